Source: an optimization exercise on an open RTL-to-GDS flow (aim: small area, a short achievable clock period and few clock cycles). Production flows keep margins and buffers that such runs may drop. RTL that was checked went through simulation tests only; none was proved equivalent to the original. Order is by start time. A run may have started before the one above it ended, and the first run may already hold edits. Not every run is shown, and edits may drop behaviour that the tests do not exercise. No functional check of the RTL was part of runs 2 to 6, 8 to 10, 14, 15, 18, 21, 24 and 30.

<file path="run.sh">
#!/bin/bash
# synth_recipe.tcl (not shown) runs the flow's synth.tcl, then flattens the netlist and writes it again
# the make line also repeats each setting of config.mk as NAME=value (left out here)
make -C /OpenROAD-flow-scripts/flow DESIGN_CONFIG=/design/flow/config.mk WORK_HOME=/design/flow/orfs CLKGATE_MAP_FILE= SYNTH_SCRIPT=/design/flow/synth_recipe.tcl finish
</file>
<file path="constraint.sdc">
create_clock -name core_clock -period 20.0 [get_ports {clk}]
set_input_delay 4.0000 -clock core_clock [delete_from_list [all_inputs] [get_ports {clk}]]
set_output_delay 4.0000 -clock core_clock [all_outputs]
set_load 0.01 [all_outputs]
</file>
<file path="design.v">
module DW_div_pipe #(
    parameter a_width     = 31,
    parameter b_width     = 31,
    parameter tc_mode     = 1,
    parameter rem_mode    = 0,
    parameter num_stages  = 10,
    parameter stall_mode  = 1,
    parameter rst_mode    = 1,
    parameter op_iso_mode = 0
) (
    input                      clk,
    input                      rst_n,
    input                      en,
    input      [a_width-1:0]   a,
    input      [b_width-1:0]   b,
    output     [a_width-1:0]   quotient,
    output     [b_width-1:0]   remainder,
    output                     divide_by_0
);
localparam NS = num_stages - 1;           
localparam W  = a_width;
wire          a_neg = (tc_mode != 0) & a[a_width-1];
wire          b_neg = (tc_mode != 0) & b[b_width-1];
wire [W-1:0]       a_mag = a_neg ? (~a + 1'b1) : a;
wire [b_width-1:0] b_mag = b_neg ? (~b + 1'b1) : b;
reg [b_width:0]   r_q [0:NS-1];
reg [W-1:0]       d_q [0:NS-1];
reg [b_width-1:0] m_q [0:NS-1];
reg               n_q [0:NS-1];
genvar k;
generate
    for (k = 0; k < NS; k = k + 1) begin : g_stage
        localparam integer LO = (k * W) / NS;
        localparam integer HI = ((k + 1) * W) / NS;
        wire [b_width:0]   r_in = (k == 0) ? {(b_width+1){1'b0}} : r_q[(k == 0) ? 0 : k-1];
        wire [W-1:0]       d_in = (k == 0) ? a_mag : d_q[(k == 0) ? 0 : k-1];
        wire [b_width-1:0] m_in = (k == 0) ? b_mag : m_q[(k == 0) ? 0 : k-1];
        wire               n_in = (k == 0) ? (a_neg ^ b_neg) : n_q[(k == 0) ? 0 : k-1];
        reg  [b_width:0]   r_c;
        reg  [W-1:0]       d_c;
        integer j;
        always @(*) begin
            r_c = r_in;
            d_c = d_in;
            for (j = LO; j < HI; j = j + 1) begin
                r_c = {r_c[b_width-1:0], d_c[W-1]};
                d_c = {d_c[W-2:0], 1'b0};
                if (r_c >= {1'b0, m_in}) begin
                    r_c = r_c - {1'b0, m_in};
                    d_c[0] = 1'b1;
                end
            end
        end
        always @(posedge clk or negedge rst_n) begin
            if (!rst_n) begin
                r_q[k] <= 0;
                d_q[k] <= 0;
                m_q[k] <= 0;
                n_q[k] <= 1'b0;
            end else if (en) begin
                r_q[k] <= r_c;
                d_q[k] <= d_c;
                m_q[k] <= m_in;
                n_q[k] <= n_in;
            end
        end
    end
endgenerate
assign quotient    = n_q[NS-1] ? (~d_q[NS-1] + 1'b1) : d_q[NS-1];
assign remainder   = {b_width{1'b0}};
assign divide_by_0 = 1'b0;
endmodule
module TRIANGLE(
    clk,
    rst_n,
    in_valid,
    in_length,
    out_cos,
    out_valid,
    out_tri
);
input wire clk, rst_n, in_valid;
input wire [7:0] in_length;
output reg out_valid;
output reg [15:0] out_cos;
output reg [1:0] out_tri;
reg 	      [7:0]length[0:2];
reg		      [3:0]cnt_in;
reg			  [4:0]current_state,next_state;	
parameter IDLE = 4'b0000;
parameter COMPUTE  = 4'b0001;
parameter COMPUTE2 = 4'b0010;
parameter COMPUTE3 = 4'b0011;
parameter COMPUTE4 = 4'b0100;
parameter inst_a_width = 31;
parameter inst_b_width = 31;
parameter inst_tc_mode = 1;
parameter inst_rem_mode = 0;
parameter inst_num_stages = 10;
parameter inst_stall_mode = 1;
parameter inst_rst_mode = 1;
parameter inst_op_iso_mode = 0;
integer i;
reg			  [4:0]active ;
wire  signed  [30:0]UP[0:2];
wire          [30:0]DOWN[0:2];
reg   signed  [30:0]a[0:2];
reg		      [30:0]b[0:2];
wire  signed  [30:0]ans[0:2];
wire	[30:0]ans1[0:2];
reg     [30:0]divide[0:2] ;
wire	c[0:2];
wire    en;
reg		[7:0]cnt_2, cnt_3;
wire	[2:0]sign[0:2];
reg 	[1:0]otri;
reg     [3:0]cnt_out,cnt_out2;
assign UP[0] =   length[1]*length[1] + length[2]*length[2] - length[0]*length[0];
assign UP[1] =   length[0]*length[0] + length[2]*length[2] - length[1]*length[1];
assign UP[2] =   length[0]*length[0] + length[1]*length[1] - length[2]*length[2]; 
assign DOWN[0] = 2*length[1]*length[2];
assign DOWN[1] = 2*length[0]*length[2];
assign DOWN[2] = 2*length[0]*length[1];
DW_div_pipe #(inst_a_width , inst_b_width, inst_tc_mode , inst_rem_mode , inst_num_stages , inst_stall_mode , inst_rst_mode , inst_op_iso_mode )
	D1(.clk(clk), .rst_n(rst_n), .en(1'b1), .a(a[0]), .b(b[0]), .quotient(ans[0]), .remainder(ans1[0]), .divide_by_0(c[0]));
DW_div_pipe #(inst_a_width , inst_b_width, inst_tc_mode , inst_rem_mode , inst_num_stages , inst_stall_mode , inst_rst_mode , inst_op_iso_mode )
	D2(.clk(clk), .rst_n(rst_n), .en(1'b1), .a(a[1]), .b(b[1]), .quotient(ans[1]), .remainder(ans1[1]), .divide_by_0(c[1]));
DW_div_pipe #(inst_a_width , inst_b_width, inst_tc_mode , inst_rem_mode , inst_num_stages , inst_stall_mode , inst_rst_mode , inst_op_iso_mode )
	D3(.clk(clk), .rst_n(rst_n), .en(1'b1), .a(a[2]), .b(b[2]), .quotient(ans[2]), .remainder(ans1[2]), .divide_by_0(c[2]));
assign sign[0] = (UP[0] < 0 ) ? 3'b100 : 3'b000;
assign sign[1] = (UP[1] < 0 ) ? 3'b100 : 3'b000;
assign sign[2] = (UP[2] < 0 ) ? 3'b100 : 3'b000;
always@(*)begin
	if(UP[0]==0 || UP[1]==0 || UP[2]==0)	otri = 2'b11 ;
	else if(sign[0] == 3'b100 || sign[1] == 3'b100 || sign[2] == 3'b100) otri = 2'b01 ;
	else otri = 2'b00 ;
end
always@(*)begin
	case(current_state)
	IDLE : begin
		a[0] = 0;
		a[1] = 0;
		a[2] = 0;
	end	
	COMPUTE : begin
		a[0] = UP[0] << 13;
		a[1] = UP[1] << 13;
		a[2] = UP[2] << 13;
	end
	default : begin
		a[0] = 0;
		a[1] = 0;
		a[2] = 0;
	end
	endcase
end 
always@(*)begin
	case(current_state)
	IDLE : begin
		b[0] = 2;
		b[1] = 2;
		b[2] = 2;
	end
	COMPUTE : begin
		b[0] = DOWN[0];
		b[1] = DOWN[1];
		b[2] = DOWN[2];
	end
	COMPUTE2: begin
		b[0] = 2;
		b[1] = 2;
		b[2] = 2;
	end
	default : begin
		b[0] = 2;
		b[1] = 2;
		b[2] = 2;
	end
	endcase
end
always@(posedge clk or negedge rst_n) begin
	if(!rst_n)begin
	   	divide[0] <= 0; 
		divide[1] <= 0;
		divide[2] <= 0;
	end
	else begin
	case(current_state)
	IDLE : begin
	   	divide[0] <= 0; 
		divide[1] <= 0;
		divide[2] <= 0;
	end
	COMPUTE2 : begin
		if(cnt_2 == 2 )begin
			divide[0] <= ans[0]; 
			divide[1] <= ans[1];
			divide[2] <= ans[2];
		end
	end
	default:; 
	endcase
	end
end
always@(posedge clk or negedge rst_n) begin
	if(!rst_n)   active <= 0;
	else begin
	case(current_state)
	IDLE : active <=0 ;
	COMPUTE : active <= active + 1;
	default:; 
	endcase
	end
end
always@(posedge clk or negedge rst_n) begin
	if(!rst_n)   cnt_2 <= 0;
	else begin
	case(current_state)
	IDLE : 	   cnt_2 <=0 ;
	COMPUTE2 : cnt_2 <= cnt_2 + 1;
	default:; 
	endcase
	end
end
always@(posedge clk or negedge rst_n) begin
	if(!rst_n)   cnt_3 <= 0;
	else begin
	case(current_state)
	IDLE : 	   cnt_3 <=0 ;
	COMPUTE3 : cnt_3 <= cnt_3 + 1;
	default:; 
	endcase
	end
end
always@(posedge clk or negedge rst_n)begin
	if(!rst_n)begin
		length[0] <= 0;
		length[1] <= 0;
		length[2] <= 0;
	end
	else begin
	if(in_valid ) length[cnt_in] <= in_length;
	else begin
		length[0] <= length[0];
		length[1] <= length[1];
		length[2] <= length[2];
	end
	end
end
always@(posedge clk or negedge rst_n)begin
	if(!rst_n)begin
		cnt_in <= 0;
	end
	else begin
	if(in_valid) cnt_in <= cnt_in + 1;
	else         cnt_in <= 0 ;	
	end
end
always@(posedge clk or negedge rst_n)begin
	if(!rst_n)  current_state <= IDLE;
	else 	    current_state <= next_state;
end	
always@(*)begin
	case(current_state)
	IDLE : begin
		if(cnt_in == 3 )	next_state = COMPUTE;
		else                next_state = IDLE;
	end
	COMPUTE : begin
		if(active == 9 ) next_state = COMPUTE2 ;
		else			 next_state = COMPUTE ; 
	end
	COMPUTE2 : begin
		if(cnt_2 == 3) next_state = COMPUTE3 ;
		else 			next_state = COMPUTE2 ;
	end
	COMPUTE3 : begin
		if(cnt_out2 == 2 )next_state = IDLE;
		else 	next_state = COMPUTE3 ;
	end
	default : next_state = current_state;
	endcase
end
always@(posedge clk or negedge rst_n) begin
	if(!rst_n)   cnt_out <= 0;
	else begin
	case(current_state)
	IDLE : cnt_out <=0 ;
	COMPUTE3 : cnt_out <= cnt_out + 1;
	default:; 
	endcase
	end
end
always@(posedge clk or negedge rst_n) begin
	if(!rst_n)   cnt_out2 <= 0;
	else begin
	case(current_state)
	IDLE : cnt_out2 <=0 ;
	COMPUTE3 : cnt_out2 <= cnt_out ;
	default:; 
	endcase
	end
end
always@(posedge clk or negedge rst_n)begin
	if(!rst_n)begin
		out_valid <= 0;
	end	
	else begin
		case(current_state)
		IDLE : out_valid <= 0;
		COMPUTE3 : begin
			if(cnt_out < 3 ) out_valid <= 1;
			else 			 out_valid <= 0;
		end
		default :out_valid <= 0;
		endcase
	end
end
always@(posedge clk or negedge rst_n)begin
	if(!rst_n)begin
		out_cos   <= 0;
	end	
	else begin
		case(current_state)
		IDLE : out_cos <= 0;
		COMPUTE3 : begin
			if( cnt_out2 < 2) out_cos <= divide[cnt_out];
			else out_cos <= 0;
		end
		default : out_cos <= 0;
		endcase
	end
end
always@(posedge clk or negedge rst_n)begin
	if(!rst_n)begin
		out_tri   <= 0;
	end	
	else begin
		case(current_state)
		IDLE : out_tri <= 0;
		COMPUTE3 : begin
			if(cnt_out == 0) out_tri <= otri;
			else			 out_tri <= 0;
		end
		default : out_tri <= 0;
		endcase
	end
end
endmodule
</file>
<file path="config.mk">
export PLATFORM = sky130hd
export DESIGN_NAME = TRIANGLE
export DESIGN_NICKNAME = TRIANGLE
export VERILOG_FILES = /design/flow/design.v
export SDC_FILE = /design/flow/constraint.sdc
export NUM_CORES = 4
export LEC_CHECK = 0
export CAP_MARGIN = 20
export CORE_MARGIN = 2
export CORE_UTILIZATION = 40
export PLACE_DENSITY = 0.6
export SLEW_MARGIN = 20
</file>
==> results by group, run 1 <==
Synthesis
  – Flops & latches, synth: 1514
  – Count leader, synth: nand2_1
  – Post-synthesis adder-cell area fraction: 16.1%
  – Synth Area in Compound Gates: 21.9%
  – Number of synthesized flops with an enable pin: 0
  – Post-Syn Instances: 21.0k
  – Synth area leader: dfrtp_1
  – Fraction of registers with async set/reset: 100%
  – Post-synth top area share: 22.8%
  – Avg Inst Size Synth: 7.90 um2
  – Synth Flop Type: dfrtp_1
  – Post-Synth Simple-Gate Area: around 22%
  – XOR/XNOR share of the synthesized area: 9.83%
  – Sequential-to-total area share from yosys stat: 22.8%
  – Most frequent cells after synthesis: 2000 x nand2_1, 1887 x nor2_1, 1694 x ha_1
  – Multiplexer share of the synthesized area: 2.14%
  – Syn. warnings: 14
  – Top cells by area, synth: dfrtp_1 23%, ha_1 13%, xnor2_1 6.6%
  – Main combinational cell family by area after synthesis: simple AND/OR/NAND/NOR gates
  – Mapped cell area: 166000 um2
  – Yosys cell types: ~100

STA
  – Worst hold slack: 0.293 ns
  – TNS Setup: 0 ns
  – Final Hold Vio Count: 0
  – RSZ-0062 raised after global routing: no
  – Post-layout min period: between 15 and 20 ns
  – Worst-Margin Slew: 1.21 ns
  – Final setup viols: 0
  – Slew margin rel.: a little under a fifth
  – Max Clock Skew: 0.0830 ns
  – Achievable Freq: 0.0650 GHz
  – Final worst-path cycle share: 77.0%
  – Fin. max-slew vios: 0

Critical path
  – Slowest cell delay on critical path: 0.56 ns
  – Crit path top cell by count: o21ai_0
  – Crit path capture type: flop
  – Crit Path Max Fanout: 35
  – Worst r2r path cells: 58
  – WS Path Type: reg -> reg
  – Reg-to-Reg Start: D3.m_q[1][2]
  – FF-to-FF setup slack: 4.61 ns
  – Critical Path AT: 16.14 ns
  – Critical path's slowest cell: a211oi_1
  – Crit path from: D3.m_q[1][2]
  – Critical Path RT: 20.75 ns
  – CP startpoint kind: flop
  – CP bufs+invs: 5
  – Critical path's top delay family: compound AO/OA/AOI/OAI gates
  – Reg-to-Reg End: D3.r_q[2][29]

Finish
  – Fillers: 41.7k
  – Area grow syn2layout: 7.61%
  – NumNets Final: 22.9k
  – Layout cells sized above 1: 4.84%
  – Fin util: 43.3%
  – Final Non-Filler Cells: 26.5k

Hold path
  – Hold path start: D1.d_q[2][24]
  – Hold path cells: 0
  – Worst hold endpoint: D1.d_q[3][27]
  – Worst hold path class: reg -> reg

Flow run
  – Maxcap violations: 0

Die
  – Io pins: 30
  – Die Wd: 649 um
  – Core Area: 413000 um2
  – Die ar.: roughly 420000 um2
  – Rows: approximately 240
  – Initial Util: between 40% and 50%
  – Die Span Y: ~650 um

GRT
  – Largest net degree at the start of global routing: 159
  – GRT overflow: 0
  – Number of antenna violations at the first check in global routing: 14
  – Gr usage total: 20.7%
  – First-pass GRT wire length: 735000 um
  – Vias in the first global route: approximately 140k

Route
  – Vias: approximately 150k
  – Avg WL per Cell: 17.1 um
  – ANT nets after route: 0
  – Initial DRC count: 10.3k
  – Vias/cell: approximately 5.6
  – DR pass1 iterations: 6
  – Drc violations: 0
  – Final wirelength: 452000 um

Clock tree
  – Worst-path clk slew: about 0.060 ns
  – Htree depth: 4
  – Clock Tree Buf Depth: 4
  – Skew-Pair Late Insertion Delay: 0.91 ns
  – CTS tree: done
  – CTS Hold Buffers Added: 0
  – Num CTS Buffers: between 150 and 200
  – CTS sink count: 1514
  – Post-CTS sizing: 0
  – Root cell of the clock tree: clkbuf_16
  – Setup Fix Bufs, Post-CTS: 0

Placed design
  – GP Congestion: 0.921
  – Post-DP HPWL: 369000 um
  – Placed insts: 26.2k
  – I/O Buffers: 29

Status
  – Status: complete, no violations
==> worst max-delay path by stage <==
stage                          endpoint  slack (ns)  depth (start not counted)
final                     D3.r_q[2][29]        4.61                         58
after global routing      D3.r_q[2][29]        2.76                         58
after CTS                 D3.r_q[2][29]        4.66                         58
after detailed placement  D3.r_q[2][29]        4.71                         58
after global placement    D2.r_q[2][22]        4.82                         58
after floorplan           D2.r_q[2][16]        6.64                         68
==> logic make-up (layout without fill, tap and decap cells) <==
logic type	Yosys count	in the layout
flops	1514	1514
simple gates	7512	7512
mux	325	325
compound gates	5705	5705
other cells	2	17
fa+ha+maj	1975	1975
buf+inv	2151	2111
xor+xnor	1863	1863
==> cell usage in the layout (no fill, tap or decap), types with 553 or more instances in the layout <==
cell,count
nor3_1,553
ha_1,1693
xor2_1,604
dfrtp_1,1513
a21oi_1,1576
o21ai_0,1360
inv_1,1585
a21o_1,558
nor2_1,1884
nand2_1,1999
xnor2_1,1258
==> metal layers <==
layer | part of all wire [%] | wire length [um] | vias to the layer above | track usage [%]
met5 | 0 | 0 | - | 0
met4 | 2.8 | 12600 | 0 | 5.44
met3 | 3.7 | 16600 | 602 | 1.70
met2 | 46 | 207000 | 2904 | 34.7
met1 | 48 | 216000 | 69600 | 28.5
li1 | - | - | 74900 | -
==> sequential cells by signal (all words and copies together) (netlist names), 84 cells and up <==
signal / flops
D1.d_q: 84
D2.d_q: 85
D2.m_q: 128
D3.m_q: 128
D2.r_q: 245
D1.m_q: 128
D1.r_q: 245
D3.r_q: 245
==> final cells by class <==
class                           instances  area [um2]  share of cell area, %
Clock inverter                         91        1190                  0.667
Antenna cell                            9        22.5                 0.0126
Inverter                             1599        6000                   3.36
Clock buffer                          236        4990                   2.79
Sequential cell                      1514       37900                   21.2
Tap cell                             5474        6850                   3.83
Timing Repair Buffer                  185        1540                  0.860
Multi-Input combinational cell      17400      120000                   67.3
==> stage by stage <==
stage          setup WS [ns]  area [um2]
2_1_floorplan           6.64      166000
3_3_place_gp            4.82      173000
3_5_place_dp            4.71      173000
4_1_cts                 4.66      179000
5_1_grt                 2.76      179000
6_report                4.61      179000
Testbench counts, summed over its fixed seeds: cycles 23,992.
Power of run 1 is left out: the tool's default activity adds up to more than one toggle a clock period on the data nets, which glitch-free logic cannot reach.
==> run 2: changes to the inputs <==
==> design.v (replaced) <==
module DW_div_pipe_unused;
endmodule
module TRIANGLE(
    input  wire        clk,
    input  wire        rst_n,
    input  wire        in_valid,
    input  wire [7:0]  in_length,
    output reg  [15:0] out_cos,
    output reg         out_valid,
    output reg  [1:0]  out_tri
);
localparam K  = 2;                        
localparam NC = (13 + K - 1) / K;         
localparam S  = NC * K;                   
localparam E  = S - 13;                   
localparam RW = 17 + E;                   
localparam [4:0] ST_CMP = 5'd3;
localparam [4:0] ST_DV0 = 5'd4;
localparam [4:0] ST_O0  = ST_DV0 + NC;
localparam [4:0] ST_O1  = ST_O0 + 5'd1;
localparam [4:0] ST_O2  = ST_O0 + 5'd2;
reg [4:0] st;
reg [7:0] la, lb, lc;                     
always @(posedge clk or negedge rst_n) begin
    if (!rst_n) st <= 5'd0;
    else if (st == 5'd0) st <= in_valid ? 5'd1 : 5'd0;
    else if (st == ST_O2) st <= 5'd0;
    else st <= st + 5'd1;
end
always @(posedge clk) begin
    if (in_valid) begin
        la <= in_length;
        lb <= la;
        lc <= lb;
    end
end
wire [15:0] s0 = lc * lc;
wire [15:0] s1 = lb * lb;
wire [15:0] s2 = la * la;
wire [15:0] p0 = lb * la;
wire [15:0] p1 = lc * la;
wire [15:0] p2 = lc * lb;
wire signed [17:0] up0 = $signed({2'b0, s1}) + $signed({2'b0, s2}) - $signed({2'b0, s0});
wire signed [17:0] up1 = $signed({2'b0, s0}) + $signed({2'b0, s2}) - $signed({2'b0, s1});
wire signed [17:0] up2 = $signed({2'b0, s0}) + $signed({2'b0, s1}) - $signed({2'b0, s2});
wire [16:0] a0 = up0[17] ? -up0[16:0] : up0[16:0];
wire [16:0] a1 = up1[17] ? -up1[16:0] : up1[16:0];
wire [16:0] a2 = up2[17] ? -up2[16:0] : up2[16:0];
wire [1:0] tri_c = (up0 == 0 || up1 == 0 || up2 == 0) ? 2'd3 :
                   (up0[17] | up1[17] | up2[17]) ? 2'd1 : 2'd0;
reg [RW-1:0] r0, r1, r2;
reg [15:0]   pp0, pp1, pp2;
reg [S-1:0]  q0, q1, q2;
reg          n0, n1, n2;
function [RW+S-1:0] dstep;    
    input [RW-1:0] r;
    input [S-1:0]  q;
    input [15:0]   p;
    reg [RW:0]   t;
    reg [RW:0]   d;
    reg [RW-1:0] rr;
    reg [S-1:0]  qq;
    integer j;
    begin
        rr = r; qq = q;
        d = {p, 1'b0} << E;
        for (j = 0; j < K; j = j + 1) begin
            t = {rr, 1'b0} - d;
            if (!t[RW]) begin rr = t[RW-1:0]; qq = {qq[S-2:0], 1'b1}; end
            else        begin rr = {rr[RW-2:0], 1'b0}; qq = {qq[S-2:0], 1'b0}; end
        end
        dstep = {rr, qq};
    end
endfunction
wire [RW+S-1:0] x0 = dstep(r0, q0, pp0);
wire [RW+S-1:0] x1 = dstep(r1, q1, pp1);
wire [RW+S-1:0] x2 = dstep(r2, q2, pp2);
always @(posedge clk) begin
    if (st == ST_CMP) begin
        r0 <= a0; r1 <= a1; r2 <= a2;
        pp0 <= p0; pp1 <= p1; pp2 <= p2;
        n0 <= up0[17]; n1 <= up1[17]; n2 <= up2[17];
        out_tri <= tri_c;
    end else if (st >= ST_DV0 && st < ST_O0) begin
        {r0, q0} <= x0;
        {r1, q1} <= x1;
        {r2, q2} <= x2;
    end
end
reg [12:0] qs;
reg        ns;
always @(*) begin
    case (st)
        ST_O1:   begin qs = q1[12:0]; ns = n1; end
        ST_O2:   begin qs = q2[12:0]; ns = n2; end
        default: begin qs = q0[12:0]; ns = n0; end
    endcase
end
wire [15:0] qx = {3'b0, qs};
always @(posedge clk) begin
    out_cos <= ns ? -qx : qx;
end
always @(posedge clk or negedge rst_n) begin
    if (!rst_n) out_valid <= 1'b0;
    else out_valid <= (st >= ST_O0 && st <= ST_O2);
end
endmodule
==> run 2 against run 1 <==
Net effect:
- still clean on timing, DRC and antenna
- non-clock buffer count fell by 124
- global-route usage fell by 0.68 points
- die area fell by 83%
- critical path type unchanged
- highest routed layer unchanged
==> results by group, run 2 <==
Status
  – Status: complete, no violations

Flow run
  – Maxcap violations: 0 (unchanged)

GRT
  – GRT overflow: 0 (unchanged)
  – Largest net degree at the start of global routing: 66 (-58%)
  – Gr usage total: 20.0% (-0.68 points)
  – Number of antenna violations at the first check in global routing: 1 (-13)
  – Vias in the first global route: 20.6k (-85%)
  – First-pass GRT wire length: 111000 um (-85%)

Finish
  – Commonest non-fill, non-tap cells in the layout: 432 x inv_1, 352 x ha_1, 256 x nand2_1
  – Commonest non-fill, non-tap cell in the layout: inv_1
  – Max reg flops: 18
  – Fillers: 6571 (-84%)
  – NumNets Final: 3616 (-84%)
  – Final Non-Filler Cells: 3906 (-85%)
  – Area grow syn2layout: 7.10%
  – Diode count: 0 (-9)
  – Layout cells sized above 1: 4.68% (-0.16 points)
  – Largest regs: r2 (18), r0 (17), r1 (17)
  – Largest Register: r2

Clock tree
  – Post-CTS sizing: 0 (unchanged)
  – Htree depth: 4 (unchanged)
  – CTS sink count: 190 (-87%)
  – Skew-Pair Late Insertion Delay: 0.51 ns (-0.40 ns)
  – Setup Fix Bufs, Post-CTS: 0 (unchanged)
  – Clock Tree Buf Depth: 2 (-2)
  – Root cell of the clock tree: clkbuf_16
  – Num CTS Buffers: 17 (-91%)
  – CTS Hold Buffers Added: 0 (unchanged)
  – CTS tree: done
  – Worst-path clk slew: 0.10 ns (+0.04 ns)

Route
  – ANT nets after route: 0 (unchanged)
  – Vias: 20.8k (-86%)
  – Routed wl met2: 30700 um (-85%)
  – Initial DRC count: 1425 (-86%)
  – Drc violations: 0 (unchanged)
  – Routed met1 length: 32700 um (-85%)
  – Routed wl met3: 3520 um (-79%)
  – DR pass1 iterations: 5 (-1)
  – Avg WL per Cell: 17.5 um (+2.4%)
  – DR top layer: met4
  – Final wirelength: 68200 um (-85%)
  – Vias/cell: 5.32 (-4.8%)

STA
  – Slew margin rel.: 34.1% (+16 points)
  – Final worst-path cycle share: 42.9% (-34 points)
  – Worst-Margin Slew: 0.988 ns (-0.222 ns)
  – Final Hold Vio Count: 0 (unchanged)
  – Post-layout min period: 8.59 ns (-6.81 ns)
  – Max Clock Skew: 0.0224 ns (-0.0606 ns)
  – TNS Setup: 0 ns (unchanged)
  – Final setup viols: 0 (unchanged)
  – Fin. max-slew vios: 0 (unchanged)
  – Fin worst setup slack: 11.41 ns (+6.81 ns)
  – Achievable Freq: 0.116 GHz (+79%)
  – Worst hold slack: 0.450 ns (+0.157 ns)
  – RSZ-0062 raised after global routing: no

Synthesis
  – Fraction of registers with async set/reset: 3.16% (-97 points)
  – Most frequent cells after synthesis: 433 x inv_1, 352 x ha_1, 257 x nand2_1
  – Synth area leader: edfxtp_1
  – Mapped cell area: 27300 um2 (-84%)
  – Sequential-to-total area share from yosys stat: 20.1% (-2.7 points)
  – Post-synth top area share: 18.1% (-4.6 points)
  – Flops & latches, synth: 190 (-87%)
  – Avg Inst Size Synth: 9.02 um2 (+14%)
  – Post-Syn Instances: 3026 (-86%)
  – Synth Flop Type: edfxtp_1
  – Syn. warnings: 1 (-13)
  – Count leader, synth: inv_1
  – Top cells by area, synth: edfxtp_1 18%, fa_1 17%, ha_1 16%
  – Number of synthesized flops with an enable pin: 165 (+165)
  – Yosys cell types: 89 (-14%)

Die
  – Initial Util: 40.5% (+0.31 points)
  – Rows: 95 (-60%)
  – Die Span Y: 265 um (-59%)
  – Die Wd: 265 um (-59%)
  – Die ar.: 70400 um2 (-83%)
  – Io pins: 30 (unchanged)
  – Core Area: 67400 um2 (-84%)

Critical path
  – Slowest cell delay on critical path: 0.92 ns (+0.36 ns)
  – WS Path Type: reg -> reg
  – CP bufs+invs: 6 (+1)
  – Crit Path Max Fanout: 18 (-49%)
  – Crit path capture type: flop
  – Critical path's top delay family: adder cells
  – Critical Path RT: 20.25 ns (-0.50 ns)
  – CP startpoint kind: flop
  – Crit path top cell by count: inv_1
  – Critical Path AT: 8.84 ns (-7.30 ns)
  – Critical path's slowest cell: edfxtp_1

Hold path
  – Worst hold path class: reg -> reg

Placed design
  – Placed insts: 3874 (-85%)
  – I/O Buffers: 29 (unchanged)
  – Post-DP HPWL: 53700 um (-85%)
  – GP Congestion: 0.909 (-1.3%)
  – Pre-CTS WS: 11.49 ns (+6.78 ns)
run 2: kinds of logic after synthesis:
group / share of synthesized area, %
xor+xnor: 7.57
mux: 2.34
buf+inv: 7.36
simple gates: 15.8
fa+ha+maj: 33.2
compound gates: 13.6
flops: 20.1
run 2: worst reg2reg max path: cells and delay by family, from the launching register on:
kind	cells	cell delay, ns
fa+ha+maj	7	2.96
simple gates	6	1.53
xor+xnor	1	0.17
flops	1	0.92
buf+inv	6	1.23
compound gates	8	1.54
run 2: through the flow:
step                      instance area [um2]  utilization (%)
after floorplan                         27300                -
after global placement                  28600             42.4
after detailed placement                28600             42.4
after CTS                               29200             43.4
after global routing                    29200             43.4
final                                   29200             43.4
run 2: final timing paths:
| check | start | to | slack, ns | cells past startpoint |
|---|---|---|---|---|
| max | lb[2] | out_tri[0] | 11.41 | 28 |
| max reg2reg | lb[2] | out_tri[0] | 11.41 | 28 |
| min in group asynchronous | rst_n | st[3] | 3.73 | 1 |
| min reg2reg | q0[7] | q0[9] | 0.45 | 0 |
| min | q0[7] | q0[9] | 0.45 | 0 |
| max in group asynchronous | rst_n | st[1] | 16.05 | 1 |
run 2: routing by layer:
metal / track usage [%] / vias to the layer above
met2: 32.1 / 439
met5: 0 / -
li1: - / 10200
met1: 28.1 / 10100
met4: 4.79 / 0
met3: 3.32 / 64
run 2: cell type report:
type	count	area, um2	share of cell area [%]
Multi-Input combinational cell	2309	19800	67.8
Sequential cell	190	5490	18.8
Inverter	441	1660	5.66
Tap cell	873	1090	3.74
Timing Repair Buffer	61	526	1.80
Clock buffer	17	425	1.45
Clock inverter	15	226	0.774
Power of run 2 is left out for the same reason.
==> run 3: changes to the inputs <==
==> design.v (replaced) <==
module DW_div_pipe #(
    parameter a_width     = 31,
    parameter b_width     = 31,
    parameter tc_mode     = 1,
    parameter rem_mode    = 0,
    parameter num_stages  = 10,
    parameter stall_mode  = 1,
    parameter rst_mode    = 1,
    parameter op_iso_mode = 0
) (
    input                      clk,
    input                      rst_n,
    input                      en,
    input      [a_width-1:0]   a,
    input      [b_width-1:0]   b,
    output     [a_width-1:0]   quotient,
    output     [b_width-1:0]   remainder,
    output                     divide_by_0
);
localparam NS = num_stages - 1;           
localparam W  = a_width;
wire          a_neg = (tc_mode != 0) & a[a_width-1];
wire          b_neg = (tc_mode != 0) & b[b_width-1];
wire [W-1:0]       a_mag = a_neg ? (~a + 1'b1) : a;
wire [b_width-1:0] b_mag = b_neg ? (~b + 1'b1) : b;
reg [b_width:0]   r_q [0:NS-1];
reg [W-1:0]       d_q [0:NS-1];
reg [b_width-1:0] m_q [0:NS-1];
reg               n_q [0:NS-1];
genvar k;
generate
    for (k = 0; k < NS; k = k + 1) begin : g_stage
        localparam integer LO = (k * W) / NS;
        localparam integer HI = ((k + 1) * W) / NS;
        wire [b_width:0]   r_in = (k == 0) ? {(b_width+1){1'b0}} : r_q[(k == 0) ? 0 : k-1];
        wire [W-1:0]       d_in = (k == 0) ? a_mag : d_q[(k == 0) ? 0 : k-1];
        wire [b_width-1:0] m_in = (k == 0) ? b_mag : m_q[(k == 0) ? 0 : k-1];
        wire               n_in = (k == 0) ? (a_neg ^ b_neg) : n_q[(k == 0) ? 0 : k-1];
        reg  [b_width:0]   r_c;
        reg  [W-1:0]       d_c;
        integer j;
        always @(*) begin
            r_c = r_in;
            d_c = d_in;
            for (j = LO; j < HI; j = j + 1) begin
                r_c = {r_c[b_width-1:0], d_c[W-1]};
                d_c = {d_c[W-2:0], 1'b0};
                if (r_c >= {1'b0, m_in}) begin
                    r_c = r_c - {1'b0, m_in};
                    d_c[0] = 1'b1;
                end
            end
        end
        always @(posedge clk or negedge rst_n) begin
            if (!rst_n) begin
                r_q[k] <= 0;
                d_q[k] <= 0;
                m_q[k] <= 0;
                n_q[k] <= 1'b0;
            end else if (en) begin
                r_q[k] <= r_c;
                d_q[k] <= d_c;
                m_q[k] <= m_in;
                n_q[k] <= n_in;
            end
        end
    end
endgenerate
assign quotient    = n_q[NS-1] ? (~d_q[NS-1] + 1'b1) : d_q[NS-1];
assign remainder   = {b_width{1'b0}};
assign divide_by_0 = 1'b0;
endmodule
module TRIANGLE(
    input  wire        clk,
    input  wire        rst_n,
    input  wire        in_valid,
    input  wire [7:0]  in_length,
    output reg  [15:0] out_cos,
    output reg         out_valid,
    output reg  [1:0]  out_tri
);
localparam K  = 2;                        
localparam NC = (13 + K - 1) / K;         
localparam QW = 12 + 2 * K;               
localparam [4:0] ST_CMP = 5'd3;
localparam [4:0] ST_DV0 = 5'd4;
localparam [4:0] ST_L   = ST_DV0 + NC - 1;    
localparam [4:0] ST_O0  = ST_L + 5'd1;
localparam [4:0] ST_O1  = ST_L + 5'd2;
reg [4:0] st;
always @(posedge clk or negedge rst_n) begin
    if (!rst_n) st <= 5'd0;
    else if (st == 5'd0) st <= in_valid ? 5'd1 : 5'd0;
    else if (st == ST_O1) st <= 5'd0;
    else st <= st + 5'd1;
end
reg [7:0] la, lb, lc;
always @(posedge clk) begin
    if (in_valid) begin
        la <= in_length;
        lb <= la;
        lc <= lb;
    end
end
wire [15:0] sq  = la * la;
wire [15:0] mab = la * lb;
wire [15:0] mac = la * lc;
reg signed [17:0] r0, r1, r2;
reg [15:0]        p0, p1, p2;
reg [QW-1:0]      q0, q1, q2;
reg               n0, n1, n2;
wire signed [17:0] sqs = $signed({2'b0, sq});
wire               first = (st == 5'd1);
wire signed [17:0] ac0 = first ? -sqs : r0 + sqs;
wire signed [17:0] ac1 = first ?  sqs : (st == 5'd2) ? r1 - sqs : r1 + sqs;
wire signed [17:0] ac2 = first ?  sqs : (st == 5'd2) ? r2 + sqs : r2 - sqs;
function [18+QW-1:0] dstep;    
    input [17:0]   r;
    input [QW-1:0] q;
    input [15:0]   p;
    input          n;
    reg signed [18:0] t, r2x, d;
    reg [17:0]   rr;
    reg [QW-1:0] qq;
    reg          b;
    integer j;
    begin
        rr = r; qq = q;
        d = n ? $signed({2'b0, p, 1'b0}) : -$signed({2'b0, p, 1'b0});
        for (j = 0; j < K; j = j + 1) begin
            r2x = {rr, 1'b0};
            t = r2x + d;
            b = n ? (t[18] | (t == 19'sd0)) : ~t[18];
            rr = b ? t[17:0] : r2x[17:0];
            qq = {qq[QW-2:0], b};
        end
        dstep = {rr, qq};
    end
endfunction
wire [18+QW-1:0] x0 = dstep(r0, q0, p0, n0);
wire [18+QW-1:0] x1 = dstep(r1, q1, p1, n1);
wire [18+QW-1:0] x2 = dstep(r2, q2, p2, n2);
always @(posedge clk) begin
    if (st >= 5'd1 && st <= ST_CMP) begin
        r0 <= ac0; r1 <= ac1; r2 <= ac2;
    end else begin
        {r0, q0} <= x0;
        {r1, q1} <= x1;
        {r2, q2} <= x2;
    end
    if (st == 5'd2) p2 <= mab;
    if (st == ST_CMP) begin
        p0 <= mab; p1 <= mac;
        n0 <= ac0[17]; n1 <= ac1[17]; n2 <= ac2[17];
    end
    if (st == ST_DV0)
        out_tri <= (r0 == 18'sd0 || r1 == 18'sd0 || r2 == 18'sd0) ? 2'd3 :
                   (n0 | n1 | n2) ? 2'd1 : 2'd0;
end
wire [11:0] qh0 = q0[11:0];
wire        b0  = x0[K-1];        
wire [12:0] q1f = q1[11+K-:13];
wire [12:0] q2f = q2[QW-1-:13];
wire        lst = (st == ST_L);
wire        o0  = (st == ST_O0);
wire [12:0] qsel = o0 ? q1f : q2f;
wire        nsel = o0 ? n1 : n2;
wire [15:0] negx = -{3'b0, lst ? {1'b0, qh0} : qsel};
wire [15:0] c0 = n0 ? (b0 ? {3'b111, ~qh0, 1'b1} : {negx[14:0], 1'b0})
                    : {3'b000, qh0, b0};
always @(posedge clk) begin
    out_cos <= lst ? c0 : (nsel ? negx : {3'b000, qsel});
end
always @(posedge clk or negedge rst_n) begin
    if (!rst_n) out_valid <= 1'b0;
    else out_valid <= (st == ST_L) | (st == ST_O0) | (st == ST_O1);
end
endmodule
--- a/config.mk
+++ b/config.mk
@@ -7,2 +7,3 @@
 export LEC_CHECK = 0
+export ABC_CLOCK_PERIOD_IN_PS = 4000
 export CAP_MARGIN = 20
==> run 3 against run 2 <==
Net effect:
- maximum frequency is 17% lower
- global-route usage rose by 1.1 points
- final area decreased by 15%
- synthesized cell count is 11% lower
- synthesized area is 15% lower
- clock-buffer cell count did not move
- cell count down 11%
- clock skew fell by 0.0022 ns
- critical endpoint is now r0[17]
- highest routed layer unchanged
==> results by group, run 3 <==
Clock tree
  – Htree depth: 4 (unchanged)
  – CTS Hold Buffers Added: 0 (unchanged)
  – CTS sink count: 195 (+2.6%)
  – Setup Fix Bufs, Post-CTS: 0 (unchanged)
  – Clock Tree Buf Depth: 2 (unchanged)
  – Post-CTS sizing: 0 (unchanged)
  – Root cell of the clock tree: clkbuf_16
  – Num CTS Buffers: 17 (unchanged)
  – CTS tree: done
  – Worst-path clk slew: 0.08 ns (-0.02 ns)
  – Skew-Pair Late Insertion Delay: 0.48 ns (-0.03 ns)

Placed design
  – Post-DP HPWL: 50600 um (-5.8%)
  – I/O Buffers: 29 (unchanged)
  – Pre-CTS WS: 9.97 ns (-1.52 ns)
  – GP Congestion: 0.945 (+4.0%)

Hold path
  – Worst hold path class: reg -> reg
  – Hold path start: q2[2]
  – Hold path cells: 0 (unchanged)
  – Worst hold endpoint: q2[4]

GRT
  – Number of antenna violations at the first check in global routing: 1 (unchanged)
  – Vias in the first global route: 18.9k (-7.8%)
  – Largest net degree at the start of global routing: 58 (-12%)
  – First-pass GRT wire length: 101000 um (-9.1%)
  – Gr usage total: 21.1% (+1.1 points)
  – GRT overflow: 0 (unchanged)

STA
  – Final worst-path cycle share: 51.4% (+8.5 points)
  – Final setup viols: 0 (unchanged)
  – Worst-Margin Slew: 1.05 ns (+0.0592 ns)
  – Slew margin rel.: 28.2% (-5.9 points)
  – TNS Setup: 0 ns (unchanged)
  – Worst hold slack: 0.430 ns (-0.0199 ns)
  – Post-layout min period: 10.29 ns (+1.70 ns)
  – RSZ-0062 raised after global routing: no
  – Fin. max-slew vios: 0 (unchanged)
  – Fin worst setup slack: 9.71 ns (-1.70 ns)
  – Final Hold Vio Count: 0 (unchanged)
  – Max Clock Skew: 0.0202 ns (-0.00217 ns)
  – Achievable Freq: 0.0972 GHz (-17%)

Critical path
  – Critical Path AT: 10.65 ns (+1.81 ns)
  – Critical path's slowest cell: o211ai_2
  – Slowest cell delay on critical path: 0.75 ns (-0.17 ns)
  – Reg-to-Reg End: r0[17]
  – CP startpoint kind: flop
  – Critical Path RT: 20.36 ns (+0.11 ns)
  – Crit path from: n0
  – Worst r2r path cells: 29 (+3.6%)
  – Crit path capture type: flop
  – Reg-to-Reg Start: n0
  – FF-to-FF setup slack: 9.71 ns (-1.70 ns)
  – WS Path Type: reg -> reg
  – Crit path top cell by count: a21oi_1
  – Crit Path Max Fanout: 42 (+24)

Synthesis
  – Post-synth top area share: 15.5% (-2.7 points)
  – Synth Area in Compound Gates: 18.8% (+5.2 points)
  – Multiplexer share of the synthesized area: 3.78% (+1.4 points)
  – Avg Inst Size Synth: 8.55 um2 (-5.2%)
  – Syn. warnings: 1 (unchanged)
  – Synth area leader: edfxtp_1
  – Yosys cell types: 88 (-1.1%)
  – Most frequent cells after synthesis: 259 x ha_1, 243 x inv_1, 217 x nand2_1
  – Sequential-to-total area share from yosys stat: 22.2% (+2.1 points)
  – Count leader, synth: ha_1
  – Post-synthesis adder-cell area fraction: 23.1% (-10 points)
  – Fraction of registers with async set/reset: 3.08% (-0.081 points)
  – Top cells by area, synth: edfxtp_1 15%, ha_1 14%, fa_1 9.1%
  – Main combinational cell family by area after synthesis: adder cells
  – Number of synthesized flops with an enable pin: 119 (-28%)
  – Post-Synth Simple-Gate Area: 18.2% (+2.3 points)
  – XOR/XNOR share of the synthesized area: 8.47% (+0.90 points)
  – Mapped cell area: 23100 um2 (-15%)
  – Synth Flop Type: edfxtp_1
  – Post-Syn Instances: 2703 (-11%)
  – Flops & latches, synth: 195 (+2.6%)

Route
  – DR pass1 iterations: 6 (+1)
  – Initial DRC count: 1251 (-12%)
  – Avg WL per Cell: 18.2 um (+4.0%)
  – Vias/cell: 5.63 (+5.9%)
  – Drc violations: 0 (unchanged)
  – ANT nets after route: 0 (unchanged)
  – Vias: 19.5k (-6.2%)
  – Final wirelength: 62900 um (-7.9%)

Die
  – Rows: 88 (-7.4%)
  – Die Wd: 244 um (-7.9%)
  – Io pins: 30 (unchanged)
  – Core Area: 57400 um2 (-15%)
  – Die Span Y: 244 um (-7.9%)
  – Initial Util: 40.3% (-0.21 points)
  – Die ar.: 59700 um2 (-15%)

Finish
  – Fin util: 43.1% (-0.25 points)
  – Layout cells sized above 1: 4.75% (+0.066 points)
  – Largest regs: r0 (18), r1 (18), r2 (18)
  – Diode count: 0 (unchanged)
  – Commonest non-fill, non-tap cells in the layout: 259 x ha_1, 242 x inv_1, 217 x nand2_1
  – Area grow syn2layout: 7.05% (about the same)
  – Commonest non-fill, non-tap cell in the layout: ha_1
  – NumNets Final: 3058 (-15%)

Status
  – Status: complete, no violations

Flow run
  – Maxcap violations: 0 (unchanged)
run 3: worst max-delay path by stage:
stage,endpoint,slack (ns),depth (start not counted)
3_5_place_dp,r0[17],9.97,29
2_1_floorplan,r2[11],11.65,34
3_3_place_gp,r0[17],10.16,31
4_1_cts,r0[17],9.88,29
6_report,r0[17],9.71,29
5_1_grt,r0[17],9.09,29
run 3: stage by stage:
stage	cells	cell area [um2]
2_1_floorplan	2703	23100
3_3_place_gp	3429	24200
3_5_place_dp	3429	24200
4_1_cts	3461	24700
5_1_grt	3461	24700
6_report	3461	24700
run 3: kinds of logic after synthesis:
| logic type | Yosys count |
|---|---|
| xor gates and xnor gates | 222 |
| and+or+nand+nor | 849 |
| adders and majority gates | 364 |
| DFF | 195 |
| AOI/OAI and AO/OA | 658 |
| muxes | 82 |
| buffers and inverters | 333 |
run 3: worst max-delay path, delay by kind of cell, from the launching register on:
kind            cells  cell delay [ns]
buf+inv             4             1.28
mux                 3             0.98
xor+xnor            2             0.40
compound gates     11             3.84
flops               1             0.32
fa+ha+maj           2             0.84
simple gates        7             2.47
run 3: layer usage:
layer | vias to the layer above | share of wire, % | track usage (%)
li1 | 9593 | - | -
met1 | 9423 | 47 | 28.4
met2 | 392 | 47 | 35.4
met3 | 90 | 3.4 | 2.30
met4 | 0 | 2.7 | 6.33
met5 | - | 0 | 0
run 3: layout make-up:
| cell class | count | area [um2] |
|---|---|---|
| flip-flops and latches | 195 | 5120 |
| inverters | 246 | 927 |
| multi-input cells | 2175 | 16700 |
| clock inverters | 15 | 149 |
| repair buffers | 48 | 433 |
| fillers | 5657 | 32600 |
| clock buffers | 17 | 425 |
| well taps | 765 | 957 |
Power of run 3 is left out for the same reason.
==> run 4: changes to the inputs <==
--- a/config.mk
+++ b/config.mk
@@ -7,3 +7,2 @@
 export LEC_CHECK = 0
-export ABC_CLOCK_PERIOD_IN_PS = 4000
 export CAP_MARGIN = 20
==> run 4 against run 3 <==
Net effect:
- still clean
- critical path depth unchanged
- synthesized area unchanged
- hold slack is the same
- wire length unchanged
- sequential share of layout area unchanged
- die area unchanged
- worst setup slack unchanged
- maximum frequency is the same
- global-route usage unchanged
- clock skew stayed put
- synthesized cell count did not move
- critical endpoint unchanged
- largest cell class unchanged
==> results by group, run 4 <==
Status
  – Status: complete, no violations

Hold path
  – Hold path start: q2[2]
  – Worst hold path class: reg -> reg

GRT
  – Largest net degree at the start of global routing: 58 (unchanged)
  – First-pass GRT wire length: 101000 um (unchanged)
  – Number of antenna violations at the first check in global routing: 1 (unchanged)
  – Gr usage total: 21.1% (unchanged)
  – Vias in the first global route: 18.9k (unchanged)
  – GRT overflow: 0 (unchanged)

Synthesis
  – Top cells by area, synth: edfxtp_1 15%, ha_1 14%, fa_1 9.1%
  – Post-synth top area share: 15.5% (unchanged)
  – Count leader, synth: ha_1
  – Yosys cell types: 88 (unchanged)
  – Post-Syn Instances: 2703 (unchanged)
  – Syn. warnings: 1 (unchanged)
  – Sequential-to-total area share from yosys stat: 22.2% (unchanged)
  – Flops & latches, synth: 195 (unchanged)
  – Mapped cell area: 23100 um2 (unchanged)
  – Number of synthesized flops with an enable pin: 119 (unchanged)
  – Most frequent cells after synthesis: 259 x ha_1, 243 x inv_1, 217 x nand2_1
  – Synth Flop Type: edfxtp_1
  – Synth area leader: edfxtp_1
  – Avg Inst Size Synth: 8.55 um2 (unchanged)
  – Fraction of registers with async set/reset: 3.08% (unchanged)

Critical path
  – Crit path from: n0
  – CP startpoint kind: flop
  – Crit Path Max Fanout: 42 (unchanged)
  – Crit path top cell by count: a21oi_1
  – Critical Path RT: 20.36 ns (about the same)
  – Slowest cell delay on critical path: 0.75 ns (about the same)
  – Critical path's slowest cell: o211ai_2
  – Reg-to-Reg Start: n0
  – WS Path Type: reg -> reg
  – FF-to-FF setup slack: 9.71 ns (about the same)
  – Crit path capture type: flop
  – Critical Path AT: 10.65 ns (about the same)

Clock tree
  – CTS sink count: 195 (unchanged)
  – Setup Fix Bufs, Post-CTS: 0 (unchanged)
  – Htree depth: 4 (unchanged)
  – Num CTS Buffers: 17 (unchanged)
  – Skew-Pair Late Insertion Delay: 0.48 ns (about the same)
  – Post-CTS sizing: 0 (unchanged)
  – Clock Tree Buf Depth: 2 (unchanged)
  – Worst-path clk slew: 0.08 ns (about the same)
  – CTS Hold Buffers Added: 0 (unchanged)
  – CTS tree: done
  – Root cell of the clock tree: clkbuf_16

Die
  – Io pins: 30 (unchanged)
  – Initial Util: 40.3% (unchanged)
  – Die Wd: 244 um (unchanged)
  – Die Span Y: 244 um (unchanged)
  – Core Area: 57400 um2 (unchanged)
  – Rows: 88 (unchanged)
  – Die ar.: 59700 um2 (unchanged)

STA
  – Post-layout min period: 10.29 ns (unchanged)
  – Achievable Freq: 0.0972 GHz (unchanged)
  – Final Hold Vio Count: 0 (unchanged)
  – Max Clock Skew: 0.0202 ns (unchanged)
  – Final setup viols: 0 (unchanged)
  – Fin. max-slew vios: 0 (unchanged)
  – RSZ-0062 raised after global routing: no
  – Slew margin rel.: 28.2% (unchanged)
  – Worst hold slack: 0.430 ns (unchanged)
  – Worst-Margin Slew: 1.05 ns (unchanged)
  – TNS Setup: 0 ns (unchanged)
  – Final worst-path cycle share: 51.4% (unchanged)

Finish
  – Largest regs: r0 (18), r1 (18), r2 (18)
  – Final Non-Filler Cells: 3461 (unchanged)
  – Cell area after layout: 24700 um2 (unchanged)
  – Commonest non-fill, non-tap cell in the layout: ha_1
  – Area grow syn2layout: 7.05% (unchanged)
  – Diode count: 0 (unchanged)
  – Commonest non-fill, non-tap cells in the layout: 259 x ha_1, 242 x inv_1, 217 x nand2_1
  – NumNets Final: 3058 (unchanged)
  – Layout cells sized above 1: 4.75% (unchanged)

Route
  – Drc violations: 0 (unchanged)
  – ANT nets after route: 0 (unchanged)
  – Final wirelength: 62900 um (unchanged)
  – Initial DRC count: 1251 (unchanged)
  – Vias: 19.5k (unchanged)
  – DR pass1 iterations: 6 (unchanged)
  – Avg WL per Cell: 18.2 um (unchanged)
  – Vias/cell: 5.63 (unchanged)

Flow run
  – Maxcap violations: 0 (unchanged)

Placed design
  – Placed insts: 3429 (unchanged)
  – Post-DP HPWL: 50600 um (unchanged)
  – I/O Buffers: 29 (unchanged)
  – Post-DP Area: 24200 um2 (unchanged)
  – GP Congestion: 0.945 (unchanged)
run 4: cell counts in the layout (fill, tap and decap cells not counted):
No cell type changed its count.
run 4: layout make-up:
class / count / area, um2
multi-input cells: 2175 / 16700
fillers: 5657 / 32600
flip-flops and latches: 195 / 5120
clock buffers: 17 / 425
inverters: 246 / 927
well taps: 765 / 957
repair buffers: 48 / 433
clock inverters: 15 / 149
run 4: path summary, 6_finish.rpt:
check                          to  cells after the start
setup / recovery           r0[17]                     29
hold / removal              q2[4]                      0
setup reg to reg           r0[17]                     29
hold reg to reg             q2[4]                      0
max in group asynchronous   st[3]                      1
min in group asynchronous   st[4]                      1
run 4: through the flow:
stage / utilization (%) / setup slack (ns)
floorplan: - / 11.65
global placement: 42.1 / 10.16
detailed placement: 42.1 / 9.97
CTS: 43.1 / 9.88
global route: 43.1 / 9.09
finish: 43.1 / 9.71
run 4: cells by family after synthesis:
family,after synthesis,synth area share [%]
flops,195,22.2
mux,82,3.78
buf+inv,333,5.50
simple gates,849,18.2
xor+xnor,222,8.47
fa+ha+maj,364,23.1
compound gates,658,18.8
run 4: critical path, delay by kind of cell (launching register included):
kind,cells,cell delay [ns]
buffers and inverters,4,1.28
AOI/OAI and AO/OA,11,3.84
muxes,3,0.98
and+or+nand+nor,7,2.47
xor gates and xnor gates,2,0.40
DFF,1,0.32
adders and majority gates,2,0.84
run 4: routing by layer:
metal | GRT usage, % | wire length [um] | vias to the layer above
met1 | 28.4 | 29600 | 9423
li1 | - | - | 9593
met5 | 0 | 0 | -
met3 | 2.30 | 2160 | 90
met2 | 35.4 | 29400 | 392
met4 | 6.33 | 1720 | 0
Power of run 4 is left out for the same reason.
==> run 5: changes to the inputs <==
--- a/design.v
+++ b/design.v
@@ -81,10 +81,9 @@
 );
-localparam K  = 2;                        
-localparam NC = (13 + K - 1) / K;         
-localparam QW = 12 + 2 * K;               
-localparam [4:0] ST_CMP = 5'd3;
-localparam [4:0] ST_DV0 = 5'd4;
-localparam [4:0] ST_L   = ST_DV0 + NC - 1;    
-localparam [4:0] ST_O0  = ST_L + 5'd1;
-localparam [4:0] ST_O1  = ST_L + 5'd2;
+localparam [4:0] ST_A1 = 5'd2;     
+localparam [4:0] ST_A2 = 5'd3;     
+localparam [4:0] ST_A3 = 5'd4;     
+localparam [4:0] ST_D0 = 5'd5;     
+localparam [4:0] ST_L  = 5'd17;    
+localparam [4:0] ST_O0 = 5'd18;
+localparam [4:0] ST_O1 = 5'd19;
 reg [4:0] st;
@@ -98,60 +97,67 @@
 always @(posedge clk) begin
-    if (in_valid) begin
-        la <= in_length;
-        lb <= la;
-        lc <= lb;
-    end
+    la <= in_length;
+    lb <= la;
+    lc <= lb;
 end
-wire [15:0] sq  = la * la;
-wire [15:0] mab = la * lb;
-wire [15:0] mac = la * lc;
-reg signed [17:0] r0, r1, r2;
-reg [15:0]        p0, p1, p2;
-reg [QW-1:0]      q0, q1, q2;
-reg               n0, n1, n2;
-wire signed [17:0] sqs = $signed({2'b0, sq});
-wire               first = (st == 5'd1);
-wire signed [17:0] ac0 = first ? -sqs : r0 + sqs;
-wire signed [17:0] ac1 = first ?  sqs : (st == 5'd2) ? r1 - sqs : r1 + sqs;
-wire signed [17:0] ac2 = first ?  sqs : (st == 5'd2) ? r2 + sqs : r2 - sqs;
-function [18+QW-1:0] dstep;    
-    input [17:0]   r;
-    input [QW-1:0] q;
-    input [15:0]   p;
-    input          n;
-    reg signed [18:0] t, r2x, d;
-    reg [17:0]   rr;
-    reg [QW-1:0] qq;
-    reg          b;
-    integer j;
+reg f_a1, f_a2, f_a3, f_acc;
+always @(posedge clk) begin
+    f_a1  <= (st == ST_A1 - 5'd1);
+    f_a2  <= (st == ST_A2 - 5'd1);
+    f_a3  <= (st == ST_A3 - 5'd1);
+    f_acc <= (st >= ST_A1 - 5'd1) && (st <= ST_A3 - 5'd1);
+end
+reg [15:0] s;
+always @(posedge clk) s <= la * la;
+wire [7:0]  mx = f_a3 ? lb : la;
+wire [7:0]  my = f_a1 ? lb : lc;
+wire [15:0] m  = mx * my;
+reg [15:0] p0, p1, p2;
+always @(posedge clk) begin
+    if (f_a1) p2 <= m;
+    if (f_a2) p1 <= m;
+    if (f_a3) p0 <= m;
+end
+wire acc  = f_acc;
+wire init = f_a1;
+function [17+1+1:0] lane;    
+    input [17:0] r;
+    input [15:0] p;
+    input        n;
+    input        sub;
+    input        acc;
+    input        init;
+    reg [18:0] a, bx, c, t;
+    reg        ci, z, b;
     begin
-        rr = r; qq = q;
-        d = n ? $signed({2'b0, p, 1'b0}) : -$signed({2'b0, p, 1'b0});
-        for (j = 0; j < K; j = j + 1) begin
-            r2x = {rr, 1'b0};
-            t = r2x + d;
-            b = n ? (t[18] | (t == 19'sd0)) : ~t[18];
-            rr = b ? t[17:0] : r2x[17:0];
-            qq = {qq[QW-2:0], b};
+        if (acc) begin
+            a  = init ? 19'd0 : {r[17], r};
+            bx = sub ? ~{3'b000, s} : {3'b000, s};
+            ci = sub;
+        end else begin
+            a  = {r, 1'b0};
+            bx = n ? {2'b00, p, 1'b0} : ~{2'b00, p, 1'b0};
+            ci = ~n;
         end
-        dstep = {rr, qq};
+        t = a + bx + {18'd0, ci};
+        c = {a[17:0] | bx[17:0], ci};
+        z = &(~(a ^ bx ^ c));
+        b = n ? (t[18] | z) : ~t[18];
+        lane = {(acc | b) ? t[17:0] : a[17:0], b, t[18]};
     end
 endfunction
-wire [18+QW-1:0] x0 = dstep(r0, q0, p0, n0);
-wire [18+QW-1:0] x1 = dstep(r1, q1, p1, n1);
-wire [18+QW-1:0] x2 = dstep(r2, q2, p2, n2);
+reg signed [17:0] r0, r1, r2;
+reg [12:0]        q0, q1, q2;
+reg               n0, n1, n2;
+wire [19:0] x0 = lane(r0, p0, n0, f_a1, acc, init);
+wire [19:0] x1 = lane(r1, p1, n1, f_a2, acc, init);
+wire [19:0] x2 = lane(r2, p2, n2, f_a3, acc, init);
 always @(posedge clk) begin
-    if (st >= 5'd1 && st <= ST_CMP) begin
-        r0 <= ac0; r1 <= ac1; r2 <= ac2;
-    end else begin
-        {r0, q0} <= x0;
-        {r1, q1} <= x1;
-        {r2, q2} <= x2;
+    r0 <= x0[19:2]; r1 <= x1[19:2]; r2 <= x2[19:2];
+    q0 <= {q0[11:0], x0[1]};
+    q1 <= {q1[11:0], x1[1]};
+    q2 <= {q2[11:0], x2[1]};
+    if (f_a3) begin
+        n0 <= x0[0]; n1 <= x1[0]; n2 <= x2[0];
     end
-    if (st == 5'd2) p2 <= mab;
-    if (st == ST_CMP) begin
-        p0 <= mab; p1 <= mac;
-        n0 <= ac0[17]; n1 <= ac1[17]; n2 <= ac2[17];
-    end
-    if (st == ST_DV0)
+    if (st == ST_D0)
         out_tri <= (r0 == 18'sd0 || r1 == 18'sd0 || r2 == 18'sd0) ? 2'd3 :
@@ -159,9 +165,9 @@
 end
+reg q2x;
+always @(posedge clk) q2x <= q2[12];
 wire [11:0] qh0 = q0[11:0];
-wire        b0  = x0[K-1];        
-wire [12:0] q1f = q1[11+K-:13];
-wire [12:0] q2f = q2[QW-1-:13];
+wire        b0  = x0[1];
 wire        lst = (st == ST_L);
 wire        o0  = (st == ST_O0);
-wire [12:0] qsel = o0 ? q1f : q2f;
+wire [12:0] qsel = o0 ? q1 : {q2x, q2[12:1]};
 wire        nsel = o0 ? n1 : n2;
@@ -175,3 +181,3 @@
     if (!rst_n) out_valid <= 1'b0;
-    else out_valid <= (st == ST_L) | (st == ST_O0) | (st == ST_O1);
+    else out_valid <= lst | o0 | (st == ST_O1);
 end
==> run 5 against run 4 <==
Net effect:
- critical path type unchanged
- sequential cell count rose by 15
- final area down 26%
- hold slack got worse by 0.098 ns
- synthesized cell count shrank 32%
- highest routed layer unchanged
- via count shrank 37%
- sequential share of layout area grew 5.2 points
- still clean on timing, DRC and antenna
- first-iteration DRC count fell by 44%
- die area decreased by 27%
==> results by group, run 5 <==
Clock tree
  – Skew-Pair Late Insertion Delay: 0.57 ns (+0.09 ns)
  – Setup Fix Bufs, Post-CTS: 0 (unchanged)
  – Worst-path clk slew: 0.06 ns (-0.02 ns)
  – CTS Hold Buffers Added: 0 (unchanged)
  – Htree depth: 1 (-3)
  – Root cell of the clock tree: clkbuf_16
  – Clock Tree Buf Depth: 3 (+1)
  – Num CTS Buffers: 26 (+9)
  – Post-CTS sizing: 0 (unchanged)
  – CTS sink count: 210 (+7.7%)
  – CTS tree: done

Synthesis
  – Syn. warnings: 1 (unchanged)
  – Synth Flop Type: dfxtp_1
  – Yosys cell types: 83 (-5.7%)
  – Number of synthesized flops with an enable pin: 53 (-55%)
  – Most frequent cells after synthesis: 230 x inv_1, 176 x ha_1, 168 x xnor2_1
  – Synth area leader: dfxtp_1
  – Post-Syn Instances: 1848 (-32%)
  – Mapped cell area: 16800 um2 (-27%)
  – Top cells by area, synth: dfxtp_1 18%, ha_1 13%, edfxtp_1 9.5%
  – Sequential-to-total area share from yosys stat: 28.4% (+6.2 points)
  – Flops & latches, synth: 210 (+7.7%)
  – Post-synth top area share: 18.0% (+2.6 points)
  – Avg Inst Size Synth: 9.07 um2 (+6.1%)
  – Count leader, synth: inv_1
  – Fraction of registers with async set/reset: 2.86% (-0.22 points)

Route
  – Initial DRC count: 697 (-44%)
  – ANT nets after route: 0 (unchanged)
  – Avg WL per Cell: 16.0 um (-12%)
  – Drc violations: 0 (unchanged)
  – Vias/cell: 5.14 (-8.8%)
  – DR pass1 iterations: 5 (-1)
  – Final wirelength: 38300 um (-39%)
  – Vias: 12.3k (-37%)

Die
  – Die Span Y: 209 um (-15%)
  – Die ar.: 43600 um2 (-27%)
  – Rows: 75 (-15%)
  – Io pins: 30 (unchanged)
  – Die Wd: 209 um (-15%)
  – Initial Util: 40.2% (-0.057 points)
  – Core Area: 41700 um2 (-27%)

Finish
  – Commonest non-fill, non-tap cells in the layout: 229 x inv_1, 176 x ha_1, 168 x xnor2_1
  – NumNets Final: 2094 (-32%)
  – Diode count: 0 (unchanged)
  – Area grow syn2layout: 9.66%
  – Commonest non-fill, non-tap cell in the layout: inv_1
  – Largest regs: r0 (18), r1 (18), r2 (18)
  – Layout cells sized above 1: 5.59% (+0.84 points)

STA
  – Worst-Margin Slew: 0.981 ns (-0.0661 ns)
  – Achievable Freq: 0.164 GHz (+69%)
  – TNS Setup: 0 ns (unchanged)
  – RSZ-0062 raised after global routing: no
  – Final worst-path cycle share: 30.5% (-21 points)
  – Max Clock Skew: 0.0400 ns (+0.0198 ns)
  – Final Hold Vio Count: 0 (unchanged)
  – Post-layout min period: 6.10 ns (-4.18 ns)
  – Final setup viols: 0 (unchanged)
  – Slew margin rel.: 34.6% (+6.4 points)
  – Fin. max-slew vios: 0 (unchanged)

Critical path
  – CP cell instances: buf_4, mux2i_1, or2_2, fa_1, fa_1, inv_1, fa_1, inv_1, fa_1, inv_1, ha_1, a21boi_0, o21ai_0, a21boi_0, o21ai_0, a21boi_0, o21ai_0, nor2b_1, xnor2_1
  – Critical Path RT: 20.34 ns (-0.02 ns)
  – Slowest cell delay on critical path: 0.68 ns (-0.07 ns)
  – Crit Path Max Fanout: 31 (-26%)
  – CP bufs+invs: 4 (unchanged)
  – Crit path capture type: flop
  – CP startpoint kind: flop
  – Critical path's slowest cell: mux2i_1
  – Crit path top cell by count: fa_1
  – Critical Path AT: 6.44 ns (-4.21 ns)
  – WS Path Type: reg -> reg
  – FF-to-FF setup slack: 13.90 ns (+4.18 ns)
  – Critical path's top delay family: adder cells

GRT
  – Vias in the first global route: 12.3k (-35%)
  – GRT overflow: 0 (unchanged)
  – Largest net degree at the start of global routing: 105 (+81%)
  – Number of antenna violations at the first check in global routing: 1 (unchanged)
  – Gr usage total: 17.9% (-3.2 points)
  – First-pass GRT wire length: 64100 um (-36%)

Status
  – Status: complete, no violations

Hold path
  – Worst hold path class: reg -> reg

Placed design
  – GP Congestion: 0.846 (-11%)
  – Post-DP HPWL: 29100 um (-43%)
  – I/O Buffers: 29 (unchanged)

Flow run
  – Maxcap violations: 0 (unchanged)
run 5: cell types whose count changed after synthesis, sizes merged, moves of 41 or more:
| cell | change |
|---|---|
| nor2 | -85 |
| a21oi | -90 |
| a22oi | +41 |
| nand2 | -102 |
| ha | -83 |
| and2 | -79 |
| edfxtp | -66 |
| xnor2 | +56 |
| o21ai | -76 |
| xor2 | -43 |
| dfxtp | +81 |
run 5: stage by stage:
step	hold slack (ns)	setup slack, ns	util [%]	area [um2]	instances
2_1_floorplan	0.310	14.00	-	16800	1848
3_3_place_gp	0.315	14.07	42.0	17500	2351
3_5_place_dp	0.317	13.93	42.0	17500	2351
4_1_cts	0.333	13.92	44.1	18400	2399
5_1_grt	0.342	13.31	44.1	18400	2399
6_report	0.332	13.90	44.1	18400	2399
run 5: worst paths after layout:
kind / start / to / depth (start not counted)
worst min-delay path: q2[0] / q2[1] / 0
max in group asynchronous: rst_n / st[1] / 1
worst max register to register: f_a3 / p2[13] / 19
worst min register to register: q2[0] / q2[1] / 0
min in group asynchronous: rst_n / st[4] / 1
worst max-delay path: f_a3 / p2[13] / 19
run 5: cell type report:
class / count / area (um2)
fill: 4121 / 23300
multi-input combinational: 1329 / 10800
sequential: 210 / 4770
inverter: 231 / 867
clock buffer: 29 / 703
tap: 539 / 674
timing repair buffer: 42 / 388
clock inverter: 19 / 175
run 5: logic make-up after synthesis:
logic type      count (synthesis)  synth area share (%)
buf+inv                       309                  7.25
simple gates                  430                  12.6
xor+xnor                      234                  12.2
compound gates                361                  14.8
mux                            61                  3.67
flops                         210                  28.4
fa+ha+maj                     243                  21.1
run 5: metal layers:
layer,global-route usage (%),wire length (um),vias up
met5,0,0,-
met2,30.4,18000,207
li1,-,-,6183
met1,24.3,18100,5892
met4,4.31,791,0
met3,1.97,1340,39
run 5: worst register-to-register path, cell delays in order (launching register included):
cell and delay, ns:
dfxtp_2 0.53, buf_4 0.51, mux2i_1 0.70, or2_2 0.24
fa_1 0.44, fa_1 0.56, inv_1 0.05, fa_1 0.47
inv_1 0.05, fa_1 0.47, inv_1 0.04, ha_1 0.30
a21boi_0 0.27, o21ai_0 0.14, a21boi_0 0.25, o21ai_0 0.14
a21boi_0 0.24, o21ai_0 0.13, nor2b_1 0.15, xnor2_1 0.24
Power of run 5 is left out for the same reason.
==> run 6: changes to the inputs <==
--- a/design.v
+++ b/design.v
@@ -95,8 +95,2 @@
 end
-reg [7:0] la, lb, lc;
-always @(posedge clk) begin
-    la <= in_length;
-    lb <= la;
-    lc <= lb;
-end
 reg f_a1, f_a2, f_a3, f_acc;
@@ -108,7 +102,11 @@
 end
+reg [7:0] la, lb, lc;
+always @(posedge clk) begin
+    la <= f_a2 ? la : in_length;
+    lb <= f_a2 ? lc : la;
+    lc <= lb;
+end
 reg [15:0] s;
 always @(posedge clk) s <= la * la;
-wire [7:0]  mx = f_a3 ? lb : la;
-wire [7:0]  my = f_a1 ? lb : lc;
-wire [15:0] m  = mx * my;
+wire [15:0] m = la * lb;
 reg [15:0] p0, p1, p2;
@@ -116,4 +114,4 @@
     if (f_a1) p2 <= m;
-    if (f_a2) p1 <= m;
-    if (f_a3) p0 <= m;
+    if (f_a2) p0 <= m;
+    if (f_a3) p1 <= m;
 end
--- a/config.mk
+++ b/config.mk
@@ -7,2 +7,3 @@
 export LEC_CHECK = 0
+export ABC_AREA = 1
 export CAP_MARGIN = 20
==> run 6 against run 5 <==
Net effect:
- critical path depth down 18
- clock skew fell by 0.022 ns
- synthesized cell count is 29% higher
- largest cell class unchanged
- final area rose by 5.8%
- hold slack worse by 0.0075 ns
- die area increased by 7.4%
- maximum frequency is 13% higher
- utilization shrank 0.22 points
==> results by group, run 6 <==
Status
  – Status: complete, no violations

Synthesis
  – Top cells by area, synth: dfxtp_1 16%, ha_1 12%, nand2_1 11%
  – Count leader, synth: nand2_1
  – Number of synthesized flops with an enable pin: 61 (+15%)
  – Most frequent cells after synthesis: 537 x nand2_1, 438 x inv_1, 176 x ha_1
  – Fraction of registers with async set/reset: 2.84% (-0.014 points)
  – Syn. warnings: 1 (unchanged)
  – Mapped cell area: 18000 um2 (+7.5%)
  – Synth area leader: dfxtp_1
  – Flops & latches, synth: 211 (+0.48%)
  – Post-Syn Instances: 2381 (+29%)
  – Avg Inst Size Synth: 7.57 um2 (-17%)
  – Yosys cell types: 50 (-40%)
  – Synth Flop Type: dfxtp_1
  – Post-synth top area share: 16.0% (-2.0 points)
  – Sequential-to-total area share from yosys stat: 27.0% (-1.4 points)

GRT
  – Vias in the first global route: 14.3k (+16%)
  – Number of antenna violations at the first check in global routing: 0 (-1)
  – Gr usage total: 18.7% (+0.85 points)
  – Largest net degree at the start of global routing: 78 (-26%)
  – First-pass GRT wire length: 71800 um (+12%)
  – GRT overflow: 0 (unchanged)

STA
  – Achievable Freq: 0.185 GHz (+13%)
  – Final setup viols: 0 (unchanged)
  – Final worst-path cycle share: 27.0% (-3.5 points)
  – RSZ-0062 raised after global routing: no
  – Max Clock Skew: 0.0180 ns (-0.0220 ns)
  – Worst-Margin Slew: 1.14 ns (+0.158 ns)
  – Slew margin rel.: 23.5% (-11 points)
  – TNS Setup: 0 ns (unchanged)
  – Fin worst setup slack: 14.59 ns (+0.699 ns)
  – Worst hold slack: 0.324 ns (-0.00753 ns)
  – Fin. max-slew vios: 0 (unchanged)
  – Final Hold Vio Count: 0 (unchanged)
  – Post-layout min period: 5.41 ns (-0.699 ns)

Placed design
  – Post-DP HPWL: 32500 um (+12%)
  – I/O Buffers: 29 (unchanged)
  – Pre-CTS WS: 15.16 ns (+1.23 ns)
  – GP Congestion: 0.870 (+2.8%)
  – Post-DP Area: 18600 um2 (+6.2%)

Flow run
  – Maxcap violations: 0 (unchanged)

Clock tree
  – Worst-path clk slew: 0.06 ns (about the same)
  – Num CTS Buffers: 27 (+3.8%)
  – Setup Fix Bufs, Post-CTS: 0 (unchanged)
  – CTS tree: done
  – CTS sink count: 211 (+0.48%)
  – Root cell of the clock tree: clkbuf_16
  – Post-CTS sizing: 0 (unchanged)
  – Skew-Pair Late Insertion Delay: 0.56 ns (about the same)
  – Htree depth: 1 (unchanged)
  – Clock Tree Buf Depth: 3 (unchanged)
  – CTS Hold Buffers Added: 0 (unchanged)

Route
  – Drc violations: 0 (unchanged)
  – Final wirelength: 43100 um (+13%)
  – Vias/cell: 4.92 (-4.2%)
  – DR pass1 iterations: 5 (unchanged)
  – Avg WL per Cell: 14.6 um (-8.4%)
  – Initial DRC count: 889 (+28%)
  – ANT nets after route: 0 (unchanged)
  – Vias: 14.5k (+18%)

Hold path
  – Worst hold endpoint: q2[1]
  – Hold path cells: 0 (unchanged)
  – Hold path start: q2[0]
  – Worst hold path class: reg -> reg

Die
  – Die Span Y: 216 um (+3.6%)
  – Rows: 77 (+2.7%)
  – Die ar.: 46800 um2 (+7.4%)
  – Initial Util: 40.7% (+0.44 points)
  – Die Wd: 216 um (+3.6%)
  – Core Area: 44300 um2 (+6.4%)
  – Io pins: 30 (unchanged)

Critical path
  – CP cell instances: clkdlybuf4s50_1
  – CP startpoint kind: flop
  – Crit path capture type: primary output
  – Reg-to-Reg Start: la[4]
  – Critical Path RT: 16.00 ns (-4.34 ns)
  – FF-to-FF setup slack: 15.22 ns (+1.32 ns)
  – Reg-to-Reg End: p1[14]
  – WS Path Type: reg -> out
  – Slowest cell delay on critical path: 0.53 ns (-0.15 ns)
  – Crit Path Max Fanout: 1 (-97%)
  – Critical Path AT: 1.41 ns (-5.03 ns)
  – Critical path's slowest cell: clkdlybuf4s50_1
  – CP bufs+invs: 1 (-3)
  – Critical path's top delay family: buffers and inverters
  – Worst r2r path cells: 17 (-2)
  – Crit path from: out_valid

Finish
  – FF+latch area: 4870 um2 (+2.0%)
  – Fillers: 4478 (+8.7%)
  – Commonest non-fill, non-tap cells in the layout: 537 x nand2_1, 438 x inv_1, 176 x ha_1
  – Cell area after layout: 19500 um2 (+5.8%)
  – NumNets Final: 2596 (+24%)
  – Multi-input gate area in the final layout: 10900 um2 (+1.3%)
  – Layout cells sized above 1: 6.10% (+0.51 points)
  – Commonest non-fill, non-tap cell in the layout: nand2_1
  – Area grow syn2layout: 7.93%
  – Largest regs: r0 (18), r1 (18), r2 (18)
  – Diode count: 0 (unchanged)
-- run 6: cell types whose count changed in the layout (fill, tap and decap cells not counted), moves of 53 or more --
cell	change
mux2i_1	-57
o21a_1	-53
nand3_1	+76
nand2_1	+421
inv_1	+209
o21ai_0	+56
-- run 6: final cells by class --
| class | instances | area share, % |
|---|---|---|
| clock buffer | 38 | 4.11 |
| clock inverter | 11 | 0.367 |
| inverter | 446 | 8.64 |
| multi-input combinational | 1619 | 56.3 |
| sequential | 211 | 25.0 |
| tap | 592 | 3.81 |
| timing repair buffer | 37 | 1.80 |
-- run 6: per-layer routing --
layer	routed length (um)	GRT usage [%]	up-vias	share of wire, %
met1	20100	24.5	6743	47
li1	-	-	7418	-
met5	0	0	-	0
met3	1780	2.48	69	4.1
met4	1440	6.80	0	3.3
met2	19800	31.6	297	46
-- run 6: worst max-delay path by stage --
stage,endpoint,cells after the start
global placement,out_valid,1
finish,out_valid,1
CTS,out_tri[0],1
global route,out_tri[0],1
floorplan,p0[14],19
detailed placement,out_tri[0],1
-- run 6: logic make-up (layout without fill, tap and decap cells) --
family                     count (synthesis)  after routing  synth area share [%]
buffers and inverters                    551            532                  12.3
AOI/OAI and AO/OA                        301            301                  9.50
DFF                                      211            211                  27.0
adders and majority gates                243            243                  19.7
xor gates and xnor gates                 205            205                  9.96
and+or+nand+nor                          870            870                  21.6
-- run 6: through the flow --
stage                     instances  utilization, %
after floorplan                2381               -
after global placement         2905            41.9
after detailed placement       2905            41.9
after CTS                      2954            43.9
after global routing           2954            43.9
final                          2954            43.9
Power of run 6 is left out for the same reason.
==> run 7: changes to the inputs <==
--- a/design.v
+++ b/design.v
@@ -108,4 +108,16 @@
 end
+function [15:0] square8;
+    input [7:0] a;
+    reg [15:0] acc;
+    integer i;
+    begin
+        acc = 16'd0;
+        for (i = 0; i < 8; i = i + 1)
+            acc = acc + (({8'd0, (a >> (i + 1)) & {8{a[i]}}} << (2 * i + 2))
+                         | ({15'd0, a[i]} << (2 * i)));
+        square8 = acc;
+    end
+endfunction
 reg [15:0] s;
-always @(posedge clk) s <= la * la;
+always @(posedge clk) s <= square8(la);
 wire [15:0] m = la * lb;
==> run 7 against run 6 <==
Net effect:
- still clean
- synthesized cell count is 3.5% lower
- final area shrank 2.9%
- die area decreased by 3.2%
- synthesized area decreased by 3.3%
- sequential cell count unchanged
- maximum frequency fell by 2.2%
- worst setup slack got worse by 0.12 ns
- critical endpoint is now r2[5]
- highest routed layer is now met5
==> results by group, run 7 <==
Status
  – Status: complete, no violations

Finish
  – NumNets Final: 2496 (-3.9%)
  – Commonest non-fill, non-tap cell in the layout: nand2_1
  – Largest regs: r0 (18), r1 (18), r2 (18)
  – Commonest non-fill, non-tap cells in the layout: 534 x nand2_1, 405 x inv_1, 174 x ha_1
  – Layout cells sized above 1: 5.93% (-0.17 points)
  – Area grow syn2layout: 8.33%
  – Diode count: 0 (unchanged)

GRT
  – Gr usage total: 19.0% (+0.26 points)
  – GRT overflow: 0 (unchanged)
  – Largest net degree at the start of global routing: 80 (+2.6%)
  – Vias in the first global route: 13.7k (-4.3%)
  – First-pass GRT wire length: 69300 um (-3.5%)
  – Number of antenna violations at the first check in global routing: 1 (+1)

Die
  – Io pins: 30 (unchanged)
  – Die ar.: 45300 um2 (-3.2%)
  – Die Wd: 213 um (-1.6%)
  – Rows: 76 (-1.3%)
  – Die Span Y: 213 um (-1.6%)
  – Initial Util: 40.5% (-0.20 points)
  – Core Area: 43100 um2 (-2.8%)

Clock tree
  – Num CTS Buffers: 26 (-3.7%)
  – Worst-path clk slew: 0.07 ns (about the same)
  – CTS Hold Buffers Added: 0 (unchanged)
  – Root cell of the clock tree: clkbuf_16
  – Clock Tree Buf Depth: 3 (unchanged)
  – CTS tree: done
  – CTS sink count: 211 (unchanged)
  – Post-CTS sizing: 0 (unchanged)
  – Htree depth: 1 (unchanged)
  – Skew-Pair Late Insertion Delay: 0.56 ns (about the same)
  – Setup Fix Bufs, Post-CTS: 0 (unchanged)

Synthesis
  – Post-Syn Instances: 2298 (-3.5%)
  – Post-synth top area share: 16.5% (+0.54 points)
  – Multiplexer share of the synthesized area: 0.0574% (+0.057 points)
  – Post-synthesis adder-cell area fraction: 18.6% (-1.1 points)
  – Top cells by area, synth: dfxtp_1 17%, ha_1 12%, nand2_1 11%
  – Yosys cell types: 57 (+14%)
  – Most frequent cells after synthesis: 534 x nand2_1, 405 x inv_1, 174 x ha_1
  – Synth Area in Compound Gates: 9.52% (+0.015 points)
  – Main combinational cell family by area after synthesis: simple AND/OR/NAND/NOR gates
  – Count leader, synth: nand2_1
  – Synth Flop Type: dfxtp_1
  – Number of synthesized flops with an enable pin: 61 (unchanged)
  – Fraction of registers with async set/reset: 2.84% (unchanged)
  – Synth area leader: dfxtp_1
  – XOR/XNOR share of the synthesized area: 10.1% (+0.17 points)
  – Mapped cell area: 17400 um2 (-3.3%)
  – Syn. warnings: 1 (unchanged)
  – Avg Inst Size Synth: 7.59 um2 (+0.20%)
  – Flops & latches, synth: 211 (unchanged)
  – Post-Synth Simple-Gate Area: 21.7% (+0.075 points)
  – Sequential-to-total area share from yosys stat: 27.9% (+0.92 points)

Critical path
  – Crit Path Max Fanout: 64 (+63)
  – CP startpoint kind: flop
  – Critical Path RT: 20.49 ns (+4.49 ns)
  – Reg-to-Reg Start: f_acc
  – Worst r2r path cells: 18 (+1)
  – Crit path capture type: flop
  – WS Path Type: reg -> reg
  – FF-to-FF setup slack: 14.47 ns (-0.75 ns)
  – Reg-to-Reg End: r2[5]
  – Critical Path AT: 6.02 ns (+4.61 ns)
  – Crit path from: f_acc

STA
  – Worst hold slack: 0.347 ns (+0.0226 ns)
  – RSZ-0062 raised after global routing: no
  – Final setup viols: 0 (unchanged)
  – Final worst-path cycle share: 27.6% (+0.62 points)
  – Fin. max-slew vios: 0 (unchanged)
  – Final Hold Vio Count: 0 (unchanged)
  – TNS Setup: 0 ns (unchanged)
  – Achievable Freq: 0.181 GHz (-2.2%)
  – Slew margin rel.: 30.9% (+7.4 points)
  – Post-layout min period: 5.53 ns (+0.124 ns)
  – Max Clock Skew: 0.0232 ns (+0.00513 ns)
  – Worst-Margin Slew: 1.03 ns (-0.112 ns)

Route
  – ANT nets after route: 0 (unchanged)
  – Avg WL per Cell: 14.8 um (+1.6%)
  – Drc violations: 0 (unchanged)
  – DR pass1 iterations: 7 (+2)
  – Vias/cell: 4.93 (+0.15%)
  – Initial DRC count: 954 (+7.3%)
  – Final wirelength: 42500 um (-1.5%)
  – Vias: 14.1k (-2.9%)

Placed design
  – Post-DP HPWL: 31900 um (-2.0%)
  – GP Congestion: 0.908 (+4.5%)
  – I/O Buffers: 29 (unchanged)

Hold path
  – Worst hold path class: reg -> reg
  – Worst hold endpoint: q2[5]
  – Hold path cells: 0 (unchanged)
  – Hold path start: q2[4]

Flow run
  – Maxcap violations: 0 (unchanged)
-- run 7: cell types whose count changed in the layout (fill, tap and decap cells not counted), sizes merged, moves of 5 or more --
| cell | previous run | this run |
|---|---|---|
| a21oi | 91 | 80 |
| fa | 67 | 53 |
| inv | 447 | 414 |
| nand3 | 104 | 99 |
| nor2 | 96 | 90 |
| o21ai | 123 | 118 |
| or2 | 17 | 9 |
| xnor2 | 130 | 123 |
-- run 7: critical path, stage by stage (launching register included) --
cell,delay (ns)
dfxtp_2,0.31
buf_4,0.65
clkinv_2,0.86
nor2_1,0.43
inv_2,0.23
buf_4,0.33
nor2_1,0.22
fa_1,0.29
inv_1,0.08
fa_1,0.48
inv_1,0.10
nand3b_1,0.07
nand2_1,0.18
nand2_1,0.10
nand3_1,0.11
nand3_2,0.40
nand3_4,0.41
nand2_1,0.09
nand2_1,0.08
-- run 7: how the worst max path moves through the flow --
stage / slack (ns) / endpoint / depth (start not counted)
4_1_cts: 14.55 / r2[8] / 18
3_5_place_dp: 14.56 / r2[5] / 18
6_report: 14.47 / r2[5] / 18
5_1_grt: 14.12 / r2[5] / 18
3_3_place_gp: 14.75 / r2[0] / 18
2_1_floorplan: 15.61 / out_tri[0] / 0
-- run 7: stage by stage --
step | area [um2] | std cells | worst slack [ns] | util, %
finish | 18900 | 2863 | 14.47 | 43.8
floorplan | 17400 | 2298 | 15.61 | -
detailed placement | 18000 | 2815 | 14.56 | 41.7
CTS | 18900 | 2863 | 14.55 | 43.8
global placement | 18000 | 2815 | 14.75 | 41.7
global route | 18900 | 2863 | 14.12 | 43.8
-- run 7: routing by layer --
layer / share of wire, % / up-vias / global-route usage [%] / routed length [um]
met5: 0.031 / - / 0 / 13
met4: 2.6 / 2 / 5.35 / 1090
met3: 4.4 / 64 / 2.34 / 1860
met2: 47 / 304 / 33.0 / 20100
met1: 46 / 6530 / 24.8 / 19400
li1: - / 7201 / - / -
-- run 7: cell type report --
cell class	instances	area [um2]
inverter	415	1570
tap	585	732
timing repair buffer	38	358
multi-input combinational	1566	10500
fill	4310	24200
sequential	211	4870
clock buffer	38	787
clock inverter	10	118
-- run 7: cell families (layout without fill, tap and decap cells) --
group           count (synthesis)  in the layout
simple gates                  850            850
buf+inv                       521            501
compound gates                288            288
fa+ha+maj                     227            227
flops                         211            211
xor+xnor                      200            200
mux                             1              1
Testbench counts for the RTL of run 7, summed over its fixed seeds: cycles 23,032.
Power of run 7 is left out for the same reason.
==> run 8: changes to the inputs <==
--- a/design.v
+++ b/design.v
@@ -138,3 +138,3 @@
     input        init;
-    reg [18:0] a, bx, c, t;
+    reg [18:0] a, bx, t;
     reg        ci, z, b;
@@ -151,4 +151,3 @@
         t = a + bx + {18'd0, ci};
-        c = {a[17:0] | bx[17:0], ci};
-        z = &(~(a ^ bx ^ c));
+        z = (t == 19'd0);
         b = n ? (t[18] | z) : ~t[18];
==> run 8 against run 7 <==
Net effect:
- first-iteration DRC count increased by 6.4%
- utilization increased by 0.38 points
- clock-buffer cell count decreased by 4
- largest cell class unchanged
- highest routed layer is now met4
==> results by group, run 8 <==
Route
  – Avg WL per Cell: 14.7 um (-0.66%)
  – ANT nets after route: 0 (unchanged)
  – Drc violations: 0 (unchanged)
  – Initial DRC count: 1015 (+6.4%)
  – Vias/cell: 4.99 (+1.3%)
  – Vias: 13.9k (-1.6%)
  – Final wirelength: 41000 um (-3.5%)
  – DR pass1 iterations: 6 (-1)

Critical path
  – CP cell instances: clkdlybuf4s50_1
  – Critical Path RT: 16.00 ns (-4.49 ns)
  – CP bufs+invs: 1 (-5)
  – Critical Path AT: 1.44 ns (-4.58 ns)
  – Crit Path Max Fanout: 1 (-98%)
  – WS Path Type: reg -> out
  – CP startpoint kind: flop
  – Critical path's slowest cell: clkdlybuf4s50_1
  – Slowest cell delay on critical path: 0.54 ns (-0.32 ns)
  – Critical path's top delay family: buffers and inverters
  – Crit path capture type: primary output

STA
  – Achievable Freq: 0.184 GHz (+1.6%)
  – Post-layout min period: 5.44 ns (-0.0868 ns)
  – Max Clock Skew: 0.0333 ns (+0.0102 ns)
  – Final Hold Vio Count: 0 (unchanged)
  – RSZ-0062 raised after global routing: no
  – Worst-Margin Slew: 1.11 ns (+0.0808 ns)
  – Fin worst setup slack: 14.56 ns (+0.0868 ns)
  – Final setup viols: 0 (unchanged)
  – Final worst-path cycle share: 27.2% (-0.43 points)
  – Slew margin rel.: 26.2% (-4.8 points)
  – Fin. max-slew vios: 0 (unchanged)
  – TNS Setup: 0 ns (unchanged)

Synthesis
  – Yosys cell types: 49 (-14%)
  – Avg Inst Size Synth: 7.11 um2 (-6.3%)
  – XOR/XNOR share of the synthesized area: 6.11% (-4.0 points)
  – Top cells by area, synth: dfxtp_1 18%, nand2_1 15%, edfxtp_1 11%
  – Synth Area in Compound Gates: 10.5% (+1.0 points)
  – Post-Synth Simple-Gate Area: 25.7% (+4.0 points)
  – Count leader, synth: nand2_1
  – Mapped cell area: 16000 um2 (-8.0%)
  – Synth area leader: dfxtp_1
  – Syn. warnings: 1 (unchanged)
  – Multiplexer share of the synthesized area: 0.0624% (+0.0050 points)
  – Number of synthesized flops with an enable pin: 61 (unchanged)
  – Post-synthesis adder-cell area fraction: 16.0% (-2.6 points)
  – Most frequent cells after synthesis: 641 x nand2_1, 382 x inv_1, 148 x nand3_1
  – Synth Flop Type: dfxtp_1
  – Post-synth top area share: 18.0% (+1.4 points)
  – Flops & latches, synth: 211 (unchanged)
  – Fraction of registers with async set/reset: 2.84% (unchanged)
  – Sequential-to-total area share from yosys stat: 30.3% (+2.4 points)
  – Main combinational cell family by area after synthesis: simple AND/OR/NAND/NOR gates
  – Post-Syn Instances: 2256 (-1.8%)

GRT
  – Largest net degree at the start of global routing: 75 (-6.3%)
  – Vias in the first global route: 13.2k (-3.6%)
  – Number of antenna violations at the first check in global routing: 0 (-1)
  – First-pass GRT wire length: 67600 um (-2.5%)
  – Gr usage total: 20.0% (+1.0 points)
  – GRT overflow: 0 (unchanged)

Finish
  – Area grow syn2layout: 9.26%
  – Commonest non-fill, non-tap cell in the layout: nand2_1
  – Fin util: 44.2% (+0.38 points)
  – Final Non-Filler Cells: 2781 (-2.9%)
  – Layout cells sized above 1: 3.68% (-2.2 points)
  – Fillers: 4094 (-5.0%)
  – Diode count: 0 (unchanged)
  – Commonest non-fill, non-tap cells in the layout: 641 x nand2_1, 382 x inv_1, 148 x nand3_1
  – Largest regs: r0 (18), r1 (18), r2 (18)
  – NumNets Final: 2422 (-3.0%)

Clock tree
  – CTS Hold Buffers Added: 0 (unchanged)
  – Htree depth: 1 (unchanged)
  – Setup Fix Bufs, Post-CTS: 0 (unchanged)
  – Clock Tree Buf Depth: 3 (unchanged)
  – CTS sink count: 211 (unchanged)
  – CTS tree: done
  – Worst-path clk slew: 0.06 ns (about the same)
  – Post-CTS sizing: 0 (unchanged)
  – Skew-Pair Late Insertion Delay: 0.55 ns (about the same)
  – Num CTS Buffers: 24 (-7.7%)
  – Root cell of the clock tree: clkbuf_16

Die
  – Rows: 73 (-3.9%)
  – Die ar.: 41700 um2 (-7.8%)
  – Core Area: 39600 um2 (-8.0%)
  – Die Wd: 204 um (-4.0%)
  – Io pins: 30 (unchanged)
  – Die Span Y: 204 um (-4.0%)
  – Initial Util: 40.5% (about the same)

Placed design
  – I/O Buffers: 29 (unchanged)
  – Placed insts: 2737 (-2.8%)
  – Post-DP HPWL: 31800 um (-0.28%)
  – Pre-CTS WS: 14.71 ns (+0.148 ns)
  – GP Congestion: 0.904 (-0.45%)

Hold path
  – Worst hold path class: reg -> reg

Status
  – Status: complete, no violations

Flow run
  – Maxcap violations: 0 (unchanged)
run 8: cell types whose count changed in the layout (fill, tap and decap cells not counted), sizes merged, moves of 14 or more:
cell,previous run,this run
nand2,556,646
ha,174,120
nand3,99,149
xnor2,123,73
xor2,77,38
nor2,90,125
a21oi,80,108
inv,414,387
nand4,54,27
a31oi,15,0
a211oi,0,14
run 8: area by class of cell:
class,count,area [um2],share of cell area [%]
multi-input cells,1575,9370,53.4
flip-flops and latches,211,4870,27.8
inverters,390,1470,8.38
clock buffers,34,708,4.04
well taps,525,657,3.75
repair buffers,36,343,1.96
clock inverters,10,119,0.678
run 8: layer usage:
metal | GRT usage, % | share of wire (%)
met5 | 0 | 0
met4 | 4.37 | 1.9
met3 | 2.09 | 4.1
met2 | 34.3 | 47
met1 | 27.2 | 47
run 8: logic make-up after synthesis:
| kind of cell | count (synthesis) |
|---|---|
| fa+ha+maj | 173 |
| compound gates | 303 |
| flops | 211 |
| xor+xnor | 111 |
| simple gates | 987 |
| mux | 1 |
| buf+inv | 470 |
run 8: worst paths after layout:
check | start | endpoint | slack [ns] | depth (start not counted)
worst min register to register | q2[0] | q2[1] | 0.33 | 0
max in group asynchronous | rst_n | st[4] | 16.09 | 1
worst max-delay path | out_tri[1] | out_tri[1] | 14.56 | 1
worst min-delay path | q2[0] | q2[1] | 0.33 | 0
worst max register to register | f_acc | r2[15] | 14.59 | 20
min in group asynchronous | rst_n | st[3] | 3.69 | 1
run 8: through the flow:
| stage | hold WS (ns) | area (um2) |
|---|---|---|
| 2_1_floorplan | 0.310 | 16000 |
| 3_3_place_gp | 0.316 | 16700 |
| 3_5_place_dp | 0.313 | 16700 |
| 4_1_cts | 0.327 | 17500 |
| 5_1_grt | 0.333 | 17500 |
| 6_report | 0.327 | 17500 |
Power of run 8 is left out for the same reason.
==> run 9: changes to the inputs <==
--- a/design.v
+++ b/design.v
@@ -95,3 +95,4 @@
 end
-reg f_a1, f_a2, f_a3, f_acc;
+reg f_a1, f_a2, f_a3;
+reg [2:0] f_acc, f_ini;
 always @(posedge clk) begin
@@ -100,3 +101,8 @@
     f_a3  <= (st == ST_A3 - 5'd1);
-    f_acc <= (st >= ST_A1 - 5'd1) && (st <= ST_A3 - 5'd1);
+    f_acc[0] <= (st >= ST_A1 - 5'd1) && (st <= ST_A3 - 5'd1);
+    f_acc[1] <= (st == 5'd1) || (st == 5'd2) || (st == 5'd3);
+    f_acc[2] <= (st[4:2] == 3'd0) && (st[1:0] != 2'd0);
+    f_ini[0] <= (st == 5'd1);
+    f_ini[1] <= (st[4:1] == 4'd0) && st[0];
+    f_ini[2] <= ~(|st[4:1]) & st[0];
 end
@@ -129,4 +135,2 @@
 end
-wire acc  = f_acc;
-wire init = f_a1;
 function [17+1+1:0] lane;    
@@ -139,3 +143,3 @@
     reg [18:0] a, bx, t;
-    reg        ci, z, b;
+    reg        ci, z, b, c0;
     begin
@@ -150,3 +154,3 @@
         end
-        t = a + bx + {18'd0, ci};
+        {t, c0} = {a, 1'b1} + {bx, ci};    
         z = (t == 19'd0);
@@ -159,5 +163,5 @@
 reg               n0, n1, n2;
-wire [19:0] x0 = lane(r0, p0, n0, f_a1, acc, init);
-wire [19:0] x1 = lane(r1, p1, n1, f_a2, acc, init);
-wire [19:0] x2 = lane(r2, p2, n2, f_a3, acc, init);
+wire [19:0] x0 = lane(r0, p0, n0, f_a1, f_acc[0], f_ini[0]);
+wire [19:0] x1 = lane(r1, p1, n1, f_a2, f_acc[1], f_ini[1]);
+wire [19:0] x2 = lane(r2, p2, n2, f_a3, f_acc[2], f_ini[2]);
 always @(posedge clk) begin
==> run 9 against run 8 <==
Net effect:
- still clean on timing, DRC and antenna
- sequential share of layout area up 0.23 points
- register-to-register slack improved by 0.05 ns
- non-clock buffer count decreased by 3
- critical path type unchanged
- highest routed layer unchanged
==> results by group, run 9 <==
Route
  – Initial DRC count: 981 (-3.3%)
  – DR pass1 iterations: 6 (unchanged)
  – Vias/cell: 5.11 (+2.4%)
  – Drc violations: 0 (unchanged)
  – Vias: 14.1k (+1.5%)
  – ANT nets after route: 0 (unchanged)
  – Avg WL per Cell: 15.7 um (+6.3%)
  – Final wirelength: 43300 um (+5.5%)

Finish
  – Area grow syn2layout: 9.33% (about the same)
  – Diode count: 0 (unchanged)
  – Commonest non-fill, non-tap cells in the layout: 599 x nand2_1, 381 x inv_1, 146 x dfxtp_1
  – NumNets Final: 2398 (-0.99%)
  – Commonest non-fill, non-tap cell in the layout: nand2_1
  – Cell area after layout: 17600 um2 (+0.39%)
  – Largest regs: r0 (18), r1 (18), r2 (18)
  – Layout cells sized above 1: 4.43% (+0.75 points)

GRT
  – Gr usage total: 20.8% (+0.83 points)
  – Largest net degree at the start of global routing: 51 (-32%)
  – Vias in the first global route: 13.7k (+3.9%)
  – Number of antenna violations at the first check in global routing: 0 (unchanged)
  – First-pass GRT wire length: 70100 um (+3.8%)
  – GRT overflow: 0 (unchanged)

Critical path
  – Crit path capture type: primary output
  – Critical path's top delay family: buffers and inverters
  – CP cell instances: clkdlybuf4s50_1
  – Critical Path RT: 16.00 ns (about the same)
  – Crit Path Max Fanout: 1 (unchanged)
  – Worst r2r path cells: 18 (-10%)
  – Critical path's slowest cell: clkdlybuf4s50_1
  – CP startpoint kind: flop
  – Critical Path AT: 1.42 ns (-0.02 ns)
  – Slowest cell delay on critical path: 0.54 ns (about the same)
  – WS Path Type: reg -> out
  – Total number of cells along the worst setup path: 1 (unchanged)
  – CP bufs+invs: 1 (unchanged)

STA
  – Worst-Margin Slew: 1.09 ns (-0.0222 ns)
  – TNS Setup: 0 ns (unchanged)
  – RSZ-0062 raised after global routing: no
  – Final worst-path cycle share: 27.1% (-0.12 points)
  – Final setup viols: 0 (unchanged)
  – Post-layout min period: 5.42 ns (-0.0232 ns)
  – Final Hold Vio Count: 0 (unchanged)
  – Max Clock Skew: 0.0198 ns (-0.0136 ns)
  – Fin. max-slew vios: 0 (unchanged)
  – Achievable Freq: 0.185 GHz (+0.43%)
  – Slew margin rel.: 27.6% (+1.5 points)

Die
  – Core Area: 39700 um2 (+0.23%)
  – Initial Util: 40.5% (+0.042 points)
  – Rows: 73 (unchanged)
  – Die ar.: 41900 um2 (+0.33%)
  – Io pins: 30 (unchanged)
  – Die Span Y: 205 um (+0.16%)
  – Die Wd: 205 um (+0.16%)

Clock tree
  – Skew-Pair Late Insertion Delay: 0.55 ns (about the same)
  – CTS tree: done
  – Num CTS Buffers: 26 (+8.3%)
  – Post-CTS sizing: 0 (unchanged)
  – Clock Tree Buf Depth: 3 (unchanged)
  – Htree depth: 1 (unchanged)
  – Root cell of the clock tree: clkbuf_16
  – CTS Hold Buffers Added: 0 (unchanged)
  – Setup Fix Bufs, Post-CTS: 0 (unchanged)
  – CTS sink count: 214 (+1.4%)
  – Worst-path clk slew: 0.06 ns (about the same)

Synthesis
  – Flops & latches, synth: 214 (+1.4%)
  – Top cells by area, synth: dfxtp_1 18%, nand2_1 14%, edfxtp_1 11%
  – Avg Inst Size Synth: 7.21 um2 (+1.4%)
  – Fraction of registers with async set/reset: 2.80% (-0.040 points)
  – Syn. warnings: 1 (unchanged)
  – Post-synth top area share: 18.3% (+0.31 points)
  – Sequential-to-total area share from yosys stat: 30.6% (+0.27 points)
  – Synth Flop Type: dfxtp_1
  – Synth area leader: dfxtp_1
  – Post-Syn Instances: 2232 (-1.1%)
  – Number of synthesized flops with an enable pin: 61 (unchanged)
  – Count leader, synth: nand2_1
  – Yosys cell types: 55 (+12%)
  – Most frequent cells after synthesis: 599 x nand2_1, 381 x inv_1, 147 x dfxtp_1
  – Mapped cell area: 16100 um2 (+0.34%)

Placed design
  – Post-DP HPWL: 33700 um (+5.9%)
  – Post-DP Area: 16700 um2 (about the same)
  – GP Congestion: 0.901 (-0.32%)
  – I/O Buffers: 29 (unchanged)

Status
  – Status: complete, no violations

Hold path
  – Hold path cells: 0 (unchanged)
  – Worst hold path class: reg -> reg

Flow run
  – Maxcap violations: 0 (unchanged)
[run 9: cell count changes after synthesis, sizes merged, moves of 4 or more]
| cell | previous run | this run |
|---|---|---|
| nand2 | 646 | 619 |
| o21ai | 119 | 97 |
| nor2 | 125 | 133 |
| nand3 | 149 | 138 |
| o21bai | 0 | 7 |
| clkbuf | 52 | 56 |
| xnor2 | 73 | 52 |
| buf | 28 | 23 |
| a21oi | 108 | 120 |
| o221ai | 0 | 6 |
| a211oi | 14 | 23 |
| o22ai | 51 | 57 |
[run 9: kinds of logic after synthesis]
logic type,share of synthesized area [%]
mux,0.0622
xor+xnor,5.05
flops,30.6
buf+inv,11.5
compound gates,11.7
simple gates,25.4
fa+ha+maj,15.8
[run 9: area by class of cell]
class	count	area, um2
Fill cell	4050	22100
Multi-Input combinational cell	1552	9330
Sequential cell	214	4930
Inverter	387	1460
Clock buffer	32	723
Tap cell	525	657
Timing Repair Buffer	33	320
Clock inverter	16	189
[run 9: worst paths after layout]
path	from	to	slack, ns
max	out_cos[4]	out_cos[4]	14.58
min	q2[0]	q2[1]	0.33
max reg2reg	f_ini[0]	r0[2]	14.64
min reg2reg	q2[0]	q2[1]	0.33
max in group asynchronous	rst_n	st[1]	16.07
min in group asynchronous	rst_n	out_valid	3.69
[run 9: worst register-to-register path, stage by stage, from the launching register on]
cell      delay, ns
dfxtp_1        0.97
nor2_1         0.31
inv_1          0.78
nor2_1         0.09
a211oi_1       0.50
ha_1           0.40
nand2_1        0.13
inv_1          0.06
a21oi_1        0.22
nand3_2        0.17
nand3_2        0.10
nand2_2        0.07
xnor2_2        0.30
nand2_1        0.41
nand2_4        0.30
nand2_8        0.13
inv_8          0.20
nand2_1        0.11
o21ai_2        0.06
[run 9: stage by stage]
| step | hold WS, ns | util (%) | std cells | worst slack (ns) |
|---|---|---|---|---|
| finish | 0.327 | 44.3 | 2759 | 14.58 |
| global route | 0.341 | 44.3 | 2759 | 14.27 |
| CTS | 0.329 | 44.3 | 2759 | 14.56 |
| detailed placement | 0.315 | 42.0 | 2711 | 14.71 |
| global placement | 0.316 | 42.0 | 2711 | 14.71 |
| floorplan | 0.310 | - | 2232 | 15.51 |
[run 9: layer usage]
| layer | wire, um | vias to the layer above | GRT usage, % |
|---|---|---|---|
| met5 | 0 | - | 0 |
| li1 | - | 7133 | - |
| met3 | 2080 | 74 | 2.99 |
| met2 | 20400 | 348 | 36.2 |
| met1 | 19600 | 6535 | 26.8 |
| met4 | 1240 | 0 | 5.98 |
Power of run 9 is left out for the same reason.
==> run 10: changes to the inputs <==
--- a/config.mk
+++ b/config.mk
@@ -11,2 +11,3 @@
 export CORE_UTILIZATION = 40
+export GPL_TIMING_DRIVEN = 0
 export PLACE_DENSITY = 0.6
==> run 10 against run 9 <==
Net effect:
- synthesized cell count unchanged
- wire length rose by 1.0%
- still clean
- sequential share of layout area is 0.46 points lower
- cell count increased by 2.6%
- via count is 2.0% higher
==> results by group, run 10 <==
Finish
  – Commonest non-fill, non-tap cell in the layout: nand2_1
  – Layout cells sized above 1: 4.77% (+0.34 points)
  – Largest regs: r0 (18), r1 (18), r2 (18)
  – Multi-input gate area in the final layout: 9330 um2 (unchanged)
  – Fillers: 4019 (-0.77%)
  – NumNets Final: 2472 (+3.1%)
  – Commonest non-fill, non-tap cells in the layout: 599 x nand2_1, 381 x inv_1, 147 x dfxtp_1
  – Area grow syn2layout: 11.1%
  – FF+latch area: 4920 um2 (about the same)
  – Diode count: 0 (unchanged)

Die
  – Initial Util: 40.5% (unchanged)
  – Io pins: 30 (unchanged)
  – Die ar.: 41900 um2 (unchanged)
  – Die Span Y: 205 um (unchanged)
  – Core Area: 39700 um2 (unchanged)
  – Rows: 73 (unchanged)
  – Die Wd: 205 um (unchanged)

Critical path
  – Slowest cell delay on critical path: 0.57 ns (+0.03 ns)
  – Crit path top cell by count: fa_1
  – Reg-to-Reg End: p1[15]
  – Critical Path AT: 6.05 ns (+4.63 ns)
  – Crit Path Max Fanout: 10 (+9)
  – Critical path's top delay family: adder cells
  – Worst r2r path cells: 19 (+1)
  – Critical Path RT: 20.23 ns (+4.23 ns)
  – WS Path Type: reg -> reg
  – Crit path capture type: flop
  – CP bufs+invs: 5 (+4)
  – FF-to-FF setup slack: 14.18 ns (-0.46 ns)
  – Critical path's slowest cell: xor2_1
  – CP startpoint kind: flop
  – Reg-to-Reg Start: la[6]
  – CP cell instances: clkbuf_1, clkbuf_1, nand2_1, fa_1, fa_1, inv_1, fa_1, inv_1, fa_1, inv_1, ha_1, nand4_1, o221ai_1, nand3_1, nand2_1, a21oi_1, nor2_1, nor2_1, xor2_1
  – Total number of cells along the worst setup path: 19 (+18)

Route
  – Vias: 14.4k (+2.0%)
  – Vias/cell: 5.08 (-0.57%)
  – DR pass1 iterations: 5 (-1)
  – Initial DRC count: 1025 (+4.5%)
  – Final wirelength: 43700 um (+1.0%)
  – Drc violations: 0 (unchanged)
  – ANT nets after route: 0 (unchanged)
  – Avg WL per Cell: 15.4 um (-1.6%)

Synthesis
  – Fraction of registers with async set/reset: 2.80% (unchanged)
  – Count leader, synth: nand2_1
  – Most frequent cells after synthesis: 599 x nand2_1, 381 x inv_1, 147 x dfxtp_1
  – Post-synthesis adder-cell area fraction: 15.8% (unchanged)
  – Sequential-to-total area share from yosys stat: 30.6% (unchanged)
  – Avg Inst Size Synth: 7.21 um2 (unchanged)
  – Syn. warnings: 1 (unchanged)
  – Post-Syn Instances: 2232 (unchanged)
  – Yosys cell types: 55 (unchanged)
  – Post-synth top area share: 18.3% (unchanged)
  – XOR/XNOR share of the synthesized area: 5.05% (unchanged)
  – Top cells by area, synth: dfxtp_1 18%, nand2_1 14%, edfxtp_1 11%
  – Flops & latches, synth: 214 (unchanged)
  – Number of synthesized flops with an enable pin: 61 (unchanged)
  – Post-Synth Simple-Gate Area: 25.4% (unchanged)
  – Synth area leader: dfxtp_1
  – Main combinational cell family by area after synthesis: simple AND/OR/NAND/NOR gates
  – Multiplexer share of the synthesized area: 0.0622% (unchanged)
  – Synth Area in Compound Gates: 11.7% (unchanged)
  – Synth Flop Type: dfxtp_1
  – Mapped cell area: 16100 um2 (unchanged)

GRT
  – GRT overflow: 0 (unchanged)
  – Largest net degree at the start of global routing: 21 (-59%)
  – Vias in the first global route: 13.9k (+1.2%)
  – Number of antenna violations at the first check in global routing: 0 (unchanged)
  – First-pass GRT wire length: 70200 um (+0.13%)
  – Gr usage total: 21.0% (+0.16 points)

Hold path
  – Hold path cells: 0 (unchanged)
  – Worst hold path class: reg -> reg
  – Hold path start: q2[0]
  – Worst hold endpoint: q2[1]

Placed design
  – I/O Buffers: 29 (unchanged)
  – Post-DP HPWL: 34800 um (+3.4%)
  – GP Congestion: 0.913 (+1.4%)

STA
  – Slew margin rel.: 31.8% (+4.2 points)
  – Worst-Margin Slew: 1.02 ns (-0.0639 ns)
  – TNS Setup: 0 ns (unchanged)
  – RSZ-0062 raised after global routing: no
  – Final setup viols: 0 (unchanged)
  – Final worst-path cycle share: 29.1% (+2.0 points)
  – Post-layout min period: 5.82 ns (+0.399 ns)
  – Max Clock Skew: 0.0120 ns (-0.00779 ns)
  – Final Hold Vio Count: 0 (unchanged)
  – Fin. max-slew vios: 0 (unchanged)
  – Achievable Freq: 0.172 GHz (-6.9%)

Clock tree
  – Root cell of the clock tree: clkbuf_16
  – Skew-Pair Late Insertion Delay: 0.54 ns (about the same)
  – CTS Hold Buffers Added: 0 (unchanged)
  – Worst-path clk slew: 0.06 ns (about the same)
  – CTS sink count: 214 (unchanged)
  – Num CTS Buffers: 25 (-3.8%)
  – Post-CTS sizing: 0 (unchanged)
  – Setup Fix Bufs, Post-CTS: 0 (unchanged)
  – Clock Tree Buf Depth: 3 (unchanged)
  – CTS tree: done
  – Htree depth: 1 (unchanged)

Flow run
  – Maxcap violations: 0 (unchanged)

Status
  – Status: complete, no violations
run 10: cell counts after synthesis:
Identical to the previous run, type by type.
run 10: metrics by stage:
step | instance area [um2] | util (%) | setup slack, ns | hold slack [ns] | std cells
global placement | 17000 | 42.9 | 14.29 | 0.320 | 2786
finish | 17900 | 45.0 | 14.18 | 0.333 | 2831
CTS | 17900 | 45.0 | 14.14 | 0.331 | 2831
global route | 17900 | 45.0 | 13.94 | 0.336 | 2831
floorplan | 16100 | - | 15.51 | 0.310 | 2232
detailed placement | 17000 | 42.9 | 14.15 | 0.316 | 2786
run 10: routing by layer:
layer,vias to the layer above,wire length (um),GRT usage [%]
met1,6645,19500,27.0
met4,0,1560,7.45
met2,366,20600,35.8
met3,89,2100,2.94
li1,7276,-,-
met5,-,0,0
run 10: worst max-delay path by stage:
stage | from | endpoint
after global routing | la[6] | p1[15]
after floorplan | la[6] | p0[15]
after detailed placement | la[6] | p1[15]
final | la[6] | p1[15]
after global placement | la[6] | p1[15]
after CTS | la[6] | p1[15]
run 10: kinds of logic after synthesis:
| logic type | Yosys count |
|---|---|
| AOI/OAI and AO/OA | 323 |
| xor gates and xnor gates | 92 |
| adders and majority gates | 173 |
| buffers and inverters | 466 |
| DFF | 214 |
| muxes | 1 |
| and+or+nand+nor | 963 |
run 10: area by class of cell:
type	count	share of cell area, %
buffer	79	2.17
tap	525	3.67
clock inverter	13	0.748
timing repair buffer	29	1.62
multi-input combinational	1552	52.1
sequential	214	27.5
inverter	387	8.16
clock buffer	32	3.99
Power of run 10 is left out for the same reason.
==> run 11: changes to the inputs <==
--- a/design.v
+++ b/design.v
@@ -135,3 +135,10 @@
 end
-function [17+1+1:0] lane;    
+function qbit;
+    input [18:0] r;
+    input        n;
+    begin
+        qbit = n ? (r[18] | (r == 19'd0)) : ~r[18];
+    end
+endfunction
+function [18:0] lane;    
     input [17:0] r;
@@ -143,3 +150,3 @@
     reg [18:0] a, bx, t;
-    reg        ci, z, b, c0;
+    reg        ci, ad, c0;
     begin
@@ -151,9 +158,8 @@
             a  = {r, 1'b0};
-            bx = n ? {2'b00, p, 1'b0} : ~{2'b00, p, 1'b0};
-            ci = ~n;
+            ad = ~(qbit({r[17], r}, n) ^ n);
+            bx = ad ? {2'b00, p, 1'b0} : ~{2'b00, p, 1'b0};
+            ci = ~ad;
         end
         {t, c0} = {a, 1'b1} + {bx, ci};    
-        z = (t == 19'd0);
-        b = n ? (t[18] | z) : ~t[18];
-        lane = {(acc | b) ? t[17:0] : a[17:0], b, t[18]};
+        lane = t;
     end
@@ -161,14 +167,19 @@
 reg signed [17:0] r0, r1, r2;
-reg [12:0]        q0, q1, q2;
+reg [10:0]        q0;
+reg [11:0]        q1;
+reg [12:0]        q2;
 reg               n0, n1, n2;
-wire [19:0] x0 = lane(r0, p0, n0, f_a1, f_acc[0], f_ini[0]);
-wire [19:0] x1 = lane(r1, p1, n1, f_a2, f_acc[1], f_ini[1]);
-wire [19:0] x2 = lane(r2, p2, n2, f_a3, f_acc[2], f_ini[2]);
-always @(posedge clk) begin
-    r0 <= x0[19:2]; r1 <= x1[19:2]; r2 <= x2[19:2];
-    q0 <= {q0[11:0], x0[1]};
-    q1 <= {q1[11:0], x1[1]};
-    q2 <= {q2[11:0], x2[1]};
+wire [18:0] x0 = lane(r0, p0, n0, f_a1, f_acc[0], f_ini[0]);
+wire [18:0] x1 = lane(r1, p1, n1, f_a2, f_acc[1], f_ini[1]);
+wire [18:0] x2 = lane(r2, p2, n2, f_a3, f_acc[2], f_ini[2]);
+wire qb0 = qbit({r0[17], r0}, n0);
+wire qb1 = qbit({r1[17], r1}, n1);
+wire qb2 = qbit({r2[17], r2}, n2);
+always @(posedge clk) begin
+    r0 <= x0[17:0]; r1 <= x1[17:0]; r2 <= x2[17:0];
+    q0 <= {q0[9:0], qb0};
+    q1 <= {q1[10:0], qb1};
+    q2 <= {q2[11:0], qb2};
     if (f_a3) begin
-        n0 <= x0[0]; n1 <= x1[0]; n2 <= x2[0];
+        n0 <= x0[18]; n1 <= x1[18]; n2 <= x2[18];
     end
@@ -178,9 +189,7 @@
 end
-reg q2x;
-always @(posedge clk) q2x <= q2[12];
-wire [11:0] qh0 = q0[11:0];
-wire        b0  = x0[1];
+wire [11:0] qh0 = {q0, qb0};
+wire        b0  = qbit(x0, n0);
 wire        lst = (st == ST_L);
 wire        o0  = (st == ST_O0);
-wire [12:0] qsel = o0 ? q1 : {q2x, q2[12:1]};
+wire [12:0] qsel = o0 ? {q1, qb1} : q2;
 wire        nsel = o0 ? n1 : n2;
--- a/config.mk
+++ b/config.mk
@@ -8,7 +8,6 @@
 export ABC_AREA = 1
-export CAP_MARGIN = 20
+export CAP_MARGIN = 60
 export CORE_MARGIN = 2
 export CORE_UTILIZATION = 40
-export GPL_TIMING_DRIVEN = 0
 export PLACE_DENSITY = 0.6
-export SLEW_MARGIN = 20
+export SLEW_MARGIN = 60
==> run 11 against run 10 <==
Net effect:
- critical path depth fell by 18
- critical path type is now reg -> out
- wire length down 17%
- final area is 8.5% lower
==> results by group, run 11 <==
Status
  – Status: complete, no violations

Critical path
  – Critical path's slowest cell: clkdlybuf4s50_1
  – WS Path Type: reg -> out
  – Crit path capture type: primary output
  – Reg-to-Reg Start: la[1]
  – CP startpoint kind: flop
  – Reg-to-Reg End: p2[15]
  – Critical Path RT: 16.00 ns (-4.23 ns)
  – Critical Path AT: 1.44 ns (-4.61 ns)
  – CP cell instances: clkdlybuf4s50_1
  – Crit Path Max Fanout: 1 (-9)
  – FF-to-FF setup slack: 15.01 ns (+0.83 ns)
  – Slowest cell delay on critical path: 0.55 ns (-0.02 ns)
  – CP bufs+invs: 1 (-4)
  – Worst r2r path cells: 22 (+3)
  – Critical path's top delay family: buffers and inverters

Finish
  – Diode count: 0 (unchanged)
  – Layout cells sized above 1: 5.66% (+0.89 points)
  – NumNets Final: 2114 (-14%)
  – Largest regs: r0 (18), r1 (18), r2 (18)
  – Commonest non-fill, non-tap cell in the layout: nand2_1
  – Fillers: 3660 (-8.9%)
  – Commonest non-fill, non-tap cells in the layout: 395 x nand2_1, 335 x inv_1, 166 x o21ai_0
  – Area grow syn2layout: 11.5%

Synthesis
  – Fraction of registers with async set/reset: 2.84% (+0.040 points)
  – Count leader, synth: nand2_1
  – Sequential-to-total area share from yosys stat: 33.1% (+2.5 points)
  – Syn. warnings: 1 (unchanged)
  – Mapped cell area: 14700 um2 (-8.7%)
  – Most frequent cells after synthesis: 399 x nand2_1, 338 x inv_1, 167 x o21ai_0
  – Synth area leader: dfxtp_1
  – Synth Flop Type: dfxtp_1
  – Flops & latches, synth: 211 (-1.4%)
  – Number of synthesized flops with an enable pin: 61 (unchanged)
  – Yosys cell types: 55 (unchanged)
  – Avg Inst Size Synth: 7.66 um2 (+6.2%)
  – Post-Syn Instances: 1918 (-14%)
  – Top cells by area, synth: dfxtp_1 20%, edfxtp_1 12%, ha_1 11%
  – Post-synth top area share: 19.6% (+1.3 points)

Placed design
  – Post-DP HPWL: 28000 um (-20%)
  – GP Congestion: 0.896 (-1.9%)
  – I/O Buffers: 29 (unchanged)

Hold path
  – Worst hold path class: reg -> reg
  – Worst hold endpoint: q1[8]
  – Hold path start: q1[7]
  – Hold path cells: 0 (unchanged)

Route
  – ANT nets after route: 0 (unchanged)
  – Vias: 12.2k (-15%)
  – Final wirelength: 36400 um (-17%)
  – DR pass1 iterations: 4 (-1)
  – Vias/cell: 5.05 (-0.61%)
  – Avg WL per Cell: 15.1 um (-2.3%)
  – Initial DRC count: 805 (-21%)
  – Drc violations: 0 (unchanged)

GRT
  – GRT overflow: 0 (unchanged)
  – Number of antenna violations at the first check in global routing: 0 (unchanged)
  – Vias in the first global route: 12.0k (-14%)
  – First-pass GRT wire length: 60700 um (-14%)
  – Gr usage total: 19.5% (-1.5 points)
  – Largest net degree at the start of global routing: 42 (+100%)

Die
  – Io pins: 30 (unchanged)
  – Rows: 70 (-4.1%)
  – Initial Util: 40.3% (-0.19 points)
  – Core Area: 36400 um2 (-8.3%)
  – Die ar.: 38300 um2 (-8.6%)
  – Die Span Y: 196 um (-4.4%)
  – Die Wd: 196 um (-4.4%)

Clock tree
  – CTS sink count: 211 (-1.4%)
  – CTS tree: done
  – Setup Fix Bufs, Post-CTS: 0 (unchanged)
  – Clock Tree Buf Depth: 3 (unchanged)
  – CTS Hold Buffers Added: 0 (unchanged)
  – Root cell of the clock tree: clkbuf_16
  – Htree depth: 1 (unchanged)
  – Skew-Pair Late Insertion Delay: 0.55 ns (about the same)
  – Post-CTS sizing: 0 (unchanged)
  – Num CTS Buffers: 26 (+4.0%)
  – Worst-path clk slew: 0.06 ns (about the same)

STA
  – Final Hold Vio Count: 0 (unchanged)
  – Achievable Freq: 0.184 GHz (+7.0%)
  – TNS Setup: 0 ns (unchanged)
  – Final worst-path cycle share: 27.2% (-1.9 points)
  – Fin. max-slew vios: 0 (unchanged)
  – Slew margin rel.: 64.1% (+32 points)
  – Final setup viols: 0 (unchanged)
  – Post-layout min period: 5.44 ns (-0.381 ns)
  – RSZ-0062 raised after global routing: no
  – Worst-Margin Slew: 0.535 ns (-0.487 ns)
  – Max Clock Skew: 0.0155 ns (+0.00353 ns)

Flow run
  – Maxcap violations: 0 (unchanged)
[run 11: final cells by class]
| cell class | count | area [um2] | area share, % |
|---|---|---|---|
| clock buffers | 35 | 747 | 4.56 |
| well taps | 468 | 586 | 3.57 |
| repair buffers | 49 | 468 | 2.86 |
| clock inverters | 11 | 155 | 0.947 |
| flip-flops and latches | 211 | 4870 | 29.7 |
| inverters | 348 | 1310 | 8.00 |
| multi-input cells | 1291 | 8250 | 50.4 |
[run 11: metrics by stage]
| stage | cell area (um2) | hold slack (ns) | worst slack, ns | util, % | std cells |
|---|---|---|---|---|---|
| after floorplan | 14700 | 0.323 | 15.20 | - | 1918 |
| after global placement | 15300 | 0.329 | 14.90 | 42.1 | 2353 |
| after detailed placement | 15400 | 0.336 | 15.03 | 42.4 | 2364 |
| after CTS | 16300 | 0.346 | 14.55 | 44.8 | 2410 |
| after global routing | 16400 | 0.352 | 14.52 | 45.0 | 2413 |
| final | 16400 | 0.347 | 14.56 | 45.0 | 2413 |
[run 11: cell families after synthesis]
kind of cell	count (synthesis)	share of synthesized area (%)
simple gates	644	18.6
buf+inv	416	10.9
compound gates	378	14.3
xor+xnor	93	5.54
flops	211	33.1
fa+ha+maj	176	17.5
[run 11: worst max path at each step]
stage	from	end	slack, ns	depth (start not counted)
floorplan	la[3]	p0[15]	15.20	23
global placement	r2[13]	r2[17]	14.90	20
detailed placement	la[1]	p2[15]	15.03	22
CTS	out_cos[1]	out_cos[1]	14.55	1
global route	out_cos[1]	out_cos[1]	14.52	1
finish	out_cos[1]	out_cos[1]	14.56	1
[run 11: routing by layer]
| layer | part of all wire, % | up-vias | GRT usage, % |
|---|---|---|---|
| met5 | 0 | - | 0 |
| met4 | 3.8 | 0 | 8.05 |
| met3 | 3.6 | 76 | 2.29 |
| met2 | 47 | 216 | 33.2 |
| met1 | 46 | 5674 | 25.2 |
| li1 | - | 6213 | - |
Testbench counts for the RTL of run 11, summed over its fixed seeds: cycles 23,032.
Power of run 11 is left out for the same reason.
==> run 12: changes to the inputs <==
--- a/config.mk
+++ b/config.mk
@@ -8,3 +8,3 @@
 export ABC_AREA = 1
-export CAP_MARGIN = 60
+export CAP_MARGIN = 20
 export CORE_MARGIN = 2
@@ -12,2 +12,2 @@
 export PLACE_DENSITY = 0.6
-export SLEW_MARGIN = 60
+export SLEW_MARGIN = 20
==> run 12 against run 11 <==
Net effect:
- die area is the same
- via count shrank 0.30%
- synthesized cell count is the same
- highest routed layer unchanged
==> results by group, run 12 <==
Critical path
  – Crit Path Max Fanout: 1 (unchanged)
  – Worst r2r path cells: 19 (-14%)
  – Critical Path AT: 1.43 ns (about the same)
  – CP bufs+invs: 1 (unchanged)
  – CP cell instances: clkdlybuf4s50_1
  – CP startpoint kind: flop
  – WS Path Type: reg -> out
  – Slowest cell delay on critical path: 0.54 ns (about the same)
  – Critical path's top delay family: buffers and inverters
  – Critical path's slowest cell: clkdlybuf4s50_1
  – Total number of cells along the worst setup path: 1 (unchanged)
  – Crit path capture type: primary output
  – Critical Path RT: 16.00 ns (about the same)

STA
  – TNS Setup: 0 ns (unchanged)
  – Fin. max-slew vios: 0 (unchanged)
  – Slew margin rel.: 32.5% (-32 points)
  – RSZ-0062 raised after global routing: no
  – Worst-Margin Slew: 1.01 ns (+0.472 ns)
  – Max Clock Skew: 0.0330 ns (+0.0175 ns)
  – Worst hold slack: 0.343 ns (-0.00394 ns)
  – Post-layout min period: 5.43 ns (-0.00890 ns)
  – Achievable Freq: 0.184 GHz (+0.16%)
  – Final setup viols: 0 (unchanged)
  – Fin worst setup slack: 14.57 ns (+0.00890 ns)
  – Final worst-path cycle share: 27.1% (-0.045 points)
  – Final Hold Vio Count: 0 (unchanged)

Route
  – Routed met1 length: 16500 um (-0.28%)
  – Final wirelength: 36400 um (about the same)
  – Vias: 12.1k (-0.30%)
  – Drc violations: 0 (unchanged)
  – Routed wl met3: 1590 um (+23%)
  – ANT nets after route: 0 (unchanged)
  – DR top layer: met4
  – DR pass1 iterations: 7 (+3)
  – Routed wl met2: 17200 um (+0.29%)
  – Vias/cell: 5.06 (+0.20%)
  – Initial DRC count: 765 (-5.0%)
  – Avg WL per Cell: 15.2 um (+0.52%)

Clock tree
  – CTS sink count: 211 (unchanged)
  – Root cell of the clock tree: clkbuf_16
  – CTS tree: done
  – Setup Fix Bufs, Post-CTS: 0 (unchanged)
  – CTS Hold Buffers Added: 0 (unchanged)
  – Htree depth: 1 (unchanged)
  – Post-CTS sizing: 0 (unchanged)
  – Worst-path clk slew: 0.06 ns (about the same)
  – Skew-Pair Late Insertion Delay: 0.55 ns (about the same)
  – Num CTS Buffers: 26 (unchanged)
  – Clock Tree Buf Depth: 3 (unchanged)

Synthesis
  – Syn. warnings: 1 (unchanged)
  – Sequential-to-total area share from yosys stat: 33.1% (unchanged)
  – Synth Area in Compound Gates: 14.3% (unchanged)
  – Top cells by area, synth: dfxtp_1 20%, edfxtp_1 12%, ha_1 11%
  – Flops & latches, synth: 211 (unchanged)
  – Avg Inst Size Synth: 7.66 um2 (unchanged)
  – Fraction of registers with async set/reset: 2.84% (unchanged)
  – Yosys cell types: 55 (unchanged)
  – Post-synthesis adder-cell area fraction: 17.5% (unchanged)
  – XOR/XNOR share of the synthesized area: 5.54% (unchanged)
  – Multiplexer share of the synthesized area: 0% (unchanged)
  – Most frequent cells after synthesis: 399 x nand2_1, 338 x inv_1, 167 x o21ai_0
  – Main combinational cell family by area after synthesis: simple AND/OR/NAND/NOR gates
  – Number of synthesized flops with an enable pin: 61 (unchanged)
  – Synth Flop Type: dfxtp_1
  – Post-synth top area share: 19.6% (unchanged)
  – Post-Synth Simple-Gate Area: 18.6% (unchanged)
  – Synth area leader: dfxtp_1
  – Post-Syn Instances: 1918 (unchanged)
  – Count leader, synth: nand2_1
  – Mapped cell area: 14700 um2 (unchanged)

Hold path
  – Hold path cells: 0 (unchanged)
  – Worst hold path class: reg -> reg

Finish
  – Largest regs: r0 (18), r1 (18), r2 (18)
  – Fin util: 44.2% (-0.76 points)
  – Diode count: 0 (unchanged)
  – NumNets Final: 2100 (-0.66%)
  – Fillers: 3703 (+1.2%)
  – Area grow syn2layout: 9.59%
  – Commonest non-fill, non-tap cells in the layout: 399 x nand2_1, 337 x inv_1, 167 x o21ai_0
  – FF+latch area: 4860 um2 (about the same)
  – Layout cells sized above 1: 4.29% (-1.4 points)
  – Commonest non-fill, non-tap cell in the layout: nand2_1
  – Multi-input gate area in the final layout: 8230 um2 (-0.21%)

GRT
  – First-pass GRT wire length: 59900 um (-1.2%)
  – Vias in the first global route: 11.9k (-0.77%)
  – Largest net degree at the start of global routing: 42 (unchanged)
  – Number of antenna violations at the first check in global routing: 0 (unchanged)
  – GRT overflow: 0 (unchanged)
  – Gr usage total: 19.3% (-0.22 points)

Placed design
  – GP Congestion: 0.896 (unchanged)
  – I/O Buffers: 29 (unchanged)
  – Post-DP HPWL: 27700 um (-1.1%)
  – Pre-CTS WS: 14.90 ns (-0.124 ns)

Flow run
  – Maxcap violations: 0 (unchanged)

Die
  – Die Span Y: 196 um (unchanged)
  – Initial Util: 40.3% (unchanged)
  – Io pins: 30 (unchanged)
  – Rows: 70 (unchanged)
  – Core Area: 36400 um2 (unchanged)
  – Die ar.: 38300 um2 (unchanged)
  – Die Wd: 196 um (unchanged)

Status
  – Status: complete, no violations
run 12: cell counts after synthesis:
Identical to the previous run, type by type.
run 12: worst paths after layout:
kind	from	to	slack, ns
max	out_cos[1]	out_cos[1]	14.57
min	q1[7]	q1[8]	0.34
min in group asynchronous	rst_n	st[4]	3.69
min reg2reg	q1[7]	q1[8]	0.34
max reg2reg	la[5]	p0[15]	14.92
max in group asynchronous	rst_n	st[1]	16.11
run 12: cells by family after synthesis:
family | after synthesis
flip-flops | 211
buffers and inverters | 416
XOR/XNOR | 93
AO/OA/AOI/OAI | 378
adder cells (fa/ha/maj) | 176
AND/OR/NAND/NOR | 644
run 12: stage by stage:
stage | cells | cell area (um2)
2_1_floorplan | 1918 | 14700
3_3_place_gp | 2353 | 15300
3_5_place_dp | 2353 | 15300
4_1_cts | 2401 | 16100
5_1_grt | 2401 | 16100
6_report | 2401 | 16100
run 12: area by class of cell:
| type | instances | area share [%] |
|---|---|---|
| well taps | 468 | 3.64 |
| multi-input cells | 1291 | 51.1 |
| clock inverters | 15 | 0.575 |
| flip-flops and latches | 211 | 30.2 |
| clock buffers | 33 | 4.27 |
| repair buffers | 35 | 2.08 |
| inverters | 348 | 8.13 |
run 12: metal layers:
| layer | track usage [%] | vias up |
|---|---|---|
| met5 | 0 | - |
| met4 | 6.54 | 0 |
| met3 | 2.48 | 61 |
| met2 | 33.1 | 242 |
| met1 | 25.1 | 5649 |
| li1 | - | 6191 |
Power of run 12 is left out for the same reason.
==> run 13: changes to the inputs <==
==> flow/run.sh (new file) <==
#!/bin/bash
# Own layout flow: the standard flow unchanged, except that the port
# buffers that buffer_ports inserts during placement are buf_2 cells rather
# than the delay buffer it picks by default.
set -euo pipefail
export BUFFER_PORTS_ARGS="-buffer_cell sky130_fd_sc_hd__buf_2"
bash standard.sh > standard_flow.log 2>&1
==> standard.sh (new file) <==
#!/bin/bash
# synth_recipe.tcl (not shown) runs the flow's synth.tcl, then flattens the netlist and writes it again
# the make line also repeats each setting of config.mk as NAME=value (left out here)
make -C /OpenROAD-flow-scripts/flow DESIGN_CONFIG=/design/flow/config.mk WORK_HOME=/design/flow/orfs CLKGATE_MAP_FILE= SYNTH_SCRIPT=/design/flow/synth_recipe.tcl "${@:-finish}"
removed: run.sh
==> run 13 against run 12 <==
Net effect:
- critical path type is now reg -> reg
- final area shrank 0.37%
- global-route usage fell by 0.070 points
- worst setup slack gained 0.36 ns
- first-iteration DRC count is 4.1% higher
- hold slack better by 0.0032 ns
==> results by group, run 13 <==
Die
  – Die Wd: 196 um (unchanged)
  – Io pins: 30 (unchanged)
  – Initial Util: 40.3% (unchanged)
  – Rows: 70 (unchanged)
  – Die ar.: 38300 um2 (unchanged)
  – Core Area: 36400 um2 (unchanged)
  – Die Span Y: 196 um (unchanged)

Clock tree
  – Clock Tree Buf Depth: 3 (unchanged)
  – Post-CTS sizing: 0 (unchanged)
  – Setup Fix Bufs, Post-CTS: 0 (unchanged)
  – CTS Hold Buffers Added: 0 (unchanged)
  – Htree depth: 1 (unchanged)
  – Worst-path clk slew: 0.06 ns (about the same)
  – CTS tree: done
  – Root cell of the clock tree: clkbuf_16
  – Num CTS Buffers: 26 (unchanged)
  – Skew-Pair Late Insertion Delay: 0.56 ns (about the same)
  – CTS sink count: 211 (unchanged)

GRT
  – Largest net degree at the start of global routing: 42 (unchanged)
  – GRT overflow: 0 (unchanged)
  – Number of antenna violations at the first check in global routing: 0 (unchanged)
  – First-pass GRT wire length: 60100 um (+0.27%)
  – Vias in the first global route: 12.0k (+0.66%)
  – Gr usage total: 19.2% (-0.070 points)

Critical path
  – Slowest cell delay on critical path: 0.82 ns (+0.28 ns)
  – FF-to-FF setup slack: 14.93 ns (about the same)
  – Reg-to-Reg Start: la[4]
  – Crit path from: la[4]
  – Crit Path Max Fanout: 17 (+16)
  – Critical path's slowest cell: edfxtp_1
  – Critical path's top delay family: adder cells
  – Reg-to-Reg End: p1[14]
  – Critical Path AT: 5.42 ns (+3.99 ns)
  – Crit path capture type: flop
  – CP startpoint kind: flop
  – Worst r2r path cells: 19 (unchanged)
  – CP bufs+invs: 3 (+2)
  – Critical Path RT: 20.35 ns (+4.35 ns)
  – WS Path Type: reg -> reg
  – CP cell instances: nand2_1, fa_1, fa_1, inv_1, fa_1, inv_1, fa_1, inv_1, ha_1, nand2_1, o21ai_0, nand2_1, nand2_1, a21oi_1, o21ai_0, a21oi_1, nor2_1, nor2_1, xor2_1

Synthesis
  – Number of synthesized flops with an enable pin: 61 (unchanged)
  – Avg Inst Size Synth: 7.66 um2 (unchanged)
  – Synth Flop Type: dfxtp_1
  – Synth area leader: dfxtp_1
  – Post-Syn Instances: 1918 (unchanged)
  – Yosys cell types: 55 (unchanged)
  – Top cells by area, synth: dfxtp_1 20%, edfxtp_1 12%, ha_1 11%
  – Syn. warnings: 1 (unchanged)
  – Post-synth top area share: 19.6% (unchanged)
  – Count leader, synth: nand2_1
  – Most frequent cells after synthesis: 399 x nand2_1, 338 x inv_1, 167 x o21ai_0
  – Flops & latches, synth: 211 (unchanged)
  – Fraction of registers with async set/reset: 2.84% (unchanged)
  – Mapped cell area: 14700 um2 (unchanged)
  – Sequential-to-total area share from yosys stat: 33.1% (unchanged)

Hold path
  – Worst hold endpoint: q1[11]
  – Worst hold path class: reg -> reg
  – Hold path cells: 0 (unchanged)
  – Hold path start: q1[10]

Finish
  – Area grow syn2layout: 9.19%
  – Commonest non-fill, non-tap cell in the layout: nand2_1
  – Layout cells sized above 1: 6.21% (+1.9 points)
  – NumNets Final: 2100 (unchanged)
  – Commonest non-fill, non-tap cells in the layout: 399 x nand2_1, 338 x inv_1, 167 x o21ai_0
  – Largest regs: r0 (18), r1 (18), r2 (18)
  – Diode count: 0 (unchanged)

STA
  – TNS Setup: 0 ns (unchanged)
  – Max Clock Skew: 0.0284 ns (-0.00463 ns)
  – Slew margin rel.: 29.6% (-2.9 points)
  – Final worst-path cycle share: 25.3% (-1.8 points)
  – Final setup viols: 0 (unchanged)
  – Fin. max-slew vios: 0 (unchanged)
  – Worst-Margin Slew: 1.06 ns (+0.0484 ns)
  – Final Hold Vio Count: 0 (unchanged)
  – RSZ-0062 raised after global routing: no
  – Achievable Freq: 0.197 GHz (+7.1%)
  – Post-layout min period: 5.07 ns (-0.359 ns)

Route
  – Initial DRC count: 796 (+4.1%)
  – Drc violations: 0 (unchanged)
  – DR pass1 iterations: 6 (-1)
  – Vias/cell: 5.07 (+0.16%)
  – ANT nets after route: 0 (unchanged)
  – Avg WL per Cell: 14.9 um (-1.5%)
  – Final wirelength: 35800 um (-1.5%)
  – Vias: 12.2k (+0.16%)

Placed design
  – Post-DP HPWL: 27500 um (-0.57%)
  – I/O Buffers: 29 (unchanged)
  – GP Congestion: 0.929 (+3.8%)

Status
  – Status: complete, no violations

Flow run
  – Maxcap violations: 0 (unchanged)
==> run 13: cell counts after synthesis <==
No cell type changed its count.
==> run 13: layout make-up <==
type,count,area (um2)
fillers,3626,20400
multi-input cells,1291,8230
flip-flops and latches,211,4860
inverters,348,1310
clock buffers,34,747
well taps,468,586
repair buffers,35,190
clock inverters,14,119
==> run 13: routing by layer <==
layer  wire, um  vias to the layer above  GRT usage [%]
met5          0                        -              0
met2      16900                      291           33.2
met1      16300                     5634           25.2
met4        971                        0           6.09
li1           -                     6183              -
met3       1600                       54           2.13
==> run 13: cell families (layout without fill, tap and decap cells) <==
logic type               after synthesis  in the layout  share of synthesized area, %
XOR/XNOR                              93             93                          5.54
adder cells (fa/ha/maj)              176            176                          17.5
AND/OR/NAND/NOR                      644            644                          18.6
AO/OA/AOI/OAI                        378            378                          14.3
buffers and inverters                416            431                          10.9
flip-flops                           211            211                          33.1
==> run 13: metrics by stage <==
step	util [%]	cells	instance area (um2)	hold WS, ns	setup WS [ns]
after floorplan	-	1918	14700	0.323	15.20
after global placement	41.7	2353	15200	0.331	15.00
after detailed placement	41.7	2353	15200	0.332	14.91
after CTS	44.0	2401	16000	0.347	14.90
after global routing	44.0	2401	16000	0.349	14.50
final	44.0	2401	16000	0.346	14.93
==> run 13: worst max path at each step <==
stage                  end  cells past startpoint
6_report            p1[14]                     19
5_1_grt        out_cos[15]                     25
4_1_cts             p1[14]                     19
3_5_place_dp        p0[14]                     19
3_3_place_gp        p0[14]                     19
2_1_floorplan       p0[15]                     23
Power of run 13 is left out for the same reason.
==> run 14: changes to the inputs <==
--- a/design.v
+++ b/design.v
@@ -77,3 +77,3 @@
     input  wire [7:0]  in_length,
-    output reg  [15:0] out_cos,
+    output wire [15:0] out_cos,
     output reg         out_valid,
@@ -108,4 +108,5 @@
 end
-reg [7:0] la, lb, lc;
-always @(posedge clk) begin
+reg [7:0] la, lb, lc, ls;
+always @(posedge clk) begin
+    ls <= in_length;
     la <= f_a2 ? la : in_length;
@@ -127,3 +128,3 @@
 reg [15:0] s;
-always @(posedge clk) s <= square8(la);
+always @(posedge clk) s <= square8(ls);
 wire [15:0] m = la * lb;
@@ -198,5 +199,7 @@
                     : {3'b000, qh0, b0};
-always @(posedge clk) begin
-    out_cos <= lst ? c0 : (nsel ? negx : {3'b000, qsel});
-end
+reg [13:0] oc;
+always @(posedge clk) begin
+    oc <= lst ? c0[13:0] : (nsel ? negx[13:0] : {1'b0, qsel});
+end
+assign out_cos = {oc[13], oc[13], oc};
 always @(posedge clk or negedge rst_n) begin
--- a/config.mk
+++ b/config.mk
@@ -10,4 +10,6 @@
 export CORE_MARGIN = 2
-export CORE_UTILIZATION = 40
-export PLACE_DENSITY = 0.6
+export CORE_UTILIZATION = 65
+export CTS_CLUSTER_DIAMETER = 100
+export CTS_CLUSTER_SIZE = 24
+export PLACE_DENSITY = 0.75
 export SLEW_MARGIN = 20
==> run 14 against run 13 <==
Net effect:
- clock skew fell by 0.018 ns
- highest routed layer is now met5
- final area fell by 4.7%
- synthesized cell count fell by 0.89%
- via count fell by 0.79%
- worst setup slack improved by 0.012 ns
- critical path depth fell by 18
- utilization rose by 26 points
- still clean
==> results by group, run 14 <==
Status
  – Status: complete, no violations

Synthesis
  – Flops & latches, synth: 217 (+2.8%)
  – Most frequent cells after synthesis: 396 x nand2_1, 337 x inv_1, 150 x dfxtp_1
  – Sequential-to-total area share from yosys stat: 34.0% (+0.88 points)
  – Top cells by area, synth: dfxtp_1 20%, edfxtp_1 12%, ha_1 11%
  – Number of synthesized flops with an enable pin: 61 (unchanged)
  – Yosys cell types: 50 (-9.1%)
  – Synth area leader: dfxtp_1
  – Post-synth top area share: 20.5% (+0.86 points)
  – Post-Syn Instances: 1901 (-0.89%)
  – Mapped cell area: 14700 um2 (-0.20%)
  – Fraction of registers with async set/reset: 2.76% (-0.079 points)
  – Synth Flop Type: dfxtp_1
  – Count leader, synth: nand2_1
  – Syn. warnings: 1 (unchanged)
  – Avg Inst Size Synth: 7.72 um2 (+0.70%)

STA
  – Fin. max-slew vios: 0 (unchanged)
  – Final worst-path cycle share: 25.3% (-0.061 points)
  – Final Hold Vio Count: 0 (unchanged)
  – Achievable Freq: 0.198 GHz (+0.24%)
  – RSZ-0062 raised after global routing: no
  – Slew margin rel.: 42.5% (+13 points)
  – TNS Setup: 0 ns (unchanged)
  – Max Clock Skew: 0.0108 ns (-0.0176 ns)
  – Worst-Margin Slew: 0.861 ns (-0.195 ns)
  – Final setup viols: 0 (unchanged)
  – Post-layout min period: 5.06 ns (-0.0121 ns)

Finish
  – NumNets Final: 2069 (-1.5%)
  – Fin util: 69.6% (+26 points)
  – Layout cells sized above 1: 4.77% (-1.4 points)
  – Largest regs: r0 (18), r1 (18), r2 (18)
  – Cell area after layout: 15300 um2 (-4.7%)
  – Commonest non-fill, non-tap cell in the layout: nand2_1
  – Area grow syn2layout: 4.27%
  – FF+latch area: 4980 um2 (+2.5%)
  – Fillers: 1896 (-48%)
  – Final Non-Filler Cells: 2168 (-9.7%)
  – Diode count: 0 (unchanged)
  – Multi-input gate area in the final layout: 8090 um2 (-1.7%)
  – Commonest non-fill, non-tap cells in the layout: 396 x nand2_1, 336 x inv_1, 150 x dfxtp_1

Clock tree
  – Worst-path clk slew: 0.09 ns (+0.03 ns)
  – CTS sink count: 217 (+2.8%)
  – Clock Tree Buf Depth: 3 (unchanged)
  – Skew-Pair Late Insertion Delay: 0.48 ns (-0.08 ns)
  – Htree depth: 1 (unchanged)
  – Num CTS Buffers: 13 (-50%)
  – Root cell of the clock tree: clkbuf_16
  – CTS Hold Buffers Added: 0 (unchanged)
  – Setup Fix Bufs, Post-CTS: 0 (unchanged)
  – CTS tree: done
  – Post-CTS sizing: 0 (unchanged)

GRT
  – GRT overflow: 0 (unchanged)
  – Vias in the first global route: 11.2k (-6.1%)
  – Gr usage total: 29.6% (+10 points)
  – First-pass GRT wire length: 56800 um (-5.5%)
  – Largest net degree at the start of global routing: 39 (-7.1%)
  – Number of antenna violations at the first check in global routing: 1 (+1)

Die
  – Die ar.: 23800 um2 (-38%)
  – Rows: 54 (-23%)
  – Io pins: 30 (unchanged)
  – Initial Util: 66.8% (+26 points)
  – Core Area: 22000 um2 (-40%)
  – Die Span Y: 154 um (-21%)
  – Die Wd: 154 um (-21%)

Placed design
  – Placed insts: 2147 (-8.8%)
  – Post-DP HPWL: 26800 um (-2.7%)
  – Post-DP Area: 14900 um2 (-1.7%)
  – GP Congestion: 0.951 (+2.3%)
  – I/O Buffers: 29 (unchanged)

Critical path
  – Reg-to-Reg Start: f_acc[0]
  – Crit path capture type: primary output
  – Crit Path Max Fanout: 1 (-16)
  – Critical path's slowest cell: edfxtp_1
  – WS Path Type: reg -> out
  – CP cell instances: buf_2
  – CP startpoint kind: flop
  – CP bufs+invs: 1 (-2)
  – Slowest cell delay on critical path: 0.42 ns (-0.40 ns)
  – Critical path's top delay family: flip-flops
  – Critical Path AT: 1.06 ns (-4.36 ns)
  – Crit path from: out_tri[0]
  – Critical Path RT: 16.00 ns (-4.35 ns)

Route
  – Vias: 12.1k (-0.79%)
  – Vias/cell: 5.57 (+9.9%)
  – Avg WL per Cell: 16.1 um (+7.8%)
  – DR pass1 iterations: 6 (unchanged)
  – Drc violations: 0 (unchanged)
  – Initial DRC count: 862 (+8.3%)
  – Final wirelength: 34900 um (-2.6%)
  – ANT nets after route: 0 (unchanged)

Flow run
  – Maxcap violations: 0 (unchanged)

Hold path
  – Hold path start: q1[5]
  – Worst hold path class: reg -> reg
-- run 14: worst register-to-register path: stages, from the launching register on --
cell	delay [ns]
dfxtp_1	0.32
buf_4	0.33
inv_1	0.12
nor2_2	0.47
inv_1	0.52
nand2_1	0.18
inv_1	0.11
fa_1	0.48
xnor2_1	0.17
inv_1	0.06
or2_2	0.28
nor2_1	0.18
nand3_1	0.10
nor2_1	0.10
nand3_1	0.08
nor2_1	0.09
nand2_1	0.07
nor2_1	0.11
nand3_1	0.12
nand2_1	0.38
nand2_2	0.28
nand2_1	0.13
nand3_1	0.08
nand2_1	0.09
nand2_1	0.05
-- run 14: metrics by stage --
stage / hold slack (ns) / setup slack (ns)
after detailed placement: 0.332 / 15.04
after CTS: 0.344 / 14.94
final: 0.351 / 14.94
after global placement: 0.328 / 15.16
after global routing: 0.354 / 14.48
after floorplan: 0.324 / 15.49
-- run 14: kinds of logic after synthesis --
| logic type | synth area share, % |
|---|---|
| compound gates | 13.9 |
| xor+xnor | 5.73 |
| fa+ha+maj | 17.6 |
| buf+inv | 10.8 |
| flops | 34.0 |
| simple gates | 17.9 |
-- run 14: worst paths after layout --
kind	end	slack (ns)	cells past startpoint
worst max-delay path	out_tri[0]	14.94	1
worst min-delay path	q1[6]	0.35	0
worst max register to register	oc[4]	15.00	24
worst min register to register	q1[6]	0.35	0
max in group asynchronous	st[0]	16.53	1
min in group asynchronous	st[4]	3.33	1
-- run 14: final cells by class --
class                           instances  area share [%]
Clock buffer                           17            2.23
Clock inverter                          4           0.188
Inverter                              349            8.58
Multi-Input combinational cell       1267            52.9
Sequential cell                       217            32.6
Tap cell                              280            2.29
Timing Repair Buffer                   34            1.19
-- run 14: layer usage --
layer | track usage (%) | vias up | wire length (um)
li1 | - | 6090 | -
met1 | 40.1 | 5536 | 15500
met2 | 49.3 | 372 | 16000
met3 | 3.31 | 66 | 1920
met4 | 11.1 | 2 | 1410
met5 | 0 | - | 9
Power of run 14 is left out for the same reason.
==> run 15: changes to the inputs <==
--- a/config.mk
+++ b/config.mk
@@ -10,6 +10,6 @@
 export CORE_MARGIN = 2
-export CORE_UTILIZATION = 65
+export CORE_UTILIZATION = 40
 export CTS_CLUSTER_DIAMETER = 100
 export CTS_CLUSTER_SIZE = 24
-export PLACE_DENSITY = 0.75
+export PLACE_DENSITY = 0.6
 export SLEW_MARGIN = 20
==> run 15 against run 14 <==
Net effect:
- still clean on timing, DRC and antenna
- cell count grew 8.8%
- synthesized cell count is the same
- global-route usage shrank 11 points
- clock skew grew 0.016 ns
- via count shrank 0.76%
- final area grew 2.2%
- wire length shrank 0.91%
- critical path depth grew 25
- clock-buffer cell count grew 3
- worst setup slack lost 0.067 ns
- critical endpoint is now oc[2]
==> results by group, run 15 <==
Clock tree
  – Htree depth: 1 (unchanged)
  – Post-CTS sizing: 0 (unchanged)
  – Num CTS Buffers: 14 (+1)
  – Skew-Pair Late Insertion Delay: 0.50 ns (+0.02 ns)
  – Worst-path clk slew: 0.09 ns (about the same)
  – CTS tree: done
  – CTS Hold Buffers Added: 0 (unchanged)
  – Clock Tree Buf Depth: 3 (unchanged)
  – Setup Fix Bufs, Post-CTS: 0 (unchanged)
  – CTS sink count: 217 (unchanged)
  – Root cell of the clock tree: clkbuf_16

STA
  – Post-layout min period: 5.12 ns (+0.0672 ns)
  – Final worst-path cycle share: 25.6% (+0.34 points)
  – Worst-Margin Slew: 1.06 ns (+0.197 ns)
  – TNS Setup: 0 ns (unchanged)
  – Fin. max-slew vios: 0 (unchanged)
  – Achievable Freq: 0.195 GHz (-1.3%)
  – RSZ-0062 raised after global routing: no
  – Slew margin rel.: 29.4% (-13 points)
  – Final setup viols: 0 (unchanged)
  – Max Clock Skew: 0.0265 ns (+0.0157 ns)
  – Final Hold Vio Count: 0 (unchanged)

Finish
  – Commonest non-fill, non-tap cells in the layout: 396 x nand2_1, 337 x inv_1, 150 x dfxtp_1
  – Area grow syn2layout: 6.54%
  – Largest regs: r0 (18), r1 (18), r2 (18)
  – Layout cells sized above 1: 4.87% (+0.098 points)
  – Diode count: 0 (unchanged)
  – Commonest non-fill, non-tap cell in the layout: nand2_1
  – NumNets Final: 2070 (+0.048%)

Critical path
  – Crit path capture type: flop
  – Worst r2r path cells: 26 (+8.3%)
  – CP bufs+invs: 2 (+1)
  – WS Path Type: reg -> reg
  – FF-to-FF setup slack: 14.88 ns (-0.12 ns)
  – Slowest cell delay on critical path: 0.81 ns (+0.39 ns)
  – Reg-to-Reg Start: n0
  – Critical path's slowest cell: edfxtp_1
  – Reg-to-Reg End: oc[2]
  – Critical path's top delay family: simple AND/OR/NAND/NOR gates
  – Crit path top cell by count: nand2_1
  – Crit path from: n0
  – Crit Path Max Fanout: 18 (+17)
  – Critical Path RT: 20.39 ns (+4.39 ns)
  – CP startpoint kind: flop
  – Critical Path AT: 5.52 ns (+4.46 ns)

Synthesis
  – Top cells by area, synth: dfxtp_1 20%, edfxtp_1 12%, ha_1 11%
  – Fraction of registers with async set/reset: 2.76% (unchanged)
  – Number of synthesized flops with an enable pin: 61 (unchanged)
  – Post-synth top area share: 20.5% (unchanged)
  – Avg Inst Size Synth: 7.72 um2 (unchanged)
  – Synth Flop Type: dfxtp_1
  – Mapped cell area: 14700 um2 (unchanged)
  – Most frequent cells after synthesis: 396 x nand2_1, 337 x inv_1, 150 x dfxtp_1
  – Post-Syn Instances: 1901 (unchanged)
  – Synth area leader: dfxtp_1
  – Sequential-to-total area share from yosys stat: 34.0% (unchanged)
  – Syn. warnings: 1 (unchanged)
  – Yosys cell types: 50 (unchanged)
  – Flops & latches, synth: 217 (unchanged)
  – Count leader, synth: nand2_1

Die
  – Initial Util: 40.4% (-26 points)
  – Io pins: 30 (unchanged)
  – Rows: 70 (+30%)
  – Die ar.: 38200 um2 (+61%)
  – Die Wd: 195 um (+27%)
  – Die Span Y: 195 um (+27%)
  – Core Area: 36300 um2 (+66%)

Route
  – ANT nets after route: 0 (unchanged)
  – Drc violations: 0 (unchanged)
  – DR pass1 iterations: 5 (-1)
  – Vias: 12.0k (-0.76%)
  – Avg WL per Cell: 14.7 um (-8.9%)
  – Vias/cell: 5.08 (-8.8%)
  – Initial DRC count: 889 (+3.1%)
  – Final wirelength: 34600 um (-0.91%)

Hold path
  – Hold path cells: 0 (unchanged)
  – Hold path start: q1[3]
  – Worst hold path class: reg -> reg
  – Worst hold endpoint: q1[4]

Placed design
  – I/O Buffers: 29 (unchanged)
  – Post-DP HPWL: 26800 um (about the same)
  – GP Congestion: 0.882 (-7.3%)

GRT
  – Largest net degree at the start of global routing: 40 (+2.6%)
  – Number of antenna violations at the first check in global routing: 0 (-1)
  – GRT overflow: 0 (unchanged)
  – Gr usage total: 18.4% (-11 points)
  – Vias in the first global route: 11.6k (+2.8%)
  – First-pass GRT wire length: 58000 um (+2.1%)

Status
  – Status: complete, no violations

Flow run
  – Maxcap violations: 0 (unchanged)
[run 15: cell counts after synthesis]
Identical to the previous run, type by type.
[run 15: how the worst max path moves through the flow]
stage,endpoint,cells past startpoint
after floorplan,out_cos[14],1
after global placement,oc[8],26
after detailed placement,oc[3],26
after CTS,oc[3],26
after global routing,oc[2],26
final,oc[2],26
[run 15: cells by family after synthesis]
| group | synth area share, % |
|---|---|
| buf+inv | 10.8 |
| compound gates | 13.9 |
| simple gates | 17.9 |
| flops | 34.0 |
| xor+xnor | 5.73 |
| fa+ha+maj | 17.6 |
[run 15: per-layer routing]
| metal | track usage (%) | vias up | share of wire, % |
|---|---|---|---|
| met5 | 0 | - | 0 |
| met1 | 24.4 | 5531 | 46 |
| met4 | 5.65 | 0 | 2.9 |
| met3 | 1.76 | 53 | 4.4 |
| li1 | - | 6093 | - |
| met2 | 31.8 | 297 | 47 |
[run 15: per-stage QoR]
stage	util (%)	hold slack, ns	cell area [um2]	setup slack (ns)	std cells
after detailed placement	41.7	0.332	15200	14.98	2335
after global placement	41.7	0.326	15200	15.13	2335
final	43.0	0.353	15600	14.88	2359
after floorplan	-	0.324	14700	15.49	1901
after CTS	43.0	0.353	15600	14.96	2359
after global routing	43.0	0.361	15600	14.35	2359
[run 15: layout make-up]
type                            count  area, um2
Sequential cell                   217       4980
Multi-Input combinational cell   1267       8090
Timing Repair Buffer               34        183
Inverter                          349       1310
Fill cell                        3665      20700
Clock buffer                       20        415
Tap cell                          468        586
Clock inverter                      4       52.6
Power of run 15 is left out for the same reason.
==> run 16: changes to the inputs <==
--- a/design.v
+++ b/design.v
@@ -131,6 +131,7 @@
 reg [15:0] p0, p1, p2;
-always @(posedge clk) begin
-    if (f_a1) p2 <= m;
-    if (f_a2) p0 <= m;
-    if (f_a3) p1 <= m;
+wire f_ld = f_a1 | f_a2 | f_a3;
+always @(posedge clk) begin
+    p0 <= p2;
+    p1 <= p0;
+    p2 <= f_ld ? m : p1;
 end
@@ -168,9 +169,7 @@
 reg signed [17:0] r0, r1, r2;
-reg [10:0]        q0;
-reg [11:0]        q1;
-reg [12:0]        q2;
+reg [12:0]        q0, q1, q2;
 reg               n0, n1, n2;
-wire [18:0] x0 = lane(r0, p0, n0, f_a1, f_acc[0], f_ini[0]);
-wire [18:0] x1 = lane(r1, p1, n1, f_a2, f_acc[1], f_ini[1]);
-wire [18:0] x2 = lane(r2, p2, n2, f_a3, f_acc[2], f_ini[2]);
+wire [18:0] x0 = lane(r0, p0, n0, 1'b1, f_acc[0], f_ini[0]);
+wire [18:0] x1 = lane(r1, p1, n1, 1'b0, f_acc[1], f_ini[1]);
+wire [18:0] x2 = lane(r2, p2, n2, 1'b0, f_acc[2], f_ini[2]);
 wire qb0 = qbit({r0[17], r0}, n0);
@@ -179,9 +178,9 @@
 always @(posedge clk) begin
-    r0 <= x0[17:0]; r1 <= x1[17:0]; r2 <= x2[17:0];
-    q0 <= {q0[9:0], qb0};
-    q1 <= {q1[10:0], qb1};
-    q2 <= {q2[11:0], qb2};
-    if (f_a3) begin
-        n0 <= x0[18]; n1 <= x1[18]; n2 <= x2[18];
-    end
+    r1 <= x0[17:0]; r2 <= x1[17:0]; r0 <= x2[17:0];
+    q1 <= {q0[11:0], qb0};
+    q2 <= {q1[11:0], qb1};
+    q0 <= {q2[11:0], qb2};
+    n1 <= f_a3 ? x0[18] : n0;
+    n2 <= f_a3 ? x1[18] : n1;
+    n0 <= f_a3 ? x2[18] : n2;
     if (st == ST_D0)
@@ -190,3 +189,3 @@
 end
-wire [11:0] qh0 = {q0, qb0};
+wire [11:0] qh0 = {q0[10:0], qb0};
 wire        b0  = qbit(x0, n0);
@@ -194,4 +193,4 @@
 wire        o0  = (st == ST_O0);
-wire [12:0] qsel = o0 ? {q1, qb1} : q2;
-wire        nsel = o0 ? n1 : n2;
+wire [12:0] qsel = o0 ? {q0[11:0], qb0} : q0;
+wire        nsel = n0;
 wire [15:0] negx = -{3'b0, lst ? {1'b0, qh0} : qsel};
--- a/config.mk
+++ b/config.mk
@@ -10,6 +10,6 @@
 export CORE_MARGIN = 2
-export CORE_UTILIZATION = 40
+export CORE_UTILIZATION = 75
 export CTS_CLUSTER_DIAMETER = 100
 export CTS_CLUSTER_SIZE = 24
-export PLACE_DENSITY = 0.6
+export PLACE_DENSITY = 0.85
 export SLEW_MARGIN = 20
==> run 16 against run 15 <==
Net effect:
- critical path depth shrank 25
- non-clock buffer count down 2
- worst setup slack better by 0.090 ns
- maximum frequency up 1.8%
- via count fell by 1.6%
- still clean
- first-iteration DRC count rose by 20%
- critical endpoint is now out_tri[1]
- sequential share of layout area shrank 0.56 points
- largest cell class unchanged
==> results by group, run 16 <==
Clock tree
  – CTS tree: done
  – Worst-path clk slew: 0.10 ns (about the same)
  – Clock Tree Buf Depth: 3 (unchanged)
  – CTS sink count: 217 (unchanged)
  – Htree depth: 1 (unchanged)
  – CTS Hold Buffers Added: 0 (unchanged)
  – Skew-Pair Late Insertion Delay: 0.48 ns (-0.02 ns)
  – Num CTS Buffers: 13 (-1)
  – Setup Fix Bufs, Post-CTS: 0 (unchanged)
  – Root cell of the clock tree: clkbuf_16
  – Post-CTS sizing: 0 (unchanged)

Route
  – ANT nets after route: 0 (unchanged)
  – Drc violations: 0 (unchanged)
  – Vias: 11.8k (-1.6%)
  – Routed wl met2: 16000 um (-1.4%)
  – Avg WL per Cell: 17.0 um (+16%)
  – DR pass1 iterations: 6 (+1)
  – Initial DRC count: 1064 (+20%)
  – Final wirelength: 33900 um (-1.9%)
  – Routed wl met3: 2710 um (+76%)
  – Vias/cell: 5.90 (+16%)
  – Routed met1 length: 13500 um (-14%)
  – DR top layer: met4

Finish
  – Commonest non-fill, non-tap cell in the layout: nand2_1
  – Diode count: 0 (unchanged)
  – Largest regs: r0 (18), r1 (18), r2 (18)
  – Fillers: 1277 (-65%)
  – Layout cells sized above 1: 6.28% (+1.4 points)
  – Area grow syn2layout: 3.98%
  – Commonest non-fill, non-tap cells in the layout: 398 x nand2_1, 281 x inv_1, 201 x dfxtp_1
  – NumNets Final: 1949 (-5.8%)
  – Fin util: 79.5% (+36 points)

Critical path
  – Total number of cells along the worst setup path: 1 (-96%)
  – Critical Path RT: 16.00 ns (-4.39 ns)
  – Critical Path AT: 1.04 ns (-4.48 ns)
  – Crit Path Max Fanout: 1 (-17)
  – Critical path's top delay family: flip-flops
  – CP startpoint kind: flop
  – Worst r2r path cells: 23 (-12%)
  – WS Path Type: reg -> out
  – Reg-to-Reg Start: la[1]
  – CP bufs+invs: 1 (-1)
  – FF-to-FF setup slack: 15.00 ns (+0.12 ns)
  – Reg-to-Reg End: p2[15]
  – Crit path from: out_tri[1]
  – Critical path's slowest cell: edfxtp_1
  – Crit path capture: out_tri[1]
  – Crit path capture type: primary output
  – Slowest cell delay on critical path: 0.40 ns (-0.41 ns)
  – CP cell instances: buf_2

STA
  – Final Hold Vio Count: 0 (unchanged)
  – Fin. max-slew vios: 0 (unchanged)
  – TNS Setup: 0 ns (unchanged)
  – Post-layout min period: 5.04 ns (-0.0896 ns)
  – Achievable Freq: 0.199 GHz (+1.8%)
  – RSZ-0062 raised after global routing: no
  – Max Clock Skew: 0.0162 ns (-0.0103 ns)
  – Slew margin rel.: 39.5% (+10 points)
  – Final setup viols: 0 (unchanged)
  – Worst-Margin Slew: 0.907 ns (-0.151 ns)
  – Final worst-path cycle share: 25.2% (-0.45 points)

Synthesis
  – Post-Syn Instances: 1778 (-6.5%)
  – Synth area leader: dfxtp_1
  – Count leader, synth: nand2_1
  – Top cells by area, synth: dfxtp_1 29%, ha_1 11%, nand2_1 11%
  – Post-synth top area share: 29.3% (+8.8 points)
  – Number of synthesized flops with an enable pin: 10 (-84%)
  – Synth Flop Type: dfxtp_1
  – Mapped cell area: 13700 um2 (-6.4%)
  – Sequential-to-total area share from yosys stat: 32.6% (-1.4 points)
  – Fraction of registers with async set/reset: 2.76% (unchanged)
  – Most frequent cells after synthesis: 398 x nand2_1, 281 x inv_1, 201 x dfxtp_1
  – Flops & latches, synth: 217 (unchanged)
  – Syn. warnings: 1 (unchanged)
  – Yosys cell types: 58 (+16%)
  – Avg Inst Size Synth: 7.72 um2 (about the same)

Die
  – Die Wd: 139 um (-29%)
  – Io pins: 30 (unchanged)
  – Core Area: 18000 um2 (-51%)
  – Die ar.: 19400 um2 (-49%)
  – Initial Util: 76.4% (+36 points)
  – Rows: 49 (-30%)
  – Die Span Y: 139 um (-29%)

GRT
  – Largest net degree at the start of global routing: 49 (+23%)
  – Gr usage total: 35.4% (+17 points)
  – Number of antenna violations at the first check in global routing: 0 (unchanged)
  – Vias in the first global route: 11.3k (-2.1%)
  – First-pass GRT wire length: 55700 um (-3.9%)
  – GRT overflow: 0 (unchanged)

Status
  – Status: complete, no violations

Placed design
  – GP Congestion: 0.996 (+13%)
  – Post-DP HPWL: 27100 um (+1.2%)
  – I/O Buffers: 29 (unchanged)

Hold path
  – Worst hold path class: reg -> reg

Flow run
  – Maxcap violations: 0 (unchanged)
## run 16: cell count changes in the layout (fill, tap and decap cells not counted), moves of 12 or more
| cell | delta |
|---|---|
| o21ai_1 | +12 |
| o221ai_1 | -14 |
| inv_1 | -56 |
| xor2_1 | -25 |
| a221oi_1 | +23 |
| nand2_2 | +13 |
| dfxtp_1 | +51 |
| nor2_1 | -37 |
| nor3_1 | +21 |
| nand3_1 | -32 |
| o21ai_0 | -42 |
| edfxtp_1 | -51 |
## run 16: final cells by class
| class | count | area [um2] | share of cell area (%) |
|---|---|---|---|
| Inverter | 295 | 1110 | 7.76 |
| Multi-Input combinational cell | 1205 | 7870 | 55.1 |
| Clock inverter | 2 | 32.5 | 0.228 |
| Clock buffer | 17 | 340 | 2.38 |
| Tap cell | 229 | 287 | 2.01 |
| Timing Repair Buffer | 32 | 168 | 1.17 |
| Sequential cell | 217 | 4470 | 31.3 |
## run 16: metrics by stage
step	setup slack (ns)	std cells	cell area, um2	hold slack (ns)
final	14.96	1997	14300	0.333
after global routing	14.54	1997	14300	0.339
after floorplan	15.49	1778	13700	0.310
after CTS	14.97	1997	14300	0.333
after global placement	15.21	1978	13900	0.310
after detailed placement	15.12	1978	13900	0.313
## run 16: per-layer routing
| metal | vias up | track usage (%) |
|---|---|---|
| met5 | - | 0 |
| met4 | 0 | 14.7 |
| met3 | 108 | 5.33 |
| met2 | 554 | 61.1 |
| met1 | 5365 | 44.4 |
| li1 | 5750 | - |
## run 16: cells by family after synthesis
| family | after synthesis | share of synthesized area (%) |
|---|---|---|
| and+or+nand+nor | 618 | 19.4 |
| buffers and inverters | 356 | 10.1 |
| AOI/OAI and AO/OA | 344 | 14.8 |
| DFF | 217 | 32.6 |
| adders and majority gates | 174 | 18.6 |
| xor gates and xnor gates | 69 | 4.46 |
## run 16: how the worst min path moves through the flow
stage | start | endpoint | slack [ns] | depth (start not counted)
final | q2[7] | q0[8] | 0.33 | 0
after detailed placement | q1[6] | q2[7] | 0.31 | 0
after CTS | q1[7] | q2[8] | 0.33 | 0
after global placement | q2[3] | q0[4] | 0.31 | 0
after floorplan | q2[9] | q0[10] | 0.31 | 0
after global routing | q1[7] | q2[8] | 0.34 | 0
Testbench counts for the RTL of run 16, summed over its fixed seeds: cycles 23,032.
Power of run 16 is left out for the same reason.
==> run 17: changes to the inputs <==
--- a/config.mk
+++ b/config.mk
@@ -10,6 +10,6 @@
 export CORE_MARGIN = 2
-export CORE_UTILIZATION = 75
+export CORE_UTILIZATION = 65
 export CTS_CLUSTER_DIAMETER = 100
 export CTS_CLUSTER_SIZE = 24
-export PLACE_DENSITY = 0.85
+export PLACE_DENSITY = 0.75
 export SLEW_MARGIN = 20
==> run 17 against run 16 <==
Net effect:
- still clean
- final area grew 0.39%
- clock-buffer cell count did not move
- global-route usage down 4.6 points
- maximum frequency rose by 1.0%
- via count decreased by 2.5%
- cell count grew 2.4%
- die area rose by 15%
- sequential share of layout area decreased by 0.12 points
- sequential cell count stayed put
- clock skew decreased by 0.0035 ns
- critical endpoint is now out_tri[0]
- largest cell class unchanged
==> results by group, run 17 <==
Route
  – Final wirelength: 33700 um (-0.47%)
  – Vias: 11.5k (-2.5%)
  – ANT nets after route: 0 (unchanged)
  – Initial DRC count: 889 (-16%)
  – DR pass1 iterations: 5 (-1)
  – Avg WL per Cell: 16.5 um (-2.8%)
  – Vias/cell: 5.62 (-4.7%)
  – Drc violations: 0 (unchanged)

Synthesis
  – Post-synthesis adder-cell area fraction: 18.6% (unchanged)
  – Sequential-to-total area share from yosys stat: 32.6% (unchanged)
  – Fraction of registers with async set/reset: 2.76% (unchanged)
  – Synth Flop Type: dfxtp_1
  – Post-Synth Simple-Gate Area: 19.4% (unchanged)
  – Post-Syn Instances: 1778 (unchanged)
  – Avg Inst Size Synth: 7.72 um2 (unchanged)
  – Synth Area in Compound Gates: 14.8% (unchanged)
  – Flops & latches, synth: 217 (unchanged)
  – XOR/XNOR share of the synthesized area: 4.46% (unchanged)
  – Syn. warnings: 1 (unchanged)
  – Synth area leader: dfxtp_1
  – Top cells by area, synth: dfxtp_1 29%, ha_1 11%, nand2_1 11%
  – Main combinational cell family by area after synthesis: simple AND/OR/NAND/NOR gates
  – Post-synth top area share: 29.3% (unchanged)
  – Count leader, synth: nand2_1
  – Multiplexer share of the synthesized area: 0% (unchanged)
  – Most frequent cells after synthesis: 398 x nand2_1, 281 x inv_1, 201 x dfxtp_1
  – Mapped cell area: 13700 um2 (unchanged)
  – Yosys cell types: 58 (unchanged)
  – Number of synthesized flops with an enable pin: 10 (unchanged)

Clock tree
  – Num CTS Buffers: 13 (unchanged)
  – CTS Hold Buffers Added: 0 (unchanged)
  – Worst-path clk slew: 0.09 ns (about the same)
  – Clock Tree Buf Depth: 3 (unchanged)
  – Post-CTS sizing: 0 (unchanged)
  – Setup Fix Bufs, Post-CTS: 0 (unchanged)
  – Htree depth: 1 (unchanged)
  – CTS sink count: 217 (unchanged)
  – Root cell of the clock tree: clkbuf_16
  – CTS tree: done
  – Skew-Pair Late Insertion Delay: 0.48 ns (about the same)

Placed design
  – I/O Buffers: 29 (unchanged)
  – GP Congestion: 0.954 (-4.2%)
  – Post-DP Area: 14000 um2 (+0.41%)
  – Post-DP HPWL: 27200 um (+0.13%)

STA
  – Max Clock Skew: 0.0127 ns (-0.00350 ns)
  – Achievable Freq: 0.201 GHz (+1.0%)
  – TNS Setup: 0 ns (unchanged)
  – RSZ-0062 raised after global routing: no
  – Final Hold Vio Count: 0 (unchanged)
  – Final worst-path cycle share: 24.9% (-0.25 points)
  – Post-layout min period: 4.98 ns (-0.0502 ns)
  – Worst-Margin Slew: 0.887 ns (-0.0198 ns)
  – Slew margin rel.: 40.8% (+1.3 points)
  – Final setup viols: 0 (unchanged)
  – Fin. max-slew vios: 0 (unchanged)

Die
  – Die Wd: 149 um (+7.2%)
  – Die ar.: 22300 um2 (+15%)
  – Initial Util: 65.7% (-11 points)
  – Die Span Y: 149 um (+7.2%)
  – Rows: 53 (+8.2%)
  – Io pins: 30 (unchanged)
  – Core Area: 20900 um2 (+16%)

GRT
  – Met2 Use GR: 53.2% (-8.0 points)
  – GRT overflow: 0 (unchanged)
  – Largest net degree at the start of global routing: 49 (unchanged)
  – Vias in the first global route: 10.7k (-5.4%)
  – Grt peak-use layer: met2
  – Gr usage total: 30.8% (-4.6 points)
  – First-pass GRT wire length: 54300 um (-2.5%)
  – GRT met1 Usage: 40.6% (-3.8 points)
  – Number of antenna violations at the first check in global routing: 0 (unchanged)
  – GR Layer Usage met3: 3.12% (-2.2 points)

Flow run
  – Maxcap violations: 0 (unchanged)

Hold path
  – Worst hold path class: reg -> reg

Status
  – Status: complete, no violations

Finish
  – Largest regs: r0 (18), r1 (18), r2 (18)
  – Layout cells sized above 1: 6.33% (+0.053 points)
  – Fillers: 1781 (+39%)
  – Diode count: 0 (unchanged)
  – Commonest non-fill, non-tap cells in the layout: 398 x nand2_1, 281 x inv_1, 201 x dfxtp_1
  – Commonest non-fill, non-tap cell in the layout: nand2_1
  – NumNets Final: 1949 (unchanged)
  – Area grow syn2layout: 4.38%
  – Cell area after layout: 14300 um2 (+0.39%)

Critical path
  – Critical Path AT: 0.98 ns (-0.06 ns)
  – Critical path's top delay family: flip-flops
  – Critical path's slowest cell: edfxtp_1
  – WS Path Type: reg -> out
  – Slowest cell delay on critical path: 0.37 ns (-0.03 ns)
  – CP startpoint kind: flop
  – Crit path capture type: primary output
  – Crit Path Max Fanout: 1 (unchanged)
  – CP bufs+invs: 1 (unchanged)
  – Critical Path RT: 16.00 ns (about the same)
  – CP cell instances: buf_2
-- run 17: changes by cell type in the layout (fill, tap and decap cells not counted) --
cell      change
clkinv_2      +1
clkinv_8      -1
clkinv_4      +1
-- run 17: layout make-up --
class | instances | area (um2) | area share (%)
Multi-Input combinational cell | 1205 | 7870 | 54.9
Sequential cell | 217 | 4470 | 31.2
Inverter | 295 | 1110 | 7.73
Tap cell | 275 | 344 | 2.40
Clock buffer | 17 | 340 | 2.37
Timing Repair Buffer | 32 | 168 | 1.17
Clock inverter | 3 | 30.0 | 0.210
-- run 17: cell families after synthesis --
group,count (synthesis)
simple gates,618
buf+inv,356
compound gates,344
flops,217
fa+ha+maj,174
xor+xnor,69
-- run 17: worst paths after layout --
path	startpoint	to	slack [ns]	depth (start not counted)
max	out_tri[0]	out_tri[0]	15.02	1
min	q1[5]	q2[6]	0.33	0
max reg2reg	n0	oc[1]	15.06	27
min reg2reg	q1[5]	q2[6]	0.33	0
max in group asynchronous	rst_n	st[4]	16.53	1
min in group asynchronous	rst_n	st[3]	3.33	1
-- run 17: stage by stage --
step                hold WS [ns]  setup slack (ns)  std cells  util (%)
finish                     0.333             15.02       2044      68.6
global route               0.339             14.43       2044      68.6
CTS                        0.334             15.00       2044      68.6
detailed placement         0.312             15.07       2024      66.8
global placement           0.310             15.18       2024      66.8
floorplan                  0.310             15.49       1778         -
-- run 17: metal layers --
metal | vias up | routed length, um | share of wire (%)
met4 | 0 | 1260 | 3.7
li1 | 5744 | - | -
met3 | 76 | 1870 | 5.5
met2 | 379 | 16000 | 48
met1 | 5285 | 14600 | 43
met5 | - | 0 | 0
Power of run 17 is left out for the same reason.
==> run 18: changes to the inputs <==
--- a/design.v
+++ b/design.v
@@ -81,9 +81,5 @@
 );
-localparam [4:0] ST_A1 = 5'd2;     
-localparam [4:0] ST_A2 = 5'd3;     
-localparam [4:0] ST_A3 = 5'd4;     
 localparam [4:0] ST_D0 = 5'd5;     
-localparam [4:0] ST_L  = 5'd17;    
-localparam [4:0] ST_O0 = 5'd18;
-localparam [4:0] ST_O1 = 5'd19;
+localparam [4:0] ST_L0 = 5'd17;    
+localparam [4:0] ST_L2 = 5'd19;    
 reg [4:0] st;
@@ -92,14 +88,13 @@
     else if (st == 5'd0) st <= in_valid ? 5'd1 : 5'd0;
-    else if (st == ST_O1) st <= 5'd0;
+    else if (st == ST_L2) st <= 5'd0;
     else st <= st + 5'd1;
 end
-reg f_a1, f_a2, f_a3;
+reg       f_sq, f_pr;
 reg [2:0] f_acc, f_ini;
 always @(posedge clk) begin
-    f_a1  <= (st == ST_A1 - 5'd1);
-    f_a2  <= (st == ST_A2 - 5'd1);
-    f_a3  <= (st == ST_A3 - 5'd1);
-    f_acc[0] <= (st >= ST_A1 - 5'd1) && (st <= ST_A3 - 5'd1);
-    f_acc[1] <= (st == 5'd1) || (st == 5'd2) || (st == 5'd3);
-    f_acc[2] <= (st[4:2] == 3'd0) && (st[1:0] != 2'd0);
+    f_sq     <= (st == 5'd0) || (st == 5'd1) || (st == 5'd2);    
+    f_pr     <= (st == 5'd3) || (st == 5'd4) || (st == 5'd5);    
+    f_acc[0] <= (st >= 5'd1) && (st <= 5'd3);                    
+    f_acc[1] <= (st >= 5'd1) && (st <= 5'd4);                    
+    f_acc[2] <= (st >= 5'd1) && (st <= 5'd5);                    
     f_ini[0] <= (st == 5'd1);
@@ -108,30 +103,17 @@
 end
-reg [7:0] la, lb, lc, ls;
+reg [7:0] mx, my, lb, lc;
 always @(posedge clk) begin
-    ls <= in_length;
-    la <= f_a2 ? la : in_length;
-    lb <= f_a2 ? lc : la;
-    lc <= lb;
+    if (st == 5'd0) lc <= in_length;
+    if (st == 5'd1) lb <= in_length;
+    mx <= (st <= 5'd2) ? in_length : (st == 5'd5) ? lb : mx;
+    my <= (st <= 5'd2) ? in_length : (st == 5'd3) ? lb : (st == 5'd4) ? lc : my;
 end
-function [15:0] square8;
-    input [7:0] a;
-    reg [15:0] acc;
-    integer i;
-    begin
-        acc = 16'd0;
-        for (i = 0; i < 8; i = i + 1)
-            acc = acc + (({8'd0, (a >> (i + 1)) & {8{a[i]}}} << (2 * i + 2))
-                         | ({15'd0, a[i]} << (2 * i)));
-        square8 = acc;
-    end
-endfunction
+wire [15:0] m = mx * my;
 reg [15:0] s;
-always @(posedge clk) s <= square8(ls);
-wire [15:0] m = la * lb;
+always @(posedge clk) s <= f_sq ? m : 16'd0;
 reg [15:0] p0, p1, p2;
-wire f_ld = f_a1 | f_a2 | f_a3;
 always @(posedge clk) begin
-    p0 <= p2;
+    p0 <= f_pr ? m : p2;
     p1 <= p0;
-    p2 <= f_ld ? m : p1;
+    p2 <= p1;
 end
@@ -148,3 +130,3 @@
     input        n;
-    input        sub;
+    input        sub;    
     input        acc;
@@ -169,3 +151,3 @@
 reg signed [17:0] r0, r1, r2;
-reg [12:0]        q0, q1, q2;
+reg [10:0]        q0, q1, q2;
 reg               n0, n1, n2;
@@ -177,10 +159,11 @@
 wire qb2 = qbit({r2[17], r2}, n2);
+wire last_acc = (st == 5'd4);
 always @(posedge clk) begin
     r1 <= x0[17:0]; r2 <= x1[17:0]; r0 <= x2[17:0];
-    q1 <= {q0[11:0], qb0};
-    q2 <= {q1[11:0], qb1};
-    q0 <= {q2[11:0], qb2};
-    n1 <= f_a3 ? x0[18] : n0;
-    n2 <= f_a3 ? x1[18] : n1;
-    n0 <= f_a3 ? x2[18] : n2;
+    q1 <= {q0[9:0], qb0};
+    q2 <= {q1[9:0], qb1};
+    q0 <= {q2[9:0], qb2};
+    n1 <= last_acc ? x0[18] : n0;
+    n2 <= last_acc ? x1[18] : n1;
+    n0 <= last_acc ? x2[18] : n2;
     if (st == ST_D0)
@@ -189,15 +172,8 @@
 end
-wire [11:0] qh0 = {q0[10:0], qb0};
-wire        b0  = qbit(x0, n0);
-wire        lst = (st == ST_L);
-wire        o0  = (st == ST_O0);
-wire [12:0] qsel = o0 ? {q0[11:0], qb0} : q0;
-wire        nsel = n0;
-wire [15:0] negx = -{3'b0, lst ? {1'b0, qh0} : qsel};
-wire [15:0] c0 = n0 ? (b0 ? {3'b111, ~qh0, 1'b1} : {negx[14:0], 1'b0})
-                    : {3'b000, qh0, b0};
+wire [11:0] qh  = {q0, qb0};
+wire        b   = qbit(x0, n0);
+wire [12:0] nqh = -{1'b0, qh};
+wire [13:0] c   = n0 ? (b ? {1'b1, ~qh, 1'b1} : {nqh, 1'b0}) : {1'b0, qh, b};
 reg [13:0] oc;
-always @(posedge clk) begin
-    oc <= lst ? c0[13:0] : (nsel ? negx[13:0] : {1'b0, qsel});
-end
+always @(posedge clk) oc <= c;
 assign out_cos = {oc[13], oc[13], oc};
@@ -205,3 +181,3 @@
     if (!rst_n) out_valid <= 1'b0;
-    else out_valid <= lst | o0 | (st == ST_O1);
+    else out_valid <= (st >= ST_L0) && (st <= ST_L2);
 end
==> run 18 against run 17 <==
Net effect:
- sequential cell count decreased by 5
- final area decreased by 7.5%
- non-clock buffer count decreased by 1
- cell count decreased by 8.3%
- via count decreased by 5.8%
- still clean
- clock-buffer cell count increased by 1
- clock skew increased by 0.0021 ns
- register-to-register slack got worse by 0.30 ns
- synthesized area decreased by 8.3%
- critical endpoint is now r2[15]
- sequential share of layout area increased by 3.6 points
- worst setup slack got worse by 0.25 ns
- critical path depth increased by 19
==> results by group, run 18 <==
STA
  – Post-layout min period: 5.24 ns (+0.252 ns)
  – Fin. max-slew vios: 0 (unchanged)
  – Worst-Margin Slew: 1.21 ns (+0.326 ns)
  – Achievable Freq: 0.191 GHz (-4.8%)
  – Final setup viols: 0 (unchanged)
  – Slew margin rel.: 18.5% (-22 points)
  – Final worst-path cycle share: 26.2% (+1.3 points)
  – Max Clock Skew: 0.0148 ns (+0.00215 ns)
  – Final Hold Vio Count: 0 (unchanged)
  – RSZ-0062 raised after global routing: no
  – TNS Setup: 0 ns (unchanged)

Placed design
  – GP Congestion: 1.02 (+7.4%)
  – Post-DP HPWL: 26700 um (-1.7%)
  – Placed insts: 1855 (-8.3%)
  – I/O Buffers: 29 (unchanged)

Clock tree
  – CTS Hold Buffers Added: 0 (unchanged)
  – Clock Tree Buf Depth: 3 (unchanged)
  – Worst-path clk slew: 0.09 ns (about the same)
  – CTS sink count: 212 (-2.3%)
  – Htree depth: 1 (unchanged)
  – CTS tree: done
  – Skew-Pair Late Insertion Delay: 0.48 ns (about the same)
  – Root cell of the clock tree: clkbuf_16
  – Setup Fix Bufs, Post-CTS: 0 (unchanged)
  – Post-CTS sizing: 0 (unchanged)
  – Num CTS Buffers: 13 (unchanged)

Synthesis
  – Yosys cell types: 42 (-28%)
  – Number of synthesized flops with an enable pin: 34 (+24)
  – Sequential-to-total area share from yosys stat: 36.7% (+4.1 points)
  – Flops & latches, synth: 212 (-2.3%)
  – Mapped cell area: 12600 um2 (-8.3%)
  – Synth area leader: dfxtp_1
  – Syn. warnings: 1 (unchanged)
  – Post-Syn Instances: 1617 (-9.1%)
  – Count leader, synth: nand2_1
  – Avg Inst Size Synth: 7.78 um2 (+0.81%)
  – Post-synth top area share: 27.4% (-2.0 points)
  – Fraction of registers with async set/reset: 2.83% (+0.065 points)
  – Most frequent cells after synthesis: 335 x nand2_1, 269 x inv_1, 172 x dfxtp_1
  – Top cells by area, synth: dfxtp_1 27%, nand2_1 10%, ha_1 9.5%
  – Synth Flop Type: dfxtp_1

Finish
  – Commonest non-fill, non-tap cells in the layout: 335 x nand2_1, 269 x inv_1, 172 x dfxtp_1
  – Multi-input gate area in the final layout: 6740 um2 (-14%)
  – Layout cells sized above 1: 4.58% (-1.7 points)
  – Area grow syn2layout: 5.30%
  – Fillers: 1593 (-11%)
  – Largest regs: r0 (18), r1 (18), r2 (18)
  – NumNets Final: 1756 (-9.9%)
  – Diode count: 0 (unchanged)
  – Commonest non-fill, non-tap cell in the layout: nand2_1
  – Final Non-Filler Cells: 1875 (-8.3%)
  – FF+latch area: 4610 um2 (+3.1%)

Status
  – Status: complete, no violations

Critical path
  – WS Path Type: reg -> reg
  – CP startpoint kind: flop
  – Crit path top cell by count: nand2_1
  – Critical path's slowest cell: clkinv_1
  – Slowest cell delay on critical path: 0.60 ns (+0.23 ns)
  – Critical Path RT: 20.36 ns (+4.36 ns)
  – Crit Path Max Fanout: 19 (+18)
  – Critical path's top delay family: simple AND/OR/NAND/NOR gates
  – Crit path capture type: flop
  – CP cell instances: nor4_1, nand4_1, nand2_1, nand2_1, nand2_1, clkinv_1, a221oi_1, ha_1, a21oi_1, o21ai_0, nand2_1, o211ai_1, a31oi_1, o21ai_0, nand2_1, nand2_1, a21o_1, nand3_1, nand2_1, xor2_1
  – FF-to-FF setup slack: 14.76 ns (-0.30 ns)
  – CP bufs+invs: 1 (unchanged)
  – Critical Path AT: 5.59 ns (+4.61 ns)

Die
  – Initial Util: 66.8% (+1.1 points)
  – Die ar.: 20500 um2 (-8.1%)
  – Core Area: 18800 um2 (-9.9%)
  – Rows: 50 (-5.7%)
  – Io pins: 30 (unchanged)
  – Die Span Y: 143 um (-4.1%)
  – Die Wd: 143 um (-4.1%)

Flow run
  – Maxcap violations: 0 (unchanged)

GRT
  – Largest net degree at the start of global routing: 51 (+4.1%)
  – GRT met1 Usage: 42.7% (+2.1 points)
  – Vias in the first global route: 10.3k (-4.0%)
  – GRT overflow: 0 (unchanged)
  – GR Layer Usage met3: 3.82% (+0.70 points)
  – Gr usage total: 33.4% (+2.6 points)
  – Number of antenna violations at the first check in global routing: 0 (unchanged)
  – Grt peak-use layer: met2
  – First-pass GRT wire length: 52900 um (-2.6%)
  – Met2 Use GR: 57.5% (+4.3 points)

Route
  – Vias: 10.8k (-5.8%)
  – Initial DRC count: 887 (-0.22%)
  – DR pass1 iterations: 7 (+2)
  – Vias/cell: 5.77 (+2.7%)
  – Final wirelength: 33400 um (-0.84%)
  – ANT nets after route: 0 (unchanged)
  – Drc violations: 0 (unchanged)
  – Avg WL per Cell: 17.8 um (+8.1%)

Hold path
  – Worst hold path class: reg -> reg
==> run 18: changes by cell type after synthesis, sizes merged, moves of 22 or more <==
cell    change
edfxtp     +24
nand3      +22
a21oi      -27
nand2      -65
inv        -23
dfxtp      -29
ha         -28
==> run 18: final timing paths <==
kind	startpoint	end	depth (start not counted)
max in group asynchronous	rst_n	out_valid	1
min in group asynchronous	rst_n	st[3]	1
min reg2reg	q2[5]	q0[6]	0
min	q2[5]	q0[6]	0
max reg2reg	r1[4]	r2[15]	20
max	r1[4]	r2[15]	20
==> run 18: cell type report <==
| class | instances | share of cell area, % |
|---|---|---|
| multi-input combinational | 1081 | 50.9 |
| sequential | 212 | 34.8 |
| inverter | 271 | 7.67 |
| clock buffer | 18 | 2.75 |
| tap | 260 | 2.45 |
| timing repair buffer | 31 | 1.21 |
| clock inverter | 2 | 0.245 |
==> run 18: worst register-to-register path, delay by kind of cell, from the launching register on <==
kind	cells	cell delay, ns
adders and majority gates	1	0.36
xor gates and xnor gates	1	0.16
and+or+nand+nor	10	2.11
DFF	1	0.34
AOI/OAI and AO/OA	7	1.58
buffers and inverters	1	0.60
==> run 18: metal layers <==
metal	wire, um	share of wire [%]
met1	14100	42
met5	0	0
met2	15900	47
met3	1960	5.9
met4	1520	4.6
==> run 18: cell families after synthesis <==
logic type	share of synthesized area [%]
AO/OA/AOI/OAI	14.0
AND/OR/NAND/NOR	20.1
buffers and inverters	9.79
XOR/XNOR	3.69
adder cells (fa/ha/maj)	15.7
flip-flops	36.7
==> run 18: per-stage QoR <==
stage          instance area [um2]  util [%]  worst slack (ns)  hold WS [ns]
2_1_floorplan                12600         -             15.49         0.310
3_3_place_gp                 12900      68.3             15.15         0.310
3_5_place_dp                 12900      68.3             15.02         0.312
4_1_cts                      13300      70.4             14.94         0.333
5_1_grt                      13300      70.4             14.40         0.337
6_report                     13300      70.4             14.76         0.332
Power of run 18 is left out for the same reason.
==> run 19: changes to the inputs <==
--- a/design.v
+++ b/design.v
@@ -119,9 +119,2 @@
 end
-function qbit;
-    input [18:0] r;
-    input        n;
-    begin
-        qbit = n ? (r[18] | (r == 19'd0)) : ~r[18];
-    end
-endfunction
 function [18:0] lane;    
@@ -129,3 +122,2 @@
     input [15:0] p;
-    input        n;
     input        sub;    
@@ -142,3 +134,3 @@
             a  = {r, 1'b0};
-            ad = ~(qbit({r[17], r}, n) ^ n);
+            ad = r[17];
             bx = ad ? {2'b00, p, 1'b0} : ~{2'b00, p, 1'b0};
@@ -152,9 +144,10 @@
 reg [10:0]        q0, q1, q2;
-reg               n0, n1, n2;
-wire [18:0] x0 = lane(r0, p0, n0, 1'b1, f_acc[0], f_ini[0]);
-wire [18:0] x1 = lane(r1, p1, n1, 1'b0, f_acc[1], f_ini[1]);
-wire [18:0] x2 = lane(r2, p2, n2, 1'b0, f_acc[2], f_ini[2]);
-wire qb0 = qbit({r0[17], r0}, n0);
-wire qb1 = qbit({r1[17], r1}, n1);
-wire qb2 = qbit({r2[17], r2}, n2);
+reg               n0, n1, n2;    
+reg               e0, e1, e2;    
+wire [18:0] x0 = lane(r0, p0, 1'b1, f_acc[0], f_ini[0]);
+wire [18:0] x1 = lane(r1, p1, 1'b0, f_acc[1], f_ini[1]);
+wire [18:0] x2 = lane(r2, p2, 1'b0, f_acc[2], f_ini[2]);
+wire z0 = (r0 == 18'sd0);
+wire z1 = (r1 == 18'sd0);
+wire z2 = (r2 == 18'sd0);
 wire last_acc = (st == 5'd4);
@@ -162,5 +155,5 @@
     r1 <= x0[17:0]; r2 <= x1[17:0]; r0 <= x2[17:0];
-    q1 <= {q0[9:0], qb0};
-    q2 <= {q1[9:0], qb1};
-    q0 <= {q2[9:0], qb2};
+    q1 <= {q0[9:0], ~r0[17]};
+    q2 <= {q1[9:0], ~r1[17]};
+    q0 <= {q2[9:0], ~r2[17]};
     n1 <= last_acc ? x0[18] : n0;
@@ -168,10 +161,14 @@
     n0 <= last_acc ? x2[18] : n2;
+    e1 <= ~f_acc[0] & (e0 | z0);
+    e2 <= ~f_acc[1] & (e1 | z1);
+    e0 <= ~f_acc[2] & (e2 | z2);
     if (st == ST_D0)
-        out_tri <= (r0 == 18'sd0 || r1 == 18'sd0 || r2 == 18'sd0) ? 2'd3 :
-                   (n0 | n1 | n2) ? 2'd1 : 2'd0;
+        out_tri <= (z0 | z1 | z2) ? 2'd3 : (n0 | n1 | n2) ? 2'd1 : 2'd0;
 end
-wire [11:0] qh  = {q0, qb0};
-wire        b   = qbit(x0, n0);
-wire [12:0] nqh = -{1'b0, qh};
-wire [13:0] c   = n0 ? (b ? {1'b1, ~qh, 1'b1} : {nqh, 1'b0}) : {1'b0, qh, b};
+wire [11:0] qh  = {q0, ~r0[17]};
+wire        b   = ~x0[18];
+wire        inc = ~(e0 | z0 | (x0 == 19'd0));
+wire [12:0] qp  = {1'b0, qh} + 13'd1;
+wire [13:0] c   = ~n0 ? {1'b0, qh, b} :
+                  (inc & b) ? {~qp[12], qp[11:0], 1'b0} : {1'b1, qh, b | inc};
 reg [13:0] oc;
--- a/config.mk
+++ b/config.mk
@@ -7,3 +7,2 @@
 export LEC_CHECK = 0
-export ABC_AREA = 1
 export CAP_MARGIN = 20
==> run 19 against run 18 <==
Net effect:
- still clean
- register-to-register slack worse by 0.27 ns
- clock-buffer cell count decreased by 1
- final area fell by 2.4%
- critical path type unchanged
- largest cell class unchanged
==> results by group, run 19 <==
Status
  – Status: complete, no violations

Synthesis
  – Post-synthesis adder-cell area fraction: 16.1% (+0.37 points)
  – Synth Area in Compound Gates: 12.8% (-1.3 points)
  – Main combinational cell family by area after synthesis: simple AND/OR/NAND/NOR gates
  – Post-synth top area share: 28.7% (+1.3 points)
  – Count leader, synth: dfxtp_1
  – Synth Flop Type: dfxtp_1
  – Flops & latches, synth: 215 (+1.4%)
  – Post-Syn Instances: 1333 (-18%)
  – Fraction of registers with async set/reset: 2.79% (-0.039 points)
  – Sequential-to-total area share from yosys stat: 38.3% (+1.6 points)
  – Most frequent cells after synthesis: 175 x dfxtp_1, 133 x nand2_1, 129 x inv_1
  – Number of synthesized flops with an enable pin: 34 (unchanged)
  – Syn. warnings: 1 (unchanged)
  – Top cells by area, synth: dfxtp_1 29%, ha_1 9.7%, edfxtp_1 8.4%
  – Synth area leader: dfxtp_1
  – Mapped cell area: 12200 um2 (-2.9%)
  – Multiplexer share of the synthesized area: 2.30% (+2.3 points)
  – Yosys cell types: 68 (+62%)
  – XOR/XNOR share of the synthesized area: 8.82% (+5.1 points)
  – Avg Inst Size Synth: 9.16 um2 (+18%)
  – Post-Synth Simple-Gate Area: 16.5% (-3.6 points)

Hold path
  – Worst hold path class: reg -> reg

STA
  – Fin. max-slew vios: 0 (unchanged)
  – TNS Setup: 0 ns (unchanged)
  – RSZ-0062 raised after global routing: no
  – Slew margin rel.: 27.3% (+8.8 points)
  – Worst hold slack: 0.334 ns (+0.00188 ns)
  – Achievable Freq: 0.182 GHz (-4.9%)
  – Post-layout min period: 5.50 ns (+0.267 ns)
  – Final Hold Vio Count: 0 (unchanged)
  – Final setup viols: 0 (unchanged)
  – Max Clock Skew: 0.0231 ns (+0.00825 ns)
  – Fin worst setup slack: 14.50 ns (-0.267 ns)
  – Final worst-path cycle share: 27.5% (+1.3 points)
  – Worst-Margin Slew: 1.09 ns (-0.125 ns)

Route
  – DR pass1 iterations: 5 (-2)
  – Drc violations: 0 (unchanged)
  – Final wirelength: 26100 um (-22%)
  – Vias: 8932 (-17%)
  – Vias/cell: 5.64 (-2.3%)
  – Initial DRC count: 405 (-54%)
  – Avg WL per Cell: 16.5 um (-7.7%)
  – ANT nets after route: 0 (unchanged)

Flow run
  – Maxcap violations: 0 (unchanged)

Die
  – Die Wd: 141 um (-1.4%)
  – Io pins: 30 (unchanged)
  – Initial Util: 65.8% (-1.1 points)
  – Die ar.: 19900 um2 (-2.9%)
  – Rows: 50 (unchanged)
  – Die Span Y: 141 um (-1.4%)
  – Core Area: 18600 um2 (-1.3%)

Placed design
  – Post-DP HPWL: 20100 um (-25%)
  – Post-DP Area: 12600 um2 (-2.3%)
  – Pre-CTS WS: 14.51 ns (-0.504 ns)
  – I/O Buffers: 29 (unchanged)
  – GP Congestion: 0.914 (-11%)

Critical path
  – Critical Path AT: 5.87 ns (+0.28 ns)
  – Critical Path RT: 20.37 ns (about the same)
  – CP startpoint kind: flop
  – WS Path Type: reg -> reg
  – Crit path capture type: flop
  – Crit Path Max Fanout: 53 (+34)

GRT
  – Vias in the first global route: 8576 (-16%)
  – First-pass GRT wire length: 42300 um (-20%)
  – GRT overflow: 0 (unchanged)
  – Gr usage total: 26.7% (-6.8 points)
  – Number of antenna violations at the first check in global routing: 0 (unchanged)
  – Largest net degree at the start of global routing: 57 (+12%)

Finish
  – Layout cells sized above 1: 7.41% (+2.8 points)
  – NumNets Final: 1490 (-15%)
  – Cell area after layout: 12900 um2 (-2.4%)
  – Area grow syn2layout: 5.89%
  – Largest regs: r0 (18), r1 (18), r2 (18)
  – Commonest non-fill, non-tap cells in the layout: 175 x dfxtp_1, 133 x nand2_1, 129 x inv_1
  – Commonest non-fill, non-tap cell in the layout: dfxtp_1

Clock tree
  – Num CTS Buffers: 13 (unchanged)
  – Worst-path clk slew: 0.09 ns (about the same)
  – Clock Tree Buf Depth: 3 (unchanged)
  – Post-CTS sizing: 0 (unchanged)
  – CTS Hold Buffers Added: 0 (unchanged)
  – Setup Fix Bufs, Post-CTS: 0 (unchanged)
  – Root cell of the clock tree: clkbuf_16
  – Skew-Pair Late Insertion Delay: 0.47 ns (about the same)
  – Htree depth: 1 (unchanged)
  – CTS tree: done
  – CTS sink count: 215 (+1.4%)
[run 19: per-stage QoR]
stage | std cells | util, %
6_report | 1584 | 69.6
5_1_grt | 1583 | 69.6
3_5_place_dp | 1564 | 67.6
2_1_floorplan | 1333 | -
4_1_cts | 1583 | 69.6
3_3_place_gp | 1564 | 67.6
[run 19: final cells by class]
class,count,area [um2]
Antenna cell,1,2.50
Clock buffer,17,350
Clock inverter,2,25.0
Fill cell,1480,5640
Inverter,130,488
Multi-Input combinational cell,949,6910
Sequential cell,215,4670
Tap cell,234,293
Timing Repair Buffer,36,198
[run 19: cell families after synthesis]
group | count (synthesis)
AND/OR/NAND/NOR | 409
flip-flops | 215
AO/OA/AOI/OAI | 258
buffers and inverters | 169
multiplexers | 25
XOR/XNOR | 123
adder cells (fa/ha/maj) | 134
[run 19: per-layer routing]
layer | up-vias | wire length, um | global-route usage [%]
met5 | - | 0 | 0
met4 | 0 | 631 | 7.32
met3 | 44 | 946 | 2.75
met2 | 157 | 12400 | 46.1
met1 | 4214 | 12100 | 35.9
li1 | 4517 | - | -
[run 19: final timing paths]
check,slack [ns],startpoint,to,cells after the start
max in group asynchronous,16.52,rst_n,st[3],1
min in group asynchronous,3.34,rst_n,st[4],1
hold reg to reg,0.33,q1[8],q2[9],0
setup reg to reg,14.50,f_acc[0],oc[12],20
hold / removal,0.33,q1[8],q2[9],0
setup / recovery,14.50,f_acc[0],oc[12],20
[run 19: worst max-delay path: stages (launching register included)]
cell      delay (ns)
dfxtp_1         0.32
buf_4           0.41
nor2b_1         0.92
nand2_1         0.10
o21ai_0         0.13
ha_1            0.32
a21oi_2         0.16
and2_4          0.16
a21oi_2         0.07
or3b_1          0.41
a311o_1         0.34
xor2_1          0.16
or4_4           0.51
nor4_2          0.32
a31oi_1         0.13
ha_1            0.27
nand2_1         0.16
nor3_1          0.11
nand2b_1        0.17
nor2_1          0.07
xor2_1          0.13
Testbench counts for the RTL of run 19, summed over its fixed seeds: cycles 23,032.
Power of run 19 is left out for the same reason.
==> run 20: changes to the inputs <==
--- a/config.mk
+++ b/config.mk
@@ -7,2 +7,3 @@
 export LEC_CHECK = 0
+export ABC_AREA = 1
 export CAP_MARGIN = 20
==> run 20 against run 19 <==
Net effect:
- first-iteration DRC count is 100% higher
- synthesized area is 5.5% higher
- die area is 5.3% higher
- sequential cell count stayed put
- highest routed layer unchanged
- synthesized cell count is 24% higher
- still clean
- final area is 4.5% higher
- largest cell class unchanged
==> results by group, run 20 <==
STA
  – Worst hold slack: 0.330 ns (-0.00370 ns)
  – RSZ-0062 raised after global routing: no
  – Slew margin rel.: 27.0% (-0.23 points)
  – Post-layout min period: 5.00 ns (-0.507 ns)
  – Final worst-path cycle share: 25.0% (-2.5 points)
  – TNS Setup: 0 ns (unchanged)
  – Final setup viols: 0 (unchanged)
  – Worst-Margin Slew: 1.09 ns (+0.00423 ns)
  – Max Clock Skew: 0.0288 ns (+0.00579 ns)
  – Achievable Freq: 0.200 GHz (+10%)
  – Fin. max-slew vios: 0 (unchanged)
  – Final Hold Vio Count: 0 (unchanged)

Finish
  – Commonest non-fill, non-tap cells in the layout: 337 x nand2_1, 275 x inv_1, 174 x dfxtp_1
  – Largest regs: r0 (18), r1 (18), r2 (18)
  – Fillers: 1669 (+13%)
  – Layout cells sized above 1: 5.86% (-1.6 points)
  – Commonest non-fill, non-tap cell in the layout: nand2_1
  – NumNets Final: 1796 (+21%)
  – Diode count: 0 (-1)
  – Area grow syn2layout: 4.88%

Die
  – Core Area: 19500 um2 (+4.7%)
  – Die Wd: 145 um (+2.6%)
  – Die Span Y: 145 um (+2.6%)
  – Rows: 51 (+2.0%)
  – Die ar.: 21000 um2 (+5.3%)
  – Io pins: 30 (unchanged)
  – Initial Util: 66.2% (+0.47 points)

Route
  – Avg WL per Cell: 17.4 um (+5.7%)
  – Initial DRC count: 822 (+100%)
  – Vias: 10.7k (+20%)
  – Drc violations: 0 (unchanged)
  – DR pass1 iterations: 6 (+1)
  – Vias/cell: 5.56 (-1.4%)
  – ANT nets after route: 0 (unchanged)
  – Final wirelength: 33400 um (+28%)

Synthesis
  – Number of synthesized flops with an enable pin: 34 (unchanged)
  – Fraction of registers with async set/reset: 2.79% (unchanged)
  – Mapped cell area: 12900 um2 (+5.5%)
  – Flops & latches, synth: 215 (unchanged)
  – Count leader, synth: nand2_1
  – Sequential-to-total area share from yosys stat: 36.3% (-2.0 points)
  – Top cells by area, synth: dfxtp_1 27%, nand2_1 9.8%, ha_1 9.2%
  – Yosys cell types: 45 (-34%)
  – Avg Inst Size Synth: 7.79 um2 (-15%)
  – Syn. warnings: 1 (unchanged)
  – Post-synth top area share: 27.2% (-1.5 points)
  – Synth Flop Type: dfxtp_1
  – Synth area leader: dfxtp_1
  – Post-Syn Instances: 1655 (+24%)
  – Most frequent cells after synthesis: 337 x nand2_1, 275 x inv_1, 175 x dfxtp_1

GRT
  – GRT overflow: 0 (unchanged)
  – Gr usage total: 32.8% (+6.1 points)
  – First-pass GRT wire length: 52700 um (+25%)
  – Vias in the first global route: 10.2k (+18%)
  – Largest net degree at the start of global routing: 37 (-35%)
  – Number of antenna violations at the first check in global routing: 0 (unchanged)

Clock tree
  – CTS Hold Buffers Added: 0 (unchanged)
  – Worst-path clk slew: 0.10 ns (about the same)
  – Setup Fix Bufs, Post-CTS: 0 (unchanged)
  – Root cell of the clock tree: clkbuf_16
  – Clock Tree Buf Depth: 3 (unchanged)
  – Htree depth: 1 (unchanged)
  – CTS sink count: 215 (unchanged)
  – Skew-Pair Late Insertion Delay: 0.48 ns (about the same)
  – Num CTS Buffers: 13 (unchanged)
  – Post-CTS sizing: 0 (unchanged)
  – CTS tree: done

Critical path
  – CP cell instances: buf_2
  – Critical path's slowest cell: edfxtp_1
  – Critical path's top delay family: flip-flops
  – CP bufs+invs: 1 (unchanged)
  – Crit Path Max Fanout: 1 (-98%)
  – CP startpoint kind: flop
  – Slowest cell delay on critical path: 0.38 ns (-0.54 ns)
  – WS Path Type: reg -> out
  – Crit path capture type: primary output
  – Critical Path AT: 1.00 ns (-4.87 ns)
  – Critical Path RT: 16.00 ns (-4.37 ns)

Placed design
  – GP Congestion: 0.946 (+3.5%)
  – Post-DP HPWL: 27100 um (+35%)
  – I/O Buffers: 29 (unchanged)

Hold path
  – Worst hold path class: reg -> reg

Flow run
  – Maxcap violations: 0 (unchanged)

Status
  – Status: complete, no violations
## run 20: layout make-up
| class | count | area, um2 | area share, % |
|---|---|---|---|
| Clock buffer | 17 | 350 | 2.59 |
| Clock inverter | 2 | 28.8 | 0.213 |
| Inverter | 287 | 1080 | 7.99 |
| Multi-Input combinational cell | 1105 | 6910 | 51.1 |
| Sequential cell | 215 | 4680 | 34.6 |
| Tap cell | 265 | 332 | 2.45 |
| Timing Repair Buffer | 29 | 145 | 1.07 |
## run 20: metal layers
metal / vias to the layer above / share of wire [%] / global-route usage, %
met4: 0 / 3.3 / 10.2
met3: 60 / 6.3 / 4.31
met2: 375 / 49 / 57.4
met1: 4942 / 42 / 42.2
met5: - / 0 / 0
li1: 5299 / - / -
## run 20: path summary, 6_finish.rpt
| kind | slack, ns | cells past startpoint | to | startpoint |
|---|---|---|---|---|
| setup / recovery | 15.00 | 1 | out_tri[0] | out_tri[0] |
| hold / removal | 0.33 | 0 | q2[9] | q1[8] |
| min in group asynchronous | 3.34 | 1 | st[2] | rst_n |
| max in group asynchronous | 16.52 | 1 | st[1] | rst_n |
| setup reg to reg | 15.28 | 24 | oc[12] | f_acc[0] |
| hold reg to reg | 0.33 | 0 | q2[9] | q1[8] |
## run 20: kinds of logic after synthesis
| family | after synthesis | share of synthesized area, % |
|---|---|---|
| AOI/OAI and AO/OA | 254 | 11.4 |
| xor gates and xnor gates | 88 | 5.98 |
| adders and majority gates | 134 | 15.3 |
| buffers and inverters | 335 | 10.1 |
| DFF | 215 | 36.3 |
| muxes | 1 | 0.0874 |
| and+or+nand+nor | 628 | 20.8 |
## run 20: metrics by stage
step	setup WS, ns	std cells	util, %	cell area [um2]
after floorplan	15.49	1655	-	12900
after global placement	15.17	1901	67.5	13100
after detailed placement	15.06	1901	67.5	13100
after CTS	14.99	1920	69.4	13500
after global routing	14.89	1920	69.5	13500
final	15.00	1920	69.5	13500
Power of run 20 is left out for the same reason.
==> run 21: changes to the inputs <==
--- a/design.v
+++ b/design.v
@@ -82,4 +82,4 @@
 localparam [4:0] ST_D0 = 5'd5;     
-localparam [4:0] ST_L0 = 5'd17;    
-localparam [4:0] ST_L2 = 5'd19;    
+localparam [4:0] ST_L0 = 5'd11;    
+localparam [4:0] ST_L2 = 5'd13;    
 reg [4:0] st;
@@ -119,3 +119,14 @@
 end
-function [18:0] lane;    
+function [18:0] step;    
+    input [17:0] r;
+    input [15:0] p;
+    reg [18:0] bx, t;
+    reg        c0;
+    begin
+        bx = r[17] ? {2'b00, p, 1'b0} : ~{2'b00, p, 1'b0};
+        {t, c0} = {r, 2'b01} + {bx, ~r[17]};
+        step = t;
+    end
+endfunction
+function [18:0] first;   
     input [17:0] r;
@@ -126,3 +137,3 @@
     reg [18:0] a, bx, t;
-    reg        ci, ad, c0;
+    reg        ci, c0;
     begin
@@ -134,8 +145,7 @@
             a  = {r, 1'b0};
-            ad = r[17];
-            bx = ad ? {2'b00, p, 1'b0} : ~{2'b00, p, 1'b0};
-            ci = ~ad;
+            bx = r[17] ? {2'b00, p, 1'b0} : ~{2'b00, p, 1'b0};
+            ci = ~r[17];
         end
         {t, c0} = {a, 1'b1} + {bx, ci};    
-        lane = t;
+        first = t;
     end
@@ -146,14 +156,19 @@
 reg               e0, e1, e2;    
-wire [18:0] x0 = lane(r0, p0, 1'b1, f_acc[0], f_ini[0]);
-wire [18:0] x1 = lane(r1, p1, 1'b0, f_acc[1], f_ini[1]);
-wire [18:0] x2 = lane(r2, p2, 1'b0, f_acc[2], f_ini[2]);
-wire z0 = (r0 == 18'sd0);
-wire z1 = (r1 == 18'sd0);
-wire z2 = (r2 == 18'sd0);
+wire [18:0] x0 = first(r0, p0, 1'b1, f_acc[0], f_ini[0]);
+wire [18:0] x1 = first(r1, p1, 1'b0, f_acc[1], f_ini[1]);
+wire [18:0] x2 = first(r2, p2, 1'b0, f_acc[2], f_ini[2]);
+wire [18:0] y0 = step(x0[17:0], p0);
+wire [18:0] y1 = step(x1[17:0], p1);
+wire [18:0] y2 = step(x2[17:0], p2);
+wire z0 = (r0 == 18'sd0) | (x0 == 19'd0);
+wire z1 = (r1 == 18'sd0) | (x1 == 19'd0);
+wire z2 = (r2 == 18'sd0) | (x2 == 19'd0);
 wire last_acc = (st == 5'd4);
 always @(posedge clk) begin
-    r1 <= x0[17:0]; r2 <= x1[17:0]; r0 <= x2[17:0];
-    q1 <= {q0[9:0], ~r0[17]};
-    q2 <= {q1[9:0], ~r1[17]};
-    q0 <= {q2[9:0], ~r2[17]};
+    r1 <= f_acc[0] ? x0[17:0] : y0[17:0];
+    r2 <= f_acc[1] ? x1[17:0] : y1[17:0];
+    r0 <= f_acc[2] ? x2[17:0] : y2[17:0];
+    q1 <= {q0[8:0], ~r0[17], ~x0[18]};
+    q2 <= {q1[8:0], ~r1[17], ~x1[18]};
+    q0 <= {q2[8:0], ~r2[17], ~x2[18]};
     n1 <= last_acc ? x0[18] : n0;
@@ -165,3 +180,4 @@
     if (st == ST_D0)
-        out_tri <= (z0 | z1 | z2) ? 2'd3 : (n0 | n1 | n2) ? 2'd1 : 2'd0;
+        out_tri <= ((r0 == 18'sd0) | (r1 == 18'sd0) | (r2 == 18'sd0)) ? 2'd3 :
+                   (n0 | n1 | n2) ? 2'd1 : 2'd0;
 end
@@ -169,3 +185,3 @@
 wire        b   = ~x0[18];
-wire        inc = ~(e0 | z0 | (x0 == 19'd0));
+wire        inc = ~(e0 | z0);
 wire [12:0] qp  = {1'b0, qh} + 13'd1;
==> run 21 against run 20 <==
Net effect:
- critical path type is now reg -> reg
- maximum frequency is 8.7% lower
- die area is 28% higher
- via count is 52% higher
- critical endpoint is now oc[11]
- wire length is 51% higher
- first-iteration DRC count is 150% higher
==> results by group, run 21 <==
STA
  – Worst-Margin Slew: 0.940 ns (-0.153 ns)
  – RSZ-0062 raised after global routing: no
  – Final worst-path cycle share: 27.4% (+2.4 points)
  – Post-layout min period: 5.47 ns (+0.477 ns)
  – Fin. max-slew vios: 0 (unchanged)
  – Achievable Freq: 0.183 GHz (-8.7%)
  – Final Hold Vio Count: 0 (unchanged)
  – Final setup viols: 0 (unchanged)
  – Max Clock Skew: 0.0206 ns (-0.00828 ns)
  – Slew margin rel.: 37.1% (+10 points)
  – TNS Setup: 0 ns (unchanged)

Clock tree
  – Setup Fix Bufs, Post-CTS: 0 (unchanged)
  – CTS Hold Buffers Added: 0 (unchanged)
  – Post-CTS sizing: 0 (unchanged)
  – Clock Tree Buf Depth: 3 (unchanged)
  – CTS sink count: 212 (-1.4%)
  – Num CTS Buffers: 14 (+1)
  – Root cell of the clock tree: clkbuf_16
  – Worst-path clk slew: 0.09 ns (about the same)
  – CTS tree: done
  – Htree depth: 1 (unchanged)
  – Skew-Pair Late Insertion Delay: 0.50 ns (+0.02 ns)

Critical path
  – CP startpoint kind: flop
  – WS Path Type: reg -> reg
  – Critical path's slowest cell: buf_4
  – Crit Path Max Fanout: 51 (+50)
  – CP bufs+invs: 5 (+4)
  – Slowest cell delay on critical path: 0.46 ns (+0.08 ns)
  – Crit path top cell by count: nand2_1
  – Crit path capture type: flop
  – Critical path's top delay family: simple AND/OR/NAND/NOR gates
  – Critical Path AT: 5.85 ns (+4.85 ns)
  – Critical Path RT: 20.38 ns (+4.38 ns)

Synthesis
  – Count leader, synth: nand2_1
  – Avg Inst Size Synth: 7.00 um2 (-10%)
  – Mapped cell area: 16600 um2 (+29%)
  – Sequential-to-total area share from yosys stat: 27.8% (-8.4 points)
  – Synth area leader: dfxtp_1
  – Syn. warnings: 1 (unchanged)
  – Fraction of registers with async set/reset: 2.83% (+0.039 points)
  – Post-synth top area share: 20.8% (-6.4 points)
  – Most frequent cells after synthesis: 537 x nand2_1, 384 x inv_1, 190 x nor2_1
  – Yosys cell types: 52 (+16%)
  – Synth Flop Type: dfxtp_1
  – Top cells by area, synth: dfxtp_1 21%, nand2_1 12%, ha_1 11%
  – Number of synthesized flops with an enable pin: 34 (unchanged)
  – Post-Syn Instances: 2367 (+43%)
  – Flops & latches, synth: 212 (-1.4%)

GRT
  – Gr usage total: 37.3% (+4.5 points)
  – Grt peak-use layer: met2
  – First-pass GRT wire length: 78400 um (+49%)
  – GRT met1 Usage: 49.1% (+6.9 points)
  – GR Layer Usage met3: 7.55% (+3.2 points)
  – Met2 Use GR: 60.0% (+2.6 points)
  – Vias in the first global route: 15.2k (+49%)
  – Largest net degree at the start of global routing: 52 (+41%)
  – GRT overflow: 0 (unchanged)
  – Number of antenna violations at the first check in global routing: 1 (+1)

Die
  – Die Span Y: 164 um (+13%)
  – Die Wd: 164 um (+13%)
  – Die ar.: 26800 um2 (+28%)
  – Initial Util: 66.0% (-0.20 points)
  – Io pins: 30 (unchanged)
  – Core Area: 25100 um2 (+29%)
  – Rows: 58 (+14%)

Status
  – Status: complete, no violations

Route
  – DR pass1 iterations: 7 (+1)
  – Initial DRC count: 2021 (+150%)
  – Vias/cell: 6.02 (+8.2%)
  – Final wirelength: 50400 um (+51%)
  – Vias: 16.2k (+52%)
  – Avg WL per Cell: 18.7 um (+7.7%)
  – Drc violations: 0 (unchanged)
  – ANT nets after route: 0 (unchanged)

Finish
  – NumNets Final: 2552 (+42%)
  – Layout cells sized above 1: 4.32% (-1.5 points)
  – Commonest non-fill, non-tap cells in the layout: 537 x nand2_1, 384 x inv_1, 190 x nor2_1
  – Largest regs: r0 (18), r1 (18), r2 (18)
  – Fillers: 2164 (+30%)
  – Commonest non-fill, non-tap cell in the layout: nand2_1
  – Area grow syn2layout: 4.56%

Hold path
  – Worst hold path class: reg -> reg

Flow run
  – Maxcap violations: 0 (unchanged)

Placed design
  – Post-DP HPWL: 40500 um (+49%)
  – I/O Buffers: 29 (unchanged)
  – GP Congestion: 1.08 (+14%)
## run 21: logic make-up after synthesis
group | after synthesis | share of synthesized area, %
and+or+nand+nor | 992 | 25.6
AOI/OAI and AO/OA | 423 | 14.7
xor gates and xnor gates | 101 | 5.34
muxes | 1 | 0.0679
buffers and inverters | 451 | 10.5
DFF | 212 | 27.8
adders and majority gates | 187 | 15.9
## run 21: final cells by class
cell class	count	area (um2)	share of cell area [%]
Inverter	389	1460	8.44
Timing Repair Buffer	33	175	1.01
Clock inverter	6	76.3	0.440
Clock buffer	18	365	2.11
Multi-Input combinational cell	1704	10200	59.0
Antenna cell	1	2.50	0.0144
Sequential cell	212	4620	26.6
Tap cell	330	413	2.38
## run 21: final timing paths
check                              end  slack (ns)  startpoint  cells past startpoint
max in group asynchronous        st[4]       16.55       rst_n                      1
worst max-delay path            oc[11]       14.53    f_acc[0]                     31
worst min-delay path             q0[6]        0.33       q2[4]                      0
worst min register to register   q0[6]        0.33       q2[4]                      0
min in group asynchronous        st[2]        3.30       rst_n                      1
worst max register to register  oc[11]       14.53    f_acc[0]                     31
## run 21: through the flow
stage | cells | util, % | setup WS, ns | cell area, um2 | hold WS [ns]
floorplan | 2367 | - | 15.49 | 16600 | 0.310
global placement | 2668 | 67.3 | 14.71 | 16900 | 0.310
detailed placement | 2668 | 67.3 | 14.65 | 16900 | 0.312
CTS | 2692 | 69.0 | 14.65 | 17300 | 0.330
global route | 2693 | 69.0 | 14.06 | 17300 | 0.335
finish | 2693 | 69.0 | 14.53 | 17300 | 0.332
## run 21: worst register-to-register path: cells and delay by family (launching register included)
kind / cells / cell delay, ns
compound gates: 3 / 0.69
xor+xnor: 2 / 0.44
fa+ha+maj: 3 / 0.73
buf+inv: 5 / 1.29
flops: 1 / 0.32
simple gates: 18 / 1.88
## run 21: routing by layer
layer,up-vias,wire (um)
met5,-,0
met2,858,22600
met3,164,5090
li1,7715,-
met4,0,2400
met1,7470,20300
Power of run 21 is left out for the same reason.
==> run 22: changes to the inputs <==
--- a/design.v
+++ b/design.v
@@ -82,4 +82,4 @@
 localparam [4:0] ST_D0 = 5'd5;     
-localparam [4:0] ST_L0 = 5'd11;    
-localparam [4:0] ST_L2 = 5'd13;    
+localparam [4:0] ST_L0 = 5'd17;    
+localparam [4:0] ST_L2 = 5'd19;    
 reg [4:0] st;
@@ -91,4 +91,4 @@
 end
-reg       f_sq, f_pr;
-reg [2:0] f_acc, f_ini;
+reg       f_sq, f_pr, f_ini;
+reg [2:0] f_acc;
 always @(posedge clk) begin
@@ -99,12 +99,10 @@
     f_acc[2] <= (st >= 5'd1) && (st <= 5'd5);                    
-    f_ini[0] <= (st == 5'd1);
-    f_ini[1] <= (st[4:1] == 4'd0) && st[0];
-    f_ini[2] <= ~(|st[4:1]) & st[0];
+    f_ini    <= (st == 5'd1);                                    
 end
-reg [7:0] mx, my, lb, lc;
+reg [7:0] mx, my;
+reg [15:0] p0, p1, p2;
 always @(posedge clk) begin
-    if (st == 5'd0) lc <= in_length;
-    if (st == 5'd1) lb <= in_length;
-    mx <= (st <= 5'd2) ? in_length : (st == 5'd5) ? lb : mx;
-    my <= (st <= 5'd2) ? in_length : (st == 5'd3) ? lb : (st == 5'd4) ? lc : my;
+    mx <= (st <= 5'd2) ? in_length : (st == 5'd5) ? p2[7:0] : mx;
+    my <= (st <= 5'd2) ? in_length : (st == 5'd3) ? p0[7:0] :
+          (st == 5'd4) ? p2[7:0] : my;
 end
@@ -113,5 +111,5 @@
 always @(posedge clk) s <= f_sq ? m : 16'd0;
-reg [15:0] p0, p1, p2;
+wire ins = (st == 5'd1) || (st == 5'd2);    
 always @(posedge clk) begin
-    p0 <= f_pr ? m : p2;
+    p0 <= f_pr ? m : ins ? {8'd0, mx} : p2;
     p1 <= p0;
@@ -119,14 +117,3 @@
 end
-function [18:0] step;    
-    input [17:0] r;
-    input [15:0] p;
-    reg [18:0] bx, t;
-    reg        c0;
-    begin
-        bx = r[17] ? {2'b00, p, 1'b0} : ~{2'b00, p, 1'b0};
-        {t, c0} = {r, 2'b01} + {bx, ~r[17]};
-        step = t;
-    end
-endfunction
-function [18:0] first;   
+function [18:0] lane;    
     input [17:0] r;
@@ -137,3 +124,3 @@
     reg [18:0] a, bx, t;
-    reg        ci, c0;
+    reg        ci, ad, c0;
     begin
@@ -145,7 +132,8 @@
             a  = {r, 1'b0};
-            bx = r[17] ? {2'b00, p, 1'b0} : ~{2'b00, p, 1'b0};
-            ci = ~r[17];
+            ad = r[17];
+            bx = ad ? {2'b00, p, 1'b0} : ~{2'b00, p, 1'b0};
+            ci = ~ad;
         end
         {t, c0} = {a, 1'b1} + {bx, ci};    
-        first = t;
+        lane = t;
     end
@@ -156,19 +144,14 @@
 reg               e0, e1, e2;    
-wire [18:0] x0 = first(r0, p0, 1'b1, f_acc[0], f_ini[0]);
-wire [18:0] x1 = first(r1, p1, 1'b0, f_acc[1], f_ini[1]);
-wire [18:0] x2 = first(r2, p2, 1'b0, f_acc[2], f_ini[2]);
-wire [18:0] y0 = step(x0[17:0], p0);
-wire [18:0] y1 = step(x1[17:0], p1);
-wire [18:0] y2 = step(x2[17:0], p2);
-wire z0 = (r0 == 18'sd0) | (x0 == 19'd0);
-wire z1 = (r1 == 18'sd0) | (x1 == 19'd0);
-wire z2 = (r2 == 18'sd0) | (x2 == 19'd0);
+wire [18:0] x0 = lane(r0, p0, 1'b1, f_acc[0], f_ini);
+wire [18:0] x1 = lane(r1, p1, 1'b0, f_acc[1], f_ini);
+wire [18:0] x2 = lane(r2, p2, 1'b0, f_acc[2], f_ini);
+wire z0 = (r0 == 18'sd0);
+wire z1 = (r1 == 18'sd0);
+wire z2 = (r2 == 18'sd0);
 wire last_acc = (st == 5'd4);
 always @(posedge clk) begin
-    r1 <= f_acc[0] ? x0[17:0] : y0[17:0];
-    r2 <= f_acc[1] ? x1[17:0] : y1[17:0];
-    r0 <= f_acc[2] ? x2[17:0] : y2[17:0];
-    q1 <= {q0[8:0], ~r0[17], ~x0[18]};
-    q2 <= {q1[8:0], ~r1[17], ~x1[18]};
-    q0 <= {q2[8:0], ~r2[17], ~x2[18]};
+    r1 <= x0[17:0]; r2 <= x1[17:0]; r0 <= x2[17:0];
+    q1 <= {q0[9:0], ~r0[17]};
+    q2 <= {q1[9:0], ~r1[17]};
+    q0 <= {q2[9:0], ~r2[17]};
     n1 <= last_acc ? x0[18] : n0;
@@ -180,4 +163,3 @@
     if (st == ST_D0)
-        out_tri <= ((r0 == 18'sd0) | (r1 == 18'sd0) | (r2 == 18'sd0)) ? 2'd3 :
-                   (n0 | n1 | n2) ? 2'd1 : 2'd0;
+        out_tri <= (z0 | z1 | z2) ? 2'd3 : (n0 | n1 | n2) ? 2'd1 : 2'd0;
 end
@@ -185,3 +167,3 @@
 wire        b   = ~x0[18];
-wire        inc = ~(e0 | z0);
+wire        inc = ~(e0 | z0 | (x0 == 19'd0));
 wire [12:0] qp  = {1'b0, qh} + 13'd1;
--- a/config.mk
+++ b/config.mk
@@ -11,4 +11,5 @@
 export CORE_UTILIZATION = 65
+export CTS_BUF_LIST = sky130_fd_sc_hd__clkbuf_4 sky130_fd_sc_hd__clkbuf_8 sky130_fd_sc_hd__clkbuf_16
 export CTS_CLUSTER_DIAMETER = 100
-export CTS_CLUSTER_SIZE = 24
+export CTS_CLUSTER_SIZE = 20
 export PLACE_DENSITY = 0.75
==> run 22 against run 21 <==
Net effect:
- utilization up 2.7 points
- clock-buffer cell count unchanged
- critical path type is now reg -> out
- cell count down 29%
- still clean on timing, DRC and antenna
==> results by group, run 22 <==
GRT
  – Vias in the first global route: 10.1k (-34%)
  – Largest net degree at the start of global routing: 37 (-29%)
  – Number of antenna violations at the first check in global routing: 0 (-1)
  – GRT overflow: 0 (unchanged)
  – First-pass GRT wire length: 51600 um (-34%)
  – Gr usage total: 32.8% (-4.5 points)

Synthesis
  – Synth area leader: dfxtp_1
  – Post-Syn Instances: 1647 (-30%)
  – Avg Inst Size Synth: 7.64 um2 (+9.1%)
  – Syn. warnings: 1 (unchanged)
  – Sequential-to-total area share from yosys stat: 33.2% (+5.3 points)
  – Mapped cell area: 12600 um2 (-24%)
  – Synth Flop Type: dfxtp_1
  – Post-synth top area share: 27.7% (+6.9 points)
  – Flops & latches, synth: 198 (-6.6%)
  – Top cells by area, synth: dfxtp_1 28%, nand2_1 10%, ha_1 9.4%
  – Fraction of registers with async set/reset: 3.03% (+0.20 points)
  – Yosys cell types: 54 (+3.8%)
  – Count leader, synth: nand2_1
  – Most frequent cells after synthesis: 342 x nand2_1, 287 x inv_1, 174 x dfxtp_1
  – Number of synthesized flops with an enable pin: 18 (-47%)

Finish
  – Largest regs: r0 (18), r1 (18), r2 (18)
  – Diode count: 0 (-1)
  – Commonest non-fill, non-tap cell in the layout: nand2_1
  – Layout cells sized above 1: 6.79% (+2.5 points)
  – Area grow syn2layout: 7.35%
  – Commonest non-fill, non-tap cells in the layout: 342 x nand2_1, 287 x inv_1, 174 x dfxtp_1
  – NumNets Final: 1796 (-30%)
  – Final Non-Filler Cells: 1924 (-29%)

Critical path
  – CP startpoint kind: flop
  – Crit path capture type: primary output
  – Slowest cell delay on critical path: 0.37 ns (-0.09 ns)
  – Crit Path Max Fanout: 1 (-98%)
  – WS Path Type: reg -> out
  – Worst r2r path cells: 17 (-45%)
  – Reg-to-Reg End: p0[12]
  – CP bufs+invs: 1 (-4)
  – Critical Path AT: 0.96 ns (-4.89 ns)
  – Critical Path RT: 16.00 ns (-4.38 ns)
  – Reg-to-Reg Start: mx[0]
  – CP cell instances: buf_2
  – Critical path's slowest cell: dfrtp_1
  – FF-to-FF setup slack: 15.63 ns (+1.10 ns)
  – Critical path's top delay family: flip-flops

Die
  – Core Area: 18800 um2 (-25%)
  – Io pins: 30 (unchanged)
  – Initial Util: 66.8% (+0.81 points)
  – Die Wd: 143 um (-13%)
  – Die Span Y: 143 um (-13%)
  – Die ar.: 20500 um2 (-24%)
  – Rows: 50 (-14%)

Route
  – Avg WL per Cell: 16.6 um (-11%)
  – Drc violations: 0 (unchanged)
  – Vias: 10.6k (-35%)
  – Final wirelength: 32000 um (-37%)
  – Vias/cell: 5.50 (-8.7%)
  – Initial DRC count: 917 (-55%)
  – DR pass1 iterations: 6 (-1)
  – ANT nets after route: 0 (unchanged)

STA
  – Worst hold slack: 0.316 ns (-0.0161 ns)
  – Worst-Margin Slew: 1.08 ns (+0.143 ns)
  – Final worst-path cycle share: 24.8% (-2.6 points)
  – Achievable Freq: 0.202 GHz (+10%)
  – RSZ-0062 raised after global routing: no
  – Max Clock Skew: 0.0202 ns (-0.000327 ns)
  – Slew margin rel.: 27.7% (-9.4 points)
  – Fin. max-slew vios: 0 (unchanged)
  – Final setup viols: 0 (unchanged)
  – Final Hold Vio Count: 0 (unchanged)
  – TNS Setup: 0 ns (unchanged)
  – Post-layout min period: 4.96 ns (-0.516 ns)

Placed design
  – Placed insts: 1892 (-29%)
  – GP Congestion: 0.991 (-7.8%)
  – Post-DP HPWL: 25600 um (-37%)
  – I/O Buffers: 29 (unchanged)

Clock tree
  – Htree depth: 4 (+3)
  – CTS sink count: 198 (-6.6%)
  – Num CTS Buffers: 17 (+3)
  – Post-CTS sizing: 0 (unchanged)
  – Root cell of the clock tree: clkbuf_16
  – CTS tree: done
  – Setup Fix Bufs, Post-CTS: 0 (unchanged)
  – CTS Hold Buffers Added: 0 (unchanged)
  – Clock Tree Buf Depth: 2 (-1)
  – Skew-Pair Late Insertion Delay: 0.45 ns (-0.05 ns)
  – Worst-path clk slew: 0.09 ns (about the same)

Hold path
  – Hold path start: q2[4]
  – Worst hold endpoint: q0[5]
  – Hold path cells: 0 (unchanged)
  – Worst hold path class: reg -> reg

Status
  – Status: complete, no violations

Flow run
  – Maxcap violations: 0 (unchanged)
-- run 22: worst max-delay path by stage --
stage | from | endpoint | slack, ns | depth (start not counted)
after detailed placement | in_length[7] | mx[7] | 15.48 | 3
after floorplan | oc[13] | out_cos[14] | 15.49 | 1
final | out_valid | out_valid | 15.04 | 1
after CTS | out_valid | out_valid | 15.02 | 1
after global routing | out_tri[0] | out_tri[0] | 15.01 | 1
after global placement | in_length[7] | mx[7] | 15.49 | 3
-- run 22: final cells by class --
class                           count  area [um2]
Multi-Input combinational cell   1102        7060
Inverter                          300        1130
Clock buffer                       18         450
Timing Repair Buffer               32         168
Fill cell                        1560        5320
Tap cell                          260         325
Clock inverter                     14         200
Sequential cell                   198        4170
-- run 22: cell families (layout without fill, tap and decap cells) --
logic type,count (synthesis),count (layout),synth area share [%]
mux,18,18,1.44
compound gates,238,238,11.0
fa+ha+maj,134,134,15.6
flops,198,198,33.2
buf+inv,347,364,10.7
simple gates,606,606,20.7
xor+xnor,106,106,7.38
-- run 22: through the flow --
step / utilization [%] / area [um2] / setup WS (ns)
finish: 71.7 / 13500 / 15.04
global route: 71.7 / 13500 / 15.01
CTS: 71.7 / 13500 / 15.02
detailed placement: 68.3 / 12900 / 15.48
global placement: 68.3 / 12900 / 15.49
floorplan: - / 12600 / 15.49
-- run 22: routing by layer --
layer / share of wire [%] / global-route usage (%) / routed length [um] / vias to the layer above
met5: 0 / 0 / 0 / -
met2: 47 / 55.4 / 15000 / 353
li1: - / - / - / 5263
met4: 3.5 / 12.6 / 1120 / 0
met1: 44 / 42.8 / 14100 / 4879
met3: 5.7 / 4.46 / 1810 / 81
Testbench counts for the RTL of run 22, summed over its fixed seeds: cycles 23,032.
Power of run 22 is left out for the same reason.
==> run 23: changes to the inputs <==
--- a/config.mk
+++ b/config.mk
@@ -11,5 +11,4 @@
 export CORE_UTILIZATION = 65
-export CTS_BUF_LIST = sky130_fd_sc_hd__clkbuf_4 sky130_fd_sc_hd__clkbuf_8 sky130_fd_sc_hd__clkbuf_16
 export CTS_CLUSTER_DIAMETER = 100
-export CTS_CLUSTER_SIZE = 20
+export CTS_CLUSTER_SIZE = 24
 export PLACE_DENSITY = 0.75
==> run 23 against run 22 <==
Net effect:
- still clean on timing, DRC and antenna
- wire length stayed put
- register-to-register slack hardly changed
- maximum frequency stayed put
- critical path depth stayed put
- cell count stayed put
- non-clock buffer count stayed put
- global-route usage stayed put
- hold slack stayed put
- synthesized cell count stayed put
- critical endpoint unchanged
==> results by group, run 23 <==
Status
  – Status: complete, no violations

Synthesis
  – Yosys cell types: 54 (unchanged)
  – Flops & latches, synth: 198 (unchanged)
  – Sequential-to-total area share from yosys stat: 33.2% (unchanged)
  – Fraction of registers with async set/reset: 3.03% (unchanged)
  – Post-synthesis adder-cell area fraction: 15.6% (unchanged)
  – Most frequent cells after synthesis: 342 x nand2_1, 287 x inv_1, 174 x dfxtp_1
  – Post-Synth Simple-Gate Area: 20.7% (unchanged)
  – Synth area leader: dfxtp_1
  – Multiplexer share of the synthesized area: 1.44% (unchanged)
  – XOR/XNOR share of the synthesized area: 7.38% (unchanged)
  – Avg Inst Size Synth: 7.64 um2 (unchanged)
  – Synth Area in Compound Gates: 11.0% (unchanged)
  – Post-Syn Instances: 1647 (unchanged)
  – Mapped cell area: 12600 um2 (unchanged)
  – Post-synth top area share: 27.7% (unchanged)
  – Top cells by area, synth: dfxtp_1 28%, nand2_1 10%, ha_1 9.4%
  – Syn. warnings: 1 (unchanged)
  – Main combinational cell family by area after synthesis: simple AND/OR/NAND/NOR gates
  – Count leader, synth: nand2_1
  – Number of synthesized flops with an enable pin: 18 (unchanged)
  – Synth Flop Type: dfxtp_1

Route
  – Initial DRC count: 917 (unchanged)
  – Avg WL per Cell: 16.6 um (unchanged)
  – Routed wl met3: 1810 um (unchanged)
  – DR pass1 iterations: 6 (unchanged)
  – Vias: 10.6k (unchanged)
  – Vias/cell: 5.50 (unchanged)
  – Final wirelength: 32000 um (unchanged)
  – Routed met1 length: 14100 um (unchanged)
  – DR top layer: met4
  – ANT nets after route: 0 (unchanged)
  – Routed wl met2: 15000 um (unchanged)
  – Drc violations: 0 (unchanged)

Clock tree
  – Worst-path clk slew: 0.09 ns (about the same)
  – CTS tree: done
  – Root cell of the clock tree: clkbuf_16
  – Htree depth: 4 (unchanged)
  – CTS sink count: 198 (unchanged)
  – Post-CTS sizing: 0 (unchanged)
  – CTS Hold Buffers Added: 0 (unchanged)
  – Setup Fix Bufs, Post-CTS: 0 (unchanged)
  – Num CTS Buffers: 17 (unchanged)
  – Clock Tree Buf Depth: 2 (unchanged)
  – Skew-Pair Late Insertion Delay: 0.45 ns (about the same)

STA
  – TNS Setup: 0 ns (unchanged)
  – Achievable Freq: 0.202 GHz (unchanged)
  – Max Clock Skew: 0.0202 ns (unchanged)
  – Worst-Margin Slew: 1.08 ns (unchanged)
  – Final Hold Vio Count: 0 (unchanged)
  – Post-layout min period: 4.96 ns (unchanged)
  – Final worst-path cycle share: 24.8% (unchanged)
  – Fin. max-slew vios: 0 (unchanged)
  – Slew margin rel.: 27.7% (unchanged)
  – Final setup viols: 0 (unchanged)
  – RSZ-0062 raised after global routing: no

Critical path
  – WS Path Type: reg -> out
  – Critical Path RT: 16.00 ns (about the same)
  – Crit path capture: out_valid
  – Reg-to-Reg End: p0[12]
  – Reg-to-Reg Start: mx[0]
  – Slowest cell delay on critical path: 0.37 ns (about the same)
  – Worst r2r path cells: 17 (unchanged)
  – FF-to-FF setup slack: 15.63 ns (about the same)
  – CP startpoint kind: flop
  – Crit path capture type: primary output
  – Critical Path AT: 0.96 ns (about the same)
  – CP cell instances: buf_2
  – Critical path's slowest cell: dfrtp_1
  – Critical path's top delay family: flip-flops
  – Total number of cells along the worst setup path: 1 (unchanged)
  – Crit path from: out_valid
  – Crit Path Max Fanout: 1 (unchanged)
  – CP bufs+invs: 1 (unchanged)

Finish
  – Commonest non-fill, non-tap cells in the layout: 342 x nand2_1, 287 x inv_1, 174 x dfxtp_1
  – Largest regs: r0 (18), r1 (18), r2 (18)
  – FF+latch area: 4170 um2 (unchanged)
  – Multi-input gate area in the final layout: 7060 um2 (unchanged)
  – Layout cells sized above 1: 6.79% (unchanged)
  – Fillers: 1560 (unchanged)
  – Commonest non-fill, non-tap cell in the layout: nand2_1
  – Area grow syn2layout: 7.35% (unchanged)
  – NumNets Final: 1796 (unchanged)
  – Diode count: 0 (unchanged)

Die
  – Io pins: 30 (unchanged)
  – Rows: 50 (unchanged)
  – Die Span Y: 143 um (unchanged)
  – Die Wd: 143 um (unchanged)
  – Core Area: 18800 um2 (unchanged)
  – Die ar.: 20500 um2 (unchanged)
  – Initial Util: 66.8% (unchanged)

Placed design
  – GP Congestion: 0.991 (unchanged)
  – Post-DP HPWL: 25600 um (unchanged)
  – I/O Buffers: 29 (unchanged)

GRT
  – GRT overflow: 0 (unchanged)
  – Largest net degree at the start of global routing: 37 (unchanged)
  – Gr usage total: 32.8% (unchanged)
  – Vias in the first global route: 10.1k (unchanged)
  – First-pass GRT wire length: 51600 um (unchanged)
  – Number of antenna violations at the first check in global routing: 0 (unchanged)

Hold path
  – Worst hold path class: reg -> reg
  – Hold path start: q2[4]

Flow run
  – Maxcap violations: 0 (unchanged)
## run 23: cell counts after synthesis
No cell type changed its count.
## run 23: final cells by class
| type | instances | share of cell area, % |
|---|---|---|
| sequential | 198 | 30.9 |
| tap | 260 | 2.41 |
| inverter | 300 | 8.35 |
| multi-input combinational | 1102 | 52.3 |
| clock inverter | 14 | 1.48 |
| clock buffer | 18 | 3.33 |
| timing repair buffer | 32 | 1.24 |
## run 23: cells by family (layout without fill, tap and decap cells)
logic type | after synthesis | after routing
flops | 198 | 198
fa+ha+maj | 134 | 134
simple gates | 606 | 606
xor+xnor | 106 | 106
mux | 18 | 18
compound gates | 238 | 238
buf+inv | 347 | 364
## run 23: worst min path at each step
stage                     endpoint  slack, ns  cells after the start
final                        q0[5]       0.32                      0
after global routing         q0[2]       0.33                      0
after CTS                    q0[5]       0.32                      0
after detailed placement     q0[4]       0.31                      0
after global placement       q2[5]       0.31                      0
after floorplan             q0[10]       0.31                      0
## run 23: routing by layer
metal | vias to the layer above | GRT usage (%)
met5 | - | 0
met4 | 0 | 12.6
met3 | 81 | 4.46
met2 | 353 | 55.4
met1 | 4879 | 42.8
li1 | 5263 | -
## run 23: stage by stage
step	instances	hold slack [ns]	cell area [um2]	util (%)	setup slack [ns]
4_1_cts	1924	0.321	13500	71.7	15.02
3_3_place_gp	1892	0.310	12900	68.3	15.49
3_5_place_dp	1892	0.312	12900	68.3	15.48
5_1_grt	1924	0.326	13500	71.7	15.01
6_report	1924	0.316	13500	71.7	15.04
2_1_floorplan	1647	0.310	12600	-	15.49
Power of run 23 is left out for the same reason.
==> run 24: changes to the inputs <==
--- a/design.v
+++ b/design.v
@@ -108,3 +108,15 @@
 end
-wire [15:0] m = mx * my;
+function [15:0] mul8;
+    input [7:0] x;
+    input [7:0] y;
+    reg [15:0] acc;
+    integer i;
+    begin
+        acc = 16'd0;
+        for (i = 0; i < 8; i = i + 1)
+            acc = acc + ({8'd0, x & {8{y[i]}}} << i);
+        mul8 = acc;
+    end
+endfunction
+wire [15:0] m = mul8(mx, my);
 reg [15:0] s;
==> run 24 against run 23 <==
Net effect:
- still clean
- global-route usage increased by 1.4 points
- synthesized cell count increased by 0.49%
- clock-buffer cell count is 1 lower
- register-to-register slack got worse by 0.35 ns
- cell count is 0.99% lower
- first-iteration DRC count decreased by 0.76%
- hold slack improved by 0.0088 ns
- sequential cell count unchanged
- via count up 2.5%
- final area decreased by 1.2%
- wire length increased by 4.1%
==> results by group, run 24 <==
GRT
  – GRT overflow: 0 (unchanged)
  – Vias in the first global route: 10.0k (-0.33%)
  – Number of antenna violations at the first check in global routing: 0 (unchanged)
  – Largest net degree at the start of global routing: 37 (unchanged)
  – Gr usage total: 34.3% (+1.4 points)
  – First-pass GRT wire length: 53100 um (+2.8%)

Die
  – Die ar.: 20300 um2 (-0.90%)
  – Core Area: 18800 um2 (-0.33%)
  – Io pins: 30 (unchanged)
  – Die Wd: 143 um (-0.45%)
  – Die Span Y: 143 um (-0.45%)
  – Rows: 50 (unchanged)
  – Initial Util: 66.4% (-0.40 points)

Synthesis
  – Post-Syn Instances: 1655 (+0.49%)
  – Top cells by area, synth: dfxtp_1 28%, nand2_1 11%, ha_1 9.0%
  – Count leader, synth: nand2_1
  – Mapped cell area: 12500 um2 (-0.92%)
  – Number of synthesized flops with an enable pin: 18 (unchanged)
  – Most frequent cells after synthesis: 354 x nand2_1, 290 x inv_1, 174 x dfxtp_1
  – Post-synth top area share: 27.9% (+0.26 points)
  – Syn. warnings: 1 (unchanged)
  – Yosys cell types: 48 (-11%)
  – Synth area leader: dfxtp_1
  – Synth Flop Type: dfxtp_1
  – Avg Inst Size Synth: 7.53 um2 (-1.4%)
  – Flops & latches, synth: 198 (unchanged)
  – Sequential-to-total area share from yosys stat: 33.5% (+0.31 points)
  – Fraction of registers with async set/reset: 3.03% (unchanged)

STA
  – RSZ-0062 raised after global routing: no
  – Max Clock Skew: 0.0170 ns (-0.00328 ns)
  – Worst-Margin Slew: 1.07 ns (-0.0166 ns)
  – Final setup viols: 0 (unchanged)
  – Final Hold Vio Count: 0 (unchanged)
  – Post-layout min period: 4.95 ns (-0.00920 ns)
  – Achievable Freq: 0.202 GHz (+0.19%)
  – TNS Setup: 0 ns (unchanged)
  – Fin. max-slew vios: 0 (unchanged)
  – Final worst-path cycle share: 24.7% (-0.046 points)
  – Slew margin rel.: 28.8% (+1.1 points)

Finish
  – Area grow syn2layout: 7.09%
  – NumNets Final: 1800 (+0.22%)
  – Diode count: 0 (unchanged)
  – Commonest non-fill, non-tap cell in the layout: nand2_1
  – Commonest non-fill, non-tap cells in the layout: 354 x nand2_1, 290 x inv_1, 173 x dfxtp_1
  – Largest regs: r0 (18), r1 (18), r2 (18)
  – Layout cells sized above 1: 6.16% (-0.63 points)

Route
  – DR pass1 iterations: 7 (+1)
  – Drc violations: 0 (unchanged)
  – ANT nets after route: 0 (unchanged)
  – Vias/cell: 5.69 (+3.6%)
  – Final wirelength: 33300 um (+4.1%)
  – Vias: 10.8k (+2.5%)
  – Avg WL per Cell: 17.5 um (+5.2%)
  – Initial DRC count: 910 (-0.76%)

Clock tree
  – Post-CTS sizing: 0 (unchanged)
  – CTS Hold Buffers Added: 0 (unchanged)
  – Root cell of the clock tree: clkbuf_16
  – Num CTS Buffers: 17 (unchanged)
  – Htree depth: 4 (unchanged)
  – Setup Fix Bufs, Post-CTS: 0 (unchanged)
  – CTS sink count: 198 (unchanged)
  – CTS tree: done
  – Skew-Pair Late Insertion Delay: 0.45 ns (about the same)
  – Clock Tree Buf Depth: 2 (unchanged)
  – Worst-path clk slew: 0.09 ns (about the same)

Placed design
  – Post-DP HPWL: 26600 um (+3.8%)
  – I/O Buffers: 29 (unchanged)
  – GP Congestion: 1.03 (+3.7%)

Critical path
  – Crit Path Max Fanout: 1 (unchanged)
  – Worst r2r path cells: 23 (+6)
  – Critical path's top delay family: flip-flops
  – Critical path's slowest cell: edfxtp_1
  – Slowest cell delay on critical path: 0.36 ns (about the same)
  – Critical Path RT: 16.00 ns (about the same)
  – Reg-to-Reg End: oc[12]
  – Crit path capture type: primary output
  – WS Path Type: reg -> out
  – Crit path from: out_tri[1]
  – FF-to-FF setup slack: 15.28 ns (-0.35 ns)
  – Total number of cells along the worst setup path: 1 (unchanged)
  – CP startpoint kind: flop
  – Crit path capture: out_tri[1]
  – Reg-to-Reg Start: f_acc[0]
  – CP cell instances: buf_2
  – CP bufs+invs: 1 (unchanged)
  – Critical Path AT: 0.95 ns (about the same)

Status
  – Status: complete, no violations

Flow run
  – Maxcap violations: 0 (unchanged)

Hold path
  – Worst hold path class: reg -> reg
-- run 24: cell count changes in the layout (fill, tap and decap cells not counted), sizes merged, moves of 6 or more --
| cell | previous run | this run |
|---|---|---|
| nand2 | 352 | 365 |
| nor2 | 138 | 155 |
| xor2 | 86 | 77 |
| xnor2 | 20 | 14 |
| a31oi | 5 | 11 |
| a221oi | 3 | 17 |
| mux2i | 17 | 0 |
| nor3 | 15 | 26 |
-- run 24: cells by family after synthesis --
kind of cell	count (synthesis)	share of synthesized area (%)
AND/OR/NAND/NOR	645	22.2
buffers and inverters	344	10.7
AO/OA/AOI/OAI	245	11.6
flip-flops	198	33.5
adder cells (fa/ha/maj)	131	15.6
XOR/XNOR	91	6.39
multiplexers	1	0.0903
-- run 24: layout make-up --
cell class | instances | area, um2
clock buffers | 17 | 425
clock inverters | 15 | 223
fillers | 1545 | 5420
inverters | 298 | 1120
multi-input cells | 1113 | 6960
flip-flops and latches | 198 | 4180
well taps | 234 | 293
repair buffers | 30 | 153
-- run 24: layer usage --
layer / routed length, um / GRT usage [%] / part of all wire (%)
met3: 3160 / 9.49 / 9.5
met1: 14300 / 45.9 / 43
met4: 1300 / 13.3 / 3.9
met5: 0 / 0 / 0
met2: 14600 / 52.7 / 44
-- run 24: stage by stage --
step	hold slack (ns)	setup WS [ns]	cells	instance area, um2	util, %
2_1_floorplan	0.310	15.49	1655	12500	-
3_3_place_gp	0.310	15.22	1873	12700	67.7
3_5_place_dp	0.312	15.08	1873	12700	67.7
4_1_cts	0.330	15.03	1905	13400	71.1
5_1_grt	0.329	14.84	1905	13400	71.1
6_report	0.325	15.05	1905	13400	71.1
-- run 24: how the worst min path moves through the flow --
stage	to	depth (start not counted)	slack (ns)	start
3_3_place_gp	q0[7]	0	0.31	q2[6]
5_1_grt	q0[8]	0	0.33	q2[7]
2_1_floorplan	q0[10]	0	0.31	q2[9]
3_5_place_dp	q0[8]	0	0.31	q2[7]
4_1_cts	q0[8]	0	0.33	q2[7]
6_report	q2[9]	0	0.32	q1[8]
Power of run 24 is left out for the same reason.
==> run 25: changes to the inputs <==
--- a/design.v
+++ b/design.v
@@ -129,2 +129,23 @@
 end
+function [19:0] add20;
+    input [19:0] x;
+    input [19:0] y;
+    reg [19:0] g, p, G, P;
+    integer i, d;
+    begin
+        g = x & y; p = x ^ y;
+        G = g; P = p;
+        for (d = 1; d < 20; d = d * 2)
+            for (i = 2 * d - 1; i < 20; i = i + 2 * d) begin
+                G[i] = G[i] | (P[i] & G[i-d]);
+                P[i] = P[i] & P[i-d];
+            end
+        for (d = 8; d >= 1; d = d / 2)
+            for (i = 3 * d - 1; i < 20; i = i + 2 * d) begin
+                G[i] = G[i] | (P[i] & G[i-d]);
+                P[i] = P[i] & P[i-d];
+            end
+        add20 = p ^ {G[18:0], 1'b0};
+    end
+endfunction
 function [18:0] lane;    
@@ -148,3 +169,3 @@
         end
-        {t, c0} = {a, 1'b1} + {bx, ci};    
+        {t, c0} = add20({a, 1'b1}, {bx, ci});    
         lane = t;
==> run 25 against run 24 <==
Net effect:
- still clean
- utilization rose by 0.35 points
- first-iteration DRC count shrank 28%
- non-clock buffer count up 3
==> results by group, run 25 <==
Finish
  – Multi-input gate area in the final layout: 6040 um2 (-13%)
  – Commonest non-fill, non-tap cell in the layout: inv_1
  – Fillers: 1362 (-12%)
  – Cell area after layout: 12400 um2 (-7.4%)
  – NumNets Final: 1568 (-13%)
  – Diode count: 0 (unchanged)
  – FF+latch area: 4170 um2 (about the same)
  – Layout cells sized above 1: 5.99% (-0.17 points)
  – Commonest non-fill, non-tap cells in the layout: 284 x inv_1, 275 x nand2_1, 174 x dfxtp_1
  – Area grow syn2layout: 7.28%
  – Largest regs: r0 (18), r1 (18), r2 (18)

Synthesis
  – Fraction of registers with async set/reset: 3.03% (unchanged)
  – Synth area leader: dfxtp_1
  – Count leader, synth: inv_1
  – Synth Flop Type: dfxtp_1
  – Avg Inst Size Synth: 8.24 um2 (+9.4%)
  – Flops & latches, synth: 198 (unchanged)
  – Top cells by area, synth: dfxtp_1 30%, fa_1 12%, inv_1 9.2%
  – Number of synthesized flops with an enable pin: 18 (unchanged)
  – Post-Syn Instances: 1399 (-15%)
  – Post-synth top area share: 30.2% (+2.3 points)
  – Yosys cell types: 41 (-15%)
  – Sequential-to-total area share from yosys stat: 36.2% (+2.7 points)
  – Mapped cell area: 11500 um2 (-7.6%)
  – Syn. warnings: 1 (unchanged)
  – Most frequent cells after synthesis: 284 x inv_1, 275 x nand2_1, 174 x dfxtp_1

Clock tree
  – Post-CTS sizing: 0 (unchanged)
  – Num CTS Buffers: 17 (unchanged)
  – Worst-path clk slew: 0.08 ns (about the same)
  – Setup Fix Bufs, Post-CTS: 0 (unchanged)
  – CTS tree: done
  – CTS Hold Buffers Added: 0 (unchanged)
  – CTS sink count: 198 (unchanged)
  – Root cell of the clock tree: clkbuf_16
  – Skew-Pair Late Insertion Delay: 0.45 ns (about the same)
  – Clock Tree Buf Depth: 2 (unchanged)
  – Htree depth: 4 (unchanged)

Route
  – Vias/cell: 5.48 (-3.8%)
  – DR pass1 iterations: 5 (-2)
  – Final wirelength: 27600 um (-17%)
  – Drc violations: 0 (unchanged)
  – ANT nets after route: 0 (unchanged)
  – Vias: 8998 (-17%)
  – Initial DRC count: 654 (-28%)
  – Avg WL per Cell: 16.8 um (-4.0%)

GRT
  – GRT overflow: 0 (unchanged)
  – GRT met1 Usage: 40.0% (-5.9 points)
  – First-pass GRT wire length: 44600 um (-16%)
  – Largest net degree at the start of global routing: 35 (-5.4%)
  – Vias in the first global route: 8962 (-11%)
  – Gr usage total: 31.5% (-2.8 points)
  – Grt peak-use layer: met2
  – Met2 Use GR: 53.1% (+0.36 points)
  – GR Layer Usage met3: 5.70% (-3.8 points)
  – Number of antenna violations at the first check in global routing: 0 (unchanged)

STA
  – Final setup viols: 0 (unchanged)
  – Post-layout min period: 4.95 ns (-0.00210 ns)
  – TNS Setup: 0 ns (unchanged)
  – Worst-Margin Slew: 1.00 ns (-0.0635 ns)
  – Max Clock Skew: 0.0147 ns (-0.00226 ns)
  – Fin. max-slew vios: 0 (unchanged)
  – Achievable Freq: 0.202 GHz (about the same)
  – Final Hold Vio Count: 0 (unchanged)
  – Slew margin rel.: 33.1% (+4.3 points)
  – RSZ-0062 raised after global routing: no
  – Final worst-path cycle share: 24.7% (about the same)

Flow run
  – Maxcap violations: 0 (unchanged)

Hold path
  – Hold path start: q2[3]
  – Worst hold path class: reg -> reg
  – Worst hold endpoint: q0[4]
  – Hold path cells: 0 (unchanged)

Critical path
  – Reg-to-Reg End: oc[11]
  – Slowest cell delay on critical path: 0.36 ns (about the same)
  – CP startpoint kind: flop
  – Crit Path Max Fanout: 1 (unchanged)
  – Critical Path AT: 0.95 ns (about the same)
  – WS Path Type: reg -> out
  – Critical path's top delay family: flip-flops
  – Critical Path RT: 16.00 ns (about the same)
  – CP bufs+invs: 1 (unchanged)
  – Worst r2r path cells: 28 (+22%)
  – Reg-to-Reg Start: f_acc[0]
  – Critical path's slowest cell: edfxtp_1
  – FF-to-FF setup slack: 15.22 ns (-0.06 ns)
  – Crit path capture type: primary output
  – CP cell instances: buf_2

Die
  – Rows: 48 (-4.0%)
  – Die ar.: 18800 um2 (-7.3%)
  – Io pins: 30 (unchanged)
  – Die Wd: 137 um (-3.7%)
  – Die Span Y: 137 um (-3.7%)
  – Initial Util: 66.6% (+0.20 points)
  – Core Area: 17300 um2 (-7.8%)

Status
  – Status: complete, no violations

Placed design
  – Post-DP HPWL: 21200 um (-20%)
  – Post-DP Area: 11800 um2 (-7.5%)
  – I/O Buffers: 29 (unchanged)
  – GP Congestion: 0.945 (-8.0%)
run 25: cell count changes after synthesis, moves of 16 or more:
cell	change
xor2_1	-58
o21a_1	+18
nor3_1	-17
a21oi_1	-38
nand2_1	-79
o21ai_1	-16
fa_1	+27
nor2_1	-33
run 25: cell families (layout without fill, tap and decap cells):
logic type      count (synthesis)  in the layout  share of synthesized area, %
simple gates                  468            468                          16.7
buf+inv                       335            354                          11.4
flops                         198            198                          36.2
compound gates                197            197                          10.9
fa+ha+maj                     152            152                          20.9
xor+xnor                       47             47                          3.64
mux                             2              2                         0.195
run 25: per-layer routing:
layer / routed length [um] / part of all wire, %
met5: 0 / 0
met4: 962 / 3.5
met3: 1960 / 7.1
met2: 13100 / 47
met1: 11600 / 42
run 25: final cells by class:
type,count,area share (%)
sequential,198,33.8
timing repair buffer,33,1.42
inverter,289,8.77
multi-input combinational,866,48.8
clock inverter,14,1.40
tap,225,2.28
clock buffer,18,3.55
run 25: how the worst max path moves through the flow:
stage | to | start | slack (ns) | depth (start not counted)
after CTS | out_tri[1] | out_tri[1] | 15.04 | 1
after global placement | oc[11] | f_acc[0] | 15.45 | 28
final | out_tri[1] | out_tri[1] | 15.05 | 1
after detailed placement | oc[11] | f_acc[0] | 15.28 | 28
after global routing | oc[11] | f_acc[0] | 14.79 | 28
after floorplan | out_cos[14] | oc[13] | 15.49 | 1
run 25: through the flow:
step	hold WS, ns	std cells	worst slack, ns	util, %
6_report	0.331	1643	15.05	71.5
3_5_place_dp	0.312	1611	15.28	68.0
4_1_cts	0.332	1643	15.04	71.5
3_3_place_gp	0.310	1611	15.45	68.0
5_1_grt	0.335	1643	14.79	71.5
2_1_floorplan	0.310	1399	15.49	-
Testbench counts for the RTL of run 25, summed over its fixed seeds: cycles 23,032.
Power of run 25 is left out for the same reason.
==> run 26: changes to the inputs <==
--- a/design.v
+++ b/design.v
@@ -150,3 +150,30 @@
 endfunction
+function [19:0] add20s;
+    input [19:0] x;
+    input [19:0] y;
+    reg [19:0] g, p, c;
+    reg [4:0] GG, PP;
+    reg [5:0] gc;
+    reg t;
+    integer i, k;
+    begin
+        g = x & y; p = x ^ y;
+        for (k = 0; k < 5; k = k + 1) begin
+            t = 1'b0;
+            PP[k] = &p[4*k +: 4];
+            for (i = 0; i < 4; i = i + 1) t = g[4*k+i] | (p[4*k+i] & t);
+            GG[k] = t;
+        end
+        gc[0] = 1'b0;
+        for (k = 0; k < 5; k = k + 1) gc[k+1] = GG[k] | (PP[k] & gc[k]);
+        for (k = 0; k < 5; k = k + 1) begin
+            c[4*k] = gc[k];
+            for (i = 1; i < 4; i = i + 1)
+                c[4*k+i] = g[4*k+i-1] | (p[4*k+i-1] & c[4*k+i-1]);
+        end
+        add20s = p ^ c;
+    end
+endfunction
 function [18:0] lane;    
+    input        fast;   
     input [17:0] r;
@@ -169,3 +196,4 @@
         end
-        {t, c0} = add20({a, 1'b1}, {bx, ci});    
+        if (fast) {t, c0} = add20({a, 1'b1}, {bx, ci});    
+        else      {t, c0} = add20s({a, 1'b1}, {bx, ci});
         lane = t;
@@ -177,5 +205,5 @@
 reg               e0, e1, e2;    
-wire [18:0] x0 = lane(r0, p0, 1'b1, f_acc[0], f_ini);
-wire [18:0] x1 = lane(r1, p1, 1'b0, f_acc[1], f_ini);
-wire [18:0] x2 = lane(r2, p2, 1'b0, f_acc[2], f_ini);
+wire [18:0] x0 = lane(1'b1, r0, p0, 1'b1, f_acc[0], f_ini);
+wire [18:0] x1 = lane(1'b0, r1, p1, 1'b0, f_acc[1], f_ini);
+wire [18:0] x2 = lane(1'b0, r2, p2, 1'b0, f_acc[2], f_ini);
 wire z0 = (r0 == 18'sd0);
==> run 26 against run 25 <==
Net effect:
- critical endpoint is now out_tri[0]
- wire length shrank 2.2%
- clock skew fell by 0.0019 ns
- die area shrank 1.1%
- global-route usage fell by 0.062 points
- maximum frequency is 0.15% lower
- utilization down 0.72 points
- register-to-register slack barely moved
- via count down 2.2%
- highest routed layer unchanged
==> results by group, run 26 <==
Route
  – Final wirelength: 27000 um (-2.2%)
  – Vias/cell: 5.50 (+0.50%)
  – Vias: 8801 (-2.2%)
  – Avg WL per Cell: 16.9 um (+0.44%)
  – Initial DRC count: 687 (+5.0%)
  – DR pass1 iterations: 7 (+2)
  – Drc violations: 0 (unchanged)
  – ANT nets after route: 0 (unchanged)

Synthesis
  – Most frequent cells after synthesis: 274 x inv_1, 262 x nand2_1, 174 x dfxtp_1
  – Sequential-to-total area share from yosys stat: 36.6% (+0.42 points)
  – Post-Synth Simple-Gate Area: 16.5% (-0.24 points)
  – Flops & latches, synth: 198 (unchanged)
  – Post-Syn Instances: 1356 (-3.1%)
  – Syn. warnings: 1 (unchanged)
  – Synth Flop Type: dfxtp_1
  – Number of synthesized flops with an enable pin: 18 (unchanged)
  – Synth area leader: dfxtp_1
  – Count leader, synth: inv_1
  – Yosys cell types: 45 (+9.8%)
  – XOR/XNOR share of the synthesized area: 2.91% (-0.73 points)
  – Synth Area in Compound Gates: 10.5% (-0.43 points)
  – Mapped cell area: 11400 um2 (-1.2%)
  – Main combinational cell family by area after synthesis: adder cells
  – Fraction of registers with async set/reset: 3.03% (unchanged)
  – Post-synth top area share: 30.6% (+0.35 points)
  – Avg Inst Size Synth: 8.40 um2 (+2.0%)
  – Post-synthesis adder-cell area fraction: 22.1% (+1.1 points)
  – Multiplexer share of the synthesized area: 0.0988% (-0.097 points)
  – Top cells by area, synth: dfxtp_1 31%, fa_1 14%, inv_1 9.0%

Critical path
  – Worst r2r path cells: 27 (-3.6%)
  – FF-to-FF setup slack: 15.23 ns (about the same)
  – Critical Path RT: 16.00 ns (about the same)
  – Crit path capture type: primary output
  – CP startpoint kind: flop
  – CP cell instances: buf_2
  – Reg-to-Reg Start: f_acc[0]
  – Crit Path Max Fanout: 1 (unchanged)
  – WS Path Type: reg -> out
  – CP bufs+invs: 1 (unchanged)
  – Critical Path AT: 0.95 ns (about the same)
  – Critical path's top delay family: flip-flops
  – Critical path's slowest cell: edfxtp_1
  – Slowest cell delay on critical path: 0.37 ns (about the same)
  – Reg-to-Reg End: oc[11]

STA
  – TNS Setup: 0 ns (unchanged)
  – Achievable Freq: 0.202 GHz (-0.15%)
  – Final setup viols: 0 (unchanged)
  – Worst hold slack: 0.327 ns (-0.00438 ns)
  – Max Clock Skew: 0.0128 ns (-0.00190 ns)
  – Post-layout min period: 4.95 ns (+0.00740 ns)
  – Final worst-path cycle share: 24.8% (+0.037 points)
  – Worst-Margin Slew: 1.03 ns (+0.0295 ns)
  – RSZ-0062 raised after global routing: no
  – Slew margin rel.: 30.9% (-2.1 points)
  – Final Hold Vio Count: 0 (unchanged)
  – Fin. max-slew vios: 0 (unchanged)

Finish
  – Area grow syn2layout: 7.07%
  – Diode count: 0 (unchanged)
  – Commonest non-fill, non-tap cells in the layout: 275 x inv_1, 262 x nand2_1, 174 x dfxtp_1
  – Layout cells sized above 1: 6.48% (+0.48 points)
  – Final Non-Filler Cells: 1599 (-2.7%)
  – Fin util: 70.8% (-0.72 points)
  – Commonest non-fill, non-tap cell in the layout: inv_1
  – Largest regs: r0 (18), r1 (18), r2 (18)
  – NumNets Final: 1526 (-2.7%)

Clock tree
  – CTS tree: done
  – Skew-Pair Late Insertion Delay: 0.44 ns (about the same)
  – Worst-path clk slew: 0.08 ns (about the same)
  – Root cell of the clock tree: clkbuf_16
  – Htree depth: 4 (unchanged)
  – Setup Fix Bufs, Post-CTS: 0 (unchanged)
  – CTS Hold Buffers Added: 0 (unchanged)
  – Num CTS Buffers: 17 (unchanged)
  – Clock Tree Buf Depth: 2 (unchanged)
  – Post-CTS sizing: 0 (unchanged)
  – CTS sink count: 198 (unchanged)

Die
  – Die Span Y: 136 um (-0.56%)
  – Io pins: 30 (unchanged)
  – Die ar.: 18600 um2 (-1.1%)
  – Initial Util: 66.1% (-0.54 points)
  – Die Wd: 136 um (-0.56%)
  – Rows: 48 (unchanged)
  – Core Area: 17200 um2 (-0.35%)

Hold path
  – Hold path cells: 0 (unchanged)
  – Worst hold path class: reg -> reg
  – Hold path start: q2[3]
  – Worst hold endpoint: q0[4]

GRT
  – First-pass GRT wire length: 43900 um (-1.7%)
  – GRT overflow: 0 (unchanged)
  – Largest net degree at the start of global routing: 35 (unchanged)
  – Gr usage total: 31.4% (-0.062 points)
  – Number of antenna violations at the first check in global routing: 0 (unchanged)
  – Vias in the first global route: 8551 (-4.6%)

Placed design
  – Post-DP HPWL: 21300 um (+0.31%)
  – I/O Buffers: 29 (unchanged)
  – Placed insts: 1567 (-2.7%)
  – GP Congestion: 0.926 (-2.0%)

Flow run
  – Maxcap violations: 0 (unchanged)

Status
  – Status: complete, no violations
-- run 26: cell count changes after synthesis, moves of 3 or more --
cell      before  now
a21oi_1       49   43
a31oi_1        9    6
fa_1          68   78
ha_1          84   76
inv_1        284  274
inv_2          2    6
nand2_1      275  262
nand3_1       38   34
nor2_1       114  110
o221ai_1       0    4
xnor2_1       27   17
-- run 26: kinds of logic after synthesis --
logic type	after synthesis
AO/OA/AOI/OAI	186
XOR/XNOR	37
adder cells (fa/ha/maj)	154
buffers and inverters	329
flip-flops	198
multiplexers	1
AND/OR/NAND/NOR	451
-- run 26: how the worst max path moves through the flow --
| stage | slack, ns | startpoint | cells after the start | end |
|---|---|---|---|---|
| after floorplan | 15.49 | oc[13] | 1 | out_cos[14] |
| after global placement | 15.41 | f_acc[0] | 25 | oc[11] |
| after detailed placement | 15.28 | f_acc[0] | 25 | oc[11] |
| after CTS | 15.04 | out_tri[0] | 1 | out_tri[0] |
| after global routing | 14.75 | f_acc[0] | 27 | oc[11] |
| final | 15.05 | out_tri[0] | 1 | out_tri[0] |
-- run 26: cell type report --
| cell class | instances | area, um2 |
|---|---|---|
| timing repair buffer | 32 | 168 |
| multi-input combinational | 829 | 5930 |
| clock inverter | 13 | 145 |
| tap | 225 | 282 |
| clock buffer | 19 | 443 |
| sequential | 198 | 4170 |
| fill | 1335 | 5040 |
| inverter | 283 | 1060 |
-- run 26: per-layer routing --
layer / track usage [%] / part of all wire (%)
met1: 40.8 / 42
met2: 51.3 / 47
met3: 6.64 / 7.3
met4: 12.8 / 3.6
met5: 0 / 0
-- run 26: stage by stage --
stage / setup slack (ns) / cell area [um2]
5_1_grt: 14.75 / 12200
2_1_floorplan: 15.49 / 11400
4_1_cts: 15.04 / 12200
3_5_place_dp: 15.28 / 11600
6_report: 15.05 / 12200
3_3_place_gp: 15.41 / 11600
Testbench counts for the RTL of run 26, summed over its fixed seeds: cycles 23,032.
Power of run 26 is left out for the same reason.
==> run 27: changes to the inputs <==
--- a/design.v
+++ b/design.v
@@ -150,30 +150,3 @@
 endfunction
-function [19:0] add20s;
-    input [19:0] x;
-    input [19:0] y;
-    reg [19:0] g, p, c;
-    reg [4:0] GG, PP;
-    reg [5:0] gc;
-    reg t;
-    integer i, k;
-    begin
-        g = x & y; p = x ^ y;
-        for (k = 0; k < 5; k = k + 1) begin
-            t = 1'b0;
-            PP[k] = &p[4*k +: 4];
-            for (i = 0; i < 4; i = i + 1) t = g[4*k+i] | (p[4*k+i] & t);
-            GG[k] = t;
-        end
-        gc[0] = 1'b0;
-        for (k = 0; k < 5; k = k + 1) gc[k+1] = GG[k] | (PP[k] & gc[k]);
-        for (k = 0; k < 5; k = k + 1) begin
-            c[4*k] = gc[k];
-            for (i = 1; i < 4; i = i + 1)
-                c[4*k+i] = g[4*k+i-1] | (p[4*k+i-1] & c[4*k+i-1]);
-        end
-        add20s = p ^ c;
-    end
-endfunction
 function [18:0] lane;    
-    input        fast;   
     input [17:0] r;
@@ -196,4 +169,3 @@
         end
-        if (fast) {t, c0} = add20({a, 1'b1}, {bx, ci});    
-        else      {t, c0} = add20s({a, 1'b1}, {bx, ci});
+        {t, c0} = add20({a, 1'b1}, {bx, ci});    
         lane = t;
@@ -205,5 +177,5 @@
 reg               e0, e1, e2;    
-wire [18:0] x0 = lane(1'b1, r0, p0, 1'b1, f_acc[0], f_ini);
-wire [18:0] x1 = lane(1'b0, r1, p1, 1'b0, f_acc[1], f_ini);
-wire [18:0] x2 = lane(1'b0, r2, p2, 1'b0, f_acc[2], f_ini);
+wire [18:0] x0 = lane(r0, p0, 1'b1, f_acc[0], f_ini);
+wire [18:0] x1 = lane(r1, p1, 1'b0, f_acc[1], f_ini);
+wire [18:0] x2 = lane(r2, p2, 1'b0, f_acc[2], f_ini);
 wire z0 = (r0 == 18'sd0);
--- a/config.mk
+++ b/config.mk
@@ -11,4 +11,3 @@
 export CORE_UTILIZATION = 65
-export CTS_CLUSTER_DIAMETER = 100
-export CTS_CLUSTER_SIZE = 24
+export CTS_BUF_LIST = sky130_fd_sc_hd__clkbuf_8 sky130_fd_sc_hd__clkbuf_16
 export PLACE_DENSITY = 0.75
==> run 27 against run 26 <==
Net effect:
- synthesized cell count grew 3.2%
- die area grew 1.1%
- critical endpoint is now out_tri[1]
- clock skew rose by 0.0019 ns
- highest routed layer unchanged
- hold slack better by 0.0044 ns
==> results by group, run 27 <==
Route
  – Initial DRC count: 654 (-4.8%)
  – ANT nets after route: 0 (unchanged)
  – Vias: 8998 (+2.2%)
  – Avg WL per Cell: 16.8 um (-0.44%)
  – Final wirelength: 27600 um (+2.3%)
  – DR pass1 iterations: 5 (-2)
  – Drc violations: 0 (unchanged)
  – Vias/cell: 5.48 (-0.50%)

Placed design
  – Post-DP HPWL: 21200 um (-0.31%)
  – Pre-CTS WS: 15.28 ns (+0.000700 ns)
  – I/O Buffers: 29 (unchanged)
  – GP Congestion: 0.945 (+2.0%)

Finish
  – Largest regs: r0 (18), r1 (18), r2 (18)
  – Commonest non-fill, non-tap cell in the layout: inv_1
  – NumNets Final: 1568 (+2.8%)
  – Layout cells sized above 1: 5.99% (-0.48 points)
  – Diode count: 0 (unchanged)
  – Commonest non-fill, non-tap cells in the layout: 284 x inv_1, 275 x nand2_1, 174 x dfxtp_1
  – Area grow syn2layout: 7.28%
  – Fillers: 1362 (+2.0%)

GRT
  – Gr usage total: 31.5% (+0.062 points)
  – Largest net degree at the start of global routing: 35 (unchanged)
  – Number of antenna violations at the first check in global routing: 0 (unchanged)
  – First-pass GRT wire length: 44600 um (+1.8%)
  – Vias in the first global route: 8962 (+4.8%)
  – GRT overflow: 0 (unchanged)

STA
  – TNS Setup: 0 ns (unchanged)
  – Worst hold slack: 0.331 ns (+0.00438 ns)
  – Slew margin rel.: 33.1% (+2.1 points)
  – Final setup viols: 0 (unchanged)
  – Final worst-path cycle share: 24.7% (-0.037 points)
  – Post-layout min period: 4.95 ns (-0.00740 ns)
  – Fin worst setup slack: 15.05 ns (+0.00740 ns)
  – Worst-Margin Slew: 1.00 ns (-0.0295 ns)
  – RSZ-0062 raised after global routing: no
  – Max Clock Skew: 0.0147 ns (+0.00190 ns)
  – Achievable Freq: 0.202 GHz (+0.15%)
  – Final Hold Vio Count: 0 (unchanged)
  – Fin. max-slew vios: 0 (unchanged)

Clock tree
  – Setup Fix Bufs, Post-CTS: 0 (unchanged)
  – Htree depth: 4 (unchanged)
  – Root cell of the clock tree: clkbuf_16
  – Worst-path clk slew: 0.08 ns (about the same)
  – CTS Hold Buffers Added: 0 (unchanged)
  – CTS tree: done
  – Num CTS Buffers: 17 (unchanged)
  – Clock Tree Buf Depth: 2 (unchanged)
  – CTS sink count: 198 (unchanged)
  – Skew-Pair Late Insertion Delay: 0.45 ns (about the same)
  – Post-CTS sizing: 0 (unchanged)

Synthesis
  – Syn. warnings: 1 (unchanged)
  – Most frequent cells after synthesis: 284 x inv_1, 275 x nand2_1, 174 x dfxtp_1
  – Flops & latches, synth: 198 (unchanged)
  – Mapped cell area: 11500 um2 (+1.2%)
  – Sequential-to-total area share from yosys stat: 36.2% (-0.42 points)
  – Count leader, synth: inv_1
  – Synth area leader: dfxtp_1
  – Number of synthesized flops with an enable pin: 18 (unchanged)
  – Post-synth top area share: 30.2% (-0.35 points)
  – Post-Syn Instances: 1399 (+3.2%)
  – Synth Flop Type: dfxtp_1
  – Fraction of registers with async set/reset: 3.03% (unchanged)
  – Yosys cell types: 41 (-8.9%)
  – Top cells by area, synth: dfxtp_1 30%, fa_1 12%, inv_1 9.2%
  – Avg Inst Size Synth: 8.24 um2 (-1.9%)

Die
  – Core Area: 17300 um2 (+0.35%)
  – Die Span Y: 137 um (+0.56%)
  – Die ar.: 18800 um2 (+1.1%)
  – Io pins: 30 (unchanged)
  – Die Wd: 137 um (+0.56%)
  – Initial Util: 66.6% (+0.54 points)
  – Rows: 48 (unchanged)

Critical path
  – Critical Path RT: 16.00 ns (about the same)
  – WS Path Type: reg -> out
  – Crit path capture type: primary output
  – Critical Path AT: 0.95 ns (about the same)
  – CP bufs+invs: 1 (unchanged)
  – Slowest cell delay on critical path: 0.36 ns (about the same)
  – CP cell instances: buf_2
  – CP startpoint kind: flop
  – Critical path's top delay family: flip-flops
  – Critical path's slowest cell: edfxtp_1
  – Crit Path Max Fanout: 1 (unchanged)

Hold path
  – Worst hold path class: reg -> reg

Flow run
  – Maxcap violations: 0 (unchanged)

Status
  – Status: complete, no violations
[run 27: changes by cell type after synthesis, sizes merged, moves of 3 or more]
cell	delta
nand2	+11
inv	+6
o221ai	-4
nand3	+3
ha	+8
xnor2	+10
a31oi	+3
nor2	+3
a21oi	+6
fa	-10
[run 27: path summary, 6_finish.rpt]
| kind | endpoint | cells past startpoint | from | slack (ns) |
|---|---|---|---|---|
| max | out_tri[1] | 1 | out_tri[1] | 15.05 |
| max reg2reg | oc[11] | 28 | f_acc[0] | 15.22 |
| min reg2reg | q0[4] | 0 | q2[3] | 0.33 |
| min | q0[4] | 0 | q2[3] | 0.33 |
| min in group asynchronous | st[2] | 1 | rst_n | 3.36 |
| max in group asynchronous | st[4] | 1 | rst_n | 16.49 |
[run 27: through the flow]
step                area [um2]  utilization (%)  cells
finish                   12400             71.5   1643
global route             12400             71.5   1643
CTS                      12400             71.5   1643
detailed placement       11800             68.0   1611
global placement         11800             68.0   1611
floorplan                11500                -   1399
[run 27: area by class of cell]
cell class	count	area [um2]	share of cell area [%]
Multi-Input combinational cell	866	6040	48.8
Sequential cell	198	4170	33.8
Inverter	289	1080	8.77
Clock buffer	18	439	3.55
Tap cell	225	282	2.28
Timing Repair Buffer	33	175	1.42
Clock inverter	14	173	1.40
[run 27: logic make-up (layout without fill, tap and decap cells)]
family,Yosys count,count (layout),synth area share (%)
simple gates,468,468,16.7
mux,2,2,0.195
fa+ha+maj,152,152,20.9
buf+inv,335,354,11.4
xor+xnor,47,47,3.64
compound gates,197,197,10.9
flops,198,198,36.2
[run 27: layer usage]
layer,vias to the layer above,share of wire [%],GRT usage (%),routed length (um)
met5,-,0,0,0
met2,308,47,53.1,13100
met4,0,3.5,12.5,962
li1,4419,-,-,-
met1,4210,42,40.0,11600
met3,61,7.1,5.70,1960
Testbench counts for the RTL of run 27, summed over its fixed seeds: cycles 23,032.
Power of run 27 is left out for the same reason.
==> run 28: changes to the inputs <==
--- a/config.mk
+++ b/config.mk
@@ -10,5 +10,5 @@
 export CORE_MARGIN = 2
-export CORE_UTILIZATION = 65
-export CTS_BUF_LIST = sky130_fd_sc_hd__clkbuf_8 sky130_fd_sc_hd__clkbuf_16
-export PLACE_DENSITY = 0.75
+export CORE_UTILIZATION = 80
+export CTS_BUF_LIST = sky130_fd_sc_hd__clkbuf_8
+export PLACE_DENSITY = 0.88
 export SLEW_MARGIN = 20
==> run 28 against run 27 <==
Net effect:
- still clean on timing, DRC and antenna
- clock skew is 0.0040 ns higher
- sequential share of layout area is 0.65 points higher
- sequential cell count stayed put
- hold slack hardly changed
- wire length is 7.6% higher
- worst setup slack worse by 0.094 ns
- maximum frequency is 1.9% lower
- global-route usage is 9.8 points higher
- critical path type unchanged
- largest cell class unchanged
==> results by group, run 28 <==
STA
  – TNS Setup: 0 ns (unchanged)
  – Fin. max-slew vios: 0 (unchanged)
  – Worst-Margin Slew: 1.04 ns (+0.0379 ns)
  – Final worst-path cycle share: 25.2% (+0.47 points)
  – Final Hold Vio Count: 0 (unchanged)
  – Final setup viols: 0 (unchanged)
  – RSZ-0062 raised after global routing: no
  – Max Clock Skew: 0.0187 ns (+0.00396 ns)
  – Slew margin rel.: 30.4% (-2.7 points)
  – Achievable Freq: 0.198 GHz (-1.9%)
  – Post-layout min period: 5.04 ns (+0.0942 ns)
  – Fin worst setup slack: 14.96 ns (-0.0942 ns)

Synthesis
  – Fraction of registers with async set/reset: 3.03% (unchanged)
  – Number of synthesized flops with an enable pin: 18 (unchanged)
  – Sequential-to-total area share from yosys stat: 36.2% (unchanged)
  – Top cells by area, synth: dfxtp_1 30%, fa_1 12%, inv_1 9.2%
  – Post-synth top area share: 30.2% (unchanged)
  – Synth Flop Type: dfxtp_1
  – Post-Syn Instances: 1399 (unchanged)
  – Synth area leader: dfxtp_1
  – Mapped cell area: 11500 um2 (unchanged)
  – Flops & latches, synth: 198 (unchanged)
  – Most frequent cells after synthesis: 284 x inv_1, 275 x nand2_1, 174 x dfxtp_1
  – Avg Inst Size Synth: 8.24 um2 (unchanged)
  – Count leader, synth: inv_1
  – Syn. warnings: 1 (unchanged)
  – Yosys cell types: 41 (unchanged)

Route
  – Vias: 9679 (+7.6%)
  – ANT nets after route: 0 (unchanged)
  – Drc violations: 0 (unchanged)
  – Initial DRC count: 1060 (+62%)
  – Vias/cell: 6.06 (+11%)
  – Final wirelength: 29700 um (+7.6%)
  – Avg WL per Cell: 18.6 um (+11%)
  – DR pass1 iterations: 7 (+2)

Finish
  – Layout cells sized above 1: 5.93% (-0.066 points)
  – NumNets Final: 1567 (-0.064%)
  – Area grow syn2layout: 5.25%
  – Commonest non-fill, non-tap cells in the layout: 284 x inv_1, 275 x nand2_1, 174 x dfxtp_1
  – Diode count: 0 (unchanged)
  – Largest regs: r0 (18), r1 (18), r2 (18)
  – Commonest non-fill, non-tap cell in the layout: inv_1

GRT
  – First-pass GRT wire length: 47300 um (+6.0%)
  – Grt peak-use layer: met2
  – Number of antenna violations at the first check in global routing: 0 (unchanged)
  – GRT overflow: 0 (unchanged)
  – Vias in the first global route: 9359 (+4.4%)
  – GRT met1 Usage: 51.4% (+11 points)
  – GR Layer Usage met3: 9.66% (+4.0 points)
  – Largest net degree at the start of global routing: 35 (unchanged)
  – Gr usage total: 41.3% (+9.8 points)
  – Met2 Use GR: 68.3% (+15 points)

Critical path
  – Critical path's slowest cell: edfxtp_1
  – CP cell instances: buf_2
  – WS Path Type: reg -> out
  – CP startpoint kind: flop
  – Crit path capture type: primary output
  – Critical Path AT: 1.04 ns (+0.09 ns)
  – CP bufs+invs: 1 (unchanged)
  – Critical path's top delay family: flip-flops
  – Critical Path RT: 16.00 ns (about the same)
  – Slowest cell delay on critical path: 0.39 ns (+0.03 ns)
  – Crit Path Max Fanout: 1 (unchanged)

Placed design
  – GP Congestion: 0.982 (+3.9%)
  – Post-DP HPWL: 22200 um (+5.0%)
  – I/O Buffers: 29 (unchanged)
  – Pre-CTS WS: 15.20 ns (-0.0724 ns)

Clock tree
  – Htree depth: 4 (unchanged)
  – Worst-path clk slew: 0.12 ns (+0.04 ns)
  – CTS tree: done
  – Skew-Pair Late Insertion Delay: 0.50 ns (+0.05 ns)
  – Root cell of the clock tree: clkbuf_8
  – CTS sink count: 198 (unchanged)
  – Clock Tree Buf Depth: 2 (unchanged)
  – Num CTS Buffers: 17 (unchanged)
  – Setup Fix Bufs, Post-CTS: 0 (unchanged)
  – Post-CTS sizing: 0 (unchanged)
  – CTS Hold Buffers Added: 0 (unchanged)

Flow run
  – Maxcap violations: 0 (unchanged)

Hold path
  – Worst hold path class: reg -> reg

Die
  – Initial Util: 82.4% (+16 points)
  – Die Span Y: 124 um (-9.6%)
  – Die ar.: 15400 um2 (-18%)
  – Core Area: 14000 um2 (-19%)
  – Io pins: 30 (unchanged)
  – Rows: 43 (-10%)
  – Die Wd: 124 um (-9.6%)

Status
  – Status: complete, no violations
==> run 28: cell counts after synthesis <==
No cell type changed its count.
==> run 28: final timing paths <==
check,startpoint,endpoint,slack (ns),cells past startpoint
max,out_tri[0],out_tri[0],14.96,1
min,q2[8],q0[9],0.33,0
max reg2reg,f_acc[0],oc[11],15.05,28
min reg2reg,q2[8],q0[9],0.33,0
max in group asynchronous,rst_n,st[3],16.57,1
min in group asynchronous,rst_n,st[1],3.30,1
==> run 28: kinds of logic (layout without fill, tap and decap cells) <==
logic type / count (synthesis) / count (layout) / synth area share (%)
simple gates: 468 / 468 / 16.7
mux: 2 / 2 / 0.195
xor+xnor: 47 / 47 / 3.64
buf+inv: 335 / 353 / 11.4
fa+ha+maj: 152 / 152 / 20.9
compound gates: 197 / 197 / 10.9
flops: 198 / 198 / 36.2
==> run 28: cell type report <==
cell class                      count  area (um2)
Multi-Input combinational cell    866        6040
Sequential cell                   198        4170
Fill cell                         782        1860
Inverter                          289        1080
Clock buffer                       18         248
Tap cell                          180         225
Clock inverter                     14         194
Timing Repair Buffer               32         168
==> run 28: stage by stage <==
step / util (%) / hold slack (ns) / std cells / area [um2]
global route: 86.7 / 0.331 / 1597 / 12100
floorplan: - / 0.310 / 1399 / 11500
CTS: 86.7 / 0.336 / 1597 / 12100
global placement: 83.6 / 0.310 / 1565 / 11700
finish: 86.7 / 0.332 / 1597 / 12100
detailed placement: 83.6 / 0.312 / 1565 / 11700
==> run 28: per-layer routing <==
| layer | up-vias | part of all wire, % |
|---|---|---|
| li1 | 4411 | - |
| met1 | 4490 | 37 |
| met2 | 632 | 47 |
| met3 | 146 | 11 |
| met4 | 0 | 5.0 |
| met5 | - | 0 |
Power of run 28 is left out for the same reason.
==> run 29: changes to the inputs <==
--- a/design.v
+++ b/design.v
@@ -150,3 +150,30 @@
 endfunction
+function [19:0] add20s;
+    input [19:0] x;
+    input [19:0] y;
+    reg [19:0] g, p, c;
+    reg [4:0] GG, PP;
+    reg [5:0] gc;
+    reg t;
+    integer i, k;
+    begin
+        g = x & y; p = x ^ y;
+        for (k = 0; k < 5; k = k + 1) begin
+            t = 1'b0;
+            PP[k] = &p[4*k +: 4];
+            for (i = 0; i < 4; i = i + 1) t = g[4*k+i] | (p[4*k+i] & t);
+            GG[k] = t;
+        end
+        gc[0] = 1'b0;
+        for (k = 0; k < 5; k = k + 1) gc[k+1] = GG[k] | (PP[k] & gc[k]);
+        for (k = 0; k < 5; k = k + 1) begin
+            c[4*k] = gc[k];
+            for (i = 1; i < 4; i = i + 1)
+                c[4*k+i] = g[4*k+i-1] | (p[4*k+i-1] & c[4*k+i-1]);
+        end
+        add20s = p ^ c;
+    end
+endfunction
 function [18:0] lane;    
+    input        fast;   
     input [17:0] r;
@@ -169,3 +196,4 @@
         end
-        {t, c0} = add20({a, 1'b1}, {bx, ci});    
+        if (fast) {t, c0} = add20({a, 1'b1}, {bx, ci});    
+        else      {t, c0} = add20s({a, 1'b1}, {bx, ci});
         lane = t;
@@ -177,5 +205,5 @@
 reg               e0, e1, e2;    
-wire [18:0] x0 = lane(r0, p0, 1'b1, f_acc[0], f_ini);
-wire [18:0] x1 = lane(r1, p1, 1'b0, f_acc[1], f_ini);
-wire [18:0] x2 = lane(r2, p2, 1'b0, f_acc[2], f_ini);
+wire [18:0] x0 = lane(1'b1, r0, p0, 1'b1, f_acc[0], f_ini);
+wire [18:0] x1 = lane(1'b0, r1, p1, 1'b0, f_acc[1], f_ini);
+wire [18:0] x2 = lane(1'b0, r2, p2, 1'b0, f_acc[2], f_ini);
 wire z0 = (r0 == 18'sd0);
==> flow/run.sh (replaced) <==
#!/bin/bash
# Own layout flow: the standard flow unchanged, except that
# - the port buffers that buffer_ports inserts during placement are buf_2
#   cells rather than the delay buffer it picks by default, and
# - clock tree synthesis builds the tree from clkbuf_8 cells under a
#   clkbuf_16 root and adds no dummy loads.
set -euo pipefail
export BUFFER_PORTS_ARGS="-buffer_cell sky130_fd_sc_hd__buf_2"
export CTS_ARGS="-sink_clustering_enable -repair_clock_nets -buf_list sky130_fd_sc_hd__clkbuf_8 -root_buf sky130_fd_sc_hd__clkbuf_16 -dont_use_dummy_load"
bash standard.sh > standard_flow.log 2>&1
--- a/config.mk
+++ b/config.mk
@@ -10,5 +10,4 @@
 export CORE_MARGIN = 2
-export CORE_UTILIZATION = 80
-export CTS_BUF_LIST = sky130_fd_sc_hd__clkbuf_8
-export PLACE_DENSITY = 0.88
+export CORE_UTILIZATION = 65
+export PLACE_DENSITY = 0.75
 export SLEW_MARGIN = 20
==> run 29 against run 28 <==
Net effect:
- worst setup slack better by 0.13 ns
- via count is 11% lower
- clock-buffer cell count is 1 lower
- die area is 21% higher
- cell count is 0.81% lower
- maximum frequency is 2.6% higher
- clock skew is 0.026 ns higher
- critical endpoint unchanged
==> results by group, run 29 <==
Synthesis
  – Synth area leader: dfxtp_1
  – Multiplexer share of the synthesized area: 0.0988% (-0.097 points)
  – Post-synth top area share: 30.6% (+0.35 points)
  – Sequential-to-total area share from yosys stat: 36.6% (+0.42 points)
  – Avg Inst Size Synth: 8.40 um2 (+2.0%)
  – XOR/XNOR share of the synthesized area: 2.91% (-0.73 points)
  – Count leader, synth: inv_1
  – Syn. warnings: 1 (unchanged)
  – Fraction of registers with async set/reset: 3.03% (unchanged)
  – Number of synthesized flops with an enable pin: 18 (unchanged)
  – Post-Synth Simple-Gate Area: 16.5% (-0.24 points)
  – Mapped cell area: 11400 um2 (-1.2%)
  – Yosys cell types: 45 (+9.8%)
  – Synth Flop Type: dfxtp_1
  – Top cells by area, synth: dfxtp_1 31%, fa_1 14%, inv_1 9.0%
  – Main combinational cell family by area after synthesis: adder cells
  – Post-Syn Instances: 1356 (-3.1%)
  – Post-synthesis adder-cell area fraction: 22.1% (+1.1 points)
  – Synth Area in Compound Gates: 10.5% (-0.43 points)
  – Flops & latches, synth: 198 (unchanged)
  – Most frequent cells after synthesis: 274 x inv_1, 262 x nand2_1, 174 x dfxtp_1

GRT
  – First-pass GRT wire length: 43200 um (-8.8%)
  – Vias in the first global route: 8432 (-9.9%)
  – Number of antenna violations at the first check in global routing: 0 (unchanged)
  – GRT overflow: 0 (unchanged)
  – Largest net degree at the start of global routing: 35 (unchanged)
  – Gr usage total: 30.9% (-10 points)

Placed design
  – Post-DP HPWL: 21300 um (-4.4%)
  – I/O Buffers: 29 (unchanged)
  – GP Congestion: 0.926 (-5.6%)
  – Placed insts: 1567 (+0.13%)
  – Pre-CTS WS: 15.28 ns (+0.0717 ns)
  – Post-DP Area: 11600 um2 (-0.67%)

STA
  – TNS Setup: 0 ns (unchanged)
  – Final setup viols: 0 (unchanged)
  – Final worst-path cycle share: 24.6% (-0.63 points)
  – Worst-Margin Slew: 1.06 ns (+0.0194 ns)
  – Post-layout min period: 4.91 ns (-0.126 ns)
  – Achievable Freq: 0.204 GHz (+2.6%)
  – RSZ-0062 raised after global routing: no
  – Max Clock Skew: 0.0445 ns (+0.0259 ns)
  – Fin worst setup slack: 15.09 ns (+0.126 ns)
  – Final Hold Vio Count: 0 (unchanged)
  – Fin. max-slew vios: 0 (unchanged)
  – Slew margin rel.: 29.1% (-1.3 points)

Critical path
  – CP bufs+invs: 1 (unchanged)
  – Critical path's slowest cell: edfxtp_1
  – Crit Path Max Fanout: 1 (unchanged)
  – CP cell instances: buf_2
  – Critical Path RT: 16.00 ns (about the same)
  – Critical Path AT: 0.91 ns (-0.13 ns)
  – Crit path capture type: primary output
  – CP startpoint kind: flop
  – Slowest cell delay on critical path: 0.38 ns (about the same)
  – WS Path Type: reg -> out
  – Critical path's top delay family: flip-flops
  – Crit path from: out_tri[0]
  – Reg-to-Reg Start: f_acc[0]

Die
  – Core Area: 17200 um2 (+23%)
  – Die ar.: 18600 um2 (+21%)
  – Die Wd: 136 um (+10%)
  – Die Span Y: 136 um (+10%)
  – Initial Util: 66.1% (-16 points)
  – Rows: 48 (+12%)
  – Io pins: 30 (unchanged)

Finish
  – Largest regs: r0 (18), r1 (18), r2 (18)
  – Diode count: 0 (unchanged)
  – NumNets Final: 1526 (-2.6%)
  – Layout cells sized above 1: 5.59% (-0.34 points)
  – Area grow syn2layout: 4.06%
  – Final Non-Filler Cells: 1584 (-0.81%)
  – Commonest non-fill, non-tap cells in the layout: 274 x inv_1, 262 x nand2_1, 174 x dfxtp_1
  – Fillers: 1404 (+80%)
  – Commonest non-fill, non-tap cell in the layout: inv_1
  – Cell area after layout: 11900 um2 (-2.3%)

Hold path
  – Worst hold path class: reg -> reg
  – Hold path start: q2[3]

Clock tree
  – Root cell of the clock tree: clkbuf_16
  – Worst-path clk slew: 0.10 ns (-0.02 ns)
  – CTS Hold Buffers Added: 0 (unchanged)
  – CTS tree: done
  – Post-CTS sizing: 0 (unchanged)
  – CTS sink count: 198 (unchanged)
  – Clock Tree Buf Depth: 2 (unchanged)
  – Skew-Pair Late Insertion Delay: 0.40 ns (-0.10 ns)
  – Setup Fix Bufs, Post-CTS: 0 (unchanged)
  – Htree depth: 4 (unchanged)
  – Num CTS Buffers: 17 (unchanged)

Route
  – Final wirelength: 26400 um (-11%)
  – DR pass1 iterations: 5 (-2)
  – Vias: 8651 (-11%)
  – Drc violations: 0 (unchanged)
  – Initial DRC count: 577 (-46%)
  – ANT nets after route: 0 (unchanged)
  – Vias/cell: 5.46 (-9.9%)
  – Avg WL per Cell: 16.7 um (-10%)

Flow run
  – Maxcap violations: 0 (unchanged)

Status
  – Status: complete, no violations
==> run 29: cell types whose count changed after synthesis, sizes merged, moves of 4 or more <==
cell    before  now
a21oi       49   43
fa          68   78
ha          84   76
inv        286  280
nand2      281  270
o221ai       0    4
xnor2       28   18
==> run 29: metal layers <==
metal	share of wire, %	wire [um]	vias up	global-route usage (%)
met1	43	11400	4057	40.8
met3	6.5	1720	45	5.78
met2	48	12600	286	50.8
met4	2.8	752	0	11.3
met5	0	0	-	0
li1	-	-	4263	-
==> run 29: kinds of logic after synthesis <==
logic type,after synthesis
buffers and inverters,329
muxes,1
and+or+nand+nor,451
adders and majority gates,154
AOI/OAI and AO/OA,186
xor gates and xnor gates,37
DFF,198
==> run 29: final cells by class <==
class                           instances  area [um2]  area share, %
Inverter                              283        1060           8.96
Clock buffer                           17         245           2.07
Multi-Input combinational cell        829        5930           50.0
Sequential cell                       198        4170           35.2
Timing Repair Buffer                   32         168           1.41
Tap cell                              225         282           2.37
==> run 29: metrics by stage <==
stage,hold WS (ns),utilization (%)
floorplan,0.310,-
global placement,0.310,67.4
detailed placement,0.312,67.4
CTS,0.323,68.8
global route,0.319,68.8
finish,0.322,68.8
==> run 29: final timing paths <==
kind | slack (ns) | end | cells past startpoint
max | 15.09 | out_tri[0] | 1
min | 0.32 | q0[4] | 0
max reg2reg | 15.24 | oc[11] | 26
min reg2reg | 0.32 | q0[4] | 0
max in group asynchronous | 16.43 | st[2] | 1
min in group asynchronous | 3.40 | st[0] | 1
Testbench counts for the RTL of run 29, summed over its fixed seeds: cycles 23,032.
Power of run 29 is left out for the same reason.
==> run 30: changes to the inputs <==
--- a/design.v
+++ b/design.v
@@ -211,2 +211,4 @@
 wire z2 = (r2 == 18'sd0);
+reg [1:0] typ;
+always @(posedge clk) out_tri <= typ;
 wire last_acc = (st == 5'd4);
@@ -224,3 +226,3 @@
     if (st == ST_D0)
-        out_tri <= (z0 | z1 | z2) ? 2'd3 : (n0 | n1 | n2) ? 2'd1 : 2'd0;
+        typ <= (z0 | z1 | z2) ? 2'd3 : (n0 | n1 | n2) ? 2'd1 : 2'd0;
 end
==> run 30 against run 29 <==
Net effect:
- die area increased by 0.34%
- cell count is 0.19% higher
- final area rose by 0.40%
- maximum frequency rose by 0.78%
- sequential share of layout area grew 0.20 points
- critical path type is now reg -> reg
==> results by group, run 30 <==
Synthesis
  – Avg Inst Size Synth: 8.42 um2 (+0.20%)
  – Synth Flop Type: dfxtp_1
  – Post-Synth Simple-Gate Area: 16.4% (-0.058 points)
  – Post-synth top area share: 30.8% (+0.24 points)
  – Most frequent cells after synthesis: 274 x inv_1, 262 x nand2_1, 176 x dfxtp_1
  – Count leader, synth: inv_1
  – Flops & latches, synth: 200 (+1.0%)
  – Top cells by area, synth: dfxtp_1 31%, fa_1 14%, inv_1 9.0%
  – Fraction of registers with async set/reset: 3.00% (-0.030 points)
  – Post-synthesis adder-cell area fraction: 22.0% (-0.077 points)
  – Synth Area in Compound Gates: 10.4% (-0.037 points)
  – Mapped cell area: 11400 um2 (+0.35%)
  – Synth area leader: dfxtp_1
  – XOR/XNOR share of the synthesized area: 2.90% (-0.010 points)
  – Number of synthesized flops with an enable pin: 18 (unchanged)
  – Main combinational cell family by area after synthesis: adder cells
  – Yosys cell types: 45 (unchanged)
  – Syn. warnings: 1 (unchanged)
  – Sequential-to-total area share from yosys stat: 36.9% (+0.22 points)
  – Multiplexer share of the synthesized area: 0.0985% (-0.00035 points)
  – Post-Syn Instances: 1358 (+0.15%)

Route
  – DR pass1 iterations: 5 (unchanged)
  – DR top layer: met4
  – Final wirelength: 27100 um (+2.4%)
  – ANT nets after route: 0 (unchanged)
  – Vias/cell: 5.55 (+1.6%)
  – Vias: 8805 (+1.8%)
  – Initial DRC count: 697 (+21%)
  – Avg WL per Cell: 17.0 um (+2.2%)
  – Drc violations: 0 (unchanged)
  – Routed met1 length: 11700 um (+3.3%)
  – Routed wl met3: 1770 um (+3.0%)
  – Routed wl met2: 12700 um (+0.64%)

GRT
  – Gr usage total: 31.3% (+0.38 points)
  – GRT overflow: 0 (unchanged)
  – Largest net degree at the start of global routing: 35 (unchanged)
  – First-pass GRT wire length: 43800 um (+1.5%)
  – Number of antenna violations at the first check in global routing: 0 (unchanged)
  – Vias in the first global route: 8529 (+1.2%)

Placed design
  – Post-DP HPWL: 21600 um (+1.7%)
  – Placed insts: 1570 (+0.19%)
  – I/O Buffers: 29 (unchanged)
  – GP Congestion: 1.01 (+8.6%)
  – Post-DP Area: 11700 um2 (+0.41%)

Finish
  – Commonest non-fill, non-tap cells in the layout: 274 x inv_1, 262 x nand2_1, 176 x dfxtp_1
  – NumNets Final: 1529 (+0.20%)
  – Area grow syn2layout: 4.11% (about the same)
  – Final Non-Filler Cells: 1587 (+0.19%)
  – Largest regs: r0 (18), r1 (18), r2 (18)
  – Diode count: 0 (unchanged)
  – Cell area after layout: 11900 um2 (+0.40%)
  – Layout cells sized above 1: 5.65% (+0.061 points)
  – Commonest non-fill, non-tap cell in the layout: inv_1

Critical path
  – Worst r2r path cells: 25 (-3.8%)
  – FF-to-FF setup slack: 15.12 ns (-0.12 ns)
  – Critical Path AT: 5.17 ns (+4.26 ns)
  – WS Path Type: reg -> reg
  – Reg-to-Reg Start: f_acc[0]
  – Crit Path Max Fanout: 34 (+33)
  – CP startpoint kind: flop
  – Critical Path RT: 20.29 ns (+4.29 ns)
  – Crit path capture type: flop
  – Reg-to-Reg End: oc[11]

STA
  – Final Hold Vio Count: 0 (unchanged)
  – Fin. max-slew vios: 0 (unchanged)
  – Worst hold slack: 0.318 ns (-0.00390 ns)
  – Worst-Margin Slew: 1.08 ns (+0.0165 ns)
  – TNS Setup: 0 ns (unchanged)
  – Achievable Freq: 0.205 GHz (+0.78%)
  – Final worst-path cycle share: 24.4% (-0.19 points)
  – RSZ-0062 raised after global routing: no
  – Post-layout min period: 4.88 ns (-0.0379 ns)
  – Slew margin rel.: 28.0% (-1.1 points)
  – Max Clock Skew: 0.0462 ns (+0.00171 ns)
  – Final setup viols: 0 (unchanged)

Clock tree
  – Setup Fix Bufs, Post-CTS: 0 (unchanged)
  – Htree depth: 4 (unchanged)
  – CTS Hold Buffers Added: 0 (unchanged)
  – Post-CTS sizing: 0 (unchanged)
  – Clock Tree Buf Depth: 2 (unchanged)
  – Skew-Pair Late Insertion Delay: 0.40 ns (about the same)
  – Worst-path clk slew: 0.11 ns (about the same)
  – CTS tree: done
  – Root cell of the clock tree: clkbuf_16
  – Num CTS Buffers: 17 (unchanged)
  – CTS sink count: 200 (+1.0%)

Status
  – Status: complete, no violations

Die
  – Io pins: 30 (unchanged)
  – Die Span Y: 137 um (+0.17%)
  – Core Area: 17200 um2 (unchanged)
  – Die Wd: 137 um (+0.17%)
  – Rows: 48 (unchanged)
  – Die ar.: 18700 um2 (+0.34%)
  – Initial Util: 66.3% (+0.23 points)

Hold path
  – Worst hold endpoint: q2[5]
  – Hold path cells: 0 (unchanged)
  – Hold path start: q1[4]
  – Worst hold path class: reg -> reg

Flow run
  – Maxcap violations: 0 (unchanged)
[run 30: worst max path at each step]
stage / from / endpoint / slack (ns) / depth (start not counted)
after floorplan: oc[13] / out_cos[14] / 15.49 / 1
after global placement: f_acc[0] / oc[11] / 15.32 / 25
after detailed placement: f_acc[0] / oc[11] / 15.17 / 25
after CTS: out_valid / out_valid / 15.11 / 1
after global routing: f_acc[0] / oc[11] / 14.67 / 26
final: f_acc[0] / oc[11] / 15.12 / 25
[run 30: cell families after synthesis]
group                      after synthesis
and+or+nand+nor                        451
adders and majority gates              154
DFF                                    200
xor gates and xnor gates                37
buffers and inverters                  329
muxes                                    1
AOI/OAI and AO/OA                      186
[run 30: layout make-up]
| type | instances | area, um2 |
|---|---|---|
| fill | 1482 | 5330 |
| inverter | 283 | 1060 |
| sequential | 200 | 4210 |
| timing repair buffer | 33 | 175 |
| multi-input combinational | 829 | 5930 |
| tap | 225 | 282 |
| clock buffer | 17 | 245 |
[run 30: critical path: stages (launching register included)]
cell and delay [ns]:
dfxtp_1 0.31, buf_4 0.24, nor2_1 0.85, a221oi_1 0.22
ha_1 0.38, or2_2 0.29, nand3_1 0.09, nand2_1 0.13
nand2_1 0.09, nand2_1 0.07, a21boi_0 0.23, fa_1 0.45
inv_1 0.09, nor2_1 0.04, nand3_1 0.07, nor3_1 0.04
nand3_1 0.07, nor2_1 0.05, nor2_1 0.10, ha_1 0.22
nand2_4 0.10, nor3_4 0.25, nand2_2 0.10, nor2_2 0.10
xor2_1 0.14, inv_1 0.04
[run 30: per-stage QoR]
| stage | setup slack (ns) | util [%] |
|---|---|---|
| after CTS | 15.11 | 69.1 |
| after global placement | 15.32 | 67.6 |
| after floorplan | 15.49 | - |
| final | 15.12 | 69.1 |
| after global routing | 14.67 | 69.1 |
| after detailed placement | 15.17 | 67.6 |
[run 30: layer usage]
metal | track usage (%) | vias up
met5 | 0 | -
met4 | 12.1 | 0
met1 | 41.6 | 4145
met2 | 51.4 | 337
met3 | 4.78 | 61
li1 | - | 4262
Power of run 30 is left out for the same reason.

-- separate check: timing with driven ports --
No port has a modelled driver above. Below, the same layouts with a new extraction and two added sets of constraints. Step 1, drivers: a clkbuf_16 drives clk and a buf_2 each remaining input, both assumed. Step 2 moves the port delays by t, midway between the first and last clock arrival at a register: inputs arrive t later, outputs are due t later. That takes back most of the time a late clock gives input paths. Three values: ideal ports, drivers, drivers and shift; two values: the first two.
run | shift t [ns] | setup slack, ns | hold slack, ns | worst data-port slew with drivers (ns) | cell pins on the clock port's net
run 1 | 0.986 | 4.605 / 4.605 / 4.605 | 0.293 / 0.293 / 0.293 | 0.17 | 1
run 2 | 0.557 | 11.412 / 11.412 / 11.412 | 0.450 / 0.450 / 0.450 | 0.03 | 1
run 3 | 0.522 | 9.713 / 9.713 / 9.713 | 0.430 / 0.430 / 0.430 | 0.03 | 1
run 4 | 0.522 | 9.713 / 9.713 / 9.713 | 0.430 / 0.430 / 0.430 | 0.03 | 1
run 5 | 0.604 | 13.895 / 13.895 / 13.895 | 0.332 / 0.332 / 0.332 | 0.03 | 1
run 6 | 0.605 | 14.595 / 14.542 / 15.147 | 0.324 / 0.324 / 0.324 | 0.03 | 1
run 7 | 0.598 | 14.471 / 14.471 / 14.471 | 0.347 / 0.347 / 0.347 | 0.03 | 1
run 8 | 0.581 | 14.557 / 14.507 / 14.590 | 0.327 / 0.327 / 0.327 | 0.04 | 1
run 9 | 0.597 | 14.581 / 14.527 / 14.643 | 0.327 / 0.327 / 0.327 | 0.04 | 1
run 10 | 0.579 | 14.181 / 14.181 / 14.181 | 0.333 / 0.333 / 0.333 | 0.04 | 1
run 11 | 0.591 | 14.562 / 14.513 / 15.006 | 0.347 / 0.347 / 0.347 | 0.04 | 1
run 12 | 0.585 | 14.571 / 14.520 / 14.924 | 0.343 / 0.343 / 0.343 | 0.04 | 1
run 13 | 0.593 | 14.930 / 14.899 / 14.930 | 0.346 / 0.346 / 0.346 | 0.04 | 1
run 14 | 0.524 | 14.942 / 14.894 / 15.000 | 0.351 / 0.351 / 0.351 | 0.03 | 1
run 15 | 0.539 | 14.875 / 14.875 / 14.875 | 0.353 / 0.353 / 0.353 | 0.03 | 1
run 16 | 0.520 | 14.965 / 14.919 / 15.003 | 0.333 / 0.333 / 0.333 | 0.03 | 1
run 17 | 0.522 | 15.015 / 14.967 / 15.060 | 0.333 / 0.333 / 0.333 | 0.03 | 1
run 18 | 0.519 | 14.764 / 14.764 / 14.764 | 0.332 / 0.332 / 0.332 | 0.03 | 1
run 19 | 0.504 | 14.496 / 14.496 / 14.496 | 0.334 / 0.334 / 0.334 | 0.03 | 1
run 20 | 0.506 | 15.003 / 14.959 / 15.285 | 0.330 / 0.330 / 0.330 | 0.03 | 1
run 21 | 0.545 | 14.526 / 14.526 / 14.526 | 0.332 / 0.332 / 0.332 | 0.10 | 1
run 22 | 0.492 | 15.043 / 14.995 / 15.468 | 0.316 / 0.316 / 0.316 | 0.03 | 1
run 23 | 0.492 | 15.043 / 14.995 / 15.468 | 0.316 / 0.316 / 0.316 | 0.03 | 1
run 24 | 0.494 | 15.052 / 15.002 / 15.279 | 0.325 / 0.325 / 0.325 | 0.03 | 1
run 25 | 0.486 | 15.054 / 15.006 / 15.215 | 0.331 / 0.331 / 0.331 | 0.03 | 1
run 26 | 0.483 | 15.047 / 14.999 / 15.234 | 0.327 / 0.327 / 0.327 | 0.03 | 1
run 27 | 0.486 | 15.054 / 15.006 / 15.215 | 0.331 / 0.331 / 0.331 | 0.03 | 1
run 28 | 0.536 | 14.960 / 14.917 / 15.052 | 0.332 / 0.332 / 0.332 | 0.03 | 1
run 29 | 0.428 | 15.086 / 15.040 / 15.243 | 0.322 / 0.322 / 0.322 | 0.03 | 1
run 30 | 0.419 | 15.124 / 15.080 / 15.124 | 0.318 / 0.318 / 0.318 | 0.03 | 1
After both steps every run listed still meets setup and hold.
